Background: an optimization exercise with open tools, aiming at small area and a short achievable clock period. Do not read the settings as production practice.
At most, simulation tests tie the RTL to the original design; equivalence was not proved.
Runs are listed by start time; runs that overlapped did not see each other's results, and the first one shown may already differ from the original design.
Not every run is shown, and edits may drop behaviour that the tests do not exercise.
For runs 3, 4, 13 to 15, 22, 30, 32, 36, 37 and 43, only the layout was checked, not whether the RTL still works.
Power is estimated from default activity; no workload was simulated.

<file path="flow/config.mk">
export PLATFORM = sky130hd
export DESIGN_NAME = FpAdd
export DESIGN_NICKNAME = FpAdd
export VERILOG_FILES = /design/flow/design.v
export SDC_FILE = /design/flow/constraint.sdc
export NUM_CORES = 4
export LEC_CHECK = 0
export CAP_MARGIN = 20
export CORE_MARGIN = 2
export CORE_UTILIZATION = 40
export SLEW_MARGIN = 20
</file>
<file path="flow/constraint.sdc">
create_clock -name core_clock -period 10.0 [get_ports {iCLK}]
set_input_delay 2.0000 -clock core_clock [delete_from_list [all_inputs] [get_ports {iCLK}]]
set_output_delay 2.0000 -clock core_clock [all_outputs]
set_load 0.01 [all_outputs]
</file>
<file path="flow/design.v">
module FpAdd (
    input             iCLK,
    input      [26:0] iA,
    input      [26:0] iB,
    output reg [26:0] oSum
);
    wire        A_s;
    wire [7:0]  A_e;
    wire [17:0] A_f;
    wire        B_s;
    wire [7:0]  B_e;
    wire [17:0] B_f;
    assign A_s = iA[26];
    assign A_e = iA[25:18];
    assign A_f = {1'b1, iA[17:1]};
    assign B_s = iB[26];
    assign B_e = iB[25:18];
    assign B_f = {1'b1, iB[17:1]};
    wire A_larger;
    wire [7:0]  exp_diff_A;
    wire [7:0]  exp_diff_B;
    wire [7:0]  larger_exp;
    wire [36:0] A_f_shifted;
    wire [36:0] B_f_shifted;
    assign exp_diff_A = B_e - A_e;  
    assign exp_diff_B = A_e - B_e;  
    assign larger_exp = (B_e > A_e) ? B_e : A_e;
    assign A_f_shifted = A_larger             ? {1'b0,  A_f, 18'b0} :
                         (exp_diff_A > 9'd35) ? 37'b0 :
                         ({1'b0, A_f, 18'b0} >> exp_diff_A);
    assign B_f_shifted = ~A_larger            ? {1'b0,  B_f, 18'b0} :
                         (exp_diff_B > 9'd35) ? 37'b0 :
                         ({1'b0, B_f, 18'b0} >> exp_diff_B);
    assign A_larger =    (A_e > B_e)                   ? 1'b1  :
                         ((A_e == B_e) && (A_f > B_f)) ? 1'b1  :
                         1'b0;
    wire [36:0] pre_sum;
    assign pre_sum = ((A_s^B_s) &  A_larger) ? A_f_shifted - B_f_shifted :
                     ((A_s^B_s) & ~A_larger) ? B_f_shifted - A_f_shifted :
                     A_f_shifted + B_f_shifted;
    reg  [36:0] buf_pre_sum;
    reg  [7:0]  buf_larger_exp;
    reg         buf_A_e_zero;
    reg         buf_B_e_zero;
    reg  [26:0] buf_A;
    reg  [26:0] buf_B;
    reg         buf_oSum_s;
    always @(posedge iCLK) begin
        buf_pre_sum    <= pre_sum;
        buf_larger_exp <= larger_exp;
        buf_A_e_zero   <= (A_e == 8'b0);
        buf_B_e_zero   <= (B_e == 8'b0);
        buf_A          <= iA;
        buf_B          <= iB;
        buf_oSum_s     <= A_larger ? A_s : B_s;
    end
    wire [36:0] pre_frac;
    assign pre_frac = buf_pre_sum;
    wire [17:0] oSum_f;
    wire [7:0]  shft_amt;
    assign shft_amt = pre_frac[36] ? 8'd0  : pre_frac[35] ? 8'd1  :
                      pre_frac[34] ? 8'd2  : pre_frac[33] ? 8'd3  :
                      pre_frac[32] ? 8'd4  : pre_frac[31] ? 8'd5  :
                      pre_frac[30] ? 8'd6  : pre_frac[29] ? 8'd7  :
                      pre_frac[28] ? 8'd8  : pre_frac[27] ? 8'd9  :
                      pre_frac[26] ? 8'd10 : pre_frac[25] ? 8'd11 :
                      pre_frac[24] ? 8'd12 : pre_frac[23] ? 8'd13 :
                      pre_frac[22] ? 8'd14 : pre_frac[21] ? 8'd15 :
                      pre_frac[20] ? 8'd16 : pre_frac[19] ? 8'd17 :
                      pre_frac[18] ? 8'd18 : pre_frac[17] ? 8'd19 :
                      pre_frac[16] ? 8'd20 : pre_frac[15] ? 8'd21 :
                      pre_frac[14] ? 8'd22 : pre_frac[13] ? 8'd23 :
                      pre_frac[12] ? 8'd24 : pre_frac[11] ? 8'd25 :
                      pre_frac[10] ? 8'd26 : pre_frac[9]  ? 8'd27 :
                      pre_frac[8]  ? 8'd28 : pre_frac[7]  ? 8'd29 :
                      pre_frac[6]  ? 8'd30 : pre_frac[5]  ? 8'd31 :
                      pre_frac[4]  ? 8'd32 : pre_frac[3]  ? 8'd33 :
                      pre_frac[2]  ? 8'd34 : pre_frac[1]  ? 8'd35 :
                      pre_frac[0]  ? 8'd36 : 8'd37;
    wire [53:0] pre_frac_shft, uflow_shift;
    assign pre_frac_shft = {pre_frac, 17'b0} << (shft_amt+1);  
	 assign uflow_shift = {pre_frac, 17'b0} << (shft_amt);  
    assign oSum_f = pre_frac_shft[53:36];
    wire [7:0] oSum_e;
    assign oSum_e = buf_larger_exp - shft_amt + 8'b1;
    wire underflow;
	 assign underflow = ~uflow_shift[53]; 
	 always @(posedge iCLK) begin
			oSum <= (buf_A_e_zero && buf_B_e_zero)    ? 27'b0 :
                  buf_A_e_zero                     ? buf_B :
                  buf_B_e_zero                     ? buf_A :
                  underflow                        ? 27'b0 :
                  (pre_frac == 0)                  ? 27'b0 :
                  {buf_oSum_s, oSum_e, oSum_f};
	 end  
endmodule
</file>
<file path="flow/run.sh">
#!/bin/bash
# synth_recipe.tcl (not shown) runs the flow's synth.tcl, then flattens the netlist and writes it again
# the make line also repeats each setting of config.mk as NAME=value (left out here)
make -C /OpenROAD-flow-scripts/flow DESIGN_CONFIG=/design/flow/config.mk WORK_HOME=/design/flow/orfs CLKGATE_MAP_FILE= SYNTH_SCRIPT=/design/flow/synth_recipe.tcl finish
</file>
==> results.cfg, run 1 <==
[outcome]
status = complete, no violations

[final_layout]
drive_above_1_share_pct = 10.6
antennaDiodeCount = 0
multi_input_area_sq_um = 11800
area_growth_pct = 15.2
regArea_sq_um = 2580
fin_cells = 2596
finalNetCount = 2244
n_fill_cell = 3777

[yosys]
syn-instance-count = 1987
syn_area_sq_um = 15200
synth_edf_count = 0
ys_top_cells_by_area = dfxtp_1 (17%), ha_1 (9.2%), mux4_2 (6.5%)
synth_top_flop_cell = dfxtp_1
synth_mux_area_share_pct = 13.1
async_reset_ff_share_pct = 0
synth_top_cell_by_area = dfxtp_1
synth_fa_ha_area_share_pct = 9.91
yosysMostFrequentCell = nand2_1
synth_common_cells = nand2_1 (209), nor2_1 (164), a21oi_1 (161)
ys_seq_elements = 129
yosysSeqAreaShare_pct = 17.0
synthSimpleGateAreaFrac_pct = 19.6
avgSynthCellArea_sq_um = 7.63
ys_types = 92
synth_xor_area_share_pct = 6.52
synth_top_area_share_pct = 17.0
yosysWarnings = 1
synth_compound_area_share_pct = 28.1
synth_top_family_by_area = compound AO/OA/AOI/OAI gates

[global_routing]
grt.total_usage_pct = 30.9
antenna_found_initial = 5
grt.overflow.total = 0
first_global_vias = 15200
grt_max_degree = 45
grt_pass1_wl_microns = 92200

[floorplan]
fp.dieW_microns = 199
placementRows = 71
coreArea_sq_um = 37500
die-area_sq_um = 39500
initial_core_util_pct = 40.4
fp.dieH_microns = 199
ios = 82

[critical_path]
worstPathMaxFanout = 9
worstPathArrival_ns = 9.69
crit_required_ns = 10.34
max_stage_delay_ns = 0.58
critPathKind = input port to flop
cpMostUsedCell = a21o_1
start_kind = input port
path_depth = 27
cp_top_family = compound AO/OA/AOI/OAI gates
ff2ff_path_depth = 16
r2r_slack_ns = 4.95
crit_buf_inv = 4
rr_endpoint = oSum[9]
crit_path_end_kind = flop
critPathSlowestCell = clkdlybuf4s50_1
r2r-start = buf_pre_sum[4]

[routing]
drtIter0Drc = 1600
routed_wl_microns = 60800
routed_via_density = 6.17
dr_total_vias = 16000
drtAntennaViolNets = 0
route.detailed.drc = 0
routedWlPerCell_microns = 23.4
dr.pass1.iters = 6

[placement]
dp_hpwl_microns = 49800
dp.cells = 2564
place_ws_ns = 0.339
placement.io_buffers = 81
gp_congestion = 1.04

[clock_tree]
cts_hold_buf = 0
cts.reportedPaths.clkPinSlew_ns = 0.06
tritoncts = done
cts_root_buffer = clkbuf_16
clock_latency_ns = 0.42
ctsLongestPathBuffers = 2
htreeDepth = 4
cts_buffers = 17
clkSinkCount = 129

[power_and_ir_drop]
power_density_nw_per_um2 = 283
leakagePower_uw = 0.00742
irDropWorstVdd_v = 0.000201

[timing]
fin_crit_ns = 9.35
slew_violations = 0
fmax_mhz = 107
finClkSkew_ns = 0.00757
rsz0062_at_grt = no
fin_ws_ns = 0.650
timing.final.crit_share_pct = 93.5
tns_ns = 0
setup_viol = 0
slew_headroom_pct = 36.0
hold_viol = 0
whs_ns = 0.428
worst_slew_pin_slew_ns = 0.958

[run]
maxCapViolCount = 0

[min_path]
hold_end = oSum[24]
whs_path_depth = 2
hold_path.class = flop to flop
worstHoldStart = buf_A[24]
-- stage by stage --
| stage | utilization [%] | total power [uW] | area, sq um |
|---|---|---|---|
| floorplan | - | 3220 | 15200 |
| global placement | 45.1 | 4280 | 16900 |
| detailed placement | 45.1 | 4300 | 16900 |
| CTS | 46.6 | 4900 | 17500 |
| global route | 46.6 | 5280 | 17500 |
| finish | 46.6 | 4950 | 17500 |
-- worst register-to-register path: cells and delay by family (launching register included) --
family	cells	cell delay (ns)
AO/OA/AOI/OAI	8	1.95
adder cells (fa/ha/maj)	1	0.29
buffers and inverters	2	0.55
flip-flops	1	0.49
multiplexers	2	1.14
AND/OR/NAND/NOR	3	0.53
-- layer usage --
layer | global-route usage (%) | wire length [microns]
met4 | 11.6 | 2210
met1 | 41.8 | 26500
met2 | 49.7 | 27300
met3 | 4.68 | 4770
met5 | 0 | 27
-- layout by cell type, fill, tap and decap left out, types with 14 or more instances in the layout --
| cell type | synthesis | final |
|---|---|---|
| o21a_1 | 23 | 23 |
| a211oi_1 | 25 | 24 |
| o22ai_1 | 20 | 20 |
| o31ai_1 | 20 | 20 |
| clkbuf_16 | 0 | 17 |
| o21bai_1 | 14 | 14 |
| and3_1 | 22 | 22 |
| a21oi_1 | 161 | 161 |
| nand3_1 | 43 | 43 |
| mux4_2 | 44 | 44 |
| nor3_1 | 39 | 39 |
| buf_4 | 1 | 83 |
| nand4_1 | 19 | 19 |
| inv_1 | 119 | 119 |
| clkdlybuf4s50_1 | 0 | 81 |
| xor2_1 | 47 | 45 |
| nor4_1 | 18 | 18 |
| nand2_1 | 209 | 209 |
| or3_1 | 20 | 20 |
| ha_1 | 112 | 111 |
| mux2_2 | 21 | 21 |
| nand2b_1 | 20 | 20 |
| dfxtp_1 | 129 | 129 |
| a22oi_1 | 36 | 36 |
| a21o_1 | 61 | 61 |
| mux2i_1 | 63 | 63 |
| xnor2_1 | 64 | 62 |
| nor2_1 | 164 | 162 |
| o211ai_1 | 21 | 21 |
| o21ai_0 | 135 | 135 |
| nor2b_1 | 18 | 18 |
| a31oi_1 | 21 | 21 |
-- worst max-delay path by stage --
stage	from	end	slack [ns]
final	iA[19]	buf_pre_sum[33]	0.65
after global routing	iA[19]	buf_pre_sum[33]	0.13
after CTS	iB[18]	buf_pre_sum[33]	0.72
after detailed placement	iB[18]	buf_pre_sum[33]	0.34
after global placement	iB[18]	buf_pre_sum[33]	0.51
after floorplan	iB[18]	buf_pre_sum[33]	1.31
-- flip-flops by register name, indices dropped and copies added (netlist names) --
signal          cells
buf_oSum_s          1
buf_larger_exp      8
buf_A_e_zero        1
buf_B              27
oSum               27
buf_pre_sum        37
buf_B_e_zero        1
buf_A              27
-- cell type report --
cell class / count / area share [%]
clock buffers: 19 / 2.54
flip-flops and latches: 129 / 14.8
well taps: 511 / 3.66
clock inverters: 13 / 0.724
multi-input cells: 1639 / 67.3
repair buffers: 166 / 8.44
inverters: 119 / 2.56
-- repair_timing --
item,in CTS,in global routing
setup buffers,0,0
gates resized for setup,0,2
endpoints found under the setup margin,0,5
-- logic make-up (layout without fill, tap and decap cells) --
family | count (synthesis) | count (layout)
AO/OA/AOI/OAI | 649 | 649
AND/OR/NAND/NOR | 628 | 628
buffers and inverters | 219 | 317
multiplexers | 133 | 133
flip-flops | 129 | 129
adder cells (fa/ha/maj) | 117 | 117
XOR/XNOR | 112 | 112
-- report_power, final --
| part | switching [uW] | internal, uW | total [uW] |
|---|---|---|---|
| Sequential | 169 | 684 | 853 |
| Combinational | 2010 | 1490 | 3500 |
| Clock | 241 | 353 | 594 |
==> inputs of run 2 (changes only) <==
==> flow/design.v (replaced) <==
module FpAdd (
    input             iCLK,
    input      [26:0] iA,
    input      [26:0] iB,
    output reg [26:0] oSum
);
    wire        A_s = iA[26];
    wire [7:0]  A_e = iA[25:18];
    wire        B_s = iB[26];
    wire [7:0]  B_e = iB[25:18];
    wire A_larger = iA[25:1] > iB[25:1];
    wire [7:0]  L_e  = A_larger ? A_e : B_e;
    wire [7:0]  S_e  = A_larger ? B_e : A_e;
    wire [16:0] L_fr = A_larger ? iA[17:1] : iB[17:1];
    wire [16:0] S_fr = A_larger ? iB[17:1] : iA[17:1];
    wire        L_0  = A_larger ? iA[0] : iB[0];
    wire        L_s  = A_larger ? A_s : B_s;
    wire pass = (A_e == 8'd0) | (B_e == 8'd0);
    wire [7:0]  d = L_e - S_e;
    wire [17:0] s = {1'b1, S_fr};
    wire [19:0] W = pass ? 20'd0 : ({s, 2'b00} >> d);
    reg sticky;
    integer i;
    always @* begin
        sticky = 1'b0;
        for (i = 0; i < 18; i = i + 1)
            if ((i + 3 <= d) && (i + 18 >= d))
                sticky = sticky | s[i];
        if (d > 8'd35 || pass)
            sticky = 1'b0;
    end
    wire [20:0] Lw = {2'b01, L_fr, pass & L_0, 1'b0};
    wire [20:0] Sw = {1'b0, W};
    wire        sub = A_s ^ B_s;
    wire [20:0] sum = sub ? (Lw - Sw - {20'd0, sticky}) : (Lw + Sw);
    reg [20:0] r_sum;
    reg [7:0]  r_e;
    reg        r_s;
    always @(posedge iCLK) begin
        r_sum <= sum;
        r_e   <= L_e;
        r_s   <= L_s;
    end
    reg [4:0] lz;
    integer j;
    always @* begin
        lz = 5'd21;
        for (j = 0; j < 21; j = j + 1)
            if (r_sum[j])
                lz = 5'd20 - j[4:0];
    end
    wire [20:0] norm  = r_sum << lz;
    wire [7:0]  e_out = r_e + 8'd1 - {3'd0, lz};
    wire        zero  = (r_e == 8'd0) | ~norm[20];
    always @(posedge iCLK)
        oSum <= zero ? 27'd0 : {r_s, e_out, norm[19:2]};
endmodule
==> results.cfg, run 2 <==
[routing]
routed_via_density = 5.58
dr.pass1.iters = 6
drtAntennaViolNets = 0
drtIter0Drc = 682
routedWlPerCell_microns = 16.4
route.detailed.drc = 0
wl_met3_microns = 998
topRoutingLayerUsed = met4
dr_total_vias = 7560
met1Wirelength_microns = 10700
routed_wl_microns = 22300
met2_length_microns = 9670

[clock_tree]
clock_latency_ns = 0.33
cts.reportedPaths.clkPinSlew_ns = 0.05
cts_buffers = 9
htreeDepth = 3
ctsLongestPathBuffers = 2
clkSinkCount = 57
post_cts.repair.setup_buffers = 0
cts_root_buffer = clkbuf_16
tritoncts = done

[placement]
placement.io_buffers = 81
dp_hpwl_microns = 18500
gp_congestion = 0.937

[timing]
fmax_mhz = 106
rsz0062_at_grt = no
slew_violations = 0
finClkSkew_ns = 0.00708
setup_viol = 0
timing.final.crit_share_pct = 94.1
tns_ns = 0
worst_slew_pin_slew_ns = 0.991
hold_viol = 0
slew_headroom_pct = 33.9
fin_crit_ns = 9.41

[yosys]
async_reset_ff_share_pct = 0
ys_top_cells_by_area = ha_1 (15%), dfxtp_1 (15%), mux2i_1 (10%)
synth_top_cell_by_area = ha_1
yosysSeqAreaShare_pct = 14.9
yosysMostFrequentCell = nand2_1
syn-instance-count = 1025
synth_edf_count = 0
yosysWarnings = 1
syn_area_sq_um = 7650
synth_common_cells = nand2_1 (99), ha_1 (92), inv_1 (87)
avgSynthCellArea_sq_um = 7.46
ys_seq_elements = 57
ys_types = 75
synth_top_area_share_pct = 15.0
synth_top_flop_cell = dfxtp_1

[global_routing]
grt_max_degree = 51
grt.total_usage_pct = 22.3
first_global_vias = 7076
grt.overflow.total = 0
antenna_found_initial = 0
grt_pass1_wl_microns = 36300

[power_and_ir_drop]
intPower_uw = 931
power_density_nw_per_um2 = 172
p_sw_share_pct = 41.4
leakagePower_uw = 0.00419
finalPower_uw = 1590
clkPwrFrac_pct = 17.0
pwr-share-seq_pct = 22.9
irDropWorstVdd_v = 0.000114
combinationalPowerShare_pct = 60.1
p_sw_uw = 658

[final_layout]
largest_register_ffs = 27
n_fill_cell = 1883
antennaDiodeCount = 0
top_regs = oSum (27), r_sum (21), r_e (8)
area_growth_pct = 20.5
final_cell_mix = nand2_1 (98), ha_1 (92), inv_1 (87), nor2_1 (85), clkdlybuf4s50_1 (81)
drive_above_1_share_pct = 9.64
finalNetCount = 1266
layout_commonest_cell = nand2_1
regMostFlops = oSum

[min_path]
worstHoldStart = r_s
whs_path_depth = 1
hold_end = oSum[26]
hold_path.class = flop to flop

[floorplan]
ios = 82
die-area_sq_um = 20300
placementRows = 50
fp.dieW_microns = 142
initial_core_util_pct = 40.8
fp.dieH_microns = 142
coreArea_sq_um = 18800

[critical_path]
start_kind = input port
critPathKind = input port to flop
critPathSlowestCell = or4_4
worstPathArrival_ns = 9.61
rr_endpoint = oSum[24]
max_stage_delay_ns = 0.61
cp-startpoint = iB[24]
r2r-start = r_sum[18]
worstPathMaxFanout = 14
cpMostUsedCell = ha_1
crit_required_ns = 10.20
ff2ff_path_depth = 11
r2r_slack_ns = 5.59
crit_path_end_kind = flop

[outcome]
status = complete, no violations

[run]
maxCapViolCount = 0
run 2: cell types whose count changed after synthesis, sizes merged, moves of 24 or more:
cell and delta:
a21o -33, a21oi -87, a22oi -29, clkbuf -42
dfxtp -72, inv -31, mux4 -48, nand2 -110
nand3 -24, nor2 -80, o21ai -97, xnor2 -42
xor2 -34
run 2: through the flow:
step	cell area (sq um)	setup WS, ns	util, %	std cells	hold WS [ns]
after global routing	9220	0.0328	49.1	1354	0.477
after floorplan	7650	0.460	-	1025	0.406
after CTS	9190	0.452	49.0	1354	0.446
final	9220	0.590	49.1	1354	0.445
after global placement	8920	0.299	47.5	1339	0.421
after detailed placement	8920	0.126	47.5	1339	0.432
run 2: worst max-delay path: cells and delay by family:
family                   cells  cell delay, ns
AO/OA/AOI/OAI               15            2.67
AND/OR/NAND/NOR             10            2.77
adder cells (fa/ha/maj)      4            1.28
buffers and inverters        4            0.90
run 2: power groups by stage:
stage / clock, uW / sequential (uW) / combinational, uW
after floorplan: 0 / 386 / 608
after global placement: 0 / 368 / 936
after detailed placement: 0 / 369 / 939
after CTS: 275 / 364 / 944
after global routing: 285 / 375 / 1060
final: 271 / 364 / 955
run 2: worst max-delay path by stage:
stage / endpoint / slack [ns] / depth (start not counted)
3_3_place_gp: r_sum[18] / 0.30 / 31
4_1_cts: r_sum[20] / 0.45 / 31
6_report: r_sum[20] / 0.59 / 33
2_1_floorplan: r_sum[18] / 0.46 / 34
5_1_grt: r_sum[17] / 0.03 / 33
3_5_place_dp: r_sum[20] / 0.13 / 31
run 2: cells by family (layout without fill, tap and decap cells):
logic type	after synthesis	after routing	synth area share, %
compound gates	264	264	22.6
simple gates	336	336	21.4
fa+ha+maj	96	96	16.0
flops	57	57	14.9
buf+inv	130	225	6.54
xor+xnor	36	36	4.12
mux	106	106	14.5
run 2: layout make-up:
type,instances,area [sq um],area share [%]
sequential,57,1140,12.4
timing repair buffer,120,1120,12.1
inverter,90,338,3.66
multi-input combinational,838,6060,65.7
tap,234,293,3.18
clock inverter,5,32.5,0.353
clock buffer,10,239,2.59
run 2: what timing repair did:
| item | in CTS | in global routing |
|---|---|---|
| gates resized for setup | 0 | 9 |
| hold buffers | 0 | 0 |
| endpoints found under the setup margin | 0 | 5 |
run 2: layer usage:
| layer | GRT usage (%) | vias to the layer above |
|---|---|---|
| li1 | - | 3874 |
| met1 | 30.5 | 3414 |
| met2 | 35.6 | 223 |
| met3 | 2.59 | 49 |
| met4 | 9.28 | 0 |
| met5 | 0 | - |
==> inputs of run 3 (changes only) <==
--- a/flow/design.v
+++ b/flow/design.v
@@ -16,7 +16,9 @@
     wire        L_0  = A_larger ? iA[0] : iB[0];
     wire        L_s  = A_larger ? A_s : B_s;
     wire pass = (A_e == 8'd0) | (B_e == 8'd0);
-    wire [7:0]  d = L_e - S_e;
+    wire [8:0]  dAB = {1'b0, A_e} - {1'b0, B_e};
+    wire [7:0]  dBA = B_e - A_e;
+    wire [7:0]  d   = dAB[8] ? dBA : dAB[7:0];
     wire [17:0] s = {1'b1, S_fr};
     wire [19:0] W = pass ? 20'd0 : ({s, 2'b00} >> d);
     reg sticky;
@@ -32,7 +34,24 @@
     wire [20:0] Lw = {2'b01, L_fr, pass & L_0, 1'b0};
     wire [20:0] Sw = {1'b0, W};
     wire        sub = A_s ^ B_s;
-    wire [20:0] sum = sub ? (Lw - Sw - {20'd0, sticky}) : (Lw + Sw);
+    wire [20:0] Sx  = Sw ^ {21{sub}};
+    wire        cin = sub & ~sticky;
+    reg  [21:0] G, P, Gn, Pn;
+    reg  [20:0] sum;
+    integer k, m;
+    always @* begin
+        G = {Lw & Sx, cin};
+        P = {Lw ^ Sx, 1'b0};
+        for (k = 1; k < 22; k = k * 2) begin
+            Gn = G; Pn = P;
+            for (m = k; m < 22; m = m + 1) begin
+                Gn[m] = G[m] | (P[m] & G[m-k]);
+                Pn[m] = P[m] & P[m-k];
+            end
+            G = Gn; P = Pn;
+        end
+        sum = (Lw ^ Sx) ^ G[20:0];
+    end
     reg [20:0] r_sum;
     reg [7:0]  r_e;
     reg        r_s;
--- a/flow/config.mk
+++ b/flow/config.mk
@@ -8,4 +8,5 @@
 export CAP_MARGIN = 20
 export CORE_MARGIN = 2
 export CORE_UTILIZATION = 40
+export SETUP_SLACK_MARGIN = 3
 export SLEW_MARGIN = 20
==> results.cfg, run 3 <==
[clock_tree]
cts.reportedPaths.clkPinSlew_ns = 0.06
cts_buffers = 9
cts_hold_buf = 0
clock_latency_ns = 0.34
clkSinkCount = 57
tritoncts = done
htreeDepth = 3
cts_root_buffer = clkbuf_16
ctsLongestPathBuffers = 2

[yosys]
yosysMostFrequentCell = nand2_1
async_reset_ff_share_pct = 0
synth_top_cell_by_area = dfxtp_1
syn-instance-count = 1064
synth_edf_count = 0
synth_top_area_share_pct = 14.9
ys_seq_elements = 57
syn_area_sq_um = 7650
yosysSeqAreaShare_pct = 14.9
ys_top_cells_by_area = dfxtp_1 (15%), ha_1 (11%), mux2i_1 (6.0%)
avgSynthCellArea_sq_um = 7.19
ys_types = 82
yosysWarnings = 1
synth_top_flop_cell = dfxtp_1
synth_common_cells = nand2_1 (118), nor2_1 (79), a21oi_1 (75)

[critical_path]
crit_required_ns = 10.21
worstPathMaxFanout = 4
critPathKind = input port to flop
critPathSlowestCell = a2111oi_4
worstPathArrival_ns = 7.38
path_depth = 33
crit_path_end_kind = flop
start_kind = input port
max_stage_delay_ns = 0.39
ff2ff_path_depth = 13
crit_buf_inv = 4
cp_top_family = compound AO/OA/AOI/OAI gates

[power_and_ir_drop]
leakagePower_uw = 0.00466
finalPower_uw = 2300
irDropWorstVdd_v = 0.000107
power_density_nw_per_um2 = 204

[placement]
placement.io_buffers = 81
place_ws_ns = 1.01
dp_hpwl_microns = 21600
gp_congestion = 0.993

[final_layout]
layout_commonest_cell = buf_4
regArea_sq_um = 1140
finalNetCount = 1384
top_regs = oSum (27), r_sum (21), r_e (8)
drive_above_1_share_pct = 32.5
antennaDiodeCount = 0
final_util_pct = 60.2
multi_input_area_sq_um = 7200
area_growth_pct = 47.6
final_cell_mix = buf_4 (126), nand2_1 (111), nor2_1 (72), a21oi_1 (59), dfxtp_1 (57)
n_fill_cell = 1674
largest_register_ffs = 27
regMostFlops = oSum

[timing]
timing.final.crit_share_pct = 71.7
fmax_mhz = 140
setup_viol = 0
hold_viol = 0
slew_headroom_pct = 40.5
fin_crit_ns = 7.17
finClkSkew_ns = 0.00842
fin_ws_ns = 2.83
worst_slew_pin_slew_ns = 0.885
slew_violations = 0
rsz0062_at_grt = yes
whs_ns = 0.414
tns_ns = 0

[global_routing]
grt_max_degree = 31
grt.overflow.total = 0
grt_pass1_wl_microns = 46300
grt.total_usage_pct = 28.9
first_global_vias = 8570
antenna_found_initial = 0

[run]
maxCapViolCount = 0

[floorplan]
placementRows = 50
fp.dieH_microns = 142
initial_core_util_pct = 40.8
fp.dieW_microns = 142
ios = 82
die-area_sq_um = 20300
coreArea_sq_um = 18800

[routing]
dr_total_vias = 9381
drtIter0Drc = 916
drtAntennaViolNets = 0
routed_wl_microns = 31000
routed_via_density = 6.25
route.detailed.drc = 0
routedWlPerCell_microns = 20.7
dr.pass1.iters = 5

[min_path]
hold_path.class = flop to flop
whs_path_depth = 2

[outcome]
status = complete, no violations
-- run 3: path summary, 6_finish.rpt --
| check | from | to | slack (ns) |
|---|---|---|---|
| worst max-delay path | iB[18] | r_sum[19] | 2.83 |
| worst max register to register | r_sum[19] | oSum[25] | 5.98 |
| worst min register to register | r_s | oSum[26] | 0.41 |
| worst min-delay path | r_s | oSum[26] | 0.41 |
-- run 3: cell type report --
class | count | area share (%)
tap | 234 | 2.59
timing repair buffer | 241 | 18.6
clock inverter | 7 | 0.487
multi-input combinational | 879 | 63.7
clock buffer | 9 | 1.99
inverter | 73 | 2.51
sequential | 57 | 10.1
-- run 3: metal layers --
metal	track usage (%)	wire, microns	part of all wire (%)
met5	0	0	0
met4	15.7	1760	5.7
met3	4.14	2590	8.3
met2	48.3	14400	46
met1	35.9	12300	40
-- run 3: cell families (layout without fill, tap and decap cells) --
family	after synthesis	count (layout)	synth area share, %
XOR/XNOR	44	44	5.03
AO/OA/AOI/OAI	339	340	29.7
flip-flops	57	57	14.9
buffers and inverters	130	330	6.83
AND/OR/NAND/NOR	370	371	23.8
multiplexers	56	56	8.22
adder cells (fa/ha/maj)	68	68	11.4
-- run 3: worst reg2reg max path, delay by kind of cell (launching register included) --
| kind | cells | cell delay [ns] |
|---|---|---|
| DFF | 1 | 0.38 |
| AOI/OAI and AO/OA | 3 | 0.49 |
| buffers and inverters | 1 | 0.44 |
| xor gates and xnor gates | 1 | 0.13 |
| and+or+nand+nor | 6 | 1.71 |
| adders and majority gates | 2 | 0.73 |
-- run 3: per-stage QoR --
stage / cells / instance area, sq um
2_1_floorplan: 1064 / 7770
3_3_place_gp: 1345 / 8780
3_5_place_dp: 1345 / 8780
4_1_cts: 1463 / 10700
5_1_grt: 1500 / 11300
6_report: 1500 / 11300
-- run 3: repair_timing --
action	in CTS	in global routing
setup buffers	100	35
setup endpoints to repair	18	12
resized for setup	288	149
pin swaps	92	75
cloned	2	2
-- run 3: report_power, final --
part / total, uW / leakage (uW) / internal [uW] / switching, uW
combinational: 1610 / 0.00404 / 726 / 888
sequential: 409 / 0.000481 / 341 / 68.1
clock: 278 / 0.000132 / 168 / 109
total: 2300 / 0.00466 / 1240 / 1070
==> inputs of run 4 (changes only) <==
--- a/flow/design.v
+++ b/flow/design.v
@@ -34,24 +34,7 @@
     wire [20:0] Lw = {2'b01, L_fr, pass & L_0, 1'b0};
     wire [20:0] Sw = {1'b0, W};
     wire        sub = A_s ^ B_s;
-    wire [20:0] Sx  = Sw ^ {21{sub}};
-    wire        cin = sub & ~sticky;
-    reg  [21:0] G, P, Gn, Pn;
-    reg  [20:0] sum;
-    integer k, m;
-    always @* begin
-        G = {Lw & Sx, cin};
-        P = {Lw ^ Sx, 1'b0};
-        for (k = 1; k < 22; k = k * 2) begin
-            Gn = G; Pn = P;
-            for (m = k; m < 22; m = m + 1) begin
-                Gn[m] = G[m] | (P[m] & G[m-k]);
-                Pn[m] = P[m] & P[m-k];
-            end
-            G = Gn; P = Pn;
-        end
-        sum = (Lw ^ Sx) ^ G[20:0];
-    end
+    wire [20:0] sum = sub ? (Lw - Sw - {20'd0, sticky}) : (Lw + Sw);
     reg [20:0] r_sum;
     reg [7:0]  r_e;
     reg        r_s;
==> results.cfg, run 4 <==
[outcome]
status = complete, no violations

[clock_tree]
cts_hold_buf = 0
cts_buffers = 9
cts_root_buffer = clkbuf_16
clock_latency_ns = 0.33
ctsLongestPathBuffers = 2
tritoncts = done
clkSinkCount = 57
htreeDepth = 3
cts.reportedPaths.clkPinSlew_ns = 0.05

[routing]
drtIter0Drc = 761
drtAntennaViolNets = 0
routedWlPerCell_microns = 18.4
dr_total_vias = 9165
routed_wl_microns = 28600
routed_via_density = 5.91
route.detailed.drc = 0
dr.pass1.iters = 5

[yosys]
ys_top_cells_by_area = ha_1 (15%), dfxtp_1 (14%), a21oi_1 (5.9%)
synth_edf_count = 0
synth_top_flop_cell = dfxtp_1
async_reset_ff_share_pct = 0
yosysSeqAreaShare_pct = 13.8
synth_top_cell_by_area = ha_1
yosysWarnings = 1
ys_seq_elements = 57
avgSynthCellArea_sq_um = 7.31
yosysMostFrequentCell = nand2_1
syn_area_sq_um = 8290
syn-instance-count = 1135
synth_common_cells = nand2_1 (122), inv_1 (103), ha_1 (100)
ys_types = 83
synth_top_area_share_pct = 15.1

[global_routing]
grt_pass1_wl_microns = 44300
grt.overflow.total = 0
first_global_vias = 8376
antenna_found_initial = 0
grt_max_degree = 26
grt.total_usage_pct = 24.9

[critical_path]
start_kind = input port
crit_buf_inv = 5
critPathSlowestCell = or4b_4
worstPathMaxFanout = 7
r2r-start = r_sum[5]
crit_path_end_kind = flop
r2r_slack_ns = 5.81
ff2ff_path_depth = 19
critPathKind = input port to flop
rr_endpoint = oSum[25]
max_stage_delay_ns = 0.49
worstPathArrival_ns = 7.17
crit_required_ns = 10.21
cp_top_family = simple AND/OR/NAND/NOR gates
cp-startpoint = iB[12]
path_depth = 27
worstSetupEndpoint = r_sum[18]
cpMostUsedCell = ha_4

[final_layout]
area_growth_pct = 37.4
largest_register_ffs = 27
drive_above_1_share_pct = 27.8
n_fill_cell = 1908
final_cell_mix = nand2_1 (115), nor2_1 (85), inv_1 (84), buf_4 (79), a21oi_1 (76)
finalNetCount = 1435
fin_cells = 1550
final_util_pct = 56.1
regMostFlops = oSum
antennaDiodeCount = 0
layout_commonest_cell = nand2_1
top_regs = oSum (27), r_sum (21), r_e (8)

[floorplan]
ios = 82
coreArea_sq_um = 20300
fp.dieH_microns = 148
fp.dieW_microns = 148
initial_core_util_pct = 40.9
die-area_sq_um = 21900
placementRows = 52

[timing]
rsz0062_at_grt = yes
slew_violations = 0
timing.final.crit_share_pct = 69.6
worst_slew_pin_slew_ns = 0.792
fin_ws_ns = 3.04
fin_crit_ns = 6.96
finClkSkew_ns = 0.00979
setup_viol = 0
tns_ns = 0
hold_viol = 0
fmax_mhz = 144
slew_headroom_pct = 46.7

[placement]
placement.io_buffers = 81
gp_congestion = 0.940
dp_hpwl_microns = 20700
place_ws_ns = 0.678
dp.cells = 1452

[power_and_ir_drop]
finalPower_uw = 2130
power_density_nw_per_um2 = 187
irDropWorstVdd_v = 0.000112
leakagePower_uw = 0.00477

[run]
maxCapViolCount = 0

[min_path]
hold_path.class = flop to flop
## run 4: cell types whose count changed in the layout (fill, tap and decap cells not counted), sizes merged, moves of 10 or more
cell,delta
buf,-60
ha,+35
inv,+31
a21oi,+22
mux2i,-17
a211oi,-16
nor2,+13
xnor2,-13
mux4,+11
nor2b,+11
o21ai,+10
## run 4: how the worst min path moves through the flow
stage / cells past startpoint / start / slack (ns) / end
3_3_place_gp: 2 / r_s / 0.43 / oSum[26]
6_report: 2 / r_s / 0.45 / oSum[26]
3_5_place_dp: 2 / r_s / 0.43 / oSum[26]
4_1_cts: 2 / r_s / 0.45 / oSum[26]
5_1_grt: 2 / r_s / 0.47 / oSum[26]
2_1_floorplan: 2 / r_s / 0.39 / oSum[26]
## run 4: timing repair
item                                   4_1_cts  5_1_grt
buffers inserted                            45       33
gates cloned                                 4        0
pin swaps                                   62       85
setup endpoints to repair                   20       13
endpoints found under the hold margin        0        0
gates resized for setup                    272      191
## run 4: logic make-up after synthesis
family,share of synthesized area [%]
buffers and inverters,7.20
AOI/OAI and AO/OA,27.7
DFF,13.8
xor gates and xnor gates,4.12
muxes,8.93
and+or+nand+nor,22.0
adders and majority gates,16.3
## run 4: power breakdown
part	switching [uW]	total (uW)	internal (uW)
combinational	781	1450	671
clock	105	285	180
sequential	69.6	397	328
## run 4: metrics by stage
stage,cell area [sq um],hold WS [ns]
6_report,11400,0.449
3_3_place_gp,9410,0.425
5_1_grt,11400,0.470
2_1_floorplan,8350,0.394
4_1_cts,10700,0.450
3_5_place_dp,9410,0.430
## run 4: final cells by class
cell class              instances  area (sq um)  area share [%]
clock buffers                  12           256            2.25
clock inverters                 4          27.5           0.242
inverters                     104           424            3.72
multi-input cells             930          7670            67.3
flip-flops and latches         57          1140            10.0
well taps                     270           338            2.97
repair buffers                173          1540            13.5
## run 4: metal layers
metal / routed length (microns) / vias to the layer above / GRT usage, %
li1: - / 4427 / -
met1: 12200 / 4258 / 33.7
met2: 13200 / 417 / 39.8
met3: 2090 / 63 / 3.70
met4: 1130 / 0 / 10.2
met5: 0 / - / 0
## run 4: worst reg2reg max path: stages (launching register included)
cell and delay, ns:
dfxtp_1 0.35, nor2_1 0.18, o31ai_1 0.12, a211oi_1 0.33, o31ai_1 0.11, a211o_1 0.31, nand2_1 0.48, inv_1 0.42
ha_1 0.38, inv_1 0.06, ha_1 0.16, inv_1 0.05, fa_1 0.38, nor2b_1 0.15, o21ai_0 0.09, nand2b_1 0.11
a21o_1 0.12, a21oi_1 0.08, xnor2_1 0.15, nor2_1 0.05
==> inputs of run 5 (changes only) <==
==> flow/design.v (replaced) <==
module FpAdd (
    input             iCLK,
    input      [26:0] iA,
    input      [26:0] iB,
    output reg [26:0] oSum
);
    wire [20:0] Lw, Sw;
    wire        sticky, sub;
    wire [7:0]  L_e;
    wire        L_s;
    FpAdd_s1 u_s1 (.iA(iA), .iB(iB), .Lw(Lw), .Sw(Sw), .sticky(sticky),
                   .sub(sub), .L_e(L_e), .L_s(L_s));
    reg [18:0] r_L;
    reg [19:0] r_S;
    reg        r_sticky;
    reg        r_sub;
    reg [7:0]  r_e;
    reg        r_s;
    always @(posedge iCLK) begin
        r_L      <= Lw[18:0];
        r_S      <= Sw[19:0];
        r_sticky <= sticky;
        r_sub    <= sub;
        r_e      <= L_e;
        r_s      <= L_s;
    end
    wire [20:0] sum;
    FpAdd_addsub u_add (.a({2'b01, r_L}), .b({1'b0, r_S}), .sub(r_sub),
                        .borrow(r_sticky), .s(sum));
    wire [26:0] res;
    FpAdd_s2 u_s2 (.r_sum(sum), .r_e(r_e), .r_s(r_s), .res(res));
    always @(posedge iCLK)
        oSum <= res;
endmodule
module FpAdd_s1 (
    input  [26:0] iA,
    input  [26:0] iB,
    output [20:0] Lw,
    output [20:0] Sw,
    output        sticky,
    output        sub,
    output [7:0]  L_e,
    output        L_s
);
    wire        A_s = iA[26];
    wire [7:0]  A_e = iA[25:18];
    wire        B_s = iB[26];
    wire [7:0]  B_e = iB[25:18];
    wire A_larger = iA[25:1] > iB[25:1];
    assign L_e = A_larger ? A_e : B_e;
    assign L_s = A_larger ? A_s : B_s;
    wire [16:0] L_fr = A_larger ? iA[17:1] : iB[17:1];
    wire        L_0  = A_larger ? iA[0] : iB[0];
    wire pass = (A_e == 8'd0) | (B_e == 8'd0);
    wire [8:0]  dAB  = {1'b0, A_e} - {1'b0, B_e};
    wire [7:0]  dBA  = B_e - A_e;
    wire        A_lt = dAB[8];
    wire [7:0]  d    = A_lt ? dBA : dAB[7:0];
    wire        tie  = (A_e == B_e);
    wire [16:0] Y_fr = A_lt ? iA[17:1] : iB[17:1];
    wire [19:0] Ysh;
    FpAdd_align u_al (.f(Y_fr), .d(d), .w(Ysh));
    wire [19:0] W = pass ? 20'd0 :
                    (tie & ~A_larger) ? {1'b1, iA[17:1], 2'b00} : Ysh;
    wire [4:0] tzA, tzB;
    FpAdd_ctz u_tzA (.f(iA[17:1]), .tz(tzA));
    FpAdd_ctz u_tzB (.f(iB[17:1]), .tz(tzB));
    wire [4:0] tzY  = A_lt ? tzA : tzB;
    wire       nzY1 = |Y_fr[16:1];
    assign     sticky = ~pass & (
                   (d >= 8'd3 && d <= 8'd18) ? ({3'd0, tzY} + 8'd3 <= d) :
                   (d == 8'd19)              ? nzY1 :
                   (d >= 8'd20 && d <= 8'd35));
    assign Lw  = {2'b01, L_fr, pass & L_0, 1'b0};
    assign Sw  = {1'b0, W};
    assign sub = A_s ^ B_s;
endmodule
module FpAdd_align (
    input  [16:0] f,
    input  [7:0]  d,
    output [19:0] w
);
    assign w = (d >= 8'd20) ? 20'd0 : ({1'b1, f, 2'b00} >> d[4:0]);
endmodule
module FpAdd_ctz (
    input  [16:0] f,
    output reg [4:0] tz
);
    integer i;
    always @* begin
        tz = 5'd17;
        for (i = 16; i >= 0; i = i - 1)
            if (f[i])
                tz = i[4:0];
    end
endmodule
module FpAdd_addsub (
    input  [20:0] a,
    input  [20:0] b,
    input         sub,
    input         borrow,
    output [20:0] s
);
    wire [20:0] y = b ^ {21{sub}};
    wire [20:0] p = a ^ y;
    reg  [20:0] G, P, Gn, Pn;
    integer k, m;
    always @* begin
        G = a & y;
        P = p;
        for (k = 1; k < 21; k = k * 2) begin
            Gn = G; Pn = P;
            for (m = k; m < 21; m = m + 1) begin
                Gn[m] = G[m] | (P[m] & G[m-k]);
                Pn[m] = P[m] & P[m-k];
            end
            G = Gn; P = Pn;
        end
    end
    wire        cin = sub & ~borrow;
    wire [20:0] c = {G[19:0] | (P[19:0] & {20{cin}}), cin};
    assign s = p ^ c;
endmodule
module FpAdd_s2 (
    input  [20:0] r_sum,
    input  [7:0]  r_e,
    input         r_s,
    output [26:0] res
);
    reg [4:0] lz;
    integer j;
    always @* begin
        lz = 5'd21;
        for (j = 0; j < 21; j = j + 1)
            if (r_sum[j])
                lz = 5'd20 - j[4:0];
    end
    wire [20:0] norm  = r_sum << lz;
    wire [7:0]  e_out = r_e + 8'd1 - {3'd0, lz};
    wire        zero  = (r_e == 8'd0) | ~norm[20];
    assign res = zero ? 27'd0 : {r_s, e_out, norm[19:2]};
endmodule
--- a/flow/config.mk
+++ b/flow/config.mk
@@ -8,5 +8,5 @@
 export CAP_MARGIN = 20
 export CORE_MARGIN = 2
 export CORE_UTILIZATION = 40
-export SETUP_SLACK_MARGIN = 3
 export SLEW_MARGIN = 20
+export SYNTH_HIERARCHICAL = 1
==> results.cfg, run 5 <==
[outcome]
status = complete, no violations

[global_routing]
first_global_vias = 7821
grt.total_usage_pct = 22.0
grt_max_degree = 45
antenna_found_initial = 0
grt_pass1_wl_microns = 40300
grt.overflow.total = 0

[critical_path]
worstPathArrival_ns = 6.59
worstPathMaxFanout = 23
cp-startpoint = r_sub
start_kind = flop
critPathKind = flop to flop
r2r_slack_ns = 3.61
crit_required_ns = 10.20
r2r-start = r_sub
crit_path_end_kind = flop

[floorplan]
ios = 82
initial_core_util_pct = 40.9
die-area_sq_um = 22700
fp.dieW_microns = 151
coreArea_sq_um = 21100
fp.dieH_microns = 151
placementRows = 53

[clock_tree]
clkSinkCount = 77
post_cts.repair.setup_buffers = 0
htreeDepth = 3
cts-resized-gates = 0
cts.reportedPaths.clkPinSlew_ns = 0.06
cts_hold_buf = 0
ctsLongestPathBuffers = 2
clock_latency_ns = 0.34
cts_root_buffer = clkbuf_16
tritoncts = done
cts_buffers = 9

[run]
maxCapViolCount = 0

[routing]
dr.pass1.iters = 7
route.detailed.drc = 0
drtAntennaViolNets = 0
routedWlPerCell_microns = 17.6
dr_total_vias = 8232
routed_wl_microns = 25000
routed_via_density = 5.78
drtIter0Drc = 572

[timing]
hold_viol = 0
fmax_mhz = 156
rsz0062_at_grt = no
fin_crit_ns = 6.39
timing.final.crit_share_pct = 63.9
finClkSkew_ns = 0.00813
whs_ns = 0.408
slew_headroom_pct = 38.4
worst_slew_pin_slew_ns = 0.921
slew_violations = 0
setup_viol = 0
tns_ns = 0

[final_layout]
drive_above_1_share_pct = 8.01
area_growth_pct = 13.7
largest_register_ffs = 27
regArea_sq_um = 1540
multi_input_area_sq_um = 6410
antennaDiodeCount = 0
top_regs = oSum (27), r_S (20), r_L (19)
finalNetCount = 1276
final_cell_mix = nor2_1 (116), clkdlybuf4s50_1 (81), nand2_1 (80), dfxtp_1 (77), ha_1 (73)
regMostFlops = oSum
n_fill_cell = 2150
layout_commonest_cell = nor2_1

[min_path]
hold_path.class = flop to flop
worstHoldStart = r_s

[placement]
dp_hpwl_microns = 19800
placement.io_buffers = 81
gp_congestion = 0.916

[power_and_ir_drop]
irDropWorstVdd_v = 0.000103
leakagePower_uw = 0.00407
power_density_nw_per_um2 = 249

[yosys]
syn-instance-count = 1102
syn_area_sq_um = 8620
yosysWarnings = 10
avgSynthCellArea_sq_um = 7.82
==> run 5: critical path, stage by stage, from the launching register on <==
cell and delay (ns):
dfxtp_1 0.31, buf_4 0.32, xor2_1 0.18, ha_1 0.31
a211oi_2 0.26, nor2_2 0.10, o2111a_2 0.31, o41ai_4 0.55
o21ai_1 0.15, xor2_1 0.75, inv_1 0.14, a211oi_1 0.32
o31ai_2 0.11, nor2_4 0.34, clkinv_2 0.30, ha_1 0.27
ha_1 0.20, fa_1 0.41, a21o_1 0.17, a21o_1 0.19
a21o_1 0.17, a21oi_1 0.18, xnor2_1 0.14, nor2_1 0.05
==> run 5: final timing paths <==
check	end	depth (start not counted)
max	oSum[25]	23
min	oSum[26]	2
max reg2reg	oSum[25]	23
min reg2reg	oSum[26]	2
==> run 5: where the power goes <==
group / switching (uW) / leakage [uW] / internal [uW]
combinational: 987 / 0.00327 / 675
clock: 135 / 0.000159 / 223
sequential: 25.4 / 0.000642 / 398
total: 1150 / 0.00407 / 1300
==> run 5: cell type report <==
cell class,instances,share of cell area (%)
sequential,77,15.7
inverter,77,2.97
multi-input combinational,888,65.4
timing repair buffer,91,9.04
clock buffer,9,2.30
clock inverter,7,1.07
tap,275,3.51
==> run 5: per-layer routing <==
layer | part of all wire (%) | vias to the layer above | track usage, % | wire length (microns)
li1 | - | 4100 | - | -
met1 | 46 | 3837 | 29.5 | 11500
met2 | 47 | 251 | 35.9 | 11700
met3 | 4.1 | 44 | 2.95 | 1030
met4 | 3.3 | 0 | 8.55 | 825
met5 | 0 | - | 0 | 0
==> run 5: stage by stage <==
| step | setup WS (ns) | cells | utilization (%) | power (uW) | area [sq um] |
|---|---|---|---|---|---|
| floorplan | 4.15 | 1103 | - | 1640 | 8620 |
| global placement | 3.60 | 1408 | 44.9 | 2070 | 9470 |
| detailed placement | 3.50 | 1408 | 44.9 | 2070 | 9470 |
| CTS | 3.58 | 1424 | 46.5 | 2440 | 9800 |
| global route | 3.09 | 1424 | 46.5 | 2640 | 9800 |
| finish | 3.61 | 1424 | 46.5 | 2440 | 9800 |
==> inputs of run 6 (changes only) <==
==> flow/design.v (replaced) <==
module FpAdd (
    input             iCLK,
    input      [26:0] iA,
    input      [26:0] iB,
    output reg [26:0] oSum
);
    wire [20:0] p, g;
    wire        cin;
    wire [7:0]  e1;
    wire        L_s;
    FpAdd_s1 u_s1 (.iA(iA), .iB(iB), .p(p), .g(g), .cin(cin), .e1(e1),
                   .L_s(L_s));
    reg [20:0] r_p;
    reg [19:1] r_g;
    reg        r_cin;
    reg [7:0]  r_e1;
    reg        r_s;
    always @(posedge iCLK) begin
        r_p   <= p;
        r_g   <= g[19:1];
        r_cin <= cin;
        r_e1  <= e1;
        r_s   <= L_s;
    end
    wire [26:0] res;
    FpAdd_s2 u_s2 (.p(r_p), .g({1'b0, r_g, 1'b0}), .cin(r_cin), .e1(r_e1),
                   .sgn(r_s), .res(res));
    always @(posedge iCLK)
        oSum <= res;
endmodule
module FpAdd_s1 (
    input  [26:0] iA,
    input  [26:0] iB,
    output [20:0] p,      
    output [20:0] g,      
    output        cin,    
    output [7:0]  e1,     
    output        L_s     
);
    wire        A_s = iA[26];
    wire [7:0]  A_e = iA[25:18];
    wire        B_s = iB[26];
    wire [7:0]  B_e = iB[25:18];
    wire A_larger = iA[25:1] > iB[25:1];
    assign L_s = A_larger ? A_s : B_s;
    wire [16:0] L_fr = A_larger ? iA[17:1] : iB[17:1];
    wire        L_0  = A_larger ? iA[0] : iB[0];
    wire pass = (A_e == 8'd0) | (B_e == 8'd0);
    wire [8:0]  dAB  = {1'b0, A_e} - {1'b0, B_e};
    wire [7:0]  dBA  = B_e - A_e;
    wire        A_lt = dAB[8];
    wire [7:0]  d    = A_lt ? dBA : dAB[7:0];
    wire        tie  = (A_e == B_e);
    assign e1 = (A_lt ? B_e : A_e) + 8'd1;
    wire [16:0] Y_fr = A_lt ? iA[17:1] : iB[17:1];
    wire [19:0] Ysh;
    FpAdd_align u_al (.f(Y_fr), .d(d), .w(Ysh));
    wire [19:0] W = pass ? 20'd0 :
                    (tie & ~A_larger) ? {1'b1, iA[17:1], 2'b00} : Ysh;
    wire [4:0] tzA, tzB;
    FpAdd_ctz u_tzA (.f(iA[17:1]), .tz(tzA));
    FpAdd_ctz u_tzB (.f(iB[17:1]), .tz(tzB));
    wire [4:0] tzY  = A_lt ? tzA : tzB;
    wire       nzY1 = |Y_fr[16:1];
    wire       sticky = ~pass & (
                   (d >= 8'd3 && d <= 8'd18) ? ({3'd0, tzY} + 8'd3 <= d) :
                   (d == 8'd19)              ? nzY1 :
                   (d >= 8'd20 && d <= 8'd35));
    wire [20:0] Lw  = {2'b01, L_fr, pass & L_0, 1'b0};
    wire        sub = A_s ^ B_s;
    wire [20:0] y   = {1'b0, W} ^ {21{sub}};
    assign p   = Lw ^ y;
    assign g   = Lw & y;
    assign cin = sub & ~sticky;
endmodule
module FpAdd_align (
    input  [16:0] f,
    input  [7:0]  d,
    output [19:0] w
);
    assign w = (d >= 8'd20) ? 20'd0 : ({1'b1, f, 2'b00} >> d[4:0]);
endmodule
module FpAdd_ctz (
    input  [16:0] f,
    output reg [4:0] tz
);
    integer i;
    always @* begin
        tz = 5'd17;
        for (i = 16; i >= 0; i = i - 1)
            if (f[i])
                tz = i[4:0];
    end
endmodule
module FpAdd_s2 (
    input  [20:0] p,
    input  [20:0] g,
    input         cin,
    input  [7:0]  e1,
    input         sgn,
    output [26:0] res
);
    reg  [20:0] G, P, Gn, Pn;
    integer k, m;
    always @* begin
        G = g;
        P = p;
        for (k = 1; k < 21; k = k * 2) begin
            Gn = G; Pn = P;
            for (m = k; m < 21; m = m + 1) begin
                Gn[m] = G[m] | (P[m] & G[m-k]);
                Pn[m] = P[m] & P[m-k];
            end
            G = Gn; P = Pn;
        end
    end
    wire [20:0] c   = {G[19:0] | (P[19:0] & {20{cin}}), cin};
    wire [20:0] sum = p ^ c;
    reg [4:0] lz;
    integer j;
    always @* begin
        lz = 5'd21;
        for (j = 0; j < 21; j = j + 1)
            if (sum[j])
                lz = 5'd20 - j[4:0];
    end
    wire [20:0] norm  = sum << lz;
    wire [7:0]  e_out = e1 - {3'd0, lz};
    wire        zero  = (e1 == 8'd1) | ~norm[20];
    assign res = zero ? 27'd0 : {sgn, e_out, norm[19:2]};
endmodule
--- a/flow/config.mk
+++ b/flow/config.mk
@@ -9,4 +9,3 @@
 export CORE_MARGIN = 2
 export CORE_UTILIZATION = 40
 export SLEW_MARGIN = 20
-export SYNTH_HIERARCHICAL = 1
==> results.cfg, run 6 <==
[final_layout]
largest_register_ffs = 27
finalInstanceArea_sq_um = 9710
n_fill_cell = 2083
final_cell_mix = mux2i_1 (92), clkdlybuf4s50_1 (81), dfxtp_1 (77), nand2_1 (72), inv_1 (71)
top_regs = oSum (27), r_p (21), r_g (19)
antennaDiodeCount = 0
layout_commonest_cell = mux2i_1
area_growth_pct = 15.8
finalNetCount = 1225
regMostFlops = oSum
drive_above_1_share_pct = 7.85

[yosys]
synth_common_cells = mux2i_1 (93), dfxtp_1 (77), nand2_1 (72)
syn-instance-count = 1051
synth_top_cell_by_area = dfxtp_1
yosysSeqAreaShare_pct = 18.4
avgSynthCellArea_sq_um = 7.98
synth_top_flop_cell = dfxtp_1
ys_top_cells_by_area = dfxtp_1 (18%), mux2i_1 (11%), ha_1 (9.6%)
yosysWarnings = 3
synth_top_area_share_pct = 18.4
ys_types = 91
yosysMostFrequentCell = mux2i_1
ys_seq_elements = 77
syn_area_sq_um = 8380
synth_edf_count = 0
async_reset_ff_share_pct = 0

[min_path]
hold_path.class = flop to flop
whs_path_depth = 2
worstHoldStart = r_s
hold_end = oSum[26]

[power_and_ir_drop]
clkPwrFrac_pct = 15.1
pg_clk_uw = 311
combinationalPowerShare_pct = 61.1
top_power_group = combinational cells
p_sw_uw = 913
pg_seq_uw = 488
intPower_uw = 1140
irDropWorstVdd_v = 0.0000968
leakagePower_uw = 0.00400
power_density_nw_per_um2 = 212
pwr-share-seq_pct = 23.7
p_sw_share_pct = 44.4
combinationalPower_uw = 1260

[floorplan]
coreArea_sq_um = 20400
fp.dieW_microns = 149
die-area_sq_um = 22100
ios = 82
initial_core_util_pct = 41.0
fp.dieH_microns = 149
placementRows = 52

[routing]
drtIter0Drc = 496
routedWlPerCell_microns = 17.3
routed_via_density = 5.79
routed_wl_microns = 23900
route.detailed.drc = 0
dr_total_vias = 7974
drtAntennaViolNets = 0
dr.pass1.iters = 6

[clock_tree]
cts-resized-gates = 0
htreeDepth = 3
cts_hold_buf = 0
clkSinkCount = 77
cts.reportedPaths.clkPinSlew_ns = 0.07
cts_root_buffer = clkbuf_16
cts_buffers = 9
post_cts.repair.setup_buffers = 0
ctsLongestPathBuffers = 2
clock_latency_ns = 0.33
tritoncts = done

[critical_path]
crit_required_ns = 10.25
critPathKind = input port to flop
r2r_slack_ns = 5.18
worstPathArrival_ns = 6.95
start_kind = input port
worstPathMaxFanout = 51
ff2ff_path_depth = 17
crit_path_end_kind = flop
r2r-start = r_p[2]
rr_endpoint = oSum[25]

[timing]
setup_viol = 0
hold_viol = 0
tns_ns = 0
timing.final.crit_share_pct = 66.9
slew_violations = 0
fin_crit_ns = 6.69
fmax_mhz = 149
slew_headroom_pct = 25.2
finClkSkew_ns = 0.0102
worst_slew_pin_slew_ns = 1.12
rsz0062_at_grt = no

[global_routing]
use_met1_pct = 29.6
grt_pass1_wl_microns = 38600
grt_max_degree = 52
first_global_vias = 7453
gr-max-usage-layer = met2
antenna_found_initial = 0
grt.total_usage_pct = 21.5
grt_use_met3_pct = 1.96
grt.overflow.total = 0
grt_use_met2_pct = 35.5

[placement]
gp_congestion = 0.932
dp_hpwl_microns = 19000
dpl_cell_area_sq_um = 9410
placement.io_buffers = 81

[run]
maxCapViolCount = 0

[outcome]
status = complete, no violations
-- run 6: through the flow --
step / instances / hold slack (ns) / setup slack, ns / utilization, % / power [uW]
CTS: 1378 / 0.432 / 3.39 / 47.5 / 2060
global placement: 1362 / 0.419 / 2.73 / 46.0 / 1730
detailed placement: 1362 / 0.428 / 3.06 / 46.1 / 1740
global route: 1378 / 0.455 / 2.86 / 47.5 / 2220
floorplan: 1051 / 0.394 / 3.95 / - / 1390
finish: 1378 / 0.421 / 3.31 / 47.5 / 2060
-- run 6: routing by layer --
layer  wire length, microns  share of wire, %
met5                      0                 0
met1                  11600                48
met4                    608               2.5
met2                  10900                46
met3                    756               3.2
-- run 6: logic make-up (layout without fill, tap and decap cells) --
| logic type | Yosys count | after routing | share of synthesized area [%] |
|---|---|---|---|
| AOI/OAI and AO/OA | 300 | 300 | 25.8 |
| DFF | 77 | 77 | 18.4 |
| xor gates and xnor gates | 50 | 50 | 5.22 |
| buffers and inverters | 124 | 181 | 6.15 |
| other | 1 | 1 | 0.0447 |
| adders and majority gates | 67 | 67 | 10.3 |
| muxes | 117 | 117 | 15.1 |
| and+or+nand+nor | 315 | 315 | 19.0 |
-- run 6: cell type report --
type                       count  area (sq um)  share of cell area [%]
sequential                    77          1540                    15.9
tap                          270           338                    3.48
multi-input combinational    850          6380                    65.7
clock inverter                 6          53.8                   0.554
clock buffer                  10           239                    2.46
timing repair buffer          89           871                    8.97
inverter                      76           285                    2.94
-- run 6: critical path: stages --
cell	delay, ns
clkdlybuf4s50_1	0.49
inv_1	0.09
ha_1	0.16
inv_1	0.05
fa_1	0.38
a21o_1	0.20
a21oi_1	0.33
o221ai_4	0.17
buf_4	0.34
nor3_1	0.31
or4b_2	0.67
o22ai_1	0.18
xnor2_1	0.10
ha_1	0.31
o21a_1	0.12
o21ai_0	0.07
nand2b_1	0.08
a21oi_1	0.06
a31oi_1	0.20
o21ai_0	0.12
o21ai_0	0.16
o21ai_0	0.10
a41oi_1	0.23
-- run 6: worst max-delay path by stage --
| stage | startpoint | endpoint | slack, ns |
|---|---|---|---|
| 4_1_cts | iA[18] | r_cin | 3.39 |
| 3_5_place_dp | iA[18] | r_cin | 3.06 |
| 6_report | iA[18] | r_cin | 3.31 |
| 2_1_floorplan | iA[18] | r_cin | 3.95 |
| 3_3_place_gp | iA[18] | r_cin | 2.73 |
| 5_1_grt | iA[18] | r_cin | 2.86 |
==> inputs of run 7 (changes only) <==
--- a/flow/design.v
+++ b/flow/design.v
@@ -4,26 +4,28 @@
     input      [26:0] iB,
     output reg [26:0] oSum
 );
-    wire [20:0] p, g;
+    wire [17:0] L;
+    wire [20:0] y;
     wire        cin;
     wire [7:0]  e1;
     wire        L_s;
-    FpAdd_s1 u_s1 (.iA(iA), .iB(iB), .p(p), .g(g), .cin(cin), .e1(e1),
+    FpAdd_s1 u_s1 (.iA(iA), .iB(iB), .L(L), .y(y), .cin(cin), .e1(e1),
                    .L_s(L_s));
-    reg [20:0] r_p;
-    reg [19:1] r_g;
+    reg [17:0] r_L;
+    reg [20:0] r_y;
     reg        r_cin;
     reg [7:0]  r_e1;
     reg        r_s;
     always @(posedge iCLK) begin
-        r_p   <= p;
-        r_g   <= g[19:1];
+        r_L   <= L;
+        r_y   <= y;
         r_cin <= cin;
         r_e1  <= e1;
         r_s   <= L_s;
     end
+    wire [20:0] Lw = {2'b01, r_L, 1'b0};
     wire [26:0] res;
-    FpAdd_s2 u_s2 (.p(r_p), .g({1'b0, r_g, 1'b0}), .cin(r_cin), .e1(r_e1),
+    FpAdd_s2 u_s2 (.p(Lw ^ r_y), .g(Lw & r_y), .cin(r_cin), .e1(r_e1),
                    .sgn(r_s), .res(res));
     always @(posedge iCLK)
         oSum <= res;
@@ -31,8 +33,8 @@
 module FpAdd_s1 (
     input  [26:0] iA,
     input  [26:0] iB,
-    output [20:0] p,      
-    output [20:0] g,      
+    output [17:0] L,      
+    output [20:0] y,      
     output        cin,    
     output [7:0]  e1,     
     output        L_s     
@@ -57,20 +59,19 @@
     FpAdd_align u_al (.f(Y_fr), .d(d), .w(Ysh));
     wire [19:0] W = pass ? 20'd0 :
                     (tie & ~A_larger) ? {1'b1, iA[17:1], 2'b00} : Ysh;
-    wire [4:0] tzA, tzB;
-    FpAdd_ctz u_tzA (.f(iA[17:1]), .tz(tzA));
-    FpAdd_ctz u_tzB (.f(iB[17:1]), .tz(tzB));
-    wire [4:0] tzY  = A_lt ? tzA : tzB;
-    wire       nzY1 = |Y_fr[16:1];
-    wire       sticky = ~pass & (
-                   (d >= 8'd3 && d <= 8'd18) ? ({3'd0, tzY} + 8'd3 <= d) :
-                   (d == 8'd19)              ? nzY1 :
-                   (d >= 8'd20 && d <= 8'd35));
-    wire [20:0] Lw  = {2'b01, L_fr, pass & L_0, 1'b0};
+    wire        d_hi = |d[7:5];
+    reg  [15:0] M;
+    integer i;
+    always @*
+        for (i = 0; i < 16; i = i + 1)
+            M[i] = ~d_hi & (d[4:0] >= i + 3) & (d[4:0] <= 5'd18);
+    wire sticky = ~pass & (
+                      |(Y_fr[15:0] & M) |
+                      (~d_hi & d[4:0] == 5'd19 & |Y_fr[16:1]) |
+                      (d >= 8'd20 && d <= 8'd35));
     wire        sub = A_s ^ B_s;
-    wire [20:0] y   = {1'b0, W} ^ {21{sub}};
-    assign p   = Lw ^ y;
-    assign g   = Lw & y;
+    assign L   = {L_fr, pass & L_0};
+    assign y   = {1'b0, W} ^ {21{sub}};
     assign cin = sub & ~sticky;
 endmodule
 module FpAdd_align (
@@ -79,18 +80,6 @@
     output [19:0] w
 );
     assign w = (d >= 8'd20) ? 20'd0 : ({1'b1, f, 2'b00} >> d[4:0]);
-endmodule
-module FpAdd_ctz (
-    input  [16:0] f,
-    output reg [4:0] tz
-);
-    integer i;
-    always @* begin
-        tz = 5'd17;
-        for (i = 16; i >= 0; i = i - 1)
-            if (f[i])
-                tz = i[4:0];
-    end
 endmodule
 module FpAdd_s2 (
     input  [20:0] p,
==> results.cfg, run 7 <==
[global_routing]
grt_pass1_wl_microns = 34400
grt.total_usage_pct = 21.0
first_global_vias = 6754
antenna_found_initial = 0
grt.overflow.total = 0
grt_max_degree = 63

[routing]
dr.pass1.iters = 6
dr_total_vias = 7025
routedWlPerCell_microns = 16.8
drtAntennaViolNets = 0
routed_wl_microns = 21000
route.detailed.drc = 0
drtIter0Drc = 432
routed_via_density = 5.63

[clock_tree]
clkSinkCount = 76
cts_root_buffer = clkbuf_16
tritoncts = done
cts-resized-gates = 0
clock_latency_ns = 0.34
htreeDepth = 3
cts.reportedPaths.clkPinSlew_ns = 0.06
cts_buffers = 9
ctsLongestPathBuffers = 2
cts_hold_buf = 0
post_cts.repair.setup_buffers = 0

[yosys]
syn_area_sq_um = 7670
async_reset_ff_share_pct = 0
yosysWarnings = 3
syn-instance-count = 956
yosysMostFrequentCell = mux2i_1
ys_top_cells_by_area = dfxtp_1 (20%), mux2i_1 (14%), ha_1 (9.3%)
synth_common_cells = mux2i_1 (106), dfxtp_1 (76), nor2_1 (74)
avgSynthCellArea_sq_um = 8.02
synth_top_flop_cell = dfxtp_1
synth_top_cell_by_area = dfxtp_1
yosysSeqAreaShare_pct = 19.8
synth_top_area_share_pct = 19.8
synth_edf_count = 0
ys_seq_elements = 76
ys_types = 81

[timing]
finClkSkew_ns = 0.00900
worst_slew_pin_slew_ns = 1.01
tns_ns = 0
hold_viol = 0
setup_viol = 0
fmax_mhz = 153
fin_crit_ns = 6.54
slew_violations = 0
whs_ns = 0.436
slew_headroom_pct = 32.5
timing.final.crit_share_pct = 65.4
fin_ws_ns = 3.46
rsz0062_at_grt = no

[min_path]
whs_path_depth = 1
hold_path.class = flop to flop
hold_end = oSum[26]
worstHoldStart = r_s

[critical_path]
crit_path_end_kind = flop
worstPathMaxFanout = 62
crit_required_ns = 10.28
critPathKind = input port to flop
r2r-start = r_y[5]
ff2ff_path_depth = 19
r2r_slack_ns = 4.81
worstPathArrival_ns = 6.82
rr_endpoint = oSum[25]
start_kind = input port

[run]
maxCapViolCount = 0

[outcome]
status = complete, no violations

[final_layout]
finalNetCount = 1123
drive_above_1_share_pct = 7.60
top_regs = oSum (27), r_y (21), r_L (18)
regMostFlops = oSum
area_growth_pct = 17.2
layout_commonest_cell = mux2i_1
fin_cells = 1247
final_cell_mix = mux2i_1 (105), clkdlybuf4s50_1 (81), dfxtp_1 (76), nor2_1 (74), nand2_1 (67)
largest_register_ffs = 27
antennaDiodeCount = 0

[placement]
dp_hpwl_microns = 16800
gp_congestion = 0.900
place_ws_ns = 3.20
placement.io_buffers = 81
dp.cells = 1231

[floorplan]
fp.dieH_microns = 142
ios = 82
initial_core_util_pct = 40.9
fp.dieW_microns = 142
die-area_sq_um = 20300
placementRows = 50
coreArea_sq_um = 18800

[power_and_ir_drop]
irDropWorstVdd_v = 0.000119
leakagePower_uw = 0.00385
power_density_nw_per_um2 = 228
-- run 7: cell types whose count changed after synthesis, sizes merged, moves of 8 or more --
cell,before,now
nand3,35,22
a21o,14,22
o311a,11,0
nor4,23,9
mux2i,96,106
nor3,33,21
inv,75,65
o21ai,62,38
o211ai,16,6
a211oi,11,31
-- run 7: final cells by class --
type	count	area, sq um
repair buffers	90	878
clock buffers	9	225
well taps	234	293
clock inverters	7	105
flip-flops and latches	76	1520
inverters	65	244
fillers	1914	9780
multi-input cells	766	5720
-- run 7: worst max-delay path by stage --
stage,from,endpoint,slack [ns]
6_report,iA[22],r_cin,3.46
5_1_grt,iA[18],r_cin,3.01
4_1_cts,iA[18],r_cin,3.54
3_5_place_dp,iA[18],r_cin,3.20
3_3_place_gp,iA[18],r_cin,3.29
2_1_floorplan,iA[18],r_cin,4.61
-- run 7: worst max-delay path: stages --
cell and delay, ns:
clkdlybuf4s50_1 0.59, inv_1 0.07, ha_1 0.37, nand4_1 0.24, o221ai_4 0.26, buf_4 0.61
nor2_1 0.08, a221oi_1 0.45, xnor2_2 0.09, buf_4 0.24, nor2_1 0.41, nand2_1 0.19
a211oi_1 0.29, o21ai_1 0.09, a221o_1 0.35, a221oi_1 0.29, o21a_1 0.16
-- run 7: power breakdown --
group,internal [uW],switching (uW)
sequential,395,30.5
combinational,561,708
clock,223,134
-- run 7: per-stage QoR --
step / instance area [sq um] / utilization, % / total power [uW]
after floorplan: 7670 / - / 1340
after global placement: 8660 / 46.1 / 1700
after detailed placement: 8660 / 46.1 / 1700
after CTS: 8990 / 47.9 / 2060
after global routing: 8990 / 47.9 / 2220
final: 8990 / 47.9 / 2050
-- run 7: metal layers --
metal	vias to the layer above	GRT usage, %	share of wire [%]	wire, microns
met1	3220	28.5	47	9950
met5	-	0	0	0
met3	39	1.99	3.8	806
li1	3599	-	-	-
met2	167	34.8	46	9730
met4	0	7.40	2.5	516
-- run 7: kinds of logic (layout without fill, tap and decap cells) --
logic type	Yosys count	after routing	share of synthesized area [%]
buf+inv	114	171	6.25
simple gates	268	268	17.1
xor+xnor	51	51	5.82
compound gates	258	258	23.5
flops	76	76	19.8
fa+ha+maj	60	60	10.1
mux	129	129	17.4
==> inputs of run 8 (changes only) <==
==> flow/flow/run.sh (new file) <==
#!/bin/bash
# Standard ORFS layout; the port buffers are buf_2 cells instead of the
# delay-buffer cell buffer_ports picks by default.
export BUFFER_PORTS_ARGS="-buffer_cell sky130_fd_sc_hd__buf_2"
bash standard.sh > standard.log 2>&1
==> flow/standard.sh (new file) <==
#!/bin/bash
# synth_recipe.tcl (not shown) runs the flow's synth.tcl, then flattens the netlist and writes it again
# the make line also repeats each setting of config.mk as NAME=value (left out here)
make -C /OpenROAD-flow-scripts/flow DESIGN_CONFIG=/design/flow/config.mk WORK_HOME=/design/flow/orfs CLKGATE_MAP_FILE= SYNTH_SCRIPT=/design/flow/synth_recipe.tcl "${@:-finish}"
removed: flow/run.sh
==> results.cfg, run 8 <==
[yosys]
yosysMostFrequentCell = mux2i_1
yosysWarnings = 3
synth_top_family_by_area = compound AO/OA/AOI/OAI gates
synth_xor_area_share_pct = 5.82
async_reset_ff_share_pct = 0
yosysSeqAreaShare_pct = 19.8
ys_types = 81
avgSynthCellArea_sq_um = 8.02
ys_top_cells_by_area = dfxtp_1 (20%), mux2i_1 (14%), ha_1 (9.3%)
synthSimpleGateAreaFrac_pct = 17.1
synth_fa_ha_area_share_pct = 10.1
synth_top_cell_by_area = dfxtp_1
syn-instance-count = 956
synth_top_area_share_pct = 19.8
synth_edf_count = 0
ys_seq_elements = 76
syn_area_sq_um = 7670
synth_mux_area_share_pct = 17.4
synth_common_cells = mux2i_1 (106), dfxtp_1 (76), nor2_1 (74)
synth_compound_area_share_pct = 23.5
synth_top_flop_cell = dfxtp_1

[floorplan]
coreArea_sq_um = 18800
fp.dieH_microns = 142
die-area_sq_um = 20300
ios = 82
fp.dieW_microns = 142
placementRows = 50
initial_core_util_pct = 40.9

[final_layout]
largest_register_ffs = 27
regArea_sq_um = 1520
final_util_pct = 45.7
top_regs = oSum (27), r_y (21), r_L (18)
final_cell_mix = mux2i_1 (105), buf_2 (81), dfxtp_1 (76), nor2_1 (74), nand2_1 (67)
finalNetCount = 1123
antennaDiodeCount = 0
multi_input_area_sq_um = 5720
n_fill_cell = 1909
area_growth_pct = 11.9
drive_above_1_share_pct = 15.6
finalInstanceArea_sq_um = 8580
layout_commonest_cell = mux2i_1
fin_cells = 1247
regMostFlops = oSum

[timing]
slew_violations = 0
tns_ns = 0
worst_slew_pin_slew_ns = 0.999
fmax_mhz = 156
finClkSkew_ns = 0.00852
rsz0062_at_grt = no
timing.final.crit_share_pct = 64.0
slew_headroom_pct = 33.1
whs_ns = 0.439
fin_crit_ns = 6.40
hold_viol = 0
setup_viol = 0

[critical_path]
r2r-start = r_y[5]
rr_endpoint = oSum[25]
worstPathMaxFanout = 37
ff2ff_path_depth = 19
r2r_slack_ns = 4.86
worstSetupEndpoint = r_cin
cp-startpoint = iA[18]
crit_required_ns = 10.28
critPathKind = input port to flop
worstPathArrival_ns = 6.68
crit_path_end_kind = flop
start_kind = input port

[power_and_ir_drop]
combinationalPowerShare_pct = 61.0
p_sw_uw = 877
p_sw_share_pct = 44.0
irDropWorstVdd_v = 0.000102
intPower_uw = 1120
clkPwrFrac_pct = 17.8
leakagePower_uw = 0.00385
pwr-share-seq_pct = 21.2
power_density_nw_per_um2 = 232

[placement]
placement.io_buffers = 81
dpl_cell_area_sq_um = 8250
gp_congestion = 0.942
dp_hpwl_microns = 16800
dp.cells = 1231

[clock_tree]
post_cts.repair.setup_buffers = 0
cts-resized-gates = 0
ctsLongestPathBuffers = 2
cts.reportedPaths.clkPinSlew_ns = 0.07
cts_root_buffer = clkbuf_16
clkSinkCount = 76
clock_latency_ns = 0.34
tritoncts = done
htreeDepth = 3
cts_hold_buf = 0
cts_buffers = 9

[global_routing]
antenna_found_initial = 0
grt.overflow.total = 0
grt_pass1_wl_microns = 34300
grt.total_usage_pct = 20.9
first_global_vias = 6699
grt_max_degree = 38

[routing]
dr_total_vias = 7044
drtAntennaViolNets = 0
routed_wl_microns = 21000
routed_via_density = 5.65
routedWlPerCell_microns = 16.9
drtIter0Drc = 398
route.detailed.drc = 0
dr.pass1.iters = 5

[min_path]
worstHoldStart = r_s
hold_path.class = flop to flop

[outcome]
status = complete, no violations

[run]
maxCapViolCount = 0
run 8: cell counts after synthesis:
Identical to the previous run, type by type.
run 8: logic make-up (layout without fill, tap and decap cells):
family / count (synthesis) / count (layout)
DFF: 76 / 76
buffers and inverters: 114 / 171
AOI/OAI and AO/OA: 258 / 258
adders and majority gates: 60 / 60
and+or+nand+nor: 268 / 268
xor gates and xnor gates: 51 / 51
muxes: 129 / 129
run 8: routing by layer:
metal	routed length [microns]	part of all wire (%)	GRT usage, %	vias up
li1	-	-	-	3597
met2	9560	45	34.5	187
met4	584	2.8	8.23	0
met1	10100	48	28.2	3215
met5	0	0	0	-
met3	820	3.9	1.99	45
run 8: final cells by class:
class / instances / share of cell area (%)
clock buffer: 9 / 2.62
clock inverter: 7 / 1.22
inverter: 65 / 2.84
multi-input combinational: 766 / 66.7
sequential: 76 / 17.7
tap: 234 / 3.41
timing repair buffer: 90 / 5.51
run 8: power by group through the flow:
stage	logic, uW	clock network [uW]	registers [uW]
2_1_floorplan	886	0	455
3_3_place_gp	1200	0	430
3_5_place_dp	1200	0	430
4_1_cts	1210	362	424
5_1_grt	1340	376	432
6_report	1220	355	423
run 8: worst max-delay path, stage by stage:
cell and delay, ns:
buf_2 0.13, inv_1 0.05, ha_1 0.19, inv_1 0.09
fa_1 0.20, a21o_1 0.12, a21oi_1 0.11, o221ai_4 0.62
buf_4 0.52, mux2i_2 0.26, buf_4 0.32, and2_1 0.27
nor2_1 0.07, a211oi_1 0.29, o21ai_1 0.11, o31a_1 0.29
a2111o_1 0.29, a221o_1 0.26, a221oi_1 0.31, o21a_1 0.15
run 8: worst min path at each step:
stage	to	depth (start not counted)	slack [ns]
after floorplan	oSum[26]	1	0.41
after global placement	oSum[26]	1	0.43
after detailed placement	oSum[26]	1	0.42
after CTS	oSum[26]	1	0.44
after global routing	oSum[26]	1	0.48
final	oSum[26]	1	0.44
run 8: through the flow:
step                      total power [uW]  setup slack [ns]
final                                 1990              3.60
after global routing                  2150              3.32
after CTS                             1990              3.64
after detailed placement              1630              3.29
after global placement                1630              3.40
after floorplan                       1340              4.61
==> inputs of run 9 (changes only) <==
--- a/flow/config.mk
+++ b/flow/config.mk
@@ -8,4 +8,5 @@
 export CAP_MARGIN = 20
 export CORE_MARGIN = 2
 export CORE_UTILIZATION = 40
+export SETUP_SLACK_MARGIN = 3.8
 export SLEW_MARGIN = 20
==> results.cfg, run 9 <==
[outcome]
status = complete, no violations

[critical_path]
crit_buf_inv = 5
r2r_slack_ns = 4.86
critical_path.cell_chain = buf_2 > inv_1 > ha_1 > inv_1 > fa_1 > a21o_1 > a21oi_2 > o221ai_4 > buf_6 > mux2i_2 > buf_4 > and2_1 > nor2_1 > a211oi_1 > o21ai_1 > o31a_1 > a2111o_1 > a221o_1 > a221oi_1 > o21a_1
crit_path_end_kind = flop
ff2ff_path_depth = 19
path_depth = 20
r2r-start = r_y[5]
cp-startpoint = iA[18]
max_stage_delay_ns = 0.39
start_kind = input port
crit_required_ns = 10.28
cpMostUsedCell = inv_1
worstSetupEndpoint = r_cin
worstPathArrival_ns = 6.41
critPathSlowestCell = fa_1
critPathKind = input port to flop
rr_endpoint = oSum[25]
worstPathMaxFanout = 37
cp_top_family = compound AO/OA/AOI/OAI gates

[global_routing]
grt.total_usage_pct = 21.1
grt.overflow.total = 0
grt_pass1_wl_microns = 34500
antenna_found_initial = 0
first_global_vias = 6733
grt_max_degree = 38

[yosys]
synth_top_cell_by_area = dfxtp_1
ys_types = 81
synth_top_flop_cell = dfxtp_1
syn_area_sq_um = 7670
yosysMostFrequentCell = mux2i_1
yosysWarnings = 3
async_reset_ff_share_pct = 0
avgSynthCellArea_sq_um = 8.02
ys_seq_elements = 76
yosysSeqAreaShare_pct = 19.8
ys_top_cells_by_area = dfxtp_1 (20%), mux2i_1 (14%), ha_1 (9.3%)
syn-instance-count = 956
synth_common_cells = mux2i_1 (106), dfxtp_1 (76), nor2_1 (74)
synth_top_area_share_pct = 19.8
synth_edf_count = 0

[final_layout]
drive_above_1_share_pct = 16.0
final_cell_mix = mux2i_1 (105), buf_2 (81), dfxtp_1 (76), nor2_1 (74), nand2_1 (67)
regMostFlops = oSum
top_regs = oSum (27), r_y (21), r_L (18)
largest_register_ffs = 27
finalNetCount = 1124
area_growth_pct = 12.4
layout_commonest_cell = mux2i_1
antennaDiodeCount = 0

[routing]
routedWlPerCell_microns = 16.9
routed_wl_microns = 21100
drtAntennaViolNets = 0
route.detailed.drc = 0
routed_via_density = 5.66
dr_total_vias = 7068
drtIter0Drc = 358
dr.pass1.iters = 5

[min_path]
worstHoldStart = r_s
hold_path.class = flop to flop

[clock_tree]
clkSinkCount = 76
htreeDepth = 3
cts_buffers = 9
tritoncts = done
cts_root_buffer = clkbuf_16
post_cts.repair.setup_buffers = 0
ctsLongestPathBuffers = 2
cts.reportedPaths.clkPinSlew_ns = 0.07
cts_hold_buf = 0
clock_latency_ns = 0.34

[placement]
placement.io_buffers = 81
dp_hpwl_microns = 16800
gp_congestion = 0.942

[power_and_ir_drop]
power_density_nw_per_um2 = 232
leakagePower_uw = 0.00386
irDropWorstVdd_v = 0.000102
finalPower_uw = 2000

[floorplan]
ios = 82
placementRows = 50
die-area_sq_um = 20300
initial_core_util_pct = 40.9
coreArea_sq_um = 18800
fp.dieH_microns = 142
fp.dieW_microns = 142

[timing]
worst_slew_pin_slew_ns = 1.01
fmax_mhz = 163
fin_crit_ns = 6.14
hold_viol = 0
timing.final.crit_share_pct = 61.4
tns_ns = 0
slew_violations = 0
finClkSkew_ns = 0.00829
slew_headroom_pct = 32.1
setup_viol = 0
rsz0062_at_grt = yes

[run]
maxCapViolCount = 0
[run 9: cell counts after synthesis]
No cell type changed its count.
[run 9: stage by stage]
stage / cell area [sq um] / util (%) / instances / hold slack [ns] / setup WS (ns)
after floorplan: 7670 / - / 956 / 0.414 / 4.61
after global placement: 8250 / 44.0 / 1231 / 0.430 / 3.40
after detailed placement: 8250 / 44.0 / 1231 / 0.424 / 3.29
after CTS: 8610 / 45.9 / 1248 / 0.439 / 3.91
after global routing: 8620 / 45.9 / 1248 / 0.479 / 3.65
final: 8620 / 45.9 / 1248 / 0.439 / 3.86
[run 9: layout make-up]
| cell class | instances | area (sq um) |
|---|---|---|
| inverter | 65 | 244 |
| sequential | 76 | 1520 |
| fill | 1906 | 10200 |
| clock buffer | 9 | 225 |
| multi-input combinational | 767 | 5750 |
| timing repair buffer | 90 | 477 |
| clock inverter | 7 | 105 |
| tap | 234 | 293 |
[run 9: how the worst min path moves through the flow]
stage,cells past startpoint,to
floorplan,1,oSum[26]
global placement,1,oSum[26]
detailed placement,1,oSum[26]
CTS,1,oSum[26]
global route,1,oSum[26]
finish,1,oSum[26]
[run 9: worst reg2reg max path: cells and delay by family (launching register included)]
kind	cells	cell delay [ns]
AOI/OAI and AO/OA	7	1.78
and+or+nand+nor	8	1.74
adders and majority gates	2	0.67
buffers and inverters	1	0.37
DFF	1	0.30
xor gates and xnor gates	1	0.15
[run 9: power breakdown]
part           switching [uW]  total, uW  internal (uW)  leakage, uW
Sequential               28.4        423            394     0.000641
Combinational             717       1220            500      0.00306
Clock                     133        356            223     0.000159
Total                     878       2000           1120      0.00386
[run 9: repair_timing]
action | 4_1_cts | 5_1_grt
cloned | 1 | 0
hold endpoints to repair | 0 | 0
pin swaps | 1 | 1
setup endpoints to repair | 1 | 9
gates resized for setup | 2 | 2
[run 9: kinds of logic after synthesis]
kind of cell	after synthesis	synth area share, %
xor gates and xnor gates	51	5.82
AOI/OAI and AO/OA	258	23.5
buffers and inverters	114	6.25
DFF	76	19.8
adders and majority gates	60	10.1
and+or+nand+nor	268	17.1
muxes	129	17.4
[run 9: metal layers]
metal  global-route usage [%]  wire, microns
met5                        0              0
met4                     8.70            635
met3                     2.02            848
met2                     34.8           9680
met1                     28.1           9980
==> inputs of run 10 (changes only) <==
--- a/flow/config.mk
+++ b/flow/config.mk
@@ -8,5 +8,5 @@
 export CAP_MARGIN = 20
 export CORE_MARGIN = 2
 export CORE_UTILIZATION = 40
-export SETUP_SLACK_MARGIN = 3.8
+export SETUP_SLACK_MARGIN = 4.5
 export SLEW_MARGIN = 20
==> results.cfg, run 10 <==
[clock_tree]
cts_hold_buf = 0
cts_root_buffer = clkbuf_16
cts.reportedPaths.clkPinSlew_ns = 0.06
htreeDepth = 3
tritoncts = done
cts_buffers = 9
clkSinkCount = 76
ctsLongestPathBuffers = 2
clock_latency_ns = 0.34

[floorplan]
fp.dieH_microns = 142
placementRows = 50
die-area_sq_um = 20300
coreArea_sq_um = 18800
ios = 82
fp.dieW_microns = 142
initial_core_util_pct = 40.9

[global_routing]
first_global_vias = 6745
use_met1_pct = 28.5
grt.overflow.total = 0
antenna_found_initial = 0
grt_use_met3_pct = 1.99
grt_pass1_wl_microns = 34700
grt_max_degree = 38
grt.total_usage_pct = 21.2
grt_use_met2_pct = 35.0
gr-max-usage-layer = met2

[critical_path]
rr_endpoint = oSum[25]
max_stage_delay_ns = 0.39
path_depth = 19
worstPathMaxFanout = 11
ff2ff_path_depth = 19
critPathSlowestCell = fa_2
critPathKind = input port to flop
crit_required_ns = 10.28
worstPathArrival_ns = 5.69
worstSetupEndpoint = r_cin
cp-startpoint = iA[18]
start_kind = input port
r2r_slack_ns = 4.99
r2r-start = r_L[1]
cp_top_family = compound AO/OA/AOI/OAI gates
crit_buf_inv = 5
crit_path_end_kind = flop
critical_path.cell_chain = buf_6 > inv_4 > ha_4 > inv_4 > fa_2 > a21o_1 > a21oi_4 > o221ai_4 > buf_12 > a21oi_2 > xnor2_2 > buf_12 > a211oi_4 > o21ai_1 > o31a_1 > a2111o_1 > a221o_1 > a221oi_2 > o21a_1

[routing]
routed_wl_microns = 22200
routed_via_density = 5.69
routedWlPerCell_microns = 17.3
dr.pass1.iters = 5
route.detailed.drc = 0
drtIter0Drc = 461
drtAntennaViolNets = 0
dr_total_vias = 7302

[run]
maxCapViolCount = 0

[yosys]
synth_fa_ha_area_share_pct = 10.1
avgSynthCellArea_sq_um = 8.02
yosysMostFrequentCell = mux2i_1
synth_edf_count = 0
ys_seq_elements = 76
synth_top_flop_cell = dfxtp_1
syn-instance-count = 956
yosysSeqAreaShare_pct = 19.8
synth_mux_area_share_pct = 17.4
synth_top_cell_by_area = dfxtp_1
yosysWarnings = 3
ys_top_cells_by_area = dfxtp_1 (20%), mux2i_1 (14%), ha_1 (9.3%)
async_reset_ff_share_pct = 0
synth_top_family_by_area = compound AO/OA/AOI/OAI gates
synth_common_cells = mux2i_1 (106), dfxtp_1 (76), nor2_1 (74)
synth_compound_area_share_pct = 23.5
syn_area_sq_um = 7670
synth_xor_area_share_pct = 5.82
ys_types = 81
synth_top_area_share_pct = 19.8
synthSimpleGateAreaFrac_pct = 17.1

[timing]
slew_violations = 0
fmax_mhz = 185
rsz0062_at_grt = no
hold_viol = 0
setup_viol = 0
slew_headroom_pct = 32.4
finClkSkew_ns = 0.00821
tns_ns = 0
timing.final.crit_share_pct = 54.1
worst_slew_pin_slew_ns = 1.01
fin_crit_ns = 5.41
fin_ws_ns = 4.59

[final_layout]
finalNetCount = 1159
fin_cells = 1283
layout_commonest_cell = mux2i_1
final_cell_mix = mux2i_1 (103), buf_2 (81), dfxtp_1 (76), nor2_1 (70), nand2_1 (66)
multi_input_area_sq_um = 5920
drive_above_1_share_pct = 21.2
regArea_sq_um = 1520
area_growth_pct = 19.1
regMostFlops = oSum
antennaDiodeCount = 0
top_regs = oSum (27), r_y (21), r_L (18)
n_fill_cell = 1851
largest_register_ffs = 27
finalInstanceArea_sq_um = 9140

[min_path]
worstHoldStart = r_s
hold_path.class = flop to flop

[power_and_ir_drop]
leakagePower_uw = 0.00407
irDropWorstVdd_v = 0.000102
power_density_nw_per_um2 = 227

[placement]
dp_hpwl_microns = 16800
placement.io_buffers = 81
place_ws_ns = 3.29
dp.cells = 1231
dpl_cell_area_sq_um = 8250
gp_congestion = 0.942

[outcome]
status = complete, no violations
-- run 10: cell counts after synthesis --
No cell type changed its count.
-- run 10: layer usage --
metal | share of wire [%] | up-vias
met5 | 0 | -
met4 | 4.1 | 0
met3 | 4.9 | 65
met2 | 46 | 225
met1 | 45 | 3330
li1 | - | 3682
-- run 10: how the worst min path moves through the flow --
stage	to	slack (ns)	cells after the start
after global routing	oSum[26]	0.48	1
after floorplan	oSum[26]	0.41	1
after global placement	oSum[26]	0.43	1
after detailed placement	oSum[26]	0.42	1
after CTS	oSum[26]	0.44	1
final	oSum[26]	0.44	1
-- run 10: metrics by stage --
stage,util [%],hold WS (ns),total power [uW]
floorplan,-,0.414,1340
global placement,44.0,0.430,1630
detailed placement,44.0,0.424,1630
CTS,46.4,0.439,2010
global route,48.7,0.479,2230
finish,48.7,0.439,2070
-- run 10: worst reg2reg max path, cell delays in order (launching register included) --
cell      delay (ns)
dfxtp_1         0.32
ha_1            0.36
a21oi_1         0.31
nand2_1         0.17
a21oi_1         0.18
xor2_1          0.51
o211ai_1        0.20
a211o_1         0.36
a21boi_0        0.17
o211a_2         0.47
clkinv_2        0.34
ha_1            0.35
nor2b_1         0.13
o21ai_0         0.14
nand2b_1        0.11
a21o_1          0.18
a21o_1          0.19
nor3_1          0.20
xnor2_1         0.15
nor2_1          0.05
-- run 10: logic make-up (layout without fill, tap and decap cells) --
group           after synthesis  in the layout
xor+xnor                     51             51
simple gates                268            269
flops                        76             76
fa+ha+maj                    60             60
compound gates              258            259
buf+inv                     114            205
mux                         129            129
-- run 10: what timing repair did --
| action | 4_1_cts | 5_1_grt |
|---|---|---|
| buffers inserted | 4 | 26 |
| gates resized for setup | 16 | 39 |
| endpoints found under the setup margin | 21 | 21 |
| cloned | 2 | 4 |
| pin swaps | 3 | 17 |
-- run 10: final cells by class --
type | instances | area share [%]
Multi-Input combinational cell | 768 | 64.8
Sequential cell | 76 | 16.7
Timing Repair Buffer | 124 | 8.94
Tap cell | 234 | 3.20
Inverter | 65 | 2.74
Clock buffer | 9 | 2.47
Clock inverter | 7 | 1.15
-- run 10: where the power goes --
group	switching (uW)	internal (uW)	total [uW]
registers	28.3	394	423
clock network	134	223	356
logic	743	549	1290
total	905	1170	2070
==> inputs of run 11 (changes only) <==
--- a/flow/config.mk
+++ b/flow/config.mk
@@ -5,6 +5,7 @@
 export SDC_FILE = /design/flow/constraint.sdc
 export NUM_CORES = 4
 export LEC_CHECK = 0
+export ABC_AREA = 1
 export CAP_MARGIN = 20
 export CORE_MARGIN = 2
 export CORE_UTILIZATION = 40
==> results.cfg, run 11 <==
[yosys]
yosysWarnings = 3
synth_top_area_share_pct = 19.8
synth_top_flop_cell = dfxtp_1
ys_top_cells_by_area = dfxtp_1 (20%), nand2_1 (16%), ha_1 (9.3%)
synth_common_cells = nand2_1 (326), inv_1 (166), nand3_1 (115)
syn-instance-count = 1236
yosysMostFrequentCell = nand2_1
synth_compound_area_share_pct = 17.1
synth_edf_count = 0
synth_xor_area_share_pct = 5.16
yosysSeqAreaShare_pct = 19.8
avgSynthCellArea_sq_um = 6.21
synthSimpleGateAreaFrac_pct = 35.6
async_reset_ff_share_pct = 0
synth_top_family_by_area = simple AND/OR/NAND/NOR gates
synth_top_cell_by_area = dfxtp_1
synth_fa_ha_area_share_pct = 10.1
ys_types = 59
ys_seq_elements = 76
synth_mux_area_share_pct = 0.782
syn_area_sq_um = 7680

[global_routing]
grt.total_usage_pct = 24.4
grt.overflow.total = 0
antenna_found_initial = 0
first_global_vias = 7671
grt_max_degree = 59
grt_pass1_wl_microns = 39400

[floorplan]
initial_core_util_pct = 40.9
ios = 82
placementRows = 50
fp.dieH_microns = 143
coreArea_sq_um = 18800
die-area_sq_um = 20300
fp.dieW_microns = 143

[critical_path]
critPathKind = input port to flop
crit_buf_inv = 4
worstPathArrival_ns = 5.44
cp-startpoint = iA[22]
crit_path_end_kind = flop
cp_top_family = simple AND/OR/NAND/NOR gates
start_kind = input port
crit_required_ns = 10.19
r2r-start = r_y[4]
critPathSlowestCell = ha_1
max_stage_delay_ns = 0.46
worstPathMaxFanout = 29
critical_path.cell_chain = buf_2 > inv_1 > ha_1 > nand2_1 > nor3_2 > nand2_2 > nand2_8 > inv_2 > o21ai_1 > o21ai_0 > o21ai_1 > inv_1 > nor2_1 > o21ai_0 > nor4_1 > nand3_1 > xor2_1

[routing]
routed_wl_microns = 24900
drtIter0Drc = 521
route.detailed.drc = 0
dr.pass1.iters = 5
dr_total_vias = 8272
drtAntennaViolNets = 0
routed_via_density = 5.35
routedWlPerCell_microns = 16.1

[final_layout]
top_regs = oSum (27), r_y (21), r_L (18)
final_cell_mix = nand2_1 (323), inv_1 (163), nand3_1 (115), o21ai_0 (101), buf_2 (81)
largest_register_ffs = 27
regMostFlops = oSum
drive_above_1_share_pct = 15.1
layout_commonest_cell = nand2_1
area_growth_pct = 14.0
antennaDiodeCount = 0
finalNetCount = 1421

[clock_tree]
htreeDepth = 3
cts_root_buffer = clkbuf_16
ctsLongestPathBuffers = 2
cts_hold_buf = 0
cts_buffers = 9
clock_latency_ns = 0.34
cts.reportedPaths.clkPinSlew_ns = 0.07
clkSinkCount = 76
tritoncts = done

[placement]
gp_congestion = 1.04
placement.io_buffers = 81
dp_hpwl_microns = 19900

[power_and_ir_drop]
irDropWorstVdd_v = 0.0000888
power_density_nw_per_um2 = 238
finalPower_uw = 2080
leakagePower_uw = 0.00444

[outcome]
status = complete, no violations

[timing]
finClkSkew_ns = 0.0117
fmax_mhz = 191
timing.final.crit_share_pct = 52.5
worst_slew_pin_slew_ns = 0.880
fin_crit_ns = 5.25
setup_viol = 0
slew_headroom_pct = 41.3
slew_violations = 0
tns_ns = 0
rsz0062_at_grt = yes
hold_viol = 0

[run]
maxCapViolCount = 0

[min_path]
worstHoldStart = r_s
hold_path.class = flop to flop
run 11: cell count changes after synthesis, moves of 14 or more:
cell,before,now
xor2_1,8,33
o21ai_0,32,107
mux2_2,21,0
mux2i_1,106,6
nor3_1,20,6
inv_1,64,166
nand3_1,22,115
nand2_1,67,326
nand2_2,0,14
a211oi_1,29,2
a21oi_1,66,52
a21o_1,22,2
xnor2_1,43,3
run 11: cell families after synthesis:
logic type	Yosys count
fa+ha+maj	60
xor+xnor	41
simple gates	607
flops	76
buf+inv	219
compound gates	227
mux	6
run 11: repair_timing:
item / 4_1_cts / 5_1_grt
setup endpoints to repair: 21 / 24
pin swaps: 1 / 3
cloned: 1 / 4
setup buffers: 7 / 3
gates resized for setup: 14 / 17
hold endpoints to repair: 0 / 0
run 11: layer usage:
metal | vias up | routed length [microns] | track usage (%)
li1 | 4200 | - | -
met1 | 3776 | 11100 | 32.6
met2 | 265 | 11800 | 41.4
met3 | 31 | 1360 | 2.59
met4 | 0 | 603 | 7.40
met5 | - | 0 | 0
run 11: area by class of cell:
type,instances,area [sq um]
Fill cell,2074,10000
Multi-Input combinational cell,943,5420
Sequential cell,76,1520
Inverter,180,687
Timing Repair Buffer,93,495
Tap cell,234,293
Clock buffer,9,225
Clock inverter,7,92.6
Timing Repair inverter,3,17.5
run 11: tightest hold or removal path, stage by stage, from the launching register on:
cell	delay, ns
dfxtp_1	0.31
inv_1	0.05
nor2_1	0.03
run 11: worst paths after layout:
kind | end | slack (ns) | cells after the start
max | r_y[0] | 4.75 | 17
max reg2reg | oSum[25] | 5.06 | 26
min reg2reg | oSum[26] | 0.42 | 2
min | oSum[26] | 0.42 | 2
run 11: stage by stage:
stage,cell area (sq um),hold WS [ns],std cells,setup WS [ns],util (%)
2_1_floorplan,7680,0.394,1236,5.33,-
4_1_cts,8650,0.430,1538,4.52,46.1
5_1_grt,8750,0.440,1545,4.47,46.6
6_report,8750,0.419,1545,4.75,46.6
3_3_place_gp,8190,0.423,1514,2.96,43.6
3_5_place_dp,8200,0.425,1514,3.14,43.7
run 11: report_power, final:
part | internal, uW | switching [uW]
registers | 396 | 29.8
logic | 437 | 880
clock network | 200 | 138
==> inputs of run 12 (changes only) <==
--- a/flow/config.mk
+++ b/flow/config.mk
@@ -9,5 +9,5 @@
 export CAP_MARGIN = 20
 export CORE_MARGIN = 2
 export CORE_UTILIZATION = 40
-export SETUP_SLACK_MARGIN = 4.5
+export SETUP_SLACK_MARGIN = 5.0
 export SLEW_MARGIN = 20
==> results.cfg, run 12 <==
[outcome]
status = complete, no violations

[critical_path]
critical_path.cell_chain = buf_2 > inv_2 > ha_2 > inv_2 > fa_2 > nand3_4 > nand2_4 > nand2_8 > nand2_8 > inv_8 > nand2_2 > o21ai_4 > o22ai_4 > xnor2_1 > nand2_2 > buf_4 > a311oi_2 > nor2_1 > nand2_1 > a21oi_1
crit_buf_inv = 5
ff2ff_path_depth = 26
worstPathArrival_ns = 5.08
cp-startpoint = iA[18]
cp_top_family = simple AND/OR/NAND/NOR gates
crit_required_ns = 10.18
worstPathMaxFanout = 7
path_depth = 20
critPathSlowestCell = xnor2_1
rr_endpoint = oSum[25]
max_stage_delay_ns = 0.53
crit_path_end_kind = flop
worstSetupEndpoint = r_cin
critPathKind = input port to flop
start_kind = input port
r2r_slack_ns = 5.48
r2r-start = r_y[4]

[timing]
setup_viol = 0
tns_ns = 0
fmax_mhz = 204
hold_viol = 0
worst_slew_pin_slew_ns = 0.899
rsz0062_at_grt = no
timing.final.crit_share_pct = 49.0
slew_headroom_pct = 40.0
slew_violations = 0
fin_crit_ns = 4.90
finClkSkew_ns = 0.0115

[floorplan]
ios = 82
initial_core_util_pct = 40.9
fp.dieW_microns = 143
placementRows = 50
die-area_sq_um = 20300
fp.dieH_microns = 143
coreArea_sq_um = 18800

[routing]
routed_via_density = 5.43
routedWlPerCell_microns = 16.7
drtAntennaViolNets = 0
dr.pass1.iters = 5
dr_total_vias = 8530
routed_wl_microns = 26200
route.detailed.drc = 0
drtIter0Drc = 543

[yosys]
ys_types = 59
synth_top_area_share_pct = 19.8
ys_top_cells_by_area = dfxtp_1 (20%), nand2_1 (16%), ha_1 (9.3%)
syn_area_sq_um = 7680
synth_edf_count = 0
syn-instance-count = 1236
synth_top_cell_by_area = dfxtp_1
yosysSeqAreaShare_pct = 19.8
async_reset_ff_share_pct = 0
synth_common_cells = nand2_1 (326), inv_1 (166), nand3_1 (115)
avgSynthCellArea_sq_um = 6.21
ys_seq_elements = 76
synth_top_flop_cell = dfxtp_1
yosysMostFrequentCell = nand2_1
yosysWarnings = 3

[global_routing]
grt_pass1_wl_microns = 40500
first_global_vias = 7834
grt.total_usage_pct = 25.2
antenna_found_initial = 0
grt.overflow.total = 0
grt_max_degree = 30

[power_and_ir_drop]
finalPower_uw = 2160
power_density_nw_per_um2 = 232
leakagePower_uw = 0.00461
irDropWorstVdd_v = 0.0000860

[placement]
dp_hpwl_microns = 19900
gp_congestion = 1.04
placement.io_buffers = 81

[final_layout]
regMostFlops = oSum
layout_commonest_cell = nand2_1
area_growth_pct = 21.2
antennaDiodeCount = 0
largest_register_ffs = 27
top_regs = oSum (27), r_y (21), r_L (18)
final_cell_mix = nand2_1 (314), inv_1 (153), nand3_1 (112), buf_2 (81), o21ai_0 (80)
drive_above_1_share_pct = 20.4
finalNetCount = 1448

[clock_tree]
tritoncts = done
cts_root_buffer = clkbuf_16
cts_hold_buf = 0
clock_latency_ns = 0.34
ctsLongestPathBuffers = 2
clkSinkCount = 76
cts.reportedPaths.clkPinSlew_ns = 0.07
cts_buffers = 9
htreeDepth = 3

[run]
maxCapViolCount = 0

[min_path]
hold_path.class = flop to flop
==> run 12: power by group <==
part	switching (uW)	leakage, uW	internal [uW]
Sequential	30.0	0.000641	396
Combinational	922	0.00381	470
Clock	138	0.000155	200
Total	1090	0.00461	1070
==> run 12: routing by layer <==
metal	GRT usage, %	part of all wire [%]	vias up
met1	33.2	44	3930
met2	42.5	48	298
met4	9.22	3.3	0
met3	2.79	5.5	47
li1	-	-	4255
met5	0	0	-
==> run 12: how the worst min path moves through the flow <==
stage / start / to / slack (ns) / cells after the start
2_1_floorplan: r_s / oSum[26] / 0.39 / 2
3_3_place_gp: r_s / oSum[26] / 0.42 / 2
3_5_place_dp: r_s / oSum[26] / 0.42 / 2
4_1_cts: r_s / oSum[26] / 0.43 / 2
5_1_grt: r_s / oSum[26] / 0.44 / 2
6_report: r_s / oSum[26] / 0.42 / 2
==> run 12: repair_timing <==
| item | 4_1_cts | 5_1_grt |
|---|---|---|
| setup buffers | 12 | 22 |
| gates resized for setup | 44 | 89 |
| pin swaps | 3 | 23 |
| gates cloned | 6 | 2 |
| endpoints found under the setup margin | 24 | 23 |
==> run 12: worst min-delay path, delay by kind of cell, from the launching register on <==
| family | cells | cell delay [ns] |
|---|---|---|
| simple gates | 1 | 0.03 |
| flops | 1 | 0.30 |
| buf+inv | 1 | 0.05 |
==> run 12: logic make-up after synthesis <==
family          synth area share [%]
simple gates                    35.6
compound gates                  17.1
buf+inv                         11.4
flops                           19.8
fa+ha+maj                       10.1
xor+xnor                        5.16
mux                            0.782
==> run 12: area by class of cell <==
| type | count | area [sq um] |
|---|---|---|
| Fill cell | 2001 | 9460 |
| Multi-Input combinational cell | 946 | 5760 |
| Sequential cell | 76 | 1520 |
| Inverter | 180 | 707 |
| Timing Repair Buffer | 117 | 687 |
| Tap cell | 234 | 293 |
| Clock buffer | 9 | 225 |
| Clock inverter | 7 | 92.6 |
| Timing Repair inverter | 3 | 17.5 |
==> run 12: stage by stage <==
stage | hold slack [ns] | setup slack (ns) | instance area (sq um) | util [%] | cells
2_1_floorplan | 0.394 | 5.33 | 7680 | - | 1236
3_3_place_gp | 0.423 | 2.96 | 8190 | 43.6 | 1514
3_5_place_dp | 0.425 | 3.14 | 8200 | 43.7 | 1514
4_1_cts | 0.430 | 4.98 | 8810 | 46.9 | 1548
5_1_grt | 0.440 | 4.97 | 9310 | 49.6 | 1572
6_report | 0.418 | 5.10 | 9310 | 49.6 | 1572
==> inputs of run 13 (changes only) <==
--- a/flow/design.v
+++ b/flow/design.v
@@ -7,25 +7,25 @@
     wire [17:0] L;
     wire [20:0] y;
     wire        cin;
-    wire [7:0]  e1;
+    wire [7:0]  L_e;
     wire        L_s;
-    FpAdd_s1 u_s1 (.iA(iA), .iB(iB), .L(L), .y(y), .cin(cin), .e1(e1),
+    FpAdd_s1 u_s1 (.iA(iA), .iB(iB), .L(L), .y(y), .cin(cin), .L_e(L_e),
                    .L_s(L_s));
     reg [17:0] r_L;
     reg [20:0] r_y;
     reg        r_cin;
-    reg [7:0]  r_e1;
+    reg [7:0]  r_e;
     reg        r_s;
     always @(posedge iCLK) begin
         r_L   <= L;
         r_y   <= y;
         r_cin <= cin;
-        r_e1  <= e1;
+        r_e   <= L_e;
         r_s   <= L_s;
     end
     wire [20:0] Lw = {2'b01, r_L, 1'b0};
     wire [26:0] res;
-    FpAdd_s2 u_s2 (.p(Lw ^ r_y), .g(Lw & r_y), .cin(r_cin), .e1(r_e1),
+    FpAdd_s2 u_s2 (.p(Lw ^ r_y), .g(Lw & r_y), .cin(r_cin), .L_e(r_e),
                    .sgn(r_s), .res(res));
     always @(posedge iCLK)
         oSum <= res;
@@ -36,24 +36,25 @@
     output [17:0] L,      
     output [20:0] y,      
     output        cin,    
-    output [7:0]  e1,     
+    output [7:0]  L_e,    
     output        L_s     
 );
     wire        A_s = iA[26];
     wire [7:0]  A_e = iA[25:18];
     wire        B_s = iB[26];
     wire [7:0]  B_e = iB[25:18];
-    wire A_larger = iA[25:1] > iB[25:1];
+    wire pass = (A_e == 8'd0) | (B_e == 8'd0);
+    wire [7:0]  dAB, dBA;
+    wire        A_lt, B_lt;
+    FpAdd_esub u_dAB (.a(A_e), .b(B_e), .d(dAB), .lt(A_lt));
+    FpAdd_esub u_dBA (.a(B_e), .b(A_e), .d(dBA), .lt(B_lt));
+    wire [7:0]  d    = A_lt ? dBA : dAB;
+    wire        tie  = (A_e == B_e);
+    wire A_larger = ~A_lt & (~tie | (iA[17:1] > iB[17:1]));
     assign L_s = A_larger ? A_s : B_s;
     wire [16:0] L_fr = A_larger ? iA[17:1] : iB[17:1];
     wire        L_0  = A_larger ? iA[0] : iB[0];
-    wire pass = (A_e == 8'd0) | (B_e == 8'd0);
-    wire [8:0]  dAB  = {1'b0, A_e} - {1'b0, B_e};
-    wire [7:0]  dBA  = B_e - A_e;
-    wire        A_lt = dAB[8];
-    wire [7:0]  d    = A_lt ? dBA : dAB[7:0];
-    wire        tie  = (A_e == B_e);
-    assign e1 = (A_lt ? B_e : A_e) + 8'd1;
+    assign L_e = A_lt ? B_e : A_e;
     wire [16:0] Y_fr = A_lt ? iA[17:1] : iB[17:1];
     wire [19:0] Ysh;
     FpAdd_align u_al (.f(Y_fr), .d(d), .w(Ysh));
@@ -74,6 +75,30 @@
     assign y   = {1'b0, W} ^ {21{sub}};
     assign cin = sub & ~sticky;
 endmodule
+module FpAdd_esub (
+    input  [7:0] a,
+    input  [7:0] b,
+    output [7:0] d,
+    output       lt
+);
+    wire [7:0] p = a ^ ~b;
+    reg  [8:0] G, P, Gn, Pn;
+    integer k, m;
+    always @* begin
+        G = {a & ~b, 1'b1};
+        P = {p, 1'b0};
+        for (k = 1; k < 9; k = k * 2) begin
+            Gn = G; Pn = P;
+            for (m = k; m < 9; m = m + 1) begin
+                Gn[m] = G[m] | (P[m] & G[m-k]);
+                Pn[m] = P[m] & P[m-k];
+            end
+            G = Gn; P = Pn;
+        end
+    end
+    assign d  = p ^ G[7:0];
+    assign lt = ~G[8];
+endmodule
 module FpAdd_align (
     input  [16:0] f,
     input  [7:0]  d,
@@ -85,7 +110,7 @@
     input  [20:0] p,
     input  [20:0] g,
     input         cin,
-    input  [7:0]  e1,
+    input  [7:0]  L_e,
     input         sgn,
     output [26:0] res
 );
@@ -114,7 +139,14 @@
                 lz = 5'd20 - j[4:0];
     end
     wire [20:0] norm  = sum << lz;
-    wire [7:0]  e_out = e1 - {3'd0, lz};
-    wire        zero  = (e1 == 8'd1) | ~norm[20];
+    reg  [7:0]  ek;
+    always @* begin
+        ek = 8'd0;
+        for (j = 0; j < 22; j = j + 1)
+            if (lz == j)
+                ek = 8'd1 - j[7:0];
+    end
+    wire [7:0]  e_out = L_e + ek;
+    wire        zero  = (L_e == 8'd0) | ~norm[20];
     assign res = zero ? 27'd0 : {sgn, e_out, norm[19:2]};
 endmodule
==> results.cfg, run 13 <==
[outcome]
status = complete, no violations

[routing]
routed_via_density = 5.37
drtIter0Drc = 716
routedWlPerCell_microns = 15.4
dr.pass1.iters = 6
route.detailed.drc = 0
routed_wl_microns = 23600
drtAntennaViolNets = 0
dr_total_vias = 8212

[global_routing]
grt_max_degree = 37
antenna_found_initial = 0
grt.total_usage_pct = 22.6
grt_pass1_wl_microns = 36300
grt.overflow.total = 0
first_global_vias = 7388

[clock_tree]
cts_root_buffer = clkbuf_16
ctsLongestPathBuffers = 2
htreeDepth = 3
clkSinkCount = 76
tritoncts = done
cts_buffers = 9
cts.reportedPaths.clkPinSlew_ns = 0.07
clock_latency_ns = 0.34
cts_hold_buf = 0

[final_layout]
area_growth_pct = 23.1
drive_above_1_share_pct = 20.8
final_cell_mix = nand2_1 (329), inv_1 (154), nand3_1 (123), buf_2 (81), o21ai_0 (80)
antennaDiodeCount = 0
regMostFlops = oSum
largest_register_ffs = 27
final_util_pct = 50.6
n_fill_cell = 1869
finalNetCount = 1412
top_regs = oSum (27), r_y (21), r_L (18)
finalInstanceArea_sq_um = 9140
layout_commonest_cell = nand2_1

[timing]
hold_viol = 0
tns_ns = 0
whs_ns = 0.421
fmax_mhz = 204
slew_headroom_pct = 40.9
worst_slew_pin_slew_ns = 0.885
slew_violations = 0
fin_crit_ns = 4.91
timing.final.crit_share_pct = 49.1
finClkSkew_ns = 0.00977
setup_viol = 0
rsz0062_at_grt = yes

[power_and_ir_drop]
power_density_nw_per_um2 = 241
p_sw_share_pct = 50.2
p_sw_uw = 1100
irDropWorstVdd_v = 0.0000998
pwr-share-seq_pct = 19.5
intPower_uw = 1100
clkPwrFrac_pct = 14.1
leakagePower_uw = 0.00459
combinationalPowerShare_pct = 66.4

[yosys]
synth_top_flop_cell = dfxtp_1
ys_types = 60
synth_top_area_share_pct = 20.5
async_reset_ff_share_pct = 0
syn-instance-count = 1197
synth_top_cell_by_area = dfxtp_1
ys_top_cells_by_area = dfxtp_1 (20%), nand2_1 (17%), ha_1 (9.9%)
synth_edf_count = 0
yosysSeqAreaShare_pct = 20.5
ys_seq_elements = 76
yosysMostFrequentCell = nand2_1
avgSynthCellArea_sq_um = 6.21
yosysWarnings = 4
syn_area_sq_um = 7430
synth_common_cells = nand2_1 (338), inv_1 (161), nand3_1 (128)

[run]
maxCapViolCount = 0

[placement]
placement.io_buffers = 81
dp_hpwl_microns = 17500
gp_congestion = 0.972
dpl_cell_area_sq_um = 7930

[floorplan]
fp.dieH_microns = 140
placementRows = 49
initial_core_util_pct = 41.1
coreArea_sq_um = 18100
ios = 82
die-area_sq_um = 19700
fp.dieW_microns = 140

[critical_path]
critPathKind = input port to flop
crit_required_ns = 10.19
worstPathMaxFanout = 8
start_kind = input port
crit_path_end_kind = flop
worstPathArrival_ns = 5.10
critPathSlowestCell = ha_2
max_stage_delay_ns = 0.39
critical_path.cell_chain = buf_2 > inv_1 > ha_2 > nand2_1 > nor3_4 > nand2_8 > nand2_8 > nand3_2 > o21ai_4 > xor2_4 > clkinvlp_4 > buf_4 > clkbuf_16 > nand2_1 > a31oi_1 > o31ai_2 > nand3_1 > xor2_1

[min_path]
hold_path.class = flop to flop
==> run 13: area by class of cell <==
type	count	area (sq um)	share of cell area, %
Clock inverter	7	55.1	0.602
Multi-Input combinational cell	908	5580	61.0
Clock buffer	9	225	2.46
Inverter	178	707	7.73
Timing Repair Buffer	120	752	8.22
Tap cell	229	287	3.13
Sequential cell	76	1520	16.6
Timing Repair inverter	3	17.5	0.192
==> run 13: power by group through the flow <==
stage                     Sequential (uW)  Clock [uW]  Combinational [uW]
final                                 429         309                1460
after global routing                  437         330                1640
after CTS                             426         319                1310
after detailed placement              432           0                1260
after global placement                432           0                1260
after floorplan                       457           0                 945
==> run 13: per-layer routing <==
| metal | part of all wire (%) | vias to the layer above | global-route usage, % |
|---|---|---|---|
| li1 | - | 4134 | - |
| met2 | 48 | 311 | 38.2 |
| met5 | 0 | - | 0 |
| met4 | 3.1 | 0 | 8.08 |
| met1 | 44 | 3700 | 29.7 |
| met3 | 5.6 | 67 | 2.67 |
==> run 13: per-stage QoR <==
stage                     setup WS [ns]  std cells  power [uW]
final                              5.09       1530        2200
after global routing               4.95       1530        2400
after CTS                          4.98       1497        2060
after detailed placement           3.00       1468        1690
after global placement             3.23       1468        1690
after floorplan                    5.29       1197        1400
==> run 13: cell families after synthesis <==
family,Yosys count,synth area share (%)
AND/OR/NAND/NOR,582,34.2
AO/OA/AOI/OAI,218,17.5
buffers and inverters,218,11.8
flip-flops,76,20.5
adder cells (fa/ha/maj),61,10.5
XOR/XNOR,40,5.32
multiplexers,2,0.286
==> run 13: what timing repair did <==
item,CTS,global route
setup buffers,9,28
gates resized for setup,31,96
hold endpoints to repair,0,0
cloned,4,5
endpoints found under the setup margin,44,24
pin swaps,3,23
==> run 13: worst paths after layout <==
| kind | cells after the start | slack, ns | endpoint | start |
|---|---|---|---|---|
| setup / recovery | 18 | 5.09 | r_y[2] | iA[23] |
| hold / removal | 2 | 0.42 | oSum[26] | r_s |
| setup reg to reg | 36 | 5.32 | oSum[25] | r_y[11] |
| hold reg to reg | 2 | 0.42 | oSum[26] | r_s |
==> run 13: worst max-delay path, delay by kind of cell <==
family          cells  cell delay [ns]
compound gates      3             0.44
buf+inv             5             0.77
xor+xnor            2             0.44
simple gates        7             1.05
fa+ha+maj           1             0.39
==> inputs of run 14 (changes only) <==
==> flow/flow/run.sh (replaced) <==
#!/bin/bash
# Standard ORFS layout; the port buffers are buf_1 cells instead of the
# delay-buffer cell buffer_ports picks by default.
export BUFFER_PORTS_ARGS="-buffer_cell sky130_fd_sc_hd__buf_1"
bash standard.sh > standard.log 2>&1
--- a/flow/config.mk
+++ b/flow/config.mk
@@ -8,6 +8,6 @@
 export ABC_AREA = 1
 export CAP_MARGIN = 20
 export CORE_MARGIN = 2
-export CORE_UTILIZATION = 40
+export CORE_UTILIZATION = 65
 export SETUP_SLACK_MARGIN = 5.0
 export SLEW_MARGIN = 20
==> results.cfg, run 14 <==
[yosys]
syn-instance-count = 1197
synth_common_cells = nand2_1 (338), inv_1 (161), nand3_1 (128)
synth_top_flop_cell = dfxtp_1
yosysMostFrequentCell = nand2_1
avgSynthCellArea_sq_um = 6.21
synth_edf_count = 0
synth_top_area_share_pct = 20.5
syn_area_sq_um = 7430
ys_top_cells_by_area = dfxtp_1 (20%), nand2_1 (17%), ha_1 (9.9%)
ys_types = 60
ys_seq_elements = 76
yosysSeqAreaShare_pct = 20.5
yosysWarnings = 4
synth_top_cell_by_area = dfxtp_1
async_reset_ff_share_pct = 0

[min_path]
hold_path.class = flop to flop

[timing]
timing.final.crit_share_pct = 49.7
tns_ns = 0
slew_violations = 0
finClkSkew_ns = 0.00845
whs_ns = 0.419
worst_slew_pin_slew_ns = 0.925
hold_viol = 0
fmax_mhz = 201
setup_viol = 0
fin_ws_ns = 5.03
rsz0062_at_grt = yes
fin_crit_ns = 4.97
slew_headroom_pct = 38.2

[critical_path]
r2r-start = r_y[7]
cp_top_family = simple AND/OR/NAND/NOR gates
worstPathMaxFanout = 11
crit_required_ns = 10.26
worstSetupEndpoint = r_cin
cp-startpoint = iB[18]
critPathSlowestCell = fa_1
crit_path_end_kind = flop
crit_buf_inv = 6
critPathKind = input port to flop
rr_endpoint = oSum[25]
max_stage_delay_ns = 0.38
critical_path.cell_chain = clkbuf_2 > inv_1 > ha_1 > fa_1 > inv_2 > nand2_1 > nand2_2 > nand3_4 > nand2_8 > nand2_8 > o21ai_4 > clkinvlp_4 > buf_4 > buf_4 > nor2_1 > a21oi_1 > a22o_1 > nor2_1 > nand3_1 > o211ai_1 > nand2_1 > a21oi_1
path_depth = 22
start_kind = input port
r2r_slack_ns = 5.13
ff2ff_path_depth = 38
worstPathArrival_ns = 5.23

[global_routing]
grt.overflow.total = 0
grt_pass1_wl_microns = 35600
grt_max_degree = 37
first_global_vias = 7535
antenna_found_initial = 0
grt.total_usage_pct = 35.0

[placement]
placement.io_buffers = 81
gp_congestion = 1.06
dp.cells = 1383
dp_hpwl_microns = 16200
place_ws_ns = 3.14

[routing]
drtIter0Drc = 960
drtAntennaViolNets = 0
route.detailed.drc = 0
routedWlPerCell_microns = 16.8
dr_total_vias = 8625
dr.pass1.iters = 6
routed_via_density = 5.94
routed_wl_microns = 24300

[floorplan]
initial_core_util_pct = 65.9
placementRows = 39
coreArea_sq_um = 11300
fp.dieH_microns = 111
ios = 82
fp.dieW_microns = 111
die-area_sq_um = 12300

[final_layout]
finalNetCount = 1419
layout_commonest_cell = nand2_1
regMostFlops = oSum
final_util_pct = 80.1
top_regs = oSum (27), r_y (21), r_L (18)
antennaDiodeCount = 0
drive_above_1_share_pct = 15.2
fin_cells = 1451
area_growth_pct = 21.6
largest_register_ffs = 27
final_cell_mix = nand2_1 (329), inv_1 (156), nand3_1 (122), o21ai_0 (79), buf_1 (77)

[outcome]
status = complete, no violations

[clock_tree]
ctsLongestPathBuffers = 2
clock_latency_ns = 0.34
htreeDepth = 3
cts_hold_buf = 0
clkSinkCount = 76
cts_buffers = 9
cts_root_buffer = clkbuf_16
cts.reportedPaths.clkPinSlew_ns = 0.06
tritoncts = done

[power_and_ir_drop]
power_density_nw_per_um2 = 254
irDropWorstVdd_v = 0.000207
leakagePower_uw = 0.00441

[run]
maxCapViolCount = 0
[run 14: metrics by stage]
stage                     total power, uW  area (sq um)
after floorplan                      1400          7430
after global placement               1650          7720
after detailed placement             1660          7720
after CTS                            2070          8320
after global routing                 2460          9030
final                                2290          9030
[run 14: worst min path at each step]
stage                     from       end  slack (ns)  depth (start not counted)
after floorplan            r_s  oSum[26]        0.39                          2
after global placement     r_s  oSum[26]        0.40                          2
after detailed placement   r_s  oSum[26]        0.41                          2
after CTS                  r_s  oSum[26]        0.42                          2
after global routing       r_s  oSum[26]        0.44                          2
final                      r_s  oSum[26]        0.42                          2
[run 14: timing repair]
item,4_1_cts,5_1_grt
endpoints found under the setup margin,26,23
gates cloned,3,5
resized for setup,30,103
hold endpoints to repair,0,0
buffers inserted,10,34
pin swaps,3,21
[run 14: kinds of logic (layout without fill, tap and decap cells)]
kind of cell / Yosys count / count (layout) / share of synthesized area, %
buffers and inverters: 218 / 324 / 11.8
AND/OR/NAND/NOR: 582 / 586 / 34.2
flip-flops: 76 / 76 / 20.5
XOR/XNOR: 40 / 40 / 5.32
AO/OA/AOI/OAI: 218 / 219 / 17.5
adder cells (fa/ha/maj): 61 / 61 / 10.5
multiplexers: 2 / 2 / 0.286
[run 14: worst reg2reg max path, delay by kind of cell (launching register included)]
| family | cells | cell delay (ns) |
|---|---|---|
| buffers and inverters | 6 | 0.68 |
| xor gates and xnor gates | 2 | 0.32 |
| adders and majority gates | 2 | 0.62 |
| DFF | 1 | 0.32 |
| AOI/OAI and AO/OA | 7 | 0.74 |
| and+or+nand+nor | 21 | 2.14 |
[run 14: cell type report]
class                      instances  area, sq um
tap                              143          179
clock buffer                      10          239
fill                             832         2240
clock inverter                     6         93.8
sequential                        76         1520
inverter                         178          724
multi-input combinational        908         5580
timing repair inverter             3         17.5
timing repair buffer             127          678
[run 14: layer usage]
metal | share of wire (%) | track usage, % | vias to the layer above
met3 | 8.7 | 6.23 | 121
met4 | 4.3 | 12.1 | 0
li1 | - | - | 4144
met2 | 48 | 61.1 | 484
met1 | 39 | 43.5 | 3876
met5 | 0 | 0 | -
[run 14: report_power, final]
| group | total [uW] | internal [uW] | switching, uW |
|---|---|---|---|
| clock | 358 | 227 | 131 |
| sequential | 436 | 397 | 39.0 |
| combinational | 1500 | 522 | 974 |
| total | 2290 | 1150 | 1140 |
==> inputs of run 15 (changes only) <==
==> flow/design.v (replaced) <==
module FpAdd (
    input             iCLK,
    input      [26:0] iA,
    input      [26:0] iB,
    output reg [26:0] oSum
);
    wire [17:0] L;
    wire [19:0] W;
    wire [2:0]  f;
    wire        sub, cinA, cinB, selA;
    wire [7:0]  L_e;
    wire        L_s;
    FpAdd_s1 u_s1 (.iA(iA), .iB(iB), .L(L), .W(W), .f(f), .sub(sub),
                   .cinA(cinA), .cinB(cinB), .selA(selA), .L_e(L_e),
                   .L_s(L_s));
    reg [17:0] r_L;
    reg [19:0] r_W;
    reg [2:0]  r_f;
    reg        r_sub;
    reg        r_cinA, r_cinB, r_selA;
    reg [7:0]  r_e;
    reg        r_s;
    always @(posedge iCLK) begin
        r_L   <= L;
        r_W   <= W;
        r_f   <= f;
        r_sub <= sub;
        r_cinA <= cinA;
        r_cinB <= cinB;
        r_selA <= selA;
        r_e   <= L_e;
        r_s   <= L_s;
    end
    wire [20:0] sum;
    wire [4:0]  lz;
    wire [7:0]  e_out;
    wire        zero;
    FpAdd_s2 u_s2 (.L(r_L), .W(r_W), .f(r_f), .sub(r_sub),
                   .cin(r_selA ? r_cinA : r_cinB), .L_e(r_e), .sum(sum),
                   .lz(lz), .e_out(e_out), .zero(zero));
    reg [20:0] q_sum;
    reg [4:0]  q_lz;
    reg [7:0]  q_e;
    reg        q_s;
    reg        q_zero;
    always @(posedge iCLK) begin
        q_sum  <= sum;
        q_lz   <= lz;
        q_e    <= e_out;
        q_s    <= r_s;
        q_zero <= zero;
    end
    wire [26:0] res;
    FpAdd_s3 u_s3 (.sum(q_sum), .lz(q_lz), .e_out(q_e), .sgn(q_s),
                   .zero(q_zero), .res(res));
    always @*
        oSum = res;
endmodule
module FpAdd_s1 (
    input  [26:0] iA,
    input  [26:0] iB,
    output [17:0] L,      
    output [19:0] W,      
    output [2:0]  f,      
    output        sub,    
    output        cinA,   
    output        cinB,   
    output        selA,   
    output [7:0]  L_e,    
    output        L_s     
);
    wire        A_s = iA[26];
    wire [7:0]  A_e = iA[25:18];
    wire        B_s = iB[26];
    wire [7:0]  B_e = iB[25:18];
    wire pass = (A_e == 8'd0) | (B_e == 8'd0);
    wire [7:0]  dAB, dBA;
    wire        A_lt, B_lt;
    FpAdd_esub u_dAB (.a(A_e), .b(B_e), .d(dAB), .lt(A_lt));
    FpAdd_esub u_dBA (.a(B_e), .b(A_e), .d(dBA), .lt(B_lt));
    wire [7:0]  d    = A_lt ? dBA : dAB;
    wire        tie  = (A_e == B_e);
    wire A_larger = ~A_lt & (~tie | (iA[17:1] > iB[17:1]));
    assign L_s = A_larger ? A_s : B_s;
    wire [16:0] L_fr = A_larger ? iA[17:1] : iB[17:1];
    wire        L_0  = A_larger ? iA[0] : iB[0];
    assign L_e = A_lt ? B_e : A_e;
    wire [16:0] Y_fr = A_lt ? iA[17:1] : iB[17:1];
    wire [19:0] Yc = (d[7:5] != 3'd0) ? 20'd0 :
                     ({1'b1, Y_fr, 2'b00} >> {d[4:3], 3'b000});
    assign f = d[2:0];
    assign W = pass ? 20'd0 :
               (tie & ~A_larger) ? {1'b1, iA[17:1], 2'b00} : Yc;
    wire stA, stB;
    FpAdd_sticky u_stA (.f(iA[17:1]), .d(dBA), .st(stA));
    FpAdd_sticky u_stB (.f(iB[17:1]), .d(dAB), .st(stB));
    assign sub = A_s ^ B_s;
    assign L   = {L_fr, pass & L_0};
    assign cinA = sub & (pass | ~stA);
    assign cinB = sub & (pass | ~stB);
    assign selA = A_lt;
endmodule
module FpAdd_esub (
    input  [7:0] a,
    input  [7:0] b,
    output [7:0] d,
    output       lt
);
    wire [7:0] p = a ^ ~b;
    reg  [8:0] G, P, Gn, Pn;
    integer k, m;
    always @* begin
        G = {a & ~b, 1'b1};
        P = {p, 1'b0};
        for (k = 1; k < 9; k = k * 2) begin
            Gn = G; Pn = P;
            for (m = k; m < 9; m = m + 1) begin
                Gn[m] = G[m] | (P[m] & G[m-k]);
                Pn[m] = P[m] & P[m-k];
            end
            G = Gn; P = Pn;
        end
    end
    assign d  = p ^ G[7:0];
    assign lt = ~G[8];
endmodule
module FpAdd_sticky (
    input  [16:0] f,
    input  [7:0]  d,
    output        st
);
    wire        d_hi = |d[7:5];
    reg  [15:0] M;
    integer i;
    always @*
        for (i = 0; i < 16; i = i + 1)
            M[i] = ~d_hi & (d[4:0] >= i + 3) & (d[4:0] <= 5'd18);
    assign st = |(f[15:0] & M) |
                (~d_hi & d[4:0] == 5'd19 & |f[16:1]) |
                (d >= 8'd20 && d <= 8'd35);
endmodule
module FpAdd_s2 (
    input  [17:0] L,
    input  [19:0] W,
    input  [2:0]  f,
    input         sub,
    input         cin,
    input  [7:0]  L_e,
    output [20:0] sum,
    output reg [4:0] lz,
    output [7:0]  e_out,
    output        zero
);
    wire [20:0] Lw = {2'b01, L, 1'b0};
    wire [20:0] y  = {1'b0, W >> f} ^ {21{sub}};
    wire [20:0] p  = Lw ^ y;
    reg  [20:0] G, P, Gn, Pn;
    integer k, m;
    always @* begin
        G = Lw & y;
        P = p;
        for (k = 1; k < 21; k = k * 2) begin
            Gn = G; Pn = P;
            for (m = k; m < 21; m = m + 1) begin
                Gn[m] = G[m] | (P[m] & G[m-k]);
                Pn[m] = P[m] & P[m-k];
            end
            G = Gn; P = Pn;
        end
    end
    wire [20:0] c = {G[19:0] | (P[19:0] & {20{cin}}), cin};
    assign sum = p ^ c;
    integer j;
    always @* begin
        lz = 5'd21;
        for (j = 0; j < 21; j = j + 1)
            if (sum[j])
                lz = 5'd20 - j[4:0];
    end
    reg  [7:0]  ek;
    always @* begin
        ek = 8'd0;
        for (j = 0; j < 22; j = j + 1)
            if (lz == j)
                ek = 8'd1 - j[7:0];
    end
    assign e_out = L_e + ek;
    assign zero = (L_e == 8'd0) | (sum == 21'd0);
endmodule
module FpAdd_s3 (
    input  [20:0] sum,
    input  [4:0]  lz,
    input  [7:0]  e_out,
    input         sgn,
    input         zero,
    output [26:0] res
);
    wire [20:0] norm = sum << lz;
    assign res = zero ? 27'd0 : {sgn, e_out, norm[19:2]};
endmodule
==> flow/flow/run.sh (replaced) <==
#!/bin/bash
# Standard ORFS layout; the port buffers are buf_2 cells instead of the
# delay-buffer cell buffer_ports picks by default.
export BUFFER_PORTS_ARGS="-buffer_cell sky130_fd_sc_hd__buf_2"
bash standard.sh > standard.log 2>&1
--- a/flow/config.mk
+++ b/flow/config.mk
@@ -8,6 +8,6 @@
 export ABC_AREA = 1
 export CAP_MARGIN = 20
 export CORE_MARGIN = 2
-export CORE_UTILIZATION = 65
+export CORE_UTILIZATION = 40
 export SETUP_SLACK_MARGIN = 5.0
 export SLEW_MARGIN = 20
==> results.cfg, run 15 <==
[critical_path]
critPathKind = flop to flop
rr_endpoint = q_e[7]
crit_path_end_kind = flop
r2r-start = r_f[0]
ff2ff_path_depth = 40
worstPathArrival_ns = 5.50
crit_required_ns = 10.25
max_stage_delay_ns = 0.43
crit_buf_inv = 7
r2r_slack_ns = 4.75
worstPathMaxFanout = 7
start_kind = flop
cp_top_family = simple AND/OR/NAND/NOR gates
critPathSlowestCell = dfxtp_4

[yosys]
synth_common_cells = nand2_1 (331), inv_1 (152), o21ai_0 (114)
ys_top_cells_by_area = dfxtp_1 (22%), nand2_1 (16%), ha_1 (9.1%)
synth_top_cell_by_area = dfxtp_1
ys_seq_elements = 89
syn-instance-count = 1269
synth_top_area_share_pct = 22.4
ys_types = 55
async_reset_ff_share_pct = 0
yosysMostFrequentCell = nand2_1
synth_top_flop_cell = dfxtp_1
avgSynthCellArea_sq_um = 6.27
syn_area_sq_um = 7950
yosysSeqAreaShare_pct = 22.4
synth_edf_count = 0
yosysWarnings = 4

[routing]
routedWlPerCell_microns = 16.2
routed_wl_microns = 26900
routed_via_density = 5.35
route.detailed.drc = 0
dr_total_vias = 8880
drtIter0Drc = 650
drtAntennaViolNets = 0
dr.pass1.iters = 5

[floorplan]
fp.dieH_microns = 145
fp.dieW_microns = 145
initial_core_util_pct = 40.9
ios = 82
placementRows = 51
die-area_sq_um = 21000
coreArea_sq_um = 19500

[placement]
dpl_cell_area_sq_um = 8590
dp_hpwl_microns = 20400
gp_congestion = 0.967
placement.io_buffers = 81

[global_routing]
antenna_found_initial = 0
grt.total_usage_pct = 24.9
grt.overflow.total = 0
grt_max_degree = 35
grt_pass1_wl_microns = 42700
first_global_vias = 8398

[clock_tree]
cts_buffers = 9
tritoncts = done
cts.reportedPaths.clkPinSlew_ns = 0.07
clkSinkCount = 89
ctsLongestPathBuffers = 2
htreeDepth = 3
clock_latency_ns = 0.35
cts_root_buffer = clkbuf_16

[min_path]
hold_end = q_s
worstHoldStart = r_s
hold_path.class = flop to flop
whs_path_depth = 0

[power_and_ir_drop]
irDropWorstVdd_v = 0.0000995
clkPwrFrac_pct = 11.9
intPower_uw = 1410
p_sw_uw = 1380
leakagePower_uw = 0.00480
power_density_nw_per_um2 = 278
combinationalPowerShare_pct = 69.1
p_sw_share_pct = 49.4
pwr-share-seq_pct = 19.0

[final_layout]
top_regs = q_sum (20), r_W (20), r_L (18)
antennaDiodeCount = 0
finalInstanceArea_sq_um = 10100
final_cell_mix = nand2_1 (312), inv_1 (141), nor2_1 (86), dfxtp_1 (84)
finalNetCount = 1506
drive_above_1_share_pct = 24.0
layout_commonest_cell = nand2_1
area_growth_pct = 26.5

[timing]
finClkSkew_ns = 0.0117
slew_violations = 0
fin_crit_ns = 5.25
worst_slew_pin_slew_ns = 0.723
hold_viol = 0
rsz0062_at_grt = yes
slew_headroom_pct = 51.4
tns_ns = 0
fmax_mhz = 191
timing.final.crit_share_pct = 52.5
setup_viol = 0

[outcome]
status = complete, no violations

[run]
maxCapViolCount = 0
run 15: logic make-up (layout without fill, tap and decap cells):
logic type,count (synthesis),count (layout),share of synthesized area [%]
simple gates,594,594,32.2
compound gates,268,268,19.6
buf+inv,204,330,9.75
fa+ha+maj,61,61,9.88
flops,89,89,22.4
xor+xnor,47,47,5.41
mux,6,6,0.755
run 15: worst max path at each step:
| stage | cells past startpoint | slack [ns] | start | end |
|---|---|---|---|---|
| after floorplan | 40 | 5.00 | r_f[0] | q_e[7] |
| after CTS | 16 | 4.85 | iB[3] | r_L[12] |
| after detailed placement | 36 | 4.03 | r_f[1] | q_e[7] |
| after global routing | 40 | 4.27 | r_f[0] | q_e[7] |
| final | 40 | 4.75 | r_f[0] | q_e[7] |
| after global placement | 35 | 4.10 | r_f[1] | q_e[7] |
run 15: repair_timing:
item | CTS | global route
hold buffers | 0 | 0
gates cloned | 2 | 0
endpoints found under the setup margin | 40 | 43
gates resized for setup | 129 | 74
setup buffers | 47 | 16
pin swaps | 55 | 60
run 15: per-layer routing:
layer / GRT usage, % / up-vias / routed length (microns)
met2: 40.2 / 322 / 12200
met5: 0 / - / 0
met4: 8.91 / 0 / 753
met1: 34.6 / 4061 / 12500
met3: 2.39 / 51 / 1530
li1: - / 4446 / -
run 15: per-stage QoR:
| step | std cells | worst slack [ns] | utilization (%) | total power [uW] | hold WS (ns) |
|---|---|---|---|---|---|
| after floorplan | 1269 | 5.00 | - | 1630 | 0.310 |
| after global placement | 1579 | 4.10 | 44.1 | 2030 | 0.316 |
| after detailed placement | 1579 | 4.03 | 44.1 | 2030 | 0.318 |
| after CTS | 1644 | 4.85 | 49.6 | 2630 | 0.332 |
| after global routing | 1660 | 4.27 | 51.7 | 3040 | 0.349 |
| final | 1660 | 4.75 | 51.7 | 2790 | 0.330 |
run 15: final cells by class:
| cell class | count | area, sq um |
|---|---|---|
| fillers | 1986 | 9400 |
| clock inverters | 7 | 73.8 |
| flip-flops and latches | 89 | 1800 |
| clock buffers | 9 | 225 |
| repair inverters | 1 | 7.51 |
| repair buffers | 148 | 961 |
| multi-input cells | 976 | 6020 |
| well taps | 265 | 332 |
| inverters | 165 | 641 |
run 15: power by group through the flow:
stage | clock network (uW) | registers (uW) | logic (uW)
5_1_grt | 354 | 541 | 2150
4_1_cts | 338 | 531 | 1760
3_3_place_gp | 0 | 537 | 1490
6_report | 333 | 529 | 1930
2_1_floorplan | 0 | 492 | 1140
3_5_place_dp | 0 | 538 | 1490
==> inputs of run 16 (changes only) <==
--- a/flow/design.v
+++ b/flow/design.v
@@ -7,17 +7,16 @@
     wire [17:0] L;
     wire [19:0] W;
     wire [2:0]  f;
-    wire        sub, cinA, cinB, selA;
+    wire        sub, cin;
     wire [7:0]  L_e;
     wire        L_s;
     FpAdd_s1 u_s1 (.iA(iA), .iB(iB), .L(L), .W(W), .f(f), .sub(sub),
-                   .cinA(cinA), .cinB(cinB), .selA(selA), .L_e(L_e),
-                   .L_s(L_s));
+                   .cin(cin), .L_e(L_e), .L_s(L_s));
     reg [17:0] r_L;
     reg [19:0] r_W;
     reg [2:0]  r_f;
     reg        r_sub;
-    reg        r_cinA, r_cinB, r_selA;
+    reg        r_cin;
     reg [7:0]  r_e;
     reg        r_s;
     always @(posedge iCLK) begin
@@ -25,19 +24,15 @@
         r_W   <= W;
         r_f   <= f;
         r_sub <= sub;
-        r_cinA <= cinA;
-        r_cinB <= cinB;
-        r_selA <= selA;
+        r_cin <= cin;
         r_e   <= L_e;
         r_s   <= L_s;
     end
     wire [20:0] sum;
     wire [4:0]  lz;
-    wire [7:0]  e_out;
     wire        zero;
-    FpAdd_s2 u_s2 (.L(r_L), .W(r_W), .f(r_f), .sub(r_sub),
-                   .cin(r_selA ? r_cinA : r_cinB), .L_e(r_e), .sum(sum),
-                   .lz(lz), .e_out(e_out), .zero(zero));
+    FpAdd_s2 u_s2 (.L(r_L), .W(r_W), .f(r_f), .sub(r_sub), .cin(r_cin),
+                   .L_e(r_e), .sum(sum), .lz(lz), .zero(zero));
     reg [20:0] q_sum;
     reg [4:0]  q_lz;
     reg [7:0]  q_e;
@@ -46,12 +41,12 @@
     always @(posedge iCLK) begin
         q_sum  <= sum;
         q_lz   <= lz;
-        q_e    <= e_out;
+        q_e    <= r_e;
         q_s    <= r_s;
         q_zero <= zero;
     end
     wire [26:0] res;
-    FpAdd_s3 u_s3 (.sum(q_sum), .lz(q_lz), .e_out(q_e), .sgn(q_s),
+    FpAdd_s3 u_s3 (.sum(q_sum), .lz(q_lz), .L_e(q_e), .sgn(q_s),
                    .zero(q_zero), .res(res));
     always @*
         oSum = res;
@@ -63,9 +58,7 @@
     output [19:0] W,      
     output [2:0]  f,      
     output        sub,    
-    output        cinA,   
-    output        cinB,   
-    output        selA,   
+    output        cin,    
     output [7:0]  L_e,    
     output        L_s     
 );
@@ -91,14 +84,19 @@
     assign f = d[2:0];
     assign W = pass ? 20'd0 :
                (tie & ~A_larger) ? {1'b1, iA[17:1], 2'b00} : Yc;
-    wire stA, stB;
-    FpAdd_sticky u_stA (.f(iA[17:1]), .d(dBA), .st(stA));
-    FpAdd_sticky u_stB (.f(iB[17:1]), .d(dAB), .st(stB));
+    wire        d_hi = |d[7:5];
+    reg  [15:0] M;
+    integer i;
+    always @*
+        for (i = 0; i < 16; i = i + 1)
+            M[i] = ~d_hi & (d[4:0] >= i + 3) & (d[4:0] <= 5'd18);
+    wire sticky = ~pass & (
+                      |(Y_fr[15:0] & M) |
+                      (~d_hi & d[4:0] == 5'd19 & |Y_fr[16:1]) |
+                      (d >= 8'd20 && d <= 8'd35));
     assign sub = A_s ^ B_s;
     assign L   = {L_fr, pass & L_0};
-    assign cinA = sub & (pass | ~stA);
-    assign cinB = sub & (pass | ~stB);
-    assign selA = A_lt;
+    assign cin = sub & ~sticky;
 endmodule
 module FpAdd_esub (
     input  [7:0] a,
@@ -124,21 +122,6 @@
     assign d  = p ^ G[7:0];
     assign lt = ~G[8];
 endmodule
-module FpAdd_sticky (
-    input  [16:0] f,
-    input  [7:0]  d,
-    output        st
-);
-    wire        d_hi = |d[7:5];
-    reg  [15:0] M;
-    integer i;
-    always @*
-        for (i = 0; i < 16; i = i + 1)
-            M[i] = ~d_hi & (d[4:0] >= i + 3) & (d[4:0] <= 5'd18);
-    assign st = |(f[15:0] & M) |
-                (~d_hi & d[4:0] == 5'd19 & |f[16:1]) |
-                (d >= 8'd20 && d <= 8'd35);
-endmodule
 module FpAdd_s2 (
     input  [17:0] L,
     input  [19:0] W,
@@ -148,7 +131,6 @@
     input  [7:0]  L_e,
     output [20:0] sum,
     output reg [4:0] lz,
-    output [7:0]  e_out,
     output        zero
 );
     wire [20:0] Lw = {2'b01, L, 1'b0};
@@ -177,24 +159,25 @@
             if (sum[j])
                 lz = 5'd20 - j[4:0];
     end
+    assign zero = (L_e == 8'd0) | (sum == 21'd0);
+endmodule
+module FpAdd_s3 (
+    input  [20:0] sum,
+    input  [4:0]  lz,
+    input  [7:0]  L_e,
+    input         sgn,
+    input         zero,
+    output [26:0] res
+);
+    wire [20:0] norm = sum << lz;
     reg  [7:0]  ek;
+    integer j;
     always @* begin
         ek = 8'd0;
         for (j = 0; j < 22; j = j + 1)
             if (lz == j)
                 ek = 8'd1 - j[7:0];
     end
-    assign e_out = L_e + ek;
-    assign zero = (L_e == 8'd0) | (sum == 21'd0);
-endmodule
-module FpAdd_s3 (
-    input  [20:0] sum,
-    input  [4:0]  lz,
-    input  [7:0]  e_out,
-    input         sgn,
-    input         zero,
-    output [26:0] res
-);
-    wire [20:0] norm = sum << lz;
+    wire [7:0]  e_out = L_e + ek;
     assign res = zero ? 27'd0 : {sgn, e_out, norm[19:2]};
 endmodule
==> results.cfg, run 16 <==
[outcome]
status = complete, no violations

[final_layout]
antennaDiodeCount = 0
n_fill_cell = 1961
area_growth_pct = 14.5
final_util_pct = 46.5
drive_above_1_share_pct = 13.8
final_cell_mix = nand2_1 (297), inv_1 (136), o21ai_0 (97), nor2_1 (92), dfxtp_1 (84)
finalInstanceArea_sq_um = 8320
layout_commonest_cell = nand2_1
finalNetCount = 1321
top_regs = q_sum (20), r_W (20), r_L (18)

[timing]
timing.final.crit_share_pct = 48.3
fmax_mhz = 207
slew_violations = 0
setup_viol = 0
slew_headroom_pct = 35.4
hold_viol = 0
worst_slew_pin_slew_ns = 0.967
fin_crit_ns = 4.83
finClkSkew_ns = 0.0102
tns_ns = 0
rsz0062_at_grt = yes

[global_routing]
grt.overflow.total = 0
use_met1_pct = 27.6
first_global_vias = 6876
grt_use_met2_pct = 35.2
antenna_found_initial = 0
grt_max_degree = 32
gr-max-usage-layer = met2
grt.total_usage_pct = 20.9
grt_pass1_wl_microns = 33500
grt_use_met3_pct = 1.83

[placement]
placement.io_buffers = 81
dpl_cell_area_sq_um = 7830
gp_congestion = 0.932
dp_hpwl_microns = 16400

[floorplan]
initial_core_util_pct = 40.6
fp.dieH_microns = 139
coreArea_sq_um = 17900
fp.dieW_microns = 139
ios = 82
placementRows = 49
die-area_sq_um = 19300

[clock_tree]
cts_buffers = 9
cts.reportedPaths.clkPinSlew_ns = 0.06
cts_root_buffer = clkbuf_16
ctsLongestPathBuffers = 2
clkSinkCount = 87
clock_latency_ns = 0.35
tritoncts = done
htreeDepth = 3

[critical_path]
crit_path_end_kind = primary output
worstPathArrival_ns = 2.83
crit_required_ns = 8.00
start_kind = flop
critPathKind = flop to primary output
worstPathMaxFanout = 10

[yosys]
ys_seq_elements = 87
syn-instance-count = 1133
synth_top_area_share_pct = 24.0
synth_top_cell_by_area = dfxtp_1
ys_top_cells_by_area = dfxtp_1 (24%), nand2_1 (15%), ha_1 (10%)
ys_types = 54
synth_edf_count = 0
avgSynthCellArea_sq_um = 6.41
synth_common_cells = nand2_1 (298), inv_1 (138), o21ai_0 (103)
async_reset_ff_share_pct = 0
syn_area_sq_um = 7270
yosysMostFrequentCell = nand2_1
synth_top_flop_cell = dfxtp_1
yosysWarnings = 5
yosysSeqAreaShare_pct = 24.0

[run]
maxCapViolCount = 0

[power_and_ir_drop]
power_density_nw_per_um2 = 275
irDropWorstVdd_v = 0.000199
leakagePower_uw = 0.00422

[routing]
routed_via_density = 5.18
dr.pass1.iters = 5
routedWlPerCell_microns = 14.2
dr_total_vias = 7456
route.detailed.drc = 0
drtAntennaViolNets = 0
drtIter0Drc = 377
routed_wl_microns = 20300

[min_path]
hold_path.class = flop to flop
## run 16: cell types whose count changed after synthesis, sizes merged, moves of 8 or more
cell / delta
nand3: -34
o22ai: +8
nand4: -9
clkbuf: -9
nand2: -35
a21oi: -23
o21ai: -8
inv: -14
## run 16: worst max-delay path: stages (launching register included)
cell and delay, ns:
dfxtp_4 0.43, nor2_4 0.06, inv_2 0.14, nor2_4 0.06, inv_1 0.09, a31oi_2 0.11, ha_2 0.22, fa_1 0.40
a21oi_1 0.17, nor2_1 0.07, nor2_1 0.08, nor2_1 0.05, nor2_1 0.08, inv_1 0.05, a21oi_2 0.12, o21ai_0 0.08
a21oi_1 0.12, buf_2 0.14
## run 16: logic make-up after synthesis
group | synth area share, %
AND/OR/NAND/NOR | 29.5
AO/OA/AOI/OAI | 19.3
buffers and inverters | 9.83
flip-flops | 24.0
XOR/XNOR | 5.30
multiplexers | 1.14
adder cells (fa/ha/maj) | 11.0
## run 16: what timing repair did
item	4_1_cts	5_1_grt
gates resized for setup	9	25
gates cloned	2	0
pin swaps	0	2
hold buffers	0	0
buffers inserted	1	7
setup endpoints to repair	15	11
## run 16: final timing paths
kind	from	endpoint	slack [ns]	cells past startpoint
min	r_s	q_s	0.33	0
min reg2reg	r_s	q_s	0.33	0
max reg2reg	r_f[0]	q_lz[4]	5.72	24
max	q_lz[3]	oSum[24]	5.17	17
## run 16: where the power goes
| group | switching, uW | total, uW | internal [uW] |
|---|---|---|---|
| Combinational | 924 | 1470 | 547 |
| Sequential | 61.8 | 495 | 433 |
| Clock | 151 | 325 | 174 |
| Total | 1140 | 2290 | 1150 |
## run 16: metrics by stage
step | worst slack [ns] | hold WS (ns) | total power (uW) | cells
2_1_floorplan | 5.51 | 0.310 | 1540 | 1133
3_3_place_gp | 4.43 | 0.313 | 1920 | 1412
3_5_place_dp | 4.42 | 0.315 | 1920 | 1412
4_1_cts | 5.03 | 0.330 | 2260 | 1431
5_1_grt | 4.87 | 0.344 | 2520 | 1438
6_report | 5.17 | 0.331 | 2290 | 1438
## run 16: cell type report
| cell class | count | area (sq um) | area share (%) |
|---|---|---|---|
| repair buffers | 94 | 515 | 6.20 |
| clock buffers | 9 | 225 | 2.71 |
| inverters | 147 | 556 | 6.68 |
| flip-flops and latches | 87 | 1750 | 21.1 |
| multi-input cells | 865 | 4920 | 59.2 |
| well taps | 229 | 287 | 3.44 |
| clock inverters | 7 | 61.3 | 0.737 |
## run 16: layer usage
layer	routed length, microns	vias to the layer above	share of wire, %
li1	-	3891	-
met4	727	0	3.6
met5	0	-	0
met2	9390	183	46
met3	763	48	3.7
met1	9470	3334	47
==> inputs of run 17 (changes only) <==
==> flow/flow/run.sh (replaced) <==
#!/bin/bash
# Standard ORFS layout, with two changes: the port buffers are buf_2 cells
# instead of the delay-buffer cell buffer_ports picks by default, and
# repair_timing aims for 6.0 ns of setup slack.
export BUFFER_PORTS_ARGS="-buffer_cell sky130_fd_sc_hd__buf_2"
export SETUP_SLACK_MARGIN=6.0
bash standard.sh > standard.log 2>&1
--- a/flow/config.mk
+++ b/flow/config.mk
@@ -9,5 +9,4 @@
 export CAP_MARGIN = 20
 export CORE_MARGIN = 2
 export CORE_UTILIZATION = 40
-export SETUP_SLACK_MARGIN = 5.0
 export SLEW_MARGIN = 20
==> results.cfg, run 17 <==
[outcome]
status = complete, no violations

[floorplan]
fp.dieH_microns = 139
ios = 82
coreArea_sq_um = 17900
initial_core_util_pct = 40.6
die-area_sq_um = 19300
placementRows = 49
fp.dieW_microns = 139

[yosys]
yosysSeqAreaShare_pct = 24.0
syn-instance-count = 1133
yosysWarnings = 5
synth_top_flop_cell = dfxtp_1
ys_types = 54
synth_edf_count = 0
syn_area_sq_um = 7270
synth_common_cells = nand2_1 (298), inv_1 (138), o21ai_0 (103)
synth_top_area_share_pct = 24.0
avgSynthCellArea_sq_um = 6.41
async_reset_ff_share_pct = 0
synth_top_cell_by_area = dfxtp_1
ys_top_cells_by_area = dfxtp_1 (24%), nand2_1 (15%), ha_1 (10%)
ys_seq_elements = 87
yosysMostFrequentCell = nand2_1

[routing]
routed_wl_microns = 23800
drtIter0Drc = 454
drtAntennaViolNets = 0
dr_total_vias = 8170
routedWlPerCell_microns = 15.5
dr.pass1.iters = 5
routed_via_density = 5.34
route.detailed.drc = 0

[critical_path]
critPathSlowestCell = dfxtp_4
worstPathMaxFanout = 5
ff2ff_path_depth = 20
max_stage_delay_ns = 0.38
crit_required_ns = 8.00
critPathKind = flop to primary output
start_kind = flop
critical_path.cell_chain = xnor2_4 > inv_2 > nand2_4 > a31oi_4 > ha_4 > fa_2 > a21oi_2 > nor2_2 > nor2_1 > nor2_1 > nor2_1 > inv_1 > a21oi_2 > o21ai_1 > a21oi_1 > buf_2
crit_path_end_kind = primary output
worstPathArrival_ns = 2.80
cpMostUsedCell = nor2_1

[timing]
tns_ns = 0
fin_crit_ns = 4.80
finClkSkew_ns = 0.00533
fmax_mhz = 208
worst_slew_pin_slew_ns = 0.989
rsz0062_at_grt = yes
timing.final.crit_share_pct = 48.0
hold_viol = 0
fin_ws_ns = 5.20
slew_headroom_pct = 34.0
setup_viol = 0
slew_violations = 0

[placement]
gp_congestion = 0.908
placement.io_buffers = 81
dp_hpwl_microns = 16300
place_ws_ns = 4.40

[clock_tree]
ctsLongestPathBuffers = 2
cts.reportedPaths.clkPinSlew_ns = 0.06
clock_latency_ns = 0.34
htreeDepth = 3
cts_hold_buf = 0
cts_buffers = 9
clkSinkCount = 87
tritoncts = done
cts_root_buffer = clkbuf_16

[global_routing]
grt.overflow.total = 0
antenna_found_initial = 0
grt.total_usage_pct = 23.2
first_global_vias = 7833
grt_max_degree = 22
grt_pass1_wl_microns = 37000

[final_layout]
final_cell_mix = nand2_1 (276), inv_1 (109), nor2_1 (81), dfxtp_1 (80), buf_4 (76)
regArea_sq_um = 1770
drive_above_1_share_pct = 31.3
top_regs = q_sum (20), r_W (20), r_L (18)
multi_input_area_sq_um = 5800
layout_commonest_cell = nand2_1
antennaDiodeCount = 0
finalNetCount = 1414
n_fill_cell = 1705
area_growth_pct = 40.0

[power_and_ir_drop]
irDropWorstVdd_v = 0.000237
power_density_nw_per_um2 = 271
leakagePower_uw = 0.00488

[min_path]
whs_path_depth = 0
hold_path.class = flop to flop

[run]
maxCapViolCount = 0
[run 17: changes by cell type in the layout (fill, tap and decap cells not counted), sizes merged, moves of 2 or more]
cell / before / now
clkinv: 1 / 3
buf: 94 / 179
clkbuf: 9 / 12
inv: 151 / 142
nand3: 73 / 75
clkinvlp: 2 / 8
nand2: 306 / 308
[run 17: power by group]
| group | internal [uW] | switching [uW] |
|---|---|---|
| Sequential | 435 | 65.2 |
| Clock | 207 | 136 |
| Combinational | 798 | 1110 |
| Total | 1440 | 1310 |
[run 17: layout make-up]
type / instances / area share, %
Multi-Input combinational cell: 869 / 57.0
Tap cell: 229 / 2.82
Sequential cell: 87 / 17.4
Timing Repair Buffer: 181 / 13.7
Inverter: 147 / 5.93
Timing Repair inverter: 2 / 0.148
Clock buffer: 11 / 2.49
Clock inverter: 5 / 0.554
[run 17: final timing paths]
kind	from	endpoint	slack (ns)
setup / recovery	q_lz[1]	oSum[24]	5.20
hold / removal	r_s	q_s	0.33
setup reg to reg	r_f[0]	q_lz[4]	6.32
hold reg to reg	r_s	q_s	0.33
[run 17: logic make-up after synthesis]
| group | synth area share [%] |
|---|---|
| AND/OR/NAND/NOR | 29.5 |
| AO/OA/AOI/OAI | 19.3 |
| buffers and inverters | 9.83 |
| flip-flops | 24.0 |
| adder cells (fa/ha/maj) | 11.0 |
| XOR/XNOR | 5.30 |
| multiplexers | 1.14 |
[run 17: per-stage QoR]
| stage | cell area (sq um) | hold slack (ns) | cells | util, % | total power [uW] |
|---|---|---|---|---|---|
| 6_report | 10200 | 0.330 | 1531 | 56.8 | 2750 |
| 5_1_grt | 10200 | 0.339 | 1531 | 56.8 | 2980 |
| 3_5_place_dp | 7960 | 0.320 | 1410 | 44.5 | 1930 |
| 3_3_place_gp | 7960 | 0.314 | 1410 | 44.5 | 1930 |
| 2_1_floorplan | 7420 | 0.310 | 1133 | - | 1550 |
| 4_1_cts | 9460 | 0.328 | 1495 | 52.8 | 2520 |
[run 17: routing by layer]
metal / vias to the layer above / track usage [%] / part of all wire (%)
li1: 4085 / - / -
met1: 3739 / 27.4 / 41
met2: 268 / 41.1 / 49
met3: 78 / 2.80 / 4.6
met4: 0 / 12.1 / 4.5
met5: - / 0 / 0
[run 17: worst max-delay path, delay by kind of cell (launching register included)]
family / cells / cell delay (ns)
compound gates: 5 / 0.62
buf+inv: 3 / 0.26
fa+ha+maj: 2 / 0.56
flops: 1 / 0.38
simple gates: 5 / 0.43
xor+xnor: 1 / 0.19
[run 17: what timing repair did]
item | in CTS | in global routing
endpoints found under the setup margin | 71 | 70
gates cloned | 9 | 1
setup buffers | 60 | 35
pin swaps | 35 | 59
resized for setup | 161 | 125
==> inputs of run 18 (changes only) <==
==> flow/flow/run.sh (replaced) <==
#!/bin/bash
# Standard ORFS layout, with two changes: the port buffers are buf_2 cells
# instead of the delay-buffer cell buffer_ports picks by default, and
# repair_timing aims for 5.5 ns of setup slack.
export BUFFER_PORTS_ARGS="-buffer_cell sky130_fd_sc_hd__buf_2"
export SETUP_SLACK_MARGIN=5.5
bash standard.sh > standard.log 2>&1
==> results.cfg, run 18 <==
[floorplan]
coreArea_sq_um = 17900
fp.dieH_microns = 139
initial_core_util_pct = 40.6
placementRows = 49
die-area_sq_um = 19300
fp.dieW_microns = 139
ios = 82

[timing]
setup_viol = 0
timing.final.crit_share_pct = 46.5
rsz0062_at_grt = yes
worst_slew_pin_slew_ns = 0.985
tns_ns = 0
finClkSkew_ns = 0.0105
fin_crit_ns = 4.65
hold_viol = 0
whs_ns = 0.331
fmax_mhz = 215
slew_headroom_pct = 34.3
slew_violations = 0

[final_layout]
drive_above_1_share_pct = 20.3
antennaDiodeCount = 0
layout_commonest_cell = nand2_1
finalNetCount = 1355
final_cell_mix = nand2_1 (292), inv_1 (127), o21ai_0 (93), nor2_1 (87), dfxtp_1 (81)
area_growth_pct = 23.8
n_fill_cell = 1858
top_regs = q_sum (20), r_W (20), r_L (18)

[global_routing]
first_global_vias = 7122
grt_pass1_wl_microns = 34500
grt.total_usage_pct = 21.6
grt.overflow.total = 0
grt_max_degree = 32
antenna_found_initial = 0

[yosys]
syn-instance-count = 1133
ys_types = 54
synth_top_area_share_pct = 24.0
ys_top_cells_by_area = dfxtp_1 (24%), nand2_1 (15%), ha_1 (10%)
yosysSeqAreaShare_pct = 24.0
synth_edf_count = 0
synth_common_cells = nand2_1 (298), inv_1 (138), o21ai_0 (103)
ys_seq_elements = 87
synth_top_flop_cell = dfxtp_1
yosysWarnings = 5
avgSynthCellArea_sq_um = 6.41
async_reset_ff_share_pct = 0
yosysMostFrequentCell = nand2_1
synth_top_cell_by_area = dfxtp_1
syn_area_sq_um = 7270

[critical_path]
max_stage_delay_ns = 0.38
crit_path_end_kind = primary output
crit_required_ns = 8.00
worstPathArrival_ns = 2.65
critPathKind = flop to primary output
critical_path.cell_chain = buf_4 > a21oi_2 > ha_4 > a21oi_2 > inv_1 > a31oi_4 > nor2_1 > nor2_1 > o21bai_1 > nand2_1 > inv_1 > nor2_1 > nor2_1 > o21a_1 > nor3_1 > buf_2
critPathSlowestCell = dfxtp_4
worstPathMaxFanout = 5
cpMostUsedCell = nor2_1
start_kind = flop
ff2ff_path_depth = 22

[clock_tree]
cts_root_buffer = clkbuf_16
clkSinkCount = 87
cts.reportedPaths.clkPinSlew_ns = 0.06
cts_buffers = 9
clock_latency_ns = 0.35
tritoncts = done
htreeDepth = 3
cts_hold_buf = 0
ctsLongestPathBuffers = 2

[power_and_ir_drop]
p_sw_uw = 1190
p_sw_share_pct = 49.4
combinationalPowerShare_pct = 66.0
irDropWorstVdd_v = 0.000205
intPower_uw = 1220
power_density_nw_per_um2 = 267
clkPwrFrac_pct = 13.5
pwr-share-seq_pct = 20.5
leakagePower_uw = 0.00445

[routing]
routedWlPerCell_microns = 14.5
routed_wl_microns = 21300
routed_via_density = 5.23
route.detailed.drc = 0
drtIter0Drc = 416
drtAntennaViolNets = 0
dr.pass1.iters = 7
dr_total_vias = 7693

[min_path]
whs_path_depth = 0
hold_path.class = flop to flop

[placement]
gp_congestion = 0.932
placement.io_buffers = 81
dp_hpwl_microns = 16400

[outcome]
status = complete, no violations

[run]
maxCapViolCount = 0
==> run 18: cell counts after synthesis <==
Identical to the previous run, type by type.
==> run 18: cells by family (layout without fill, tap and decap cells) <==
kind of cell    count (synthesis)  after routing  synth area share, %
simple gates                  511            514                 29.5
compound gates                242            242                 19.3
fa+ha+maj                      62             62                 11.0
flops                          87             87                 24.0
xor+xnor                       41             41                 5.30
buf+inv                       183            290                 9.83
mux                             7              7                 1.14
==> run 18: cell type report <==
cell class	count	area (sq um)	area share, %
multi-input combinational	866	5300	58.9
inverter	147	573	6.37
timing repair buffer	127	793	8.82
clock buffer	9	225	2.50
clock inverter	7	61.3	0.682
tap	229	287	3.18
sequential	87	1760	19.6
==> run 18: repair_timing <==
item	CTS	global route
setup endpoints to repair	42	34
gates resized for setup	78	51
pin swaps	19	23
buffers inserted	25	16
cloned	2	1
==> run 18: through the flow <==
| stage | worst slack [ns] | cell area (sq um) | power, uW | std cells | util (%) |
|---|---|---|---|---|---|
| after global routing | 5.13 | 9000 | 2630 | 1472 | 50.3 |
| after global placement | 4.43 | 7830 | 1920 | 1412 | 43.8 |
| after detailed placement | 4.42 | 7830 | 1920 | 1412 | 43.8 |
| final | 5.35 | 9000 | 2410 | 1472 | 50.3 |
| after floorplan | 5.51 | 7270 | 1540 | 1133 | - |
| after CTS | 5.31 | 8630 | 2340 | 1455 | 48.2 |
==> run 18: worst paths after layout <==
path | start | end | slack [ns]
min reg2reg | r_s | q_s | 0.33
max | q_lz[3] | oSum[25] | 5.35
min | r_s | q_s | 0.33
max reg2reg | r_f[2] | q_lz[4] | 6.01
==> run 18: worst max-delay path, delay by kind of cell (launching register included) <==
kind,cells,cell delay [ns]
adders and majority gates,1,0.23
buffers and inverters,4,0.45
AOI/OAI and AO/OA,5,0.74
and+or+nand+nor,6,0.51
DFF,1,0.38
==> run 18: power by group through the flow <==
stage / Sequential (uW) / Clock [uW] / Combinational, uW
floorplan: 465 / 0 / 1070
global placement: 503 / 0 / 1420
detailed placement: 505 / 0 / 1420
CTS: 491 / 331 / 1520
global route: 503 / 344 / 1780
finish: 494 / 325 / 1590
==> run 18: routing by layer <==
metal	vias up	wire [microns]	GRT usage [%]
li1	3962	-	-
met5	-	0	0
met4	0	788	9.20
met1	3467	9670	28.0
met3	47	860	1.76
met2	217	10000	36.9
==> inputs of run 19 (changes only) <==
==> flow/flow/run.sh (replaced) <==
#!/bin/bash
# Standard ORFS layout; the port buffers are buf_2 cells instead of the
# delay-buffer cell buffer_ports picks by default.
export BUFFER_PORTS_ARGS="-buffer_cell sky130_fd_sc_hd__buf_2"
bash standard.sh > standard.log 2>&1
--- a/flow/config.mk
+++ b/flow/config.mk
@@ -9,4 +9,5 @@
 export CAP_MARGIN = 20
 export CORE_MARGIN = 2
 export CORE_UTILIZATION = 40
+export SETUP_SLACK_MARGIN = 4.0
 export SLEW_MARGIN = 20
==> results.cfg, run 19 <==
[yosys]
ys_top_cells_by_area = dfxtp_1 (24%), nand2_1 (15%), ha_1 (10%)
synth_top_flop_cell = dfxtp_1
ys_seq_elements = 87
yosysMostFrequentCell = nand2_1
avgSynthCellArea_sq_um = 6.41
yosysSeqAreaShare_pct = 24.0
synth_top_cell_by_area = dfxtp_1
syn-instance-count = 1133
synth_common_cells = nand2_1 (298), inv_1 (138), o21ai_0 (103)
ys_types = 54
async_reset_ff_share_pct = 0
syn_area_sq_um = 7270
yosysWarnings = 5
synth_top_area_share_pct = 24.0
synth_edf_count = 0

[power_and_ir_drop]
p_sw_share_pct = 49.8
pwr-share-seq_pct = 22.2
clkPwrFrac_pct = 14.5
power_density_nw_per_um2 = 276
irDropWorstVdd_v = 0.000191
finalPower_uw = 2240
combinationalPowerShare_pct = 63.4
intPower_uw = 1130
leakagePower_uw = 0.00415
p_sw_uw = 1120

[routing]
dr.pass1.iters = 5
routedWlPerCell_microns = 13.7
route.detailed.drc = 0
routed_via_density = 5.11
dr_total_vias = 7296
routed_wl_microns = 19600
drtIter0Drc = 378
drtAntennaViolNets = 0

[floorplan]
fp.dieW_microns = 139
ios = 82
coreArea_sq_um = 17900
fp.dieH_microns = 139
placementRows = 49
die-area_sq_um = 19300
initial_core_util_pct = 40.6

[global_routing]
grt.overflow.total = 0
grt_max_degree = 64
grt_pass1_wl_microns = 32800
antenna_found_initial = 1
first_global_vias = 6813
grt.total_usage_pct = 20.4

[clock_tree]
htreeDepth = 3
ctsLongestPathBuffers = 2
cts_hold_buf = 0
cts_buffers = 9
cts.reportedPaths.clkPinSlew_ns = 0.07
tritoncts = done
post_cts.repair.setup_buffers = 0
clkSinkCount = 87
clock_latency_ns = 0.34
cts_root_buffer = clkbuf_16
cts-resized-gates = 0

[final_layout]
final_cell_mix = nand2_1 (298), inv_1 (138), o21ai_0 (103), nor2_1 (95), dfxtp_1 (87)
top_regs = q_sum (20), r_W (20), r_L (18)
regArea_sq_um = 1740
area_growth_pct = 11.7
finalNetCount = 1311
drive_above_1_share_pct = 11.3
antennaDiodeCount = 0
multi_input_area_sq_um = 4810
layout_commonest_cell = nand2_1
n_fill_cell = 1961

[timing]
rsz0062_at_grt = no
slew_headroom_pct = 35.3
worst_slew_pin_slew_ns = 0.969
whs_ns = 0.330
fmax_mhz = 187
hold_viol = 0
slew_violations = 0
timing.final.crit_share_pct = 53.4
tns_ns = 0
setup_viol = 0
fin_crit_ns = 5.34
finClkSkew_ns = 0.00990

[placement]
dp_hpwl_microns = 16400
placement.io_buffers = 81
gp_congestion = 0.932

[critical_path]
crit_required_ns = 8.00
start_kind = flop
worstPathArrival_ns = 3.34
worstPathMaxFanout = 11
crit_path_end_kind = primary output
critPathKind = flop to primary output

[run]
maxCapViolCount = 0

[outcome]
status = complete, no violations

[min_path]
hold_path.class = flop to flop
[run 19: critical path, cell delays in order (launching register included)]
cell	delay, ns
dfxtp_1	0.60
nor2_1	0.13
inv_1	0.22
nor2_1	0.14
inv_1	0.15
a31oi_1	0.12
ha_1	0.23
fa_1	0.41
a21oi_1	0.17
nor2_1	0.07
nor2_1	0.08
nor2_1	0.05
nor2_1	0.08
inv_1	0.04
a21oi_1	0.15
o21ai_0	0.09
a21oi_1	0.12
buf_2	0.14
[run 19: worst paths after layout]
check | from | end | slack [ns] | cells past startpoint
min | r_s | q_s | 0.33 | 0
max reg2reg | r_f[0] | q_lz[4] | 5.71 | 24
min reg2reg | r_s | q_s | 0.33 | 0
max | q_lz[2] | oSum[24] | 4.66 | 17
[run 19: cells by family after synthesis]
logic type,count (synthesis),share of synthesized area (%)
muxes,7,1.14
AOI/OAI and AO/OA,242,19.3
DFF,87,24.0
and+or+nand+nor,511,29.5
buffers and inverters,183,9.83
adders and majority gates,62,11.0
xor gates and xnor gates,41,5.30
[run 19: stage by stage]
stage | instance area (sq um) | instances | setup slack [ns] | utilization (%)
global route | 8120 | 1428 | 4.21 | 45.4
global placement | 7830 | 1412 | 4.43 | 43.8
floorplan | 7270 | 1133 | 5.51 | -
CTS | 8120 | 1428 | 4.67 | 45.4
detailed placement | 7830 | 1412 | 4.42 | 43.8
finish | 8120 | 1428 | 4.66 | 45.4
[run 19: cell type report]
| type | instances | share of cell area [%] |
|---|---|---|
| Multi-Input combinational cell | 863 | 59.2 |
| Clock buffer | 9 | 2.77 |
| Inverter | 147 | 6.80 |
| Timing Repair Buffer | 86 | 5.46 |
| Tap cell | 229 | 3.53 |
| Clock inverter | 7 | 0.755 |
| Sequential cell | 87 | 21.5 |
[run 19: layer usage]
layer / part of all wire (%) / routed length (microns) / track usage [%]
met5: 0.036 / 7 / 0
met4: 3.2 / 629 / 8.35
met3: 3.7 / 725 / 1.90
met2: 45 / 8900 / 34.0
met1: 48 / 9310 / 27.2
[run 19: power by group through the flow]
stage	Sequential, uW	Combinational (uW)	Clock [uW]
floorplan	465	1070	0
global placement	503	1420	0
CTS	497	1420	331
detailed placement	505	1420	0
global route	507	1620	344
finish	497	1420	324
==> inputs of run 20 (changes only) <==
--- a/flow/config.mk
+++ b/flow/config.mk
@@ -9,5 +9,5 @@
 export CAP_MARGIN = 20
 export CORE_MARGIN = 2
 export CORE_UTILIZATION = 40
-export SETUP_SLACK_MARGIN = 4.0
+export SETUP_SLACK_MARGIN = 4.5
 export SLEW_MARGIN = 20
==> results.cfg, run 20 <==
[timing]
slew_violations = 0
fmax_mhz = 195
worst_slew_pin_slew_ns = 0.984
setup_viol = 0
fin_ws_ns = 4.87
slew_headroom_pct = 34.3
fin_crit_ns = 5.13
timing.final.crit_share_pct = 51.3
tns_ns = 0
rsz0062_at_grt = yes
hold_viol = 0
finClkSkew_ns = 0.0109

[min_path]
hold_path.class = flop to flop

[outcome]
status = complete, no violations

[yosys]
yosysSeqAreaShare_pct = 24.0
avgSynthCellArea_sq_um = 6.41
yosysWarnings = 5
synth_edf_count = 0
syn-instance-count = 1133
ys_seq_elements = 87
synth_top_flop_cell = dfxtp_1
synth_top_area_share_pct = 24.0
yosysMostFrequentCell = nand2_1
ys_types = 54
syn_area_sq_um = 7270
async_reset_ff_share_pct = 0
ys_top_cells_by_area = dfxtp_1 (24%), nand2_1 (15%), ha_1 (10%)
synth_top_cell_by_area = dfxtp_1
synth_common_cells = nand2_1 (298), inv_1 (138), o21ai_0 (103)

[critical_path]
critical_path.cell_chain = nor2_1 > inv_1 > nor2_1 > inv_1 > a31oi_1 > ha_1 > fa_1 > a21oi_1 > nor2_1 > nor2_1 > nor2_1 > nor2_1 > inv_1 > a21oi_1 > o21ai_0 > a21oi_1 > buf_2
critPathSlowestCell = dfxtp_2
worstPathMaxFanout = 11
crit_required_ns = 8.00
worstPathArrival_ns = 3.13
start_kind = flop
critPathKind = flop to primary output
max_stage_delay_ns = 0.47
crit_buf_inv = 4
cp_top_family = compound AO/OA/AOI/OAI gates
crit_path_end_kind = primary output
cpMostUsedCell = nor2_1

[floorplan]
initial_core_util_pct = 40.6
placementRows = 49
ios = 82
fp.dieW_microns = 139
fp.dieH_microns = 139
die-area_sq_um = 19300
coreArea_sq_um = 17900

[routing]
routed_wl_microns = 19800
routedWlPerCell_microns = 13.9
dr.pass1.iters = 5
routed_via_density = 5.14
dr_total_vias = 7352
drtIter0Drc = 387
drtAntennaViolNets = 0
route.detailed.drc = 0

[final_layout]
finalNetCount = 1312
final_cell_mix = nand2_1 (298), inv_1 (138), o21ai_0 (103), nor2_1 (95), dfxtp_1 (84)
top_regs = q_sum (20), r_W (20), r_L (18)
antennaDiodeCount = 0
n_fill_cell = 1958
layout_commonest_cell = nand2_1
area_growth_pct = 11.9
drive_above_1_share_pct = 11.7

[clock_tree]
clock_latency_ns = 0.35
cts.reportedPaths.clkPinSlew_ns = 0.07
tritoncts = done
clkSinkCount = 87
post_cts.repair.setup_buffers = 0
cts_root_buffer = clkbuf_16
htreeDepth = 3
cts_hold_buf = 0
cts-resized-gates = 0
cts_buffers = 9
ctsLongestPathBuffers = 2

[run]
maxCapViolCount = 0

[global_routing]
grt_pass1_wl_microns = 32800
first_global_vias = 6813
grt.overflow.total = 0
grt_max_degree = 64
grt.total_usage_pct = 20.4
antenna_found_initial = 1

[placement]
dp_hpwl_microns = 16400
place_ws_ns = 4.42
placement.io_buffers = 81
gp_congestion = 0.932

[power_and_ir_drop]
power_density_nw_per_um2 = 276
leakagePower_uw = 0.00416
irDropWorstVdd_v = 0.000190
[run 20: cell counts after synthesis]
No cell type changed its count.
[run 20: final cells by class]
cell class | count | area (sq um) | area share [%]
multi-input combinational | 864 | 4820 | 59.3
sequential | 87 | 1750 | 21.5
clock inverter | 7 | 61.3 | 0.754
clock buffer | 9 | 225 | 2.77
inverter | 147 | 552 | 6.78
timing repair buffer | 86 | 443 | 5.45
tap | 229 | 287 | 3.52
[run 20: kinds of logic after synthesis]
logic type | after synthesis | share of synthesized area (%)
AND/OR/NAND/NOR | 511 | 29.5
flip-flops | 87 | 24.0
buffers and inverters | 183 | 9.83
XOR/XNOR | 41 | 5.30
AO/OA/AOI/OAI | 242 | 19.3
multiplexers | 7 | 1.14
adder cells (fa/ha/maj) | 62 | 11.0
[run 20: path summary, 6_finish.rpt]
kind | startpoint | to | slack [ns] | depth (start not counted)
worst max register to register | r_f[0] | q_lz[4] | 5.71 | 24
worst min-delay path | r_s | q_s | 0.33 | 0
worst min register to register | r_s | q_s | 0.33 | 0
worst max-delay path | q_lz[2] | oSum[24] | 4.87 | 17
[run 20: routing by layer]
| metal | global-route usage, % | vias up | part of all wire, % |
|---|---|---|---|
| li1 | - | 3876 | - |
| met1 | 27.2 | 3266 | 48 |
| met2 | 34.0 | 171 | 46 |
| met3 | 1.90 | 37 | 3.6 |
| met4 | 8.35 | 2 | 3.1 |
| met5 | 0 | - | 0.035 |
[run 20: per-stage QoR]
| step | instances | total power (uW) | instance area, sq um | hold WS (ns) | utilization, % |
|---|---|---|---|---|---|
| floorplan | 1133 | 1540 | 7270 | 0.310 | - |
| finish | 1429 | 2240 | 8130 | 0.331 | 45.4 |
| CTS | 1428 | 2250 | 8120 | 0.330 | 45.4 |
| detailed placement | 1412 | 1920 | 7830 | 0.315 | 43.8 |
| global route | 1429 | 2470 | 8130 | 0.344 | 45.4 |
| global placement | 1412 | 1920 | 7830 | 0.313 | 43.8 |
[run 20: power by group]
part           switching [uW]  internal (uW)
combinational             902            520
sequential               65.3            432
clock                     151            174
total                    1120           1130
==> inputs of run 21 (changes only) <==
==> flow/design.v (replaced) <==
module FpAdd (
    input             iCLK,
    input      [26:0] iA,
    input      [26:0] iB,
    output reg [26:0] oSum
);
    wire [17:0] L;
    wire [16:0] Y;
    wire [5:0]  d;
    wire        flush, sub;
    wire [7:0]  L_e;
    wire        L_s;
    FpAdd_s1 u_s1 (.iA(iA), .iB(iB), .L(L), .Y(Y), .d(d), .flush(flush),
                   .sub(sub), .L_e(L_e), .L_s(L_s));
    reg [17:0] r_L;
    reg [16:0] r_Y;
    reg [5:0]  r_d;
    reg        r_flush;
    reg        r_sub;
    reg [7:0]  r_e;
    reg        r_s;
    always @(posedge iCLK) begin
        r_L     <= L;
        r_Y     <= Y;
        r_d     <= d;
        r_flush <= flush;
        r_sub   <= sub;
        r_e     <= L_e;
        r_s     <= L_s;
    end
    wire [20:0] sum;
    wire [4:0]  lz;
    wire        zero;
    FpAdd_s2 u_s2 (.L(r_L), .Y(r_Y), .d(r_d), .flush(r_flush), .sub(r_sub),
                   .L_e(r_e), .sum(sum), .lz(lz), .zero(zero));
    reg [20:0] q_sum;
    reg [4:0]  q_lz;
    reg [7:0]  q_e;
    reg        q_s;
    reg        q_zero;
    always @(posedge iCLK) begin
        q_sum  <= sum;
        q_lz   <= lz;
        q_e    <= r_e;
        q_s    <= r_s;
        q_zero <= zero;
    end
    wire [26:0] res;
    FpAdd_s3 u_s3 (.sum(q_sum), .lz(q_lz), .L_e(q_e), .sgn(q_s),
                   .zero(q_zero), .res(res));
    always @*
        oSum = res;
endmodule
module FpAdd_s1 (
    input  [26:0] iA,
    input  [26:0] iB,
    output [17:0] L,      
    output [16:0] Y,      
    output [5:0]  d,      
    output        flush,  
    output        sub,    
    output [7:0]  L_e,    
    output        L_s     
);
    wire        A_s = iA[26];
    wire [7:0]  A_e = iA[25:18];
    wire        B_s = iB[26];
    wire [7:0]  B_e = iB[25:18];
    wire pass = (A_e == 8'd0) | (B_e == 8'd0);
    wire [7:0]  dAB, dBA;
    wire        A_lt, B_lt;
    FpAdd_esub u_dAB (.a(A_e), .b(B_e), .d(dAB), .lt(A_lt));
    FpAdd_esub u_dBA (.a(B_e), .b(A_e), .d(dBA), .lt(B_lt));
    wire [7:0]  dd  = A_lt ? dBA : dAB;
    wire        tie = (A_e == B_e);
    wire A_larger = ~A_lt & (~tie | (iA[17:1] > iB[17:1]));
    assign L_s = A_larger ? A_s : B_s;
    assign L_e = A_lt ? B_e : A_e;
    assign L   = A_larger ? {iA[17:1], pass & iA[0]} : {iB[17:1], pass & iB[0]};
    assign Y   = A_larger ? iB[17:1] : iA[17:1];
    assign d     = dd[5:0];
    assign flush = pass | (dd > 8'd35);
    assign sub   = A_s ^ B_s;
endmodule
module FpAdd_esub (
    input  [7:0] a,
    input  [7:0] b,
    output [7:0] d,
    output       lt
);
    wire [7:0] p = a ^ ~b;
    reg  [8:0] G, P, Gn, Pn;
    integer k, m;
    always @* begin
        G = {a & ~b, 1'b1};
        P = {p, 1'b0};
        for (k = 1; k < 9; k = k * 2) begin
            Gn = G; Pn = P;
            for (m = k; m < 9; m = m + 1) begin
                Gn[m] = G[m] | (P[m] & G[m-k]);
                Pn[m] = P[m] & P[m-k];
            end
            G = Gn; P = Pn;
        end
    end
    assign d  = p ^ G[7:0];
    assign lt = ~G[8];
endmodule
module FpAdd_s2 (
    input  [17:0] L,
    input  [16:0] Y,
    input  [5:0]  d,
    input         flush,
    input         sub,
    input  [7:0]  L_e,
    output [20:0] sum,
    output reg [4:0] lz,
    output        zero
);
    wire [19:0] W = flush ? 20'd0 : ({1'b1, Y, 2'b00} >> d);
    reg  [15:0] M;
    integer i;
    always @*
        for (i = 0; i < 16; i = i + 1)
            M[i] = (d >= i + 3) & (d <= 6'd18);
    wire sticky = ~flush & (|(Y[15:0] & M) |
                            (d == 6'd19 & |Y[16:1]) |
                            (d >= 6'd20));
    wire [20:0] Lw  = {2'b01, L, 1'b0};
    wire [20:0] y   = {1'b0, W} ^ {21{sub}};
    wire        cin = sub & ~sticky;
    wire [20:0] p   = Lw ^ y;
    reg  [20:0] G, P, Gn, Pn;
    integer k, m;
    always @* begin
        G = Lw & y;
        P = p;
        for (k = 1; k < 21; k = k * 2) begin
            Gn = G; Pn = P;
            for (m = k; m < 21; m = m + 1) begin
                Gn[m] = G[m] | (P[m] & G[m-k]);
                Pn[m] = P[m] & P[m-k];
            end
            G = Gn; P = Pn;
        end
    end
    wire [20:0] c = {G[19:0] | (P[19:0] & {20{cin}}), cin};
    assign sum = p ^ c;
    integer j;
    always @* begin
        lz = 5'd21;
        for (j = 0; j < 21; j = j + 1)
            if (sum[j])
                lz = 5'd20 - j[4:0];
    end
    assign zero = (L_e == 8'd0) | (sum == 21'd0);
endmodule
module FpAdd_s3 (
    input  [20:0] sum,
    input  [4:0]  lz,
    input  [7:0]  L_e,
    input         sgn,
    input         zero,
    output [26:0] res
);
    wire [20:0] norm = sum << lz;
    wire [7:0] t = L_e + 8'd1;
    wire [4:0] e_lo;
    wire       e_b;
    FpAdd_sub5 u_elo (.a(t[4:0]), .b(lz), .d(e_lo), .lt(e_b));
    wire [7:0] e_out = {e_b ? t[7:5] - 3'd1 : t[7:5], e_lo};
    assign res = zero ? 27'd0 : {sgn, e_out, norm[19:2]};
endmodule
module FpAdd_sub5 (
    input  [4:0] a,
    input  [4:0] b,
    output [4:0] d,
    output       lt
);
    wire [4:0] p = a ^ ~b;
    reg  [5:0] G, P, Gn, Pn;
    integer k, m;
    always @* begin
        G = {a & ~b, 1'b1};
        P = {p, 1'b0};
        for (k = 1; k < 6; k = k * 2) begin
            Gn = G; Pn = P;
            for (m = k; m < 6; m = m + 1) begin
                Gn[m] = G[m] | (P[m] & G[m-k]);
                Pn[m] = P[m] & P[m-k];
            end
            G = Gn; P = Pn;
        end
    end
    assign d  = p ^ G[4:0];
    assign lt = ~G[5];
endmodule
--- a/flow/config.mk
+++ b/flow/config.mk
@@ -9,5 +9,5 @@
 export CAP_MARGIN = 20
 export CORE_MARGIN = 2
 export CORE_UTILIZATION = 40
-export SETUP_SLACK_MARGIN = 4.5
+export SETUP_SLACK_MARGIN = 5.0
 export SLEW_MARGIN = 20
==> results.cfg, run 21 <==
[floorplan]
ios = 82
coreArea_sq_um = 17400
die-area_sq_um = 19000
initial_core_util_pct = 41.2
fp.dieW_microns = 138
fp.dieH_microns = 138
placementRows = 48

[routing]
topRoutingLayerUsed = met4
drtIter0Drc = 426
route.detailed.drc = 0
routedWlPerCell_microns = 13.4
wl_met3_microns = 785
met2_length_microns = 8890
dr_total_vias = 7161
drtAntennaViolNets = 0
dr.pass1.iters = 5
routed_via_density = 5.06
met1Wirelength_microns = 8760
routed_wl_microns = 19000

[timing]
fmax_mhz = 210
hold_viol = 0
rsz0062_at_grt = no
whs_ns = 0.356
slew_violations = 0
fin_crit_ns = 4.77
setup_viol = 0
slew_headroom_pct = 47.6
timing.final.crit_share_pct = 47.7
finClkSkew_ns = 0.0107
worst_slew_pin_slew_ns = 0.785
tns_ns = 0

[yosys]
synth_top_flop_cell = dfxtp_1
synth_top_cell_by_area = dfxtp_1
yosysWarnings = 4
ys_top_cells_by_area = dfxtp_1 (24%), nand2_1 (17%), ha_1 (10%)
syn_area_sq_um = 7170
syn-instance-count = 1129
synth_edf_count = 0
synth_top_area_share_pct = 24.3
avgSynthCellArea_sq_um = 6.35
ys_seq_elements = 87
synth_common_cells = nand2_1 (325), inv_1 (149), o21ai_0 (110)
yosysSeqAreaShare_pct = 24.3
ys_types = 52
yosysMostFrequentCell = nand2_1
async_reset_ff_share_pct = 0

[clock_tree]
clkSinkCount = 87
cts_buffers = 9
post_cts.repair.setup_buffers = 0
cts.reportedPaths.clkPinSlew_ns = 0.06
cts_root_buffer = clkbuf_16
tritoncts = done
clock_latency_ns = 0.35
ctsLongestPathBuffers = 2
htreeDepth = 3

[final_layout]
largest_register_ffs = 20
final_cell_mix = nand2_1 (324), inv_1 (147), o21ai_0 (110), dfxtp_1 (82), buf_2 (81)
area_growth_pct = 11.9
regMostFlops = q_sum
top_regs = q_sum (20), r_L (18), r_Y (17)
layout_commonest_cell = nand2_1
antennaDiodeCount = 0
final_util_pct = 46.1
drive_above_1_share_pct = 11.3
finalNetCount = 1302

[critical_path]
critPathKind = flop to primary output
worstPathMaxFanout = 21
crit_required_ns = 8.00
crit_path_end_kind = primary output
worstPathArrival_ns = 2.77
start_kind = flop

[min_path]
hold_path.class = flop to flop

[global_routing]
antenna_found_initial = 0
grt.total_usage_pct = 20.6
grt_pass1_wl_microns = 31000
grt_max_degree = 38
first_global_vias = 6633
grt.overflow.total = 0

[placement]
dp_hpwl_microns = 15400
gp_congestion = 0.952
placement.io_buffers = 81

[outcome]
status = complete, no violations

[power_and_ir_drop]
irDropWorstVdd_v = 0.000158
power_density_nw_per_um2 = 236
leakagePower_uw = 0.00407
finalPower_uw = 1890

[run]
maxCapViolCount = 0
==> run 21: cell count changes after synthesis, sizes merged, moves of 8 or more <==
cell / delta
nand2: +25
nand3: -12
nor2: -12
a211oi: -8
o21a: -8
o22ai: -8
==> run 21: logic make-up after synthesis <==
kind of cell	synth area share (%)
and+or+nand+nor	29.5
xor gates and xnor gates	5.58
DFF	24.3
AOI/OAI and AO/OA	18.5
adders and majority gates	10.9
muxes	0.698
buffers and inverters	10.5
==> run 21: worst max-delay path, cell delays in order, from the launching register on <==
cell and delay (ns):
dfxtp_1 0.79, clkinv_2 0.42, o21ai_0 0.32, nand2_1 0.07, o311ai_0 0.10, o21ai_0 0.27
o221ai_1 0.21, nand2_1 0.07, inv_1 0.05, buf_2 0.11
==> run 21: final timing paths <==
path,start,endpoint,slack (ns),depth (start not counted)
worst max-delay path,q_lz[0],oSum[17],5.23,9
worst min-delay path,r_e[6],q_e[6],0.36,0
worst max register to register,r_d[1],q_lz[4],5.54,26
worst min register to register,r_e[6],q_e[6],0.36,0
==> run 21: cell type report <==
class                           count  area (sq um)
Timing Repair inverter              2          10.0
Timing Repair Buffer               82           413
Sequential cell                    87          1750
Clock inverter                      6          70.1
Tap cell                          225           282
Inverter                          155           592
Clock buffer                        9           225
Multi-Input combinational cell    849          4680
Fill cell                        1879          9400
==> run 21: per-stage QoR <==
step           cells  setup slack [ns]  instance area, sq um
3_5_place_dp    1398              4.36                  7690
4_1_cts         1413              5.06                  7990
5_1_grt         1415              5.00                  8020
2_1_floorplan   1129              5.83                  7170
6_report        1415              5.23                  8020
3_3_place_gp    1398              4.50                  7690
==> run 21: metal layers <==
metal,track usage [%],vias to the layer above
met2,35.2,195
met5,0,-
li1,-,3801
met3,2.19,39
met4,8.90,0
met1,26.2,3126
==> run 21: report_power, final <==
| group | switching (uW) | internal [uW] |
|---|---|---|
| Sequential | 96.3 | 432 |
| Combinational | 655 | 379 |
| Clock | 138 | 194 |
| Total | 890 | 1000 |
==> run 21: what timing repair did <==
| item | in CTS | in global routing |
|---|---|---|
| hold buffers | 0 | 0 |
| setup endpoints to repair | 24 | 31 |
| cloned | 0 | 2 |
| resized for setup | 3 | 8 |
==> inputs of run 22 (changes only) <==
--- a/flow/design.v
+++ b/flow/design.v
@@ -30,24 +30,21 @@
     end
     wire [20:0] sum;
     wire [4:0]  lz;
-    wire        zero;
     FpAdd_s2 u_s2 (.L(r_L), .Y(r_Y), .d(r_d), .flush(r_flush), .sub(r_sub),
-                   .L_e(r_e), .sum(sum), .lz(lz), .zero(zero));
+                   .sum(sum), .lz(lz));
     reg [20:0] q_sum;
     reg [4:0]  q_lz;
     reg [7:0]  q_e;
     reg        q_s;
-    reg        q_zero;
     always @(posedge iCLK) begin
         q_sum  <= sum;
         q_lz   <= lz;
         q_e    <= r_e;
         q_s    <= r_s;
-        q_zero <= zero;
     end
     wire [26:0] res;
     FpAdd_s3 u_s3 (.sum(q_sum), .lz(q_lz), .L_e(q_e), .sgn(q_s),
-                   .zero(q_zero), .res(res));
+                   .res(res));
     always @*
         oSum = res;
 endmodule
@@ -112,10 +109,8 @@
     input  [5:0]  d,
     input         flush,
     input         sub,
-    input  [7:0]  L_e,
     output [20:0] sum,
-    output reg [4:0] lz,
-    output        zero
+    output reg [4:0] lz    
 );
     wire [19:0] W = flush ? 20'd0 : ({1'b1, Y, 2'b00} >> d);
     reg  [15:0] M;
@@ -153,16 +148,15 @@
             if (sum[j])
                 lz = 5'd20 - j[4:0];
     end
-    assign zero = (L_e == 8'd0) | (sum == 21'd0);
 endmodule
 module FpAdd_s3 (
     input  [20:0] sum,
     input  [4:0]  lz,
     input  [7:0]  L_e,
     input         sgn,
-    input         zero,
     output [26:0] res
 );
+    wire zero = (lz == 5'd21) | (L_e == 8'd0);
     wire [20:0] norm = sum << lz;
     wire [7:0] t = L_e + 8'd1;
     wire [4:0] e_lo;
==> results.cfg, run 22 <==
[clock_tree]
htreeDepth = 3
ctsLongestPathBuffers = 2
cts_root_buffer = clkbuf_16
clock_latency_ns = 0.35
cts.reportedPaths.clkPinSlew_ns = 0.06
cts_buffers = 9
tritoncts = done
clkSinkCount = 86

[critical_path]
critPathKind = flop to primary output
crit_required_ns = 8.00
critPathSlowestCell = dfxtp_4
r2r_slack_ns = 5.64
ff2ff_path_depth = 29
critical_path.cell_chain = clkinvlp_4 > ha_1 > a21o_1 > a21oi_1 > nor2_1 > nor2_1 > inv_1 > a21oi_1 > inv_1 > o21ai_0 > a21oi_1 > buf_2
cpMostUsedCell = a21oi_1
path_depth = 12
cp_top_family = compound AO/OA/AOI/OAI gates
worstPathMaxFanout = 18
max_stage_delay_ns = 0.47
worstPathArrival_ns = 2.73
rr_endpoint = q_lz[3]
crit_path_end_kind = primary output
crit_buf_inv = 4
r2r-start = r_d[0]
start_kind = flop

[timing]
hold_viol = 0
tns_ns = 0
slew_headroom_pct = 31.9
finClkSkew_ns = 0.00913
timing.final.crit_share_pct = 47.3
setup_viol = 0
fin_ws_ns = 5.27
fin_crit_ns = 4.73
fmax_mhz = 212
worst_slew_pin_slew_ns = 1.01
slew_violations = 0
rsz0062_at_grt = no

[final_layout]
largest_register_ffs = 20
regMostFlops = q_sum
final_util_pct = 45.3
regArea_sq_um = 1730
multi_input_area_sq_um = 4770
finalNetCount = 1276
final_cell_mix = nand2_1 (283), inv_1 (135), o21ai_0 (101), buf_2 (81), dfxtp_1 (81)
drive_above_1_share_pct = 14.3
area_growth_pct = 11.8
top_regs = q_sum (20), r_L (18), r_Y (17)
n_fill_cell = 1875
finalInstanceArea_sq_um = 8090
antennaDiodeCount = 0
layout_commonest_cell = nand2_1

[yosys]
synth_top_flop_cell = dfxtp_1
synth_edf_count = 0
ys_types = 58
async_reset_ff_share_pct = 0
syn-instance-count = 1100
ys_top_cells_by_area = dfxtp_1 (24%), nand2_1 (15%), ha_1 (10%)
yosysSeqAreaShare_pct = 23.8
yosysMostFrequentCell = nand2_1
synth_top_area_share_pct = 23.8
synth_common_cells = nand2_1 (285), inv_1 (137), o21ai_0 (101)
syn_area_sq_um = 7230
avgSynthCellArea_sq_um = 6.58
ys_seq_elements = 86
yosysWarnings = 4
synth_top_cell_by_area = dfxtp_1

[routing]
route.detailed.drc = 0
routed_wl_microns = 18200
routed_via_density = 4.99
dr_total_vias = 6954
dr.pass1.iters = 5
drtAntennaViolNets = 0
drtIter0Drc = 360
routedWlPerCell_microns = 13.1

[floorplan]
placementRows = 49
ios = 82
fp.dieW_microns = 138
coreArea_sq_um = 17800
fp.dieH_microns = 138
die-area_sq_um = 19200
initial_core_util_pct = 40.5

[placement]
dp_hpwl_microns = 14800
gp_congestion = 0.943
placement.io_buffers = 81
place_ws_ns = 3.33
dpl_cell_area_sq_um = 7720

[outcome]
status = complete, no violations

[min_path]
hold_path.class = flop to flop
hold_end = q_e[0]
worstHoldStart = r_e[0]
whs_path_depth = 0

[global_routing]
grt.total_usage_pct = 19.2
antenna_found_initial = 0
first_global_vias = 6469
grt_pass1_wl_microns = 30700
grt_max_degree = 38
grt.overflow.total = 0

[power_and_ir_drop]
leakagePower_uw = 0.00408
irDropWorstVdd_v = 0.000162
power_density_nw_per_um2 = 232

[run]
maxCapViolCount = 0
==> run 22: how the worst max path moves through the flow <==
stage,start,endpoint,slack [ns]
floorplan,iB[18],r_flush,5.42
global route,r_d[0],q_lz[3],5.00
detailed placement,iB[18],r_L[14],3.33
CTS,iB[18],r_flush,4.93
global placement,iB[18],r_Y[0],3.43
finish,q_lz[1],oSum[24],5.27
==> run 22: per-layer routing <==
metal	share of wire [%]	global-route usage, %	wire [microns]
met1	47	25.1	8630
met2	46	32.7	8460
met3	3.7	2.63	675
met4	2.4	6.34	433
met5	0	0	0
==> run 22: logic make-up after synthesis <==
logic type      after synthesis  synth area share [%]
buf+inv                     186                  10.6
compound gates              222                  18.0
mux                           7                 0.986
simple gates                494                  30.2
xor+xnor                     43                  5.52
flops                        86                  23.8
fa+ha+maj                    62                  10.9
==> run 22: worst reg2reg max path, delay by kind of cell (launching register included) <==
| family | cells | cell delay [ns] |
|---|---|---|
| AND/OR/NAND/NOR | 19 | 1.83 |
| AO/OA/AOI/OAI | 5 | 1.04 |
| adder cells (fa/ha/maj) | 1 | 0.36 |
| XOR/XNOR | 1 | 0.16 |
| flip-flops | 1 | 0.31 |
| buffers and inverters | 3 | 0.60 |
==> run 22: area by class of cell <==
class / instances / area share [%]
clock buffers: 10 / 2.95
multi-input cells: 828 / 59.0
well taps: 229 / 3.54
inverters: 148 / 7.01
repair buffers: 84 / 5.29
clock inverters: 6 / 0.650
repair inverters: 2 / 0.155
flip-flops and latches: 86 / 21.4
==> run 22: repair_timing <==
item / 4_1_cts / 5_1_grt
gates resized for setup: 7 / 11
hold buffers: 0 / 0
buffers inserted: 0 / 2
endpoints found under the setup margin: 26 / 46
endpoints found under the hold margin: 0 / 0
cloned: 1 / 1
==> run 22: power breakdown <==
part           total, uW  switching (uW)  leakage, uW  internal [uW]
Clock                319             141     0.000138            179
Combinational       1040             648      0.00321            390
Sequential           518            91.7     0.000725            427
==> run 22: stage by stage <==
step           power (uW)  instances  hold slack [ns]
2_1_floorplan        1280       1100            0.310
3_3_place_gp         1540       1373            0.311
3_5_place_dp         1550       1373            0.312
4_1_cts              1870       1390            0.318
5_1_grt              2070       1393            0.330
6_report             1880       1393            0.320
==> inputs of run 23 (changes only) <==
--- a/flow/design.v
+++ b/flow/design.v
@@ -30,21 +30,24 @@
     end
     wire [20:0] sum;
     wire [4:0]  lz;
+    wire        zero;
     FpAdd_s2 u_s2 (.L(r_L), .Y(r_Y), .d(r_d), .flush(r_flush), .sub(r_sub),
-                   .sum(sum), .lz(lz));
+                   .L_e(r_e), .sum(sum), .lz(lz), .zero(zero));
     reg [20:0] q_sum;
     reg [4:0]  q_lz;
     reg [7:0]  q_e;
     reg        q_s;
+    reg        q_zero;
     always @(posedge iCLK) begin
         q_sum  <= sum;
         q_lz   <= lz;
         q_e    <= r_e;
         q_s    <= r_s;
+        q_zero <= zero;
     end
     wire [26:0] res;
     FpAdd_s3 u_s3 (.sum(q_sum), .lz(q_lz), .L_e(q_e), .sgn(q_s),
-                   .res(res));
+                   .zero(q_zero), .res(res));
     always @*
         oSum = res;
 endmodule
@@ -109,8 +112,10 @@
     input  [5:0]  d,
     input         flush,
     input         sub,
+    input  [7:0]  L_e,
     output [20:0] sum,
-    output reg [4:0] lz    
+    output reg [4:0] lz,
+    output        zero
 );
     wire [19:0] W = flush ? 20'd0 : ({1'b1, Y, 2'b00} >> d);
     reg  [15:0] M;
@@ -148,15 +153,16 @@
             if (sum[j])
                 lz = 5'd20 - j[4:0];
     end
+    assign zero = (L_e == 8'd0) | (sum == 21'd0);
 endmodule
 module FpAdd_s3 (
     input  [20:0] sum,
     input  [4:0]  lz,
     input  [7:0]  L_e,
     input         sgn,
+    input         zero,
     output [26:0] res
 );
-    wire zero = (lz == 5'd21) | (L_e == 8'd0);
     wire [20:0] norm = sum << lz;
     wire [7:0] t = L_e + 8'd1;
     wire [4:0] e_lo;
==> flow/flow/run.sh (replaced) <==
#!/bin/bash
# Standard ORFS layout, with two changes: the port buffers are buf_2 cells
# instead of the delay-buffer cell buffer_ports picks by default, and
# repair_timing aims for 5.3 ns of setup slack.
export BUFFER_PORTS_ARGS="-buffer_cell sky130_fd_sc_hd__buf_2"
export SETUP_SLACK_MARGIN=5.3
bash standard.sh > standard.log 2>&1
--- a/flow/config.mk
+++ b/flow/config.mk
@@ -9,5 +9,4 @@
 export CAP_MARGIN = 20
 export CORE_MARGIN = 2
 export CORE_UTILIZATION = 40
-export SETUP_SLACK_MARGIN = 5.0
 export SLEW_MARGIN = 20
==> results.cfg, run 23 <==
[yosys]
yosysSeqAreaShare_pct = 24.3
ys_types = 52
ys_top_cells_by_area = dfxtp_1 (24%), nand2_1 (17%), ha_1 (10%)
syn-instance-count = 1129
async_reset_ff_share_pct = 0
synth_top_cell_by_area = dfxtp_1
avgSynthCellArea_sq_um = 6.35
synth_common_cells = nand2_1 (325), inv_1 (149), o21ai_0 (110)
yosysMostFrequentCell = nand2_1
ys_seq_elements = 87
synth_top_area_share_pct = 24.3
synth_edf_count = 0
synth_top_flop_cell = dfxtp_1
yosysWarnings = 4
syn_area_sq_um = 7170

[timing]
fin_crit_ns = 4.44
finClkSkew_ns = 0.0113
fmax_mhz = 225
setup_viol = 0
slew_headroom_pct = 47.9
rsz0062_at_grt = no
timing.final.crit_share_pct = 44.4
worst_slew_pin_slew_ns = 0.780
tns_ns = 0
slew_violations = 0
hold_viol = 0

[routing]
routed_wl_microns = 19200
routed_via_density = 5.07
drtIter0Drc = 413
routedWlPerCell_microns = 13.5
dr.pass1.iters = 5
route.detailed.drc = 0
drtAntennaViolNets = 0
dr_total_vias = 7197
wl_met3_microns = 770
topRoutingLayerUsed = met4
met1Wirelength_microns = 8780
met2_length_microns = 8970

[critical_path]
critPathKind = flop to primary output
cp_top_family = compound AO/OA/AOI/OAI gates
ff2ff_path_depth = 28
critPathSlowestCell = dfxtp_2
crit_path_end_kind = primary output
r2r-start = r_d[0]
critical_path.cell_chain = clkinv_2 > o21ai_0 > nand2_1 > o311ai_0 > o21ai_0 > o221ai_1 > nand2_1 > inv_1 > buf_2
path_depth = 9
crit_required_ns = 8.00
r2r_slack_ns = 5.78
max_stage_delay_ns = 0.57
worstPathMaxFanout = 21
start_kind = flop
worstPathArrival_ns = 2.44
rr_endpoint = q_lz[4]
cp-startpoint = q_lz[0]
worstSetupEndpoint = oSum[17]
crit_buf_inv = 3

[floorplan]
fp.dieW_microns = 138
ios = 82
initial_core_util_pct = 41.2
coreArea_sq_um = 17400
placementRows = 48
fp.dieH_microns = 138
die-area_sq_um = 19000

[global_routing]
use_met1_pct = 26.1
first_global_vias = 6689
grt.overflow.total = 0
grt_pass1_wl_microns = 31100
grt_use_met2_pct = 35.3
gr-max-usage-layer = met2
grt_use_met3_pct = 2.23
grt_max_degree = 38
grt.total_usage_pct = 20.7
antenna_found_initial = 0

[final_layout]
regMostFlops = q_sum
area_growth_pct = 12.9
drive_above_1_share_pct = 12.1
final_cell_mix = nand2_1 (324), inv_1 (146), o21ai_0 (110), buf_2 (81), dfxtp_1 (81)
layout_commonest_cell = nand2_1
top_regs = q_sum (20), r_L (18), r_Y (17)
finalNetCount = 1307
largest_register_ffs = 20
antennaDiodeCount = 0

[clock_tree]
cts_hold_buf = 0
clkSinkCount = 87
htreeDepth = 3
cts_buffers = 9
cts.reportedPaths.clkPinSlew_ns = 0.06
tritoncts = done
cts_root_buffer = clkbuf_16
ctsLongestPathBuffers = 2
clock_latency_ns = 0.35

[power_and_ir_drop]
leakagePower_uw = 0.00409
finalPower_uw = 1910
power_density_nw_per_um2 = 236
irDropWorstVdd_v = 0.000157

[placement]
dp_hpwl_microns = 15400
placement.io_buffers = 81
gp_congestion = 0.952

[outcome]
status = complete, no violations

[run]
maxCapViolCount = 0

[min_path]
hold_path.class = flop to flop
==> run 23: changes by cell type after synthesis, moves of 9 or more <==
cell,before,now
inv_1,137,149
nand3_1,68,57
o21ai_0,101,110
nand2_2,20,5
nand2_1,285,325
==> run 23: report_power, final <==
part | internal [uW] | switching, uW | leakage (uW) | total (uW)
clock network | 194 | 138 | 0.000135 | 332
logic | 390 | 664 | 0.00322 | 1050
registers | 433 | 94.4 | 0.000734 | 527
total | 1020 | 896 | 0.00409 | 1910
==> run 23: worst min path at each step <==
stage | startpoint | to | cells after the start
final | r_e[6] | q_e[6] | 0
after global routing | r_e[4] | q_e[4] | 0
after CTS | r_e[6] | q_e[6] | 0
after detailed placement | r_e[6] | q_e[6] | 0
after global placement | r_e[6] | q_e[6] | 0
after floorplan | r_s | q_s | 0
==> run 23: metrics by stage <==
step / worst slack [ns] / instance area (sq um) / hold slack, ns / utilization, % / instances
final: 5.56 / 8090 / 0.353 / 46.5 / 1420
after global routing: 5.31 / 8090 / 0.363 / 46.5 / 1420
after CTS: 5.32 / 8010 / 0.351 / 46.0 / 1414
after detailed placement: 4.36 / 7690 / 0.339 / 44.2 / 1398
after global placement: 4.50 / 7690 / 0.335 / 44.2 / 1398
after floorplan: 5.83 / 7170 / 0.310 / - / 1129
==> run 23: kinds of logic (layout without fill, tap and decap cells) <==
logic type | count (synthesis) | in the layout | synth area share, %
adder cells (fa/ha/maj) | 61 | 61 | 10.9
multiplexers | 5 | 5 | 0.698
flip-flops | 87 | 87 | 24.3
XOR/XNOR | 44 | 44 | 5.58
buffers and inverters | 193 | 259 | 10.5
AND/OR/NAND/NOR | 509 | 509 | 29.5
AO/OA/AOI/OAI | 230 | 230 | 18.5
==> run 23: final cells by class <==
type | instances | area, sq um
fillers | 1868 | 9320
multi-input cells | 849 | 4700
flip-flops and latches | 87 | 1760
inverters | 155 | 597
repair buffers | 86 | 443
well taps | 225 | 282
clock buffers | 9 | 225
clock inverters | 6 | 70.1
repair inverters | 3 | 17.5
==> run 23: worst register-to-register path: cells and delay by family, from the launching register on <==
family / cells / cell delay [ns]
flops: 1 / 0.51
fa+ha+maj: 1 / 0.37
simple gates: 17 / 1.66
xor+xnor: 2 / 0.32
compound gates: 4 / 0.87
buf+inv: 4 / 0.41
==> run 23: what timing repair did <==
item / 4_1_cts / 5_1_grt
setup buffers: 0 / 4
setup endpoints to repair: 45 / 29
gates cloned: 1 / 2
pin swaps: 0 / 0
resized for setup: 10 / 11
==> inputs of run 24 (changes only) <==
==> flow/flow/run.sh (replaced) <==
#!/bin/bash
# Standard ORFS layout; the port buffers are buf_2 cells instead of the
# delay-buffer cell buffer_ports picks by default.
export BUFFER_PORTS_ARGS="-buffer_cell sky130_fd_sc_hd__buf_2"
bash standard.sh > standard.log 2>&1
--- a/flow/config.mk
+++ b/flow/config.mk
@@ -9,4 +9,7 @@
 export CAP_MARGIN = 20
 export CORE_MARGIN = 2
 export CORE_UTILIZATION = 40
+export CTS_BUF_LIST = sky130_fd_sc_hd__clkbuf_8
+export CTS_CLUSTER_SIZE = 30
+export SETUP_SLACK_MARGIN = 5.0
 export SLEW_MARGIN = 20
==> results.cfg, run 24 <==
[global_routing]
grt_max_degree = 38
grt_pass1_wl_microns = 31000
first_global_vias = 6618
antenna_found_initial = 0
grt.overflow.total = 0
grt.total_usage_pct = 20.6

[timing]
rsz0062_at_grt = no
fmax_mhz = 213
setup_viol = 0
fin_crit_ns = 4.70
tns_ns = 0
whs_ns = 0.357
finClkSkew_ns = 0.0170
slew_violations = 0
hold_viol = 0
slew_headroom_pct = 48.5
timing.final.crit_share_pct = 47.0
worst_slew_pin_slew_ns = 0.772

[floorplan]
fp.dieH_microns = 138
ios = 82
fp.dieW_microns = 138
placementRows = 48
coreArea_sq_um = 17400
die-area_sq_um = 19000
initial_core_util_pct = 41.2

[final_layout]
n_fill_cell = 1886
multi_input_area_sq_um = 4680
regArea_sq_um = 1750
largest_register_ffs = 20
antennaDiodeCount = 0
layout_commonest_cell = nand2_1
fin_cells = 1415
finalNetCount = 1302
area_growth_pct = 10.5
regMostFlops = q_sum
drive_above_1_share_pct = 11.4
top_regs = q_sum (20), r_L (18), r_Y (17)
final_cell_mix = nand2_1 (324), inv_1 (147), o21ai_0 (110), buf_2 (81), dfxtp_1 (81)

[routing]
routed_via_density = 5.02
route.detailed.drc = 0
routed_wl_microns = 19000
drtAntennaViolNets = 0
dr_total_vias = 7101
dr.pass1.iters = 5
drtIter0Drc = 440
routedWlPerCell_microns = 13.4

[placement]
gp_congestion = 0.952
placement.io_buffers = 81
dp.cells = 1398
dp_hpwl_microns = 15400

[critical_path]
rr_endpoint = q_lz[4]
critical_path.cell_chain = clkinvlp_4 > ha_1 > a21o_1 > a21oi_1 > nor2_1 > nor2_1 > inv_1 > a21oi_1 > inv_1 > o21ai_0 > a21oi_1 > buf_2
cp-startpoint = q_lz[1]
cpMostUsedCell = a21oi_1
max_stage_delay_ns = 0.50
r2r-start = r_d[1]
worstPathMaxFanout = 23
worstSetupEndpoint = oSum[23]
crit_path_end_kind = primary output
critPathSlowestCell = dfxtp_4
start_kind = flop
worstPathArrival_ns = 2.70
critPathKind = flop to primary output
ff2ff_path_depth = 26
r2r_slack_ns = 5.55
crit_required_ns = 8.00

[clock_tree]
ctsLongestPathBuffers = 2
cts_hold_buf = 0
htreeDepth = 3
post_cts.repair.setup_buffers = 0
tritoncts = done
cts_buffers = 9
cts.reportedPaths.clkPinSlew_ns = 0.09
cts_root_buffer = clkbuf_8
clkSinkCount = 87
clock_latency_ns = 0.38

[yosys]
ys_seq_elements = 87
ys_types = 52
async_reset_ff_share_pct = 0
ys_top_cells_by_area = dfxtp_1 (24%), nand2_1 (17%), ha_1 (10%)
synth_top_cell_by_area = dfxtp_1
yosysWarnings = 4
synth_common_cells = nand2_1 (325), inv_1 (149), o21ai_0 (110)
syn_area_sq_um = 7170
synth_top_flop_cell = dfxtp_1
syn-instance-count = 1129
synth_top_area_share_pct = 24.3
synth_edf_count = 0
yosysSeqAreaShare_pct = 24.3
yosysMostFrequentCell = nand2_1
avgSynthCellArea_sq_um = 6.35

[power_and_ir_drop]
power_density_nw_per_um2 = 228
finalPower_uw = 1810
irDropWorstVdd_v = 0.000160
leakagePower_uw = 0.00403

[run]
maxCapViolCount = 0

[outcome]
status = complete, no violations

[min_path]
hold_path.class = flop to flop
run 24: cell counts after synthesis:
No cell type changed its count.
run 24: what timing repair did:
action                                 in CTS  in global routing
endpoints found under the hold margin       0                  0
gates cloned                                0                  2
setup endpoints to repair                  25                 31
resized for setup                           3                  9
run 24: cells by family after synthesis:
family | synth area share, %
and+or+nand+nor | 29.5
muxes | 0.698
adders and majority gates | 10.9
buffers and inverters | 10.5
xor gates and xnor gates | 5.58
AOI/OAI and AO/OA | 18.5
DFF | 24.3
run 24: metrics by stage:
stage                     setup slack [ns]  util (%)  area [sq um]
after global routing                  5.03      45.5          7920
after global placement                4.50      44.2          7690
after floorplan                       5.83         -          7170
after CTS                             5.02      45.3          7890
final                                 5.30      45.5          7920
after detailed placement              4.36      44.2          7690
run 24: critical path: cells and delay by family, from the launching register on:
kind                     cells  cell delay (ns)
AO/OA/AOI/OAI                5             0.74
adder cells (fa/ha/maj)      1             0.40
buffers and inverters        4             0.54
flip-flops                   1             0.50
AND/OR/NAND/NOR              2             0.14
run 24: final cells by class:
type                       count  share of cell area (%)
clock inverter                 6                   0.885
clock buffer                   9                    1.56
sequential                    87                    22.1
inverter                     155                    7.47
tap                          225                    3.55
timing repair buffer          82                    5.21
timing repair inverter         2                   0.126
multi-input combinational    849                    59.1
run 24: report_power, final:
| group | leakage [uW] | switching [uW] | internal, uW |
|---|---|---|---|
| registers | 0.000733 | 96.5 | 432 |
| logic | 0.00320 | 655 | 378 |
| clock network | 0.0000883 | 129 | 116 |
run 24: how the worst min path moves through the flow:
stage / slack [ns] / start / endpoint / depth (start not counted)
2_1_floorplan: 0.31 / r_s / q_s / 0
3_3_place_gp: 0.33 / r_e[6] / q_e[6] / 0
3_5_place_dp: 0.34 / r_e[6] / q_e[6] / 0
4_1_cts: 0.35 / r_e[6] / q_e[6] / 0
5_1_grt: 0.37 / r_e[4] / q_e[4] / 0
6_report: 0.36 / r_e[6] / q_e[6] / 0
run 24: per-layer routing:
| layer | up-vias | GRT usage (%) | share of wire (%) |
|---|---|---|---|
| li1 | 3803 | - | - |
| met1 | 3081 | 26.3 | 46 |
| met2 | 177 | 34.9 | 46 |
| met3 | 40 | 2.41 | 4.2 |
| met4 | 0 | 8.90 | 3.2 |
| met5 | - | 0 | 0 |
==> inputs of run 25 (changes only) <==
==> flow/flow/run.sh (replaced) <==
#!/bin/bash
# Standard ORFS layout, with two changes: the port buffers are buf_2 cells
# instead of the delay-buffer cell buffer_ports picks by default, and
# repair_timing aims for 5.9 ns of setup slack.
export BUFFER_PORTS_ARGS="-buffer_cell sky130_fd_sc_hd__buf_2"
export SETUP_SLACK_MARGIN=5.9
bash standard.sh > standard.log 2>&1
--- a/flow/config.mk
+++ b/flow/config.mk
@@ -9,7 +9,4 @@
 export CAP_MARGIN = 20
 export CORE_MARGIN = 2
 export CORE_UTILIZATION = 40
-export CTS_BUF_LIST = sky130_fd_sc_hd__clkbuf_8
-export CTS_CLUSTER_SIZE = 30
-export SETUP_SLACK_MARGIN = 5.0
 export SLEW_MARGIN = 20
==> results.cfg, run 25 <==
[yosys]
synth_common_cells = nand2_1 (325), inv_1 (149), o21ai_0 (110)
synth_top_cell_by_area = dfxtp_1
synth_top_area_share_pct = 24.3
synth_top_flop_cell = dfxtp_1
async_reset_ff_share_pct = 0
syn-instance-count = 1129
ys_types = 52
ys_top_cells_by_area = dfxtp_1 (24%), nand2_1 (17%), ha_1 (10%)
yosysWarnings = 4
ys_seq_elements = 87
avgSynthCellArea_sq_um = 6.35
synth_edf_count = 0
syn_area_sq_um = 7170
yosysMostFrequentCell = nand2_1
yosysSeqAreaShare_pct = 24.3

[final_layout]
regMostFlops = q_sum
finalInstanceArea_sq_um = 8790
top_regs = q_sum (20), r_L (18), r_Y (17)
finalNetCount = 1360
final_cell_mix = nand2_1 (318), inv_1 (142), o21ai_0 (84), buf_2 (82), dfxtp_1 (77)
largest_register_ffs = 20
layout_commonest_cell = nand2_1
final_util_pct = 50.5
antennaDiodeCount = 0
area_growth_pct = 22.6
drive_above_1_share_pct = 20.5

[critical_path]
worstPathArrival_ns = 2.22
crit_required_ns = 8.00
critPathKind = flop to primary output
critPathSlowestCell = dfxtp_4
worstPathMaxFanout = 4
critical_path.cell_chain = ha_4 > ha_4 > a21o_1 > a21oi_2 > nor2_1 > nor2_1 > inv_1 > a21oi_2 > inv_2 > o21ai_2 > a21oi_2 > buf_2
cp-startpoint = q_e[0]
cpMostUsedCell = a21oi_2
crit_buf_inv = 3
start_kind = flop
crit_path_end_kind = primary output
cp_top_family = compound AO/OA/AOI/OAI gates
r2r-start = r_d[0]
max_stage_delay_ns = 0.35

[placement]
gp_congestion = 0.938
dpl_cell_area_sq_um = 7690
dp_hpwl_microns = 15500
placement.io_buffers = 81

[routing]
dr_total_vias = 7419
routedWlPerCell_microns = 13.9
dr.pass1.iters = 7
drtIter0Drc = 464
routed_via_density = 5.03
route.detailed.drc = 0
drtAntennaViolNets = 0
routed_wl_microns = 20500

[timing]
worst_slew_pin_slew_ns = 0.530
slew_headroom_pct = 64.7
finClkSkew_ns = 0.00952
rsz0062_at_grt = yes
fin_crit_ns = 4.22
tns_ns = 0
slew_violations = 0
setup_viol = 0
hold_viol = 0
whs_ns = 0.349
fmax_mhz = 237
timing.final.crit_share_pct = 42.2

[clock_tree]
clock_latency_ns = 0.35
htreeDepth = 3
ctsLongestPathBuffers = 2
cts_buffers = 9
cts.reportedPaths.clkPinSlew_ns = 0.06
clkSinkCount = 87
cts_root_buffer = clkbuf_16
cts_hold_buf = 0
tritoncts = done

[global_routing]
grt.total_usage_pct = 21.2
antenna_found_initial = 0
grt_max_degree = 38
first_global_vias = 6687
grt.overflow.total = 0
grt_pass1_wl_microns = 31900

[outcome]
status = complete, no violations

[power_and_ir_drop]
power_density_nw_per_um2 = 232
leakagePower_uw = 0.00437
irDropWorstVdd_v = 0.000138

[floorplan]
fp.dieH_microns = 138
die-area_sq_um = 19000
placementRows = 48
fp.dieW_microns = 138
ios = 82
initial_core_util_pct = 41.2
coreArea_sq_um = 17400

[min_path]
worstHoldStart = r_e[6]
hold_path.class = flop to flop

[run]
maxCapViolCount = 0
[run 25: what timing repair did]
action,CTS,global route
pin swaps,5,31
setup buffers,16,39
setup endpoints to repair,80,37
cloned,5,1
resized for setup,39,100
[run 25: report_power, final]
group	leakage [uW]	internal [uW]	switching (uW)
Sequential	0.000735	435	79.7
Combinational	0.00351	484	738
Clock	0.000126	169	138
Total	0.00437	1090	955
[run 25: final timing paths]
kind                            endpoint  slack, ns  depth (start not counted)
worst min register to register    q_e[6]       0.35                          0
worst max-delay path            oSum[24]       5.78                         12
worst max register to register   q_lz[4]       6.12                         21
worst min-delay path              q_e[6]       0.35                          0
[run 25: routing by layer]
metal	routed length, microns	global-route usage [%]	vias to the layer above	share of wire, %
met1	9160	26.3	3251	45
met5	0	0	-	0
li1	-	-	3922	-
met2	9930	36.6	199	48
met3	780	2.38	47	3.8
met4	672	10.2	0	3.3
[run 25: cells by family (layout without fill, tap and decap cells)]
logic type	count (synthesis)	in the layout	synth area share, %
AND/OR/NAND/NOR	509	511	29.5
AO/OA/AOI/OAI	230	230	18.5
buffers and inverters	193	311	10.5
flip-flops	87	87	24.3
adder cells (fa/ha/maj)	61	61	10.9
XOR/XNOR	44	44	5.58
multiplexers	5	5	0.698
[run 25: area by class of cell]
type                    instances  area, sq um
flip-flops and latches         87         1770
well taps                     225          282
repair inverters                4         27.5
clock inverters                 6         45.0
repair buffers                136          846
inverters                     155          617
clock buffers                  10          229
fillers                      1860         8630
multi-input cells             851         4970
[run 25: worst reg2reg max path, stage by stage, from the launching register on]
cell and delay [ns]:
dfxtp_4 0.44, buf_6 0.17, o21ai_1 0.12, o211ai_1 0.33
o221ai_2 0.16, nand2_1 0.09, o21ai_1 0.07, xor2_1 0.15
ha_1 0.37, buf_6 0.15, a221oi_4 0.28, nand2_2 0.11
nand2_2 0.11, nand2_4 0.06, a21oi_4 0.22, o31ai_2 0.08
xor2_1 0.21, nor2_1 0.17, nand4_1 0.22, nor2_4 0.20
inv_2 0.05, nor2_1 0.07
[run 25: stage by stage]
| step | std cells | setup slack, ns | power, uW |
|---|---|---|---|
| final | 1474 | 5.78 | 2040 |
| after global routing | 1474 | 5.63 | 2240 |
| after CTS | 1434 | 5.76 | 1930 |
| after detailed placement | 1397 | 3.64 | 1550 |
| after global placement | 1397 | 3.75 | 1550 |
| after floorplan | 1129 | 5.91 | 1270 |
==> inputs of run 26 (changes only) <==
==> flow/flow/run.sh (replaced) <==
#!/bin/bash
# Standard ORFS layout, with two changes: the port buffers are buf_2 cells
# instead of the delay-buffer cell buffer_ports picks by default, and
# repair_timing aims for 5.5 ns of setup slack.
export BUFFER_PORTS_ARGS="-buffer_cell sky130_fd_sc_hd__buf_2"
export SETUP_SLACK_MARGIN=5.5
bash standard.sh > standard.log 2>&1
--- a/flow/config.mk
+++ b/flow/config.mk
@@ -9,4 +9,6 @@
 export CAP_MARGIN = 20
 export CORE_MARGIN = 2
 export CORE_UTILIZATION = 40
+export CTS_BUF_LIST = sky130_fd_sc_hd__clkbuf_8
+export CTS_CLUSTER_SIZE = 30
 export SLEW_MARGIN = 20
==> results.cfg, run 26 <==
[timing]
worst_slew_pin_slew_ns = 0.775
fmax_mhz = 232
setup_viol = 0
fin_crit_ns = 4.31
slew_headroom_pct = 48.3
fin_ws_ns = 5.69
finClkSkew_ns = 0.0160
tns_ns = 0
slew_violations = 0
timing.final.crit_share_pct = 43.1
hold_viol = 0
rsz0062_at_grt = yes

[clock_tree]
htreeDepth = 3
clkSinkCount = 87
cts_hold_buf = 0
tritoncts = done
cts_root_buffer = clkbuf_8
clock_latency_ns = 0.38
cts.reportedPaths.clkPinSlew_ns = 0.09
cts_buffers = 9
ctsLongestPathBuffers = 2

[placement]
dpl_cell_area_sq_um = 7690
dp.cells = 1398
placement.io_buffers = 81
place_ws_ns = 4.36
dp_hpwl_microns = 15400
gp_congestion = 0.952

[yosys]
synth_xor_area_share_pct = 5.58
synth_mux_area_share_pct = 0.698
async_reset_ff_share_pct = 0
synth_top_family_by_area = simple AND/OR/NAND/NOR gates
synth_fa_ha_area_share_pct = 10.9
synth_common_cells = nand2_1 (325), inv_1 (149), o21ai_0 (110)
synth_top_flop_cell = dfxtp_1
syn-instance-count = 1129
avgSynthCellArea_sq_um = 6.35
ys_seq_elements = 87
yosysSeqAreaShare_pct = 24.3
synth_edf_count = 0
yosysWarnings = 4
yosysMostFrequentCell = nand2_1
synth_top_area_share_pct = 24.3
syn_area_sq_um = 7170
ys_top_cells_by_area = dfxtp_1 (24%), nand2_1 (17%), ha_1 (10%)
synth_top_cell_by_area = dfxtp_1
ys_types = 52
synth_compound_area_share_pct = 18.5
synthSimpleGateAreaFrac_pct = 29.5

[global_routing]
antenna_found_initial = 0
grt.total_usage_pct = 20.9
grt.overflow.total = 0
grt_max_degree = 38
first_global_vias = 6735
grt_pass1_wl_microns = 31500

[power_and_ir_drop]
clkPwrFrac_pct = 13.3
power_density_nw_per_um2 = 228
p_sw_uw = 897
combinationalPowerShare_pct = 58.5
p_sw_share_pct = 48.5
irDropWorstVdd_v = 0.000158
pwr-share-seq_pct = 28.3
leakagePower_uw = 0.00408
intPower_uw = 952

[critical_path]
worstPathMaxFanout = 20
critPathKind = flop to primary output
worstPathArrival_ns = 2.31
crit_path_end_kind = primary output
start_kind = flop
crit_required_ns = 8.00

[final_layout]
regMostFlops = q_sum
finalInstanceArea_sq_um = 8100
drive_above_1_share_pct = 13.2
n_fill_cell = 1865
top_regs = q_sum (20), r_L (18), r_Y (17)
fin_cells = 1428
final_cell_mix = nand2_1 (324), inv_1 (146), o21ai_0 (106), buf_2 (82)
layout_commonest_cell = nand2_1
antennaDiodeCount = 0
area_growth_pct = 13.0
largest_register_ffs = 20
finalNetCount = 1315

[floorplan]
fp.dieW_microns = 138
coreArea_sq_um = 17400
ios = 82
placementRows = 48
die-area_sq_um = 19000
fp.dieH_microns = 138
initial_core_util_pct = 41.2

[routing]
routed_via_density = 5.07
routedWlPerCell_microns = 13.7
route.detailed.drc = 0
drtAntennaViolNets = 0
routed_wl_microns = 19500
drtIter0Drc = 392
dr_total_vias = 7236
dr.pass1.iters = 6

[outcome]
status = complete, no violations

[run]
maxCapViolCount = 0

[min_path]
hold_path.class = flop to flop
==> run 26: stage by stage <==
stage / util [%] / hold WS, ns / total power, uW
2_1_floorplan: - / 0.310 / 1270
3_3_place_gp: 44.2 / 0.335 / 1550
3_5_place_dp: 44.2 / 0.339 / 1550
4_1_cts: 45.7 / 0.354 / 1820
5_1_grt: 46.5 / 0.367 / 2050
6_report: 46.5 / 0.358 / 1850
==> run 26: routing by layer <==
metal | vias to the layer above | routed length (microns) | global-route usage [%]
met1 | 3145 | 8890 | 26.4
met3 | 48 | 857 | 2.45
met4 | 0 | 630 | 9.30
met2 | 208 | 9160 | 35.8
met5 | - | 0 | 0
li1 | 3835 | - | -
==> run 26: critical path, cell delays in order (launching register included) <==
cell and delay, ns:
dfxtp_4 0.49, clkinvlp_4 0.20, ha_1 0.36, a21oi_2 0.16, nor2_1 0.05, nor2_1 0.08, inv_1 0.05, a21oi_2 0.13
nand2_1 0.08, o21ai_0 0.15, a21oi_1 0.05, buf_2 0.14
==> run 26: final timing paths <==
kind | from | depth (start not counted) | endpoint | slack (ns)
worst min register to register | r_e[6] | 0 | q_e[6] | 0.36
worst min-delay path | r_e[6] | 0 | q_e[6] | 0.36
worst max-delay path | q_lz[2] | 11 | oSum[25] | 5.69
worst max register to register | r_d[1] | 25 | q_lz[4] | 5.90
==> run 26: cells by family (layout without fill, tap and decap cells) <==
logic type,after synthesis,after routing
AOI/OAI and AO/OA,230,230
xor gates and xnor gates,44,44
adders and majority gates,61,61
buffers and inverters,193,267
DFF,87,87
muxes,5,5
and+or+nand+nor,509,509
==> run 26: power groups by stage <==
stage,clock (uW),combinational [uW],sequential [uW]
after CTS,252,1040,523
after global routing,268,1240,535
after global placement,0,1020,529
after floorplan,0,796,472
after detailed placement,0,1020,530
final,245,1080,523
==> run 26: cell type report <==
class | instances | area [sq um] | share of cell area (%)
clock buffer | 9 | 124 | 1.53
inverter | 155 | 601 | 7.41
timing repair inverter | 4 | 25.0 | 0.309
tap | 225 | 282 | 3.48
multi-input combinational | 849 | 4730 | 58.4
timing repair buffer | 93 | 499 | 6.16
clock inverter | 6 | 70.1 | 0.865
sequential | 87 | 1770 | 21.8
==> run 26: timing repair <==
action,CTS,global route
pin swaps,0,2
resized for setup,15,21
buffers inserted,2,9
cloned,2,2
endpoints found under the setup margin,51,36
==> inputs of run 27 (changes only) <==
==> flow/flow/run.sh (replaced) <==
#!/bin/bash
# Standard ORFS layout, with two changes: the port buffers are buf_2 cells
# instead of the delay-buffer cell buffer_ports picks by default, and
# repair_timing aims for 5.7 ns of setup slack.
export BUFFER_PORTS_ARGS="-buffer_cell sky130_fd_sc_hd__buf_2"
export SETUP_SLACK_MARGIN=5.7
bash standard.sh > standard.log 2>&1
==> results.cfg, run 27 <==
[clock_tree]
tritoncts = done
cts_root_buffer = clkbuf_8
cts_buffers = 9
clkSinkCount = 87
cts.reportedPaths.clkPinSlew_ns = 0.08
htreeDepth = 3
clock_latency_ns = 0.38
ctsLongestPathBuffers = 2

[yosys]
synth_top_area_share_pct = 24.3
yosysWarnings = 4
syn-instance-count = 1129
ys_types = 52
avgSynthCellArea_sq_um = 6.35
async_reset_ff_share_pct = 0
synth_top_flop_cell = dfxtp_1
ys_seq_elements = 87
synth_common_cells = nand2_1 (325), inv_1 (149), o21ai_0 (110)
synth_top_cell_by_area = dfxtp_1
yosysMostFrequentCell = nand2_1
synth_edf_count = 0
yosysSeqAreaShare_pct = 24.3
ys_top_cells_by_area = dfxtp_1 (24%), nand2_1 (17%), ha_1 (10%)
syn_area_sq_um = 7170

[timing]
slew_violations = 0
worst_slew_pin_slew_ns = 0.776
fmax_mhz = 233
finClkSkew_ns = 0.0124
whs_ns = 0.356
setup_viol = 0
timing.final.crit_share_pct = 42.9
tns_ns = 0
fin_crit_ns = 4.29
rsz0062_at_grt = yes
hold_viol = 0
slew_headroom_pct = 48.2
fin_ws_ns = 5.71

[power_and_ir_drop]
leakagePower_uw = 0.00412
clkPwrFrac_pct = 13.0
combinationalPowerShare_pct = 59.4
p_sw_share_pct = 48.5
finalPower_uw = 1870
power_density_nw_per_um2 = 228
intPower_uw = 966
irDropWorstVdd_v = 0.000158
pwr-share-seq_pct = 27.6
p_sw_uw = 909

[routing]
dr_total_vias = 7308
routed_wl_microns = 19800
routed_via_density = 5.10
drtAntennaViolNets = 0
dr.pass1.iters = 6
drtIter0Drc = 398
route.detailed.drc = 0
routedWlPerCell_microns = 13.8

[floorplan]
initial_core_util_pct = 41.2
fp.dieW_microns = 138
fp.dieH_microns = 138
placementRows = 48
die-area_sq_um = 19000
coreArea_sq_um = 17400
ios = 82

[global_routing]
grt_max_degree = 38
antenna_found_initial = 0
grt.total_usage_pct = 21.2
first_global_vias = 6851
grt.overflow.total = 0
grt_pass1_wl_microns = 31900

[critical_path]
max_stage_delay_ns = 0.35
crit_buf_inv = 2
worstPathArrival_ns = 2.29
critPathSlowestCell = dfxtp_2
critPathKind = flop to primary output
cp_top_family = compound AO/OA/AOI/OAI gates
crit_required_ns = 8.00
start_kind = flop
critical_path.cell_chain = ha_4 > ha_4 > a21o_1 > a21oi_2 > nor2_1 > nor2_1 > inv_1 > a21oi_2 > nand2_1 > o21ai_1 > a21oi_1 > buf_2
crit_path_end_kind = primary output
worstPathMaxFanout = 5

[min_path]
hold_path.class = flop to flop

[final_layout]
top_regs = q_sum (20), r_L (18), r_Y (17)
finalNetCount = 1321
final_cell_mix = nand2_1 (323), inv_1 (144), o21ai_0 (94), buf_2 (83), dfxtp_1 (78)
area_growth_pct = 14.4
regMostFlops = q_sum
fin_cells = 1434
layout_commonest_cell = nand2_1
drive_above_1_share_pct = 14.8
largest_register_ffs = 20
antennaDiodeCount = 0

[placement]
place_ws_ns = 4.36
placement.io_buffers = 81
gp_congestion = 0.952
dp.cells = 1398
dp_hpwl_microns = 15400

[outcome]
status = complete, no violations

[run]
maxCapViolCount = 0
run 27: cell counts after synthesis:
No cell type changed its count.
run 27: per-stage QoR:
stage                     cell area [sq um]  utilization [%]
after floorplan                        7170                -
after global placement                 7690             44.2
after detailed placement               7690             44.2
after CTS                              8030             46.1
after global routing                   8210             47.1
final                                  8210             47.1
run 27: layout make-up:
class / count / area, sq um
Fill cell: 1868 / 9210
Multi-Input combinational cell: 849 / 4780
Sequential cell: 87 / 1770
Clock buffer: 9 / 124
Timing Repair Buffer: 99 / 542
Clock inverter: 6 / 70.1
Tap cell: 225 / 282
Inverter: 155 / 612
Timing Repair inverter: 4 / 27.5
run 27: per-layer routing:
metal | vias up | track usage, % | share of wire (%)
met2 | 219 | 35.5 | 46
met5 | - | 0 | 0
met4 | 0 | 11.5 | 4.6
li1 | 3846 | - | -
met1 | 3180 | 26.5 | 44
met3 | 63 | 2.49 | 4.8
run 27: worst paths after layout:
| check | start | endpoint | slack (ns) | cells past startpoint |
|---|---|---|---|---|
| max | q_e[0] | oSum[25] | 5.71 | 12 |
| max reg2reg | r_d[0] | q_lz[4] | 6.07 | 26 |
| min | r_e[6] | q_e[6] | 0.36 | 0 |
| min reg2reg | r_e[6] | q_e[6] | 0.36 | 0 |
run 27: what timing repair did:
action                                  4_1_cts  5_1_grt
hold buffers                                  0        0
pin swaps                                     2        3
gates resized for setup                      27       39
endpoints found under the setup margin       53       35
setup buffers                                 6       11
cloned                                        3        1
run 27: logic make-up (layout without fill, tap and decap cells):
| group | count (synthesis) | count (layout) | synth area share, % |
|---|---|---|---|
| mux | 5 | 5 | 0.698 |
| fa+ha+maj | 61 | 61 | 10.9 |
| compound gates | 230 | 230 | 18.5 |
| buf+inv | 193 | 273 | 10.5 |
| simple gates | 509 | 509 | 29.5 |
| flops | 87 | 87 | 24.3 |
| xor+xnor | 44 | 44 | 5.58 |
run 27: power groups by stage:
stage | Clock, uW | Sequential, uW | Combinational, uW
after floorplan | 0 | 472 | 796
after global placement | 0 | 529 | 1020
after detailed placement | 0 | 530 | 1020
after CTS | 252 | 521 | 1060
after global routing | 268 | 530 | 1280
final | 243 | 518 | 1110
==> inputs of run 28 (changes only) <==
==> flow/flow/run.sh (replaced) <==
#!/bin/bash
# Standard ORFS layout, with two changes: the port buffers are buf_2 cells
# instead of the delay-buffer cell buffer_ports picks by default, and
# repair_timing aims for 5.6 ns of setup slack.
export BUFFER_PORTS_ARGS="-buffer_cell sky130_fd_sc_hd__buf_2"
export SETUP_SLACK_MARGIN=5.6
bash standard.sh > standard.log 2>&1
--- a/flow/config.mk
+++ b/flow/config.mk
@@ -9,6 +9,4 @@
 export CAP_MARGIN = 20
 export CORE_MARGIN = 2
 export CORE_UTILIZATION = 40
-export CTS_BUF_LIST = sky130_fd_sc_hd__clkbuf_8
-export CTS_CLUSTER_SIZE = 30
 export SLEW_MARGIN = 20
==> results.cfg, run 28 <==
[critical_path]
worstPathArrival_ns = 2.27
start_kind = flop
worstSetupEndpoint = oSum[25]
max_stage_delay_ns = 0.34
crit_path_end_kind = primary output
cp-startpoint = q_e[0]
ff2ff_path_depth = 27
r2r-start = r_d[0]
crit_buf_inv = 2
cp_top_family = compound AO/OA/AOI/OAI gates
r2r_slack_ns = 6.03
rr_endpoint = q_lz[4]
critical_path.cell_chain = ha_4 > ha_4 > a21o_1 > a21oi_2 > nor2_1 > nor2_1 > inv_1 > a21oi_2 > nand2_1 > o21ai_1 > a21oi_1 > buf_2
worstPathMaxFanout = 5
critPathKind = flop to primary output
crit_required_ns = 8.00
path_depth = 12
critPathSlowestCell = dfxtp_2

[final_layout]
area_growth_pct = 14.4
finalInstanceArea_sq_um = 8200
n_fill_cell = 1865
final_util_pct = 47.1
finalNetCount = 1313
antennaDiodeCount = 0
layout_commonest_cell = nand2_1
top_regs = q_sum (20), r_L (18), r_Y (17)
fin_cells = 1426
regMostFlops = q_sum
largest_register_ffs = 20
final_cell_mix = nand2_1 (324), inv_1 (145), o21ai_0 (103), buf_2 (82), nor2_1 (79)
drive_above_1_share_pct = 13.5

[routing]
drtIter0Drc = 391
route.detailed.drc = 0
drtAntennaViolNets = 0
routedWlPerCell_microns = 13.7
dr.pass1.iters = 8
dr_total_vias = 7300
routed_wl_microns = 19600
routed_via_density = 5.12

[clock_tree]
cts_buffers = 9
cts_hold_buf = 0
clkSinkCount = 87
cts_root_buffer = clkbuf_16
cts.reportedPaths.clkPinSlew_ns = 0.06
ctsLongestPathBuffers = 2
clock_latency_ns = 0.35
tritoncts = done
htreeDepth = 3

[global_routing]
grt_max_degree = 38
grt.total_usage_pct = 21.0
grt.overflow.total = 0
grt_pass1_wl_microns = 31600
antenna_found_initial = 0
first_global_vias = 6817

[power_and_ir_drop]
p_sw_uw = 908
pwr-share-seq_pct = 27.0
intPower_uw = 1030
leakagePower_uw = 0.00412
irDropWorstVdd_v = 0.000158
finalPower_uw = 1940
power_density_nw_per_um2 = 236
clkPwrFrac_pct = 17.1
combinationalPowerShare_pct = 55.9
p_sw_share_pct = 46.9

[yosys]
yosysSeqAreaShare_pct = 24.3
synth_common_cells = nand2_1 (325), inv_1 (149), o21ai_0 (110)
ys_seq_elements = 87
syn-instance-count = 1129
avgSynthCellArea_sq_um = 6.35
synth_top_flop_cell = dfxtp_1
ys_types = 52
synth_top_cell_by_area = dfxtp_1
ys_top_cells_by_area = dfxtp_1 (24%), nand2_1 (17%), ha_1 (10%)
synth_edf_count = 0
yosysMostFrequentCell = nand2_1
yosysWarnings = 4
synth_top_area_share_pct = 24.3
syn_area_sq_um = 7170
async_reset_ff_share_pct = 0

[timing]
slew_headroom_pct = 47.5
worst_slew_pin_slew_ns = 0.786
timing.final.crit_share_pct = 42.7
setup_viol = 0
hold_viol = 0
slew_violations = 0
rsz0062_at_grt = yes
whs_ns = 0.353
fin_ws_ns = 5.73
fmax_mhz = 234
tns_ns = 0
finClkSkew_ns = 0.0113
fin_crit_ns = 4.27

[floorplan]
fp.dieW_microns = 138
coreArea_sq_um = 17400
fp.dieH_microns = 138
die-area_sq_um = 19000
placementRows = 48
initial_core_util_pct = 41.2
ios = 82

[min_path]
whs_path_depth = 0
hold_path.class = flop to flop
hold_end = q_e[6]
worstHoldStart = r_e[6]

[placement]
place_ws_ns = 4.36
dp_hpwl_microns = 15400
gp_congestion = 0.952
dpl_cell_area_sq_um = 7690
dp.cells = 1398
placement.io_buffers = 81

[outcome]
status = complete, no violations

[run]
maxCapViolCount = 0
[run 28: cell count changes in the layout (fill, tap and decap cells not counted), moves of 2 or more]
cell        change
nor2_2          -3
clkbuf_8        -9
clkbuf_4        -2
nor2_1          +3
o21ai_1         -9
o21ai_0         +9
clkbuf_16       +9
clkinvlp_4      -2
buf_4           -5
[run 28: repair_timing]
| action | 4_1_cts | 5_1_grt |
|---|---|---|
| cloned | 3 | 1 |
| setup endpoints to repair | 52 | 36 |
| setup buffers | 3 | 6 |
| gates resized for setup | 20 | 25 |
| pin swaps | 0 | 3 |
[run 28: routing by layer]
layer	share of wire (%)	vias up	global-route usage, %
li1	-	3837	-
met1	45	3211	26.3
met2	47	204	36.0
met3	4.3	48	2.23
met4	3.5	0	10.6
met5	0	-	0
[run 28: worst reg2reg max path, stage by stage, from the launching register on]
cell	delay (ns)
dfxtp_4	0.40
clkbuf_8	0.20
nand2_1	0.11
inv_1	0.11
a21oi_1	0.26
nand2_1	0.09
o21ai_0	0.14
nand2_1	0.10
o211ai_1	0.10
nand2_1	0.09
xor2_1	0.16
ha_1	0.23
a21oi_1	0.27
nor2_1	0.07
a211oi_1	0.24
o21ai_2	0.12
inv_2	0.07
nor2_1	0.04
nor2_2	0.15
o21ai_2	0.09
nand2_1	0.09
nand2_2	0.08
xor2_2	0.17
nor2_2	0.12
nand2_1	0.09
nor2_1	0.17
inv_1	0.08
nor2_1	0.08
[run 28: cells by family (layout without fill, tap and decap cells)]
logic type | count (synthesis) | after routing | share of synthesized area (%)
adder cells (fa/ha/maj) | 61 | 61 | 10.9
flip-flops | 87 | 87 | 24.3
buffers and inverters | 193 | 265 | 10.5
multiplexers | 5 | 5 | 0.698
AO/OA/AOI/OAI | 230 | 230 | 18.5
AND/OR/NAND/NOR | 509 | 509 | 29.5
XOR/XNOR | 44 | 44 | 5.58
[run 28: final cells by class]
type / count / area [sq um] / share of cell area, %
repair inverters: 4 / 25.0 / 0.305
well taps: 225 / 282 / 3.43
clock inverters: 6 / 70.1 / 0.854
clock buffers: 9 / 225 / 2.75
repair buffers: 91 / 484 / 5.90
inverters: 155 / 606 / 7.38
flip-flops and latches: 87 / 1770 / 21.6
multi-input cells: 849 / 4740 / 57.8
[run 28: power by group through the flow]
stage               combinational (uW)  sequential [uW]  clock, uW
CTS                               1050              526        338
detailed placement                1020              530          0
finish                            1080              524        332
floorplan                          796              472          0
global route                      1250              536        356
global placement                  1020              529          0
==> inputs of run 29 (changes only) <==
--- a/flow/config.mk
+++ b/flow/config.mk
@@ -9,4 +9,5 @@
 export CAP_MARGIN = 20
 export CORE_MARGIN = 2
 export CORE_UTILIZATION = 40
+export GPL_TIMING_DRIVEN = 1
 export SLEW_MARGIN = 20
==> results.cfg, run 29 <==
[outcome]
status = complete, no violations

[clock_tree]
clkSinkCount = 87
ctsLongestPathBuffers = 2
cts_root_buffer = clkbuf_16
cts_buffers = 9
htreeDepth = 3
clock_latency_ns = 0.35
cts_hold_buf = 0
tritoncts = done
cts.reportedPaths.clkPinSlew_ns = 0.06

[critical_path]
critPathSlowestCell = dfxtp_2
start_kind = flop
max_stage_delay_ns = 0.34
rr_endpoint = q_lz[4]
crit_path_end_kind = primary output
crit_buf_inv = 2
crit_required_ns = 8.00
critPathKind = flop to primary output
critical_path.cell_chain = ha_4 > ha_4 > a21o_1 > a21oi_2 > nor2_1 > nor2_1 > inv_1 > a21oi_2 > nand2_1 > o21ai_1 > a21oi_1 > buf_2
cp_top_family = compound AO/OA/AOI/OAI gates
r2r-start = r_d[0]
worstPathMaxFanout = 5
worstPathArrival_ns = 2.27
r2r_slack_ns = 6.03
path_depth = 12
ff2ff_path_depth = 27

[power_and_ir_drop]
finalPower_uw = 1940
power_density_nw_per_um2 = 236
leakagePower_uw = 0.00412
irDropWorstVdd_v = 0.000158

[yosys]
avgSynthCellArea_sq_um = 6.35
synth_top_cell_by_area = dfxtp_1
syn_area_sq_um = 7170
ys_top_cells_by_area = dfxtp_1 (24%), nand2_1 (17%), ha_1 (10%)
synth_top_area_share_pct = 24.3
ys_seq_elements = 87
async_reset_ff_share_pct = 0
synth_common_cells = nand2_1 (325), inv_1 (149), o21ai_0 (110)
yosysWarnings = 4
yosysSeqAreaShare_pct = 24.3
syn-instance-count = 1129
ys_types = 52
yosysMostFrequentCell = nand2_1
synth_top_flop_cell = dfxtp_1
synth_edf_count = 0

[floorplan]
initial_core_util_pct = 41.2
fp.dieH_microns = 138
die-area_sq_um = 19000
placementRows = 48
ios = 82
coreArea_sq_um = 17400
fp.dieW_microns = 138

[routing]
routedWlPerCell_microns = 13.7
route.detailed.drc = 0
dr_total_vias = 7300
drtAntennaViolNets = 0
routed_via_density = 5.12
dr.pass1.iters = 8
drtIter0Drc = 391
routed_wl_microns = 19600

[placement]
dp_hpwl_microns = 15400
placement.io_buffers = 81
gp_congestion = 0.952

[final_layout]
regMostFlops = q_sum
largest_register_ffs = 20
area_growth_pct = 14.4
top_regs = q_sum (20), r_L (18), r_Y (17)
finalNetCount = 1313
layout_commonest_cell = nand2_1
drive_above_1_share_pct = 13.5
antennaDiodeCount = 0
final_cell_mix = nand2_1 (324), inv_1 (145), o21ai_0 (103), buf_2 (82), nor2_1 (79)

[min_path]
worstHoldStart = r_e[6]
hold_end = q_e[6]
hold_path.class = flop to flop
whs_path_depth = 0

[timing]
slew_headroom_pct = 47.5
finClkSkew_ns = 0.0113
tns_ns = 0
slew_violations = 0
rsz0062_at_grt = yes
hold_viol = 0
fmax_mhz = 234
setup_viol = 0
worst_slew_pin_slew_ns = 0.786
timing.final.crit_share_pct = 42.7
fin_crit_ns = 4.27

[global_routing]
antenna_found_initial = 0
first_global_vias = 6817
grt.total_usage_pct = 21.0
grt_max_degree = 38
grt_pass1_wl_microns = 31600
grt.overflow.total = 0

[run]
maxCapViolCount = 0
[run 29: cell counts after synthesis]
No cell type changed its count.
[run 29: worst max-delay path by stage]
stage | start | to
detailed placement | iA[23] | r_L[3]
floorplan | iA[20] | r_flush
global route | q_e[0] | oSum[25]
finish | q_e[0] | oSum[25]
global placement | iA[23] | r_L[3]
CTS | q_e[0] | oSum[23]
[run 29: routing by layer]
metal | GRT usage, % | share of wire, % | vias to the layer above
met1 | 26.3 | 45 | 3211
met2 | 36.0 | 47 | 204
li1 | - | - | 3837
met3 | 2.23 | 4.3 | 48
met4 | 10.6 | 3.5 | 0
met5 | 0 | 0 | -
[run 29: report_power, final]
group          total (uW)  switching [uW]  internal (uW)
Combinational        1080             681            402
Sequential            524            89.3            434
Clock                 332             138            194
Total                1940             908           1030
[run 29: what timing repair did]
item	CTS	global route
buffers inserted	3	6
resized for setup	20	25
cloned	3	1
setup endpoints to repair	52	36
pin swaps	0	3
[run 29: layout make-up]
| type | count | area, sq um |
|---|---|---|
| timing repair inverter | 4 | 25.0 |
| tap | 225 | 282 |
| timing repair buffer | 91 | 484 |
| multi-input combinational | 849 | 4740 |
| fill | 1865 | 9220 |
| clock inverter | 6 | 70.1 |
| inverter | 155 | 606 |
| sequential | 87 | 1770 |
| clock buffer | 9 | 225 |
[run 29: per-stage QoR]
step | hold slack, ns | cell area, sq um | std cells | utilization [%] | setup slack, ns
floorplan | 0.310 | 7170 | 1129 | - | 5.83
global placement | 0.335 | 7690 | 1398 | 44.2 | 4.50
detailed placement | 0.339 | 7690 | 1398 | 44.2 | 4.36
CTS | 0.351 | 8090 | 1419 | 46.4 | 5.60
global route | 0.363 | 8200 | 1426 | 47.1 | 5.57
finish | 0.353 | 8200 | 1426 | 47.1 | 5.73
[run 29: kinds of logic after synthesis]
kind of cell / Yosys count / share of synthesized area, %
buffers and inverters: 193 / 10.5
AOI/OAI and AO/OA: 230 / 18.5
muxes: 5 / 0.698
and+or+nand+nor: 509 / 29.5
DFF: 87 / 24.3
xor gates and xnor gates: 44 / 5.58
adders and majority gates: 61 / 10.9
==> inputs of run 30 (changes only) <==
--- a/flow/design.v
+++ b/flow/design.v
@@ -79,7 +79,7 @@
     assign L   = A_larger ? {iA[17:1], pass & iA[0]} : {iB[17:1], pass & iB[0]};
     assign Y   = A_larger ? iB[17:1] : iA[17:1];
     assign d     = dd[5:0];
-    assign flush = pass | (dd > 8'd35);
+    assign flush = pass | (A_lt ? (dBA > 8'd35) : (dAB > 8'd35));
     assign sub   = A_s ^ B_s;
 endmodule
 module FpAdd_esub (
--- a/flow/config.mk
+++ b/flow/config.mk
@@ -9,5 +9,4 @@
 export CAP_MARGIN = 20
 export CORE_MARGIN = 2
 export CORE_UTILIZATION = 40
-export GPL_TIMING_DRIVEN = 1
 export SLEW_MARGIN = 20
==> results.cfg, run 30 <==
[yosys]
ys_seq_elements = 87
avgSynthCellArea_sq_um = 6.36
yosysSeqAreaShare_pct = 23.5
synth_top_cell_by_area = dfxtp_1
ys_top_cells_by_area = dfxtp_1 (23%), nand2_1 (15%), ha_1 (9.9%)
synth_common_cells = nand2_1 (301), inv_1 (137), nor2_1 (104)
yosysWarnings = 4
ys_types = 55
synth_top_flop_cell = dfxtp_1
syn_area_sq_um = 7430
yosysMostFrequentCell = nand2_1
synth_top_area_share_pct = 23.5
async_reset_ff_share_pct = 0
syn-instance-count = 1167
synth_edf_count = 0

[power_and_ir_drop]
finalPower_uw = 2100
irDropWorstVdd_v = 0.000103
power_density_nw_per_um2 = 247
leakagePower_uw = 0.00428

[timing]
whs_ns = 0.344
finClkSkew_ns = 0.00892
setup_viol = 0
hold_viol = 0
fin_crit_ns = 4.25
slew_headroom_pct = 41.7
rsz0062_at_grt = yes
slew_violations = 0
fmax_mhz = 235
fin_ws_ns = 5.75
tns_ns = 0
timing.final.crit_share_pct = 42.5
worst_slew_pin_slew_ns = 0.874

[global_routing]
grt.total_usage_pct = 20.6
grt_pass1_wl_microns = 33500
grt_max_degree = 36
antenna_found_initial = 0
grt.overflow.total = 0
first_global_vias = 6987

[clock_tree]
cts_buffers = 9
tritoncts = done
cts.reportedPaths.clkPinSlew_ns = 0.07
clock_latency_ns = 0.35
htreeDepth = 3
ctsLongestPathBuffers = 2
clkSinkCount = 87
cts_root_buffer = clkbuf_16

[floorplan]
die-area_sq_um = 19700
placementRows = 49
fp.dieH_microns = 140
initial_core_util_pct = 41.1
ios = 82
coreArea_sq_um = 18100
fp.dieW_microns = 140

[routing]
dr.pass1.iters = 6
drtAntennaViolNets = 0
routed_wl_microns = 20300
drtIter0Drc = 555
routed_via_density = 5.15
routedWlPerCell_microns = 13.8
dr_total_vias = 7559
route.detailed.drc = 0

[critical_path]
start_kind = flop
worstPathMaxFanout = 5
crit_path_end_kind = primary output
worstPathArrival_ns = 2.25
crit_required_ns = 8.00
critPathKind = flop to primary output

[placement]
dp.cells = 1438
gp_congestion = 0.958
placement.io_buffers = 81
dp_hpwl_microns = 15800
place_ws_ns = 4.76

[run]
maxCapViolCount = 0

[final_layout]
layout_commonest_cell = nand2_1
regMostFlops = q_sum
finalNetCount = 1350
top_regs = q_sum (20), r_L (18), r_Y (17)
largest_register_ffs = 20
n_fill_cell = 1921
final_cell_mix = nand2_1 (300), inv_1 (135), nor2_1 (104), o21ai_0 (92)
drive_above_1_share_pct = 14.7
area_growth_pct = 14.8
antennaDiodeCount = 0
fin_cells = 1468

[outcome]
status = complete, no violations

[min_path]
hold_path.class = flop to flop
-- run 30: power breakdown --
part / internal, uW / switching [uW]
Combinational: 460 / 789
Clock: 187 / 150
Sequential: 435 / 81.2
-- run 30: area by class of cell --
cell class	count	area (sq um)	area share, %
Multi-Input combinational cell	895	5080	59.6
Sequential cell	87	1760	20.7
Inverter	147	574	6.74
Timing Repair Buffer	92	509	5.97
Tap cell	229	287	3.36
Clock buffer	11	253	2.96
Clock inverter	5	47.5	0.558
Timing Repair inverter	2	10.0	0.117
-- run 30: worst paths after layout --
check | from | end | slack (ns) | depth (start not counted)
worst max-delay path | q_e[0] | oSum[24] | 5.75 | 12
worst max register to register | r_d[0] | q_zero | 5.93 | 30
worst min register to register | r_e[0] | q_e[0] | 0.34 | 0
worst min-delay path | r_e[0] | q_e[0] | 0.34 | 0
-- run 30: metrics by stage --
stage,util (%),area [sq um]
floorplan,-,7430
global placement,43.8,7920
detailed placement,43.8,7920
CTS,46.1,8340
global route,47.1,8520
finish,47.1,8520
-- run 30: metal layers --
layer	part of all wire, %	routed length [microns]	GRT usage, %	vias to the layer above
met5	0	0	0	-
met4	2.2	443	7.71	0
met3	4.0	809	2.32	41
met2	46	9420	33.6	199
met1	47	9630	28.1	3360
li1	-	-	-	3959
-- run 30: kinds of logic (layout without fill, tap and decap cells) --
logic type,Yosys count,count (layout),synth area share (%)
flops,87,87,23.5
xor+xnor,47,47,5.64
buf+inv,189,257,10.5
simple gates,549,553,31.7
fa+ha+maj,61,61,10.5
mux,5,5,0.674
compound gates,229,229,17.6
-- run 30: critical path: stages, from the launching register on --
cell and delay (ns):
dfxtp_4 0.36, ha_4 0.24, ha_4 0.23, a21o_1 0.19
a21oi_2 0.15, nor2_1 0.05, nor2_1 0.08, inv_1 0.05
a21oi_2 0.14, inv_1 0.09, o21ai_1 0.12, a21oi_1 0.05
buf_2 0.14
-- run 30: what timing repair did --
item / in CTS / in global routing
setup buffers: 3 / 5
gates cloned: 3 / 3
setup endpoints to repair: 55 / 52
resized for setup: 18 / 33
pin swaps: 1 / 3
hold buffers: 0 / 0
==> inputs of run 31 (changes only) <==
--- a/flow/design.v
+++ b/flow/design.v
@@ -79,7 +79,7 @@
     assign L   = A_larger ? {iA[17:1], pass & iA[0]} : {iB[17:1], pass & iB[0]};
     assign Y   = A_larger ? iB[17:1] : iA[17:1];
     assign d     = dd[5:0];
-    assign flush = pass | (A_lt ? (dBA > 8'd35) : (dAB > 8'd35));
+    assign flush = pass | (dd > 8'd35);
     assign sub   = A_s ^ B_s;
 endmodule
 module FpAdd_esub (
--- a/flow/config.mk
+++ b/flow/config.mk
@@ -8,5 +8,5 @@
 export ABC_AREA = 1
 export CAP_MARGIN = 20
 export CORE_MARGIN = 2
-export CORE_UTILIZATION = 40
+export CORE_UTILIZATION = 55
 export SLEW_MARGIN = 20
==> results.cfg, run 31 <==
[yosys]
synth_top_flop_cell = dfxtp_1
syn-instance-count = 1129
synth_top_area_share_pct = 24.3
synth_common_cells = nand2_1 (325), inv_1 (149), o21ai_0 (110)
synth_top_family_by_area = simple AND/OR/NAND/NOR gates
ys_top_cells_by_area = dfxtp_1 (24%), nand2_1 (17%), ha_1 (10%)
syn_area_sq_um = 7170
async_reset_ff_share_pct = 0
ys_seq_elements = 87
synth_compound_area_share_pct = 18.5
synthSimpleGateAreaFrac_pct = 29.5
synth_mux_area_share_pct = 0.698
synth_xor_area_share_pct = 5.58
synth_edf_count = 0
yosysSeqAreaShare_pct = 24.3
ys_types = 52
synth_fa_ha_area_share_pct = 10.9
avgSynthCellArea_sq_um = 6.35
yosysWarnings = 4
yosysMostFrequentCell = nand2_1
synth_top_cell_by_area = dfxtp_1

[outcome]
status = complete, no violations

[final_layout]
regMostFlops = q_sum
top_regs = q_sum (20), r_L (18), r_Y (17)
final_cell_mix = nand2_1 (322), inv_1 (145), o21ai_0 (101), buf_2 (81), dfxtp_1 (81)
largest_register_ffs = 20
finalNetCount = 1319
antennaDiodeCount = 0
drive_above_1_share_pct = 14.1
area_growth_pct = 14.2
layout_commonest_cell = nand2_1

[timing]
fin_ws_ns = 5.74
slew_violations = 0
setup_viol = 0
finClkSkew_ns = 0.0107
hold_viol = 0
fin_crit_ns = 4.26
worst_slew_pin_slew_ns = 0.762
rsz0062_at_grt = yes
timing.final.crit_share_pct = 42.6
fmax_mhz = 235
slew_headroom_pct = 49.1
tns_ns = 0

[critical_path]
critPathKind = flop to primary output
max_stage_delay_ns = 0.38
worstPathMaxFanout = 5
crit_required_ns = 8.00
critPathSlowestCell = dfxtp_1
worstPathArrival_ns = 2.26
crit_path_end_kind = primary output
start_kind = flop
critical_path.cell_chain = ha_4 > ha_4 > a21o_1 > a21oi_2 > nor2_1 > nor2_1 > inv_1 > a21oi_2 > inv_1 > o21ai_0 > a21oi_1 > buf_2

[routing]
route.detailed.drc = 0
drtAntennaViolNets = 0
dr.pass1.iters = 6
routed_via_density = 5.34
routed_wl_microns = 18600
dr_total_vias = 7368
drtIter0Drc = 489
routedWlPerCell_microns = 13.5

[floorplan]
ios = 82
fp.dieW_microns = 118
coreArea_sq_um = 12700
initial_core_util_pct = 56.6
die-area_sq_um = 14000
placementRows = 41
fp.dieH_microns = 118

[clock_tree]
cts.reportedPaths.clkPinSlew_ns = 0.06
clkSinkCount = 87
cts_buffers = 9
ctsLongestPathBuffers = 2
tritoncts = done
htreeDepth = 3
clock_latency_ns = 0.34
cts_root_buffer = clkbuf_16

[placement]
gp_congestion = 0.983
dp_hpwl_microns = 14500
placement.io_buffers = 81
place_ws_ns = 3.83

[global_routing]
grt_use_met3_pct = 3.57
first_global_vias = 6615
grt_pass1_wl_microns = 30100
grt_max_degree = 38
grt.overflow.total = 0
gr-max-usage-layer = met2
use_met1_pct = 32.2
antenna_found_initial = 0
grt_use_met2_pct = 46.1
grt.total_usage_pct = 26.1

[power_and_ir_drop]
leakagePower_uw = 0.00415
irDropWorstVdd_v = 0.0000952
power_density_nw_per_um2 = 236

[run]
maxCapViolCount = 0

[min_path]
hold_path.class = flop to flop
run 31: routing by layer:
| metal | wire length, microns | part of all wire, % | vias up |
|---|---|---|---|
| met5 | 0 | 0 | - |
| met4 | 564 | 3.0 | 0 |
| met3 | 936 | 5.0 | 42 |
| met2 | 8960 | 48 | 231 |
| met1 | 8150 | 44 | 3259 |
| li1 | - | - | 3836 |
run 31: where the power goes:
part	internal (uW)	switching (uW)	total, uW
combinational	412	699	1110
sequential	433	80.0	513
clock	176	136	312
run 31: worst paths after layout:
check,end,slack (ns),startpoint,depth (start not counted)
max,oSum[23],5.74,q_e[1],12
min,q_e[2],0.34,r_e[2],0
max reg2reg,q_lz[4],5.91,r_d[0],29
min reg2reg,q_e[2],0.34,r_e[2],0
run 31: final cells by class:
type                            count  area [sq um]
Tap cell                          172           215
Clock buffer                       10           239
Sequential cell                    87          1760
Timing Repair Buffer               96           522
Clock inverter                      6          42.5
Multi-Input combinational cell    850          4780
Fill cell                        1235          4480
Timing Repair inverter              4          25.0
Inverter                          155           607
run 31: stage by stage:
stage / instances / util, % / area, sq um / hold slack, ns / total power, uW
after floorplan: 1129 / - / 7170 / 0.310 / 1270
after global placement: 1345 / 60.2 / 7630 / 0.338 / 1550
after detailed placement: 1345 / 60.2 / 7630 / 0.337 / 1560
after CTS: 1367 / 63.2 / 8010 / 0.344 / 1900
after global routing: 1380 / 64.6 / 8190 / 0.351 / 2120
final: 1380 / 64.6 / 8190 / 0.344 / 1940
run 31: cells by family (layout without fill, tap and decap cells):
group,count (synthesis),in the layout
and+or+nand+nor,509,510
AOI/OAI and AO/OA,230,230
buffers and inverters,193,271
DFF,87,87
adders and majority gates,61,61
xor gates and xnor gates,44,44
muxes,5,5
run 31: what timing repair did:
item / in CTS / in global routing
hold buffers: 0 / 0
setup buffers: 3 / 11
setup endpoints to repair: 59 / 33
resized for setup: 21 / 28
cloned: 3 / 2
pin swaps: 1 / 3
run 31: worst max-delay path: cells and delay by family, from the launching register on:
| kind | cells | cell delay, ns |
|---|---|---|
| and+or+nand+nor | 2 | 0.13 |
| DFF | 1 | 0.38 |
| AOI/OAI and AO/OA | 5 | 0.67 |
| adders and majority gates | 2 | 0.46 |
| buffers and inverters | 3 | 0.28 |
==> inputs of run 32 (changes only) <==
--- a/flow/design.v
+++ b/flow/design.v
@@ -6,16 +6,16 @@
 );
     wire [17:0] L;
     wire [16:0] Y;
-    wire [5:0]  d;
-    wire        flush, sub;
+    wire [7:0]  d;
+    wire        pass, sub;
     wire [7:0]  L_e;
     wire        L_s;
-    FpAdd_s1 u_s1 (.iA(iA), .iB(iB), .L(L), .Y(Y), .d(d), .flush(flush),
+    FpAdd_s1 u_s1 (.iA(iA), .iB(iB), .L(L), .Y(Y), .d(d), .pass(pass),
                    .sub(sub), .L_e(L_e), .L_s(L_s));
     reg [17:0] r_L;
     reg [16:0] r_Y;
-    reg [5:0]  r_d;
-    reg        r_flush;
+    reg [7:0]  r_d;
+    reg        r_pass;
     reg        r_sub;
     reg [7:0]  r_e;
     reg        r_s;
@@ -23,7 +23,7 @@
         r_L     <= L;
         r_Y     <= Y;
         r_d     <= d;
-        r_flush <= flush;
+        r_pass  <= pass;
         r_sub   <= sub;
         r_e     <= L_e;
         r_s     <= L_s;
@@ -31,22 +31,22 @@
     wire [20:0] sum;
     wire [4:0]  lz;
     wire        zero;
-    FpAdd_s2 u_s2 (.L(r_L), .Y(r_Y), .d(r_d), .flush(r_flush), .sub(r_sub),
+    FpAdd_s2 u_s2 (.L(r_L), .Y(r_Y), .d(r_d), .pass(r_pass), .sub(r_sub),
                    .L_e(r_e), .sum(sum), .lz(lz), .zero(zero));
     reg [20:0] q_sum;
     reg [4:0]  q_lz;
-    reg [7:0]  q_e;
+    reg [7:0]  q_e1;
     reg        q_s;
     reg        q_zero;
     always @(posedge iCLK) begin
         q_sum  <= sum;
         q_lz   <= lz;
-        q_e    <= r_e;
+        q_e1   <= r_e + 8'd1;
         q_s    <= r_s;
         q_zero <= zero;
     end
     wire [26:0] res;
-    FpAdd_s3 u_s3 (.sum(q_sum), .lz(q_lz), .L_e(q_e), .sgn(q_s),
+    FpAdd_s3 u_s3 (.sum(q_sum), .lz(q_lz), .e1(q_e1), .sgn(q_s),
                    .zero(q_zero), .res(res));
     always @*
         oSum = res;
@@ -56,8 +56,8 @@
     input  [26:0] iB,
     output [17:0] L,      
     output [16:0] Y,      
-    output [5:0]  d,      
-    output        flush,  
+    output [7:0]  d,      
+    output        pass,   
     output        sub,    
     output [7:0]  L_e,    
     output        L_s     
@@ -66,7 +66,7 @@
     wire [7:0]  A_e = iA[25:18];
     wire        B_s = iB[26];
     wire [7:0]  B_e = iB[25:18];
-    wire pass = (A_e == 8'd0) | (B_e == 8'd0);
+    assign pass = (A_e == 8'd0) | (B_e == 8'd0);
     wire [7:0]  dAB, dBA;
     wire        A_lt, B_lt;
     FpAdd_esub u_dAB (.a(A_e), .b(B_e), .d(dAB), .lt(A_lt));
@@ -78,8 +78,7 @@
     assign L_e = A_lt ? B_e : A_e;
     assign L   = A_larger ? {iA[17:1], pass & iA[0]} : {iB[17:1], pass & iB[0]};
     assign Y   = A_larger ? iB[17:1] : iA[17:1];
-    assign d     = dd[5:0];
-    assign flush = pass | (dd > 8'd35);
+    assign d     = dd;
     assign sub   = A_s ^ B_s;
 endmodule
 module FpAdd_esub (
@@ -109,23 +108,24 @@
 module FpAdd_s2 (
     input  [17:0] L,
     input  [16:0] Y,
-    input  [5:0]  d,
-    input         flush,
+    input  [7:0]  d,
+    input         pass,
     input         sub,
     input  [7:0]  L_e,
     output [20:0] sum,
     output reg [4:0] lz,
     output        zero
 );
-    wire [19:0] W = flush ? 20'd0 : ({1'b1, Y, 2'b00} >> d);
+    wire        flush = pass | (d > 8'd35);
+    wire [19:0] W = flush ? 20'd0 : ({1'b1, Y, 2'b00} >> d[5:0]);
     reg  [15:0] M;
     integer i;
     always @*
         for (i = 0; i < 16; i = i + 1)
-            M[i] = (d >= i + 3) & (d <= 6'd18);
+            M[i] = (d[5:0] >= i + 3) & (d[5:0] <= 6'd18);
     wire sticky = ~flush & (|(Y[15:0] & M) |
-                            (d == 6'd19 & |Y[16:1]) |
-                            (d >= 6'd20));
+                            (d[5:0] == 6'd19 & |Y[16:1]) |
+                            (d[5:0] >= 6'd20));
     wire [20:0] Lw  = {2'b01, L, 1'b0};
     wire [20:0] y   = {1'b0, W} ^ {21{sub}};
     wire        cin = sub & ~sticky;
@@ -158,13 +158,13 @@
 module FpAdd_s3 (
     input  [20:0] sum,
     input  [4:0]  lz,
-    input  [7:0]  L_e,
+    input  [7:0]  e1,
     input         sgn,
     input         zero,
     output [26:0] res
 );
     wire [20:0] norm = sum << lz;
-    wire [7:0] t = L_e + 8'd1;
+    wire [7:0] t = e1;
     wire [4:0] e_lo;
     wire       e_b;
     FpAdd_sub5 u_elo (.a(t[4:0]), .b(lz), .d(e_lo), .lt(e_b));
--- a/flow/config.mk
+++ b/flow/config.mk
@@ -8,5 +8,5 @@
 export ABC_AREA = 1
 export CAP_MARGIN = 20
 export CORE_MARGIN = 2
-export CORE_UTILIZATION = 55
+export CORE_UTILIZATION = 40
 export SLEW_MARGIN = 20
==> results.cfg, run 32 <==
[floorplan]
placementRows = 49
coreArea_sq_um = 17800
fp.dieH_microns = 138
fp.dieW_microns = 138
die-area_sq_um = 19100
ios = 82
initial_core_util_pct = 40.5

[power_and_ir_drop]
leakagePower_uw = 0.00421
power_density_nw_per_um2 = 246
irDropWorstVdd_v = 0.000171
finalPower_uw = 2100

[timing]
worst_slew_pin_slew_ns = 0.635
hold_viol = 0
fin_crit_ns = 4.29
tns_ns = 0
setup_viol = 0
whs_ns = 0.359
fmax_mhz = 233
slew_violations = 0
timing.final.crit_share_pct = 42.9
rsz0062_at_grt = yes
finClkSkew_ns = 0.00822
slew_headroom_pct = 57.5

[routing]
drtAntennaViolNets = 0
route.detailed.drc = 0
routed_wl_microns = 20000
routed_via_density = 5.12
drtIter0Drc = 486
dr_total_vias = 7276
dr.pass1.iters = 5
routedWlPerCell_microns = 14.1

[yosys]
synth_common_cells = nand2_1 (280), inv_1 (123), nor2_1 (94)
syn-instance-count = 1098
yosysSeqAreaShare_pct = 24.7
yosysMostFrequentCell = nand2_1
synth_top_area_share_pct = 24.7
ys_top_cells_by_area = dfxtp_1 (25%), nand2_1 (15%), ha_1 (10%)
synth_top_flop_cell = dfxtp_1
syn_area_sq_um = 7220
avgSynthCellArea_sq_um = 6.58
ys_types = 60
ys_seq_elements = 89
yosysWarnings = 4
async_reset_ff_share_pct = 0
synth_edf_count = 0
synth_top_cell_by_area = dfxtp_1

[clock_tree]
cts_buffers = 9
clkSinkCount = 89
htreeDepth = 3
cts_hold_buf = 0
clock_latency_ns = 0.35
cts_root_buffer = clkbuf_16
cts.reportedPaths.clkPinSlew_ns = 0.07
ctsLongestPathBuffers = 2
tritoncts = done

[run]
maxCapViolCount = 0

[global_routing]
grt.total_usage_pct = 20.5
grt.overflow.total = 0
antenna_found_initial = 0
first_global_vias = 6807
grt_pass1_wl_microns = 32700
grt_max_degree = 37

[final_layout]
final_util_pct = 47.9
drive_above_1_share_pct = 17.9
regMostFlops = q_sum
top_regs = q_sum (20), r_L (18), r_Y (17)
antennaDiodeCount = 0
final_cell_mix = nand2_1 (277), inv_1 (120), nor2_1 (91), dfxtp_1 (85), buf_2 (82)
finalNetCount = 1305
finalInstanceArea_sq_um = 8540
layout_commonest_cell = nand2_1
largest_register_ffs = 20
n_fill_cell = 1867
area_growth_pct = 18.3

[critical_path]
start_kind = flop
critPathKind = flop to primary output
crit_path_end_kind = primary output
worstPathMaxFanout = 5
worstPathArrival_ns = 2.29
crit_required_ns = 8.00

[placement]
gp_congestion = 0.954
dp_hpwl_microns = 15500
dpl_cell_area_sq_um = 7790
placement.io_buffers = 81

[outcome]
status = complete, no violations

[min_path]
hold_path.class = flop to flop
==> run 32: cell count changes after synthesis, sizes merged, moves of 3 or more <==
cell	previous run	this run
o21ai	117	83
nor2	86	101
nand3	59	84
nand2	331	295
nor4	8	3
nand4	10	13
a21oi	53	68
o211ai	11	7
mux2i	5	9
o32ai	4	1
inv	153	134
clkbuf	26	23
==> run 32: routing by layer <==
metal,part of all wire [%],routed length [microns],vias up,global-route usage [%]
li1,-,-,3806,-
met1,46,9260,3226,26.8
met2,47,9480,201,34.8
met3,3.8,766,43,2.77
met4,2.6,528,0,7.20
met5,0,0,-,0
==> run 32: cells by family (layout without fill, tap and decap cells) <==
logic type	count (synthesis)	after routing	share of synthesized area, %
buf+inv	169	263	9.39
compound gates	209	209	17.3
fa+ha+maj	62	62	10.9
mux	11	11	1.56
flops	89	89	24.7
simple gates	514	515	30.7
xor+xnor	44	44	5.44
==> run 32: metrics by stage <==
stage	instances	setup slack, ns
floorplan	1098	5.80
global placement	1379	5.06
detailed placement	1379	4.96
CTS	1402	5.48
global route	1422	5.43
finish	1422	5.71
==> run 32: final timing paths <==
kind	start	end	slack [ns]	cells past startpoint
max	q_lz[1]	oSum[25]	5.71	13
min	r_s	q_s	0.36	0
max reg2reg	r_d[1]	q_lz[4]	5.90	25
min reg2reg	r_s	q_s	0.36	0
==> run 32: layout make-up <==
type	count	area [sq um]	share of cell area [%]
multi-input combinational	841	4910	57.5
inverter	135	524	6.14
tap	229	287	3.35
sequential	89	1800	21.0
clock buffer	9	225	2.64
timing repair inverter	2	10.0	0.117
clock inverter	7	68.8	0.806
timing repair buffer	110	719	8.42
==> run 32: power by group <==
group,switching [uW],internal (uW),total [uW]
logic,782,477,1260
registers,67.5,444,512
clock network,155,175,330
==> run 32: worst max-delay path: stages (launching register included) <==
cell	delay, ns
dfxtp_4	0.37
clkinvlp_4	0.12
ha_4	0.25
a21o_1	0.20
a21oi_2	0.17
nor2_1	0.06
nor2_1	0.08
inv_1	0.05
a21oi_2	0.18
inv_2	0.07
nor2_2	0.09
o21ai_1	0.06
a21oi_1	0.11
buf_2	0.14
==> run 32: timing repair <==
item / in CTS / in global routing
gates cloned: 3 / 3
gates resized for setup: 13 / 49
setup endpoints to repair: 54 / 44
setup buffers: 4 / 17
pin swaps: 0 / 18
==> inputs of run 33 (changes only) <==
==> flow/design.v: back to that of run 21 <==
--- a/flow/config.mk
+++ b/flow/config.mk
@@ -10,3 +10,4 @@
 export CORE_MARGIN = 2
 export CORE_UTILIZATION = 40
 export SLEW_MARGIN = 20
+export SYNTH_HIERARCHICAL = 1
==> results.cfg, run 33 <==
[run]
maxCapViolCount = 0

[routing]
drtAntennaViolNets = 0
routed_wl_microns = 21900
dr_total_vias = 8155
dr.pass1.iters = 5
routed_via_density = 4.98
routedWlPerCell_microns = 13.4
drtIter0Drc = 560
route.detailed.drc = 0

[floorplan]
fp.dieH_microns = 146
placementRows = 51
initial_core_util_pct = 41.1
fp.dieW_microns = 146
die-area_sq_um = 21300
coreArea_sq_um = 19700
ios = 82

[clock_tree]
cts_buffers = 9
tritoncts = done
cts_root_buffer = clkbuf_16
clkSinkCount = 87
cts.reportedPaths.clkPinSlew_ns = 0.06
clock_latency_ns = 0.36
cts_hold_buf = 0
ctsLongestPathBuffers = 2
htreeDepth = 3

[power_and_ir_drop]
irDropWorstVdd_v = 0.0000882
power_density_nw_per_um2 = 235
finalPower_uw = 2110
leakagePower_uw = 0.00478

[critical_path]
ff2ff_path_depth = 25
worstPathArrival_ns = 2.45
crit_required_ns = 8.00
start_kind = flop
r2r-start = r_d[0]
cp-startpoint = q_e[0]
r2r_slack_ns = 5.90
rr_endpoint = q_lz[3]
worstSetupEndpoint = oSum[25]
worstPathMaxFanout = 3
critPathKind = flop to primary output
crit_path_end_kind = primary output

[placement]
place_ws_ns = 5.32
placement.io_buffers = 81
dp_hpwl_microns = 17700
dpl_cell_area_sq_um = 8590
gp_congestion = 0.966

[global_routing]
grt_max_degree = 53
gr-max-usage-layer = met2
grt_use_met2_pct = 31.2
grt_pass1_wl_microns = 35100
grt.total_usage_pct = 20.0
antenna_found_initial = 0
grt_use_met3_pct = 3.53
use_met1_pct = 27.7
grt.overflow.total = 0
first_global_vias = 7255

[timing]
timing.final.crit_share_pct = 44.5
worst_slew_pin_slew_ns = 0.660
hold_viol = 0
rsz0062_at_grt = yes
slew_violations = 0
tns_ns = 0
finClkSkew_ns = 0.0237
slew_headroom_pct = 55.9
fin_crit_ns = 4.45
setup_viol = 0
fmax_mhz = 225
fin_ws_ns = 5.55

[final_layout]
largest_register_ffs = 20
finalNetCount = 1485
antennaDiodeCount = 0
area_growth_pct = 11.3
regMostFlops = q_sum
finalInstanceArea_sq_um = 8990
top_regs = q_sum (20), r_L (18), r_Y (17)
drive_above_1_share_pct = 14.4
final_cell_mix = nand2_1 (438), inv_1 (169), nand3_1 (129), nor2_1 (83), buf_2 (81)
layout_commonest_cell = nand2_1

[yosys]
syn-instance-count = 1304
yosysWarnings = 10
avgSynthCellArea_sq_um = 6.20
syn_area_sq_um = 8080

[outcome]
status = complete, no violations

[min_path]
hold_path.class = flop to flop
==> run 33: worst max-delay path, cell delays in order (launching register included) <==
cell and delay [ns]:
dfxtp_2 0.36, ha_4 0.17, nand3_4 0.09, xnor2_2 0.14, ha_1 0.34, a21oi_1 0.18
o21ai_1 0.09, nor2_1 0.15, nand2_1 0.08, xnor2_1 0.16, inv_1 0.07, o21ai_2 0.10
a21oi_1 0.05, buf_2 0.14
==> run 33: worst min path at each step <==
| stage | start | endpoint | slack, ns | cells past startpoint |
|---|---|---|---|---|
| finish | r_e[1] | q_e[1] | 0.34 | 0 |
| global route | r_s | q_s | 0.35 | 0 |
| CTS | r_s | q_s | 0.35 | 0 |
| detailed placement | r_s | q_s | 0.33 | 0 |
| global placement | r_e[4] | q_e[4] | 0.34 | 0 |
| floorplan | r_s | q_s | 0.31 | 0 |
==> run 33: metal layers <==
| metal | up-vias | part of all wire [%] |
|---|---|---|
| met5 | - | 0 |
| met4 | 0 | 2.5 |
| met3 | 50 | 5.9 |
| met2 | 251 | 44 |
| met1 | 3572 | 47 |
| li1 | 4282 | - |
==> run 33: area by class of cell <==
type	count	area, sq um
sequential	87	1760
fill	2148	10700
multi-input combinational	994	5460
inverter	187	714
timing repair buffer	89	465
tap	265	332
clock buffer	10	229
clock inverter	5	36.3
==> run 33: stage by stage <==
step / instances / util [%] / hold slack, ns
after floorplan: 1304 / - / 0.310
after global placement: 1617 / 43.7 / 0.337
after detailed placement: 1617 / 43.7 / 0.334
after CTS: 1634 / 45.2 / 0.348
after global routing: 1637 / 45.8 / 0.353
final: 1637 / 45.8 / 0.343
==> run 33: what timing repair did <==
action / in CTS / in global routing
gates resized for setup: 8 / 25
setup buffers: 2 / 3
setup endpoints to repair: 15 / 45
pin swaps: 3 / 8
==> run 33: power breakdown <==
group          internal [uW]  switching [uW]  leakage (uW)  total, uW
combinational            464             791       0.00393       1260
sequential               435             107      0.000734        543
clock                    167             147      0.000121        314
total                   1070            1050       0.00478       2110
==> inputs of run 34 (changes only) <==
==> flow/flow/run.sh (replaced) <==
#!/bin/bash
# Standard ORFS layout, with two changes: the port buffers are buf_2 cells
# instead of the delay-buffer cell buffer_ports picks by default, and
# repair_timing aims for 5.7 ns of setup slack.
export BUFFER_PORTS_ARGS="-buffer_cell sky130_fd_sc_hd__buf_2"
export SETUP_SLACK_MARGIN=5.7
bash standard.sh > standard.log 2>&1
--- a/flow/config.mk
+++ b/flow/config.mk
@@ -10,4 +10,3 @@
 export CORE_MARGIN = 2
 export CORE_UTILIZATION = 40
 export SLEW_MARGIN = 20
-export SYNTH_HIERARCHICAL = 1
==> results.cfg, run 34 <==
[global_routing]
antenna_found_initial = 0
grt.total_usage_pct = 21.2
first_global_vias = 6844
grt_pass1_wl_microns = 31800
grt.overflow.total = 0
grt_max_degree = 38

[yosys]
synth_top_cell_by_area = dfxtp_1
ys_types = 52
synth_edf_count = 0
synth_common_cells = nand2_1 (325), inv_1 (149), o21ai_0 (110)
ys_seq_elements = 87
ys_top_cells_by_area = dfxtp_1 (24%), nand2_1 (17%), ha_1 (10%)
yosysMostFrequentCell = nand2_1
yosysSeqAreaShare_pct = 24.3
synth_top_flop_cell = dfxtp_1
syn_area_sq_um = 7170
yosysWarnings = 4
syn-instance-count = 1129
synth_top_area_share_pct = 24.3
avgSynthCellArea_sq_um = 6.35
async_reset_ff_share_pct = 0

[power_and_ir_drop]
clkPwrFrac_pct = 16.9
p_sw_share_pct = 46.9
p_sw_uw = 921
leakagePower_uw = 0.00417
power_density_nw_per_um2 = 236
combinationalPowerShare_pct = 56.7
irDropWorstVdd_v = 0.000159
intPower_uw = 1040
pwr-share-seq_pct = 26.4

[clock_tree]
cts_buffers = 9
clock_latency_ns = 0.35
cts.reportedPaths.clkPinSlew_ns = 0.06
tritoncts = done
htreeDepth = 3
cts_root_buffer = clkbuf_16
ctsLongestPathBuffers = 2
clkSinkCount = 87

[timing]
finClkSkew_ns = 0.0107
fin_crit_ns = 4.27
fin_ws_ns = 5.73
slew_violations = 0
slew_headroom_pct = 48.2
worst_slew_pin_slew_ns = 0.775
rsz0062_at_grt = yes
fmax_mhz = 234
hold_viol = 0
tns_ns = 0
timing.final.crit_share_pct = 42.7
setup_viol = 0

[routing]
drtIter0Drc = 411
routed_wl_microns = 19900
drtAntennaViolNets = 0
met2_length_microns = 9340
wl_met3_microns = 977
route.detailed.drc = 0
met1Wirelength_microns = 8790
routed_via_density = 5.12
dr_total_vias = 7343
dr.pass1.iters = 8
topRoutingLayerUsed = met4
routedWlPerCell_microns = 13.9

[floorplan]
coreArea_sq_um = 17400
fp.dieH_microns = 138
placementRows = 48
initial_core_util_pct = 41.2
fp.dieW_microns = 138
die-area_sq_um = 19000
ios = 82

[critical_path]
r2r-start = r_d[0]
critPathKind = flop to primary output
crit_required_ns = 8.00
worstPathArrival_ns = 2.27
worstSetupEndpoint = oSum[25]
rr_endpoint = q_lz[4]
crit_path_end_kind = primary output
critical_path.cell_chain = ha_4 > ha_4 > a21o_1 > a21oi_2 > nor2_1 > nor2_1 > inv_1 > a21oi_2 > nand2_1 > o21ai_1 > a21oi_1 > buf_2
cp_top_family = compound AO/OA/AOI/OAI gates
critPathSlowestCell = dfxtp_4
path_depth = 12
start_kind = flop
crit_buf_inv = 2
ff2ff_path_depth = 24
max_stage_delay_ns = 0.36
r2r_slack_ns = 6.09
worstPathMaxFanout = 4
cp-startpoint = q_e[0]

[placement]
placement.io_buffers = 81
dp_hpwl_microns = 15400
dp.cells = 1398
gp_congestion = 0.952
place_ws_ns = 4.36

[final_layout]
top_regs = q_sum (20), r_L (18), r_Y (17)
area_growth_pct = 15.9
layout_commonest_cell = nand2_1
antennaDiodeCount = 0
drive_above_1_share_pct = 15.0
finalNetCount = 1322
final_cell_mix = nand2_1 (323), inv_1 (144), o21ai_0 (95), buf_2 (82), dfxtp_1 (78)
regMostFlops = q_sum
multi_input_area_sq_um = 4780
regArea_sq_um = 1770
fin_cells = 1435
n_fill_cell = 1858
largest_register_ffs = 20

[run]
maxCapViolCount = 0

[min_path]
hold_path.class = flop to flop

[outcome]
status = complete, no violations
run 34: power groups by stage:
stage	clock [uW]	sequential [uW]	combinational, uW
finish	331	519	1110
global route	356	530	1280
CTS	338	523	1060
detailed placement	0	530	1020
global placement	0	529	1020
floorplan	0	472	796
run 34: per-layer routing:
| layer | track usage, % | vias up |
|---|---|---|
| li1 | - | 3856 |
| met1 | 26.4 | 3216 |
| met5 | 0 | - |
| met4 | 10.4 | 0 |
| met3 | 2.16 | 51 |
| met2 | 36.3 | 220 |
run 34: worst min-delay path by stage:
stage,depth (start not counted),endpoint,slack [ns],startpoint
floorplan,0,q_s,0.31,r_s
global placement,0,q_e[6],0.33,r_e[6]
detailed placement,0,q_e[6],0.34,r_e[6]
CTS,0,q_e[6],0.35,r_e[6]
global route,0,q_e[4],0.36,r_e[4]
finish,0,q_e[0],0.35,r_e[0]
run 34: final cells by class:
class	instances	share of cell area, %
repair buffers	99	6.55
inverters	155	7.36
clock inverters	6	0.843
well taps	225	3.39
flip-flops and latches	87	21.3
multi-input cells	850	57.5
clock buffers	9	2.71
repair inverters	4	0.331
run 34: stage by stage:
| step | hold slack (ns) | utilization (%) | power [uW] | instance area [sq um] |
|---|---|---|---|---|
| 5_1_grt | 0.363 | 47.7 | 2160 | 8310 |
| 4_1_cts | 0.351 | 46.6 | 1920 | 8120 |
| 3_3_place_gp | 0.335 | 44.2 | 1550 | 7690 |
| 2_1_floorplan | 0.310 | - | 1270 | 7170 |
| 3_5_place_dp | 0.339 | 44.2 | 1550 | 7690 |
| 6_report | 0.352 | 47.7 | 1960 | 8310 |
run 34: kinds of logic (layout without fill, tap and decap cells):
| group | count (synthesis) | in the layout | share of synthesized area, % |
|---|---|---|---|
| buffers and inverters | 193 | 273 | 10.5 |
| AND/OR/NAND/NOR | 509 | 510 | 29.5 |
| adder cells (fa/ha/maj) | 61 | 61 | 10.9 |
| multiplexers | 5 | 5 | 0.698 |
| flip-flops | 87 | 87 | 24.3 |
| AO/OA/AOI/OAI | 230 | 230 | 18.5 |
| XOR/XNOR | 44 | 44 | 5.58 |
run 34: what timing repair did:
action / in CTS / in global routing
gates resized for setup: 27 / 39
hold endpoints to repair: 0 / 0
buffers inserted: 4 / 13
cloned: 3 / 2
hold buffers: 0 / 0
pin swaps: 1 / 5
setup endpoints to repair: 53 / 35
==> inputs of run 35 (changes only) <==
==> flow/flow/run.sh (replaced) <==
#!/bin/bash
# Standard ORFS layout, with two changes: the port buffers are buf_2 cells
# instead of the delay-buffer cell buffer_ports picks by default, and
# repair_timing aims for 5.5 ns of setup slack.
export BUFFER_PORTS_ARGS="-buffer_cell sky130_fd_sc_hd__buf_2"
export SETUP_SLACK_MARGIN=5.5
bash standard.sh > standard.log 2>&1
==> results.cfg, run 35 <==
[yosys]
syn-instance-count = 1129
avgSynthCellArea_sq_um = 6.35
async_reset_ff_share_pct = 0
synth_top_area_share_pct = 24.3
synth_fa_ha_area_share_pct = 10.9
synth_mux_area_share_pct = 0.698
synth_compound_area_share_pct = 18.5
ys_seq_elements = 87
yosysMostFrequentCell = nand2_1
ys_types = 52
ys_top_cells_by_area = dfxtp_1 (24%), nand2_1 (17%), ha_1 (10%)
synthSimpleGateAreaFrac_pct = 29.5
synth_top_flop_cell = dfxtp_1
synth_common_cells = nand2_1 (325), inv_1 (149), o21ai_0 (110)
synth_edf_count = 0
synth_xor_area_share_pct = 5.58
syn_area_sq_um = 7170
yosysSeqAreaShare_pct = 24.3
synth_top_family_by_area = simple AND/OR/NAND/NOR gates
yosysWarnings = 4
synth_top_cell_by_area = dfxtp_1

[power_and_ir_drop]
finalPower_uw = 1930
power_density_nw_per_um2 = 236
leakagePower_uw = 0.00413
irDropWorstVdd_v = 0.000158

[floorplan]
fp.dieW_microns = 138
placementRows = 48
fp.dieH_microns = 138
coreArea_sq_um = 17400
initial_core_util_pct = 41.2
die-area_sq_um = 19000
ios = 82

[critical_path]
r2r_slack_ns = 5.93
crit_buf_inv = 2
worstPathMaxFanout = 5
worstPathArrival_ns = 2.37
rr_endpoint = q_lz[4]
max_stage_delay_ns = 0.34
crit_required_ns = 8.00
critPathSlowestCell = dfxtp_1
critPathKind = flop to primary output
r2r-start = r_d[0]
ff2ff_path_depth = 26
critical_path.cell_chain = ha_1 > ha_4 > a21o_1 > a21oi_2 > nor2_1 > nor2_1 > inv_1 > a21oi_2 > nand2_1 > o21ai_0 > a21oi_1 > buf_2
crit_path_end_kind = primary output
cp_top_family = compound AO/OA/AOI/OAI gates
start_kind = flop

[final_layout]
top_regs = q_sum (20), r_L (18), r_Y (17)
largest_register_ffs = 20
regMostFlops = q_sum
finalNetCount = 1316
final_cell_mix = nand2_1 (324), inv_1 (146), o21ai_0 (105), buf_2 (82), dfxtp_1 (81)
antennaDiodeCount = 0
drive_above_1_share_pct = 13.1
multi_input_area_sq_um = 4720
n_fill_cell = 1864
regArea_sq_um = 1760
layout_commonest_cell = nand2_1
area_growth_pct = 14.1

[run]
maxCapViolCount = 0

[global_routing]
antenna_found_initial = 0
grt.total_usage_pct = 20.8
grt_pass1_wl_microns = 31300
gr-max-usage-layer = met2
grt.overflow.total = 0
use_met1_pct = 26.2
first_global_vias = 6733
grt_max_degree = 38
grt_use_met3_pct = 2.23
grt_use_met2_pct = 35.9

[timing]
worst_slew_pin_slew_ns = 0.782
fmax_mhz = 229
finClkSkew_ns = 0.0129
fin_crit_ns = 4.37
slew_headroom_pct = 47.8
timing.final.crit_share_pct = 43.7
rsz0062_at_grt = yes
slew_violations = 0
tns_ns = 0
hold_viol = 0
setup_viol = 0
whs_ns = 0.355

[outcome]
status = complete, no violations

[clock_tree]
cts_root_buffer = clkbuf_16
tritoncts = done
clock_latency_ns = 0.35
htreeDepth = 3
cts_hold_buf = 0
cts_buffers = 9
clkSinkCount = 87
post_cts.repair.setup_buffers = 2
cts.reportedPaths.clkPinSlew_ns = 0.06
cts-resized-gates = 14
ctsLongestPathBuffers = 2

[placement]
gp_congestion = 0.952
placement.io_buffers = 81
dp_hpwl_microns = 15400

[min_path]
whs_path_depth = 0
hold_end = q_e[6]
hold_path.class = flop to flop
worstHoldStart = r_e[6]

[routing]
drtAntennaViolNets = 0
dr.pass1.iters = 9
routedWlPerCell_microns = 13.7
route.detailed.drc = 0
drtIter0Drc = 404
dr_total_vias = 7291
routed_via_density = 5.10
routed_wl_microns = 19500
==> run 35: cell counts after synthesis <==
Identical to the previous run, type by type.
==> run 35: layer usage <==
metal	vias up	part of all wire, %
li1	3840	-
met1	3195	45
met2	210	48
met3	46	4.4
met4	0	3.2
met5	-	0
==> run 35: layout make-up <==
type | instances | area share [%]
clock buffer | 9 | 2.75
tap | 225 | 3.44
sequential | 87 | 21.5
inverter | 155 | 7.34
multi-input combinational | 849 | 57.7
clock inverter | 6 | 0.856
timing repair buffer | 93 | 6.02
timing repair inverter | 5 | 0.367
==> run 35: kinds of logic (layout without fill, tap and decap cells) <==
| kind of cell | count (synthesis) | after routing |
|---|---|---|
| AOI/OAI and AO/OA | 230 | 230 |
| xor gates and xnor gates | 44 | 44 |
| adders and majority gates | 61 | 61 |
| buffers and inverters | 193 | 268 |
| DFF | 87 | 87 |
| muxes | 5 | 5 |
| and+or+nand+nor | 509 | 509 |
==> run 35: worst max path at each step <==
stage | depth (start not counted) | to | slack [ns] | from
after global placement | 11 | r_L[3] | 4.50 | iA[23]
after floorplan | 15 | r_flush | 5.83 | iA[20]
after detailed placement | 11 | r_L[3] | 4.36 | iA[23]
final | 12 | oSum[25] | 5.63 | q_e[0]
after CTS | 12 | oSum[23] | 5.52 | q_e[0]
after global routing | 12 | oSum[25] | 5.46 | q_e[0]
==> run 35: worst register-to-register path, cell delays in order, from the launching register on <==
cell,delay (ns)
dfxtp_4,0.40
buf_4,0.20
nand2_1,0.11
inv_1,0.11
a21oi_1,0.27
nand2_1,0.09
o21ai_0,0.14
nand2_1,0.11
o211ai_1,0.11
nand2_1,0.09
xor2_1,0.16
ha_1,0.37
a21oi_2,0.19
nor2_1,0.06
a211oi_1,0.31
nand2_4,0.11
nand4_1,0.09
nand2_1,0.10
nand3_1,0.10
nand3_2,0.08
xor2_2,0.16
inv_1,0.08
nor2_2,0.13
nand2_1,0.09
nor2_1,0.17
inv_1,0.08
nor2_1,0.08
==> run 35: power by group <==
part | switching [uW] | leakage (uW) | internal (uW) | total (uW)
sequential | 92.5 | 0.000734 | 433 | 526
clock | 140 | 0.000135 | 194 | 334
combinational | 675 | 0.00326 | 400 | 1080
total | 907 | 0.00413 | 1030 | 1930
==> run 35: metrics by stage <==
step,util [%],setup WS (ns),std cells,area [sq um]
floorplan,-,5.83,1129,7170
global placement,44.2,4.50,1398,7690
detailed placement,44.2,4.36,1398,7690
CTS,46.2,5.52,1417,8040
global route,47.0,5.46,1429,8180
finish,47.0,5.63,1429,8180
==> inputs of run 36 (changes only) <==
--- a/flow/design.v
+++ b/flow/design.v
@@ -30,24 +30,21 @@
     end
     wire [20:0] sum;
     wire [4:0]  lz;
-    wire        zero;
     FpAdd_s2 u_s2 (.L(r_L), .Y(r_Y), .d(r_d), .flush(r_flush), .sub(r_sub),
-                   .L_e(r_e), .sum(sum), .lz(lz), .zero(zero));
+                   .sum(sum), .lz(lz));
     reg [20:0] q_sum;
     reg [4:0]  q_lz;
     reg [7:0]  q_e;
     reg        q_s;
-    reg        q_zero;
     always @(posedge iCLK) begin
         q_sum  <= sum;
         q_lz   <= lz;
         q_e    <= r_e;
         q_s    <= r_s;
-        q_zero <= zero;
     end
     wire [26:0] res;
     FpAdd_s3 u_s3 (.sum(q_sum), .lz(q_lz), .L_e(q_e), .sgn(q_s),
-                   .zero(q_zero), .res(res));
+                   .res(res));
     always @*
         oSum = res;
 endmodule
@@ -112,10 +109,8 @@
     input  [5:0]  d,
     input         flush,
     input         sub,
-    input  [7:0]  L_e,
     output [20:0] sum,
-    output reg [4:0] lz,
-    output        zero
+    output reg [4:0] lz    
 );
     wire [19:0] W = flush ? 20'd0 : ({1'b1, Y, 2'b00} >> d);
     reg  [15:0] M;
@@ -153,16 +148,15 @@
             if (sum[j])
                 lz = 5'd20 - j[4:0];
     end
-    assign zero = (L_e == 8'd0) | (sum == 21'd0);
 endmodule
 module FpAdd_s3 (
     input  [20:0] sum,
     input  [4:0]  lz,
     input  [7:0]  L_e,
     input         sgn,
-    input         zero,
     output [26:0] res
 );
+    wire zero = (lz == 5'd21) | (L_e == 8'd0);
     wire [20:0] norm = sum << lz;
     wire [7:0] t = L_e + 8'd1;
     wire [4:0] e_lo;
==> flow/flow/run.sh (replaced) <==
#!/bin/bash
# Standard ORFS layout, with two changes: the port buffers are buf_2 cells
# instead of the delay-buffer cell buffer_ports picks by default, and
# repair_timing aims for 5.6 ns of setup slack.
export BUFFER_PORTS_ARGS="-buffer_cell sky130_fd_sc_hd__buf_2"
export SETUP_SLACK_MARGIN=5.6
bash standard.sh > standard.log 2>&1
==> results.cfg, run 36 <==
[outcome]
status = complete, no violations

[global_routing]
grt.total_usage_pct = 19.6
grt_pass1_wl_microns = 31400
use_met1_pct = 25.2
antenna_found_initial = 0
grt_max_degree = 38
grt.overflow.total = 0
first_global_vias = 6675
grt_use_met2_pct = 33.7
grt_use_met3_pct = 2.49
gr-max-usage-layer = met2

[routing]
routed_via_density = 5.13
dr.pass1.iters = 7
routed_wl_microns = 20000
drtAntennaViolNets = 0
route.detailed.drc = 0
routedWlPerCell_microns = 14.0
drtIter0Drc = 483
dr_total_vias = 7327

[power_and_ir_drop]
p_sw_uw = 918
leakagePower_uw = 0.00425
combinationalPowerShare_pct = 57.0
p_sw_share_pct = 46.4
irDropWorstVdd_v = 0.000183
finalPower_uw = 1980
intPower_uw = 1060
pwr-share-seq_pct = 26.1
power_density_nw_per_um2 = 231
clkPwrFrac_pct = 16.9

[yosys]
ys_top_cells_by_area = dfxtp_1 (24%), nand2_1 (15%), ha_1 (10%)
synth_compound_area_share_pct = 18.0
synth_common_cells = nand2_1 (285), inv_1 (137), o21ai_0 (101)
synth_fa_ha_area_share_pct = 10.9
yosysMostFrequentCell = nand2_1
ys_types = 58
syn-instance-count = 1100
synth_top_area_share_pct = 23.8
synth_top_cell_by_area = dfxtp_1
synth_top_family_by_area = simple AND/OR/NAND/NOR gates
ys_seq_elements = 86
synth_mux_area_share_pct = 0.986
syn_area_sq_um = 7230
async_reset_ff_share_pct = 0
synthSimpleGateAreaFrac_pct = 30.2
avgSynthCellArea_sq_um = 6.58
yosysWarnings = 4
synth_xor_area_share_pct = 5.52
yosysSeqAreaShare_pct = 23.8
synth_edf_count = 0
synth_top_flop_cell = dfxtp_1

[floorplan]
coreArea_sq_um = 17800
fp.dieW_microns = 138
fp.dieH_microns = 138
placementRows = 49
ios = 82
initial_core_util_pct = 40.5
die-area_sq_um = 19200

[critical_path]
max_stage_delay_ns = 0.36
worstPathMaxFanout = 4
cp-startpoint = q_e[0]
r2r-start = r_d[0]
worstSetupEndpoint = oSum[23]
crit_path_end_kind = primary output
crit_required_ns = 8.00
rr_endpoint = q_lz[3]
r2r_slack_ns = 5.91
critPathSlowestCell = dfxtp_4
critical_path.cell_chain = ha_2 > xor2_1 > ha_1 > a21oi_2 > nor2_1 > nor2_1 > inv_1 > a21oi_2 > inv_2 > o21ai_1 > a21oi_1 > buf_2
start_kind = flop
worstPathArrival_ns = 2.34
ff2ff_path_depth = 23
critPathKind = flop to primary output

[final_layout]
final_cell_mix = nand2_1 (281), inv_1 (127), o21ai_0 (96), buf_2 (80), dfxtp_1 (77)
top_regs = q_sum (20), r_L (18), r_Y (17)
drive_above_1_share_pct = 19.3
antennaDiodeCount = 0
n_fill_cell = 1834
regMostFlops = q_sum
finalNetCount = 1312
area_growth_pct = 18.4
largest_register_ffs = 20
layout_commonest_cell = nand2_1
finalInstanceArea_sq_um = 8560

[clock_tree]
cts_root_buffer = clkbuf_16
clock_latency_ns = 0.35
cts_buffers = 9
ctsLongestPathBuffers = 2
tritoncts = done
cts_hold_buf = 0
htreeDepth = 3
cts.reportedPaths.clkPinSlew_ns = 0.06
clkSinkCount = 86

[timing]
fmax_mhz = 230
setup_viol = 0
fin_crit_ns = 4.34
worst_slew_pin_slew_ns = 0.920
slew_violations = 0
timing.final.crit_share_pct = 43.4
slew_headroom_pct = 37.9
hold_viol = 0
rsz0062_at_grt = yes
finClkSkew_ns = 0.0109
tns_ns = 0

[placement]
placement.io_buffers = 81
dpl_cell_area_sq_um = 7740
dp_hpwl_microns = 14800
gp_congestion = 0.956

[min_path]
hold_path.class = flop to flop

[run]
maxCapViolCount = 0
-- run 36: cell type report --
type | instances | area, sq um | share of cell area (%)
Clock buffer | 10 | 229 | 2.67
Clock inverter | 6 | 71.3 | 0.833
Inverter | 148 | 593 | 6.92
Multi-Input combinational cell | 830 | 4910 | 57.3
Sequential cell | 86 | 1750 | 20.4
Tap cell | 229 | 287 | 3.35
Timing Repair Buffer | 115 | 693 | 8.09
Timing Repair inverter | 5 | 30.0 | 0.351
-- run 36: worst min-delay path by stage --
stage / startpoint / endpoint / slack (ns) / depth (start not counted)
after detailed placement: r_e[3] / q_e[3] / 0.31 / 0
final: r_e[5] / q_e[5] / 0.33 / 0
after global placement: r_e[2] / q_e[2] / 0.31 / 0
after global routing: r_e[6] / q_e[6] / 0.33 / 0
after CTS: r_e[3] / q_e[3] / 0.33 / 0
after floorplan: r_e[0] / q_e[0] / 0.31 / 0
-- run 36: cell families (layout without fill, tap and decap cells) --
logic type / count (synthesis) / count (layout)
AOI/OAI and AO/OA: 222 / 222
muxes: 7 / 7
xor gates and xnor gates: 43 / 43
DFF: 86 / 86
and+or+nand+nor: 494 / 496
buffers and inverters: 186 / 284
adders and majority gates: 62 / 62
-- run 36: per-stage QoR --
stage / hold WS [ns] / util [%] / std cells / setup WS, ns
finish: 0.327 / 48.0 / 1429 / 5.66
global route: 0.332 / 48.0 / 1429 / 5.51
CTS: 0.328 / 46.0 / 1397 / 5.48
detailed placement: 0.312 / 43.4 / 1373 / 3.70
global placement: 0.311 / 43.4 / 1373 / 3.85
floorplan: 0.310 / - / 1100 / 5.54
-- run 36: what timing repair did --
| item | CTS | global route |
|---|---|---|
| gates cloned | 4 | 4 |
| pin swaps | 1 | 17 |
| setup endpoints to repair | 72 | 43 |
| setup buffers | 4 | 28 |
| resized for setup | 29 | 37 |
-- run 36: power by group through the flow --
stage	registers, uW	logic, uW	clock network (uW)
finish	516	1130	334
global route	528	1280	353
CTS	520	1050	339
detailed placement	520	1030	0
global placement	520	1020	0
floorplan	465	818	0
-- run 36: critical path, delay by kind of cell (launching register included) --
kind / cells / cell delay (ns)
AOI/OAI and AO/OA: 4 / 0.54
adders and majority gates: 2 / 0.53
DFF: 1 / 0.36
buffers and inverters: 3 / 0.27
xor gates and xnor gates: 1 / 0.17
and+or+nand+nor: 2 / 0.13
-- run 36: routing by layer --
layer / share of wire (%) / wire length (microns)
met5: 0 / 0
met4: 3.0 / 599
met3: 5.0 / 1010
met2: 47 / 9420
met1: 45 / 8980
==> inputs of run 37 (changes only) <==
==> flow/design.v: back to that of run 32 <==
==> flow/flow/run.sh (replaced) <==
#!/bin/bash
# Standard ORFS layout, with two changes: the port buffers are buf_2 cells
# instead of the delay-buffer cell buffer_ports picks by default, and
# repair_timing aims for 5.3 ns of setup slack.
export BUFFER_PORTS_ARGS="-buffer_cell sky130_fd_sc_hd__buf_2"
export SETUP_SLACK_MARGIN=5.3
bash standard.sh > standard.log 2>&1
==> results.cfg, run 37 <==
[outcome]
status = complete, no violations

[yosys]
ys_seq_elements = 89
syn_area_sq_um = 7220
synth_top_flop_cell = dfxtp_1
avgSynthCellArea_sq_um = 6.58
yosysMostFrequentCell = nand2_1
syn-instance-count = 1098
yosysSeqAreaShare_pct = 24.7
synth_edf_count = 0
ys_top_cells_by_area = dfxtp_1 (25%), nand2_1 (15%), ha_1 (10%)
synth_top_cell_by_area = dfxtp_1
async_reset_ff_share_pct = 0
synth_top_area_share_pct = 24.7
ys_types = 60
yosysWarnings = 4
synth_common_cells = nand2_1 (280), inv_1 (123), nor2_1 (94)

[timing]
slew_violations = 0
hold_viol = 0
fin_ws_ns = 5.41
finClkSkew_ns = 0.00764
tns_ns = 0
fin_crit_ns = 4.59
whs_ns = 0.360
worst_slew_pin_slew_ns = 0.605
slew_headroom_pct = 59.5
setup_viol = 0
rsz0062_at_grt = yes
fmax_mhz = 218
timing.final.crit_share_pct = 45.9

[final_layout]
drive_above_1_share_pct = 14.9
final_cell_mix = nand2_1 (279), inv_1 (121), nor2_1 (94), dfxtp_1 (86), buf_2 (82)
layout_commonest_cell = nand2_1
area_growth_pct = 13.6
regMostFlops = q_sum
fin_cells = 1405
largest_register_ffs = 20
antennaDiodeCount = 0
finalNetCount = 1288
top_regs = q_sum (20), r_L (18), r_Y (17)

[floorplan]
initial_core_util_pct = 40.5
placementRows = 49
coreArea_sq_um = 17800
ios = 82
fp.dieW_microns = 138
die-area_sq_um = 19100
fp.dieH_microns = 138

[global_routing]
grt_pass1_wl_microns = 32100
grt.total_usage_pct = 20.2
antenna_found_initial = 0
grt.overflow.total = 0
grt_max_degree = 72
first_global_vias = 6728

[routing]
drtAntennaViolNets = 0
routed_via_density = 5.10
routed_wl_microns = 19200
drtIter0Drc = 484
dr.pass1.iters = 5
route.detailed.drc = 0
routedWlPerCell_microns = 13.6
dr_total_vias = 7166

[critical_path]
r2r-start = r_d[1]
worstPathMaxFanout = 12
r2r_slack_ns = 5.60
worstPathArrival_ns = 2.59
crit_path_end_kind = primary output
critPathKind = flop to primary output
ff2ff_path_depth = 25
crit_required_ns = 8.00
start_kind = flop
rr_endpoint = q_lz[4]

[placement]
dp.cells = 1379
placement.io_buffers = 81
place_ws_ns = 4.96
dp_hpwl_microns = 15500
gp_congestion = 0.954

[clock_tree]
clkSinkCount = 89
tritoncts = done
cts.reportedPaths.clkPinSlew_ns = 0.07
cts_buffers = 9
cts_hold_buf = 0
ctsLongestPathBuffers = 2
cts_root_buffer = clkbuf_16
htreeDepth = 3
clock_latency_ns = 0.35

[run]
maxCapViolCount = 0

[min_path]
hold_end = q_s
worstHoldStart = r_s
hold_path.class = flop to flop
whs_path_depth = 0

[power_and_ir_drop]
power_density_nw_per_um2 = 249
finalPower_uw = 2040
leakagePower_uw = 0.00405
irDropWorstVdd_v = 0.000164
==> run 37: cell count changes after synthesis, sizes merged, moves of 6 or more <==
| cell | delta |
|---|---|
| o21ai | -24 |
| nor2 | +22 |
| a21oi | +20 |
| nand3 | +12 |
| nand2 | -11 |
| inv | -10 |
| nand3b | -8 |
| nor4 | -6 |
==> run 37: critical path, stage by stage, from the launching register on <==
cell,delay (ns)
dfxtp_4,0.43
clkinvlp_4,0.14
ha_1,0.36
a21o_1,0.22
a21oi_2,0.16
nor2_1,0.06
nor2_1,0.08
inv_1,0.04
a21oi_1,0.19
inv_1,0.10
nor2_1,0.12
o21ai_0,0.09
a21oi_1,0.12
buf_2,0.14
==> run 37: power breakdown <==
group	switching (uW)	total, uW	internal [uW]
clock	155	329	175
sequential	71.9	516	444
combinational	754	1190	440
==> run 37: kinds of logic (layout without fill, tap and decap cells) <==
logic type | after synthesis | count (layout) | synth area share (%)
xor+xnor | 44 | 44 | 5.44
flops | 89 | 89 | 24.7
compound gates | 209 | 209 | 17.3
fa+ha+maj | 62 | 62 | 10.9
mux | 11 | 11 | 1.56
buf+inv | 169 | 247 | 9.39
simple gates | 514 | 514 | 30.7
==> run 37: how the worst max path moves through the flow <==
stage	from	slack, ns	endpoint
2_1_floorplan	iB[3]	5.80	r_L[0]
3_3_place_gp	iA[19]	5.06	r_d[7]
3_5_place_dp	iA[19]	4.96	r_d[7]
4_1_cts	iA[19]	5.34	r_d[7]
5_1_grt	q_lz[1]	5.10	oSum[25]
6_report	q_lz[1]	5.41	oSum[25]
==> run 37: per-stage QoR <==
stage	area (sq um)	util (%)
after floorplan	7220	-
after global placement	7790	43.7
after detailed placement	7790	43.7
after CTS	8130	45.6
after global routing	8200	46.0
final	8200	46.0
==> run 37: area by class of cell <==
| class | count | area (sq um) |
|---|---|---|
| clock buffer | 9 | 225 |
| clock inverter | 7 | 68.8 |
| fill | 1903 | 9640 |
| inverter | 135 | 520 |
| multi-input combinational | 840 | 4790 |
| sequential | 89 | 1790 |
| tap | 229 | 287 |
| timing repair buffer | 94 | 512 |
| timing repair inverter | 2 | 10.0 |
==> run 37: per-layer routing <==
metal / GRT usage, % / wire (microns)
met1: 26.6 / 9110
met2: 33.8 / 8940
met3: 2.77 / 686
met4: 7.20 / 432
met5: 0 / 0
==> run 37: repair_timing <==
action	in CTS	in global routing
setup buffers	3	5
gates resized for setup	5	10
gates cloned	2	0
pin swaps	0	0
setup endpoints to repair	5	41
==> inputs of run 38 (changes only) <==
==> flow/design.v: back to that of run 21 <==
==> flow/flow/run.sh (replaced) <==
#!/bin/bash
# Standard ORFS layout, with two changes: the port buffers are buf_2 cells
# instead of the delay-buffer cell buffer_ports picks by default, and
# repair_timing aims for 5.6 ns of setup slack.
export BUFFER_PORTS_ARGS="-buffer_cell sky130_fd_sc_hd__buf_2"
export SETUP_SLACK_MARGIN=5.6
bash standard.sh > standard.log 2>&1
--- a/flow/config.mk
+++ b/flow/config.mk
@@ -9,4 +9,5 @@
 export CAP_MARGIN = 20
 export CORE_MARGIN = 2
 export CORE_UTILIZATION = 40
+export PLACE_DENSITY = 0.75
 export SLEW_MARGIN = 20
==> results.cfg, run 38 <==
[timing]
fmax_mhz = 233
tns_ns = 0
slew_violations = 0
worst_slew_pin_slew_ns = 0.730
slew_headroom_pct = 51.3
rsz0062_at_grt = yes
fin_crit_ns = 4.30
fin_ws_ns = 5.70
hold_viol = 0
finClkSkew_ns = 0.00949
setup_viol = 0
timing.final.crit_share_pct = 43.0

[clock_tree]
htreeDepth = 3
clkSinkCount = 87
cts.reportedPaths.clkPinSlew_ns = 0.06
cts_buffers = 9
tritoncts = done
cts_hold_buf = 0
ctsLongestPathBuffers = 2
cts_root_buffer = clkbuf_16
clock_latency_ns = 0.34

[min_path]
hold_path.class = flop to flop

[routing]
dr_total_vias = 7352
routedWlPerCell_microns = 13.3
drtAntennaViolNets = 0
route.detailed.drc = 0
drtIter0Drc = 446
routed_wl_microns = 19200
routed_via_density = 5.12
dr.pass1.iters = 5

[floorplan]
initial_core_util_pct = 41.2
ios = 82
die-area_sq_um = 19000
fp.dieH_microns = 138
fp.dieW_microns = 138
coreArea_sq_um = 17400
placementRows = 48

[final_layout]
area_growth_pct = 16.1
n_fill_cell = 1829
layout_commonest_cell = nand2_1
finalNetCount = 1322
drive_above_1_share_pct = 14.3
regMostFlops = q_sum
final_cell_mix = nand2_1 (322), inv_1 (145), o21ai_0 (99), buf_2 (82), dfxtp_1 (81)
top_regs = q_sum (20), r_L (18), r_Y (17)
largest_register_ffs = 20
antennaDiodeCount = 0

[yosys]
yosysWarnings = 4
syn_area_sq_um = 7170
yosysSeqAreaShare_pct = 24.3
yosysMostFrequentCell = nand2_1
synth_top_flop_cell = dfxtp_1
synth_top_area_share_pct = 24.3
async_reset_ff_share_pct = 0
ys_seq_elements = 87
ys_top_cells_by_area = dfxtp_1 (24%), nand2_1 (17%), ha_1 (10%)
syn-instance-count = 1129
synth_top_cell_by_area = dfxtp_1
avgSynthCellArea_sq_um = 6.35
synth_edf_count = 0
synth_common_cells = nand2_1 (325), inv_1 (149), o21ai_0 (110)
ys_types = 52

[critical_path]
worstPathArrival_ns = 2.30
critPathKind = flop to primary output
start_kind = flop
crit_required_ns = 8.00
crit_path_end_kind = primary output
r2r_slack_ns = 6.04
worstPathMaxFanout = 4

[outcome]
status = complete, no violations

[power_and_ir_drop]
power_density_nw_per_um2 = 237
leakagePower_uw = 0.00420
irDropWorstVdd_v = 0.000178

[placement]
gp_congestion = 0.951
dp_hpwl_microns = 14800
placement.io_buffers = 81
place_ws_ns = 3.76

[global_routing]
grt_max_degree = 38
grt.overflow.total = 0
grt.total_usage_pct = 20.3
first_global_vias = 6852
antenna_found_initial = 0
grt_pass1_wl_microns = 31100

[run]
maxCapViolCount = 0
==> run 38: per-stage QoR <==
step	cell area (sq um)	utilization (%)	hold WS [ns]	power, uW	cells
2_1_floorplan	7170	-	0.310	1270	1129
3_3_place_gp	7700	44.2	0.337	1540	1399
3_5_place_dp	7700	44.2	0.339	1550	1399
4_1_cts	8110	46.6	0.351	1930	1420
5_1_grt	8330	47.8	0.358	2170	1436
6_report	8330	47.8	0.351	1980	1436
==> run 38: path summary, 6_finish.rpt <==
kind / startpoint / to / cells after the start
setup reg to reg: r_d[0] / q_lz[4] / 26
setup / recovery: q_e[0] / oSum[23] / 12
hold reg to reg: r_e[6] / q_e[6] / 0
hold / removal: r_e[6] / q_e[6] / 0
==> run 38: layout make-up <==
type | instances | area, sq um | area share, %
timing repair buffer | 99 | 552 | 6.63
timing repair inverter | 4 | 25.0 | 0.301
inverter | 155 | 601 | 7.21
clock inverter | 6 | 93.8 | 1.13
tap | 225 | 282 | 3.38
clock buffer | 10 | 229 | 2.75
sequential | 87 | 1760 | 21.2
multi-input combinational | 850 | 4780 | 57.4
==> run 38: cells by family after synthesis <==
logic type / share of synthesized area, %
xor gates and xnor gates: 5.58
AOI/OAI and AO/OA: 18.5
buffers and inverters: 10.5
and+or+nand+nor: 29.5
DFF: 24.3
adders and majority gates: 10.9
muxes: 0.698
==> run 38: where the power goes <==
part / switching, uW / internal (uW)
sequential: 72.1 / 432
clock: 138 / 221
combinational: 698 / 415
total: 908 / 1070
==> run 38: worst max-delay path, cell delays in order, from the launching register on <==
cell,delay [ns]
dfxtp_4,0.36
ha_4,0.17
xor2_2,0.14
ha_1,0.34
a21oi_2,0.16
nor2_1,0.07
nor2_1,0.11
inv_1,0.06
a21oi_2,0.16
inv_2,0.08
o21ai_2,0.12
a21oi_1,0.05
buf_2,0.16
==> run 38: per-layer routing <==
layer | vias to the layer above | part of all wire, % | track usage (%)
met5 | - | 0 | 0
met3 | 51 | 5.7 | 3.00
met4 | 0 | 3.8 | 9.75
li1 | 3838 | - | -
met2 | 264 | 45 | 33.7
met1 | 3199 | 45 | 25.9
==> run 38: what timing repair did <==
item | in CTS | in global routing
setup buffers | 3 | 13
resized for setup | 16 | 37
setup endpoints to repair | 58 | 29
pin swaps | 1 | 13
cloned | 2 | 3
==> inputs of run 39 (changes only) <==
--- a/flow/config.mk
+++ b/flow/config.mk
@@ -9,5 +9,5 @@
 export CAP_MARGIN = 20
 export CORE_MARGIN = 2
 export CORE_UTILIZATION = 40
-export PLACE_DENSITY = 0.75
+export PLACE_DENSITY = 0.45
 export SLEW_MARGIN = 20
==> results.cfg, run 39 <==
[routing]
route.detailed.drc = 0
routed_wl_microns = 20800
dr_total_vias = 7207
routedWlPerCell_microns = 14.5
routed_via_density = 5.01
dr.pass1.iters = 5
drtIter0Drc = 384
drtAntennaViolNets = 0

[floorplan]
initial_core_util_pct = 41.2
placementRows = 48
coreArea_sq_um = 17400
fp.dieH_microns = 138
die-area_sq_um = 19000
ios = 82
fp.dieW_microns = 138

[critical_path]
crit_path_end_kind = primary output
rr_endpoint = q_lz[4]
ff2ff_path_depth = 23
crit_required_ns = 8.00
r2r_slack_ns = 5.99
max_stage_delay_ns = 0.36
critPathKind = flop to primary output
r2r-start = r_Y[11]
worstPathArrival_ns = 2.32
worstPathMaxFanout = 5
critical_path.cell_chain = ha_4 > ha_4 > a21o_1 > a21oi_2 > nor2_1 > nor2_1 > inv_1 > a21oi_2 > nand2_1 > o21ai_1 > a21oi_1 > buf_2
critPathSlowestCell = dfxtp_4
start_kind = flop

[final_layout]
fin_cells = 1439
layout_commonest_cell = nand2_1
top_regs = q_sum (20), r_L (18), r_Y (17)
largest_register_ffs = 20
area_growth_pct = 16.3
regMostFlops = q_sum
final_cell_mix = nand2_1 (322), inv_1 (145), o21ai_0 (100), dfxtp_1 (82), buf_2 (81)
finalNetCount = 1325
antennaDiodeCount = 0
drive_above_1_share_pct = 14.5

[placement]
dp_hpwl_microns = 16500
gp_congestion = 0.905
placement.io_buffers = 81
dp.cells = 1402

[power_and_ir_drop]
p_sw_uw = 949
combinationalPowerShare_pct = 58.2
leakagePower_uw = 0.00421
pwr-share-seq_pct = 25.3
power_density_nw_per_um2 = 239
p_sw_share_pct = 47.7
irDropWorstVdd_v = 0.000147
clkPwrFrac_pct = 16.5
intPower_uw = 1040

[yosys]
yosysWarnings = 4
synth_common_cells = nand2_1 (325), inv_1 (149), o21ai_0 (110)
async_reset_ff_share_pct = 0
syn-instance-count = 1129
synth_top_flop_cell = dfxtp_1
ys_types = 52
yosysSeqAreaShare_pct = 24.3
yosysMostFrequentCell = nand2_1
syn_area_sq_um = 7170
ys_seq_elements = 87
synth_top_cell_by_area = dfxtp_1
synth_edf_count = 0
avgSynthCellArea_sq_um = 6.35
synth_top_area_share_pct = 24.3
ys_top_cells_by_area = dfxtp_1 (24%), nand2_1 (17%), ha_1 (10%)

[min_path]
whs_path_depth = 0
hold_end = q_e[1]
worstHoldStart = r_e[1]
hold_path.class = flop to flop

[run]
maxCapViolCount = 0

[timing]
slew_headroom_pct = 46.8
timing.final.crit_share_pct = 43.2
fmax_mhz = 231
worst_slew_pin_slew_ns = 0.789
finClkSkew_ns = 0.0108
hold_viol = 0
fin_crit_ns = 4.32
slew_violations = 0
tns_ns = 0
setup_viol = 0
rsz0062_at_grt = yes

[global_routing]
grt_max_degree = 38
grt.total_usage_pct = 21.9
antenna_found_initial = 0
grt_pass1_wl_microns = 32400
grt.overflow.total = 0
first_global_vias = 6494

[clock_tree]
cts_root_buffer = clkbuf_16
tritoncts = done
clkSinkCount = 87
htreeDepth = 3
cts_hold_buf = 0
cts.reportedPaths.clkPinSlew_ns = 0.06
ctsLongestPathBuffers = 2
cts_buffers = 9
clock_latency_ns = 0.36

[outcome]
status = complete, no violations
[run 39: cell types whose count changed in the layout (fill, tap and decap cells not counted), moves of 2 or more]
cell | previous run | this run
buf_4 | 13 | 17
o21ai_2 | 5 | 3
bufinv_16 | 2 | 0
clkinvlp_2 | 2 | 0
[run 39: cell families after synthesis]
family / synth area share (%)
and+or+nand+nor: 29.5
adders and majority gates: 10.9
DFF: 24.3
AOI/OAI and AO/OA: 18.5
xor gates and xnor gates: 5.58
muxes: 0.698
buffers and inverters: 10.5
[run 39: layout make-up]
class | count | area [sq um]
clock buffer | 10 | 239
fill | 1869 | 9080
timing repair buffer | 103 | 614
tap | 225 | 282
inverter | 155 | 602
sequential | 87 | 1760
clock inverter | 6 | 52.6
multi-input combinational | 851 | 4780
timing repair inverter | 2 | 15.0
[run 39: worst max path at each step]
stage / startpoint / end / slack (ns) / depth (start not counted)
final: q_e[0] / oSum[25] / 5.68 / 12
after global routing: r_d[2] / q_lz[4] / 5.49 / 24
after CTS: q_lz[1] / oSum[23] / 5.53 / 13
after detailed placement: iA[23] / r_L[8] / 3.65 / 10
after global placement: iA[23] / r_L[3] / 3.82 / 10
after floorplan: iA[20] / r_flush / 5.83 / 15
[run 39: power groups by stage]
stage          sequential, uW  combinational (uW)  clock (uW)
4_1_cts                   503                1100         338
3_5_place_dp              513                1080           0
5_1_grt                   513                1320         350
2_1_floorplan             472                 796           0
6_report                  503                1160         328
3_3_place_gp              513                1080           0
[run 39: metal layers]
metal | track usage, % | up-vias | share of wire, %
li1 | - | 3846 | -
met1 | 27.9 | 3216 | 46
met2 | 38.1 | 122 | 49
met3 | 3.22 | 23 | 3.0
met4 | 6.97 | 0 | 2.1
met5 | 0 | - | 0
[run 39: stage by stage]
stage / power [uW] / worst slack (ns) / area [sq um] / utilization, % / hold slack (ns)
floorplan: 1270 / 5.83 / 7170 / - / 0.310
detailed placement: 1590 / 3.65 / 7720 / 44.4 / 0.340
global route: 2180 / 5.49 / 8340 / 47.9 / 0.357
finish: 1990 / 5.68 / 8340 / 47.9 / 0.351
CTS: 1950 / 5.53 / 8090 / 46.4 / 0.352
global placement: 1600 / 3.82 / 7720 / 44.4 / 0.337
[run 39: timing repair]
action,in CTS,in global routing
pin swaps,0,15
setup buffers,1,15
resized for setup,17,37
gates cloned,1,4
endpoints found under the setup margin,59,33
[run 39: worst max-delay path: cells and delay by family (launching register included)]
| family | cells | cell delay, ns |
|---|---|---|
| flops | 1 | 0.36 |
| compound gates | 5 | 0.67 |
| fa+ha+maj | 2 | 0.49 |
| buf+inv | 2 | 0.20 |
| simple gates | 3 | 0.25 |
==> inputs of run 40 (changes only) <==
--- a/flow/config.mk
+++ b/flow/config.mk
@@ -9,5 +9,5 @@
 export CAP_MARGIN = 20
 export CORE_MARGIN = 2
 export CORE_UTILIZATION = 40
-export PLACE_DENSITY = 0.45
 export SLEW_MARGIN = 20
+export TNS_END_PERCENT = 30
==> results.cfg, run 40 <==
[final_layout]
top_regs = q_sum (20), r_L (18), r_Y (17)
largest_register_ffs = 20
area_growth_pct = 14.8
finalNetCount = 1318
final_cell_mix = nand2_1 (324), inv_1 (146), o21ai_0 (101), buf_2 (82)
layout_commonest_cell = nand2_1
antennaDiodeCount = 0
final_util_pct = 47.2
drive_above_1_share_pct = 13.8
regMostFlops = q_sum
n_fill_cell = 1866

[floorplan]
fp.dieW_microns = 138
coreArea_sq_um = 17400
die-area_sq_um = 19000
placementRows = 48
ios = 82
initial_core_util_pct = 41.2
fp.dieH_microns = 138

[clock_tree]
clock_latency_ns = 0.35
cts.reportedPaths.clkPinSlew_ns = 0.06
cts_buffers = 9
tritoncts = done
clkSinkCount = 87
cts_root_buffer = clkbuf_16
ctsLongestPathBuffers = 2
htreeDepth = 3
cts_hold_buf = 0

[outcome]
status = complete, no violations

[placement]
place_ws_ns = 4.36
dp_hpwl_microns = 15400
gp_congestion = 0.952
placement.io_buffers = 81

[timing]
setup_viol = 0
fin_ws_ns = 5.72
fin_crit_ns = 4.28
whs_ns = 0.353
tns_ns = 0
fmax_mhz = 234
worst_slew_pin_slew_ns = 0.765
finClkSkew_ns = 0.0112
hold_viol = 0
slew_violations = 0
timing.final.crit_share_pct = 42.8
rsz0062_at_grt = yes
slew_headroom_pct = 49.0

[critical_path]
start_kind = flop
critPathKind = flop to primary output
crit_path_end_kind = primary output
crit_required_ns = 8.00
worstPathArrival_ns = 2.28
worstPathMaxFanout = 5

[routing]
routedWlPerCell_microns = 13.8
dr_total_vias = 7333
route.detailed.drc = 0
routed_via_density = 5.12
drtIter0Drc = 392
drtAntennaViolNets = 0
routed_wl_microns = 19700
dr.pass1.iters = 6

[yosys]
syn_area_sq_um = 7170
ys_top_cells_by_area = dfxtp_1 (24%), nand2_1 (17%), ha_1 (10%)
yosysMostFrequentCell = nand2_1
synth_top_area_share_pct = 24.3
synth_top_flop_cell = dfxtp_1
syn-instance-count = 1129
synth_common_cells = nand2_1 (325), inv_1 (149), o21ai_0 (110)
synth_edf_count = 0
ys_types = 52
synth_top_cell_by_area = dfxtp_1
yosysSeqAreaShare_pct = 24.3
async_reset_ff_share_pct = 0
avgSynthCellArea_sq_um = 6.35
ys_seq_elements = 87
yosysWarnings = 4

[power_and_ir_drop]
power_density_nw_per_um2 = 236
irDropWorstVdd_v = 0.000158
leakagePower_uw = 0.00414

[global_routing]
grt.overflow.total = 0
grt_pass1_wl_microns = 31500
antenna_found_initial = 0
grt_max_degree = 38
first_global_vias = 6766
grt.total_usage_pct = 20.9

[run]
maxCapViolCount = 0

[min_path]
hold_path.class = flop to flop
-- run 40: cell counts after synthesis --
Identical to the previous run, type by type.
-- run 40: where the power goes --
group | internal (uW) | switching, uW | total, uW
clock | 194 | 138 | 332
sequential | 434 | 89.1 | 523
combinational | 405 | 683 | 1090
-- run 40: through the flow --
stage | power [uW] | instance area (sq um) | instances
2_1_floorplan | 1270 | 7170 | 1129
3_3_place_gp | 1550 | 7690 | 1398
3_5_place_dp | 1550 | 7690 | 1398
4_1_cts | 1910 | 8060 | 1418
5_1_grt | 2140 | 8230 | 1431
6_report | 1940 | 8230 | 1431
-- run 40: timing repair --
action                                  4_1_cts  5_1_grt
cloned                                        2        4
pin swaps                                     0        4
buffers inserted                              3        9
endpoints found under the setup margin       52       44
resized for setup                            15       31
-- run 40: cells by family after synthesis --
family / count (synthesis) / synth area share [%]
AND/OR/NAND/NOR: 509 / 29.5
AO/OA/AOI/OAI: 230 / 18.5
buffers and inverters: 193 / 10.5
flip-flops: 87 / 24.3
adder cells (fa/ha/maj): 61 / 10.9
XOR/XNOR: 44 / 5.58
multiplexers: 5 / 0.698
-- run 40: final cells by class --
class	instances	area [sq um]	area share, %
repair buffers	94	500	6.08
well taps	225	282	3.42
multi-input cells	850	4750	57.7
clock inverters	6	70.1	0.851
inverters	155	603	7.33
flip-flops and latches	87	1770	21.5
repair inverters	5	30.0	0.365
clock buffers	9	225	2.74
-- run 40: final timing paths --
| path | start | end | slack (ns) | depth (start not counted) |
|---|---|---|---|---|
| max | q_e[1] | oSum[24] | 5.72 | 12 |
| min | r_e[6] | q_e[6] | 0.35 | 0 |
| max reg2reg | r_d[0] | q_lz[4] | 6.05 | 26 |
| min reg2reg | r_e[6] | q_e[6] | 0.35 | 0 |
-- run 40: routing by layer --
metal / up-vias / share of wire, % / global-route usage, %
met5: - / 0 / 0
met1: 3221 / 45 / 26.2
li1: 3846 / - / -
met4: 0 / 4.0 / 9.64
met2: 208 / 47 / 36.0
met3: 58 / 4.4 / 2.23
-- run 40: critical path: stages, from the launching register on --
cell and delay, ns:
dfxtp_1 0.38, ha_4 0.23, ha_4 0.23, a21o_1 0.20
a21oi_2 0.16, nor2_1 0.05, nor2_1 0.08, inv_1 0.05
a21oi_2 0.13, inv_1 0.09, o21ai_0 0.14, a21oi_1 0.05
buf_2 0.14
==> inputs of run 41 (changes only) <==
--- a/flow/config.mk
+++ b/flow/config.mk
@@ -10,4 +10,4 @@
 export CORE_MARGIN = 2
 export CORE_UTILIZATION = 40
 export SLEW_MARGIN = 20
-export TNS_END_PERCENT = 30
+export TNS_END_PERCENT = 10
==> results.cfg, run 41 <==
[power_and_ir_drop]
irDropWorstVdd_v = 0.000157
p_sw_uw = 911
pwr-share-seq_pct = 26.9
finalPower_uw = 1950
p_sw_share_pct = 46.8
leakagePower_uw = 0.00415
power_density_nw_per_um2 = 236
clkPwrFrac_pct = 17.1
combinationalPowerShare_pct = 56.0
intPower_uw = 1030

[timing]
tns_ns = 0
slew_violations = 0
fin_ws_ns = 5.71
finClkSkew_ns = 0.0125
hold_viol = 0
timing.final.crit_share_pct = 42.9
fin_crit_ns = 4.29
fmax_mhz = 233
worst_slew_pin_slew_ns = 0.778
slew_headroom_pct = 48.0
setup_viol = 0
whs_ns = 0.353
rsz0062_at_grt = yes

[critical_path]
cp_top_family = compound AO/OA/AOI/OAI gates
critPathKind = flop to primary output
worstPathMaxFanout = 21
critical_path.cell_chain = ha_1 > inv_1 > a21o_1 > a21oi_2 > nor2_1 > nor2_1 > inv_1 > a21oi_2 > inv_1 > o21ai_0 > a21oi_1 > buf_2
crit_required_ns = 8.00
max_stage_delay_ns = 0.59
crit_buf_inv = 4
crit_path_end_kind = primary output
cpMostUsedCell = inv_1
start_kind = flop
worstPathArrival_ns = 2.29
r2r_slack_ns = 6.04
critPathSlowestCell = dfxtp_2

[routing]
dr_total_vias = 7300
dr.pass1.iters = 7
routed_via_density = 5.10
drtAntennaViolNets = 0
routed_wl_microns = 19600
routedWlPerCell_microns = 13.7
route.detailed.drc = 0
drtIter0Drc = 423

[final_layout]
n_fill_cell = 1857
finalNetCount = 1319
layout_commonest_cell = nand2_1
fin_cells = 1432
drive_above_1_share_pct = 13.8
largest_register_ffs = 20
antennaDiodeCount = 0
final_cell_mix = nand2_1 (324), inv_1 (146), o21ai_0 (101), buf_2 (82)
top_regs = q_sum (20), r_L (18), r_Y (17)
regMostFlops = q_sum
area_growth_pct = 14.8

[clock_tree]
htreeDepth = 3
cts_root_buffer = clkbuf_16
cts.reportedPaths.clkPinSlew_ns = 0.06
ctsLongestPathBuffers = 2
clock_latency_ns = 0.35
tritoncts = done
cts_buffers = 9
clkSinkCount = 87
cts_hold_buf = 0

[yosys]
yosysWarnings = 4
ys_seq_elements = 87
ys_top_cells_by_area = dfxtp_1 (24%), nand2_1 (17%), ha_1 (10%)
yosysMostFrequentCell = nand2_1
synth_top_flop_cell = dfxtp_1
avgSynthCellArea_sq_um = 6.35
synth_top_area_share_pct = 24.3
syn_area_sq_um = 7170
syn-instance-count = 1129
synth_top_cell_by_area = dfxtp_1
ys_types = 52
synth_edf_count = 0
yosysSeqAreaShare_pct = 24.3
synth_common_cells = nand2_1 (325), inv_1 (149), o21ai_0 (110)
async_reset_ff_share_pct = 0

[outcome]
status = complete, no violations

[global_routing]
grt_max_degree = 38
grt.total_usage_pct = 20.8
first_global_vias = 6729
grt_pass1_wl_microns = 31300
grt.overflow.total = 0
antenna_found_initial = 0

[run]
maxCapViolCount = 0

[floorplan]
ios = 82
initial_core_util_pct = 41.2
fp.dieW_microns = 138
die-area_sq_um = 19000
fp.dieH_microns = 138
coreArea_sq_um = 17400
placementRows = 48

[placement]
placement.io_buffers = 81
place_ws_ns = 4.36
dp_hpwl_microns = 15400
gp_congestion = 0.952
dp.cells = 1398

[min_path]
hold_path.class = flop to flop
[run 41: cell types whose count changed in the layout (fill, tap and decap cells not counted), sizes merged]
cell,delta
buf,+2
nand2,-1
[run 41: power groups by stage]
stage	logic [uW]	registers, uW	clock network, uW
floorplan	796	472	0
global placement	1020	529	0
detailed placement	1020	530	0
CTS	1040	524	338
global route	1250	535	355
finish	1090	524	333
[run 41: cell type report]
type	instances	area [sq um]	share of cell area, %
clock buffers	9	225	2.73
clock inverters	6	70.1	0.851
repair inverters	5	30.0	0.365
repair buffers	96	515	6.26
well taps	225	282	3.42
inverters	155	603	7.32
flip-flops and latches	87	1760	21.4
multi-input cells	849	4750	57.6
[run 41: kinds of logic (layout without fill, tap and decap cells)]
family	Yosys count	in the layout	synth area share, %
AOI/OAI and AO/OA	230	230	18.5
xor gates and xnor gates	44	44	5.58
adders and majority gates	61	61	10.9
buffers and inverters	193	271	10.5
DFF	87	87	24.3
muxes	5	5	0.698
and+or+nand+nor	509	509	29.5
[run 41: per-stage QoR]
step                      util, %  cell area, sq um
after floorplan                 -              7170
final                        47.3              8240
after detailed placement     44.2              7690
after global routing         47.3              8240
after CTS                    46.2              8040
after global placement       44.2              7690
[run 41: worst paths after layout]
path	start	end	cells after the start
setup / recovery	q_lz[0]	oSum[24]	12
hold / removal	r_e[6]	q_e[6]	0
setup reg to reg	r_d[0]	q_lz[4]	27
hold reg to reg	r_e[6]	q_e[6]	0
[run 41: worst register-to-register path, delay by kind of cell, from the launching register on]
family,cells,cell delay [ns]
AO/OA/AOI/OAI,7,1.18
XOR/XNOR,2,0.33
buffers and inverters,4,0.46
AND/OR/NAND/NOR,13,1.29
adder cells (fa/ha/maj),1,0.24
flip-flops,1,0.41
[run 41: what timing repair did]
action,4_1_cts,5_1_grt
pin swaps,0,4
buffers inserted,2,12
resized for setup,13,32
setup endpoints to repair,52,44
cloned,2,3
hold endpoints to repair,0,0
[run 41: metal layers]
metal / vias to the layer above / part of all wire (%) / GRT usage, %
met5: - / 0 / 0
met4: 0 / 3.3 / 9.30
met3: 50 / 4.5 / 2.23
met2: 212 / 47 / 35.9
met1: 3197 / 45 / 26.2
li1: 3841 / - / -
==> inputs of run 42 (changes only) <==
--- a/flow/config.mk
+++ b/flow/config.mk
@@ -9,5 +9,6 @@
 export CAP_MARGIN = 20
 export CORE_MARGIN = 2
 export CORE_UTILIZATION = 40
+export CTS_BUF_LIST = sky130_fd_sc_hd__clkbuf_8
+export CTS_CLUSTER_SIZE = 30
 export SLEW_MARGIN = 20
-export TNS_END_PERCENT = 10
==> results.cfg, run 42 <==
[global_routing]
antenna_found_initial = 0
grt.total_usage_pct = 21.0
grt_pass1_wl_microns = 31600
first_global_vias = 6797
grt_max_degree = 38
grt.overflow.total = 0

[final_layout]
regMostFlops = q_sum
n_fill_cell = 1880
drive_above_1_share_pct = 13.9
area_growth_pct = 13.5
final_cell_mix = nand2_1 (324), inv_1 (145), o21ai_0 (102), buf_2 (82), nor2_1 (79)
layout_commonest_cell = nand2_1
largest_register_ffs = 20
top_regs = q_sum (20), r_L (18), r_Y (17)
finalNetCount = 1317
antennaDiodeCount = 0
fin_cells = 1430

[yosys]
yosysMostFrequentCell = nand2_1
ys_seq_elements = 87
syn-instance-count = 1129
synth_top_flop_cell = dfxtp_1
synth_common_cells = nand2_1 (325), inv_1 (149), o21ai_0 (110)
synth_edf_count = 0
synth_top_area_share_pct = 24.3
yosysWarnings = 4
async_reset_ff_share_pct = 0
ys_types = 52
synth_top_cell_by_area = dfxtp_1
yosysSeqAreaShare_pct = 24.3
avgSynthCellArea_sq_um = 6.35
ys_top_cells_by_area = dfxtp_1 (24%), nand2_1 (17%), ha_1 (10%)
syn_area_sq_um = 7170

[critical_path]
worstPathMaxFanout = 4
critical_path.cell_chain = ha_4 > ha_4 > a21o_1 > a21oi_2 > nor2_1 > nor2_1 > inv_1 > a21oi_2 > inv_1 > o21ai_0 > a21oi_1 > buf_2
rr_endpoint = q_lz[4]
critPathKind = flop to primary output
r2r-start = r_d[0]
ff2ff_path_depth = 26
critPathSlowestCell = dfxtp_4
start_kind = flop
max_stage_delay_ns = 0.36
r2r_slack_ns = 6.03
worstPathArrival_ns = 2.31
crit_required_ns = 8.00
crit_path_end_kind = primary output

[timing]
slew_violations = 0
finClkSkew_ns = 0.0158
slew_headroom_pct = 48.5
tns_ns = 0
setup_viol = 0
hold_viol = 0
rsz0062_at_grt = yes
fin_crit_ns = 4.31
fin_ws_ns = 5.69
whs_ns = 0.357
timing.final.crit_share_pct = 43.1
worst_slew_pin_slew_ns = 0.772
fmax_mhz = 232

[routing]
topRoutingLayerUsed = met4
dr_total_vias = 7277
dr.pass1.iters = 8
route.detailed.drc = 0
wl_met3_microns = 999
routedWlPerCell_microns = 13.7
drtAntennaViolNets = 0
routed_wl_microns = 19600
drtIter0Drc = 363
met1Wirelength_microns = 8660
routed_via_density = 5.09
met2_length_microns = 9140

[outcome]
status = complete, no violations

[run]
maxCapViolCount = 0

[power_and_ir_drop]
power_density_nw_per_um2 = 228
irDropWorstVdd_v = 0.000158
leakagePower_uw = 0.00409

[min_path]
hold_path.class = flop to flop
hold_end = q_e[0]
whs_path_depth = 0
worstHoldStart = r_e[0]

[floorplan]
die-area_sq_um = 19000
coreArea_sq_um = 17400
ios = 82
fp.dieW_microns = 138
initial_core_util_pct = 41.2
fp.dieH_microns = 138
placementRows = 48

[placement]
dp.cells = 1398
placement.io_buffers = 81
dp_hpwl_microns = 15400
place_ws_ns = 4.36
gp_congestion = 0.952

[clock_tree]
tritoncts = done
ctsLongestPathBuffers = 2
htreeDepth = 3
cts.reportedPaths.clkPinSlew_ns = 0.09
clkSinkCount = 87
clock_latency_ns = 0.38
cts_buffers = 9
cts_root_buffer = clkbuf_8
==> run 42: cell families (layout without fill, tap and decap cells) <==
group | count (synthesis) | count (layout) | share of synthesized area, %
AND/OR/NAND/NOR | 509 | 509 | 29.5
adder cells (fa/ha/maj) | 61 | 61 | 10.9
AO/OA/AOI/OAI | 230 | 230 | 18.5
buffers and inverters | 193 | 269 | 10.5
XOR/XNOR | 44 | 44 | 5.58
multiplexers | 5 | 5 | 0.698
flip-flops | 87 | 87 | 24.3
==> run 42: where the power goes <==
group          leakage (uW)  total, uW  internal [uW]  switching, uW
Clock             0.0000883        245            116            130
Combinational       0.00327       1090            409            682
Sequential         0.000735        524            434           89.7
Total               0.00409       1860            959            901
==> run 42: final cells by class <==
type / instances / area [sq um] / area share, %
timing repair inverter: 4 / 25.0 / 0.307
inverter: 155 / 607 / 7.45
clock inverter: 6 / 70.1 / 0.861
clock buffer: 9 / 124 / 1.52
timing repair buffer: 95 / 514 / 6.32
multi-input combinational: 849 / 4750 / 58.3
tap: 225 / 282 / 3.46
sequential: 87 / 1770 / 21.7
==> run 42: worst max-delay path: cells and delay by family (launching register included) <==
family                     cells  cell delay, ns
AOI/OAI and AO/OA              5            0.69
adders and majority gates      2            0.47
buffers and inverters          3            0.28
DFF                            1            0.36
and+or+nand+nor                2            0.13
==> run 42: how the worst max path moves through the flow <==
stage | startpoint | end | slack, ns | cells past startpoint
2_1_floorplan | iA[20] | r_flush | 5.83 | 15
3_3_place_gp | iA[23] | r_L[3] | 4.50 | 11
3_5_place_dp | iA[23] | r_L[3] | 4.36 | 11
4_1_cts | r_d[0] | q_lz[4] | 5.60 | 28
5_1_grt | q_e[0] | oSum[23] | 5.53 | 12
6_report | q_e[0] | oSum[24] | 5.69 | 12
==> run 42: what timing repair did <==
action                     4_1_cts  5_1_grt
gates resized for setup         20       28
setup endpoints to repair       52       40
cloned                           3        1
pin swaps                        1        3
setup buffers                    3       10
hold buffers                     0        0
==> run 42: stage by stage <==
stage | area (sq um) | utilization [%] | power, uW
finish | 8140 | 46.7 | 1860
global route | 8140 | 46.7 | 2060
CTS | 7980 | 45.8 | 1820
detailed placement | 7690 | 44.2 | 1550
global placement | 7690 | 44.2 | 1550
floorplan | 7170 | - | 1270
==> run 42: layer usage <==
metal	GRT usage, %	up-vias
met2	35.6	210
met1	26.3	3174
met5	0	-
met3	2.45	52
met4	10.7	0
li1	-	3841
==> inputs of run 43 (changes only) <==
--- a/flow/design.v
+++ b/flow/design.v
@@ -35,18 +35,18 @@
                    .L_e(r_e), .sum(sum), .lz(lz), .zero(zero));
     reg [20:0] q_sum;
     reg [4:0]  q_lz;
-    reg [7:0]  q_e;
+    reg [7:0]  q_e1;
     reg        q_s;
     reg        q_zero;
     always @(posedge iCLK) begin
         q_sum  <= sum;
         q_lz   <= lz;
-        q_e    <= r_e;
+        q_e1   <= r_e + 8'd1;
         q_s    <= r_s;
         q_zero <= zero;
     end
     wire [26:0] res;
-    FpAdd_s3 u_s3 (.sum(q_sum), .lz(q_lz), .L_e(q_e), .sgn(q_s),
+    FpAdd_s3 u_s3 (.sum(q_sum), .lz(q_lz), .e1(q_e1), .sgn(q_s),
                    .zero(q_zero), .res(res));
     always @*
         oSum = res;
@@ -158,13 +158,13 @@
 module FpAdd_s3 (
     input  [20:0] sum,
     input  [4:0]  lz,
-    input  [7:0]  L_e,
+    input  [7:0]  e1,
     input         sgn,
     input         zero,
     output [26:0] res
 );
     wire [20:0] norm = sum << lz;
-    wire [7:0] t = L_e + 8'd1;
+    wire [7:0] t = e1;
     wire [4:0] e_lo;
     wire       e_b;
     FpAdd_sub5 u_elo (.a(t[4:0]), .b(lz), .d(e_lo), .lt(e_b));
--- a/flow/config.mk
+++ b/flow/config.mk
@@ -9,6 +9,4 @@
 export CAP_MARGIN = 20
 export CORE_MARGIN = 2
 export CORE_UTILIZATION = 40
-export CTS_BUF_LIST = sky130_fd_sc_hd__clkbuf_8
-export CTS_CLUSTER_SIZE = 30
 export SLEW_MARGIN = 20
==> results.cfg, run 43 <==
[outcome]
status = complete, no violations

[routing]
routed_wl_microns = 19600
routedWlPerCell_microns = 13.8
dr.pass1.iters = 5
drtIter0Drc = 394
drtAntennaViolNets = 0
routed_via_density = 5.08
route.detailed.drc = 0
dr_total_vias = 7198

[critical_path]
worstPathArrival_ns = 4.55
worstSetupEndpoint = q_zero
start_kind = flop
ff2ff_path_depth = 25
worstPathMaxFanout = 15
cpMostUsedCell = nand2_1
r2r_slack_ns = 5.74
max_stage_delay_ns = 0.39
crit_path_end_kind = flop
crit_required_ns = 10.29
r2r-start = r_d[0]
critPathSlowestCell = o21ai_0
rr_endpoint = q_zero
critPathKind = flop to flop
cp-startpoint = r_d[0]

[placement]
dp_hpwl_microns = 15000
gp_congestion = 0.952
placement.io_buffers = 81
place_ws_ns = 4.49

[timing]
fin_ws_ns = 5.74
hold_viol = 0
tns_ns = 0
fin_crit_ns = 4.26
timing.final.crit_share_pct = 42.6
slew_headroom_pct = 53.5
worst_slew_pin_slew_ns = 0.692
rsz0062_at_grt = yes
setup_viol = 0
fmax_mhz = 235
slew_violations = 0
finClkSkew_ns = 0.0114

[power_and_ir_drop]
power_density_nw_per_um2 = 247
leakagePower_uw = 0.00422
irDropWorstVdd_v = 0.000169

[yosys]
ys_seq_elements = 87
synth_top_area_share_pct = 24.0
async_reset_ff_share_pct = 0
ys_types = 63
syn-instance-count = 1106
synth_edf_count = 0
synth_top_cell_by_area = dfxtp_1
yosysSeqAreaShare_pct = 24.0
yosysMostFrequentCell = nand2_1
ys_top_cells_by_area = dfxtp_1 (24%), nand2_1 (15%), ha_1 (10%)
avgSynthCellArea_sq_um = 6.56
yosysWarnings = 4
synth_top_flop_cell = dfxtp_1
syn_area_sq_um = 7260
synth_common_cells = nand2_1 (289), inv_1 (130), nor2_1 (92)

[global_routing]
grt_use_met3_pct = 2.76
antenna_found_initial = 0
use_met1_pct = 25.8
grt.overflow.total = 0
gr-max-usage-layer = met2
grt.total_usage_pct = 19.9
first_global_vias = 6645
grt_pass1_wl_microns = 31700
grt_max_degree = 36
grt_use_met2_pct = 34.2

[final_layout]
drive_above_1_share_pct = 17.4
finalNetCount = 1299
largest_register_ffs = 20
top_regs = q_sum (20), r_L (18), r_Y (17)
layout_commonest_cell = nand2_1
final_cell_mix = nand2_1 (286), inv_1 (128), nor2_1 (92), dfxtp_1 (82), buf_2 (80)
area_growth_pct = 16.4
regMostFlops = q_sum
antennaDiodeCount = 0

[clock_tree]
ctsLongestPathBuffers = 2
tritoncts = done
cts.reportedPaths.clkPinSlew_ns = 0.06
clkSinkCount = 87
cts_root_buffer = clkbuf_16
cts_buffers = 9
cts_hold_buf = 0
htreeDepth = 3
clock_latency_ns = 0.36

[run]
maxCapViolCount = 0

[floorplan]
fp.dieW_microns = 139
die-area_sq_um = 19200
ios = 82
fp.dieH_microns = 139
placementRows = 49
coreArea_sq_um = 17900
initial_core_util_pct = 40.6

[min_path]
whs_path_depth = 0
hold_path.class = flop to flop
[run 43: worst min-delay path by stage]
stage	startpoint	end	slack [ns]
final	r_s	q_s	0.36
after global routing	r_s	q_s	0.36
after CTS	r_s	q_s	0.35
after detailed placement	r_s	q_s	0.34
after global placement	r_s	q_s	0.35
after floorplan	r_s	q_s	0.31
[run 43: critical path: cells and delay by family, from the launching register on]
| kind | cells | cell delay [ns] |
|---|---|---|
| compound gates | 7 | 1.50 |
| xor+xnor | 2 | 0.33 |
| fa+ha+maj | 1 | 0.36 |
| buf+inv | 3 | 0.28 |
| flops | 1 | 0.37 |
| mux | 1 | 0.25 |
| simple gates | 11 | 1.11 |
[run 43: cells by family (layout without fill, tap and decap cells)]
| logic type | count (synthesis) | in the layout | share of synthesized area, % |
|---|---|---|---|
| muxes | 12 | 12 | 1.69 |
| buffers and inverters | 180 | 259 | 9.82 |
| AOI/OAI and AO/OA | 219 | 219 | 18.0 |
| DFF | 87 | 87 | 24.0 |
| adders and majority gates | 62 | 62 | 10.9 |
| xor gates and xnor gates | 42 | 42 | 5.58 |
| and+or+nand+nor | 504 | 506 | 30.0 |
[run 43: through the flow]
| step | hold slack, ns | power, uW | util [%] | std cells | cell area (sq um) |
|---|---|---|---|---|---|
| 3_3_place_gp | 0.347 | 1670 | 43.6 | 1384 | 7810 |
| 3_5_place_dp | 0.336 | 1670 | 43.6 | 1384 | 7810 |
| 5_1_grt | 0.356 | 2280 | 47.2 | 1416 | 8450 |
| 2_1_floorplan | 0.310 | 1360 | - | 1106 | 7270 |
| 6_report | 0.359 | 2090 | 47.2 | 1416 | 8450 |
| 4_1_cts | 0.348 | 2050 | 46.2 | 1409 | 8270 |
[run 43: what timing repair did]
item	4_1_cts	5_1_grt
endpoints found under the setup margin	61	42
buffers inserted	6	6
resized for setup	26	30
pin swaps	7	9
gates cloned	3	1
[run 43: layout make-up]
cell class              instances  area, sq um
inverters                     146          562
multi-input cells             841         4980
well taps                     229          287
fillers                      1858         9450
repair inverters                1         7.51
clock inverters                 6         68.8
clock buffers                  10          229
repair buffers                 96          558
flip-flops and latches         87         1760
[run 43: metal layers]
metal	vias up	wire length, microns
met5	-	0
met2	173	9180
met4	0	408
li1	3792	-
met1	3204	9320
met3	29	684
[run 43: where the power goes]
| group | internal [uW] | total, uW | leakage (uW) | switching, uW |
|---|---|---|---|---|
| clock network | 196 | 344 | 0.000149 | 148 |
| logic | 461 | 1230 | 0.00334 | 767 |
| registers | 436 | 516 | 0.000734 | 80.5 |
==> inputs of run 44 (changes only) <==
--- a/flow/design.v
+++ b/flow/design.v
@@ -35,18 +35,18 @@
                    .L_e(r_e), .sum(sum), .lz(lz), .zero(zero));
     reg [20:0] q_sum;
     reg [4:0]  q_lz;
-    reg [7:0]  q_e1;
+    reg [7:0]  q_e;
     reg        q_s;
     reg        q_zero;
     always @(posedge iCLK) begin
         q_sum  <= sum;
         q_lz   <= lz;
-        q_e1   <= r_e + 8'd1;
+        q_e    <= r_e;
         q_s    <= r_s;
         q_zero <= zero;
     end
     wire [26:0] res;
-    FpAdd_s3 u_s3 (.sum(q_sum), .lz(q_lz), .e1(q_e1), .sgn(q_s),
+    FpAdd_s3 u_s3 (.sum(q_sum), .lz(q_lz), .L_e(q_e), .sgn(q_s),
                    .zero(q_zero), .res(res));
     always @*
         oSum = res;
@@ -158,13 +158,13 @@
 module FpAdd_s3 (
     input  [20:0] sum,
     input  [4:0]  lz,
-    input  [7:0]  e1,
+    input  [7:0]  L_e,
     input         sgn,
     input         zero,
     output [26:0] res
 );
     wire [20:0] norm = sum << lz;
-    wire [7:0] t = e1;
+    wire [7:0] t = L_e + 8'd1;
     wire [4:0] e_lo;
     wire       e_b;
     FpAdd_sub5 u_elo (.a(t[4:0]), .b(lz), .d(e_lo), .lt(e_b));
==> flow/flow/run.sh (replaced) <==
#!/bin/bash
# Standard ORFS layout, with two changes: the port buffers are buf_1 cells
# instead of the delay-buffer cell buffer_ports picks by default, and
# repair_timing aims for 5.6 ns of setup slack.
export BUFFER_PORTS_ARGS="-buffer_cell sky130_fd_sc_hd__buf_1"
export SETUP_SLACK_MARGIN=5.6
bash standard.sh > standard.log 2>&1
==> results.cfg, run 44 <==
[outcome]
status = complete, no violations

[power_and_ir_drop]
pwr-share-seq_pct = 27.5
power_density_nw_per_um2 = 234
clkPwrFrac_pct = 17.2
combinationalPowerShare_pct = 55.2
p_sw_uw = 902
finalPower_uw = 1910
intPower_uw = 1010
irDropWorstVdd_v = 0.000138
leakagePower_uw = 0.00394
p_sw_share_pct = 47.3

[yosys]
ys_types = 52
yosysSeqAreaShare_pct = 24.3
synth_fa_ha_area_share_pct = 10.9
synthSimpleGateAreaFrac_pct = 29.5
syn_area_sq_um = 7170
yosysMostFrequentCell = nand2_1
syn-instance-count = 1129
synth_top_family_by_area = simple AND/OR/NAND/NOR gates
synth_top_flop_cell = dfxtp_1
synth_edf_count = 0
synth_mux_area_share_pct = 0.698
ys_top_cells_by_area = dfxtp_1 (24%), nand2_1 (17%), ha_1 (10%)
synth_compound_area_share_pct = 18.5
yosysWarnings = 4
synth_xor_area_share_pct = 5.58
synth_top_area_share_pct = 24.3
ys_seq_elements = 87
synth_common_cells = nand2_1 (325), inv_1 (149), o21ai_0 (110)
async_reset_ff_share_pct = 0
avgSynthCellArea_sq_um = 6.35
synth_top_cell_by_area = dfxtp_1

[critical_path]
max_stage_delay_ns = 0.38
cp_top_family = compound AO/OA/AOI/OAI gates
worstPathMaxFanout = 4
rr_endpoint = q_lz[3]
r2r_slack_ns = 5.96
worstPathArrival_ns = 2.31
crit_path_end_kind = primary output
crit_required_ns = 8.00
start_kind = flop
ff2ff_path_depth = 26
crit_buf_inv = 2
critical_path.cell_chain = ha_4 > ha_4 > a21o_1 > a21oi_2 > nor2_1 > nor2_1 > inv_1 > a21oi_2 > nand2_1 > o21ai_1 > a21oi_1 > buf_2
critPathSlowestCell = dfxtp_2
critPathKind = flop to primary output
r2r-start = r_d[1]

[timing]
slew_violations = 0
worst_slew_pin_slew_ns = 0.778
hold_viol = 0
slew_headroom_pct = 48.0
fmax_mhz = 232
setup_viol = 0
finClkSkew_ns = 0.0108
rsz0062_at_grt = yes
fin_crit_ns = 4.31
timing.final.crit_share_pct = 43.1
tns_ns = 0
fin_ws_ns = 5.69

[final_layout]
largest_register_ffs = 20
layout_commonest_cell = nand2_1
drive_above_1_share_pct = 7.55
regArea_sq_um = 1770
final_util_pct = 46.8
final_cell_mix = nand2_1 (323), inv_1 (145), o21ai_0 (104), nor2_1 (80), dfxtp_1 (80)
area_growth_pct = 13.8
antennaDiodeCount = 0
finalInstanceArea_sq_um = 8160
n_fill_cell = 1915
finalNetCount = 1318
top_regs = q_sum (20), r_L (18), r_Y (17)
regMostFlops = q_sum
multi_input_area_sq_um = 4770

[routing]
dr.pass1.iters = 5
routed_wl_microns = 19100
routed_via_density = 5.00
drtIter0Drc = 353
drtAntennaViolNets = 0
dr_total_vias = 7150
routedWlPerCell_microns = 13.3
route.detailed.drc = 0

[clock_tree]
clock_latency_ns = 0.35
htreeDepth = 3
cts_root_buffer = clkbuf_16
tritoncts = done
clkSinkCount = 87
cts_buffers = 9
ctsLongestPathBuffers = 2
cts.reportedPaths.clkPinSlew_ns = 0.06

[min_path]
hold_end = q_e[6]
worstHoldStart = r_e[6]
whs_path_depth = 0
hold_path.class = flop to flop

[floorplan]
coreArea_sq_um = 17400
fp.dieH_microns = 138
placementRows = 48
ios = 82
fp.dieW_microns = 138
die-area_sq_um = 19000
initial_core_util_pct = 41.2

[placement]
placement.io_buffers = 81
dp_hpwl_microns = 15100
dpl_cell_area_sq_um = 7590
gp_congestion = 0.948
place_ws_ns = 4.21

[run]
maxCapViolCount = 0

[global_routing]
grt_pass1_wl_microns = 30500
grt.overflow.total = 0
antenna_found_initial = 0
grt_max_degree = 38
grt.total_usage_pct = 20.2
first_global_vias = 6370
## run 44: cell types whose count changed in the layout (fill, tap and decap cells not counted), moves of 6 or more
cell,previous run,this run
inv_1,128,145
nand2_1,286,323
inv_2,15,5
buf_1,0,77
o21ai_0,75,104
a21oi_1,62,47
buf_2,80,2
nor2_1,92,80
nand2_2,13,7
## run 44: layer usage
| layer | up-vias | GRT usage [%] | part of all wire [%] |
|---|---|---|---|
| li1 | 3832 | - | - |
| met1 | 3107 | 25.6 | 46 |
| met2 | 167 | 34.0 | 47 |
| met3 | 44 | 2.52 | 3.5 |
| met4 | 0 | 9.81 | 3.5 |
| met5 | - | 0 | 0 |
## run 44: repair_timing
| action | 4_1_cts | 5_1_grt |
|---|---|---|
| hold buffers | 0 | 0 |
| gates cloned | 2 | 3 |
| setup endpoints to repair | 55 | 34 |
| pin swaps | 0 | 10 |
| buffers inserted | 3 | 10 |
| gates resized for setup | 18 | 34 |
## run 44: final cells by class
cell class,count,share of cell area [%]
clock inverter,6,0.828
multi-input combinational,850,58.5
tap,225,3.45
timing repair inverter,4,0.307
inverter,155,7.42
sequential,87,21.6
clock buffer,9,2.76
timing repair buffer,95,5.12
## run 44: power by group through the flow
| stage | logic, uW | clock network (uW) | registers (uW) |
|---|---|---|---|
| after floorplan | 796 | 0 | 472 |
| after global placement | 994 | 0 | 529 |
| after detailed placement | 995 | 0 | 528 |
| after CTS | 1020 | 336 | 523 |
| after global routing | 1220 | 351 | 538 |
| final | 1050 | 329 | 525 |
## run 44: logic make-up (layout without fill, tap and decap cells)
group           Yosys count  after routing
mux                       5              5
xor+xnor                 44             44
compound gates          230            230
flops                    87             87
fa+ha+maj                61             61
buf+inv                 193            269
simple gates            509            510
## run 44: worst max-delay path by stage
stage	start	endpoint	cells after the start
3_5_place_dp	iA[23]	r_L[10]	11
5_1_grt	q_e[0]	oSum[25]	12
6_report	q_e[0]	oSum[25]	12
4_1_cts	r_d[1]	q_lz[3]	26
3_3_place_gp	iA[23]	r_L[3]	11
2_1_floorplan	iA[20]	r_flush	15
## run 44: stage by stage
| stage | cells | hold slack [ns] |
|---|---|---|
| after floorplan | 1129 | 0.310 |
| after global placement | 1398 | 0.335 |
| after detailed placement | 1398 | 0.338 |
| after CTS | 1418 | 0.350 |
| after global routing | 1431 | 0.361 |
| final | 1431 | 0.349 |
==> inputs of run 45 (changes only) <==
==> flow/flow/run.sh (replaced) <==
#!/bin/bash
# Standard ORFS layout, with two changes: the port buffers are buf_2 cells
# instead of the delay-buffer cell buffer_ports picks by default, and
# repair_timing aims for 5.6 ns of setup slack.
export BUFFER_PORTS_ARGS="-buffer_cell sky130_fd_sc_hd__buf_2"
export SETUP_SLACK_MARGIN=5.6
bash standard.sh > standard.log 2>&1
--- a/flow/config.mk
+++ b/flow/config.mk
@@ -8,5 +8,5 @@
 export ABC_AREA = 1
 export CAP_MARGIN = 20
 export CORE_MARGIN = 2
-export CORE_UTILIZATION = 40
+export CORE_UTILIZATION = 30
 export SLEW_MARGIN = 20
==> results.cfg, run 45 <==
[outcome]
status = complete, no violations

[final_layout]
antennaDiodeCount = 0
largest_register_ffs = 20
area_growth_pct = 17.8
finalInstanceArea_sq_um = 8450
final_cell_mix = nand2_1 (322), inv_1 (145), o21ai_0 (96), buf_2 (82)
top_regs = q_sum (20), r_L (18), r_Y (17)
finalNetCount = 1323
layout_commonest_cell = nand2_1
regMostFlops = q_sum
drive_above_1_share_pct = 14.5

[routing]
drtAntennaViolNets = 0
drtIter0Drc = 538
met2_length_microns = 8910
met1Wirelength_microns = 9800
route.detailed.drc = 0
wl_met3_microns = 1030
dr_total_vias = 7302
routed_via_density = 4.77
routed_wl_microns = 20200
routedWlPerCell_microns = 13.2
topRoutingLayerUsed = met4
dr.pass1.iters = 6

[min_path]
hold_end = q_e[2]
whs_path_depth = 0
hold_path.class = flop to flop
worstHoldStart = r_e[2]

[global_routing]
grt_use_met2_pct = 24.4
grt.overflow.total = 0
use_met1_pct = 22.1
grt_max_degree = 38
first_global_vias = 6512
grt.total_usage_pct = 15.8
grt_use_met3_pct = 2.78
antenna_found_initial = 0
gr-max-usage-layer = met2
grt_pass1_wl_microns = 31800

[yosys]
yosysWarnings = 4
async_reset_ff_share_pct = 0
synth_common_cells = nand2_1 (325), inv_1 (149), o21ai_0 (110)
yosysMostFrequentCell = nand2_1
syn-instance-count = 1129
ys_types = 52
syn_area_sq_um = 7170
synth_top_flop_cell = dfxtp_1
synth_edf_count = 0
ys_seq_elements = 87
yosysSeqAreaShare_pct = 24.3
synth_top_area_share_pct = 24.3
ys_top_cells_by_area = dfxtp_1 (24%), nand2_1 (17%), ha_1 (10%)
avgSynthCellArea_sq_um = 6.35
synth_top_cell_by_area = dfxtp_1

[critical_path]
crit_required_ns = 8.00
ff2ff_path_depth = 25
r2r_slack_ns = 6.00
crit_path_end_kind = primary output
start_kind = flop
worstPathArrival_ns = 2.24
r2r-start = r_d[0]
rr_endpoint = q_lz[3]
critPathKind = flop to primary output
worstPathMaxFanout = 5

[placement]
placement.io_buffers = 81
dpl_cell_area_sq_um = 7800
dp_hpwl_microns = 15700
gp_congestion = 0.961

[power_and_ir_drop]
leakagePower_uw = 0.00419
power_density_nw_per_um2 = 235
finalPower_uw = 1990
irDropWorstVdd_v = 0.000104

[clock_tree]
ctsLongestPathBuffers = 2
cts.reportedPaths.clkPinSlew_ns = 0.06
cts_hold_buf = 0
cts_root_buffer = clkbuf_16
clkSinkCount = 87
tritoncts = done
cts_buffers = 9
clock_latency_ns = 0.35
htreeDepth = 3

[floorplan]
die-area_sq_um = 25200
fp.dieH_microns = 159
fp.dieW_microns = 159
initial_core_util_pct = 30.5
ios = 82
placementRows = 56
coreArea_sq_um = 23500

[run]
maxCapViolCount = 0

[timing]
tns_ns = 0
slew_violations = 0
slew_headroom_pct = 49.4
timing.final.crit_share_pct = 42.4
fin_crit_ns = 4.24
rsz0062_at_grt = no
hold_viol = 0
setup_viol = 0
worst_slew_pin_slew_ns = 0.758
finClkSkew_ns = 0.0116
fmax_mhz = 236
run 45: cell types whose count changed in the layout (fill, tap and decap cells not counted), moves of 2 or more:
cell / previous run / this run
buf_1: 77 / 0
buf_2: 2 / 82
buf_4: 12 / 14
clkbuf_2: 3 / 0
clkbuf_4: 0 / 2
clkinv_4: 1 / 3
clkinvlp_4: 7 / 5
dfxtp_1: 80 / 78
nand2_4: 1 / 3
nor2_1: 80 / 78
nor2_2: 4 / 6
o21ai_0: 104 / 96
o21ai_1: 10 / 17
run 45: worst max-delay path by stage:
stage / startpoint / end / slack [ns] / cells after the start
after detailed placement: iA[23] / r_L[11] / 3.65 / 10
after floorplan: iA[20] / r_flush / 5.83 / 15
after global placement: iA[23] / r_L[16] / 3.85 / 10
after CTS: r_d[1] / q_lz[3] / 5.54 / 24
after global routing: q_e[0] / oSum[25] / 5.60 / 12
final: q_e[0] / oSum[25] / 5.76 / 12
run 45: repair_timing:
item                       in CTS  in global routing
setup endpoints to repair      70                 37
pin swaps                       1                 10
buffers inserted                4                 14
gates resized for setup        21                 40
cloned                          3                  3
run 45: final cells by class:
class	instances	area, sq um
fillers	2577	15000
multi-input cells	851	4790
flip-flops and latches	87	1770
inverters	155	606
repair buffers	99	544
well taps	319	399
clock buffers	10	229
clock inverters	5	82.6
repair inverters	4	25.0
run 45: through the flow:
step | util [%] | std cells | hold slack [ns] | setup slack (ns)
global placement | 33.3 | 1491 | 0.338 | 3.85
detailed placement | 33.3 | 1491 | 0.338 | 3.65
CTS | 35.0 | 1513 | 0.350 | 5.54
floorplan | - | 1129 | 0.310 | 5.83
finish | 36.0 | 1530 | 0.350 | 5.76
global route | 36.0 | 1530 | 0.361 | 5.60
run 45: cell families (layout without fill, tap and decap cells):
kind of cell / count (synthesis) / in the layout / synth area share [%]
AND/OR/NAND/NOR: 509 / 511 / 29.5
AO/OA/AOI/OAI: 230 / 230 / 18.5
buffers and inverters: 193 / 273 / 10.5
flip-flops: 87 / 87 / 24.3
adder cells (fa/ha/maj): 61 / 61 / 10.9
XOR/XNOR: 44 / 44 / 5.58
multiplexers: 5 / 5 / 0.698
run 45: worst max-delay path, stage by stage, from the launching register on:
cell	delay, ns
dfxtp_4	0.35
ha_4	0.27
ha_4	0.20
a21o_1	0.17
a21oi_2	0.15
nor2_1	0.05
nor2_1	0.08
inv_1	0.05
a21oi_2	0.16
nand2_1	0.09
o21ai_1	0.13
a21oi_1	0.05
buf_2	0.15
run 45: power breakdown:
group	switching (uW)	internal (uW)
Clock	135	218
Sequential	86.4	435
Combinational	700	411
Total	921	1060
==> inputs of run 46 (changes only) <==
--- a/flow/config.mk
+++ b/flow/config.mk
@@ -8,5 +8,6 @@
 export ABC_AREA = 1
 export CAP_MARGIN = 20
 export CORE_MARGIN = 2
-export CORE_UTILIZATION = 30
+export CORE_UTILIZATION = 40
+export GPL_ROUTABILITY_DRIVEN = 0
 export SLEW_MARGIN = 20
==> results.cfg, run 46 <==
[outcome]
status = complete, no violations

[yosys]
yosysSeqAreaShare_pct = 24.3
avgSynthCellArea_sq_um = 6.35
synth_top_area_share_pct = 24.3
syn_area_sq_um = 7170
ys_top_cells_by_area = dfxtp_1 (24%), nand2_1 (17%), ha_1 (10%)
yosysMostFrequentCell = nand2_1
syn-instance-count = 1129
async_reset_ff_share_pct = 0
yosysWarnings = 4
synth_top_flop_cell = dfxtp_1
synth_top_cell_by_area = dfxtp_1
synth_edf_count = 0
ys_types = 52
synth_common_cells = nand2_1 (325), inv_1 (149), o21ai_0 (110)
ys_seq_elements = 87

[final_layout]
n_fill_cell = 1870
finalNetCount = 1317
final_cell_mix = nand2_1 (323), inv_1 (146), o21ai_0 (101), buf_2 (82)
antennaDiodeCount = 0
layout_commonest_cell = nand2_1
regMostFlops = q_sum
regArea_sq_um = 1770
top_regs = q_sum (20), r_L (18), r_Y (17)
multi_input_area_sq_um = 4750
drive_above_1_share_pct = 13.6
largest_register_ffs = 20
area_growth_pct = 14.6
finalInstanceArea_sq_um = 8220

[clock_tree]
cts.reportedPaths.clkPinSlew_ns = 0.06
clock_latency_ns = 0.35
cts_buffers = 9
htreeDepth = 3
cts_hold_buf = 0
ctsLongestPathBuffers = 2
cts_root_buffer = clkbuf_16
clkSinkCount = 87
tritoncts = done

[timing]
rsz0062_at_grt = no
slew_violations = 0
setup_viol = 0
fmax_mhz = 236
finClkSkew_ns = 0.00731
whs_ns = 0.353
fin_crit_ns = 4.23
timing.final.crit_share_pct = 42.3
tns_ns = 0
worst_slew_pin_slew_ns = 0.771
slew_headroom_pct = 48.6
hold_viol = 0

[global_routing]
antenna_found_initial = 0
grt_max_degree = 38
grt.total_usage_pct = 20.4
first_global_vias = 6543
grt.overflow.total = 0
grt_pass1_wl_microns = 30800

[routing]
dr.pass1.iters = 5
drtIter0Drc = 426
routed_via_density = 5.07
routedWlPerCell_microns = 13.3
route.detailed.drc = 0
dr_total_vias = 7259
drtAntennaViolNets = 0
routed_wl_microns = 19100

[placement]
dp_hpwl_microns = 15100
placement.io_buffers = 81
dpl_cell_area_sq_um = 7690

[floorplan]
die-area_sq_um = 19000
ios = 82
placementRows = 48
fp.dieW_microns = 138
initial_core_util_pct = 41.2
fp.dieH_microns = 138
coreArea_sq_um = 17400

[critical_path]
cp-startpoint = q_e[0]
worstPathArrival_ns = 2.23
crit_path_end_kind = primary output
r2r-start = r_d[3]
worstPathMaxFanout = 5
crit_required_ns = 8.00
critPathKind = flop to primary output
start_kind = flop

[run]
maxCapViolCount = 0

[min_path]
worstHoldStart = r_e[7]
hold_path.class = flop to flop

[power_and_ir_drop]
power_density_nw_per_um2 = 233
irDropWorstVdd_v = 0.000145
leakagePower_uw = 0.00414
==> run 46: layout make-up <==
class | instances | share of cell area [%]
timing repair buffer | 94 | 6.21
tap | 225 | 3.43
clock buffer | 10 | 2.79
sequential | 87 | 21.5
clock inverter | 6 | 0.548
multi-input combinational | 850 | 57.9
timing repair inverter | 4 | 0.305
inverter | 155 | 7.37
==> run 46: timing repair <==
| action | 4_1_cts | 5_1_grt |
|---|---|---|
| pin swaps | 1 | 5 |
| resized for setup | 17 | 29 |
| endpoints found under the setup margin | 53 | 36 |
| buffers inserted | 3 | 9 |
| gates cloned | 2 | 3 |
==> run 46: layer usage <==
metal | vias up | GRT usage [%] | part of all wire (%)
met1 | 3169 | 26.1 | 45
li1 | 3840 | - | -
met3 | 38 | 3.00 | 5.3
met5 | - | 0 | 0
met4 | 0 | 8.84 | 3.0
met2 | 212 | 34.2 | 46
==> run 46: worst paths after layout <==
| path | endpoint | slack, ns | cells past startpoint |
|---|---|---|---|
| max | oSum[24] | 5.77 | 12 |
| min | q_e[7] | 0.35 | 0 |
| max reg2reg | q_lz[4] | 6.05 | 18 |
| min reg2reg | q_e[7] | 0.35 | 0 |
==> run 46: kinds of logic (layout without fill, tap and decap cells) <==
kind of cell	after synthesis	in the layout	synth area share, %
AND/OR/NAND/NOR	509	510	29.5
AO/OA/AOI/OAI	230	230	18.5
buffers and inverters	193	269	10.5
flip-flops	87	87	24.3
adder cells (fa/ha/maj)	61	61	10.9
XOR/XNOR	44	44	5.58
multiplexers	5	5	0.698
==> run 46: critical path, stage by stage, from the launching register on <==
cell and delay (ns):
dfxtp_2 0.34, ha_4 0.25, ha_4 0.23, a21o_1 0.19, a21oi_2 0.16, nor2_1 0.05, nor2_1 0.08, inv_1 0.05
a21oi_2 0.13, inv_1 0.09, o21ai_1 0.11, a21oi_1 0.05, buf_2 0.14
==> run 46: through the flow <==
stage                     setup WS [ns]  instances  utilization (%)  power, uW
after floorplan                    5.83       1129                -       1270
after global placement             4.52       1398             44.2       1540
after detailed placement           4.29       1398             44.2       1550
after CTS                          5.61       1419             46.2       1880
after global routing               5.55       1431             47.2       2110
final                              5.77       1431             47.2       1910
==> run 46: report_power, final <==
| group | switching (uW) | total [uW] | internal [uW] |
|---|---|---|---|
| Clock | 137 | 307 | 169 |
| Combinational | 675 | 1080 | 406 |
| Sequential | 90.0 | 524 | 434 |
==> inputs of run 47 (changes only) <==
--- a/flow/config.mk
+++ b/flow/config.mk
@@ -6,8 +6,7 @@
 export NUM_CORES = 4
 export LEC_CHECK = 0
 export ABC_AREA = 1
-export CAP_MARGIN = 20
+export CAP_MARGIN = 10
 export CORE_MARGIN = 2
 export CORE_UTILIZATION = 40
-export GPL_ROUTABILITY_DRIVEN = 0
-export SLEW_MARGIN = 20
+export SLEW_MARGIN = 10
==> results.cfg, run 47 <==
[placement]
dp_hpwl_microns = 15400
placement.io_buffers = 81
place_ws_ns = 4.36
gp_congestion = 0.952

[timing]
worst_slew_pin_slew_ns = 0.786
finClkSkew_ns = 0.0113
fmax_mhz = 234
setup_viol = 0
timing.final.crit_share_pct = 42.7
whs_ns = 0.353
tns_ns = 0
slew_violations = 0
fin_ws_ns = 5.73
fin_crit_ns = 4.27
hold_viol = 0
slew_headroom_pct = 47.5
rsz0062_at_grt = yes

[floorplan]
ios = 82
fp.dieH_microns = 138
placementRows = 48
initial_core_util_pct = 41.2
coreArea_sq_um = 17400
fp.dieW_microns = 138
die-area_sq_um = 19000

[yosys]
synth_top_flop_cell = dfxtp_1
synth_common_cells = nand2_1 (325), inv_1 (149), o21ai_0 (110)
synth_top_cell_by_area = dfxtp_1
synth_top_area_share_pct = 24.3
ys_types = 52
ys_seq_elements = 87
syn-instance-count = 1129
yosysSeqAreaShare_pct = 24.3
yosysMostFrequentCell = nand2_1
async_reset_ff_share_pct = 0
yosysWarnings = 4
avgSynthCellArea_sq_um = 6.35
syn_area_sq_um = 7170
ys_top_cells_by_area = dfxtp_1 (24%), nand2_1 (17%), ha_1 (10%)
synth_edf_count = 0

[critical_path]
start_kind = flop
worstPathArrival_ns = 2.27
critical_path.cell_chain = ha_4 > ha_4 > a21o_1 > a21oi_2 > nor2_1 > nor2_1 > inv_1 > a21oi_2 > nand2_1 > o21ai_1 > a21oi_1 > buf_2
crit_required_ns = 8.00
ff2ff_path_depth = 27
critPathSlowestCell = dfxtp_2
max_stage_delay_ns = 0.34
rr_endpoint = q_lz[4]
crit_buf_inv = 2
crit_path_end_kind = primary output
cp_top_family = compound AO/OA/AOI/OAI gates
worstPathMaxFanout = 5
r2r_slack_ns = 6.03
r2r-start = r_d[0]
critPathKind = flop to primary output

[clock_tree]
cts.reportedPaths.clkPinSlew_ns = 0.06
cts_buffers = 9
cts_hold_buf = 0
htreeDepth = 3
clock_latency_ns = 0.35
cts_root_buffer = clkbuf_16
ctsLongestPathBuffers = 2
tritoncts = done
clkSinkCount = 87

[final_layout]
largest_register_ffs = 20
antennaDiodeCount = 0
area_growth_pct = 14.4
layout_commonest_cell = nand2_1
drive_above_1_share_pct = 13.5
finalNetCount = 1313
regMostFlops = q_sum
top_regs = q_sum (20), r_L (18), r_Y (17)
n_fill_cell = 1865
final_cell_mix = nand2_1 (324), inv_1 (145), o21ai_0 (103), buf_2 (82), nor2_1 (79)

[routing]
routedWlPerCell_microns = 13.7
routed_via_density = 5.12
drtIter0Drc = 391
drtAntennaViolNets = 0
route.detailed.drc = 0
dr_total_vias = 7300
dr.pass1.iters = 8
routed_wl_microns = 19600

[global_routing]
grt_max_degree = 38
grt.overflow.total = 0
antenna_found_initial = 0
grt_pass1_wl_microns = 31600
grt.total_usage_pct = 21.0
first_global_vias = 6817

[power_and_ir_drop]
power_density_nw_per_um2 = 236
irDropWorstVdd_v = 0.000158
finalPower_uw = 1940
leakagePower_uw = 0.00412

[min_path]
worstHoldStart = r_e[6]
hold_path.class = flop to flop
hold_end = q_e[6]
whs_path_depth = 0

[run]
maxCapViolCount = 0

[outcome]
status = complete, no violations
-- run 47: area by class of cell --
class                           count  area (sq um)  share of cell area, %
Tap cell                          225           282                   3.43
Sequential cell                    87          1770                   21.6
Clock inverter                      6          70.1                  0.854
Clock buffer                        9           225                   2.75
Timing Repair Buffer               91           484                   5.90
Timing Repair inverter              4          25.0                  0.305
Multi-Input combinational cell    849          4740                   57.8
Inverter                          155           606                   7.38
-- run 47: cells by family after synthesis --
| logic type | count (synthesis) | synth area share [%] |
|---|---|---|
| adders and majority gates | 61 | 10.9 |
| and+or+nand+nor | 509 | 29.5 |
| AOI/OAI and AO/OA | 230 | 18.5 |
| xor gates and xnor gates | 44 | 5.58 |
| DFF | 87 | 24.3 |
| buffers and inverters | 193 | 10.5 |
| muxes | 5 | 0.698 |
-- run 47: worst reg2reg max path, delay by kind of cell (launching register included) --
kind | cells | cell delay, ns
and+or+nand+nor | 13 | 1.28
AOI/OAI and AO/OA | 7 | 1.22
buffers and inverters | 4 | 0.46
DFF | 1 | 0.40
xor gates and xnor gates | 2 | 0.33
adders and majority gates | 1 | 0.23
-- run 47: per-stage QoR --
step	instance area (sq um)	util, %	cells
2_1_floorplan	7170	-	1129
3_3_place_gp	7690	44.2	1398
3_5_place_dp	7690	44.2	1398
4_1_cts	8090	46.4	1419
5_1_grt	8200	47.1	1426
6_report	8200	47.1	1426
-- run 47: worst max path at each step --
stage / slack, ns / depth (start not counted) / to / start
finish: 5.73 / 12 / oSum[25] / q_e[0]
CTS: 5.60 / 12 / oSum[23] / q_e[0]
global placement: 4.50 / 11 / r_L[3] / iA[23]
global route: 5.57 / 12 / oSum[25] / q_e[0]
detailed placement: 4.36 / 11 / r_L[3] / iA[23]
floorplan: 5.83 / 15 / r_flush / iA[20]
-- run 47: what timing repair did --
item / 4_1_cts / 5_1_grt
pin swaps: 0 / 3
gates cloned: 3 / 1
buffers inserted: 3 / 6
gates resized for setup: 20 / 25
endpoints found under the hold margin: 0 / 0
endpoints found under the setup margin: 52 / 36
-- run 47: metal layers --
| metal | GRT usage (%) | part of all wire, % | vias to the layer above |
|---|---|---|---|
| met5 | 0 | 0 | - |
| met4 | 10.6 | 3.5 | 0 |
| met3 | 2.23 | 4.3 | 48 |
| met2 | 36.0 | 47 | 204 |
| met1 | 26.3 | 45 | 3211 |
| li1 | - | - | 3837 |
-- run 47: power breakdown --
| group | internal, uW | switching [uW] | total (uW) |
|---|---|---|---|
| registers | 434 | 89.3 | 524 |
| logic | 402 | 681 | 1080 |
| clock network | 194 | 138 | 332 |
==> inputs of run 48 (changes only) <==
--- a/flow/config.mk
+++ b/flow/config.mk
@@ -6,7 +6,7 @@
 export NUM_CORES = 4
 export LEC_CHECK = 0
 export ABC_AREA = 1
-export CAP_MARGIN = 10
+export CAP_MARGIN = 0
 export CORE_MARGIN = 2
 export CORE_UTILIZATION = 40
-export SLEW_MARGIN = 10
+export SLEW_MARGIN = 0
==> results.cfg, run 48 <==
[timing]
worst_slew_pin_slew_ns = 0.786
hold_viol = 0
fin_crit_ns = 4.27
timing.final.crit_share_pct = 42.7
rsz0062_at_grt = yes
finClkSkew_ns = 0.0113
whs_ns = 0.353
setup_viol = 0
slew_violations = 0
tns_ns = 0
fmax_mhz = 234
slew_headroom_pct = 47.5

[yosys]
ys_top_cells_by_area = dfxtp_1 (24%), nand2_1 (17%), ha_1 (10%)
avgSynthCellArea_sq_um = 6.35
synth_xor_area_share_pct = 5.58
synth_mux_area_share_pct = 0.698
synth_common_cells = nand2_1 (325), inv_1 (149), o21ai_0 (110)
synthSimpleGateAreaFrac_pct = 29.5
ys_types = 52
synth_top_flop_cell = dfxtp_1
async_reset_ff_share_pct = 0
synth_edf_count = 0
yosysWarnings = 4
synth_top_cell_by_area = dfxtp_1
synth_top_family_by_area = simple AND/OR/NAND/NOR gates
yosysMostFrequentCell = nand2_1
ys_seq_elements = 87
synth_fa_ha_area_share_pct = 10.9
synth_compound_area_share_pct = 18.5
synth_top_area_share_pct = 24.3
yosysSeqAreaShare_pct = 24.3
syn_area_sq_um = 7170
syn-instance-count = 1129

[power_and_ir_drop]
p_sw_share_pct = 46.9
power_density_nw_per_um2 = 236
leakagePower_uw = 0.00412
combinationalPowerShare_pct = 55.9
irDropWorstVdd_v = 0.000158
intPower_uw = 1030
pwr-share-seq_pct = 27.0
p_sw_uw = 908
clkPwrFrac_pct = 17.1

[global_routing]
gr-max-usage-layer = met2
first_global_vias = 6817
grt_use_met2_pct = 36.0
grt.total_usage_pct = 21.0
use_met1_pct = 26.3
antenna_found_initial = 0
grt_use_met3_pct = 2.23
grt_max_degree = 38
grt_pass1_wl_microns = 31600
grt.overflow.total = 0

[floorplan]
fp.dieW_microns = 138
fp.dieH_microns = 138
ios = 82
die-area_sq_um = 19000
placementRows = 48
initial_core_util_pct = 41.2
coreArea_sq_um = 17400

[min_path]
whs_path_depth = 0
hold_path.class = flop to flop

[placement]
dp.cells = 1398
dpl_cell_area_sq_um = 7690
gp_congestion = 0.952
dp_hpwl_microns = 15400
placement.io_buffers = 81

[clock_tree]
cts_root_buffer = clkbuf_16
clock_latency_ns = 0.35
cts_hold_buf = 0
htreeDepth = 3
cts.reportedPaths.clkPinSlew_ns = 0.06
cts_buffers = 9
tritoncts = done
clkSinkCount = 87
ctsLongestPathBuffers = 2

[critical_path]
worstPathArrival_ns = 2.27
critical_path.cell_chain = ha_4 > ha_4 > a21o_1 > a21oi_2 > nor2_1 > nor2_1 > inv_1 > a21oi_2 > nand2_1 > o21ai_1 > a21oi_1 > buf_2
worstPathMaxFanout = 5
cp_top_family = compound AO/OA/AOI/OAI gates
start_kind = flop
crit_required_ns = 8.00
max_stage_delay_ns = 0.34
ff2ff_path_depth = 27
crit_path_end_kind = primary output
critPathKind = flop to primary output
critPathSlowestCell = dfxtp_2
path_depth = 12
crit_buf_inv = 2

[final_layout]
finalInstanceArea_sq_um = 8200
drive_above_1_share_pct = 13.5
regMostFlops = q_sum
final_cell_mix = nand2_1 (324), inv_1 (145), o21ai_0 (103), buf_2 (82), nor2_1 (79)
area_growth_pct = 14.4
layout_commonest_cell = nand2_1
top_regs = q_sum (20), r_L (18), r_Y (17)
largest_register_ffs = 20
antennaDiodeCount = 0
fin_cells = 1426
finalNetCount = 1313

[routing]
drtAntennaViolNets = 0
routed_wl_microns = 19600
dr_total_vias = 7300
drtIter0Drc = 391
routed_via_density = 5.12
dr.pass1.iters = 8
routedWlPerCell_microns = 13.7
route.detailed.drc = 0

[run]
maxCapViolCount = 0

[outcome]
status = complete, no violations
## run 48: cell counts after synthesis
Identical to the previous run, type by type.
## run 48: cells by family (layout without fill, tap and decap cells)
group | after synthesis | count (layout)
AO/OA/AOI/OAI | 230 | 230
XOR/XNOR | 44 | 44
adder cells (fa/ha/maj) | 61 | 61
buffers and inverters | 193 | 265
flip-flops | 87 | 87
multiplexers | 5 | 5
AND/OR/NAND/NOR | 509 | 509
## run 48: path summary, 6_finish.rpt
path	start	to	slack, ns
min	r_e[6]	q_e[6]	0.35
min reg2reg	r_e[6]	q_e[6]	0.35
max reg2reg	r_d[0]	q_lz[4]	6.03
max	q_e[0]	oSum[25]	5.73
## run 48: power groups by stage
stage	clock (uW)	combinational, uW	sequential (uW)
2_1_floorplan	0	796	472
3_3_place_gp	0	1020	529
3_5_place_dp	0	1020	530
4_1_cts	338	1050	526
5_1_grt	356	1250	536
6_report	332	1080	524
## run 48: cell type report
| class | instances | area (sq um) |
|---|---|---|
| repair inverters | 4 | 25.0 |
| fillers | 1865 | 9220 |
| clock buffers | 9 | 225 |
| clock inverters | 6 | 70.1 |
| repair buffers | 91 | 484 |
| flip-flops and latches | 87 | 1770 |
| multi-input cells | 849 | 4740 |
| inverters | 155 | 606 |
| well taps | 225 | 282 |
## run 48: layer usage
metal	wire [microns]	vias up
li1	-	3837
met4	690	0
met3	835	48
met5	0	-
met2	9240	204
met1	8790	3211
## run 48: metrics by stage
stage / setup slack, ns / utilization [%] / power, uW
floorplan: 5.83 / - / 1270
global placement: 4.50 / 44.2 / 1550
detailed placement: 4.36 / 44.2 / 1550
CTS: 5.60 / 46.4 / 1910
global route: 5.57 / 47.1 / 2140
finish: 5.73 / 47.1 / 1940
## run 48: repair_timing
item | in CTS | in global routing
endpoints found under the setup margin | 52 | 36
buffers inserted | 3 | 6
resized for setup | 20 | 25
hold endpoints to repair | 0 | 0
gates cloned | 3 | 1
pin swaps | 0 | 3
## run 48: worst reg2reg max path, delay by kind of cell, from the launching register on
kind	cells	cell delay, ns
and+or+nand+nor	13	1.28
adders and majority gates	1	0.23
buffers and inverters	4	0.46
xor gates and xnor gates	2	0.33
AOI/OAI and AO/OA	7	1.22
DFF	1	0.40
==> inputs of run 49 (changes only) <==
==> flow/flow/run.sh (replaced) <==
#!/bin/bash
# Standard ORFS layout, with two changes: the port buffers are buf_2 cells
# instead of the delay-buffer cell buffer_ports picks by default, and
# repair_timing aims for 5.6 ns of setup slack
# and does not clone gates.
export BUFFER_PORTS_ARGS="-buffer_cell sky130_fd_sc_hd__buf_2"
export SETUP_SLACK_MARGIN=5.6
export SKIP_GATE_CLONING=1
bash standard.sh > standard.log 2>&1
--- a/flow/config.mk
+++ b/flow/config.mk
@@ -6,7 +6,7 @@
 export NUM_CORES = 4
 export LEC_CHECK = 0
 export ABC_AREA = 1
-export CAP_MARGIN = 0
+export CAP_MARGIN = 20
 export CORE_MARGIN = 2
 export CORE_UTILIZATION = 40
-export SLEW_MARGIN = 0
+export SLEW_MARGIN = 20
==> results.cfg, run 49 <==
[critical_path]
critPathKind = flop to primary output
worstPathMaxFanout = 5
start_kind = flop
ff2ff_path_depth = 28
max_stage_delay_ns = 0.34
crit_path_end_kind = primary output
crit_required_ns = 8.00
critPathSlowestCell = dfxtp_2
worstPathArrival_ns = 2.27
critical_path.cell_chain = ha_4 > ha_4 > a21o_1 > a21oi_2 > nor2_1 > nor2_1 > inv_1 > a21oi_2 > nand2_1 > o21ai_1 > a21oi_1 > buf_2

[min_path]
hold_path.class = flop to flop
whs_path_depth = 0

[routing]
routed_via_density = 5.08
routedWlPerCell_microns = 13.7
route.detailed.drc = 0
dr.pass1.iters = 6
dr_total_vias = 7253
routed_wl_microns = 19500
drtIter0Drc = 385
drtAntennaViolNets = 0

[final_layout]
antennaDiodeCount = 0
drive_above_1_share_pct = 14.1
regMostFlops = q_sum
final_cell_mix = nand2_1 (324), inv_1 (145), o21ai_0 (102), buf_2 (84), nor2_1 (79)
area_growth_pct = 15.0
finalNetCount = 1316
multi_input_area_sq_um = 4770
final_util_pct = 47.4
n_fill_cell = 1859
regArea_sq_um = 1770
layout_commonest_cell = nand2_1
largest_register_ffs = 20
fin_cells = 1429
top_regs = q_sum (20), r_L (18), r_Y (17)

[power_and_ir_drop]
power_density_nw_per_um2 = 236
finalPower_uw = 1950
leakagePower_uw = 0.00416
irDropWorstVdd_v = 0.000159

[yosys]
synth_fa_ha_area_share_pct = 10.9
synthSimpleGateAreaFrac_pct = 29.5
synth_top_family_by_area = simple AND/OR/NAND/NOR gates
syn_area_sq_um = 7170
yosysMostFrequentCell = nand2_1
ys_seq_elements = 87
synth_xor_area_share_pct = 5.58
syn-instance-count = 1129
avgSynthCellArea_sq_um = 6.35
synth_common_cells = nand2_1 (325), inv_1 (149), o21ai_0 (110)
synth_top_cell_by_area = dfxtp_1
yosysWarnings = 4
async_reset_ff_share_pct = 0
yosysSeqAreaShare_pct = 24.3
synth_top_flop_cell = dfxtp_1
synth_compound_area_share_pct = 18.5
synth_mux_area_share_pct = 0.698
synth_edf_count = 0
synth_top_area_share_pct = 24.3
ys_top_cells_by_area = dfxtp_1 (24%), nand2_1 (17%), ha_1 (10%)
ys_types = 52

[clock_tree]
tritoncts = done
cts.reportedPaths.clkPinSlew_ns = 0.06
clock_latency_ns = 0.35
ctsLongestPathBuffers = 2
cts_buffers = 9
cts_root_buffer = clkbuf_16
htreeDepth = 3
cts_hold_buf = 0
clkSinkCount = 87

[placement]
placement.io_buffers = 81
gp_congestion = 0.952
place_ws_ns = 4.36
dp.cells = 1398
dp_hpwl_microns = 15400

[timing]
worst_slew_pin_slew_ns = 0.779
tns_ns = 0
setup_viol = 0
finClkSkew_ns = 0.0115
fmax_mhz = 234
rsz0062_at_grt = yes
fin_ws_ns = 5.73
slew_violations = 0
fin_crit_ns = 4.27
slew_headroom_pct = 48.0
timing.final.crit_share_pct = 42.7
hold_viol = 0

[global_routing]
antenna_found_initial = 0
grt_pass1_wl_microns = 31500
grt.overflow.total = 0
grt_max_degree = 38
first_global_vias = 6760
grt.total_usage_pct = 21.0

[floorplan]
fp.dieH_microns = 138
die-area_sq_um = 19000
placementRows = 48
fp.dieW_microns = 138
ios = 82
initial_core_util_pct = 41.2
coreArea_sq_um = 17400

[run]
maxCapViolCount = 0

[outcome]
status = complete, no violations
## run 49: critical path, delay by kind of cell (launching register included)
family                   cells  cell delay (ns)
flip-flops                   1             0.34
buffers and inverters        2             0.19
AND/OR/NAND/NOR              3             0.22
adder cells (fa/ha/maj)      2             0.47
AO/OA/AOI/OAI                5             0.68
## run 49: worst paths after layout
path,start,endpoint,slack (ns)
setup / recovery,q_e[0],oSum[25],5.73
hold / removal,r_e[6],q_e[6],0.35
setup reg to reg,r_d[0],q_lz[4],5.96
hold reg to reg,r_e[6],q_e[6],0.35
## run 49: power by group
group | total, uW | switching (uW) | internal (uW)
sequential | 522 | 87.5 | 434
clock | 333 | 139 | 194
combinational | 1090 | 684 | 409
## run 49: logic make-up (layout without fill, tap and decap cells)
| group | count (synthesis) | after routing |
|---|---|---|
| AND/OR/NAND/NOR | 509 | 509 |
| AO/OA/AOI/OAI | 230 | 230 |
| buffers and inverters | 193 | 268 |
| flip-flops | 87 | 87 |
| adder cells (fa/ha/maj) | 61 | 61 |
| XOR/XNOR | 44 | 44 |
| multiplexers | 5 | 5 |
## run 49: final cells by class
cell class,instances,share of cell area (%)
clock buffers,9,2.73
clock inverters,6,0.850
inverters,155,7.34
multi-input cells,849,57.9
flip-flops and latches,87,21.4
well taps,225,3.41
repair buffers,98,6.37
## run 49: what timing repair did
item / 4_1_cts / 5_1_grt
setup buffers: 6 / 10
pin swaps: 0 / 5
endpoints found under the setup margin: 52 / 36
gates cloned: 0 / 0
resized for setup: 19 / 31
## run 49: metrics by stage
step,hold WS (ns),area (sq um)
3_5_place_dp,0.339,7690
3_3_place_gp,0.335,7690
4_1_cts,0.351,8090
5_1_grt,0.363,8250
2_1_floorplan,0.310,7170
6_report,0.353,8250
## run 49: routing by layer
| metal | share of wire, % | up-vias | wire, microns | GRT usage, % |
|---|---|---|---|---|
| li1 | - | 3837 | - | - |
| met1 | 45 | 3157 | 8790 | 26.3 |
| met2 | 47 | 208 | 9180 | 36.0 |
| met3 | 4.4 | 51 | 855 | 2.23 |
| met4 | 3.6 | 0 | 707 | 10.1 |
| met5 | 0 | - | 0 | 0 |
==> inputs of run 50 (changes only) <==
==> flow/flow/run.sh (replaced) <==
#!/bin/bash
# Standard ORFS layout, with two changes: the port buffers are buf_2 cells
# instead of the delay-buffer cell buffer_ports picks by default, and
# repair_timing aims for 5.6 ns of setup slack
# and skips its last-gasp pass.
export BUFFER_PORTS_ARGS="-buffer_cell sky130_fd_sc_hd__buf_2"
export SETUP_SLACK_MARGIN=5.6
export SKIP_LAST_GASP=1
bash standard.sh > standard.log 2>&1
==> results.cfg, run 50 <==
[global_routing]
grt_max_degree = 38
grt.overflow.total = 0
first_global_vias = 6817
grt_pass1_wl_microns = 31600
grt.total_usage_pct = 21.0
antenna_found_initial = 0

[clock_tree]
cts_buffers = 9
cts_hold_buf = 0
clkSinkCount = 87
cts_root_buffer = clkbuf_16
htreeDepth = 3
ctsLongestPathBuffers = 2
clock_latency_ns = 0.35
cts.reportedPaths.clkPinSlew_ns = 0.06
tritoncts = done

[timing]
finClkSkew_ns = 0.0113
tns_ns = 0
slew_headroom_pct = 47.5
timing.final.crit_share_pct = 42.7
slew_violations = 0
setup_viol = 0
worst_slew_pin_slew_ns = 0.786
fin_crit_ns = 4.27
fmax_mhz = 234
hold_viol = 0
whs_ns = 0.353
rsz0062_at_grt = yes

[power_and_ir_drop]
leakagePower_uw = 0.00412
pwr-share-seq_pct = 27.0
irDropWorstVdd_v = 0.000158
power_density_nw_per_um2 = 236
p_sw_share_pct = 46.9
p_sw_uw = 908
finalPower_uw = 1940
combinationalPowerShare_pct = 55.9
clkPwrFrac_pct = 17.1
intPower_uw = 1030

[routing]
drtAntennaViolNets = 0
dr_total_vias = 7300
drtIter0Drc = 391
wl_met3_microns = 835
met1Wirelength_microns = 8790
dr.pass1.iters = 8
routed_wl_microns = 19600
routed_via_density = 5.12
topRoutingLayerUsed = met4
met2_length_microns = 9240
route.detailed.drc = 0
routedWlPerCell_microns = 13.7

[floorplan]
placementRows = 48
fp.dieH_microns = 138
ios = 82
initial_core_util_pct = 41.2
coreArea_sq_um = 17400
fp.dieW_microns = 138
die-area_sq_um = 19000

[critical_path]
ff2ff_path_depth = 27
crit_required_ns = 8.00
r2r-start = r_d[0]
worstPathArrival_ns = 2.27
r2r_slack_ns = 6.03
rr_endpoint = q_lz[4]
start_kind = flop
critPathKind = flop to primary output
worstPathMaxFanout = 5
crit_path_end_kind = primary output
cp-startpoint = q_e[0]

[final_layout]
finalNetCount = 1313
largest_register_ffs = 20
final_util_pct = 47.1
regMostFlops = q_sum
final_cell_mix = nand2_1 (324), inv_1 (145), o21ai_0 (103), buf_2 (82), nor2_1 (79)
top_regs = q_sum (20), r_L (18), r_Y (17)
area_growth_pct = 14.4
layout_commonest_cell = nand2_1
antennaDiodeCount = 0
drive_above_1_share_pct = 13.5
finalInstanceArea_sq_um = 8200

[yosys]
syn_area_sq_um = 7170
syn-instance-count = 1129
yosysWarnings = 4
synth_top_flop_cell = dfxtp_1
yosysMostFrequentCell = nand2_1
avgSynthCellArea_sq_um = 6.35
synth_top_cell_by_area = dfxtp_1
ys_types = 52
yosysSeqAreaShare_pct = 24.3
synth_top_area_share_pct = 24.3
ys_top_cells_by_area = dfxtp_1 (24%), nand2_1 (17%), ha_1 (10%)
synth_edf_count = 0
ys_seq_elements = 87
synth_common_cells = nand2_1 (325), inv_1 (149), o21ai_0 (110)
async_reset_ff_share_pct = 0

[outcome]
status = complete, no violations

[placement]
placement.io_buffers = 81
dp_hpwl_microns = 15400
gp_congestion = 0.952
dpl_cell_area_sq_um = 7690

[min_path]
worstHoldStart = r_e[6]
hold_path.class = flop to flop
hold_end = q_e[6]
whs_path_depth = 0

[run]
maxCapViolCount = 0
==> run 50: cell counts after synthesis <==
Identical to the previous run, type by type.
==> run 50: power by group through the flow <==
stage               Sequential [uW]  Combinational [uW]  Clock, uW
finish                          524                1080        332
CTS                             526                1050        338
global route                    536                1250        356
floorplan                       472                 796          0
detailed placement              530                1020          0
global placement                529                1020          0
==> run 50: how the worst max path moves through the flow <==
stage / end / cells past startpoint
finish: oSum[25] / 12
global route: oSum[25] / 12
CTS: oSum[23] / 12
detailed placement: r_L[3] / 11
global placement: r_L[3] / 11
floorplan: r_flush / 15
==> run 50: critical path, stage by stage, from the launching register on <==
cell,delay [ns]
dfxtp_2,0.34
ha_4,0.27
ha_4,0.20
a21o_1,0.20
a21oi_2,0.16
nor2_1,0.05
nor2_1,0.08
inv_1,0.05
a21oi_2,0.15
nand2_1,0.09
o21ai_1,0.12
a21oi_1,0.05
buf_2,0.14
==> run 50: routing by layer <==
| metal | GRT usage [%] | up-vias |
|---|---|---|
| li1 | - | 3837 |
| met1 | 26.3 | 3211 |
| met2 | 36.0 | 204 |
| met3 | 2.23 | 48 |
| met4 | 10.6 | 0 |
| met5 | 0 | - |
==> run 50: logic make-up after synthesis <==
| logic type | after synthesis | synth area share (%) |
|---|---|---|
| compound gates | 230 | 18.5 |
| xor+xnor | 44 | 5.58 |
| fa+ha+maj | 61 | 10.9 |
| buf+inv | 193 | 10.5 |
| flops | 87 | 24.3 |
| mux | 5 | 0.698 |
| simple gates | 509 | 29.5 |
==> run 50: final cells by class <==
type / count / area, sq um
fill: 1865 / 9220
tap: 225 / 282
inverter: 155 / 606
clock buffer: 9 / 225
multi-input combinational: 849 / 4740
timing repair buffer: 91 / 484
timing repair inverter: 4 / 25.0
clock inverter: 6 / 70.1
sequential: 87 / 1770
==> run 50: stage by stage <==
step	setup slack [ns]	cells
floorplan	5.83	1129
global route	5.57	1426
finish	5.73	1426
CTS	5.60	1419
detailed placement	4.36	1398
global placement	4.50	1398
==> run 50: repair_timing <==
action | CTS | global route
resized for setup | 20 | 25
cloned | 3 | 1
pin swaps | 0 | 3
endpoints found under the setup margin | 52 | 36
buffers inserted | 3 | 6

[what the ideal ports hide]
In the flow no input, the clock included, has a driving cell. The finished layouts below were timed again as built, in two steps. Step 1 sets driving cells, clkbuf_16 on the clock port and buf_2 on the other inputs (assumed; they add their load-dependent delay and slew). Step 2 moves the port delays by t, midway between the first and last clock arrival at a register: inputs arrive t later, outputs are due t later. That takes back most of the time a late clock gives input paths. Slacks: ideal ports / drivers / drivers and shift; pairs: ideal ports / drivers.
run	shift t [ns]	slack for setup (ns)	hold WS [ns]	worst setup path at the end	worst data-port slew with drivers (ns)
run 1	0.463	0.650 / 0.672 / 0.209	0.428 / 0.428 / 0.428	input to register	0.07
run 2	0.365	0.590 / 0.601 / 0.236	0.445 / 0.445 / 0.445	input to register	0.07
run 3	0.367	2.833 / 2.844 / 2.476	0.414 / 0.414 / 0.414	input to register	0.05
run 4	0.368	3.038 / 3.019 / 2.651	0.449 / 0.449 / 0.449	input to register	0.06
run 5	0.375	3.609 / 3.609 / 3.443	0.408 / 0.408 / 0.408	input to register	0.04
run 6	0.370	3.307 / 3.328 / 2.958	0.421 / 0.421 / 0.421	input to register	0.03
run 7	0.377	3.460 / 3.474 / 3.098	0.436 / 0.436 / 0.436	input to register	0.04
run 8	0.377	3.599 / 3.621 / 3.244	0.439 / 0.439 / 0.439	input to register	0.03
run 9	0.378	3.865 / 3.889 / 3.511	0.439 / 0.439 / 0.439	input to register	0.03
run 10	0.379	4.594 / 4.606 / 4.227	0.439 / 0.439 / 0.439	input to register	0.04
run 11	0.380	4.755 / 4.758 / 4.379	0.419 / 0.419 / 0.419	input to register	0.04
run 12	0.380	5.104 / 5.125 / 4.745	0.418 / 0.418 / 0.418	input to register	0.04
run 13	0.374	5.092 / 5.106 / 4.731	0.421 / 0.421 / 0.421	input to register	0.03
run 14	0.377	5.027 / 5.037 / 4.660	0.419 / 0.419 / 0.419	input to register	0.04
run 15	0.391	4.753 / 4.753 / 4.753	0.330 / 0.330 / 0.330	register to register	0.03
run 16	0.380	5.167 / 5.128 / 4.845	0.331 / 0.331 / 0.331	input to register	0.03
run 17	0.380	5.199 / 5.159 / 5.194	0.330 / 0.330 / 0.330	input to register	0.06
run 18	0.379	5.347 / 5.307 / 5.233	0.331 / 0.331 / 0.331	input to register	0.04
run 19	0.379	4.662 / 4.623 / 4.397	0.330 / 0.330 / 0.330	input to register	0.03
run 20	0.380	4.870 / 4.830 / 4.571	0.331 / 0.331 / 0.331	input to register	0.03
run 21	0.389	5.233 / 5.190 / 5.087	0.356 / 0.356 / 0.356	input to register	0.05
run 22	0.387	5.275 / 5.231 / 4.988	0.320 / 0.320 / 0.320	input to register	0.03
run 23	0.391	5.565 / 5.521 / 5.284	0.353 / 0.353 / 0.353	input to register	0.05
run 24	0.412	5.305 / 5.265 / 5.083	0.357 / 0.357 / 0.357	input to register	0.05
run 25	0.386	5.776 / 5.732 / 5.669	0.349 / 0.349 / 0.349	input to register	0.06
run 26	0.416	5.685 / 5.645 / 5.385	0.358 / 0.358 / 0.358	input to register	0.05
run 27	0.411	5.711 / 5.671 / 5.466	0.356 / 0.356 / 0.356	input to register	0.05
run 28	0.393	5.730 / 5.685 / 5.437	0.353 / 0.353 / 0.353	input to register	0.05
run 29	0.393	5.730 / 5.685 / 5.437	0.353 / 0.353 / 0.353	input to register	0.05
run 30	0.385	5.750 / 5.708 / 5.531	0.344 / 0.344 / 0.344	input to register	0.04
run 31	0.381	5.739 / 5.695 / 5.394	0.344 / 0.344 / 0.344	input to register	0.03
run 32	0.386	5.706 / 5.668 / 5.418	0.359 / 0.359 / 0.359	input to register	0.04
run 33	0.391	5.547 / 5.505 / 5.431	0.343 / 0.343 / 0.343	input to register	0.03
run 34	0.393	5.731 / 5.685 / 5.473	0.352 / 0.352 / 0.352	input to register	0.05
run 35	0.392	5.631 / 5.587 / 5.400	0.355 / 0.355 / 0.355	input to register	0.05
run 36	0.390	5.656 / 5.612 / 5.315	0.327 / 0.327 / 0.327	input to register	0.03
run 37	0.387	5.410 / 5.371 / 5.238	0.360 / 0.360 / 0.360	input to register	0.04
run 38	0.380	5.703 / 5.661 / 5.468	0.351 / 0.351 / 0.351	input to register	0.04
run 39	0.402	5.678 / 5.628 / 5.377	0.351 / 0.351 / 0.351	input to register	0.03
run 40	0.388	5.724 / 5.681 / 5.405	0.353 / 0.353 / 0.353	input to register	0.05
run 41	0.389	5.708 / 5.665 / 5.396	0.353 / 0.353 / 0.353	input to register	0.05
run 42	0.415	5.692 / 5.652 / 5.388	0.357 / 0.357 / 0.357	input to register	0.05
run 43	0.392	5.742 / 5.722 / 5.396	0.359 / 0.359 / 0.359	input to register	0.04
run 44	0.388	5.691 / 5.648 / 5.481	0.349 / 0.349 / 0.349	input to register	0.05
run 45	0.385	5.758 / 5.717 / 5.476	0.350 / 0.350 / 0.350	input to register	0.04
run 46	0.393	5.768 / 5.720 / 5.424	0.353 / 0.353 / 0.353	input to register	0.04
run 47	0.393	5.730 / 5.685 / 5.437	0.353 / 0.353 / 0.353	input to register	0.05
run 48	0.393	5.730 / 5.685 / 5.437	0.353 / 0.353 / 0.353	input to register	0.05
run 49	0.393	5.731 / 5.686 / 5.419	0.353 / 0.353 / 0.353	input to register	0.05
run 50	0.393	5.730 / 5.685 / 5.437	0.353 / 0.353 / 0.353	input to register	0.05
After both steps every run listed still meets setup and hold. The setup slack of run 1, which loses most, moves by +0.022 ns with the drivers and by -0.441 ns with both steps.
